This design comes from an exercise in tuning for small area, a short achievable clock period and few clock cycles per item on the open sky130 flow, not from production work. RTL that was checked went through simulation tests only; none was proved equivalent to the original. The runs stand in the order in which they began. Some may have run side by side, so a run need not build on the results above it, and the first need not be the original design. Not every run is shown, and edits may drop behaviour that the tests do not exercise. The RTL of runs 1, 2, 7 to 11, 17, 18, 24 to 26, 28, 31, 33, 34 and 37 to 40 was laid out without a check of its function.

==> design/flow/design.v <==
module PixelSolverMultiCore (
  input               io_cmd_valid,
  output              io_cmd_ready,
  input      [27:0]   io_cmd_payload_x,
  input      [27:0]   io_cmd_payload_y,
  output              io_rsp_valid,
  input               io_rsp_ready,
  output     [5:0]    io_rsp_payload_iteration,
  input               clk,
  input               reset
);
  reg         ib_v;
  reg  [27:0] ib_x, ib_y;
  reg  [27:0] r0_x, r0_y, r0_x0, r0_y0;
  reg  [5:0]  r0_it;
  reg  [2:0] r0_seq;
  reg         r0_cont;    
  reg         r0_fin;     
  reg         tk;         
  reg  [55:0] r0_snap;
  reg  [1:1] act;
  reg  [5:0]  rob_d [0:7];
  reg  [7:0] rob_v;
  reg  [2:0] head, alloc;
  reg  [3:0] used;
  reg         o_v;
  reg  [5:0]  o_it;
  assign io_cmd_ready = ~ib_v | tk;
  assign io_rsp_valid = o_v;
  assign io_rsp_payload_iteration = o_it;
  wire [27:0] xe = tk ? ib_x : r0_x;
  wire [27:0] ye = tk ? ib_y : r0_y;
  wire [27:0] x0e = tk ? ib_x : r0_x0;
  wire [27:0] y0e = tk ? ib_y : r0_y0;
  wire [5:0]  ite = tk ? 6'd1 : r0_it;
  wire [2:0] seqe = tk ? alloc : r0_seq;
  wire        acte = tk | r0_cont;
  wire        snapok = (r0_it > 6'd4);
  wire        cyce = r0_cont & snapok & ({r0_x, r0_y} == r0_snap);
  wire [55:0] snape = (ite[1:0] == 0) ? {xe, ye} : r0_snap;
  wire        ld = ~o_v | io_rsp_ready;
  wire        pop = ld & rob_v[head];
  wire pp1;
  wire pp2;
  wire pp3;
  wire pp4;
  wire pp5;
  wire pp6;
  wire pp7;
  wire pp8;
  wire pp9;
  wire pp10;
  wire pp11;
  wire pp12;
  wire pp13;
  wire pp14;
  wire pp15;
  wire pp16;
  wire pp17;
  wire pp18;
  wire pp19;
  wire pp20;
  wire pp21;
  wire pp22;
  wire pp23;
  wire pp24;
  wire pp25;
  wire pp26;
  wire pp27;
  wire pp28;
  wire pp29;
  wire pp30;
  wire pp31;
  wire pp32;
  wire pp33;
  wire pp34;
  wire pp35;
  wire pp36;
  wire pp37;
  wire pp38;
  wire pp39;
  wire pp40;
  wire pp41;
  wire pp42;
  wire pp43;
  wire pp44;
  wire pp45;
  wire pp46;
  wire pp47;
  wire pp48;
  wire pp49;
  wire pp50;
  wire pp51;
  wire pp52;
  wire pp53;
  wire pp54;
  wire pp55;
  wire pp56;
  wire pp57;
  wire pp58;
  wire pp59;
  wire pp60;
  wire pp61;
  wire pp62;
  wire pp63;
  wire pp64;
  wire pp65;
  wire pp66;
  wire pp67;
  wire pp68;
  wire pp69;
  wire pp70;
  wire pp71;
  wire pp72;
  wire pp73;
  wire pp74;
  wire pp75;
  wire pp76;
  wire pp77;
  wire pp78;
  wire pp79;
  wire pp80;
  wire pp81;
  wire pp82;
  wire pp83;
  wire pp84;
  wire pp85;
  wire pp86;
  wire pp87;
  wire pp88;
  wire pp89;
  wire pp90;
  wire pp91;
  wire pp92;
  wire pp93;
  wire pp94;
  wire pp95;
  wire pp96;
  wire pp97;
  wire pp98;
  wire pp99;
  wire pp100;
  wire pp101;
  wire pp102;
  wire pp103;
  wire pp104;
  wire pp105;
  wire pp106;
  wire pp107;
  wire pp108;
  wire pp109;
  wire pp110;
  wire pp111;
  wire pp112;
  wire pp113;
  wire pp114;
  wire pp115;
  wire pp116;
  wire pp117;
  wire pp118;
  wire pp119;
  wire pp120;
  wire pp121;
  wire pp122;
  wire pp123;
  wire pp124;
  wire pp125;
  wire pp126;
  wire pp127;
  wire pp128;
  wire pp129;
  wire pp130;
  wire pp131;
  wire pp132;
  wire pp133;
  wire pp134;
  wire pp135;
  wire pp136;
  wire pp137;
  wire pp138;
  wire pp139;
  wire pp140;
  wire pp141;
  wire pp142;
  wire pp143;
  wire pp144;
  wire pp145;
  wire pp146;
  wire pp147;
  wire pp148;
  wire pp149;
  wire pp150;
  wire pp151;
  wire pp152;
  wire pp153;
  wire pp154;
  wire pp155;
  wire pp156;
  wire pp157;
  wire pp158;
  wire pp159;
  wire pp160;
  wire pp161;
  wire pp162;
  wire pp163;
  wire pp164;
  wire pp165;
  wire pp166;
  wire pp167;
  wire pp168;
  wire pp169;
  wire pp170;
  wire pp171;
  wire pp172;
  wire pp173;
  wire pp174;
  wire pp175;
  wire pp176;
  wire pp177;
  wire pp178;
  wire pp179;
  wire pp180;
  wire pp181;
  wire pp182;
  wire pp183;
  wire pp184;
  wire pp185;
  wire pp186;
  wire pp187;
  wire pp188;
  wire pp189;
  wire pp190;
  wire pp191;
  wire pp192;
  wire pp193;
  wire pp194;
  wire pp195;
  wire pp196;
  wire pp197;
  wire pp198;
  wire pp199;
  wire pp200;
  wire pp201;
  wire pp202;
  wire pp203;
  wire pp204;
  wire pp205;
  wire pp206;
  wire pp207;
  wire pp208;
  wire pp209;
  wire pp210;
  wire pp211;
  wire pp212;
  wire pp213;
  wire pp214;
  wire pp215;
  wire pp216;
  wire pp217;
  wire pp218;
  wire pp219;
  wire pp220;
  wire pp221;
  wire pp222;
  wire pp223;
  wire pp224;
  wire pp225;
  wire pp226;
  wire pp227;
  wire pp228;
  wire pp229;
  wire pp230;
  wire pp231;
  wire pp232;
  wire pp233;
  wire pp234;
  wire pp235;
  wire pp236;
  wire pp237;
  wire pp238;
  wire pp239;
  wire pp240;
  wire pp241;
  wire pp242;
  wire pp243;
  wire pp244;
  wire pp245;
  wire pp246;
  wire pp247;
  wire pp248;
  wire pp249;
  wire pp250;
  wire pp251;
  wire pp252;
  wire pp253;
  wire pp254;
  wire pp255;
  wire pp256;
  wire pp257;
  wire pp258;
  wire pp259;
  wire pp260;
  wire pp261;
  wire pp262;
  wire pp263;
  wire pp264;
  wire pp265;
  wire pp266;
  wire pp267;
  wire pp268;
  wire pp269;
  wire pp270;
  wire pp271;
  wire pp272;
  wire pp273;
  wire pp274;
  wire pp275;
  wire pp276;
  wire pp277;
  wire pp278;
  wire pp279;
  wire pp280;
  wire pp281;
  wire pp282;
  wire pp283;
  wire pp284;
  wire pp285;
  wire pp286;
  wire pp287;
  wire pp288;
  wire pp289;
  wire pp290;
  wire pp291;
  wire pp292;
  wire pp293;
  wire pp294;
  wire pp295;
  wire pp296;
  wire pp297;
  wire pp298;
  wire pp299;
  wire pp300;
  wire pp301;
  wire pp302;
  wire pp303;
  wire pp304;
  wire pp305;
  wire pp306;
  wire pp307;
  wire pp308;
  wire pp309;
  wire pp310;
  wire pp311;
  wire pp312;
  wire pp313;
  wire pp314;
  wire pp315;
  wire pp316;
  wire pp317;
  wire pp318;
  wire pp319;
  wire pp320;
  wire pp321;
  wire pp322;
  wire pp323;
  wire pp324;
  wire pp325;
  wire pp326;
  wire pp327;
  wire pp328;
  wire pp329;
  wire pp330;
  wire pp331;
  wire pp332;
  wire pp333;
  wire pp334;
  wire pp335;
  wire pp336;
  wire pp337;
  wire pp338;
  wire pp339;
  wire pp340;
  wire pp341;
  wire pp342;
  wire pp343;
  wire pp344;
  wire pp345;
  wire pp346;
  wire pp347;
  wire pp348;
  wire pp349;
  wire pp350;
  wire pp351;
  wire pp352;
  wire pp353;
  wire pp354;
  wire pp355;
  wire pp356;
  wire pp357;
  wire pp358;
  wire pp359;
  wire pp360;
  wire pp361;
  wire pp362;
  wire pp363;
  wire pp364;
  wire pp365;
  wire pp366;
  wire pp367;
  wire pp368;
  wire pp369;
  wire pp370;
  wire pp371;
  wire pp372;
  wire pp373;
  wire pp374;
  wire pp375;
  wire pp376;
  wire pp377;
  wire pp378;
  wire pp379;
  wire pp380;
  wire pp381;
  wire pp382;
  wire pp383;
  wire pp384;
  wire pp385;
  wire pp386;
  wire pp387;
  wire pp388;
  wire pp389;
  wire pp390;
  wire pp391;
  wire pp392;
  wire pp393;
  wire pp394;
  wire pp395;
  wire pp396;
  wire pp397;
  wire pp398;
  wire pp399;
  wire pp400;
  wire pp401;
  wire pp402;
  wire pp403;
  wire pp404;
  wire pp405;
  wire pp406;
  wire pp407;
  wire pp408;
  wire pp409;
  wire pp410;
  wire pp411;
  wire pp412;
  wire pp413;
  wire pp414;
  wire pp415;
  wire pp416;
  wire pp417;
  wire pp418;
  wire pp419;
  wire pp420;
  wire pp421;
  wire pp422;
  wire pp423;
  wire pp424;
  wire pp425;
  wire pp426;
  wire pp427;
  wire pp428;
  wire pp429;
  wire pp430;
  wire pp431;
  wire pp432;
  wire pp433;
  wire pp434;
  wire pp435;
  wire pp436;
  wire pp437;
  wire pp438;
  wire pp439;
  wire pp440;
  wire pp441;
  wire pp442;
  wire pp443;
  wire pp444;
  wire pp445;
  wire pp446;
  wire pp447;
  wire pp448;
  wire pp449;
  wire pp450;
  wire pp451;
  wire pp452;
  wire pp453;
  wire pp454;
  wire pp455;
  wire pp456;
  wire pp457;
  wire pp458;
  wire pp459;
  wire pp460;
  wire pp461;
  wire pp462;
  wire pp463;
  wire pp464;
  wire pp465;
  wire pp466;
  wire pp467;
  wire pp468;
  wire pp469;
  wire pp470;
  wire pp471;
  wire pp472;
  wire pp473;
  wire pp474;
  wire pp475;
  wire pp476;
  wire pp477;
  wire pp478;
  wire pp479;
  wire pp480;
  wire pp481;
  wire pp482;
  wire pp483;
  wire pp484;
  wire pp485;
  wire pp486;
  wire pp487;
  wire pp488;
  wire pp489;
  wire pp490;
  wire pp491;
  wire pp492;
  wire pp493;
  wire pp494;
  wire pp495;
  wire pp496;
  wire pp497;
  wire pp498;
  wire pp499;
  wire pp500;
  wire pp501;
  wire pp502;
  wire pp503;
  wire pp504;
  wire pp505;
  wire pp506;
  wire pp507;
  wire pp508;
  wire pp509;
  wire pp510;
  wire pp511;
  wire pp512;
  wire pp513;
  wire pp514;
  wire pp515;
  wire pp516;
  wire pp517;
  wire pp518;
  wire pp519;
  wire pp520;
  wire pp521;
  wire pp522;
  wire pp523;
  wire pp524;
  wire pp525;
  wire pp526;
  wire pp527;
  wire pp528;
  wire pp529;
  wire pp530;
  wire pp531;
  wire pp532;
  wire pp533;
  wire pp534;
  wire pp535;
  wire pp536;
  wire pp537;
  wire pp538;
  wire pp539;
  wire pp540;
  wire pp541;
  wire pp542;
  wire pp543;
  wire pp544;
  wire pp545;
  wire pp546;
  wire pp547;
  wire pp548;
  wire pp549;
  wire pp550;
  wire pp551;
  wire pp552;
  wire pp553;
  wire pp554;
  wire pp555;
  wire pp556;
  wire pp557;
  wire pp558;
  wire pp559;
  wire pp560;
  wire pp561;
  wire pp562;
  wire pp563;
  wire pp564;
  wire pp565;
  wire pp566;
  wire pp567;
  wire pp568;
  wire pp569;
  wire pp570;
  wire pp571;
  wire pp572;
  wire pp573;
  wire pp574;
  wire pp575;
  wire pp576;
  wire pp577;
  wire pp578;
  wire pp579;
  wire pp580;
  wire pp581;
  wire pp582;
  wire pp583;
  wire pp584;
  wire pp585;
  wire pp586;
  wire pp587;
  wire pp588;
  wire pp589;
  wire pp590;
  wire pp591;
  wire pp592;
  wire pp593;
  wire pp594;
  wire pp595;
  wire pp596;
  wire pp597;
  wire pp598;
  wire pp599;
  wire pp600;
  wire pp601;
  wire pp602;
  wire pp603;
  wire pp604;
  wire pp605;
  wire pp606;
  wire pp607;
  wire pp608;
  wire pp609;
  wire pp610;
  wire pp611;
  wire pp612;
  wire pp613;
  wire pp614;
  wire pp615;
  wire pp616;
  wire pp617;
  wire pp618;
  wire pp619;
  wire pp620;
  wire pp621;
  wire pp622;
  wire pp623;
  wire pp624;
  wire pp625;
  wire pp626;
  wire pp627;
  wire pp628;
  wire pp629;
  wire pp630;
  wire pp631;
  wire pp632;
  wire pp633;
  wire pp634;
  wire pp635;
  wire pp636;
  wire pp637;
  wire pp638;
  wire pp639;
  wire pp640;
  wire pp641;
  wire pp642;
  wire pp643;
  wire pp644;
  wire pp645;
  wire pp646;
  wire pp647;
  wire pp648;
  wire pp649;
  wire pp650;
  wire pp651;
  wire pp652;
  wire pp653;
  wire pp654;
  wire pp655;
  wire pp656;
  wire pp657;
  wire pp658;
  wire pp659;
  wire pp660;
  wire pp661;
  wire pp662;
  wire pp663;
  wire pp664;
  wire pp665;
  wire pp666;
  wire pp667;
  wire pp668;
  wire pp669;
  wire pp670;
  wire pp671;
  wire pp672;
  wire pp673;
  wire pp674;
  wire pp675;
  wire pp676;
  wire pp677;
  wire pp678;
  wire pp679;
  wire pp680;
  wire pp681;
  wire pp682;
  wire pp683;
  wire pp684;
  wire pp685;
  wire pp686;
  wire pp687;
  wire pp688;
  wire pp689;
  wire pp690;
  wire pp691;
  wire pp692;
  wire pp693;
  wire pp694;
  wire pp695;
  wire pp696;
  wire pp697;
  wire pp698;
  wire pp699;
  wire pp700;
  wire pp701;
  wire pp702;
  wire pp703;
  wire pp704;
  wire pp705;
  wire pp706;
  wire pp707;
  wire pp708;
  wire pp709;
  wire pp710;
  wire pp711;
  wire pp712;
  wire pp713;
  wire pp714;
  wire pp715;
  wire pp716;
  wire pp717;
  wire pp718;
  wire pp719;
  wire pp720;
  wire pp721;
  wire pp722;
  wire pp723;
  wire pp724;
  wire n725;
  wire n726;
  wire n727;
  wire n728;
  wire n729;
  wire n730;
  wire n731;
  wire n732;
  wire n733;
  wire n734;
  wire n735;
  wire n736;
  wire n737;
  wire n738;
  wire n739;
  wire n740;
  wire n741;
  wire n742;
  wire n743;
  wire n744;
  wire n745;
  wire n746;
  wire n747;
  wire n748;
  wire n749;
  wire n750;
  wire n751;
  wire n752;
  wire n753;
  wire bo754;
  wire bt755;
  wire pp756;
  wire pp757;
  wire pp758;
  wire pp759;
  wire pp760;
  wire pp761;
  wire pp762;
  wire pp763;
  wire pp764;
  wire pp765;
  wire pp766;
  wire pp767;
  wire pp768;
  wire pp769;
  wire pp770;
  wire pp771;
  wire pp772;
  wire pp773;
  wire pp774;
  wire pp775;
  wire pp776;
  wire pp777;
  wire pp778;
  wire pp779;
  wire pp780;
  wire pp781;
  wire pp782;
  wire pp783;
  wire pp784;
  wire bo785;
  wire bt786;
  wire pp787;
  wire pp788;
  wire pp789;
  wire pp790;
  wire pp791;
  wire pp792;
  wire pp793;
  wire pp794;
  wire pp795;
  wire pp796;
  wire pp797;
  wire pp798;
  wire pp799;
  wire pp800;
  wire pp801;
  wire pp802;
  wire pp803;
  wire pp804;
  wire pp805;
  wire pp806;
  wire pp807;
  wire pp808;
  wire pp809;
  wire pp810;
  wire pp811;
  wire pp812;
  wire pp813;
  wire pp814;
  wire pp815;
  wire bo816;
  wire bt817;
  wire pp818;
  wire pp819;
  wire pp820;
  wire pp821;
  wire pp822;
  wire pp823;
  wire pp824;
  wire pp825;
  wire pp826;
  wire pp827;
  wire pp828;
  wire pp829;
  wire pp830;
  wire pp831;
  wire pp832;
  wire pp833;
  wire pp834;
  wire pp835;
  wire pp836;
  wire pp837;
  wire pp838;
  wire pp839;
  wire pp840;
  wire pp841;
  wire pp842;
  wire pp843;
  wire pp844;
  wire pp845;
  wire pp846;
  wire bo847;
  wire bt848;
  wire pp849;
  wire pp850;
  wire pp851;
  wire pp852;
  wire pp853;
  wire pp854;
  wire pp855;
  wire pp856;
  wire pp857;
  wire pp858;
  wire pp859;
  wire pp860;
  wire pp861;
  wire pp862;
  wire pp863;
  wire pp864;
  wire pp865;
  wire pp866;
  wire pp867;
  wire pp868;
  wire pp869;
  wire pp870;
  wire pp871;
  wire pp872;
  wire pp873;
  wire pp874;
  wire pp875;
  wire pp876;
  wire pp877;
  wire bo878;
  wire bt879;
  wire pp880;
  wire pp881;
  wire pp882;
  wire pp883;
  wire pp884;
  wire pp885;
  wire pp886;
  wire pp887;
  wire pp888;
  wire pp889;
  wire pp890;
  wire pp891;
  wire pp892;
  wire pp893;
  wire pp894;
  wire pp895;
  wire pp896;
  wire pp897;
  wire pp898;
  wire pp899;
  wire pp900;
  wire pp901;
  wire pp902;
  wire pp903;
  wire pp904;
  wire pp905;
  wire pp906;
  wire pp907;
  wire pp908;
  wire bo909;
  wire bt910;
  wire pp911;
  wire pp912;
  wire pp913;
  wire pp914;
  wire pp915;
  wire pp916;
  wire pp917;
  wire pp918;
  wire pp919;
  wire pp920;
  wire pp921;
  wire pp922;
  wire pp923;
  wire pp924;
  wire pp925;
  wire pp926;
  wire pp927;
  wire pp928;
  wire pp929;
  wire pp930;
  wire pp931;
  wire pp932;
  wire pp933;
  wire pp934;
  wire pp935;
  wire pp936;
  wire pp937;
  wire pp938;
  wire pp939;
  wire bo940;
  wire bt941;
  wire pp942;
  wire pp943;
  wire pp944;
  wire pp945;
  wire pp946;
  wire pp947;
  wire pp948;
  wire pp949;
  wire pp950;
  wire pp951;
  wire pp952;
  wire pp953;
  wire pp954;
  wire pp955;
  wire pp956;
  wire pp957;
  wire pp958;
  wire pp959;
  wire pp960;
  wire pp961;
  wire pp962;
  wire pp963;
  wire pp964;
  wire pp965;
  wire pp966;
  wire pp967;
  wire pp968;
  wire pp969;
  wire pp970;
  wire bo971;
  wire bt972;
  wire pp973;
  wire pp974;
  wire pp975;
  wire pp976;
  wire pp977;
  wire pp978;
  wire pp979;
  wire pp980;
  wire pp981;
  wire pp982;
  wire pp983;
  wire pp984;
  wire pp985;
  wire pp986;
  wire pp987;
  wire pp988;
  wire pp989;
  wire pp990;
  wire pp991;
  wire pp992;
  wire pp993;
  wire pp994;
  wire pp995;
  wire pp996;
  wire pp997;
  wire pp998;
  wire pp999;
  wire pp1000;
  wire pp1001;
  wire bo1002;
  wire bt1003;
  wire pp1004;
  wire pp1005;
  wire pp1006;
  wire pp1007;
  wire pp1008;
  wire pp1009;
  wire pp1010;
  wire pp1011;
  wire pp1012;
  wire pp1013;
  wire pp1014;
  wire pp1015;
  wire pp1016;
  wire pp1017;
  wire pp1018;
  wire pp1019;
  wire pp1020;
  wire pp1021;
  wire pp1022;
  wire pp1023;
  wire pp1024;
  wire pp1025;
  wire pp1026;
  wire pp1027;
  wire pp1028;
  wire pp1029;
  wire pp1030;
  wire pp1031;
  wire pp1032;
  wire bo1033;
  wire bt1034;
  wire pp1035;
  wire pp1036;
  wire pp1037;
  wire pp1038;
  wire pp1039;
  wire pp1040;
  wire pp1041;
  wire pp1042;
  wire pp1043;
  wire pp1044;
  wire pp1045;
  wire pp1046;
  wire pp1047;
  wire pp1048;
  wire pp1049;
  wire pp1050;
  wire pp1051;
  wire pp1052;
  wire pp1053;
  wire pp1054;
  wire pp1055;
  wire pp1056;
  wire pp1057;
  wire pp1058;
  wire pp1059;
  wire pp1060;
  wire pp1061;
  wire pp1062;
  wire pp1063;
  wire bo1064;
  wire bt1065;
  wire pp1066;
  wire pp1067;
  wire pp1068;
  wire pp1069;
  wire pp1070;
  wire pp1071;
  wire pp1072;
  wire pp1073;
  wire pp1074;
  wire pp1075;
  wire pp1076;
  wire pp1077;
  wire pp1078;
  wire pp1079;
  wire pp1080;
  wire pp1081;
  wire pp1082;
  wire pp1083;
  wire pp1084;
  wire pp1085;
  wire pp1086;
  wire pp1087;
  wire pp1088;
  wire pp1089;
  wire pp1090;
  wire pp1091;
  wire pp1092;
  wire pp1093;
  wire bo1094;
  wire bt1095;
  wire pp1096;
  wire pp1097;
  wire pp1098;
  wire pp1099;
  wire pp1100;
  wire pp1101;
  wire pp1102;
  wire pp1103;
  wire pp1104;
  wire pp1105;
  wire pp1106;
  wire pp1107;
  wire pp1108;
  wire pp1109;
  wire pp1110;
  wire pp1111;
  wire pp1112;
  wire pp1113;
  wire pp1114;
  wire pp1115;
  wire pp1116;
  wire pp1117;
  wire pp1118;
  wire pp1119;
  wire pp1120;
  wire pp1121;
  wire bo1122;
  wire bt1123;
  wire pp1124;
  wire pp1125;
  wire pp1126;
  wire pp1127;
  wire pp1128;
  wire pp1129;
  wire pp1130;
  wire pp1131;
  wire pp1132;
  wire pp1133;
  wire pp1134;
  wire pp1135;
  wire pp1136;
  wire pp1137;
  wire pp1138;
  wire pp1139;
  wire pp1140;
  wire pp1141;
  wire pp1142;
  wire pp1143;
  wire pp1144;
  wire pp1145;
  wire pp1146;
  wire pp1147;
  wire bo1148;
  wire bt1149;
  wire pp1150;
  wire pp1151;
  wire pp1152;
  wire pp1153;
  wire pp1154;
  wire pp1155;
  wire pp1156;
  wire pp1157;
  wire pp1158;
  wire pp1159;
  wire pp1160;
  wire pp1161;
  wire pp1162;
  wire pp1163;
  wire pp1164;
  wire pp1165;
  wire pp1166;
  wire pp1167;
  wire pp1168;
  wire pp1169;
  wire pp1170;
  wire pp1171;
  wire s1172, c1173;
  wire s1174, c1175;
  wire s1176, c1177;
  wire s1178, c1179;
  wire s1180, c1181;
  wire s1182, c1183;
  wire s1184, c1185;
  wire s1186, c1187;
  wire s1188, c1189;
  wire s1190, c1191;
  wire s1192, c1193;
  wire s1194, c1195;
  wire s1196, c1197;
  wire s1198, c1199;
  wire s1200, c1201;
  wire s1202, c1203;
  wire s1204, c1205;
  wire s1206, c1207;
  wire s1208, c1209;
  wire s1210, c1211;
  wire s1212, c1213;
  wire s1214, c1215;
  wire s1216, c1217;
  wire s1218, c1219;
  wire s1220, c1221;
  wire s1222, c1223;
  wire s1224, c1225;
  wire s1226, c1227;
  wire s1228, c1229;
  wire s1230, c1231;
  wire s1232, c1233;
  wire s1234, c1235;
  wire s1236, c1237;
  wire s1238, c1239;
  wire s1240, c1241;
  wire s1242, c1243;
  wire s1244, c1245;
  wire s1246, c1247;
  wire s1248, c1249;
  wire s1250, c1251;
  wire s1252, c1253;
  wire s1254, c1255;
  wire s1256, c1257;
  wire s1258, c1259;
  wire s1260, c1261;
  wire s1262, c1263;
  wire s1264, c1265;
  wire s1266, c1267;
  wire s1268, c1269;
  wire s1270, c1271;
  wire s1272, c1273;
  wire s1274, c1275;
  wire s1276, c1277;
  wire s1278, c1279;
  wire s1280, c1281;
  wire s1282, c1283;
  wire s1284, c1285;
  wire s1286, c1287;
  wire s1288, c1289;
  wire s1290, c1291;
  wire s1292, c1293;
  wire s1294, c1295;
  wire s1296, c1297;
  wire s1298, c1299;
  wire s1300, c1301;
  wire s1302, c1303;
  wire s1304, c1305;
  wire s1306, c1307;
  wire s1308, c1309;
  wire s1310, c1311;
  wire s1312, c1313;
  wire s1314, c1315;
  wire s1316, c1317;
  wire s1318, c1319;
  wire s1320, c1321;
  wire s1322, c1323;
  wire s1324, c1325;
  wire s1326, c1327;
  wire s1328, c1329;
  wire s1330, c1331;
  wire s1332, c1333;
  wire s1334, c1335;
  wire s1336, c1337;
  wire s1338, c1339;
  wire s1340, c1341;
  wire s1342, c1343;
  wire s1344, c1345;
  wire s1346, c1347;
  wire s1348, c1349;
  wire s1350, c1351;
  wire s1352, c1353;
  wire s1354, c1355;
  wire s1356, c1357;
  wire s1358, c1359;
  wire s1360, c1361;
  wire s1362, c1363;
  wire s1364, c1365;
  wire s1366, c1367;
  wire s1368, c1369;
  wire s1370, c1371;
  wire s1372, c1373;
  wire s1374, c1375;
  wire s1376, c1377;
  wire s1378, c1379;
  wire s1380, c1381;
  wire s1382, c1383;
  wire s1384, c1385;
  wire s1386, c1387;
  wire s1388, c1389;
  wire s1390, c1391;
  wire s1392, c1393;
  wire s1394, c1395;
  wire s1396, c1397;
  wire s1398, c1399;
  wire s1400, c1401;
  wire s1402, c1403;
  wire s1404, c1405;
  wire s1406, c1407;
  wire s1408, c1409;
  wire s1410, c1411;
  wire s1412, c1413;
  wire s1414, c1415;
  wire s1416, c1417;
  wire s1418, c1419;
  wire s1420, c1421;
  wire s1422, c1423;
  wire s1424, c1425;
  wire s1426, c1427;
  wire s1428, c1429;
  wire s1430, c1431;
  wire s1432, c1433;
  wire s1434, c1435;
  wire s1436, c1437;
  wire s1438, c1439;
  wire s1440, c1441;
  wire s1442, c1443;
  wire s1444, c1445;
  wire s1446, c1447;
  wire s1448, c1449;
  wire s1450, c1451;
  wire s1452, c1453;
  wire s1454, c1455;
  wire s1456, c1457;
  wire s1458, c1459;
  wire s1460, c1461;
  wire s1462, c1463;
  wire s1464, c1465;
  wire s1466, c1467;
  wire s1468, c1469;
  wire s1470, c1471;
  wire s1472, c1473;
  wire s1474, c1475;
  wire s1476, c1477;
  wire s1478, c1479;
  wire s1480, c1481;
  wire s1482, c1483;
  wire s1484, c1485;
  wire s1486, c1487;
  wire s1488, c1489;
  wire s1490, c1491;
  wire s1492, c1493;
  wire s1494, c1495;
  wire s1496, c1497;
  wire s1498, c1499;
  wire s1500, c1501;
  wire s1502, c1503;
  wire s1504, c1505;
  wire s1506, c1507;
  wire s1508, c1509;
  wire s1510, c1511;
  wire s1512, c1513;
  wire s1514, c1515;
  wire s1516, c1517;
  wire s1518, c1519;
  wire s1520, c1521;
  wire s1522, c1523;
  wire s1524, c1525;
  wire s1526, c1527;
  wire s1528, c1529;
  wire s1530, c1531;
  wire s1532, c1533;
  wire s1534, c1535;
  wire s1536, c1537;
  wire s1538, c1539;
  wire s1540, c1541;
  wire s1542, c1543;
  wire s1544, c1545;
  wire s1546, c1547;
  wire s1548, c1549;
  wire s1550, c1551;
  wire s1552, c1553;
  wire s1554, c1555;
  wire s1556, c1557;
  wire s1558, c1559;
  wire s1560, c1561;
  wire s1562, c1563;
  wire s1564, c1565;
  wire s1566, c1567;
  wire s1568, c1569;
  wire s1570, c1571;
  wire s1572, c1573;
  wire s1574, c1575;
  wire s1576, c1577;
  wire s1578, c1579;
  wire s1580, c1581;
  wire s1582, c1583;
  wire s1584, c1585;
  wire s1586, c1587;
  wire s1588, c1589;
  wire s1590, c1591;
  wire s1592, c1593;
  wire s1594, c1595;
  wire s1596, c1597;
  wire s1598, c1599;
  wire s1600, c1601;
  wire s1602, c1603;
  wire s1604, c1605;
  wire s1606, c1607;
  wire s1608, c1609;
  wire s1610, c1611;
  wire s1612, c1613;
  wire s1614, c1615;
  wire s1616, c1617;
  wire s1618, c1619;
  wire s1620, c1621;
  wire s1622, c1623;
  wire s1624, c1625;
  wire s1626, c1627;
  wire s1628, c1629;
  wire s1630, c1631;
  wire s1632, c1633;
  wire s1634, c1635;
  wire s1636, c1637;
  wire s1638, c1639;
  wire s1640, c1641;
  wire s1642, c1643;
  wire s1644, c1645;
  wire s1646, c1647;
  wire s1648, c1649;
  wire s1650, c1651;
  wire s1652, c1653;
  wire s1654, c1655;
  wire s1656, c1657;
  wire s1658, c1659;
  wire s1660, c1661;
  wire s1662, c1663;
  wire s1664, c1665;
  wire s1666, c1667;
  wire s1668, c1669;
  wire s1670, c1671;
  wire s1672, c1673;
  wire s1674, c1675;
  wire s1676, c1677;
  wire s1678, c1679;
  wire s1680, c1681;
  wire s1682, c1683;
  wire s1684, c1685;
  wire s1686, c1687;
  wire s1688, c1689;
  wire s1690, c1691;
  wire s1692, c1693;
  wire s1694, c1695;
  wire s1696, c1697;
  wire s1698, c1699;
  wire s1700, c1701;
  wire s1702, c1703;
  wire s1704, c1705;
  wire s1706, c1707;
  wire s1708, c1709;
  wire s1710, c1711;
  wire s1712, c1713;
  wire s1714, c1715;
  wire s1716, c1717;
  wire s1718, c1719;
  wire s1720, c1721;
  wire s1722, c1723;
  wire s1724, c1725;
  wire s1726, c1727;
  wire s1728, c1729;
  wire s1730, c1731;
  wire s1732, c1733;
  wire s1734, c1735;
  wire s1736, c1737;
  wire s1738, c1739;
  wire s1740, c1741;
  wire s1742, c1743;
  wire s1744, c1745;
  wire s1746, c1747;
  wire s1748, c1749;
  wire s1750, c1751;
  wire s1752, c1753;
  wire s1754, c1755;
  wire s1756, c1757;
  wire s1758, c1759;
  wire s1760, c1761;
  wire s1762, c1763;
  wire s1764, c1765;
  wire s1766, c1767;
  wire s1768, c1769;
  wire s1770, c1771;
  wire s1772, c1773;
  wire s1774, c1775;
  wire s1776, c1777;
  wire s1778, c1779;
  wire s1780, c1781;
  wire s1782, c1783;
  wire s1784, c1785;
  wire s1786, c1787;
  wire s1788, c1789;
  wire s1790, c1791;
  wire s1792, c1793;
  wire s1794, c1795;
  wire s1796, c1797;
  wire s1798, c1799;
  wire s1800, c1801;
  wire s1802, c1803;
  wire s1804, c1805;
  wire s1806, c1807;
  wire s1808, c1809;
  wire s1810, c1811;
  wire s1812, c1813;
  wire s1814, c1815;
  wire s1816, c1817;
  wire s1818, c1819;
  wire s1820, c1821;
  wire s1822, c1823;
  wire s1824, c1825;
  wire s1826, c1827;
  wire s1828, c1829;
  wire s1830, c1831;
  wire s1832, c1833;
  wire s1834, c1835;
  wire s1836, c1837;
  wire s1838, c1839;
  wire s1840, c1841;
  wire s1842, c1843;
  wire s1844, c1845;
  wire s1846, c1847;
  wire s1848, c1849;
  wire s1850, c1851;
  wire s1852, c1853;
  wire s1854, c1855;
  wire s1856, c1857;
  wire s1858, c1859;
  wire s1860, c1861;
  wire s1862, c1863;
  wire s1864, c1865;
  wire s1866, c1867;
  wire s1868, c1869;
  wire s1870, c1871;
  wire s1872, c1873;
  wire s1874, c1875;
  wire s1876, c1877;
  wire s1878, c1879;
  wire s1880, c1881;
  wire s1882, c1883;
  wire s1884, c1885;
  wire s1886, c1887;
  wire s1888, c1889;
  wire s1890, c1891;
  wire s1892, c1893;
  wire s1894, c1895;
  wire s1896, c1897;
  wire s1898, c1899;
  wire s1900, c1901;
  wire s1902, c1903;
  wire s1904, c1905;
  wire s1906, c1907;
  wire s1908, c1909;
  wire s1910, c1911;
  wire s1912, c1913;
  wire s1914, c1915;
  wire s1916, c1917;
  wire s1918, c1919;
  wire s1920, c1921;
  wire s1922, c1923;
  wire s1924, c1925;
  wire s1926, c1927;
  wire s1928, c1929;
  wire s1930, c1931;
  wire s1932, c1933;
  wire s1934, c1935;
  wire s1936, c1937;
  wire s1938, c1939;
  wire s1940, c1941;
  wire s1942, c1943;
  wire s1944, c1945;
  wire s1946, c1947;
  wire s1948, c1949;
  wire s1950, c1951;
  wire s1952, c1953;
  wire s1954, c1955;
  wire s1956, c1957;
  wire s1958, c1959;
  wire s1960, c1961;
  wire s1962, c1963;
  wire s1964, c1965;
  wire s1966, c1967;
  wire s1968, c1969;
  wire s1970, c1971;
  wire s1972, c1973;
  wire s1974, c1975;
  wire s1976, c1977;
  wire s1978, c1979;
  wire s1980, c1981;
  wire s1982, c1983;
  wire s1984, c1985;
  wire s1986, c1987;
  wire s1988, c1989;
  wire s1990, c1991;
  wire s1992, c1993;
  wire s1994, c1995;
  wire s1996, c1997;
  wire s1998, c1999;
  wire s2000, c2001;
  wire s2002, c2003;
  wire s2004, c2005;
  wire s2006, c2007;
  wire s2008, c2009;
  wire s2010, c2011;
  wire s2012, c2013;
  wire s2014, c2015;
  wire s2016, c2017;
  wire s2018, c2019;
  wire s2020, c2021;
  wire s2022, c2023;
  wire s2024, c2025;
  wire s2026, c2027;
  wire s2028, c2029;
  wire s2030, c2031;
  wire s2032, c2033;
  wire s2034, c2035;
  wire s2036, c2037;
  wire s2038, c2039;
  wire s2040, c2041;
  wire s2042, c2043;
  wire s2044, c2045;
  wire s2046, c2047;
  wire s2048, c2049;
  wire s2050, c2051;
  wire s2052, c2053;
  wire s2054, c2055;
  wire s2056, c2057;
  wire s2058, c2059;
  wire s2060, c2061;
  wire s2062, c2063;
  wire s2064, c2065;
  wire s2066, c2067;
  wire s2068, c2069;
  wire s2070, c2071;
  wire s2072, c2073;
  wire s2074, c2075;
  wire s2076, c2077;
  wire s2078, c2079;
  wire s2080, c2081;
  wire s2082, c2083;
  wire s2084, c2085;
  wire s2086, c2087;
  wire s2088, c2089;
  wire s2090, c2091;
  wire s2092, c2093;
  wire s2094, c2095;
  wire s2096, c2097;
  wire s2098, c2099;
  wire s2100, c2101;
  wire s2102, c2103;
  wire s2104, c2105;
  wire s2106, c2107;
  wire s2108, c2109;
  wire s2110, c2111;
  wire s2112, c2113;
  wire s2114, c2115;
  wire s2116, c2117;
  wire s2118, c2119;
  wire s2120, c2121;
  wire s2122, c2123;
  wire s2124, c2125;
  wire s2126, c2127;
  wire s2128, c2129;
  wire s2130, c2131;
  wire s2132, c2133;
  wire s2134, c2135;
  wire s2136, c2137;
  wire s2138, c2139;
  wire s2140, c2141;
  wire s2142, c2143;
  wire s2144, c2145;
  wire s2146, c2147;
  wire s2148, c2149;
  wire s2150, c2151;
  wire s2152, c2153;
  wire s2154, c2155;
  wire s2156, c2157;
  wire s2158, c2159;
  wire s2160, c2161;
  wire s2162, c2163;
  wire s2164, c2165;
  wire s2166, c2167;
  wire s2168, c2169;
  wire s2170, c2171;
  wire s2172, c2173;
  wire s2174, c2175;
  wire s2176, c2177;
  wire s2178, c2179;
  wire s2180, c2181;
  wire s2182, c2183;
  wire s2184, c2185;
  wire s2186, c2187;
  wire s2188, c2189;
  wire s2190, c2191;
  wire s2192, c2193;
  wire s2194, c2195;
  wire s2196, c2197;
  wire s2198, c2199;
  wire s2200, c2201;
  wire s2202, c2203;
  wire s2204, c2205;
  wire s2206, c2207;
  wire s2208, c2209;
  wire s2210, c2211;
  wire s2212, c2213;
  wire s2214, c2215;
  wire s2216, c2217;
  wire s2218, c2219;
  wire s2220, c2221;
  wire s2222, c2223;
  wire s2224, c2225;
  wire s2226, c2227;
  wire s2228, c2229;
  wire s2230, c2231;
  wire s2232, c2233;
  wire s2234, c2235;
  wire s2236, c2237;
  wire s2238, c2239;
  wire s2240, c2241;
  wire s2242, c2243;
  wire s2244, c2245;
  wire s2246, c2247;
  wire s2248, c2249;
  wire s2250, c2251;
  wire s2252, c2253;
  wire s2254, c2255;
  wire s2256, c2257;
  wire s2258, c2259;
  wire s2260, c2261;
  wire s2262, c2263;
  wire s2264, c2265;
  wire s2266, c2267;
  wire s2268, c2269;
  wire s2270, c2271;
  wire s2272, c2273;
  wire s2274, c2275;
  wire s2276, c2277;
  wire s2278, c2279;
  wire s2280, c2281;
  wire s2282, c2283;
  wire s2284, c2285;
  wire s2286, c2287;
  wire s2288, c2289;
  wire s2290, c2291;
  wire s2292, c2293;
  wire s2294, c2295;
  wire s2296, c2297;
  wire s2298, c2299;
  wire s2300, c2301;
  wire s2302, c2303;
  wire s2304, c2305;
  wire s2306, c2307;
  wire s2308, c2309;
  wire s2310, c2311;
  wire s2312, c2313;
  wire s2314, c2315;
  wire s2316, c2317;
  wire s2318, c2319;
  wire s2320, c2321;
  wire s2322, c2323;
  wire s2324, c2325;
  wire s2326, c2327;
  wire s2328, c2329;
  wire s2330, c2331;
  wire s2332, c2333;
  wire s2334, c2335;
  wire s2336, c2337;
  wire s2338, c2339;
  wire s2340, c2341;
  wire s2342, c2343;
  wire s2344, c2345;
  wire s2346, c2347;
  wire s2348, c2349;
  wire s2350, c2351;
  wire s2352, c2353;
  wire s2354, c2355;
  wire s2356, c2357;
  wire s2358, c2359;
  wire s2360, c2361;
  wire s2362, c2363;
  wire s2364, c2365;
  wire s2366, c2367;
  wire s2368, c2369;
  wire s2370, c2371;
  wire s2372, c2373;
  wire s2374, c2375;
  wire s2376, c2377;
  wire s2378, c2379;
  wire s2380, c2381;
  wire s2382, c2383;
  wire s2384, c2385;
  wire s2386, c2387;
  wire s2388, c2389;
  wire s2390, c2391;
  wire s2392, c2393;
  wire s2394, c2395;
  wire s2396, c2397;
  wire s2398, c2399;
  wire s2400, c2401;
  wire s2402, c2403;
  wire s2404, c2405;
  wire s2406, c2407;
  wire s2408, c2409;
  wire s2410, c2411;
  wire s2412, c2413;
  wire s2414, c2415;
  wire s2416, c2417;
  wire s2418, c2419;
  wire s2420, c2421;
  wire s2422, c2423;
  wire s2424, c2425;
  wire s2426, c2427;
  wire s2428, c2429;
  wire s2430, c2431;
  wire s2432, c2433;
  wire s2434, c2435;
  wire s2436, c2437;
  wire s2438, c2439;
  wire s2440, c2441;
  wire s2442, c2443;
  wire s2444, c2445;
  wire s2446, c2447;
  wire s2448, c2449;
  wire s2450, c2451;
  wire s2452, c2453;
  wire s2454, c2455;
  wire s2456, c2457;
  wire s2458, c2459;
  wire s2460, c2461;
  wire s2462, c2463;
  wire s2464, c2465;
  wire s2466, c2467;
  wire s2468, c2469;
  wire s2470, c2471;
  wire s2472, c2473;
  wire s2474, c2475;
  wire s2476, c2477;
  wire s2478, c2479;
  wire s2480, c2481;
  wire s2482, c2483;
  wire s2484, c2485;
  wire s2486, c2487;
  wire s2488, c2489;
  wire s2490, c2491;
  wire s2492, c2493;
  wire s2494, c2495;
  wire s2496, c2497;
  wire s2498, c2499;
  wire s2500, c2501;
  wire s2502, c2503;
  wire s2504, c2505;
  wire s2506, c2507;
  wire s2508, c2509;
  wire s2510, c2511;
  wire s2512, c2513;
  wire s2514, c2515;
  wire s2516, c2517;
  wire s2518, c2519;
  wire s2520, c2521;
  wire s2522, c2523;
  wire s2524, c2525;
  wire s2526, c2527;
  wire s2528, c2529;
  wire s2530, c2531;
  wire s2532, c2533;
  wire s2534, c2535;
  wire s2536, c2537;
  wire s2538, c2539;
  wire s2540, c2541;
  wire s2542, c2543;
  wire s2544, c2545;
  wire s2546, c2547;
  wire s2548, c2549;
  wire s2550, c2551;
  wire s2552, c2553;
  wire s2554, c2555;
  wire s2556, c2557;
  wire s2558, c2559;
  wire s2560, c2561;
  wire s2562, c2563;
  wire s2564, c2565;
  wire s2566, c2567;
  wire s2568, c2569;
  wire s2570, c2571;
  wire s2572, c2573;
  wire s2574, c2575;
  wire s2576, c2577;
  wire s2578, c2579;
  wire s2580, c2581;
  wire s2582, c2583;
  wire s2584, c2585;
  wire s2586, c2587;
  wire s2588, c2589;
  wire s2590, c2591;
  wire s2592, c2593;
  wire s2594, c2595;
  wire s2596, c2597;
  wire s2598, c2599;
  wire s2600, c2601;
  wire s2602, c2603;
  wire s2604, c2605;
  wire s2606, c2607;
  wire s2608, c2609;
  wire s2610, c2611;
  wire s2612, c2613;
  wire s2614, c2615;
  wire s2616, c2617;
  wire s2618, c2619;
  wire s2620, c2621;
  wire s2622, c2623;
  wire s2624, c2625;
  wire s2626, c2627;
  wire s2628, c2629;
  wire s2630, c2631;
  wire s2632, c2633;
  wire s2634, c2635;
  wire s2636, c2637;
  wire s2638, c2639;
  wire s2640, c2641;
  wire s2642, c2643;
  wire s2644, c2645;
  wire s2646, c2647;
  wire s2648, c2649;
  wire s2650, c2651;
  wire s2652, c2653;
  wire s2654, c2655;
  wire s2656, c2657;
  wire s2658, c2659;
  wire s2660, c2661;
  wire s2662, c2663;
  wire s2664, c2665;
  wire s2666, c2667;
  wire s2668, c2669;
  wire s2670, c2671;
  wire s2672, c2673;
  wire s2674, c2675;
  wire s2676, c2677;
  wire s2678, c2679;
  wire s2680, c2681;
  wire s2682, c2683;
  wire s2684, c2685;
  wire s2686, c2687;
  wire s2688, c2689;
  wire s2690, c2691;
  wire s2692, c2693;
  wire s2694, c2695;
  wire s2696, c2697;
  wire s2698, c2699;
  wire s2700, c2701;
  wire s2702, c2703;
  wire s2704, c2705;
  wire s2706, c2707;
  wire s2708, c2709;
  wire s2710, c2711;
  wire s2712, c2713;
  wire s2714, c2715;
  wire s2716, c2717;
  wire s2718, c2719;
  wire s2720, c2721;
  wire s2722, c2723;
  wire s2724, c2725;
  wire s2726, c2727;
  wire s2728, c2729;
  wire s2730, c2731;
  wire s2732, c2733;
  wire s2734, c2735;
  wire s2736, c2737;
  wire s2738, c2739;
  wire s2740, c2741;
  wire s2742, c2743;
  wire s2744, c2745;
  wire s2746, c2747;
  wire s2748, c2749;
  wire s2750, c2751;
  wire s2752, c2753;
  wire s2754, c2755;
  wire s2756, c2757;
  wire s2758, c2759;
  wire s2760, c2761;
  wire s2762, c2763;
  wire s2764, c2765;
  wire s2766, c2767;
  wire s2768, c2769;
  wire s2770, c2771;
  wire s2772, c2773;
  wire s2774, c2775;
  wire s2776, c2777;
  wire s2778, c2779;
  wire s2780, c2781;
  wire s2782, c2783;
  wire s2784, c2785;
  wire s2786, c2787;
  wire s2788, c2789;
  wire s2790, c2791;
  wire s2792, c2793;
  wire s2794, c2795;
  wire s2796, c2797;
  wire s2798, c2799;
  wire s2800, c2801;
  wire s2802, c2803;
  wire s2804, c2805;
  wire s2806, c2807;
  wire s2808, c2809;
  wire s2810, c2811;
  wire s2812, c2813;
  wire s2814, c2815;
  wire s2816, c2817;
  wire s2818, c2819;
  wire s2820, c2821;
  wire s2822, c2823;
  wire s2824, c2825;
  wire s2826, c2827;
  wire s2828, c2829;
  wire s2830, c2831;
  wire s2832, c2833;
  wire s2834, c2835;
  wire s2836, c2837;
  wire s2838, c2839;
  wire s2840, c2841;
  wire s2842, c2843;
  wire s2844, c2845;
  wire s2846, c2847;
  wire s2848, c2849;
  wire s2850, c2851;
  wire s2852, c2853;
  wire s2854, c2855;
  wire s2856, c2857;
  wire s2858, c2859;
  wire s2860, c2861;
  wire s2862, c2863;
  wire s2864, c2865;
  wire s2866, c2867;
  wire s2868, c2869;
  wire s2870, c2871;
  wire s2872, c2873;
  wire s2874, c2875;
  wire s2876, c2877;
  wire s2878, c2879;
  wire s2880, c2881;
  wire s2882, c2883;
  wire s2884, c2885;
  wire s2886, c2887;
  wire s2888, c2889;
  wire s2890, c2891;
  wire s2892, c2893;
  wire s2894, c2895;
  wire s2896, c2897;
  wire s2898, c2899;
  wire s2900, c2901;
  wire s2902, c2903;
  wire s2904, c2905;
  wire s2906, c2907;
  wire s2908, c2909;
  wire s2910, c2911;
  wire s2912, c2913;
  wire s2914, c2915;
  wire s2916, c2917;
  wire s2918, c2919;
  wire s2920, c2921;
  wire s2922, c2923;
  wire s2924, c2925;
  wire s2926, c2927;
  wire s2928, c2929;
  wire s2930, c2931;
  wire s2932, c2933;
  wire s2934, c2935;
  wire s2936, c2937;
  wire s2938, c2939;
  wire s2940, c2941;
  wire s2942, c2943;
  wire s2944, c2945;
  wire s2946, c2947;
  wire s2948, c2949;
  wire s2950, c2951;
  wire s2952, c2953;
  wire s2954, c2955;
  wire s2956, c2957;
  wire s2958, c2959;
  wire s2960, c2961;
  wire s2962, c2963;
  wire s2964, c2965;
  wire s2966, c2967;
  wire s2968, c2969;
  wire s2970, c2971;
  wire s2972, c2973;
  wire s2974, c2975;
  wire s2976, c2977;
  wire s2978, c2979;
  wire s2980, c2981;
  wire s2982, c2983;
  wire s2984, c2985;
  wire s2986, c2987;
  wire s2988, c2989;
  wire s2990, c2991;
  wire s2992, c2993;
  wire s2994, c2995;
  wire s2996, c2997;
  wire s2998, c2999;
  wire s3000, c3001;
  wire s3002, c3003;
  wire s3004, c3005;
  wire s3006, c3007;
  wire s3008, c3009;
  wire s3010, c3011;
  wire s3012, c3013;
  wire s3014, c3015;
  wire s3016, c3017;
  wire s3018, c3019;
  wire s3020, c3021;
  wire s3022, c3023;
  wire s3024, c3025;
  wire s3026, c3027;
  wire s3028, c3029;
  wire s3030, c3031;
  wire s3032, c3033;
  wire s3034, c3035;
  wire s3036, c3037;
  wire s3038, c3039;
  wire s3040, c3041;
  wire s3042, c3043;
  wire s3044, c3045;
  wire s3046, c3047;
  wire s3048, c3049;
  wire s3050, c3051;
  wire s3052, c3053;
  wire s3054, c3055;
  wire s3056, c3057;
  wire s3058, c3059;
  wire s3060, c3061;
  wire s3062, c3063;
  wire s3064, c3065;
  wire s3066, c3067;
  wire s3068, c3069;
  wire s3070, c3071;
  wire s3072, c3073;
  wire s3074, c3075;
  wire s3076, c3077;
  wire s3078, c3079;
  wire s3080, c3081;
  wire s3082, c3083;
  wire s3084, c3085;
  wire s3086, c3087;
  wire s3088, c3089;
  wire s3090, c3091;
  wire s3092, c3093;
  wire s3094, c3095;
  wire s3096, c3097;
  wire s3098, c3099;
  wire s3100, c3101;
  wire s3102, c3103;
  wire s3104, c3105;
  wire s3106, c3107;
  wire s3108, c3109;
  wire s3110, c3111;
  wire s3112, c3113;
  wire s3114, c3115;
  wire s3116, c3117;
  wire s3118, c3119;
  wire s3120, c3121;
  wire s3122, c3123;
  wire s3124, c3125;
  wire s3126, c3127;
  wire s3128, c3129;
  wire s3130, c3131;
  wire s3132, c3133;
  wire s3134, c3135;
  wire s3136, c3137;
  wire s3138, c3139;
  wire s3140, c3141;
  wire s3142, c3143;
  wire s3144, c3145;
  wire s3146, c3147;
  wire s3148, c3149;
  wire s3150, c3151;
  wire s3152, c3153;
  wire s3154, c3155;
  wire s3156, c3157;
  wire s3158, c3159;
  wire s3160, c3161;
  wire s3162, c3163;
  wire s3164, c3165;
  wire s3166, c3167;
  wire s3168, c3169;
  wire s3170, c3171;
  wire s3172, c3173;
  wire s3174, c3175;
  wire s3176, c3177;
  wire s3178, c3179;
  wire s3180, c3181;
  wire s3182, c3183;
  wire s3184, c3185;
  wire s3186, c3187;
  wire s3188, c3189;
  wire s3190, c3191;
  wire s3192, c3193;
  wire s3194, c3195;
  wire s3196, c3197;
  wire s3198, c3199;
  wire s3200, c3201;
  wire s3202, c3203;
  wire s3204, c3205;
  wire s3206, c3207;
  wire s3208, c3209;
  wire s3210, c3211;
  wire s3212, c3213;
  wire s3214, c3215;
  wire s3216, c3217;
  wire s3218, c3219;
  wire s3220, c3221;
  wire s3222, c3223;
  wire s3224, c3225;
  wire s3226, c3227;
  wire s3228, c3229;
  wire s3230, c3231;
  wire s3232, c3233;
  wire s3234, c3235;
  wire s3236, c3237;
  wire s3238, c3239;
  wire s3240, c3241;
  wire s3242, c3243;
  wire s3244, c3245;
  wire s3246, c3247;
  wire s3248, c3249;
  wire s3250, c3251;
  wire s3252, c3253;
  wire s3254, c3255;
  wire s3256, c3257;
  wire s3258, c3259;
  wire s3260, c3261;
  wire s3262, c3263;
  wire s3264, c3265;
  wire s3266, c3267;
  wire s3268, c3269;
  wire s3270, c3271;
  wire s3272, c3273;
  wire s3274, c3275;
  wire s3276, c3277;
  wire s3278, c3279;
  wire s3280, c3281;
  wire s3282, c3283;
  wire s3284, c3285;
  wire s3286, c3287;
  wire s3288, c3289;
  wire s3290, c3291;
  wire s3292, c3293;
  wire s3294, c3295;
  wire [47:0] sum3296;
  reg q1_s1850;
  reg q1_s1848;
  reg q1_s1846;
  reg q1_s1844;
  reg q1_s1842;
  reg q1_s1840;
  reg q1_s1838;
  reg q1_s1836;
  reg q1_s1834;
  reg q1_s1832;
  reg q1_s1830;
  reg q1_s1828;
  reg q1_s1826;
  reg q1_s1824;
  reg q1_s1822;
  reg q1_s1820;
  reg q1_s1818;
  reg q1_s1816;
  reg q1_s1814;
  reg q1_s1812;
  reg q1_s1810;
  reg q1_s1808;
  reg q1_s1806;
  reg q1_s1804;
  reg q1_s1802;
  reg q1_s1800;
  reg q1_s1798;
  reg q1_s1796;
  reg q1_s1794;
  reg q1_s1792;
  reg q1_s1790;
  reg q1_s1788;
  reg q1_s1786;
  reg q1_s1784;
  reg q1_s1782;
  reg q1_s1780;
  reg q1_s1778;
  reg q1_s1776;
  reg q1_s1774;
  reg q1_s1772;
  reg q1_s1770;
  reg q1_s1768;
  reg q1_s1766;
  reg q1_xe_2;
  reg q1_pp2;
  reg q1_pp1;
  reg q1_xe_0;
  reg q1_c1849;
  reg q1_c1847;
  reg q1_c1845;
  reg q1_c1843;
  reg q1_c1841;
  reg q1_c1839;
  reg q1_c1837;
  reg q1_c1835;
  reg q1_c1833;
  reg q1_c1831;
  reg q1_c1829;
  reg q1_c1827;
  reg q1_c1825;
  reg q1_c1823;
  reg q1_c1821;
  reg q1_c1819;
  reg q1_c1817;
  reg q1_c1815;
  reg q1_c1813;
  reg q1_c1811;
  reg q1_c1809;
  reg q1_c1807;
  reg q1_c1805;
  reg q1_c1803;
  reg q1_c1801;
  reg q1_c1799;
  reg q1_c1797;
  reg q1_c1795;
  reg q1_c1793;
  reg q1_c1791;
  reg q1_c1789;
  reg q1_c1787;
  reg q1_c1785;
  reg q1_c1783;
  reg q1_c1781;
  reg q1_c1779;
  reg q1_c1777;
  reg q1_c1775;
  reg q1_c1773;
  reg q1_c1771;
  reg q1_c1769;
  reg q1_c1767;
  reg q1_c1765;
  reg q1_s1764;
  reg q1_xe_1;
  wire [47:0] sum3297;
  reg q1_s2538;
  reg q1_s2536;
  reg q1_s2534;
  reg q1_s2532;
  reg q1_s2530;
  reg q1_s2528;
  reg q1_s2526;
  reg q1_s2524;
  reg q1_s2522;
  reg q1_s2520;
  reg q1_s2518;
  reg q1_s2516;
  reg q1_s2514;
  reg q1_s2512;
  reg q1_s2510;
  reg q1_s2508;
  reg q1_s2506;
  reg q1_s2504;
  reg q1_s2502;
  reg q1_s2500;
  reg q1_s2498;
  reg q1_s2496;
  reg q1_s2494;
  reg q1_s2492;
  reg q1_s2490;
  reg q1_s2488;
  reg q1_s2486;
  reg q1_s2484;
  reg q1_s2482;
  reg q1_s2480;
  reg q1_s2478;
  reg q1_s2476;
  reg q1_s2474;
  reg q1_s2472;
  reg q1_s2470;
  reg q1_s2468;
  reg q1_s2466;
  reg q1_s2464;
  reg q1_s2462;
  reg q1_s2460;
  reg q1_s2458;
  reg q1_s2456;
  reg q1_s2454;
  reg q1_ye_2;
  reg q1_pp364;
  reg q1_pp363;
  reg q1_ye_0;
  reg q1_c2537;
  reg q1_c2535;
  reg q1_c2533;
  reg q1_c2531;
  reg q1_c2529;
  reg q1_c2527;
  reg q1_c2525;
  reg q1_c2523;
  reg q1_c2521;
  reg q1_c2519;
  reg q1_c2517;
  reg q1_c2515;
  reg q1_c2513;
  reg q1_c2511;
  reg q1_c2509;
  reg q1_c2507;
  reg q1_c2505;
  reg q1_c2503;
  reg q1_c2501;
  reg q1_c2499;
  reg q1_c2497;
  reg q1_c2495;
  reg q1_c2493;
  reg q1_c2491;
  reg q1_c2489;
  reg q1_c2487;
  reg q1_c2485;
  reg q1_c2483;
  reg q1_c2481;
  reg q1_c2479;
  reg q1_c2477;
  reg q1_c2475;
  reg q1_c2473;
  reg q1_c2471;
  reg q1_c2469;
  reg q1_c2467;
  reg q1_c2465;
  reg q1_c2463;
  reg q1_c2461;
  reg q1_c2459;
  reg q1_c2457;
  reg q1_c2455;
  reg q1_c2453;
  reg q1_s2452;
  reg q1_ye_1;
  wire [47:0] sum3298;
  reg q1_s3294;
  reg q1_s3292;
  reg q1_s3290;
  reg q1_s3288;
  reg q1_s3286;
  reg q1_s3284;
  reg q1_s3282;
  reg q1_s3280;
  reg q1_s3278;
  reg q1_s3276;
  reg q1_s3274;
  reg q1_s3272;
  reg q1_s3270;
  reg q1_s3268;
  reg q1_s3266;
  reg q1_s3264;
  reg q1_s3262;
  reg q1_s3260;
  reg q1_s3258;
  reg q1_s3256;
  reg q1_s3254;
  reg q1_s3252;
  reg q1_s3250;
  reg q1_s3248;
  reg q1_s3246;
  reg q1_s3244;
  reg q1_s3242;
  reg q1_s3240;
  reg q1_s3238;
  reg q1_s3236;
  reg q1_s3234;
  reg q1_s3232;
  reg q1_s3230;
  reg q1_s3228;
  reg q1_s3226;
  reg q1_s3224;
  reg q1_s3222;
  reg q1_s3220;
  reg q1_s3218;
  reg q1_s3216;
  reg q1_s3214;
  reg q1_s3212;
  reg q1_s3210;
  reg q1_s3208;
  reg q1_s3206;
  reg q1_ye_3;
  reg q1_pp757;
  reg q1_pp756;
  reg q1_c3293;
  reg q1_c3291;
  reg q1_c3289;
  reg q1_c3287;
  reg q1_c3285;
  reg q1_c3283;
  reg q1_c3281;
  reg q1_c3279;
  reg q1_c3277;
  reg q1_c3275;
  reg q1_c3273;
  reg q1_c3271;
  reg q1_c3269;
  reg q1_c3267;
  reg q1_c3265;
  reg q1_c3263;
  reg q1_c3261;
  reg q1_c3259;
  reg q1_c3257;
  reg q1_c3255;
  reg q1_c3253;
  reg q1_c3251;
  reg q1_c3249;
  reg q1_c3247;
  reg q1_c3245;
  reg q1_c3243;
  reg q1_c3241;
  reg q1_c3239;
  reg q1_c3237;
  reg q1_c3235;
  reg q1_c3233;
  reg q1_c3231;
  reg q1_c3229;
  reg q1_c3227;
  reg q1_c3225;
  reg q1_c3223;
  reg q1_c3221;
  reg q1_c3219;
  reg q1_c3217;
  reg q1_c3215;
  reg q1_c3213;
  reg q1_c3211;
  reg q1_c3209;
  reg q1_c3207;
  reg q1_c3205;
  reg q1_s3204;
  wire [27:0] xn3299;
  reg q1_y0e_0;
  wire [27:0] e3300;
  reg q1_x0e_0;
  wire esc3301;
  reg [27:0] p1_x0;
  reg [27:0] p1_y0;
  reg [5:0] p1_it;
  reg [2:0] p1_seq;
  reg [55:0] p1_snap;
  reg [0:0] p1_cyc;
  assign pp1 = xe[0] & xe[1];
  assign pp2 = xe[0] & xe[2];
  assign pp3 = xe[0] & xe[3];
  assign pp4 = xe[0] & xe[4];
  assign pp5 = xe[0] & xe[5];
  assign pp6 = xe[0] & xe[6];
  assign pp7 = xe[0] & xe[7];
  assign pp8 = xe[0] & xe[8];
  assign pp9 = xe[0] & xe[9];
  assign pp10 = xe[0] & xe[10];
  assign pp11 = xe[0] & xe[11];
  assign pp12 = xe[0] & xe[12];
  assign pp13 = xe[0] & xe[13];
  assign pp14 = xe[0] & xe[14];
  assign pp15 = xe[0] & xe[15];
  assign pp16 = xe[0] & xe[16];
  assign pp17 = xe[0] & xe[17];
  assign pp18 = xe[0] & xe[18];
  assign pp19 = xe[0] & xe[19];
  assign pp20 = xe[0] & xe[20];
  assign pp21 = xe[0] & xe[21];
  assign pp22 = xe[0] & xe[22];
  assign pp23 = xe[0] & xe[23];
  assign pp24 = xe[0] & xe[24];
  assign pp25 = xe[0] & xe[25];
  assign pp26 = xe[0] & xe[26];
  assign pp27 = ~(xe[0] & xe[27]);
  assign pp28 = xe[1] & xe[2];
  assign pp29 = xe[1] & xe[3];
  assign pp30 = xe[1] & xe[4];
  assign pp31 = xe[1] & xe[5];
  assign pp32 = xe[1] & xe[6];
  assign pp33 = xe[1] & xe[7];
  assign pp34 = xe[1] & xe[8];
  assign pp35 = xe[1] & xe[9];
  assign pp36 = xe[1] & xe[10];
  assign pp37 = xe[1] & xe[11];
  assign pp38 = xe[1] & xe[12];
  assign pp39 = xe[1] & xe[13];
  assign pp40 = xe[1] & xe[14];
  assign pp41 = xe[1] & xe[15];
  assign pp42 = xe[1] & xe[16];
  assign pp43 = xe[1] & xe[17];
  assign pp44 = xe[1] & xe[18];
  assign pp45 = xe[1] & xe[19];
  assign pp46 = xe[1] & xe[20];
  assign pp47 = xe[1] & xe[21];
  assign pp48 = xe[1] & xe[22];
  assign pp49 = xe[1] & xe[23];
  assign pp50 = xe[1] & xe[24];
  assign pp51 = xe[1] & xe[25];
  assign pp52 = xe[1] & xe[26];
  assign pp53 = ~(xe[1] & xe[27]);
  assign pp54 = xe[2] & xe[3];
  assign pp55 = xe[2] & xe[4];
  assign pp56 = xe[2] & xe[5];
  assign pp57 = xe[2] & xe[6];
  assign pp58 = xe[2] & xe[7];
  assign pp59 = xe[2] & xe[8];
  assign pp60 = xe[2] & xe[9];
  assign pp61 = xe[2] & xe[10];
  assign pp62 = xe[2] & xe[11];
  assign pp63 = xe[2] & xe[12];
  assign pp64 = xe[2] & xe[13];
  assign pp65 = xe[2] & xe[14];
  assign pp66 = xe[2] & xe[15];
  assign pp67 = xe[2] & xe[16];
  assign pp68 = xe[2] & xe[17];
  assign pp69 = xe[2] & xe[18];
  assign pp70 = xe[2] & xe[19];
  assign pp71 = xe[2] & xe[20];
  assign pp72 = xe[2] & xe[21];
  assign pp73 = xe[2] & xe[22];
  assign pp74 = xe[2] & xe[23];
  assign pp75 = xe[2] & xe[24];
  assign pp76 = xe[2] & xe[25];
  assign pp77 = xe[2] & xe[26];
  assign pp78 = ~(xe[2] & xe[27]);
  assign pp79 = xe[3] & xe[4];
  assign pp80 = xe[3] & xe[5];
  assign pp81 = xe[3] & xe[6];
  assign pp82 = xe[3] & xe[7];
  assign pp83 = xe[3] & xe[8];
  assign pp84 = xe[3] & xe[9];
  assign pp85 = xe[3] & xe[10];
  assign pp86 = xe[3] & xe[11];
  assign pp87 = xe[3] & xe[12];
  assign pp88 = xe[3] & xe[13];
  assign pp89 = xe[3] & xe[14];
  assign pp90 = xe[3] & xe[15];
  assign pp91 = xe[3] & xe[16];
  assign pp92 = xe[3] & xe[17];
  assign pp93 = xe[3] & xe[18];
  assign pp94 = xe[3] & xe[19];
  assign pp95 = xe[3] & xe[20];
  assign pp96 = xe[3] & xe[21];
  assign pp97 = xe[3] & xe[22];
  assign pp98 = xe[3] & xe[23];
  assign pp99 = xe[3] & xe[24];
  assign pp100 = xe[3] & xe[25];
  assign pp101 = xe[3] & xe[26];
  assign pp102 = ~(xe[3] & xe[27]);
  assign pp103 = xe[4] & xe[5];
  assign pp104 = xe[4] & xe[6];
  assign pp105 = xe[4] & xe[7];
  assign pp106 = xe[4] & xe[8];
  assign pp107 = xe[4] & xe[9];
  assign pp108 = xe[4] & xe[10];
  assign pp109 = xe[4] & xe[11];
  assign pp110 = xe[4] & xe[12];
  assign pp111 = xe[4] & xe[13];
  assign pp112 = xe[4] & xe[14];
  assign pp113 = xe[4] & xe[15];
  assign pp114 = xe[4] & xe[16];
  assign pp115 = xe[4] & xe[17];
  assign pp116 = xe[4] & xe[18];
  assign pp117 = xe[4] & xe[19];
  assign pp118 = xe[4] & xe[20];
  assign pp119 = xe[4] & xe[21];
  assign pp120 = xe[4] & xe[22];
  assign pp121 = xe[4] & xe[23];
  assign pp122 = xe[4] & xe[24];
  assign pp123 = xe[4] & xe[25];
  assign pp124 = xe[4] & xe[26];
  assign pp125 = ~(xe[4] & xe[27]);
  assign pp126 = xe[5] & xe[6];
  assign pp127 = xe[5] & xe[7];
  assign pp128 = xe[5] & xe[8];
  assign pp129 = xe[5] & xe[9];
  assign pp130 = xe[5] & xe[10];
  assign pp131 = xe[5] & xe[11];
  assign pp132 = xe[5] & xe[12];
  assign pp133 = xe[5] & xe[13];
  assign pp134 = xe[5] & xe[14];
  assign pp135 = xe[5] & xe[15];
  assign pp136 = xe[5] & xe[16];
  assign pp137 = xe[5] & xe[17];
  assign pp138 = xe[5] & xe[18];
  assign pp139 = xe[5] & xe[19];
  assign pp140 = xe[5] & xe[20];
  assign pp141 = xe[5] & xe[21];
  assign pp142 = xe[5] & xe[22];
  assign pp143 = xe[5] & xe[23];
  assign pp144 = xe[5] & xe[24];
  assign pp145 = xe[5] & xe[25];
  assign pp146 = xe[5] & xe[26];
  assign pp147 = ~(xe[5] & xe[27]);
  assign pp148 = xe[6] & xe[7];
  assign pp149 = xe[6] & xe[8];
  assign pp150 = xe[6] & xe[9];
  assign pp151 = xe[6] & xe[10];
  assign pp152 = xe[6] & xe[11];
  assign pp153 = xe[6] & xe[12];
  assign pp154 = xe[6] & xe[13];
  assign pp155 = xe[6] & xe[14];
  assign pp156 = xe[6] & xe[15];
  assign pp157 = xe[6] & xe[16];
  assign pp158 = xe[6] & xe[17];
  assign pp159 = xe[6] & xe[18];
  assign pp160 = xe[6] & xe[19];
  assign pp161 = xe[6] & xe[20];
  assign pp162 = xe[6] & xe[21];
  assign pp163 = xe[6] & xe[22];
  assign pp164 = xe[6] & xe[23];
  assign pp165 = xe[6] & xe[24];
  assign pp166 = xe[6] & xe[25];
  assign pp167 = xe[6] & xe[26];
  assign pp168 = ~(xe[6] & xe[27]);
  assign pp169 = xe[7] & xe[8];
  assign pp170 = xe[7] & xe[9];
  assign pp171 = xe[7] & xe[10];
  assign pp172 = xe[7] & xe[11];
  assign pp173 = xe[7] & xe[12];
  assign pp174 = xe[7] & xe[13];
  assign pp175 = xe[7] & xe[14];
  assign pp176 = xe[7] & xe[15];
  assign pp177 = xe[7] & xe[16];
  assign pp178 = xe[7] & xe[17];
  assign pp179 = xe[7] & xe[18];
  assign pp180 = xe[7] & xe[19];
  assign pp181 = xe[7] & xe[20];
  assign pp182 = xe[7] & xe[21];
  assign pp183 = xe[7] & xe[22];
  assign pp184 = xe[7] & xe[23];
  assign pp185 = xe[7] & xe[24];
  assign pp186 = xe[7] & xe[25];
  assign pp187 = xe[7] & xe[26];
  assign pp188 = ~(xe[7] & xe[27]);
  assign pp189 = xe[8] & xe[9];
  assign pp190 = xe[8] & xe[10];
  assign pp191 = xe[8] & xe[11];
  assign pp192 = xe[8] & xe[12];
  assign pp193 = xe[8] & xe[13];
  assign pp194 = xe[8] & xe[14];
  assign pp195 = xe[8] & xe[15];
  assign pp196 = xe[8] & xe[16];
  assign pp197 = xe[8] & xe[17];
  assign pp198 = xe[8] & xe[18];
  assign pp199 = xe[8] & xe[19];
  assign pp200 = xe[8] & xe[20];
  assign pp201 = xe[8] & xe[21];
  assign pp202 = xe[8] & xe[22];
  assign pp203 = xe[8] & xe[23];
  assign pp204 = xe[8] & xe[24];
  assign pp205 = xe[8] & xe[25];
  assign pp206 = xe[8] & xe[26];
  assign pp207 = ~(xe[8] & xe[27]);
  assign pp208 = xe[9] & xe[10];
  assign pp209 = xe[9] & xe[11];
  assign pp210 = xe[9] & xe[12];
  assign pp211 = xe[9] & xe[13];
  assign pp212 = xe[9] & xe[14];
  assign pp213 = xe[9] & xe[15];
  assign pp214 = xe[9] & xe[16];
  assign pp215 = xe[9] & xe[17];
  assign pp216 = xe[9] & xe[18];
  assign pp217 = xe[9] & xe[19];
  assign pp218 = xe[9] & xe[20];
  assign pp219 = xe[9] & xe[21];
  assign pp220 = xe[9] & xe[22];
  assign pp221 = xe[9] & xe[23];
  assign pp222 = xe[9] & xe[24];
  assign pp223 = xe[9] & xe[25];
  assign pp224 = xe[9] & xe[26];
  assign pp225 = ~(xe[9] & xe[27]);
  assign pp226 = xe[10] & xe[11];
  assign pp227 = xe[10] & xe[12];
  assign pp228 = xe[10] & xe[13];
  assign pp229 = xe[10] & xe[14];
  assign pp230 = xe[10] & xe[15];
  assign pp231 = xe[10] & xe[16];
  assign pp232 = xe[10] & xe[17];
  assign pp233 = xe[10] & xe[18];
  assign pp234 = xe[10] & xe[19];
  assign pp235 = xe[10] & xe[20];
  assign pp236 = xe[10] & xe[21];
  assign pp237 = xe[10] & xe[22];
  assign pp238 = xe[10] & xe[23];
  assign pp239 = xe[10] & xe[24];
  assign pp240 = xe[10] & xe[25];
  assign pp241 = xe[10] & xe[26];
  assign pp242 = ~(xe[10] & xe[27]);
  assign pp243 = xe[11] & xe[12];
  assign pp244 = xe[11] & xe[13];
  assign pp245 = xe[11] & xe[14];
  assign pp246 = xe[11] & xe[15];
  assign pp247 = xe[11] & xe[16];
  assign pp248 = xe[11] & xe[17];
  assign pp249 = xe[11] & xe[18];
  assign pp250 = xe[11] & xe[19];
  assign pp251 = xe[11] & xe[20];
  assign pp252 = xe[11] & xe[21];
  assign pp253 = xe[11] & xe[22];
  assign pp254 = xe[11] & xe[23];
  assign pp255 = xe[11] & xe[24];
  assign pp256 = xe[11] & xe[25];
  assign pp257 = xe[11] & xe[26];
  assign pp258 = ~(xe[11] & xe[27]);
  assign pp259 = xe[12] & xe[13];
  assign pp260 = xe[12] & xe[14];
  assign pp261 = xe[12] & xe[15];
  assign pp262 = xe[12] & xe[16];
  assign pp263 = xe[12] & xe[17];
  assign pp264 = xe[12] & xe[18];
  assign pp265 = xe[12] & xe[19];
  assign pp266 = xe[12] & xe[20];
  assign pp267 = xe[12] & xe[21];
  assign pp268 = xe[12] & xe[22];
  assign pp269 = xe[12] & xe[23];
  assign pp270 = xe[12] & xe[24];
  assign pp271 = xe[12] & xe[25];
  assign pp272 = xe[12] & xe[26];
  assign pp273 = ~(xe[12] & xe[27]);
  assign pp274 = xe[13] & xe[14];
  assign pp275 = xe[13] & xe[15];
  assign pp276 = xe[13] & xe[16];
  assign pp277 = xe[13] & xe[17];
  assign pp278 = xe[13] & xe[18];
  assign pp279 = xe[13] & xe[19];
  assign pp280 = xe[13] & xe[20];
  assign pp281 = xe[13] & xe[21];
  assign pp282 = xe[13] & xe[22];
  assign pp283 = xe[13] & xe[23];
  assign pp284 = xe[13] & xe[24];
  assign pp285 = xe[13] & xe[25];
  assign pp286 = xe[13] & xe[26];
  assign pp287 = ~(xe[13] & xe[27]);
  assign pp288 = xe[14] & xe[15];
  assign pp289 = xe[14] & xe[16];
  assign pp290 = xe[14] & xe[17];
  assign pp291 = xe[14] & xe[18];
  assign pp292 = xe[14] & xe[19];
  assign pp293 = xe[14] & xe[20];
  assign pp294 = xe[14] & xe[21];
  assign pp295 = xe[14] & xe[22];
  assign pp296 = xe[14] & xe[23];
  assign pp297 = xe[14] & xe[24];
  assign pp298 = xe[14] & xe[25];
  assign pp299 = xe[14] & xe[26];
  assign pp300 = ~(xe[14] & xe[27]);
  assign pp301 = xe[15] & xe[16];
  assign pp302 = xe[15] & xe[17];
  assign pp303 = xe[15] & xe[18];
  assign pp304 = xe[15] & xe[19];
  assign pp305 = xe[15] & xe[20];
  assign pp306 = xe[15] & xe[21];
  assign pp307 = xe[15] & xe[22];
  assign pp308 = xe[15] & xe[23];
  assign pp309 = xe[15] & xe[24];
  assign pp310 = xe[15] & xe[25];
  assign pp311 = xe[15] & xe[26];
  assign pp312 = ~(xe[15] & xe[27]);
  assign pp313 = xe[16] & xe[17];
  assign pp314 = xe[16] & xe[18];
  assign pp315 = xe[16] & xe[19];
  assign pp316 = xe[16] & xe[20];
  assign pp317 = xe[16] & xe[21];
  assign pp318 = xe[16] & xe[22];
  assign pp319 = xe[16] & xe[23];
  assign pp320 = xe[16] & xe[24];
  assign pp321 = xe[16] & xe[25];
  assign pp322 = xe[16] & xe[26];
  assign pp323 = ~(xe[16] & xe[27]);
  assign pp324 = xe[17] & xe[18];
  assign pp325 = xe[17] & xe[19];
  assign pp326 = xe[17] & xe[20];
  assign pp327 = xe[17] & xe[21];
  assign pp328 = xe[17] & xe[22];
  assign pp329 = xe[17] & xe[23];
  assign pp330 = xe[17] & xe[24];
  assign pp331 = xe[17] & xe[25];
  assign pp332 = xe[17] & xe[26];
  assign pp333 = ~(xe[17] & xe[27]);
  assign pp334 = xe[18] & xe[19];
  assign pp335 = xe[18] & xe[20];
  assign pp336 = xe[18] & xe[21];
  assign pp337 = xe[18] & xe[22];
  assign pp338 = xe[18] & xe[23];
  assign pp339 = xe[18] & xe[24];
  assign pp340 = xe[18] & xe[25];
  assign pp341 = xe[18] & xe[26];
  assign pp342 = ~(xe[18] & xe[27]);
  assign pp343 = xe[19] & xe[20];
  assign pp344 = xe[19] & xe[21];
  assign pp345 = xe[19] & xe[22];
  assign pp346 = xe[19] & xe[23];
  assign pp347 = xe[19] & xe[24];
  assign pp348 = xe[19] & xe[25];
  assign pp349 = xe[19] & xe[26];
  assign pp350 = ~(xe[19] & xe[27]);
  assign pp351 = xe[20] & xe[21];
  assign pp352 = xe[20] & xe[22];
  assign pp353 = xe[20] & xe[23];
  assign pp354 = xe[20] & xe[24];
  assign pp355 = xe[20] & xe[25];
  assign pp356 = xe[20] & xe[26];
  assign pp357 = xe[21] & xe[22];
  assign pp358 = xe[21] & xe[23];
  assign pp359 = xe[21] & xe[24];
  assign pp360 = xe[21] & xe[25];
  assign pp361 = xe[22] & xe[23];
  assign pp362 = xe[22] & xe[24];
  assign pp363 = ye[0] & ye[1];
  assign pp364 = ye[0] & ye[2];
  assign pp365 = ye[0] & ye[3];
  assign pp366 = ye[0] & ye[4];
  assign pp367 = ye[0] & ye[5];
  assign pp368 = ye[0] & ye[6];
  assign pp369 = ye[0] & ye[7];
  assign pp370 = ye[0] & ye[8];
  assign pp371 = ye[0] & ye[9];
  assign pp372 = ye[0] & ye[10];
  assign pp373 = ye[0] & ye[11];
  assign pp374 = ye[0] & ye[12];
  assign pp375 = ye[0] & ye[13];
  assign pp376 = ye[0] & ye[14];
  assign pp377 = ye[0] & ye[15];
  assign pp378 = ye[0] & ye[16];
  assign pp379 = ye[0] & ye[17];
  assign pp380 = ye[0] & ye[18];
  assign pp381 = ye[0] & ye[19];
  assign pp382 = ye[0] & ye[20];
  assign pp383 = ye[0] & ye[21];
  assign pp384 = ye[0] & ye[22];
  assign pp385 = ye[0] & ye[23];
  assign pp386 = ye[0] & ye[24];
  assign pp387 = ye[0] & ye[25];
  assign pp388 = ye[0] & ye[26];
  assign pp389 = ~(ye[0] & ye[27]);
  assign pp390 = ye[1] & ye[2];
  assign pp391 = ye[1] & ye[3];
  assign pp392 = ye[1] & ye[4];
  assign pp393 = ye[1] & ye[5];
  assign pp394 = ye[1] & ye[6];
  assign pp395 = ye[1] & ye[7];
  assign pp396 = ye[1] & ye[8];
  assign pp397 = ye[1] & ye[9];
  assign pp398 = ye[1] & ye[10];
  assign pp399 = ye[1] & ye[11];
  assign pp400 = ye[1] & ye[12];
  assign pp401 = ye[1] & ye[13];
  assign pp402 = ye[1] & ye[14];
  assign pp403 = ye[1] & ye[15];
  assign pp404 = ye[1] & ye[16];
  assign pp405 = ye[1] & ye[17];
  assign pp406 = ye[1] & ye[18];
  assign pp407 = ye[1] & ye[19];
  assign pp408 = ye[1] & ye[20];
  assign pp409 = ye[1] & ye[21];
  assign pp410 = ye[1] & ye[22];
  assign pp411 = ye[1] & ye[23];
  assign pp412 = ye[1] & ye[24];
  assign pp413 = ye[1] & ye[25];
  assign pp414 = ye[1] & ye[26];
  assign pp415 = ~(ye[1] & ye[27]);
  assign pp416 = ye[2] & ye[3];
  assign pp417 = ye[2] & ye[4];
  assign pp418 = ye[2] & ye[5];
  assign pp419 = ye[2] & ye[6];
  assign pp420 = ye[2] & ye[7];
  assign pp421 = ye[2] & ye[8];
  assign pp422 = ye[2] & ye[9];
  assign pp423 = ye[2] & ye[10];
  assign pp424 = ye[2] & ye[11];
  assign pp425 = ye[2] & ye[12];
  assign pp426 = ye[2] & ye[13];
  assign pp427 = ye[2] & ye[14];
  assign pp428 = ye[2] & ye[15];
  assign pp429 = ye[2] & ye[16];
  assign pp430 = ye[2] & ye[17];
  assign pp431 = ye[2] & ye[18];
  assign pp432 = ye[2] & ye[19];
  assign pp433 = ye[2] & ye[20];
  assign pp434 = ye[2] & ye[21];
  assign pp435 = ye[2] & ye[22];
  assign pp436 = ye[2] & ye[23];
  assign pp437 = ye[2] & ye[24];
  assign pp438 = ye[2] & ye[25];
  assign pp439 = ye[2] & ye[26];
  assign pp440 = ~(ye[2] & ye[27]);
  assign pp441 = ye[3] & ye[4];
  assign pp442 = ye[3] & ye[5];
  assign pp443 = ye[3] & ye[6];
  assign pp444 = ye[3] & ye[7];
  assign pp445 = ye[3] & ye[8];
  assign pp446 = ye[3] & ye[9];
  assign pp447 = ye[3] & ye[10];
  assign pp448 = ye[3] & ye[11];
  assign pp449 = ye[3] & ye[12];
  assign pp450 = ye[3] & ye[13];
  assign pp451 = ye[3] & ye[14];
  assign pp452 = ye[3] & ye[15];
  assign pp453 = ye[3] & ye[16];
  assign pp454 = ye[3] & ye[17];
  assign pp455 = ye[3] & ye[18];
  assign pp456 = ye[3] & ye[19];
  assign pp457 = ye[3] & ye[20];
  assign pp458 = ye[3] & ye[21];
  assign pp459 = ye[3] & ye[22];
  assign pp460 = ye[3] & ye[23];
  assign pp461 = ye[3] & ye[24];
  assign pp462 = ye[3] & ye[25];
  assign pp463 = ye[3] & ye[26];
  assign pp464 = ~(ye[3] & ye[27]);
  assign pp465 = ye[4] & ye[5];
  assign pp466 = ye[4] & ye[6];
  assign pp467 = ye[4] & ye[7];
  assign pp468 = ye[4] & ye[8];
  assign pp469 = ye[4] & ye[9];
  assign pp470 = ye[4] & ye[10];
  assign pp471 = ye[4] & ye[11];
  assign pp472 = ye[4] & ye[12];
  assign pp473 = ye[4] & ye[13];
  assign pp474 = ye[4] & ye[14];
  assign pp475 = ye[4] & ye[15];
  assign pp476 = ye[4] & ye[16];
  assign pp477 = ye[4] & ye[17];
  assign pp478 = ye[4] & ye[18];
  assign pp479 = ye[4] & ye[19];
  assign pp480 = ye[4] & ye[20];
  assign pp481 = ye[4] & ye[21];
  assign pp482 = ye[4] & ye[22];
  assign pp483 = ye[4] & ye[23];
  assign pp484 = ye[4] & ye[24];
  assign pp485 = ye[4] & ye[25];
  assign pp486 = ye[4] & ye[26];
  assign pp487 = ~(ye[4] & ye[27]);
  assign pp488 = ye[5] & ye[6];
  assign pp489 = ye[5] & ye[7];
  assign pp490 = ye[5] & ye[8];
  assign pp491 = ye[5] & ye[9];
  assign pp492 = ye[5] & ye[10];
  assign pp493 = ye[5] & ye[11];
  assign pp494 = ye[5] & ye[12];
  assign pp495 = ye[5] & ye[13];
  assign pp496 = ye[5] & ye[14];
  assign pp497 = ye[5] & ye[15];
  assign pp498 = ye[5] & ye[16];
  assign pp499 = ye[5] & ye[17];
  assign pp500 = ye[5] & ye[18];
  assign pp501 = ye[5] & ye[19];
  assign pp502 = ye[5] & ye[20];
  assign pp503 = ye[5] & ye[21];
  assign pp504 = ye[5] & ye[22];
  assign pp505 = ye[5] & ye[23];
  assign pp506 = ye[5] & ye[24];
  assign pp507 = ye[5] & ye[25];
  assign pp508 = ye[5] & ye[26];
  assign pp509 = ~(ye[5] & ye[27]);
  assign pp510 = ye[6] & ye[7];
  assign pp511 = ye[6] & ye[8];
  assign pp512 = ye[6] & ye[9];
  assign pp513 = ye[6] & ye[10];
  assign pp514 = ye[6] & ye[11];
  assign pp515 = ye[6] & ye[12];
  assign pp516 = ye[6] & ye[13];
  assign pp517 = ye[6] & ye[14];
  assign pp518 = ye[6] & ye[15];
  assign pp519 = ye[6] & ye[16];
  assign pp520 = ye[6] & ye[17];
  assign pp521 = ye[6] & ye[18];
  assign pp522 = ye[6] & ye[19];
  assign pp523 = ye[6] & ye[20];
  assign pp524 = ye[6] & ye[21];
  assign pp525 = ye[6] & ye[22];
  assign pp526 = ye[6] & ye[23];
  assign pp527 = ye[6] & ye[24];
  assign pp528 = ye[6] & ye[25];
  assign pp529 = ye[6] & ye[26];
  assign pp530 = ~(ye[6] & ye[27]);
  assign pp531 = ye[7] & ye[8];
  assign pp532 = ye[7] & ye[9];
  assign pp533 = ye[7] & ye[10];
  assign pp534 = ye[7] & ye[11];
  assign pp535 = ye[7] & ye[12];
  assign pp536 = ye[7] & ye[13];
  assign pp537 = ye[7] & ye[14];
  assign pp538 = ye[7] & ye[15];
  assign pp539 = ye[7] & ye[16];
  assign pp540 = ye[7] & ye[17];
  assign pp541 = ye[7] & ye[18];
  assign pp542 = ye[7] & ye[19];
  assign pp543 = ye[7] & ye[20];
  assign pp544 = ye[7] & ye[21];
  assign pp545 = ye[7] & ye[22];
  assign pp546 = ye[7] & ye[23];
  assign pp547 = ye[7] & ye[24];
  assign pp548 = ye[7] & ye[25];
  assign pp549 = ye[7] & ye[26];
  assign pp550 = ~(ye[7] & ye[27]);
  assign pp551 = ye[8] & ye[9];
  assign pp552 = ye[8] & ye[10];
  assign pp553 = ye[8] & ye[11];
  assign pp554 = ye[8] & ye[12];
  assign pp555 = ye[8] & ye[13];
  assign pp556 = ye[8] & ye[14];
  assign pp557 = ye[8] & ye[15];
  assign pp558 = ye[8] & ye[16];
  assign pp559 = ye[8] & ye[17];
  assign pp560 = ye[8] & ye[18];
  assign pp561 = ye[8] & ye[19];
  assign pp562 = ye[8] & ye[20];
  assign pp563 = ye[8] & ye[21];
  assign pp564 = ye[8] & ye[22];
  assign pp565 = ye[8] & ye[23];
  assign pp566 = ye[8] & ye[24];
  assign pp567 = ye[8] & ye[25];
  assign pp568 = ye[8] & ye[26];
  assign pp569 = ~(ye[8] & ye[27]);
  assign pp570 = ye[9] & ye[10];
  assign pp571 = ye[9] & ye[11];
  assign pp572 = ye[9] & ye[12];
  assign pp573 = ye[9] & ye[13];
  assign pp574 = ye[9] & ye[14];
  assign pp575 = ye[9] & ye[15];
  assign pp576 = ye[9] & ye[16];
  assign pp577 = ye[9] & ye[17];
  assign pp578 = ye[9] & ye[18];
  assign pp579 = ye[9] & ye[19];
  assign pp580 = ye[9] & ye[20];
  assign pp581 = ye[9] & ye[21];
  assign pp582 = ye[9] & ye[22];
  assign pp583 = ye[9] & ye[23];
  assign pp584 = ye[9] & ye[24];
  assign pp585 = ye[9] & ye[25];
  assign pp586 = ye[9] & ye[26];
  assign pp587 = ~(ye[9] & ye[27]);
  assign pp588 = ye[10] & ye[11];
  assign pp589 = ye[10] & ye[12];
  assign pp590 = ye[10] & ye[13];
  assign pp591 = ye[10] & ye[14];
  assign pp592 = ye[10] & ye[15];
  assign pp593 = ye[10] & ye[16];
  assign pp594 = ye[10] & ye[17];
  assign pp595 = ye[10] & ye[18];
  assign pp596 = ye[10] & ye[19];
  assign pp597 = ye[10] & ye[20];
  assign pp598 = ye[10] & ye[21];
  assign pp599 = ye[10] & ye[22];
  assign pp600 = ye[10] & ye[23];
  assign pp601 = ye[10] & ye[24];
  assign pp602 = ye[10] & ye[25];
  assign pp603 = ye[10] & ye[26];
  assign pp604 = ~(ye[10] & ye[27]);
  assign pp605 = ye[11] & ye[12];
  assign pp606 = ye[11] & ye[13];
  assign pp607 = ye[11] & ye[14];
  assign pp608 = ye[11] & ye[15];
  assign pp609 = ye[11] & ye[16];
  assign pp610 = ye[11] & ye[17];
  assign pp611 = ye[11] & ye[18];
  assign pp612 = ye[11] & ye[19];
  assign pp613 = ye[11] & ye[20];
  assign pp614 = ye[11] & ye[21];
  assign pp615 = ye[11] & ye[22];
  assign pp616 = ye[11] & ye[23];
  assign pp617 = ye[11] & ye[24];
  assign pp618 = ye[11] & ye[25];
  assign pp619 = ye[11] & ye[26];
  assign pp620 = ~(ye[11] & ye[27]);
  assign pp621 = ye[12] & ye[13];
  assign pp622 = ye[12] & ye[14];
  assign pp623 = ye[12] & ye[15];
  assign pp624 = ye[12] & ye[16];
  assign pp625 = ye[12] & ye[17];
  assign pp626 = ye[12] & ye[18];
  assign pp627 = ye[12] & ye[19];
  assign pp628 = ye[12] & ye[20];
  assign pp629 = ye[12] & ye[21];
  assign pp630 = ye[12] & ye[22];
  assign pp631 = ye[12] & ye[23];
  assign pp632 = ye[12] & ye[24];
  assign pp633 = ye[12] & ye[25];
  assign pp634 = ye[12] & ye[26];
  assign pp635 = ~(ye[12] & ye[27]);
  assign pp636 = ye[13] & ye[14];
  assign pp637 = ye[13] & ye[15];
  assign pp638 = ye[13] & ye[16];
  assign pp639 = ye[13] & ye[17];
  assign pp640 = ye[13] & ye[18];
  assign pp641 = ye[13] & ye[19];
  assign pp642 = ye[13] & ye[20];
  assign pp643 = ye[13] & ye[21];
  assign pp644 = ye[13] & ye[22];
  assign pp645 = ye[13] & ye[23];
  assign pp646 = ye[13] & ye[24];
  assign pp647 = ye[13] & ye[25];
  assign pp648 = ye[13] & ye[26];
  assign pp649 = ~(ye[13] & ye[27]);
  assign pp650 = ye[14] & ye[15];
  assign pp651 = ye[14] & ye[16];
  assign pp652 = ye[14] & ye[17];
  assign pp653 = ye[14] & ye[18];
  assign pp654 = ye[14] & ye[19];
  assign pp655 = ye[14] & ye[20];
  assign pp656 = ye[14] & ye[21];
  assign pp657 = ye[14] & ye[22];
  assign pp658 = ye[14] & ye[23];
  assign pp659 = ye[14] & ye[24];
  assign pp660 = ye[14] & ye[25];
  assign pp661 = ye[14] & ye[26];
  assign pp662 = ~(ye[14] & ye[27]);
  assign pp663 = ye[15] & ye[16];
  assign pp664 = ye[15] & ye[17];
  assign pp665 = ye[15] & ye[18];
  assign pp666 = ye[15] & ye[19];
  assign pp667 = ye[15] & ye[20];
  assign pp668 = ye[15] & ye[21];
  assign pp669 = ye[15] & ye[22];
  assign pp670 = ye[15] & ye[23];
  assign pp671 = ye[15] & ye[24];
  assign pp672 = ye[15] & ye[25];
  assign pp673 = ye[15] & ye[26];
  assign pp674 = ~(ye[15] & ye[27]);
  assign pp675 = ye[16] & ye[17];
  assign pp676 = ye[16] & ye[18];
  assign pp677 = ye[16] & ye[19];
  assign pp678 = ye[16] & ye[20];
  assign pp679 = ye[16] & ye[21];
  assign pp680 = ye[16] & ye[22];
  assign pp681 = ye[16] & ye[23];
  assign pp682 = ye[16] & ye[24];
  assign pp683 = ye[16] & ye[25];
  assign pp684 = ye[16] & ye[26];
  assign pp685 = ~(ye[16] & ye[27]);
  assign pp686 = ye[17] & ye[18];
  assign pp687 = ye[17] & ye[19];
  assign pp688 = ye[17] & ye[20];
  assign pp689 = ye[17] & ye[21];
  assign pp690 = ye[17] & ye[22];
  assign pp691 = ye[17] & ye[23];
  assign pp692 = ye[17] & ye[24];
  assign pp693 = ye[17] & ye[25];
  assign pp694 = ye[17] & ye[26];
  assign pp695 = ~(ye[17] & ye[27]);
  assign pp696 = ye[18] & ye[19];
  assign pp697 = ye[18] & ye[20];
  assign pp698 = ye[18] & ye[21];
  assign pp699 = ye[18] & ye[22];
  assign pp700 = ye[18] & ye[23];
  assign pp701 = ye[18] & ye[24];
  assign pp702 = ye[18] & ye[25];
  assign pp703 = ye[18] & ye[26];
  assign pp704 = ~(ye[18] & ye[27]);
  assign pp705 = ye[19] & ye[20];
  assign pp706 = ye[19] & ye[21];
  assign pp707 = ye[19] & ye[22];
  assign pp708 = ye[19] & ye[23];
  assign pp709 = ye[19] & ye[24];
  assign pp710 = ye[19] & ye[25];
  assign pp711 = ye[19] & ye[26];
  assign pp712 = ~(ye[19] & ye[27]);
  assign pp713 = ye[20] & ye[21];
  assign pp714 = ye[20] & ye[22];
  assign pp715 = ye[20] & ye[23];
  assign pp716 = ye[20] & ye[24];
  assign pp717 = ye[20] & ye[25];
  assign pp718 = ye[20] & ye[26];
  assign pp719 = ye[21] & ye[22];
  assign pp720 = ye[21] & ye[23];
  assign pp721 = ye[21] & ye[24];
  assign pp722 = ye[21] & ye[25];
  assign pp723 = ye[22] & ye[23];
  assign pp724 = ye[22] & ye[24];
  assign n725 = ~x0e[1];
  assign n726 = ~x0e[2];
  assign n727 = ~x0e[3];
  assign n728 = ~x0e[4];
  assign n729 = ~x0e[5];
  assign n730 = ~x0e[6];
  assign n731 = ~x0e[7];
  assign n732 = ~x0e[8];
  assign n733 = ~x0e[9];
  assign n734 = ~x0e[10];
  assign n735 = ~x0e[11];
  assign n736 = ~x0e[12];
  assign n737 = ~x0e[13];
  assign n738 = ~x0e[14];
  assign n739 = ~x0e[15];
  assign n740 = ~x0e[16];
  assign n741 = ~x0e[17];
  assign n742 = ~x0e[18];
  assign n743 = ~x0e[19];
  assign n744 = ~x0e[20];
  assign n745 = ~x0e[21];
  assign n746 = ~x0e[22];
  assign n747 = ~x0e[23];
  assign n748 = ~x0e[24];
  assign n749 = ~x0e[25];
  assign n750 = ~x0e[26];
  assign n751 = ~x0e[27];
  assign n752 = ~x0e[27];
  assign n753 = ~x0e[0];
  assign bo754 = ye[0];
  assign bt755 = ye[1] & ~ye[0];
  assign pp756 = (bo754 & xe[0]) ^ ye[1];
  assign pp757 = ((bo754 & xe[1]) | (bt755 & xe[0])) ^ ye[1];
  assign pp758 = ((bo754 & xe[2]) | (bt755 & xe[1])) ^ ye[1];
  assign pp759 = ((bo754 & xe[3]) | (bt755 & xe[2])) ^ ye[1];
  assign pp760 = ((bo754 & xe[4]) | (bt755 & xe[3])) ^ ye[1];
  assign pp761 = ((bo754 & xe[5]) | (bt755 & xe[4])) ^ ye[1];
  assign pp762 = ((bo754 & xe[6]) | (bt755 & xe[5])) ^ ye[1];
  assign pp763 = ((bo754 & xe[7]) | (bt755 & xe[6])) ^ ye[1];
  assign pp764 = ((bo754 & xe[8]) | (bt755 & xe[7])) ^ ye[1];
  assign pp765 = ((bo754 & xe[9]) | (bt755 & xe[8])) ^ ye[1];
  assign pp766 = ((bo754 & xe[10]) | (bt755 & xe[9])) ^ ye[1];
  assign pp767 = ((bo754 & xe[11]) | (bt755 & xe[10])) ^ ye[1];
  assign pp768 = ((bo754 & xe[12]) | (bt755 & xe[11])) ^ ye[1];
  assign pp769 = ((bo754 & xe[13]) | (bt755 & xe[12])) ^ ye[1];
  assign pp770 = ((bo754 & xe[14]) | (bt755 & xe[13])) ^ ye[1];
  assign pp771 = ((bo754 & xe[15]) | (bt755 & xe[14])) ^ ye[1];
  assign pp772 = ((bo754 & xe[16]) | (bt755 & xe[15])) ^ ye[1];
  assign pp773 = ((bo754 & xe[17]) | (bt755 & xe[16])) ^ ye[1];
  assign pp774 = ((bo754 & xe[18]) | (bt755 & xe[17])) ^ ye[1];
  assign pp775 = ((bo754 & xe[19]) | (bt755 & xe[18])) ^ ye[1];
  assign pp776 = ((bo754 & xe[20]) | (bt755 & xe[19])) ^ ye[1];
  assign pp777 = ((bo754 & xe[21]) | (bt755 & xe[20])) ^ ye[1];
  assign pp778 = ((bo754 & xe[22]) | (bt755 & xe[21])) ^ ye[1];
  assign pp779 = ((bo754 & xe[23]) | (bt755 & xe[22])) ^ ye[1];
  assign pp780 = ((bo754 & xe[24]) | (bt755 & xe[23])) ^ ye[1];
  assign pp781 = ((bo754 & xe[25]) | (bt755 & xe[24])) ^ ye[1];
  assign pp782 = ((bo754 & xe[26]) | (bt755 & xe[25])) ^ ye[1];
  assign pp783 = ((bo754 & xe[27]) | (bt755 & xe[26])) ^ ye[1];
  assign pp784 = ~(((bo754 & xe[27]) | (bt755 & xe[27])) ^ ye[1]);
  assign bo785 = ye[2] ^ ye[1];
  assign bt786 = (ye[3] & ~ye[2] & ~ye[1]) | (~ye[3] & ye[2] & ye[1]);
  assign pp787 = (bo785 & xe[0]) ^ ye[3];
  assign pp788 = ((bo785 & xe[1]) | (bt786 & xe[0])) ^ ye[3];
  assign pp789 = ((bo785 & xe[2]) | (bt786 & xe[1])) ^ ye[3];
  assign pp790 = ((bo785 & xe[3]) | (bt786 & xe[2])) ^ ye[3];
  assign pp791 = ((bo785 & xe[4]) | (bt786 & xe[3])) ^ ye[3];
  assign pp792 = ((bo785 & xe[5]) | (bt786 & xe[4])) ^ ye[3];
  assign pp793 = ((bo785 & xe[6]) | (bt786 & xe[5])) ^ ye[3];
  assign pp794 = ((bo785 & xe[7]) | (bt786 & xe[6])) ^ ye[3];
  assign pp795 = ((bo785 & xe[8]) | (bt786 & xe[7])) ^ ye[3];
  assign pp796 = ((bo785 & xe[9]) | (bt786 & xe[8])) ^ ye[3];
  assign pp797 = ((bo785 & xe[10]) | (bt786 & xe[9])) ^ ye[3];
  assign pp798 = ((bo785 & xe[11]) | (bt786 & xe[10])) ^ ye[3];
  assign pp799 = ((bo785 & xe[12]) | (bt786 & xe[11])) ^ ye[3];
  assign pp800 = ((bo785 & xe[13]) | (bt786 & xe[12])) ^ ye[3];
  assign pp801 = ((bo785 & xe[14]) | (bt786 & xe[13])) ^ ye[3];
  assign pp802 = ((bo785 & xe[15]) | (bt786 & xe[14])) ^ ye[3];
  assign pp803 = ((bo785 & xe[16]) | (bt786 & xe[15])) ^ ye[3];
  assign pp804 = ((bo785 & xe[17]) | (bt786 & xe[16])) ^ ye[3];
  assign pp805 = ((bo785 & xe[18]) | (bt786 & xe[17])) ^ ye[3];
  assign pp806 = ((bo785 & xe[19]) | (bt786 & xe[18])) ^ ye[3];
  assign pp807 = ((bo785 & xe[20]) | (bt786 & xe[19])) ^ ye[3];
  assign pp808 = ((bo785 & xe[21]) | (bt786 & xe[20])) ^ ye[3];
  assign pp809 = ((bo785 & xe[22]) | (bt786 & xe[21])) ^ ye[3];
  assign pp810 = ((bo785 & xe[23]) | (bt786 & xe[22])) ^ ye[3];
  assign pp811 = ((bo785 & xe[24]) | (bt786 & xe[23])) ^ ye[3];
  assign pp812 = ((bo785 & xe[25]) | (bt786 & xe[24])) ^ ye[3];
  assign pp813 = ((bo785 & xe[26]) | (bt786 & xe[25])) ^ ye[3];
  assign pp814 = ((bo785 & xe[27]) | (bt786 & xe[26])) ^ ye[3];
  assign pp815 = ~(((bo785 & xe[27]) | (bt786 & xe[27])) ^ ye[3]);
  assign bo816 = ye[4] ^ ye[3];
  assign bt817 = (ye[5] & ~ye[4] & ~ye[3]) | (~ye[5] & ye[4] & ye[3]);
  assign pp818 = (bo816 & xe[0]) ^ ye[5];
  assign pp819 = ((bo816 & xe[1]) | (bt817 & xe[0])) ^ ye[5];
  assign pp820 = ((bo816 & xe[2]) | (bt817 & xe[1])) ^ ye[5];
  assign pp821 = ((bo816 & xe[3]) | (bt817 & xe[2])) ^ ye[5];
  assign pp822 = ((bo816 & xe[4]) | (bt817 & xe[3])) ^ ye[5];
  assign pp823 = ((bo816 & xe[5]) | (bt817 & xe[4])) ^ ye[5];
  assign pp824 = ((bo816 & xe[6]) | (bt817 & xe[5])) ^ ye[5];
  assign pp825 = ((bo816 & xe[7]) | (bt817 & xe[6])) ^ ye[5];
  assign pp826 = ((bo816 & xe[8]) | (bt817 & xe[7])) ^ ye[5];
  assign pp827 = ((bo816 & xe[9]) | (bt817 & xe[8])) ^ ye[5];
  assign pp828 = ((bo816 & xe[10]) | (bt817 & xe[9])) ^ ye[5];
  assign pp829 = ((bo816 & xe[11]) | (bt817 & xe[10])) ^ ye[5];
  assign pp830 = ((bo816 & xe[12]) | (bt817 & xe[11])) ^ ye[5];
  assign pp831 = ((bo816 & xe[13]) | (bt817 & xe[12])) ^ ye[5];
  assign pp832 = ((bo816 & xe[14]) | (bt817 & xe[13])) ^ ye[5];
  assign pp833 = ((bo816 & xe[15]) | (bt817 & xe[14])) ^ ye[5];
  assign pp834 = ((bo816 & xe[16]) | (bt817 & xe[15])) ^ ye[5];
  assign pp835 = ((bo816 & xe[17]) | (bt817 & xe[16])) ^ ye[5];
  assign pp836 = ((bo816 & xe[18]) | (bt817 & xe[17])) ^ ye[5];
  assign pp837 = ((bo816 & xe[19]) | (bt817 & xe[18])) ^ ye[5];
  assign pp838 = ((bo816 & xe[20]) | (bt817 & xe[19])) ^ ye[5];
  assign pp839 = ((bo816 & xe[21]) | (bt817 & xe[20])) ^ ye[5];
  assign pp840 = ((bo816 & xe[22]) | (bt817 & xe[21])) ^ ye[5];
  assign pp841 = ((bo816 & xe[23]) | (bt817 & xe[22])) ^ ye[5];
  assign pp842 = ((bo816 & xe[24]) | (bt817 & xe[23])) ^ ye[5];
  assign pp843 = ((bo816 & xe[25]) | (bt817 & xe[24])) ^ ye[5];
  assign pp844 = ((bo816 & xe[26]) | (bt817 & xe[25])) ^ ye[5];
  assign pp845 = ((bo816 & xe[27]) | (bt817 & xe[26])) ^ ye[5];
  assign pp846 = ~(((bo816 & xe[27]) | (bt817 & xe[27])) ^ ye[5]);
  assign bo847 = ye[6] ^ ye[5];
  assign bt848 = (ye[7] & ~ye[6] & ~ye[5]) | (~ye[7] & ye[6] & ye[5]);
  assign pp849 = (bo847 & xe[0]) ^ ye[7];
  assign pp850 = ((bo847 & xe[1]) | (bt848 & xe[0])) ^ ye[7];
  assign pp851 = ((bo847 & xe[2]) | (bt848 & xe[1])) ^ ye[7];
  assign pp852 = ((bo847 & xe[3]) | (bt848 & xe[2])) ^ ye[7];
  assign pp853 = ((bo847 & xe[4]) | (bt848 & xe[3])) ^ ye[7];
  assign pp854 = ((bo847 & xe[5]) | (bt848 & xe[4])) ^ ye[7];
  assign pp855 = ((bo847 & xe[6]) | (bt848 & xe[5])) ^ ye[7];
  assign pp856 = ((bo847 & xe[7]) | (bt848 & xe[6])) ^ ye[7];
  assign pp857 = ((bo847 & xe[8]) | (bt848 & xe[7])) ^ ye[7];
  assign pp858 = ((bo847 & xe[9]) | (bt848 & xe[8])) ^ ye[7];
  assign pp859 = ((bo847 & xe[10]) | (bt848 & xe[9])) ^ ye[7];
  assign pp860 = ((bo847 & xe[11]) | (bt848 & xe[10])) ^ ye[7];
  assign pp861 = ((bo847 & xe[12]) | (bt848 & xe[11])) ^ ye[7];
  assign pp862 = ((bo847 & xe[13]) | (bt848 & xe[12])) ^ ye[7];
  assign pp863 = ((bo847 & xe[14]) | (bt848 & xe[13])) ^ ye[7];
  assign pp864 = ((bo847 & xe[15]) | (bt848 & xe[14])) ^ ye[7];
  assign pp865 = ((bo847 & xe[16]) | (bt848 & xe[15])) ^ ye[7];
  assign pp866 = ((bo847 & xe[17]) | (bt848 & xe[16])) ^ ye[7];
  assign pp867 = ((bo847 & xe[18]) | (bt848 & xe[17])) ^ ye[7];
  assign pp868 = ((bo847 & xe[19]) | (bt848 & xe[18])) ^ ye[7];
  assign pp869 = ((bo847 & xe[20]) | (bt848 & xe[19])) ^ ye[7];
  assign pp870 = ((bo847 & xe[21]) | (bt848 & xe[20])) ^ ye[7];
  assign pp871 = ((bo847 & xe[22]) | (bt848 & xe[21])) ^ ye[7];
  assign pp872 = ((bo847 & xe[23]) | (bt848 & xe[22])) ^ ye[7];
  assign pp873 = ((bo847 & xe[24]) | (bt848 & xe[23])) ^ ye[7];
  assign pp874 = ((bo847 & xe[25]) | (bt848 & xe[24])) ^ ye[7];
  assign pp875 = ((bo847 & xe[26]) | (bt848 & xe[25])) ^ ye[7];
  assign pp876 = ((bo847 & xe[27]) | (bt848 & xe[26])) ^ ye[7];
  assign pp877 = ~(((bo847 & xe[27]) | (bt848 & xe[27])) ^ ye[7]);
  assign bo878 = ye[8] ^ ye[7];
  assign bt879 = (ye[9] & ~ye[8] & ~ye[7]) | (~ye[9] & ye[8] & ye[7]);
  assign pp880 = (bo878 & xe[0]) ^ ye[9];
  assign pp881 = ((bo878 & xe[1]) | (bt879 & xe[0])) ^ ye[9];
  assign pp882 = ((bo878 & xe[2]) | (bt879 & xe[1])) ^ ye[9];
  assign pp883 = ((bo878 & xe[3]) | (bt879 & xe[2])) ^ ye[9];
  assign pp884 = ((bo878 & xe[4]) | (bt879 & xe[3])) ^ ye[9];
  assign pp885 = ((bo878 & xe[5]) | (bt879 & xe[4])) ^ ye[9];
  assign pp886 = ((bo878 & xe[6]) | (bt879 & xe[5])) ^ ye[9];
  assign pp887 = ((bo878 & xe[7]) | (bt879 & xe[6])) ^ ye[9];
  assign pp888 = ((bo878 & xe[8]) | (bt879 & xe[7])) ^ ye[9];
  assign pp889 = ((bo878 & xe[9]) | (bt879 & xe[8])) ^ ye[9];
  assign pp890 = ((bo878 & xe[10]) | (bt879 & xe[9])) ^ ye[9];
  assign pp891 = ((bo878 & xe[11]) | (bt879 & xe[10])) ^ ye[9];
  assign pp892 = ((bo878 & xe[12]) | (bt879 & xe[11])) ^ ye[9];
  assign pp893 = ((bo878 & xe[13]) | (bt879 & xe[12])) ^ ye[9];
  assign pp894 = ((bo878 & xe[14]) | (bt879 & xe[13])) ^ ye[9];
  assign pp895 = ((bo878 & xe[15]) | (bt879 & xe[14])) ^ ye[9];
  assign pp896 = ((bo878 & xe[16]) | (bt879 & xe[15])) ^ ye[9];
  assign pp897 = ((bo878 & xe[17]) | (bt879 & xe[16])) ^ ye[9];
  assign pp898 = ((bo878 & xe[18]) | (bt879 & xe[17])) ^ ye[9];
  assign pp899 = ((bo878 & xe[19]) | (bt879 & xe[18])) ^ ye[9];
  assign pp900 = ((bo878 & xe[20]) | (bt879 & xe[19])) ^ ye[9];
  assign pp901 = ((bo878 & xe[21]) | (bt879 & xe[20])) ^ ye[9];
  assign pp902 = ((bo878 & xe[22]) | (bt879 & xe[21])) ^ ye[9];
  assign pp903 = ((bo878 & xe[23]) | (bt879 & xe[22])) ^ ye[9];
  assign pp904 = ((bo878 & xe[24]) | (bt879 & xe[23])) ^ ye[9];
  assign pp905 = ((bo878 & xe[25]) | (bt879 & xe[24])) ^ ye[9];
  assign pp906 = ((bo878 & xe[26]) | (bt879 & xe[25])) ^ ye[9];
  assign pp907 = ((bo878 & xe[27]) | (bt879 & xe[26])) ^ ye[9];
  assign pp908 = ~(((bo878 & xe[27]) | (bt879 & xe[27])) ^ ye[9]);
  assign bo909 = ye[10] ^ ye[9];
  assign bt910 = (ye[11] & ~ye[10] & ~ye[9]) | (~ye[11] & ye[10] & ye[9]);
  assign pp911 = (bo909 & xe[0]) ^ ye[11];
  assign pp912 = ((bo909 & xe[1]) | (bt910 & xe[0])) ^ ye[11];
  assign pp913 = ((bo909 & xe[2]) | (bt910 & xe[1])) ^ ye[11];
  assign pp914 = ((bo909 & xe[3]) | (bt910 & xe[2])) ^ ye[11];
  assign pp915 = ((bo909 & xe[4]) | (bt910 & xe[3])) ^ ye[11];
  assign pp916 = ((bo909 & xe[5]) | (bt910 & xe[4])) ^ ye[11];
  assign pp917 = ((bo909 & xe[6]) | (bt910 & xe[5])) ^ ye[11];
  assign pp918 = ((bo909 & xe[7]) | (bt910 & xe[6])) ^ ye[11];
  assign pp919 = ((bo909 & xe[8]) | (bt910 & xe[7])) ^ ye[11];
  assign pp920 = ((bo909 & xe[9]) | (bt910 & xe[8])) ^ ye[11];
  assign pp921 = ((bo909 & xe[10]) | (bt910 & xe[9])) ^ ye[11];
  assign pp922 = ((bo909 & xe[11]) | (bt910 & xe[10])) ^ ye[11];
  assign pp923 = ((bo909 & xe[12]) | (bt910 & xe[11])) ^ ye[11];
  assign pp924 = ((bo909 & xe[13]) | (bt910 & xe[12])) ^ ye[11];
  assign pp925 = ((bo909 & xe[14]) | (bt910 & xe[13])) ^ ye[11];
  assign pp926 = ((bo909 & xe[15]) | (bt910 & xe[14])) ^ ye[11];
  assign pp927 = ((bo909 & xe[16]) | (bt910 & xe[15])) ^ ye[11];
  assign pp928 = ((bo909 & xe[17]) | (bt910 & xe[16])) ^ ye[11];
  assign pp929 = ((bo909 & xe[18]) | (bt910 & xe[17])) ^ ye[11];
  assign pp930 = ((bo909 & xe[19]) | (bt910 & xe[18])) ^ ye[11];
  assign pp931 = ((bo909 & xe[20]) | (bt910 & xe[19])) ^ ye[11];
  assign pp932 = ((bo909 & xe[21]) | (bt910 & xe[20])) ^ ye[11];
  assign pp933 = ((bo909 & xe[22]) | (bt910 & xe[21])) ^ ye[11];
  assign pp934 = ((bo909 & xe[23]) | (bt910 & xe[22])) ^ ye[11];
  assign pp935 = ((bo909 & xe[24]) | (bt910 & xe[23])) ^ ye[11];
  assign pp936 = ((bo909 & xe[25]) | (bt910 & xe[24])) ^ ye[11];
  assign pp937 = ((bo909 & xe[26]) | (bt910 & xe[25])) ^ ye[11];
  assign pp938 = ((bo909 & xe[27]) | (bt910 & xe[26])) ^ ye[11];
  assign pp939 = ~(((bo909 & xe[27]) | (bt910 & xe[27])) ^ ye[11]);
  assign bo940 = ye[12] ^ ye[11];
  assign bt941 = (ye[13] & ~ye[12] & ~ye[11]) | (~ye[13] & ye[12] & ye[11]);
  assign pp942 = (bo940 & xe[0]) ^ ye[13];
  assign pp943 = ((bo940 & xe[1]) | (bt941 & xe[0])) ^ ye[13];
  assign pp944 = ((bo940 & xe[2]) | (bt941 & xe[1])) ^ ye[13];
  assign pp945 = ((bo940 & xe[3]) | (bt941 & xe[2])) ^ ye[13];
  assign pp946 = ((bo940 & xe[4]) | (bt941 & xe[3])) ^ ye[13];
  assign pp947 = ((bo940 & xe[5]) | (bt941 & xe[4])) ^ ye[13];
  assign pp948 = ((bo940 & xe[6]) | (bt941 & xe[5])) ^ ye[13];
  assign pp949 = ((bo940 & xe[7]) | (bt941 & xe[6])) ^ ye[13];
  assign pp950 = ((bo940 & xe[8]) | (bt941 & xe[7])) ^ ye[13];
  assign pp951 = ((bo940 & xe[9]) | (bt941 & xe[8])) ^ ye[13];
  assign pp952 = ((bo940 & xe[10]) | (bt941 & xe[9])) ^ ye[13];
  assign pp953 = ((bo940 & xe[11]) | (bt941 & xe[10])) ^ ye[13];
  assign pp954 = ((bo940 & xe[12]) | (bt941 & xe[11])) ^ ye[13];
  assign pp955 = ((bo940 & xe[13]) | (bt941 & xe[12])) ^ ye[13];
  assign pp956 = ((bo940 & xe[14]) | (bt941 & xe[13])) ^ ye[13];
  assign pp957 = ((bo940 & xe[15]) | (bt941 & xe[14])) ^ ye[13];
  assign pp958 = ((bo940 & xe[16]) | (bt941 & xe[15])) ^ ye[13];
  assign pp959 = ((bo940 & xe[17]) | (bt941 & xe[16])) ^ ye[13];
  assign pp960 = ((bo940 & xe[18]) | (bt941 & xe[17])) ^ ye[13];
  assign pp961 = ((bo940 & xe[19]) | (bt941 & xe[18])) ^ ye[13];
  assign pp962 = ((bo940 & xe[20]) | (bt941 & xe[19])) ^ ye[13];
  assign pp963 = ((bo940 & xe[21]) | (bt941 & xe[20])) ^ ye[13];
  assign pp964 = ((bo940 & xe[22]) | (bt941 & xe[21])) ^ ye[13];
  assign pp965 = ((bo940 & xe[23]) | (bt941 & xe[22])) ^ ye[13];
  assign pp966 = ((bo940 & xe[24]) | (bt941 & xe[23])) ^ ye[13];
  assign pp967 = ((bo940 & xe[25]) | (bt941 & xe[24])) ^ ye[13];
  assign pp968 = ((bo940 & xe[26]) | (bt941 & xe[25])) ^ ye[13];
  assign pp969 = ((bo940 & xe[27]) | (bt941 & xe[26])) ^ ye[13];
  assign pp970 = ~(((bo940 & xe[27]) | (bt941 & xe[27])) ^ ye[13]);
  assign bo971 = ye[14] ^ ye[13];
  assign bt972 = (ye[15] & ~ye[14] & ~ye[13]) | (~ye[15] & ye[14] & ye[13]);
  assign pp973 = (bo971 & xe[0]) ^ ye[15];
  assign pp974 = ((bo971 & xe[1]) | (bt972 & xe[0])) ^ ye[15];
  assign pp975 = ((bo971 & xe[2]) | (bt972 & xe[1])) ^ ye[15];
  assign pp976 = ((bo971 & xe[3]) | (bt972 & xe[2])) ^ ye[15];
  assign pp977 = ((bo971 & xe[4]) | (bt972 & xe[3])) ^ ye[15];
  assign pp978 = ((bo971 & xe[5]) | (bt972 & xe[4])) ^ ye[15];
  assign pp979 = ((bo971 & xe[6]) | (bt972 & xe[5])) ^ ye[15];
  assign pp980 = ((bo971 & xe[7]) | (bt972 & xe[6])) ^ ye[15];
  assign pp981 = ((bo971 & xe[8]) | (bt972 & xe[7])) ^ ye[15];
  assign pp982 = ((bo971 & xe[9]) | (bt972 & xe[8])) ^ ye[15];
  assign pp983 = ((bo971 & xe[10]) | (bt972 & xe[9])) ^ ye[15];
  assign pp984 = ((bo971 & xe[11]) | (bt972 & xe[10])) ^ ye[15];
  assign pp985 = ((bo971 & xe[12]) | (bt972 & xe[11])) ^ ye[15];
  assign pp986 = ((bo971 & xe[13]) | (bt972 & xe[12])) ^ ye[15];
  assign pp987 = ((bo971 & xe[14]) | (bt972 & xe[13])) ^ ye[15];
  assign pp988 = ((bo971 & xe[15]) | (bt972 & xe[14])) ^ ye[15];
  assign pp989 = ((bo971 & xe[16]) | (bt972 & xe[15])) ^ ye[15];
  assign pp990 = ((bo971 & xe[17]) | (bt972 & xe[16])) ^ ye[15];
  assign pp991 = ((bo971 & xe[18]) | (bt972 & xe[17])) ^ ye[15];
  assign pp992 = ((bo971 & xe[19]) | (bt972 & xe[18])) ^ ye[15];
  assign pp993 = ((bo971 & xe[20]) | (bt972 & xe[19])) ^ ye[15];
  assign pp994 = ((bo971 & xe[21]) | (bt972 & xe[20])) ^ ye[15];
  assign pp995 = ((bo971 & xe[22]) | (bt972 & xe[21])) ^ ye[15];
  assign pp996 = ((bo971 & xe[23]) | (bt972 & xe[22])) ^ ye[15];
  assign pp997 = ((bo971 & xe[24]) | (bt972 & xe[23])) ^ ye[15];
  assign pp998 = ((bo971 & xe[25]) | (bt972 & xe[24])) ^ ye[15];
  assign pp999 = ((bo971 & xe[26]) | (bt972 & xe[25])) ^ ye[15];
  assign pp1000 = ((bo971 & xe[27]) | (bt972 & xe[26])) ^ ye[15];
  assign pp1001 = ~(((bo971 & xe[27]) | (bt972 & xe[27])) ^ ye[15]);
  assign bo1002 = ye[16] ^ ye[15];
  assign bt1003 = (ye[17] & ~ye[16] & ~ye[15]) | (~ye[17] & ye[16] & ye[15]);
  assign pp1004 = (bo1002 & xe[0]) ^ ye[17];
  assign pp1005 = ((bo1002 & xe[1]) | (bt1003 & xe[0])) ^ ye[17];
  assign pp1006 = ((bo1002 & xe[2]) | (bt1003 & xe[1])) ^ ye[17];
  assign pp1007 = ((bo1002 & xe[3]) | (bt1003 & xe[2])) ^ ye[17];
  assign pp1008 = ((bo1002 & xe[4]) | (bt1003 & xe[3])) ^ ye[17];
  assign pp1009 = ((bo1002 & xe[5]) | (bt1003 & xe[4])) ^ ye[17];
  assign pp1010 = ((bo1002 & xe[6]) | (bt1003 & xe[5])) ^ ye[17];
  assign pp1011 = ((bo1002 & xe[7]) | (bt1003 & xe[6])) ^ ye[17];
  assign pp1012 = ((bo1002 & xe[8]) | (bt1003 & xe[7])) ^ ye[17];
  assign pp1013 = ((bo1002 & xe[9]) | (bt1003 & xe[8])) ^ ye[17];
  assign pp1014 = ((bo1002 & xe[10]) | (bt1003 & xe[9])) ^ ye[17];
  assign pp1015 = ((bo1002 & xe[11]) | (bt1003 & xe[10])) ^ ye[17];
  assign pp1016 = ((bo1002 & xe[12]) | (bt1003 & xe[11])) ^ ye[17];
  assign pp1017 = ((bo1002 & xe[13]) | (bt1003 & xe[12])) ^ ye[17];
  assign pp1018 = ((bo1002 & xe[14]) | (bt1003 & xe[13])) ^ ye[17];
  assign pp1019 = ((bo1002 & xe[15]) | (bt1003 & xe[14])) ^ ye[17];
  assign pp1020 = ((bo1002 & xe[16]) | (bt1003 & xe[15])) ^ ye[17];
  assign pp1021 = ((bo1002 & xe[17]) | (bt1003 & xe[16])) ^ ye[17];
  assign pp1022 = ((bo1002 & xe[18]) | (bt1003 & xe[17])) ^ ye[17];
  assign pp1023 = ((bo1002 & xe[19]) | (bt1003 & xe[18])) ^ ye[17];
  assign pp1024 = ((bo1002 & xe[20]) | (bt1003 & xe[19])) ^ ye[17];
  assign pp1025 = ((bo1002 & xe[21]) | (bt1003 & xe[20])) ^ ye[17];
  assign pp1026 = ((bo1002 & xe[22]) | (bt1003 & xe[21])) ^ ye[17];
  assign pp1027 = ((bo1002 & xe[23]) | (bt1003 & xe[22])) ^ ye[17];
  assign pp1028 = ((bo1002 & xe[24]) | (bt1003 & xe[23])) ^ ye[17];
  assign pp1029 = ((bo1002 & xe[25]) | (bt1003 & xe[24])) ^ ye[17];
  assign pp1030 = ((bo1002 & xe[26]) | (bt1003 & xe[25])) ^ ye[17];
  assign pp1031 = ((bo1002 & xe[27]) | (bt1003 & xe[26])) ^ ye[17];
  assign pp1032 = ~(((bo1002 & xe[27]) | (bt1003 & xe[27])) ^ ye[17]);
  assign bo1033 = ye[18] ^ ye[17];
  assign bt1034 = (ye[19] & ~ye[18] & ~ye[17]) | (~ye[19] & ye[18] & ye[17]);
  assign pp1035 = (bo1033 & xe[0]) ^ ye[19];
  assign pp1036 = ((bo1033 & xe[1]) | (bt1034 & xe[0])) ^ ye[19];
  assign pp1037 = ((bo1033 & xe[2]) | (bt1034 & xe[1])) ^ ye[19];
  assign pp1038 = ((bo1033 & xe[3]) | (bt1034 & xe[2])) ^ ye[19];
  assign pp1039 = ((bo1033 & xe[4]) | (bt1034 & xe[3])) ^ ye[19];
  assign pp1040 = ((bo1033 & xe[5]) | (bt1034 & xe[4])) ^ ye[19];
  assign pp1041 = ((bo1033 & xe[6]) | (bt1034 & xe[5])) ^ ye[19];
  assign pp1042 = ((bo1033 & xe[7]) | (bt1034 & xe[6])) ^ ye[19];
  assign pp1043 = ((bo1033 & xe[8]) | (bt1034 & xe[7])) ^ ye[19];
  assign pp1044 = ((bo1033 & xe[9]) | (bt1034 & xe[8])) ^ ye[19];
  assign pp1045 = ((bo1033 & xe[10]) | (bt1034 & xe[9])) ^ ye[19];
  assign pp1046 = ((bo1033 & xe[11]) | (bt1034 & xe[10])) ^ ye[19];
  assign pp1047 = ((bo1033 & xe[12]) | (bt1034 & xe[11])) ^ ye[19];
  assign pp1048 = ((bo1033 & xe[13]) | (bt1034 & xe[12])) ^ ye[19];
  assign pp1049 = ((bo1033 & xe[14]) | (bt1034 & xe[13])) ^ ye[19];
  assign pp1050 = ((bo1033 & xe[15]) | (bt1034 & xe[14])) ^ ye[19];
  assign pp1051 = ((bo1033 & xe[16]) | (bt1034 & xe[15])) ^ ye[19];
  assign pp1052 = ((bo1033 & xe[17]) | (bt1034 & xe[16])) ^ ye[19];
  assign pp1053 = ((bo1033 & xe[18]) | (bt1034 & xe[17])) ^ ye[19];
  assign pp1054 = ((bo1033 & xe[19]) | (bt1034 & xe[18])) ^ ye[19];
  assign pp1055 = ((bo1033 & xe[20]) | (bt1034 & xe[19])) ^ ye[19];
  assign pp1056 = ((bo1033 & xe[21]) | (bt1034 & xe[20])) ^ ye[19];
  assign pp1057 = ((bo1033 & xe[22]) | (bt1034 & xe[21])) ^ ye[19];
  assign pp1058 = ((bo1033 & xe[23]) | (bt1034 & xe[22])) ^ ye[19];
  assign pp1059 = ((bo1033 & xe[24]) | (bt1034 & xe[23])) ^ ye[19];
  assign pp1060 = ((bo1033 & xe[25]) | (bt1034 & xe[24])) ^ ye[19];
  assign pp1061 = ((bo1033 & xe[26]) | (bt1034 & xe[25])) ^ ye[19];
  assign pp1062 = ((bo1033 & xe[27]) | (bt1034 & xe[26])) ^ ye[19];
  assign pp1063 = ~(((bo1033 & xe[27]) | (bt1034 & xe[27])) ^ ye[19]);
  assign bo1064 = ye[20] ^ ye[19];
  assign bt1065 = (ye[21] & ~ye[20] & ~ye[19]) | (~ye[21] & ye[20] & ye[19]);
  assign pp1066 = (bo1064 & xe[0]) ^ ye[21];
  assign pp1067 = ((bo1064 & xe[1]) | (bt1065 & xe[0])) ^ ye[21];
  assign pp1068 = ((bo1064 & xe[2]) | (bt1065 & xe[1])) ^ ye[21];
  assign pp1069 = ((bo1064 & xe[3]) | (bt1065 & xe[2])) ^ ye[21];
  assign pp1070 = ((bo1064 & xe[4]) | (bt1065 & xe[3])) ^ ye[21];
  assign pp1071 = ((bo1064 & xe[5]) | (bt1065 & xe[4])) ^ ye[21];
  assign pp1072 = ((bo1064 & xe[6]) | (bt1065 & xe[5])) ^ ye[21];
  assign pp1073 = ((bo1064 & xe[7]) | (bt1065 & xe[6])) ^ ye[21];
  assign pp1074 = ((bo1064 & xe[8]) | (bt1065 & xe[7])) ^ ye[21];
  assign pp1075 = ((bo1064 & xe[9]) | (bt1065 & xe[8])) ^ ye[21];
  assign pp1076 = ((bo1064 & xe[10]) | (bt1065 & xe[9])) ^ ye[21];
  assign pp1077 = ((bo1064 & xe[11]) | (bt1065 & xe[10])) ^ ye[21];
  assign pp1078 = ((bo1064 & xe[12]) | (bt1065 & xe[11])) ^ ye[21];
  assign pp1079 = ((bo1064 & xe[13]) | (bt1065 & xe[12])) ^ ye[21];
  assign pp1080 = ((bo1064 & xe[14]) | (bt1065 & xe[13])) ^ ye[21];
  assign pp1081 = ((bo1064 & xe[15]) | (bt1065 & xe[14])) ^ ye[21];
  assign pp1082 = ((bo1064 & xe[16]) | (bt1065 & xe[15])) ^ ye[21];
  assign pp1083 = ((bo1064 & xe[17]) | (bt1065 & xe[16])) ^ ye[21];
  assign pp1084 = ((bo1064 & xe[18]) | (bt1065 & xe[17])) ^ ye[21];
  assign pp1085 = ((bo1064 & xe[19]) | (bt1065 & xe[18])) ^ ye[21];
  assign pp1086 = ((bo1064 & xe[20]) | (bt1065 & xe[19])) ^ ye[21];
  assign pp1087 = ((bo1064 & xe[21]) | (bt1065 & xe[20])) ^ ye[21];
  assign pp1088 = ((bo1064 & xe[22]) | (bt1065 & xe[21])) ^ ye[21];
  assign pp1089 = ((bo1064 & xe[23]) | (bt1065 & xe[22])) ^ ye[21];
  assign pp1090 = ((bo1064 & xe[24]) | (bt1065 & xe[23])) ^ ye[21];
  assign pp1091 = ((bo1064 & xe[25]) | (bt1065 & xe[24])) ^ ye[21];
  assign pp1092 = ((bo1064 & xe[26]) | (bt1065 & xe[25])) ^ ye[21];
  assign pp1093 = ((bo1064 & xe[27]) | (bt1065 & xe[26])) ^ ye[21];
  assign bo1094 = ye[22] ^ ye[21];
  assign bt1095 = (ye[23] & ~ye[22] & ~ye[21]) | (~ye[23] & ye[22] & ye[21]);
  assign pp1096 = (bo1094 & xe[0]) ^ ye[23];
  assign pp1097 = ((bo1094 & xe[1]) | (bt1095 & xe[0])) ^ ye[23];
  assign pp1098 = ((bo1094 & xe[2]) | (bt1095 & xe[1])) ^ ye[23];
  assign pp1099 = ((bo1094 & xe[3]) | (bt1095 & xe[2])) ^ ye[23];
  assign pp1100 = ((bo1094 & xe[4]) | (bt1095 & xe[3])) ^ ye[23];
  assign pp1101 = ((bo1094 & xe[5]) | (bt1095 & xe[4])) ^ ye[23];
  assign pp1102 = ((bo1094 & xe[6]) | (bt1095 & xe[5])) ^ ye[23];
  assign pp1103 = ((bo1094 & xe[7]) | (bt1095 & xe[6])) ^ ye[23];
  assign pp1104 = ((bo1094 & xe[8]) | (bt1095 & xe[7])) ^ ye[23];
  assign pp1105 = ((bo1094 & xe[9]) | (bt1095 & xe[8])) ^ ye[23];
  assign pp1106 = ((bo1094 & xe[10]) | (bt1095 & xe[9])) ^ ye[23];
  assign pp1107 = ((bo1094 & xe[11]) | (bt1095 & xe[10])) ^ ye[23];
  assign pp1108 = ((bo1094 & xe[12]) | (bt1095 & xe[11])) ^ ye[23];
  assign pp1109 = ((bo1094 & xe[13]) | (bt1095 & xe[12])) ^ ye[23];
  assign pp1110 = ((bo1094 & xe[14]) | (bt1095 & xe[13])) ^ ye[23];
  assign pp1111 = ((bo1094 & xe[15]) | (bt1095 & xe[14])) ^ ye[23];
  assign pp1112 = ((bo1094 & xe[16]) | (bt1095 & xe[15])) ^ ye[23];
  assign pp1113 = ((bo1094 & xe[17]) | (bt1095 & xe[16])) ^ ye[23];
  assign pp1114 = ((bo1094 & xe[18]) | (bt1095 & xe[17])) ^ ye[23];
  assign pp1115 = ((bo1094 & xe[19]) | (bt1095 & xe[18])) ^ ye[23];
  assign pp1116 = ((bo1094 & xe[20]) | (bt1095 & xe[19])) ^ ye[23];
  assign pp1117 = ((bo1094 & xe[21]) | (bt1095 & xe[20])) ^ ye[23];
  assign pp1118 = ((bo1094 & xe[22]) | (bt1095 & xe[21])) ^ ye[23];
  assign pp1119 = ((bo1094 & xe[23]) | (bt1095 & xe[22])) ^ ye[23];
  assign pp1120 = ((bo1094 & xe[24]) | (bt1095 & xe[23])) ^ ye[23];
  assign pp1121 = ((bo1094 & xe[25]) | (bt1095 & xe[24])) ^ ye[23];
  assign bo1122 = ye[24] ^ ye[23];
  assign bt1123 = (ye[25] & ~ye[24] & ~ye[23]) | (~ye[25] & ye[24] & ye[23]);
  assign pp1124 = (bo1122 & xe[0]) ^ ye[25];
  assign pp1125 = ((bo1122 & xe[1]) | (bt1123 & xe[0])) ^ ye[25];
  assign pp1126 = ((bo1122 & xe[2]) | (bt1123 & xe[1])) ^ ye[25];
  assign pp1127 = ((bo1122 & xe[3]) | (bt1123 & xe[2])) ^ ye[25];
  assign pp1128 = ((bo1122 & xe[4]) | (bt1123 & xe[3])) ^ ye[25];
  assign pp1129 = ((bo1122 & xe[5]) | (bt1123 & xe[4])) ^ ye[25];
  assign pp1130 = ((bo1122 & xe[6]) | (bt1123 & xe[5])) ^ ye[25];
  assign pp1131 = ((bo1122 & xe[7]) | (bt1123 & xe[6])) ^ ye[25];
  assign pp1132 = ((bo1122 & xe[8]) | (bt1123 & xe[7])) ^ ye[25];
  assign pp1133 = ((bo1122 & xe[9]) | (bt1123 & xe[8])) ^ ye[25];
  assign pp1134 = ((bo1122 & xe[10]) | (bt1123 & xe[9])) ^ ye[25];
  assign pp1135 = ((bo1122 & xe[11]) | (bt1123 & xe[10])) ^ ye[25];
  assign pp1136 = ((bo1122 & xe[12]) | (bt1123 & xe[11])) ^ ye[25];
  assign pp1137 = ((bo1122 & xe[13]) | (bt1123 & xe[12])) ^ ye[25];
  assign pp1138 = ((bo1122 & xe[14]) | (bt1123 & xe[13])) ^ ye[25];
  assign pp1139 = ((bo1122 & xe[15]) | (bt1123 & xe[14])) ^ ye[25];
  assign pp1140 = ((bo1122 & xe[16]) | (bt1123 & xe[15])) ^ ye[25];
  assign pp1141 = ((bo1122 & xe[17]) | (bt1123 & xe[16])) ^ ye[25];
  assign pp1142 = ((bo1122 & xe[18]) | (bt1123 & xe[17])) ^ ye[25];
  assign pp1143 = ((bo1122 & xe[19]) | (bt1123 & xe[18])) ^ ye[25];
  assign pp1144 = ((bo1122 & xe[20]) | (bt1123 & xe[19])) ^ ye[25];
  assign pp1145 = ((bo1122 & xe[21]) | (bt1123 & xe[20])) ^ ye[25];
  assign pp1146 = ((bo1122 & xe[22]) | (bt1123 & xe[21])) ^ ye[25];
  assign pp1147 = ((bo1122 & xe[23]) | (bt1123 & xe[22])) ^ ye[25];
  assign bo1148 = ye[26] ^ ye[25];
  assign bt1149 = (ye[27] & ~ye[26] & ~ye[25]) | (~ye[27] & ye[26] & ye[25]);
  assign pp1150 = (bo1148 & xe[0]) ^ ye[27];
  assign pp1151 = ((bo1148 & xe[1]) | (bt1149 & xe[0])) ^ ye[27];
  assign pp1152 = ((bo1148 & xe[2]) | (bt1149 & xe[1])) ^ ye[27];
  assign pp1153 = ((bo1148 & xe[3]) | (bt1149 & xe[2])) ^ ye[27];
  assign pp1154 = ((bo1148 & xe[4]) | (bt1149 & xe[3])) ^ ye[27];
  assign pp1155 = ((bo1148 & xe[5]) | (bt1149 & xe[4])) ^ ye[27];
  assign pp1156 = ((bo1148 & xe[6]) | (bt1149 & xe[5])) ^ ye[27];
  assign pp1157 = ((bo1148 & xe[7]) | (bt1149 & xe[6])) ^ ye[27];
  assign pp1158 = ((bo1148 & xe[8]) | (bt1149 & xe[7])) ^ ye[27];
  assign pp1159 = ((bo1148 & xe[9]) | (bt1149 & xe[8])) ^ ye[27];
  assign pp1160 = ((bo1148 & xe[10]) | (bt1149 & xe[9])) ^ ye[27];
  assign pp1161 = ((bo1148 & xe[11]) | (bt1149 & xe[10])) ^ ye[27];
  assign pp1162 = ((bo1148 & xe[12]) | (bt1149 & xe[11])) ^ ye[27];
  assign pp1163 = ((bo1148 & xe[13]) | (bt1149 & xe[12])) ^ ye[27];
  assign pp1164 = ((bo1148 & xe[14]) | (bt1149 & xe[13])) ^ ye[27];
  assign pp1165 = ((bo1148 & xe[15]) | (bt1149 & xe[14])) ^ ye[27];
  assign pp1166 = ((bo1148 & xe[16]) | (bt1149 & xe[15])) ^ ye[27];
  assign pp1167 = ((bo1148 & xe[17]) | (bt1149 & xe[16])) ^ ye[27];
  assign pp1168 = ((bo1148 & xe[18]) | (bt1149 & xe[17])) ^ ye[27];
  assign pp1169 = ((bo1148 & xe[19]) | (bt1149 & xe[18])) ^ ye[27];
  assign pp1170 = ((bo1148 & xe[20]) | (bt1149 & xe[19])) ^ ye[27];
  assign pp1171 = ((bo1148 & xe[21]) | (bt1149 & xe[20])) ^ ye[27];
  MandelHA us1172 (.a(pp23), .b(pp48), .s(s1172), .co(c1173));
  MandelHA us1174 (.a(pp24), .b(pp49), .s(s1174), .co(c1175));
  MandelFA us1176 (.a(pp25), .b(pp50), .c(pp74), .s(s1176), .co(c1177));
  MandelHA us1178 (.a(pp97), .b(pp119), .s(s1178), .co(c1179));
  MandelFA us1180 (.a(pp26), .b(pp51), .c(pp75), .s(s1180), .co(c1181));
  MandelHA us1182 (.a(pp98), .b(pp120), .s(s1182), .co(c1183));
  MandelFA us1184 (.a(1'b1), .b(pp27), .c(pp52), .s(s1184), .co(c1185));
  MandelFA us1186 (.a(pp76), .b(pp99), .c(pp121), .s(s1186), .co(c1187));
  MandelFA us1188 (.a(pp142), .b(pp162), .c(pp181), .s(s1188), .co(c1189));
  MandelFA us1190 (.a(pp53), .b(pp77), .c(pp100), .s(s1190), .co(c1191));
  MandelFA us1192 (.a(pp122), .b(pp143), .c(pp163), .s(s1192), .co(c1193));
  MandelFA us1194 (.a(pp78), .b(pp101), .c(pp123), .s(s1194), .co(c1195));
  MandelFA us1196 (.a(pp144), .b(pp164), .c(pp183), .s(s1196), .co(c1197));
  MandelFA us1198 (.a(pp102), .b(pp124), .c(pp145), .s(s1198), .co(c1199));
  MandelFA us1200 (.a(pp125), .b(pp146), .c(pp166), .s(s1200), .co(c1201));
  MandelHA us1202 (.a(pp17), .b(pp42), .s(s1202), .co(c1203));
  MandelHA us1204 (.a(pp18), .b(pp43), .s(s1204), .co(c1205));
  MandelFA us1206 (.a(pp19), .b(pp44), .c(pp68), .s(s1206), .co(c1207));
  MandelFA us1208 (.a(pp91), .b(pp113), .c(pp134), .s(s1208), .co(c1209));
  MandelFA us1210 (.a(pp20), .b(pp45), .c(pp69), .s(s1210), .co(c1211));
  MandelFA us1212 (.a(pp92), .b(pp114), .c(pp135), .s(s1212), .co(c1213));
  MandelFA us1214 (.a(pp21), .b(pp46), .c(pp70), .s(s1214), .co(c1215));
  MandelFA us1216 (.a(pp93), .b(pp115), .c(pp136), .s(s1216), .co(c1217));
  MandelFA us1218 (.a(pp156), .b(pp175), .c(pp193), .s(s1218), .co(c1219));
  MandelFA us1220 (.a(pp22), .b(pp47), .c(pp71), .s(s1220), .co(c1221));
  MandelFA us1222 (.a(pp94), .b(pp116), .c(pp137), .s(s1222), .co(c1223));
  MandelFA us1224 (.a(pp157), .b(pp176), .c(pp194), .s(s1224), .co(c1225));
  MandelFA us1226 (.a(pp72), .b(pp95), .c(pp117), .s(s1226), .co(c1227));
  MandelFA us1228 (.a(pp138), .b(pp158), .c(pp177), .s(s1228), .co(c1229));
  MandelFA us1230 (.a(pp195), .b(pp212), .c(pp228), .s(s1230), .co(c1231));
  MandelHA us1232 (.a(pp243), .b(xe[12]), .s(s1232), .co(c1233));
  MandelFA us1234 (.a(pp73), .b(pp96), .c(pp118), .s(s1234), .co(c1235));
  MandelFA us1236 (.a(pp139), .b(pp159), .c(pp178), .s(s1236), .co(c1237));
  MandelFA us1238 (.a(pp196), .b(pp213), .c(pp229), .s(s1238), .co(c1239));
  MandelFA us1240 (.a(pp244), .b(x0e[6]), .c(s1174), .s(s1240), .co(c1241));
  MandelFA us1242 (.a(pp140), .b(pp160), .c(pp179), .s(s1242), .co(c1243));
  MandelFA us1244 (.a(pp197), .b(pp214), .c(pp230), .s(s1244), .co(c1245));
  MandelFA us1246 (.a(pp245), .b(pp259), .c(xe[13]), .s(s1246), .co(c1247));
  MandelFA us1248 (.a(x0e[7]), .b(s1176), .c(s1178), .s(s1248), .co(c1249));
  MandelFA us1250 (.a(pp141), .b(pp161), .c(pp180), .s(s1250), .co(c1251));
  MandelFA us1252 (.a(pp198), .b(pp215), .c(pp231), .s(s1252), .co(c1253));
  MandelFA us1254 (.a(pp246), .b(pp260), .c(x0e[8]), .s(s1254), .co(c1255));
  MandelFA us1256 (.a(s1180), .b(s1182), .c(c1177), .s(s1256), .co(c1257));
  MandelFA us1258 (.a(pp199), .b(pp216), .c(pp232), .s(s1258), .co(c1259));
  MandelFA us1260 (.a(pp247), .b(pp261), .c(pp274), .s(s1260), .co(c1261));
  MandelFA us1262 (.a(xe[14]), .b(x0e[9]), .c(s1184), .s(s1262), .co(c1263));
  MandelFA us1264 (.a(s1186), .b(s1188), .c(c1181), .s(s1264), .co(c1265));
  MandelFA us1266 (.a(pp182), .b(pp200), .c(pp217), .s(s1266), .co(c1267));
  MandelFA us1268 (.a(pp233), .b(pp248), .c(pp262), .s(s1268), .co(c1269));
  MandelFA us1270 (.a(pp275), .b(x0e[10]), .c(s1190), .s(s1270), .co(c1271));
  MandelFA us1272 (.a(s1192), .b(c1185), .c(c1187), .s(s1272), .co(c1273));
  MandelFA us1274 (.a(pp201), .b(pp218), .c(pp234), .s(s1274), .co(c1275));
  MandelFA us1276 (.a(pp249), .b(pp263), .c(pp276), .s(s1276), .co(c1277));
  MandelFA us1278 (.a(pp288), .b(xe[15]), .c(x0e[11]), .s(s1278), .co(c1279));
  MandelFA us1280 (.a(s1194), .b(s1196), .c(c1191), .s(s1280), .co(c1281));
  MandelFA us1282 (.a(pp165), .b(pp184), .c(pp202), .s(s1282), .co(c1283));
  MandelFA us1284 (.a(pp219), .b(pp235), .c(pp250), .s(s1284), .co(c1285));
  MandelFA us1286 (.a(pp264), .b(pp277), .c(pp289), .s(s1286), .co(c1287));
  MandelFA us1288 (.a(x0e[12]), .b(s1198), .c(c1195), .s(s1288), .co(c1289));
  MandelFA us1290 (.a(pp185), .b(pp203), .c(pp220), .s(s1290), .co(c1291));
  MandelFA us1292 (.a(pp236), .b(pp251), .c(pp265), .s(s1292), .co(c1293));
  MandelFA us1294 (.a(pp278), .b(pp290), .c(pp301), .s(s1294), .co(c1295));
  MandelFA us1296 (.a(xe[16]), .b(x0e[13]), .c(s1200), .s(s1296), .co(c1297));
  MandelFA us1298 (.a(pp147), .b(pp167), .c(pp186), .s(s1298), .co(c1299));
  MandelFA us1300 (.a(pp204), .b(pp221), .c(pp237), .s(s1300), .co(c1301));
  MandelFA us1302 (.a(pp252), .b(pp266), .c(pp279), .s(s1302), .co(c1303));
  MandelFA us1304 (.a(pp291), .b(pp302), .c(x0e[14]), .s(s1304), .co(c1305));
  MandelFA us1306 (.a(pp168), .b(pp187), .c(pp205), .s(s1306), .co(c1307));
  MandelFA us1308 (.a(pp222), .b(pp238), .c(pp253), .s(s1308), .co(c1309));
  MandelFA us1310 (.a(pp267), .b(pp280), .c(pp292), .s(s1310), .co(c1311));
  MandelFA us1312 (.a(pp303), .b(pp313), .c(xe[17]), .s(s1312), .co(c1313));
  MandelFA us1314 (.a(pp188), .b(pp206), .c(pp223), .s(s1314), .co(c1315));
  MandelFA us1316 (.a(pp239), .b(pp254), .c(pp268), .s(s1316), .co(c1317));
  MandelFA us1318 (.a(pp281), .b(pp293), .c(pp304), .s(s1318), .co(c1319));
  MandelFA us1320 (.a(pp207), .b(pp224), .c(pp240), .s(s1320), .co(c1321));
  MandelFA us1322 (.a(pp255), .b(pp269), .c(pp282), .s(s1322), .co(c1323));
  MandelFA us1324 (.a(pp294), .b(pp305), .c(pp315), .s(s1324), .co(c1325));
  MandelFA us1326 (.a(pp225), .b(pp241), .c(pp256), .s(s1326), .co(c1327));
  MandelFA us1328 (.a(pp270), .b(pp283), .c(pp295), .s(s1328), .co(c1329));
  MandelFA us1330 (.a(pp242), .b(pp257), .c(pp271), .s(s1330), .co(c1331));
  MandelFA us1332 (.a(pp284), .b(pp296), .c(pp307), .s(s1332), .co(c1333));
  MandelFA us1334 (.a(pp258), .b(pp272), .c(pp285), .s(s1334), .co(c1335));
  MandelFA us1336 (.a(pp273), .b(pp286), .c(pp298), .s(s1336), .co(c1337));
  MandelHA us1338 (.a(pp11), .b(pp36), .s(s1338), .co(c1339));
  MandelHA us1340 (.a(pp12), .b(pp37), .s(s1340), .co(c1341));
  MandelFA us1342 (.a(pp13), .b(pp38), .c(pp62), .s(s1342), .co(c1343));
  MandelHA us1344 (.a(pp85), .b(pp107), .s(s1344), .co(c1345));
  MandelFA us1346 (.a(pp14), .b(pp39), .c(pp63), .s(s1346), .co(c1347));
  MandelHA us1348 (.a(pp86), .b(pp108), .s(s1348), .co(c1349));
  MandelFA us1350 (.a(pp15), .b(pp40), .c(pp64), .s(s1350), .co(c1351));
  MandelFA us1352 (.a(pp87), .b(pp109), .c(pp130), .s(s1352), .co(c1353));
  MandelHA us1354 (.a(pp150), .b(pp169), .s(s1354), .co(c1355));
  MandelFA us1356 (.a(pp16), .b(pp41), .c(pp65), .s(s1356), .co(c1357));
  MandelFA us1358 (.a(pp88), .b(pp110), .c(pp131), .s(s1358), .co(c1359));
  MandelHA us1360 (.a(pp151), .b(pp170), .s(s1360), .co(c1361));
  MandelFA us1362 (.a(pp66), .b(pp89), .c(pp111), .s(s1362), .co(c1363));
  MandelFA us1364 (.a(pp132), .b(pp152), .c(pp171), .s(s1364), .co(c1365));
  MandelFA us1366 (.a(pp189), .b(xe[9]), .c(s1202), .s(s1366), .co(c1367));
  MandelFA us1368 (.a(pp67), .b(pp90), .c(pp112), .s(s1368), .co(c1369));
  MandelFA us1370 (.a(pp133), .b(pp153), .c(pp172), .s(s1370), .co(c1371));
  MandelFA us1372 (.a(pp190), .b(s1204), .c(c1203), .s(s1372), .co(c1373));
  MandelFA us1374 (.a(pp154), .b(pp173), .c(pp191), .s(s1374), .co(c1375));
  MandelFA us1376 (.a(pp208), .b(xe[10]), .c(x0e[1]), .s(s1376), .co(c1377));
  MandelFA us1378 (.a(s1206), .b(s1208), .c(c1205), .s(s1378), .co(c1379));
  MandelFA us1380 (.a(pp155), .b(pp174), .c(pp192), .s(s1380), .co(c1381));
  MandelFA us1382 (.a(pp209), .b(x0e[2]), .c(s1210), .s(s1382), .co(c1383));
  MandelFA us1384 (.a(s1212), .b(c1207), .c(c1209), .s(s1384), .co(c1385));
  MandelFA us1386 (.a(pp210), .b(pp226), .c(xe[11]), .s(s1386), .co(c1387));
  MandelFA us1388 (.a(x0e[3]), .b(s1214), .c(s1216), .s(s1388), .co(c1389));
  MandelFA us1390 (.a(s1218), .b(c1211), .c(c1213), .s(s1390), .co(c1391));
  MandelFA us1392 (.a(pp211), .b(pp227), .c(x0e[4]), .s(s1392), .co(c1393));
  MandelFA us1394 (.a(s1220), .b(s1222), .c(s1224), .s(s1394), .co(c1395));
  MandelFA us1396 (.a(c1215), .b(c1217), .c(c1219), .s(s1396), .co(c1397));
  MandelFA us1398 (.a(x0e[5]), .b(s1172), .c(s1226), .s(s1398), .co(c1399));
  MandelFA us1400 (.a(s1228), .b(s1230), .c(s1232), .s(s1400), .co(c1401));
  MandelFA us1402 (.a(c1221), .b(c1223), .c(c1225), .s(s1402), .co(c1403));
  MandelFA us1404 (.a(c1173), .b(s1234), .c(s1236), .s(s1404), .co(c1405));
  MandelFA us1406 (.a(s1238), .b(s1240), .c(c1227), .s(s1406), .co(c1407));
  MandelFA us1408 (.a(c1229), .b(c1231), .c(c1233), .s(s1408), .co(c1409));
  MandelFA us1410 (.a(c1175), .b(s1242), .c(s1244), .s(s1410), .co(c1411));
  MandelFA us1412 (.a(s1246), .b(s1248), .c(c1235), .s(s1412), .co(c1413));
  MandelFA us1414 (.a(c1237), .b(c1239), .c(c1241), .s(s1414), .co(c1415));
  MandelFA us1416 (.a(c1179), .b(s1250), .c(s1252), .s(s1416), .co(c1417));
  MandelFA us1418 (.a(s1254), .b(s1256), .c(c1243), .s(s1418), .co(c1419));
  MandelFA us1420 (.a(c1245), .b(c1247), .c(c1249), .s(s1420), .co(c1421));
  MandelFA us1422 (.a(c1183), .b(s1258), .c(s1260), .s(s1422), .co(c1423));
  MandelFA us1424 (.a(s1262), .b(s1264), .c(c1251), .s(s1424), .co(c1425));
  MandelFA us1426 (.a(c1253), .b(c1255), .c(c1257), .s(s1426), .co(c1427));
  MandelFA us1428 (.a(c1189), .b(s1266), .c(s1268), .s(s1428), .co(c1429));
  MandelFA us1430 (.a(s1270), .b(s1272), .c(c1259), .s(s1430), .co(c1431));
  MandelFA us1432 (.a(c1261), .b(c1263), .c(c1265), .s(s1432), .co(c1433));
  MandelFA us1434 (.a(c1193), .b(s1274), .c(s1276), .s(s1434), .co(c1435));
  MandelFA us1436 (.a(s1278), .b(s1280), .c(c1267), .s(s1436), .co(c1437));
  MandelFA us1438 (.a(c1269), .b(c1271), .c(c1273), .s(s1438), .co(c1439));
  MandelFA us1440 (.a(c1197), .b(s1282), .c(s1284), .s(s1440), .co(c1441));
  MandelFA us1442 (.a(s1286), .b(s1288), .c(c1275), .s(s1442), .co(c1443));
  MandelFA us1444 (.a(c1277), .b(c1279), .c(c1281), .s(s1444), .co(c1445));
  MandelFA us1446 (.a(c1199), .b(s1290), .c(s1292), .s(s1446), .co(c1447));
  MandelFA us1448 (.a(s1294), .b(s1296), .c(c1283), .s(s1448), .co(c1449));
  MandelFA us1450 (.a(c1285), .b(c1287), .c(c1289), .s(s1450), .co(c1451));
  MandelFA us1452 (.a(c1201), .b(s1298), .c(s1300), .s(s1452), .co(c1453));
  MandelFA us1454 (.a(s1302), .b(s1304), .c(c1291), .s(s1454), .co(c1455));
  MandelFA us1456 (.a(c1293), .b(c1295), .c(c1297), .s(s1456), .co(c1457));
  MandelFA us1458 (.a(x0e[15]), .b(s1306), .c(s1308), .s(s1458), .co(c1459));
  MandelFA us1460 (.a(s1310), .b(s1312), .c(c1299), .s(s1460), .co(c1461));
  MandelFA us1462 (.a(c1301), .b(c1303), .c(c1305), .s(s1462), .co(c1463));
  MandelFA us1464 (.a(pp314), .b(x0e[16]), .c(s1314), .s(s1464), .co(c1465));
  MandelFA us1466 (.a(s1316), .b(s1318), .c(c1307), .s(s1466), .co(c1467));
  MandelFA us1468 (.a(c1309), .b(c1311), .c(c1313), .s(s1468), .co(c1469));
  MandelFA us1470 (.a(pp324), .b(xe[18]), .c(x0e[17]), .s(s1470), .co(c1471));
  MandelFA us1472 (.a(s1320), .b(s1322), .c(s1324), .s(s1472), .co(c1473));
  MandelFA us1474 (.a(c1315), .b(c1317), .c(c1319), .s(s1474), .co(c1475));
  MandelFA us1476 (.a(pp306), .b(pp316), .c(pp325), .s(s1476), .co(c1477));
  MandelFA us1478 (.a(x0e[18]), .b(s1326), .c(s1328), .s(s1478), .co(c1479));
  MandelFA us1480 (.a(c1321), .b(c1323), .c(c1325), .s(s1480), .co(c1481));
  MandelFA us1482 (.a(pp317), .b(pp326), .c(pp334), .s(s1482), .co(c1483));
  MandelFA us1484 (.a(xe[19]), .b(x0e[19]), .c(s1330), .s(s1484), .co(c1485));
  MandelFA us1486 (.a(s1332), .b(c1327), .c(c1329), .s(s1486), .co(c1487));
  MandelFA us1488 (.a(pp297), .b(pp308), .c(pp318), .s(s1488), .co(c1489));
  MandelFA us1490 (.a(pp327), .b(pp335), .c(x0e[20]), .s(s1490), .co(c1491));
  MandelFA us1492 (.a(s1334), .b(c1331), .c(c1333), .s(s1492), .co(c1493));
  MandelFA us1494 (.a(pp309), .b(pp319), .c(pp328), .s(s1494), .co(c1495));
  MandelFA us1496 (.a(pp336), .b(pp343), .c(xe[20]), .s(s1496), .co(c1497));
  MandelFA us1498 (.a(x0e[21]), .b(s1336), .c(c1335), .s(s1498), .co(c1499));
  MandelFA us1500 (.a(pp287), .b(pp299), .c(pp310), .s(s1500), .co(c1501));
  MandelFA us1502 (.a(pp320), .b(pp329), .c(pp337), .s(s1502), .co(c1503));
  MandelFA us1504 (.a(pp344), .b(x0e[22]), .c(c1337), .s(s1504), .co(c1505));
  MandelFA us1506 (.a(pp300), .b(pp311), .c(pp321), .s(s1506), .co(c1507));
  MandelFA us1508 (.a(pp330), .b(pp338), .c(pp345), .s(s1508), .co(c1509));
  MandelFA us1510 (.a(pp351), .b(xe[21]), .c(x0e[23]), .s(s1510), .co(c1511));
  MandelFA us1512 (.a(pp312), .b(pp322), .c(pp331), .s(s1512), .co(c1513));
  MandelFA us1514 (.a(pp339), .b(pp346), .c(pp352), .s(s1514), .co(c1515));
  MandelFA us1516 (.a(pp323), .b(pp332), .c(pp340), .s(s1516), .co(c1517));
  MandelFA us1518 (.a(pp347), .b(pp353), .c(pp357), .s(s1518), .co(c1519));
  MandelFA us1520 (.a(pp333), .b(pp341), .c(pp348), .s(s1520), .co(c1521));
  MandelFA us1522 (.a(pp342), .b(pp349), .c(pp355), .s(s1522), .co(c1523));
  MandelHA us1524 (.a(pp7), .b(pp32), .s(s1524), .co(c1525));
  MandelHA us1526 (.a(pp8), .b(pp33), .s(s1526), .co(c1527));
  MandelFA us1528 (.a(pp9), .b(pp34), .c(pp58), .s(s1528), .co(c1529));
  MandelHA us1530 (.a(pp81), .b(pp103), .s(s1530), .co(c1531));
  MandelFA us1532 (.a(pp10), .b(pp35), .c(pp59), .s(s1532), .co(c1533));
  MandelHA us1534 (.a(pp82), .b(pp104), .s(s1534), .co(c1535));
  MandelFA us1536 (.a(pp60), .b(pp83), .c(pp105), .s(s1536), .co(c1537));
  MandelFA us1538 (.a(pp126), .b(xe[6]), .c(s1338), .s(s1538), .co(c1539));
  MandelFA us1540 (.a(pp61), .b(pp84), .c(pp106), .s(s1540), .co(c1541));
  MandelFA us1542 (.a(pp127), .b(s1340), .c(c1339), .s(s1542), .co(c1543));
  MandelFA us1544 (.a(pp128), .b(pp148), .c(xe[7]), .s(s1544), .co(c1545));
  MandelFA us1546 (.a(s1342), .b(s1344), .c(c1341), .s(s1546), .co(c1547));
  MandelFA us1548 (.a(pp129), .b(pp149), .c(s1346), .s(s1548), .co(c1549));
  MandelFA us1550 (.a(s1348), .b(c1343), .c(c1345), .s(s1550), .co(c1551));
  MandelFA us1552 (.a(xe[8]), .b(s1350), .c(s1352), .s(s1552), .co(c1553));
  MandelFA us1554 (.a(s1354), .b(c1347), .c(c1349), .s(s1554), .co(c1555));
  MandelFA us1556 (.a(s1356), .b(s1358), .c(s1360), .s(s1556), .co(c1557));
  MandelFA us1558 (.a(c1351), .b(c1353), .c(c1355), .s(s1558), .co(c1559));
  MandelFA us1560 (.a(s1362), .b(s1364), .c(s1366), .s(s1560), .co(c1561));
  MandelFA us1562 (.a(c1357), .b(c1359), .c(c1361), .s(s1562), .co(c1563));
  MandelFA us1564 (.a(s1368), .b(s1370), .c(s1372), .s(s1564), .co(c1565));
  MandelFA us1566 (.a(c1363), .b(c1365), .c(c1367), .s(s1566), .co(c1567));
  MandelFA us1568 (.a(s1374), .b(s1376), .c(s1378), .s(s1568), .co(c1569));
  MandelFA us1570 (.a(c1369), .b(c1371), .c(c1373), .s(s1570), .co(c1571));
  MandelFA us1572 (.a(s1380), .b(s1382), .c(s1384), .s(s1572), .co(c1573));
  MandelFA us1574 (.a(c1375), .b(c1377), .c(c1379), .s(s1574), .co(c1575));
  MandelFA us1576 (.a(s1386), .b(s1388), .c(s1390), .s(s1576), .co(c1577));
  MandelFA us1578 (.a(c1381), .b(c1383), .c(c1385), .s(s1578), .co(c1579));
  MandelFA us1580 (.a(s1392), .b(s1394), .c(s1396), .s(s1580), .co(c1581));
  MandelFA us1582 (.a(c1387), .b(c1389), .c(c1391), .s(s1582), .co(c1583));
  MandelFA us1584 (.a(s1398), .b(s1400), .c(s1402), .s(s1584), .co(c1585));
  MandelFA us1586 (.a(c1393), .b(c1395), .c(c1397), .s(s1586), .co(c1587));
  MandelFA us1588 (.a(s1404), .b(s1406), .c(s1408), .s(s1588), .co(c1589));
  MandelFA us1590 (.a(c1399), .b(c1401), .c(c1403), .s(s1590), .co(c1591));
  MandelFA us1592 (.a(s1410), .b(s1412), .c(s1414), .s(s1592), .co(c1593));
  MandelFA us1594 (.a(c1405), .b(c1407), .c(c1409), .s(s1594), .co(c1595));
  MandelFA us1596 (.a(s1416), .b(s1418), .c(s1420), .s(s1596), .co(c1597));
  MandelFA us1598 (.a(c1411), .b(c1413), .c(c1415), .s(s1598), .co(c1599));
  MandelFA us1600 (.a(s1422), .b(s1424), .c(s1426), .s(s1600), .co(c1601));
  MandelFA us1602 (.a(c1417), .b(c1419), .c(c1421), .s(s1602), .co(c1603));
  MandelFA us1604 (.a(s1428), .b(s1430), .c(s1432), .s(s1604), .co(c1605));
  MandelFA us1606 (.a(c1423), .b(c1425), .c(c1427), .s(s1606), .co(c1607));
  MandelFA us1608 (.a(s1434), .b(s1436), .c(s1438), .s(s1608), .co(c1609));
  MandelFA us1610 (.a(c1429), .b(c1431), .c(c1433), .s(s1610), .co(c1611));
  MandelFA us1612 (.a(s1440), .b(s1442), .c(s1444), .s(s1612), .co(c1613));
  MandelFA us1614 (.a(c1435), .b(c1437), .c(c1439), .s(s1614), .co(c1615));
  MandelFA us1616 (.a(s1446), .b(s1448), .c(s1450), .s(s1616), .co(c1617));
  MandelFA us1618 (.a(c1441), .b(c1443), .c(c1445), .s(s1618), .co(c1619));
  MandelFA us1620 (.a(s1452), .b(s1454), .c(s1456), .s(s1620), .co(c1621));
  MandelFA us1622 (.a(c1447), .b(c1449), .c(c1451), .s(s1622), .co(c1623));
  MandelFA us1624 (.a(s1458), .b(s1460), .c(s1462), .s(s1624), .co(c1625));
  MandelFA us1626 (.a(c1453), .b(c1455), .c(c1457), .s(s1626), .co(c1627));
  MandelFA us1628 (.a(s1464), .b(s1466), .c(s1468), .s(s1628), .co(c1629));
  MandelFA us1630 (.a(c1459), .b(c1461), .c(c1463), .s(s1630), .co(c1631));
  MandelFA us1632 (.a(s1470), .b(s1472), .c(s1474), .s(s1632), .co(c1633));
  MandelFA us1634 (.a(c1465), .b(c1467), .c(c1469), .s(s1634), .co(c1635));
  MandelFA us1636 (.a(s1476), .b(s1478), .c(s1480), .s(s1636), .co(c1637));
  MandelFA us1638 (.a(c1471), .b(c1473), .c(c1475), .s(s1638), .co(c1639));
  MandelFA us1640 (.a(s1482), .b(s1484), .c(s1486), .s(s1640), .co(c1641));
  MandelFA us1642 (.a(c1477), .b(c1479), .c(c1481), .s(s1642), .co(c1643));
  MandelFA us1644 (.a(s1488), .b(s1490), .c(s1492), .s(s1644), .co(c1645));
  MandelFA us1646 (.a(c1483), .b(c1485), .c(c1487), .s(s1646), .co(c1647));
  MandelFA us1648 (.a(s1494), .b(s1496), .c(s1498), .s(s1648), .co(c1649));
  MandelFA us1650 (.a(c1489), .b(c1491), .c(c1493), .s(s1650), .co(c1651));
  MandelFA us1652 (.a(s1500), .b(s1502), .c(s1504), .s(s1652), .co(c1653));
  MandelFA us1654 (.a(c1495), .b(c1497), .c(c1499), .s(s1654), .co(c1655));
  MandelFA us1656 (.a(s1506), .b(s1508), .c(s1510), .s(s1656), .co(c1657));
  MandelFA us1658 (.a(c1501), .b(c1503), .c(c1505), .s(s1658), .co(c1659));
  MandelFA us1660 (.a(x0e[24]), .b(s1512), .c(s1514), .s(s1660), .co(c1661));
  MandelFA us1662 (.a(c1507), .b(c1509), .c(c1511), .s(s1662), .co(c1663));
  MandelFA us1664 (.a(xe[22]), .b(x0e[25]), .c(s1516), .s(s1664), .co(c1665));
  MandelFA us1666 (.a(s1518), .b(c1513), .c(c1515), .s(s1666), .co(c1667));
  MandelFA us1668 (.a(pp354), .b(pp358), .c(x0e[26]), .s(s1668), .co(c1669));
  MandelFA us1670 (.a(s1520), .b(c1517), .c(c1519), .s(s1670), .co(c1671));
  MandelFA us1672 (.a(pp359), .b(pp361), .c(xe[23]), .s(s1672), .co(c1673));
  MandelFA us1674 (.a(x0e[27]), .b(s1522), .c(c1521), .s(s1674), .co(c1675));
  MandelFA us1676 (.a(pp350), .b(pp356), .c(pp360), .s(s1676), .co(c1677));
  MandelFA us1678 (.a(pp362), .b(x0e[27]), .c(c1523), .s(s1678), .co(c1679));
  MandelHA us1680 (.a(pp5), .b(pp30), .s(s1680), .co(c1681));
  MandelHA us1682 (.a(pp6), .b(pp31), .s(s1682), .co(c1683));
  MandelFA us1684 (.a(pp56), .b(pp79), .c(xe[4]), .s(s1684), .co(c1685));
  MandelFA us1686 (.a(pp57), .b(pp80), .c(s1526), .s(s1686), .co(c1687));
  MandelFA us1688 (.a(xe[5]), .b(s1528), .c(s1530), .s(s1688), .co(c1689));
  MandelFA us1690 (.a(s1532), .b(s1534), .c(c1529), .s(s1690), .co(c1691));
  MandelFA us1692 (.a(s1536), .b(s1538), .c(c1533), .s(s1692), .co(c1693));
  MandelFA us1694 (.a(s1540), .b(s1542), .c(c1537), .s(s1694), .co(c1695));
  MandelFA us1696 (.a(s1544), .b(s1546), .c(c1541), .s(s1696), .co(c1697));
  MandelFA us1698 (.a(s1548), .b(s1550), .c(c1545), .s(s1698), .co(c1699));
  MandelFA us1700 (.a(s1552), .b(s1554), .c(c1549), .s(s1700), .co(c1701));
  MandelFA us1702 (.a(s1556), .b(s1558), .c(c1553), .s(s1702), .co(c1703));
  MandelFA us1704 (.a(s1560), .b(s1562), .c(c1557), .s(s1704), .co(c1705));
  MandelFA us1706 (.a(s1564), .b(s1566), .c(c1561), .s(s1706), .co(c1707));
  MandelFA us1708 (.a(s1568), .b(s1570), .c(c1565), .s(s1708), .co(c1709));
  MandelFA us1710 (.a(s1572), .b(s1574), .c(c1569), .s(s1710), .co(c1711));
  MandelFA us1712 (.a(s1576), .b(s1578), .c(c1573), .s(s1712), .co(c1713));
  MandelFA us1714 (.a(s1580), .b(s1582), .c(c1577), .s(s1714), .co(c1715));
  MandelFA us1716 (.a(s1584), .b(s1586), .c(c1581), .s(s1716), .co(c1717));
  MandelFA us1718 (.a(s1588), .b(s1590), .c(c1585), .s(s1718), .co(c1719));
  MandelFA us1720 (.a(s1592), .b(s1594), .c(c1589), .s(s1720), .co(c1721));
  MandelFA us1722 (.a(s1596), .b(s1598), .c(c1593), .s(s1722), .co(c1723));
  MandelFA us1724 (.a(s1600), .b(s1602), .c(c1597), .s(s1724), .co(c1725));
  MandelFA us1726 (.a(s1604), .b(s1606), .c(c1601), .s(s1726), .co(c1727));
  MandelFA us1728 (.a(s1608), .b(s1610), .c(c1605), .s(s1728), .co(c1729));
  MandelFA us1730 (.a(s1612), .b(s1614), .c(c1609), .s(s1730), .co(c1731));
  MandelFA us1732 (.a(s1616), .b(s1618), .c(c1613), .s(s1732), .co(c1733));
  MandelFA us1734 (.a(s1620), .b(s1622), .c(c1617), .s(s1734), .co(c1735));
  MandelFA us1736 (.a(s1624), .b(s1626), .c(c1621), .s(s1736), .co(c1737));
  MandelFA us1738 (.a(s1628), .b(s1630), .c(c1625), .s(s1738), .co(c1739));
  MandelFA us1740 (.a(s1632), .b(s1634), .c(c1629), .s(s1740), .co(c1741));
  MandelFA us1742 (.a(s1636), .b(s1638), .c(c1633), .s(s1742), .co(c1743));
  MandelFA us1744 (.a(s1640), .b(s1642), .c(c1637), .s(s1744), .co(c1745));
  MandelFA us1746 (.a(s1644), .b(s1646), .c(c1641), .s(s1746), .co(c1747));
  MandelFA us1748 (.a(s1648), .b(s1650), .c(c1645), .s(s1748), .co(c1749));
  MandelFA us1750 (.a(s1652), .b(s1654), .c(c1649), .s(s1750), .co(c1751));
  MandelFA us1752 (.a(s1656), .b(s1658), .c(c1653), .s(s1752), .co(c1753));
  MandelFA us1754 (.a(s1660), .b(s1662), .c(c1657), .s(s1754), .co(c1755));
  MandelFA us1756 (.a(s1664), .b(s1666), .c(c1661), .s(s1756), .co(c1757));
  MandelFA us1758 (.a(s1668), .b(s1670), .c(c1665), .s(s1758), .co(c1759));
  MandelFA us1760 (.a(s1672), .b(s1674), .c(c1669), .s(s1760), .co(c1761));
  MandelFA us1762 (.a(s1676), .b(s1678), .c(c1673), .s(s1762), .co(c1763));
  MandelHA us1764 (.a(pp3), .b(pp28), .s(s1764), .co(c1765));
  MandelHA us1766 (.a(pp4), .b(pp29), .s(s1766), .co(c1767));
  MandelFA us1768 (.a(pp54), .b(xe[3]), .c(s1680), .s(s1768), .co(c1769));
  MandelFA us1770 (.a(pp55), .b(s1682), .c(c1681), .s(s1770), .co(c1771));
  MandelFA us1772 (.a(s1524), .b(s1684), .c(c1683), .s(s1772), .co(c1773));
  MandelFA us1774 (.a(c1525), .b(s1686), .c(c1685), .s(s1774), .co(c1775));
  MandelFA us1776 (.a(c1527), .b(s1688), .c(c1687), .s(s1776), .co(c1777));
  MandelFA us1778 (.a(c1531), .b(s1690), .c(c1689), .s(s1778), .co(c1779));
  MandelFA us1780 (.a(c1535), .b(s1692), .c(c1691), .s(s1780), .co(c1781));
  MandelFA us1782 (.a(c1539), .b(s1694), .c(c1693), .s(s1782), .co(c1783));
  MandelFA us1784 (.a(c1543), .b(s1696), .c(c1695), .s(s1784), .co(c1785));
  MandelFA us1786 (.a(c1547), .b(s1698), .c(c1697), .s(s1786), .co(c1787));
  MandelFA us1788 (.a(c1551), .b(s1700), .c(c1699), .s(s1788), .co(c1789));
  MandelFA us1790 (.a(c1555), .b(s1702), .c(c1701), .s(s1790), .co(c1791));
  MandelFA us1792 (.a(c1559), .b(s1704), .c(c1703), .s(s1792), .co(c1793));
  MandelFA us1794 (.a(c1563), .b(s1706), .c(c1705), .s(s1794), .co(c1795));
  MandelFA us1796 (.a(c1567), .b(s1708), .c(c1707), .s(s1796), .co(c1797));
  MandelFA us1798 (.a(c1571), .b(s1710), .c(c1709), .s(s1798), .co(c1799));
  MandelFA us1800 (.a(c1575), .b(s1712), .c(c1711), .s(s1800), .co(c1801));
  MandelFA us1802 (.a(c1579), .b(s1714), .c(c1713), .s(s1802), .co(c1803));
  MandelFA us1804 (.a(c1583), .b(s1716), .c(c1715), .s(s1804), .co(c1805));
  MandelFA us1806 (.a(c1587), .b(s1718), .c(c1717), .s(s1806), .co(c1807));
  MandelFA us1808 (.a(c1591), .b(s1720), .c(c1719), .s(s1808), .co(c1809));
  MandelFA us1810 (.a(c1595), .b(s1722), .c(c1721), .s(s1810), .co(c1811));
  MandelFA us1812 (.a(c1599), .b(s1724), .c(c1723), .s(s1812), .co(c1813));
  MandelFA us1814 (.a(c1603), .b(s1726), .c(c1725), .s(s1814), .co(c1815));
  MandelFA us1816 (.a(c1607), .b(s1728), .c(c1727), .s(s1816), .co(c1817));
  MandelFA us1818 (.a(c1611), .b(s1730), .c(c1729), .s(s1818), .co(c1819));
  MandelFA us1820 (.a(c1615), .b(s1732), .c(c1731), .s(s1820), .co(c1821));
  MandelFA us1822 (.a(c1619), .b(s1734), .c(c1733), .s(s1822), .co(c1823));
  MandelFA us1824 (.a(c1623), .b(s1736), .c(c1735), .s(s1824), .co(c1825));
  MandelFA us1826 (.a(c1627), .b(s1738), .c(c1737), .s(s1826), .co(c1827));
  MandelFA us1828 (.a(c1631), .b(s1740), .c(c1739), .s(s1828), .co(c1829));
  MandelFA us1830 (.a(c1635), .b(s1742), .c(c1741), .s(s1830), .co(c1831));
  MandelFA us1832 (.a(c1639), .b(s1744), .c(c1743), .s(s1832), .co(c1833));
  MandelFA us1834 (.a(c1643), .b(s1746), .c(c1745), .s(s1834), .co(c1835));
  MandelFA us1836 (.a(c1647), .b(s1748), .c(c1747), .s(s1836), .co(c1837));
  MandelFA us1838 (.a(c1651), .b(s1750), .c(c1749), .s(s1838), .co(c1839));
  MandelFA us1840 (.a(c1655), .b(s1752), .c(c1751), .s(s1840), .co(c1841));
  MandelFA us1842 (.a(c1659), .b(s1754), .c(c1753), .s(s1842), .co(c1843));
  MandelFA us1844 (.a(c1663), .b(s1756), .c(c1755), .s(s1844), .co(c1845));
  MandelFA us1846 (.a(c1667), .b(s1758), .c(c1757), .s(s1846), .co(c1847));
  MandelFA us1848 (.a(c1671), .b(s1760), .c(c1759), .s(s1848), .co(c1849));
  MandelFA us1850 (.a(c1675), .b(s1762), .c(c1761), .s(s1850), .co(c1851));
  MandelHA us1852 (.a(pp385), .b(pp410), .s(s1852), .co(c1853));
  MandelHA us1854 (.a(pp386), .b(pp411), .s(s1854), .co(c1855));
  MandelFA us1856 (.a(pp387), .b(pp412), .c(pp436), .s(s1856), .co(c1857));
  MandelHA us1858 (.a(pp459), .b(pp481), .s(s1858), .co(c1859));
  MandelFA us1860 (.a(pp388), .b(pp413), .c(pp437), .s(s1860), .co(c1861));
  MandelHA us1862 (.a(pp460), .b(pp482), .s(s1862), .co(c1863));
  MandelFA us1864 (.a(1'b1), .b(pp389), .c(pp414), .s(s1864), .co(c1865));
  MandelFA us1866 (.a(pp438), .b(pp461), .c(pp483), .s(s1866), .co(c1867));
  MandelFA us1868 (.a(pp504), .b(pp524), .c(pp543), .s(s1868), .co(c1869));
  MandelFA us1870 (.a(pp415), .b(pp439), .c(pp462), .s(s1870), .co(c1871));
  MandelFA us1872 (.a(pp484), .b(pp505), .c(pp525), .s(s1872), .co(c1873));
  MandelFA us1874 (.a(pp440), .b(pp463), .c(pp485), .s(s1874), .co(c1875));
  MandelFA us1876 (.a(pp506), .b(pp526), .c(pp545), .s(s1876), .co(c1877));
  MandelFA us1878 (.a(pp464), .b(pp486), .c(pp507), .s(s1878), .co(c1879));
  MandelFA us1880 (.a(pp487), .b(pp508), .c(pp528), .s(s1880), .co(c1881));
  MandelHA us1882 (.a(pp379), .b(pp404), .s(s1882), .co(c1883));
  MandelHA us1884 (.a(pp380), .b(pp405), .s(s1884), .co(c1885));
  MandelFA us1886 (.a(pp381), .b(pp406), .c(pp430), .s(s1886), .co(c1887));
  MandelFA us1888 (.a(pp453), .b(pp475), .c(pp496), .s(s1888), .co(c1889));
  MandelHA us1890 (.a(pp516), .b(pp535), .s(s1890), .co(c1891));
  MandelFA us1892 (.a(pp382), .b(pp407), .c(pp431), .s(s1892), .co(c1893));
  MandelFA us1894 (.a(pp454), .b(pp476), .c(pp497), .s(s1894), .co(c1895));
  MandelHA us1896 (.a(pp517), .b(pp536), .s(s1896), .co(c1897));
  MandelFA us1898 (.a(pp383), .b(pp408), .c(pp432), .s(s1898), .co(c1899));
  MandelFA us1900 (.a(pp455), .b(pp477), .c(pp498), .s(s1900), .co(c1901));
  MandelFA us1902 (.a(pp518), .b(pp537), .c(pp555), .s(s1902), .co(c1903));
  MandelHA us1904 (.a(pp572), .b(pp588), .s(s1904), .co(c1905));
  MandelFA us1906 (.a(pp384), .b(pp409), .c(pp433), .s(s1906), .co(c1907));
  MandelFA us1908 (.a(pp456), .b(pp478), .c(pp499), .s(s1908), .co(c1909));
  MandelFA us1910 (.a(pp519), .b(pp538), .c(pp556), .s(s1910), .co(c1911));
  MandelHA us1912 (.a(pp573), .b(pp589), .s(s1912), .co(c1913));
  MandelFA us1914 (.a(pp434), .b(pp457), .c(pp479), .s(s1914), .co(c1915));
  MandelFA us1916 (.a(pp500), .b(pp520), .c(pp539), .s(s1916), .co(c1917));
  MandelFA us1918 (.a(pp557), .b(pp574), .c(pp590), .s(s1918), .co(c1919));
  MandelFA us1920 (.a(pp605), .b(ye[12]), .c(n729), .s(s1920), .co(c1921));
  MandelFA us1922 (.a(pp435), .b(pp458), .c(pp480), .s(s1922), .co(c1923));
  MandelFA us1924 (.a(pp501), .b(pp521), .c(pp540), .s(s1924), .co(c1925));
  MandelFA us1926 (.a(pp558), .b(pp575), .c(pp591), .s(s1926), .co(c1927));
  MandelFA us1928 (.a(pp606), .b(n730), .c(s1854), .s(s1928), .co(c1929));
  MandelFA us1930 (.a(pp502), .b(pp522), .c(pp541), .s(s1930), .co(c1931));
  MandelFA us1932 (.a(pp559), .b(pp576), .c(pp592), .s(s1932), .co(c1933));
  MandelFA us1934 (.a(pp607), .b(pp621), .c(ye[13]), .s(s1934), .co(c1935));
  MandelFA us1936 (.a(n731), .b(s1856), .c(s1858), .s(s1936), .co(c1937));
  MandelFA us1938 (.a(pp503), .b(pp523), .c(pp542), .s(s1938), .co(c1939));
  MandelFA us1940 (.a(pp560), .b(pp577), .c(pp593), .s(s1940), .co(c1941));
  MandelFA us1942 (.a(pp608), .b(pp622), .c(n732), .s(s1942), .co(c1943));
  MandelFA us1944 (.a(s1860), .b(s1862), .c(c1857), .s(s1944), .co(c1945));
  MandelFA us1946 (.a(pp561), .b(pp578), .c(pp594), .s(s1946), .co(c1947));
  MandelFA us1948 (.a(pp609), .b(pp623), .c(pp636), .s(s1948), .co(c1949));
  MandelFA us1950 (.a(ye[14]), .b(n733), .c(s1864), .s(s1950), .co(c1951));
  MandelFA us1952 (.a(s1866), .b(s1868), .c(c1861), .s(s1952), .co(c1953));
  MandelFA us1954 (.a(pp544), .b(pp562), .c(pp579), .s(s1954), .co(c1955));
  MandelFA us1956 (.a(pp595), .b(pp610), .c(pp624), .s(s1956), .co(c1957));
  MandelFA us1958 (.a(pp637), .b(n734), .c(s1870), .s(s1958), .co(c1959));
  MandelFA us1960 (.a(s1872), .b(c1865), .c(c1867), .s(s1960), .co(c1961));
  MandelFA us1962 (.a(pp563), .b(pp580), .c(pp596), .s(s1962), .co(c1963));
  MandelFA us1964 (.a(pp611), .b(pp625), .c(pp638), .s(s1964), .co(c1965));
  MandelFA us1966 (.a(pp650), .b(ye[15]), .c(n735), .s(s1966), .co(c1967));
  MandelFA us1968 (.a(s1874), .b(s1876), .c(c1871), .s(s1968), .co(c1969));
  MandelFA us1970 (.a(pp527), .b(pp546), .c(pp564), .s(s1970), .co(c1971));
  MandelFA us1972 (.a(pp581), .b(pp597), .c(pp612), .s(s1972), .co(c1973));
  MandelFA us1974 (.a(pp626), .b(pp639), .c(pp651), .s(s1974), .co(c1975));
  MandelFA us1976 (.a(n736), .b(s1878), .c(c1875), .s(s1976), .co(c1977));
  MandelFA us1978 (.a(pp547), .b(pp565), .c(pp582), .s(s1978), .co(c1979));
  MandelFA us1980 (.a(pp598), .b(pp613), .c(pp627), .s(s1980), .co(c1981));
  MandelFA us1982 (.a(pp640), .b(pp652), .c(pp663), .s(s1982), .co(c1983));
  MandelFA us1984 (.a(ye[16]), .b(n737), .c(s1880), .s(s1984), .co(c1985));
  MandelFA us1986 (.a(pp509), .b(pp529), .c(pp548), .s(s1986), .co(c1987));
  MandelFA us1988 (.a(pp566), .b(pp583), .c(pp599), .s(s1988), .co(c1989));
  MandelFA us1990 (.a(pp614), .b(pp628), .c(pp641), .s(s1990), .co(c1991));
  MandelFA us1992 (.a(pp653), .b(pp664), .c(n738), .s(s1992), .co(c1993));
  MandelFA us1994 (.a(pp530), .b(pp549), .c(pp567), .s(s1994), .co(c1995));
  MandelFA us1996 (.a(pp584), .b(pp600), .c(pp615), .s(s1996), .co(c1997));
  MandelFA us1998 (.a(pp629), .b(pp642), .c(pp654), .s(s1998), .co(c1999));
  MandelFA us2000 (.a(pp665), .b(pp675), .c(ye[17]), .s(s2000), .co(c2001));
  MandelFA us2002 (.a(pp550), .b(pp568), .c(pp585), .s(s2002), .co(c2003));
  MandelFA us2004 (.a(pp601), .b(pp616), .c(pp630), .s(s2004), .co(c2005));
  MandelFA us2006 (.a(pp643), .b(pp655), .c(pp666), .s(s2006), .co(c2007));
  MandelFA us2008 (.a(pp569), .b(pp586), .c(pp602), .s(s2008), .co(c2009));
  MandelFA us2010 (.a(pp617), .b(pp631), .c(pp644), .s(s2010), .co(c2011));
  MandelFA us2012 (.a(pp656), .b(pp667), .c(pp677), .s(s2012), .co(c2013));
  MandelFA us2014 (.a(pp587), .b(pp603), .c(pp618), .s(s2014), .co(c2015));
  MandelFA us2016 (.a(pp632), .b(pp645), .c(pp657), .s(s2016), .co(c2017));
  MandelFA us2018 (.a(pp604), .b(pp619), .c(pp633), .s(s2018), .co(c2019));
  MandelFA us2020 (.a(pp646), .b(pp658), .c(pp669), .s(s2020), .co(c2021));
  MandelFA us2022 (.a(pp620), .b(pp634), .c(pp647), .s(s2022), .co(c2023));
  MandelFA us2024 (.a(pp635), .b(pp648), .c(pp660), .s(s2024), .co(c2025));
  MandelHA us2026 (.a(pp373), .b(pp398), .s(s2026), .co(c2027));
  MandelHA us2028 (.a(pp374), .b(pp399), .s(s2028), .co(c2029));
  MandelFA us2030 (.a(pp375), .b(pp400), .c(pp424), .s(s2030), .co(c2031));
  MandelHA us2032 (.a(pp447), .b(pp469), .s(s2032), .co(c2033));
  MandelFA us2034 (.a(pp376), .b(pp401), .c(pp425), .s(s2034), .co(c2035));
  MandelHA us2036 (.a(pp448), .b(pp470), .s(s2036), .co(c2037));
  MandelFA us2038 (.a(pp377), .b(pp402), .c(pp426), .s(s2038), .co(c2039));
  MandelFA us2040 (.a(pp449), .b(pp471), .c(pp492), .s(s2040), .co(c2041));
  MandelHA us2042 (.a(pp512), .b(pp531), .s(s2042), .co(c2043));
  MandelFA us2044 (.a(pp378), .b(pp403), .c(pp427), .s(s2044), .co(c2045));
  MandelFA us2046 (.a(pp450), .b(pp472), .c(pp493), .s(s2046), .co(c2047));
  MandelHA us2048 (.a(pp513), .b(pp532), .s(s2048), .co(c2049));
  MandelFA us2050 (.a(pp428), .b(pp451), .c(pp473), .s(s2050), .co(c2051));
  MandelFA us2052 (.a(pp494), .b(pp514), .c(pp533), .s(s2052), .co(c2053));
  MandelFA us2054 (.a(pp551), .b(ye[9]), .c(s1882), .s(s2054), .co(c2055));
  MandelFA us2056 (.a(pp429), .b(pp452), .c(pp474), .s(s2056), .co(c2057));
  MandelFA us2058 (.a(pp495), .b(pp515), .c(pp534), .s(s2058), .co(c2059));
  MandelFA us2060 (.a(pp552), .b(s1884), .c(c1883), .s(s2060), .co(c2061));
  MandelFA us2062 (.a(pp553), .b(pp570), .c(ye[10]), .s(s2062), .co(c2063));
  MandelFA us2064 (.a(n725), .b(n753), .c(s1886), .s(s2064), .co(c2065));
  MandelFA us2066 (.a(s1888), .b(s1890), .c(c1885), .s(s2066), .co(c2067));
  MandelFA us2068 (.a(pp554), .b(pp571), .c(n726), .s(s2068), .co(c2069));
  MandelFA us2070 (.a(s1892), .b(s1894), .c(s1896), .s(s2070), .co(c2071));
  MandelFA us2072 (.a(c1887), .b(c1889), .c(c1891), .s(s2072), .co(c2073));
  MandelFA us2074 (.a(ye[11]), .b(n727), .c(s1898), .s(s2074), .co(c2075));
  MandelFA us2076 (.a(s1900), .b(s1902), .c(s1904), .s(s2076), .co(c2077));
  MandelFA us2078 (.a(c1893), .b(c1895), .c(c1897), .s(s2078), .co(c2079));
  MandelFA us2080 (.a(n728), .b(s1906), .c(s1908), .s(s2080), .co(c2081));
  MandelFA us2082 (.a(s1910), .b(s1912), .c(c1899), .s(s2082), .co(c2083));
  MandelFA us2084 (.a(c1901), .b(c1903), .c(c1905), .s(s2084), .co(c2085));
  MandelFA us2086 (.a(s1852), .b(s1914), .c(s1916), .s(s2086), .co(c2087));
  MandelFA us2088 (.a(s1918), .b(s1920), .c(c1907), .s(s2088), .co(c2089));
  MandelFA us2090 (.a(c1909), .b(c1911), .c(c1913), .s(s2090), .co(c2091));
  MandelFA us2092 (.a(c1853), .b(s1922), .c(s1924), .s(s2092), .co(c2093));
  MandelFA us2094 (.a(s1926), .b(s1928), .c(c1915), .s(s2094), .co(c2095));
  MandelFA us2096 (.a(c1917), .b(c1919), .c(c1921), .s(s2096), .co(c2097));
  MandelFA us2098 (.a(c1855), .b(s1930), .c(s1932), .s(s2098), .co(c2099));
  MandelFA us2100 (.a(s1934), .b(s1936), .c(c1923), .s(s2100), .co(c2101));
  MandelFA us2102 (.a(c1925), .b(c1927), .c(c1929), .s(s2102), .co(c2103));
  MandelFA us2104 (.a(c1859), .b(s1938), .c(s1940), .s(s2104), .co(c2105));
  MandelFA us2106 (.a(s1942), .b(s1944), .c(c1931), .s(s2106), .co(c2107));
  MandelFA us2108 (.a(c1933), .b(c1935), .c(c1937), .s(s2108), .co(c2109));
  MandelFA us2110 (.a(c1863), .b(s1946), .c(s1948), .s(s2110), .co(c2111));
  MandelFA us2112 (.a(s1950), .b(s1952), .c(c1939), .s(s2112), .co(c2113));
  MandelFA us2114 (.a(c1941), .b(c1943), .c(c1945), .s(s2114), .co(c2115));
  MandelFA us2116 (.a(c1869), .b(s1954), .c(s1956), .s(s2116), .co(c2117));
  MandelFA us2118 (.a(s1958), .b(s1960), .c(c1947), .s(s2118), .co(c2119));
  MandelFA us2120 (.a(c1949), .b(c1951), .c(c1953), .s(s2120), .co(c2121));
  MandelFA us2122 (.a(c1873), .b(s1962), .c(s1964), .s(s2122), .co(c2123));
  MandelFA us2124 (.a(s1966), .b(s1968), .c(c1955), .s(s2124), .co(c2125));
  MandelFA us2126 (.a(c1957), .b(c1959), .c(c1961), .s(s2126), .co(c2127));
  MandelFA us2128 (.a(c1877), .b(s1970), .c(s1972), .s(s2128), .co(c2129));
  MandelFA us2130 (.a(s1974), .b(s1976), .c(c1963), .s(s2130), .co(c2131));
  MandelFA us2132 (.a(c1965), .b(c1967), .c(c1969), .s(s2132), .co(c2133));
  MandelFA us2134 (.a(c1879), .b(s1978), .c(s1980), .s(s2134), .co(c2135));
  MandelFA us2136 (.a(s1982), .b(s1984), .c(c1971), .s(s2136), .co(c2137));
  MandelFA us2138 (.a(c1973), .b(c1975), .c(c1977), .s(s2138), .co(c2139));
  MandelFA us2140 (.a(c1881), .b(s1986), .c(s1988), .s(s2140), .co(c2141));
  MandelFA us2142 (.a(s1990), .b(s1992), .c(c1979), .s(s2142), .co(c2143));
  MandelFA us2144 (.a(c1981), .b(c1983), .c(c1985), .s(s2144), .co(c2145));
  MandelFA us2146 (.a(n739), .b(s1994), .c(s1996), .s(s2146), .co(c2147));
  MandelFA us2148 (.a(s1998), .b(s2000), .c(c1987), .s(s2148), .co(c2149));
  MandelFA us2150 (.a(c1989), .b(c1991), .c(c1993), .s(s2150), .co(c2151));
  MandelFA us2152 (.a(pp676), .b(n740), .c(s2002), .s(s2152), .co(c2153));
  MandelFA us2154 (.a(s2004), .b(s2006), .c(c1995), .s(s2154), .co(c2155));
  MandelFA us2156 (.a(c1997), .b(c1999), .c(c2001), .s(s2156), .co(c2157));
  MandelFA us2158 (.a(pp686), .b(ye[18]), .c(n741), .s(s2158), .co(c2159));
  MandelFA us2160 (.a(s2008), .b(s2010), .c(s2012), .s(s2160), .co(c2161));
  MandelFA us2162 (.a(c2003), .b(c2005), .c(c2007), .s(s2162), .co(c2163));
  MandelFA us2164 (.a(pp668), .b(pp678), .c(pp687), .s(s2164), .co(c2165));
  MandelFA us2166 (.a(n742), .b(s2014), .c(s2016), .s(s2166), .co(c2167));
  MandelFA us2168 (.a(c2009), .b(c2011), .c(c2013), .s(s2168), .co(c2169));
  MandelFA us2170 (.a(pp679), .b(pp688), .c(pp696), .s(s2170), .co(c2171));
  MandelFA us2172 (.a(ye[19]), .b(n743), .c(s2018), .s(s2172), .co(c2173));
  MandelFA us2174 (.a(s2020), .b(c2015), .c(c2017), .s(s2174), .co(c2175));
  MandelFA us2176 (.a(pp659), .b(pp670), .c(pp680), .s(s2176), .co(c2177));
  MandelFA us2178 (.a(pp689), .b(pp697), .c(n744), .s(s2178), .co(c2179));
  MandelFA us2180 (.a(s2022), .b(c2019), .c(c2021), .s(s2180), .co(c2181));
  MandelFA us2182 (.a(pp671), .b(pp681), .c(pp690), .s(s2182), .co(c2183));
  MandelFA us2184 (.a(pp698), .b(pp705), .c(ye[20]), .s(s2184), .co(c2185));
  MandelFA us2186 (.a(n745), .b(s2024), .c(c2023), .s(s2186), .co(c2187));
  MandelFA us2188 (.a(pp649), .b(pp661), .c(pp672), .s(s2188), .co(c2189));
  MandelFA us2190 (.a(pp682), .b(pp691), .c(pp699), .s(s2190), .co(c2191));
  MandelFA us2192 (.a(pp706), .b(n746), .c(c2025), .s(s2192), .co(c2193));
  MandelFA us2194 (.a(pp662), .b(pp673), .c(pp683), .s(s2194), .co(c2195));
  MandelFA us2196 (.a(pp692), .b(pp700), .c(pp707), .s(s2196), .co(c2197));
  MandelFA us2198 (.a(pp713), .b(ye[21]), .c(n747), .s(s2198), .co(c2199));
  MandelFA us2200 (.a(pp674), .b(pp684), .c(pp693), .s(s2200), .co(c2201));
  MandelFA us2202 (.a(pp701), .b(pp708), .c(pp714), .s(s2202), .co(c2203));
  MandelFA us2204 (.a(pp685), .b(pp694), .c(pp702), .s(s2204), .co(c2205));
  MandelFA us2206 (.a(pp709), .b(pp715), .c(pp719), .s(s2206), .co(c2207));
  MandelFA us2208 (.a(pp695), .b(pp703), .c(pp710), .s(s2208), .co(c2209));
  MandelFA us2210 (.a(pp704), .b(pp711), .c(pp717), .s(s2210), .co(c2211));
  MandelHA us2212 (.a(pp369), .b(pp394), .s(s2212), .co(c2213));
  MandelHA us2214 (.a(pp370), .b(pp395), .s(s2214), .co(c2215));
  MandelFA us2216 (.a(pp371), .b(pp396), .c(pp420), .s(s2216), .co(c2217));
  MandelHA us2218 (.a(pp443), .b(pp465), .s(s2218), .co(c2219));
  MandelFA us2220 (.a(pp372), .b(pp397), .c(pp421), .s(s2220), .co(c2221));
  MandelHA us2222 (.a(pp444), .b(pp466), .s(s2222), .co(c2223));
  MandelFA us2224 (.a(pp422), .b(pp445), .c(pp467), .s(s2224), .co(c2225));
  MandelFA us2226 (.a(pp488), .b(ye[6]), .c(s2026), .s(s2226), .co(c2227));
  MandelFA us2228 (.a(pp423), .b(pp446), .c(pp468), .s(s2228), .co(c2229));
  MandelFA us2230 (.a(pp489), .b(s2028), .c(c2027), .s(s2230), .co(c2231));
  MandelFA us2232 (.a(pp490), .b(pp510), .c(ye[7]), .s(s2232), .co(c2233));
  MandelFA us2234 (.a(s2030), .b(s2032), .c(c2029), .s(s2234), .co(c2235));
  MandelFA us2236 (.a(pp491), .b(pp511), .c(s2034), .s(s2236), .co(c2237));
  MandelFA us2238 (.a(s2036), .b(c2031), .c(c2033), .s(s2238), .co(c2239));
  MandelFA us2240 (.a(ye[8]), .b(s2038), .c(s2040), .s(s2240), .co(c2241));
  MandelFA us2242 (.a(s2042), .b(c2035), .c(c2037), .s(s2242), .co(c2243));
  MandelFA us2244 (.a(s2044), .b(s2046), .c(s2048), .s(s2244), .co(c2245));
  MandelFA us2246 (.a(c2039), .b(c2041), .c(c2043), .s(s2246), .co(c2247));
  MandelFA us2248 (.a(s2050), .b(s2052), .c(s2054), .s(s2248), .co(c2249));
  MandelFA us2250 (.a(c2045), .b(c2047), .c(c2049), .s(s2250), .co(c2251));
  MandelFA us2252 (.a(s2056), .b(s2058), .c(s2060), .s(s2252), .co(c2253));
  MandelFA us2254 (.a(c2051), .b(c2053), .c(c2055), .s(s2254), .co(c2255));
  MandelFA us2256 (.a(s2062), .b(s2064), .c(s2066), .s(s2256), .co(c2257));
  MandelFA us2258 (.a(c2057), .b(c2059), .c(c2061), .s(s2258), .co(c2259));
  MandelFA us2260 (.a(s2068), .b(s2070), .c(s2072), .s(s2260), .co(c2261));
  MandelFA us2262 (.a(c2063), .b(c2065), .c(c2067), .s(s2262), .co(c2263));
  MandelFA us2264 (.a(s2074), .b(s2076), .c(s2078), .s(s2264), .co(c2265));
  MandelFA us2266 (.a(c2069), .b(c2071), .c(c2073), .s(s2266), .co(c2267));
  MandelFA us2268 (.a(s2080), .b(s2082), .c(s2084), .s(s2268), .co(c2269));
  MandelFA us2270 (.a(c2075), .b(c2077), .c(c2079), .s(s2270), .co(c2271));
  MandelFA us2272 (.a(s2086), .b(s2088), .c(s2090), .s(s2272), .co(c2273));
  MandelFA us2274 (.a(c2081), .b(c2083), .c(c2085), .s(s2274), .co(c2275));
  MandelFA us2276 (.a(s2092), .b(s2094), .c(s2096), .s(s2276), .co(c2277));
  MandelFA us2278 (.a(c2087), .b(c2089), .c(c2091), .s(s2278), .co(c2279));
  MandelFA us2280 (.a(s2098), .b(s2100), .c(s2102), .s(s2280), .co(c2281));
  MandelFA us2282 (.a(c2093), .b(c2095), .c(c2097), .s(s2282), .co(c2283));
  MandelFA us2284 (.a(s2104), .b(s2106), .c(s2108), .s(s2284), .co(c2285));
  MandelFA us2286 (.a(c2099), .b(c2101), .c(c2103), .s(s2286), .co(c2287));
  MandelFA us2288 (.a(s2110), .b(s2112), .c(s2114), .s(s2288), .co(c2289));
  MandelFA us2290 (.a(c2105), .b(c2107), .c(c2109), .s(s2290), .co(c2291));
  MandelFA us2292 (.a(s2116), .b(s2118), .c(s2120), .s(s2292), .co(c2293));
  MandelFA us2294 (.a(c2111), .b(c2113), .c(c2115), .s(s2294), .co(c2295));
  MandelFA us2296 (.a(s2122), .b(s2124), .c(s2126), .s(s2296), .co(c2297));
  MandelFA us2298 (.a(c2117), .b(c2119), .c(c2121), .s(s2298), .co(c2299));
  MandelFA us2300 (.a(s2128), .b(s2130), .c(s2132), .s(s2300), .co(c2301));
  MandelFA us2302 (.a(c2123), .b(c2125), .c(c2127), .s(s2302), .co(c2303));
  MandelFA us2304 (.a(s2134), .b(s2136), .c(s2138), .s(s2304), .co(c2305));
  MandelFA us2306 (.a(c2129), .b(c2131), .c(c2133), .s(s2306), .co(c2307));
  MandelFA us2308 (.a(s2140), .b(s2142), .c(s2144), .s(s2308), .co(c2309));
  MandelFA us2310 (.a(c2135), .b(c2137), .c(c2139), .s(s2310), .co(c2311));
  MandelFA us2312 (.a(s2146), .b(s2148), .c(s2150), .s(s2312), .co(c2313));
  MandelFA us2314 (.a(c2141), .b(c2143), .c(c2145), .s(s2314), .co(c2315));
  MandelFA us2316 (.a(s2152), .b(s2154), .c(s2156), .s(s2316), .co(c2317));
  MandelFA us2318 (.a(c2147), .b(c2149), .c(c2151), .s(s2318), .co(c2319));
  MandelFA us2320 (.a(s2158), .b(s2160), .c(s2162), .s(s2320), .co(c2321));
  MandelFA us2322 (.a(c2153), .b(c2155), .c(c2157), .s(s2322), .co(c2323));
  MandelFA us2324 (.a(s2164), .b(s2166), .c(s2168), .s(s2324), .co(c2325));
  MandelFA us2326 (.a(c2159), .b(c2161), .c(c2163), .s(s2326), .co(c2327));
  MandelFA us2328 (.a(s2170), .b(s2172), .c(s2174), .s(s2328), .co(c2329));
  MandelFA us2330 (.a(c2165), .b(c2167), .c(c2169), .s(s2330), .co(c2331));
  MandelFA us2332 (.a(s2176), .b(s2178), .c(s2180), .s(s2332), .co(c2333));
  MandelFA us2334 (.a(c2171), .b(c2173), .c(c2175), .s(s2334), .co(c2335));
  MandelFA us2336 (.a(s2182), .b(s2184), .c(s2186), .s(s2336), .co(c2337));
  MandelFA us2338 (.a(c2177), .b(c2179), .c(c2181), .s(s2338), .co(c2339));
  MandelFA us2340 (.a(s2188), .b(s2190), .c(s2192), .s(s2340), .co(c2341));
  MandelFA us2342 (.a(c2183), .b(c2185), .c(c2187), .s(s2342), .co(c2343));
  MandelFA us2344 (.a(s2194), .b(s2196), .c(s2198), .s(s2344), .co(c2345));
  MandelFA us2346 (.a(c2189), .b(c2191), .c(c2193), .s(s2346), .co(c2347));
  MandelFA us2348 (.a(n748), .b(s2200), .c(s2202), .s(s2348), .co(c2349));
  MandelFA us2350 (.a(c2195), .b(c2197), .c(c2199), .s(s2350), .co(c2351));
  MandelFA us2352 (.a(ye[22]), .b(n749), .c(s2204), .s(s2352), .co(c2353));
  MandelFA us2354 (.a(s2206), .b(c2201), .c(c2203), .s(s2354), .co(c2355));
  MandelFA us2356 (.a(pp716), .b(pp720), .c(n750), .s(s2356), .co(c2357));
  MandelFA us2358 (.a(s2208), .b(c2205), .c(c2207), .s(s2358), .co(c2359));
  MandelFA us2360 (.a(pp721), .b(pp723), .c(ye[23]), .s(s2360), .co(c2361));
  MandelFA us2362 (.a(n751), .b(s2210), .c(c2209), .s(s2362), .co(c2363));
  MandelFA us2364 (.a(pp712), .b(pp718), .c(pp722), .s(s2364), .co(c2365));
  MandelFA us2366 (.a(pp724), .b(n752), .c(c2211), .s(s2366), .co(c2367));
  MandelHA us2368 (.a(pp367), .b(pp392), .s(s2368), .co(c2369));
  MandelHA us2370 (.a(pp368), .b(pp393), .s(s2370), .co(c2371));
  MandelFA us2372 (.a(pp418), .b(pp441), .c(ye[4]), .s(s2372), .co(c2373));
  MandelFA us2374 (.a(pp419), .b(pp442), .c(s2214), .s(s2374), .co(c2375));
  MandelFA us2376 (.a(ye[5]), .b(s2216), .c(s2218), .s(s2376), .co(c2377));
  MandelFA us2378 (.a(s2220), .b(s2222), .c(c2217), .s(s2378), .co(c2379));
  MandelFA us2380 (.a(s2224), .b(s2226), .c(c2221), .s(s2380), .co(c2381));
  MandelFA us2382 (.a(s2228), .b(s2230), .c(c2225), .s(s2382), .co(c2383));
  MandelFA us2384 (.a(s2232), .b(s2234), .c(c2229), .s(s2384), .co(c2385));
  MandelFA us2386 (.a(s2236), .b(s2238), .c(c2233), .s(s2386), .co(c2387));
  MandelFA us2388 (.a(s2240), .b(s2242), .c(c2237), .s(s2388), .co(c2389));
  MandelFA us2390 (.a(s2244), .b(s2246), .c(c2241), .s(s2390), .co(c2391));
  MandelFA us2392 (.a(s2248), .b(s2250), .c(c2245), .s(s2392), .co(c2393));
  MandelFA us2394 (.a(s2252), .b(s2254), .c(c2249), .s(s2394), .co(c2395));
  MandelFA us2396 (.a(s2256), .b(s2258), .c(c2253), .s(s2396), .co(c2397));
  MandelFA us2398 (.a(s2260), .b(s2262), .c(c2257), .s(s2398), .co(c2399));
  MandelFA us2400 (.a(s2264), .b(s2266), .c(c2261), .s(s2400), .co(c2401));
  MandelFA us2402 (.a(s2268), .b(s2270), .c(c2265), .s(s2402), .co(c2403));
  MandelFA us2404 (.a(s2272), .b(s2274), .c(c2269), .s(s2404), .co(c2405));
  MandelFA us2406 (.a(s2276), .b(s2278), .c(c2273), .s(s2406), .co(c2407));
  MandelFA us2408 (.a(s2280), .b(s2282), .c(c2277), .s(s2408), .co(c2409));
  MandelFA us2410 (.a(s2284), .b(s2286), .c(c2281), .s(s2410), .co(c2411));
  MandelFA us2412 (.a(s2288), .b(s2290), .c(c2285), .s(s2412), .co(c2413));
  MandelFA us2414 (.a(s2292), .b(s2294), .c(c2289), .s(s2414), .co(c2415));
  MandelFA us2416 (.a(s2296), .b(s2298), .c(c2293), .s(s2416), .co(c2417));
  MandelFA us2418 (.a(s2300), .b(s2302), .c(c2297), .s(s2418), .co(c2419));
  MandelFA us2420 (.a(s2304), .b(s2306), .c(c2301), .s(s2420), .co(c2421));
  MandelFA us2422 (.a(s2308), .b(s2310), .c(c2305), .s(s2422), .co(c2423));
  MandelFA us2424 (.a(s2312), .b(s2314), .c(c2309), .s(s2424), .co(c2425));
  MandelFA us2426 (.a(s2316), .b(s2318), .c(c2313), .s(s2426), .co(c2427));
  MandelFA us2428 (.a(s2320), .b(s2322), .c(c2317), .s(s2428), .co(c2429));
  MandelFA us2430 (.a(s2324), .b(s2326), .c(c2321), .s(s2430), .co(c2431));
  MandelFA us2432 (.a(s2328), .b(s2330), .c(c2325), .s(s2432), .co(c2433));
  MandelFA us2434 (.a(s2332), .b(s2334), .c(c2329), .s(s2434), .co(c2435));
  MandelFA us2436 (.a(s2336), .b(s2338), .c(c2333), .s(s2436), .co(c2437));
  MandelFA us2438 (.a(s2340), .b(s2342), .c(c2337), .s(s2438), .co(c2439));
  MandelFA us2440 (.a(s2344), .b(s2346), .c(c2341), .s(s2440), .co(c2441));
  MandelFA us2442 (.a(s2348), .b(s2350), .c(c2345), .s(s2442), .co(c2443));
  MandelFA us2444 (.a(s2352), .b(s2354), .c(c2349), .s(s2444), .co(c2445));
  MandelFA us2446 (.a(s2356), .b(s2358), .c(c2353), .s(s2446), .co(c2447));
  MandelFA us2448 (.a(s2360), .b(s2362), .c(c2357), .s(s2448), .co(c2449));
  MandelFA us2450 (.a(s2364), .b(s2366), .c(c2361), .s(s2450), .co(c2451));
  MandelHA us2452 (.a(pp365), .b(pp390), .s(s2452), .co(c2453));
  MandelHA us2454 (.a(pp366), .b(pp391), .s(s2454), .co(c2455));
  MandelFA us2456 (.a(pp416), .b(ye[3]), .c(s2368), .s(s2456), .co(c2457));
  MandelFA us2458 (.a(pp417), .b(s2370), .c(c2369), .s(s2458), .co(c2459));
  MandelFA us2460 (.a(s2212), .b(s2372), .c(c2371), .s(s2460), .co(c2461));
  MandelFA us2462 (.a(c2213), .b(s2374), .c(c2373), .s(s2462), .co(c2463));
  MandelFA us2464 (.a(c2215), .b(s2376), .c(c2375), .s(s2464), .co(c2465));
  MandelFA us2466 (.a(c2219), .b(s2378), .c(c2377), .s(s2466), .co(c2467));
  MandelFA us2468 (.a(c2223), .b(s2380), .c(c2379), .s(s2468), .co(c2469));
  MandelFA us2470 (.a(c2227), .b(s2382), .c(c2381), .s(s2470), .co(c2471));
  MandelFA us2472 (.a(c2231), .b(s2384), .c(c2383), .s(s2472), .co(c2473));
  MandelFA us2474 (.a(c2235), .b(s2386), .c(c2385), .s(s2474), .co(c2475));
  MandelFA us2476 (.a(c2239), .b(s2388), .c(c2387), .s(s2476), .co(c2477));
  MandelFA us2478 (.a(c2243), .b(s2390), .c(c2389), .s(s2478), .co(c2479));
  MandelFA us2480 (.a(c2247), .b(s2392), .c(c2391), .s(s2480), .co(c2481));
  MandelFA us2482 (.a(c2251), .b(s2394), .c(c2393), .s(s2482), .co(c2483));
  MandelFA us2484 (.a(c2255), .b(s2396), .c(c2395), .s(s2484), .co(c2485));
  MandelFA us2486 (.a(c2259), .b(s2398), .c(c2397), .s(s2486), .co(c2487));
  MandelFA us2488 (.a(c2263), .b(s2400), .c(c2399), .s(s2488), .co(c2489));
  MandelFA us2490 (.a(c2267), .b(s2402), .c(c2401), .s(s2490), .co(c2491));
  MandelFA us2492 (.a(c2271), .b(s2404), .c(c2403), .s(s2492), .co(c2493));
  MandelFA us2494 (.a(c2275), .b(s2406), .c(c2405), .s(s2494), .co(c2495));
  MandelFA us2496 (.a(c2279), .b(s2408), .c(c2407), .s(s2496), .co(c2497));
  MandelFA us2498 (.a(c2283), .b(s2410), .c(c2409), .s(s2498), .co(c2499));
  MandelFA us2500 (.a(c2287), .b(s2412), .c(c2411), .s(s2500), .co(c2501));
  MandelFA us2502 (.a(c2291), .b(s2414), .c(c2413), .s(s2502), .co(c2503));
  MandelFA us2504 (.a(c2295), .b(s2416), .c(c2415), .s(s2504), .co(c2505));
  MandelFA us2506 (.a(c2299), .b(s2418), .c(c2417), .s(s2506), .co(c2507));
  MandelFA us2508 (.a(c2303), .b(s2420), .c(c2419), .s(s2508), .co(c2509));
  MandelFA us2510 (.a(c2307), .b(s2422), .c(c2421), .s(s2510), .co(c2511));
  MandelFA us2512 (.a(c2311), .b(s2424), .c(c2423), .s(s2512), .co(c2513));
  MandelFA us2514 (.a(c2315), .b(s2426), .c(c2425), .s(s2514), .co(c2515));
  MandelFA us2516 (.a(c2319), .b(s2428), .c(c2427), .s(s2516), .co(c2517));
  MandelFA us2518 (.a(c2323), .b(s2430), .c(c2429), .s(s2518), .co(c2519));
  MandelFA us2520 (.a(c2327), .b(s2432), .c(c2431), .s(s2520), .co(c2521));
  MandelFA us2522 (.a(c2331), .b(s2434), .c(c2433), .s(s2522), .co(c2523));
  MandelFA us2524 (.a(c2335), .b(s2436), .c(c2435), .s(s2524), .co(c2525));
  MandelFA us2526 (.a(c2339), .b(s2438), .c(c2437), .s(s2526), .co(c2527));
  MandelFA us2528 (.a(c2343), .b(s2440), .c(c2439), .s(s2528), .co(c2529));
  MandelFA us2530 (.a(c2347), .b(s2442), .c(c2441), .s(s2530), .co(c2531));
  MandelFA us2532 (.a(c2351), .b(s2444), .c(c2443), .s(s2532), .co(c2533));
  MandelFA us2534 (.a(c2355), .b(s2446), .c(c2445), .s(s2534), .co(c2535));
  MandelFA us2536 (.a(c2359), .b(s2448), .c(c2447), .s(s2536), .co(c2537));
  MandelFA us2538 (.a(c2363), .b(s2450), .c(c2449), .s(s2538), .co(c2539));
  MandelHA us2540 (.a(pp778), .b(pp807), .s(s2540), .co(c2541));
  MandelHA us2542 (.a(pp779), .b(pp808), .s(s2542), .co(c2543));
  MandelFA us2544 (.a(pp780), .b(pp809), .c(pp838), .s(s2544), .co(c2545));
  MandelHA us2546 (.a(pp867), .b(pp896), .s(s2546), .co(c2547));
  MandelFA us2548 (.a(pp781), .b(pp810), .c(pp839), .s(s2548), .co(c2549));
  MandelHA us2550 (.a(pp868), .b(pp897), .s(s2550), .co(c2551));
  MandelFA us2552 (.a(pp782), .b(pp811), .c(pp840), .s(s2552), .co(c2553));
  MandelFA us2554 (.a(pp869), .b(pp898), .c(pp927), .s(s2554), .co(c2555));
  MandelHA us2556 (.a(pp956), .b(pp985), .s(s2556), .co(c2557));
  MandelFA us2558 (.a(pp783), .b(pp812), .c(pp841), .s(s2558), .co(c2559));
  MandelFA us2560 (.a(pp870), .b(pp899), .c(pp928), .s(s2560), .co(c2561));
  MandelHA us2562 (.a(pp957), .b(pp986), .s(s2562), .co(c2563));
  MandelFA us2564 (.a(1'b1), .b(pp784), .c(pp813), .s(s2564), .co(c2565));
  MandelFA us2566 (.a(pp842), .b(pp871), .c(pp900), .s(s2566), .co(c2567));
  MandelFA us2568 (.a(pp929), .b(pp958), .c(pp987), .s(s2568), .co(c2569));
  MandelFA us2570 (.a(1'b1), .b(pp814), .c(pp843), .s(s2570), .co(c2571));
  MandelFA us2572 (.a(pp872), .b(pp901), .c(pp930), .s(s2572), .co(c2573));
  MandelHA us2574 (.a(pp959), .b(pp988), .s(s2574), .co(c2575));
  MandelFA us2576 (.a(pp815), .b(pp844), .c(pp873), .s(s2576), .co(c2577));
  MandelFA us2578 (.a(pp902), .b(pp931), .c(pp960), .s(s2578), .co(c2579));
  MandelFA us2580 (.a(1'b1), .b(pp845), .c(pp874), .s(s2580), .co(c2581));
  MandelHA us2582 (.a(pp903), .b(pp932), .s(s2582), .co(c2583));
  MandelFA us2584 (.a(pp846), .b(pp875), .c(pp904), .s(s2584), .co(c2585));
  MandelHA us2586 (.a(1'b1), .b(pp876), .s(s2586), .co(c2587));
  MandelHA us2588 (.a(pp772), .b(pp801), .s(s2588), .co(c2589));
  MandelHA us2590 (.a(pp773), .b(pp802), .s(s2590), .co(c2591));
  MandelFA us2592 (.a(pp774), .b(pp803), .c(pp832), .s(s2592), .co(c2593));
  MandelHA us2594 (.a(pp861), .b(pp890), .s(s2594), .co(c2595));
  MandelFA us2596 (.a(pp775), .b(pp804), .c(pp833), .s(s2596), .co(c2597));
  MandelHA us2598 (.a(pp862), .b(pp891), .s(s2598), .co(c2599));
  MandelFA us2600 (.a(pp776), .b(pp805), .c(pp834), .s(s2600), .co(c2601));
  MandelFA us2602 (.a(pp863), .b(pp892), .c(pp921), .s(s2602), .co(c2603));
  MandelFA us2604 (.a(pp950), .b(pp979), .c(pp1008), .s(s2604), .co(c2605));
  MandelFA us2606 (.a(pp777), .b(pp806), .c(pp835), .s(s2606), .co(c2607));
  MandelFA us2608 (.a(pp864), .b(pp893), .c(pp922), .s(s2608), .co(c2609));
  MandelFA us2610 (.a(pp951), .b(pp980), .c(pp1009), .s(s2610), .co(c2611));
  MandelFA us2612 (.a(pp836), .b(pp865), .c(pp894), .s(s2612), .co(c2613));
  MandelFA us2614 (.a(pp923), .b(pp952), .c(pp981), .s(s2614), .co(c2615));
  MandelFA us2616 (.a(pp1010), .b(pp1039), .c(pp1068), .s(s2616), .co(c2617));
  MandelHA us2618 (.a(pp1096), .b(ye[23]), .s(s2618), .co(c2619));
  MandelFA us2620 (.a(pp837), .b(pp866), .c(pp895), .s(s2620), .co(c2621));
  MandelFA us2622 (.a(pp924), .b(pp953), .c(pp982), .s(s2622), .co(c2623));
  MandelFA us2624 (.a(pp1011), .b(pp1040), .c(pp1069), .s(s2624), .co(c2625));
  MandelFA us2626 (.a(pp1097), .b(y0e[4]), .c(s2542), .s(s2626), .co(c2627));
  MandelFA us2628 (.a(pp925), .b(pp954), .c(pp983), .s(s2628), .co(c2629));
  MandelFA us2630 (.a(pp1012), .b(pp1041), .c(pp1070), .s(s2630), .co(c2631));
  MandelFA us2632 (.a(pp1098), .b(pp1124), .c(ye[25]), .s(s2632), .co(c2633));
  MandelFA us2634 (.a(y0e[5]), .b(s2544), .c(s2546), .s(s2634), .co(c2635));
  MandelFA us2636 (.a(pp926), .b(pp955), .c(pp984), .s(s2636), .co(c2637));
  MandelFA us2638 (.a(pp1013), .b(pp1042), .c(pp1071), .s(s2638), .co(c2639));
  MandelFA us2640 (.a(pp1099), .b(pp1125), .c(y0e[6]), .s(s2640), .co(c2641));
  MandelFA us2642 (.a(s2548), .b(s2550), .c(c2545), .s(s2642), .co(c2643));
  MandelFA us2644 (.a(pp1014), .b(pp1043), .c(pp1072), .s(s2644), .co(c2645));
  MandelFA us2646 (.a(pp1100), .b(pp1126), .c(pp1150), .s(s2646), .co(c2647));
  MandelFA us2648 (.a(ye[27]), .b(y0e[7]), .c(s2552), .s(s2648), .co(c2649));
  MandelFA us2650 (.a(s2554), .b(s2556), .c(c2549), .s(s2650), .co(c2651));
  MandelFA us2652 (.a(pp1015), .b(pp1044), .c(pp1073), .s(s2652), .co(c2653));
  MandelFA us2654 (.a(pp1101), .b(pp1127), .c(pp1151), .s(s2654), .co(c2655));
  MandelFA us2656 (.a(y0e[8]), .b(s2558), .c(s2560), .s(s2656), .co(c2657));
  MandelFA us2658 (.a(s2562), .b(c2553), .c(c2555), .s(s2658), .co(c2659));
  MandelFA us2660 (.a(pp1016), .b(pp1045), .c(pp1074), .s(s2660), .co(c2661));
  MandelFA us2662 (.a(pp1102), .b(pp1128), .c(pp1152), .s(s2662), .co(c2663));
  MandelFA us2664 (.a(y0e[9]), .b(s2564), .c(s2566), .s(s2664), .co(c2665));
  MandelFA us2666 (.a(s2568), .b(c2559), .c(c2561), .s(s2666), .co(c2667));
  MandelFA us2668 (.a(pp1017), .b(pp1046), .c(pp1075), .s(s2668), .co(c2669));
  MandelFA us2670 (.a(pp1103), .b(pp1129), .c(pp1153), .s(s2670), .co(c2671));
  MandelFA us2672 (.a(y0e[10]), .b(s2570), .c(s2572), .s(s2672), .co(c2673));
  MandelFA us2674 (.a(s2574), .b(c2565), .c(c2567), .s(s2674), .co(c2675));
  MandelFA us2676 (.a(pp989), .b(pp1018), .c(pp1047), .s(s2676), .co(c2677));
  MandelFA us2678 (.a(pp1076), .b(pp1104), .c(pp1130), .s(s2678), .co(c2679));
  MandelFA us2680 (.a(pp1154), .b(y0e[11]), .c(s2576), .s(s2680), .co(c2681));
  MandelFA us2682 (.a(s2578), .b(c2571), .c(c2573), .s(s2682), .co(c2683));
  MandelFA us2684 (.a(pp961), .b(pp990), .c(pp1019), .s(s2684), .co(c2685));
  MandelFA us2686 (.a(pp1048), .b(pp1077), .c(pp1105), .s(s2686), .co(c2687));
  MandelFA us2688 (.a(pp1131), .b(pp1155), .c(y0e[12]), .s(s2688), .co(c2689));
  MandelFA us2690 (.a(s2580), .b(s2582), .c(c2577), .s(s2690), .co(c2691));
  MandelFA us2692 (.a(pp933), .b(pp962), .c(pp991), .s(s2692), .co(c2693));
  MandelFA us2694 (.a(pp1020), .b(pp1049), .c(pp1078), .s(s2694), .co(c2695));
  MandelFA us2696 (.a(pp1106), .b(pp1132), .c(pp1156), .s(s2696), .co(c2697));
  MandelFA us2698 (.a(y0e[13]), .b(s2584), .c(c2581), .s(s2698), .co(c2699));
  MandelFA us2700 (.a(pp905), .b(pp934), .c(pp963), .s(s2700), .co(c2701));
  MandelFA us2702 (.a(pp992), .b(pp1021), .c(pp1050), .s(s2702), .co(c2703));
  MandelFA us2704 (.a(pp1079), .b(pp1107), .c(pp1133), .s(s2704), .co(c2705));
  MandelFA us2706 (.a(pp1157), .b(y0e[14]), .c(s2586), .s(s2706), .co(c2707));
  MandelFA us2708 (.a(pp877), .b(pp906), .c(pp935), .s(s2708), .co(c2709));
  MandelFA us2710 (.a(pp964), .b(pp993), .c(pp1022), .s(s2710), .co(c2711));
  MandelFA us2712 (.a(pp1051), .b(pp1080), .c(pp1108), .s(s2712), .co(c2713));
  MandelFA us2714 (.a(pp1134), .b(pp1158), .c(y0e[15]), .s(s2714), .co(c2715));
  MandelFA us2716 (.a(1'b1), .b(pp907), .c(pp936), .s(s2716), .co(c2717));
  MandelFA us2718 (.a(pp965), .b(pp994), .c(pp1023), .s(s2718), .co(c2719));
  MandelFA us2720 (.a(pp1052), .b(pp1081), .c(pp1109), .s(s2720), .co(c2721));
  MandelHA us2722 (.a(pp1135), .b(pp1159), .s(s2722), .co(c2723));
  MandelFA us2724 (.a(pp908), .b(pp937), .c(pp966), .s(s2724), .co(c2725));
  MandelFA us2726 (.a(pp995), .b(pp1024), .c(pp1053), .s(s2726), .co(c2727));
  MandelFA us2728 (.a(pp1082), .b(pp1110), .c(pp1136), .s(s2728), .co(c2729));
  MandelFA us2730 (.a(1'b1), .b(pp938), .c(pp967), .s(s2730), .co(c2731));
  MandelFA us2732 (.a(pp996), .b(pp1025), .c(pp1054), .s(s2732), .co(c2733));
  MandelHA us2734 (.a(pp1083), .b(pp1111), .s(s2734), .co(c2735));
  MandelFA us2736 (.a(pp939), .b(pp968), .c(pp997), .s(s2736), .co(c2737));
  MandelFA us2738 (.a(pp1026), .b(pp1055), .c(pp1084), .s(s2738), .co(c2739));
  MandelFA us2740 (.a(1'b1), .b(pp969), .c(pp998), .s(s2740), .co(c2741));
  MandelHA us2742 (.a(pp1027), .b(pp1056), .s(s2742), .co(c2743));
  MandelFA us2744 (.a(pp970), .b(pp999), .c(pp1028), .s(s2744), .co(c2745));
  MandelHA us2746 (.a(1'b1), .b(pp1000), .s(s2746), .co(c2747));
  MandelHA us2748 (.a(pp766), .b(pp795), .s(s2748), .co(c2749));
  MandelHA us2750 (.a(pp767), .b(pp796), .s(s2750), .co(c2751));
  MandelFA us2752 (.a(pp768), .b(pp797), .c(pp826), .s(s2752), .co(c2753));
  MandelHA us2754 (.a(pp855), .b(pp884), .s(s2754), .co(c2755));
  MandelFA us2756 (.a(pp769), .b(pp798), .c(pp827), .s(s2756), .co(c2757));
  MandelHA us2758 (.a(pp856), .b(pp885), .s(s2758), .co(c2759));
  MandelFA us2760 (.a(pp770), .b(pp799), .c(pp828), .s(s2760), .co(c2761));
  MandelFA us2762 (.a(pp857), .b(pp886), .c(pp915), .s(s2762), .co(c2763));
  MandelHA us2764 (.a(pp944), .b(pp973), .s(s2764), .co(c2765));
  MandelFA us2766 (.a(pp771), .b(pp800), .c(pp829), .s(s2766), .co(c2767));
  MandelFA us2768 (.a(pp858), .b(pp887), .c(pp916), .s(s2768), .co(c2769));
  MandelHA us2770 (.a(pp945), .b(pp974), .s(s2770), .co(c2771));
  MandelFA us2772 (.a(pp830), .b(pp859), .c(pp888), .s(s2772), .co(c2773));
  MandelFA us2774 (.a(pp917), .b(pp946), .c(pp975), .s(s2774), .co(c2775));
  MandelFA us2776 (.a(pp1004), .b(ye[17]), .c(s2588), .s(s2776), .co(c2777));
  MandelFA us2778 (.a(pp831), .b(pp860), .c(pp889), .s(s2778), .co(c2779));
  MandelFA us2780 (.a(pp918), .b(pp947), .c(pp976), .s(s2780), .co(c2781));
  MandelFA us2782 (.a(pp1005), .b(s2590), .c(c2589), .s(s2782), .co(c2783));
  MandelFA us2784 (.a(pp919), .b(pp948), .c(pp977), .s(s2784), .co(c2785));
  MandelFA us2786 (.a(pp1006), .b(pp1035), .c(ye[19]), .s(s2786), .co(c2787));
  MandelFA us2788 (.a(s2592), .b(s2594), .c(c2591), .s(s2788), .co(c2789));
  MandelFA us2790 (.a(pp920), .b(pp949), .c(pp978), .s(s2790), .co(c2791));
  MandelFA us2792 (.a(pp1007), .b(pp1036), .c(s2596), .s(s2792), .co(c2793));
  MandelFA us2794 (.a(s2598), .b(c2593), .c(c2595), .s(s2794), .co(c2795));
  MandelFA us2796 (.a(pp1037), .b(pp1066), .c(ye[21]), .s(s2796), .co(c2797));
  MandelFA us2798 (.a(y0e[1]), .b(s2600), .c(s2602), .s(s2798), .co(c2799));
  MandelFA us2800 (.a(s2604), .b(c2597), .c(c2599), .s(s2800), .co(c2801));
  MandelFA us2802 (.a(pp1038), .b(pp1067), .c(y0e[2]), .s(s2802), .co(c2803));
  MandelFA us2804 (.a(s2606), .b(s2608), .c(s2610), .s(s2804), .co(c2805));
  MandelFA us2806 (.a(c2601), .b(c2603), .c(c2605), .s(s2806), .co(c2807));
  MandelFA us2808 (.a(y0e[3]), .b(s2540), .c(s2612), .s(s2808), .co(c2809));
  MandelFA us2810 (.a(s2614), .b(s2616), .c(s2618), .s(s2810), .co(c2811));
  MandelFA us2812 (.a(c2607), .b(c2609), .c(c2611), .s(s2812), .co(c2813));
  MandelFA us2814 (.a(c2541), .b(s2620), .c(s2622), .s(s2814), .co(c2815));
  MandelFA us2816 (.a(s2624), .b(s2626), .c(c2613), .s(s2816), .co(c2817));
  MandelFA us2818 (.a(c2615), .b(c2617), .c(c2619), .s(s2818), .co(c2819));
  MandelFA us2820 (.a(c2543), .b(s2628), .c(s2630), .s(s2820), .co(c2821));
  MandelFA us2822 (.a(s2632), .b(s2634), .c(c2621), .s(s2822), .co(c2823));
  MandelFA us2824 (.a(c2623), .b(c2625), .c(c2627), .s(s2824), .co(c2825));
  MandelFA us2826 (.a(c2547), .b(s2636), .c(s2638), .s(s2826), .co(c2827));
  MandelFA us2828 (.a(s2640), .b(s2642), .c(c2629), .s(s2828), .co(c2829));
  MandelFA us2830 (.a(c2631), .b(c2633), .c(c2635), .s(s2830), .co(c2831));
  MandelFA us2832 (.a(c2551), .b(s2644), .c(s2646), .s(s2832), .co(c2833));
  MandelFA us2834 (.a(s2648), .b(s2650), .c(c2637), .s(s2834), .co(c2835));
  MandelFA us2836 (.a(c2639), .b(c2641), .c(c2643), .s(s2836), .co(c2837));
  MandelFA us2838 (.a(c2557), .b(s2652), .c(s2654), .s(s2838), .co(c2839));
  MandelFA us2840 (.a(s2656), .b(s2658), .c(c2645), .s(s2840), .co(c2841));
  MandelFA us2842 (.a(c2647), .b(c2649), .c(c2651), .s(s2842), .co(c2843));
  MandelFA us2844 (.a(c2563), .b(s2660), .c(s2662), .s(s2844), .co(c2845));
  MandelFA us2846 (.a(s2664), .b(s2666), .c(c2653), .s(s2846), .co(c2847));
  MandelFA us2848 (.a(c2655), .b(c2657), .c(c2659), .s(s2848), .co(c2849));
  MandelFA us2850 (.a(c2569), .b(s2668), .c(s2670), .s(s2850), .co(c2851));
  MandelFA us2852 (.a(s2672), .b(s2674), .c(c2661), .s(s2852), .co(c2853));
  MandelFA us2854 (.a(c2663), .b(c2665), .c(c2667), .s(s2854), .co(c2855));
  MandelFA us2856 (.a(c2575), .b(s2676), .c(s2678), .s(s2856), .co(c2857));
  MandelFA us2858 (.a(s2680), .b(s2682), .c(c2669), .s(s2858), .co(c2859));
  MandelFA us2860 (.a(c2671), .b(c2673), .c(c2675), .s(s2860), .co(c2861));
  MandelFA us2862 (.a(c2579), .b(s2684), .c(s2686), .s(s2862), .co(c2863));
  MandelFA us2864 (.a(s2688), .b(s2690), .c(c2677), .s(s2864), .co(c2865));
  MandelFA us2866 (.a(c2679), .b(c2681), .c(c2683), .s(s2866), .co(c2867));
  MandelFA us2868 (.a(c2583), .b(s2692), .c(s2694), .s(s2868), .co(c2869));
  MandelFA us2870 (.a(s2696), .b(s2698), .c(c2685), .s(s2870), .co(c2871));
  MandelFA us2872 (.a(c2687), .b(c2689), .c(c2691), .s(s2872), .co(c2873));
  MandelFA us2874 (.a(c2585), .b(s2700), .c(s2702), .s(s2874), .co(c2875));
  MandelFA us2876 (.a(s2704), .b(s2706), .c(c2693), .s(s2876), .co(c2877));
  MandelFA us2878 (.a(c2695), .b(c2697), .c(c2699), .s(s2878), .co(c2879));
  MandelFA us2880 (.a(c2587), .b(s2708), .c(s2710), .s(s2880), .co(c2881));
  MandelFA us2882 (.a(s2712), .b(s2714), .c(c2701), .s(s2882), .co(c2883));
  MandelFA us2884 (.a(c2703), .b(c2705), .c(c2707), .s(s2884), .co(c2885));
  MandelFA us2886 (.a(y0e[16]), .b(s2716), .c(s2718), .s(s2886), .co(c2887));
  MandelFA us2888 (.a(s2720), .b(s2722), .c(c2709), .s(s2888), .co(c2889));
  MandelFA us2890 (.a(c2711), .b(c2713), .c(c2715), .s(s2890), .co(c2891));
  MandelFA us2892 (.a(pp1160), .b(y0e[17]), .c(s2724), .s(s2892), .co(c2893));
  MandelFA us2894 (.a(s2726), .b(s2728), .c(c2717), .s(s2894), .co(c2895));
  MandelFA us2896 (.a(c2719), .b(c2721), .c(c2723), .s(s2896), .co(c2897));
  MandelFA us2898 (.a(pp1137), .b(pp1161), .c(y0e[18]), .s(s2898), .co(c2899));
  MandelFA us2900 (.a(s2730), .b(s2732), .c(s2734), .s(s2900), .co(c2901));
  MandelFA us2902 (.a(c2725), .b(c2727), .c(c2729), .s(s2902), .co(c2903));
  MandelFA us2904 (.a(pp1112), .b(pp1138), .c(pp1162), .s(s2904), .co(c2905));
  MandelFA us2906 (.a(y0e[19]), .b(s2736), .c(s2738), .s(s2906), .co(c2907));
  MandelFA us2908 (.a(c2731), .b(c2733), .c(c2735), .s(s2908), .co(c2909));
  MandelFA us2910 (.a(pp1085), .b(pp1113), .c(pp1139), .s(s2910), .co(c2911));
  MandelFA us2912 (.a(pp1163), .b(y0e[20]), .c(s2740), .s(s2912), .co(c2913));
  MandelFA us2914 (.a(s2742), .b(c2737), .c(c2739), .s(s2914), .co(c2915));
  MandelFA us2916 (.a(pp1057), .b(pp1086), .c(pp1114), .s(s2916), .co(c2917));
  MandelFA us2918 (.a(pp1140), .b(pp1164), .c(y0e[21]), .s(s2918), .co(c2919));
  MandelFA us2920 (.a(s2744), .b(c2741), .c(c2743), .s(s2920), .co(c2921));
  MandelFA us2922 (.a(pp1029), .b(pp1058), .c(pp1087), .s(s2922), .co(c2923));
  MandelFA us2924 (.a(pp1115), .b(pp1141), .c(pp1165), .s(s2924), .co(c2925));
  MandelFA us2926 (.a(y0e[22]), .b(s2746), .c(c2745), .s(s2926), .co(c2927));
  MandelFA us2928 (.a(pp1001), .b(pp1030), .c(pp1059), .s(s2928), .co(c2929));
  MandelFA us2930 (.a(pp1088), .b(pp1116), .c(pp1142), .s(s2930), .co(c2931));
  MandelFA us2932 (.a(pp1166), .b(y0e[23]), .c(c2747), .s(s2932), .co(c2933));
  MandelFA us2934 (.a(1'b1), .b(pp1031), .c(pp1060), .s(s2934), .co(c2935));
  MandelFA us2936 (.a(pp1089), .b(pp1117), .c(pp1143), .s(s2936), .co(c2937));
  MandelHA us2938 (.a(pp1167), .b(y0e[24]), .s(s2938), .co(c2939));
  MandelFA us2940 (.a(pp1032), .b(pp1061), .c(pp1090), .s(s2940), .co(c2941));
  MandelFA us2942 (.a(pp1118), .b(pp1144), .c(pp1168), .s(s2942), .co(c2943));
  MandelFA us2944 (.a(1'b1), .b(pp1062), .c(pp1091), .s(s2944), .co(c2945));
  MandelHA us2946 (.a(pp1119), .b(pp1145), .s(s2946), .co(c2947));
  MandelFA us2948 (.a(pp1063), .b(pp1092), .c(pp1120), .s(s2948), .co(c2949));
  MandelHA us2950 (.a(1'b1), .b(pp1093), .s(s2950), .co(c2951));
  MandelHA us2952 (.a(pp762), .b(pp791), .s(s2952), .co(c2953));
  MandelHA us2954 (.a(pp763), .b(pp792), .s(s2954), .co(c2955));
  MandelFA us2956 (.a(pp764), .b(pp793), .c(pp822), .s(s2956), .co(c2957));
  MandelHA us2958 (.a(pp851), .b(pp880), .s(s2958), .co(c2959));
  MandelFA us2960 (.a(pp765), .b(pp794), .c(pp823), .s(s2960), .co(c2961));
  MandelHA us2962 (.a(pp852), .b(pp881), .s(s2962), .co(c2963));
  MandelFA us2964 (.a(pp824), .b(pp853), .c(pp882), .s(s2964), .co(c2965));
  MandelFA us2966 (.a(pp911), .b(ye[11]), .c(s2748), .s(s2966), .co(c2967));
  MandelFA us2968 (.a(pp825), .b(pp854), .c(pp883), .s(s2968), .co(c2969));
  MandelFA us2970 (.a(pp912), .b(s2750), .c(c2749), .s(s2970), .co(c2971));
  MandelFA us2972 (.a(pp913), .b(pp942), .c(ye[13]), .s(s2972), .co(c2973));
  MandelFA us2974 (.a(s2752), .b(s2754), .c(c2751), .s(s2974), .co(c2975));
  MandelFA us2976 (.a(pp914), .b(pp943), .c(s2756), .s(s2976), .co(c2977));
  MandelFA us2978 (.a(s2758), .b(c2753), .c(c2755), .s(s2978), .co(c2979));
  MandelFA us2980 (.a(ye[15]), .b(s2760), .c(s2762), .s(s2980), .co(c2981));
  MandelFA us2982 (.a(s2764), .b(c2757), .c(c2759), .s(s2982), .co(c2983));
  MandelFA us2984 (.a(s2766), .b(s2768), .c(s2770), .s(s2984), .co(c2985));
  MandelFA us2986 (.a(c2761), .b(c2763), .c(c2765), .s(s2986), .co(c2987));
  MandelFA us2988 (.a(s2772), .b(s2774), .c(s2776), .s(s2988), .co(c2989));
  MandelFA us2990 (.a(c2767), .b(c2769), .c(c2771), .s(s2990), .co(c2991));
  MandelFA us2992 (.a(s2778), .b(s2780), .c(s2782), .s(s2992), .co(c2993));
  MandelFA us2994 (.a(c2773), .b(c2775), .c(c2777), .s(s2994), .co(c2995));
  MandelFA us2996 (.a(s2784), .b(s2786), .c(s2788), .s(s2996), .co(c2997));
  MandelFA us2998 (.a(c2779), .b(c2781), .c(c2783), .s(s2998), .co(c2999));
  MandelFA us3000 (.a(s2790), .b(s2792), .c(s2794), .s(s3000), .co(c3001));
  MandelFA us3002 (.a(c2785), .b(c2787), .c(c2789), .s(s3002), .co(c3003));
  MandelFA us3004 (.a(s2796), .b(s2798), .c(s2800), .s(s3004), .co(c3005));
  MandelFA us3006 (.a(c2791), .b(c2793), .c(c2795), .s(s3006), .co(c3007));
  MandelFA us3008 (.a(s2802), .b(s2804), .c(s2806), .s(s3008), .co(c3009));
  MandelFA us3010 (.a(c2797), .b(c2799), .c(c2801), .s(s3010), .co(c3011));
  MandelFA us3012 (.a(s2808), .b(s2810), .c(s2812), .s(s3012), .co(c3013));
  MandelFA us3014 (.a(c2803), .b(c2805), .c(c2807), .s(s3014), .co(c3015));
  MandelFA us3016 (.a(s2814), .b(s2816), .c(s2818), .s(s3016), .co(c3017));
  MandelFA us3018 (.a(c2809), .b(c2811), .c(c2813), .s(s3018), .co(c3019));
  MandelFA us3020 (.a(s2820), .b(s2822), .c(s2824), .s(s3020), .co(c3021));
  MandelFA us3022 (.a(c2815), .b(c2817), .c(c2819), .s(s3022), .co(c3023));
  MandelFA us3024 (.a(s2826), .b(s2828), .c(s2830), .s(s3024), .co(c3025));
  MandelFA us3026 (.a(c2821), .b(c2823), .c(c2825), .s(s3026), .co(c3027));
  MandelFA us3028 (.a(s2832), .b(s2834), .c(s2836), .s(s3028), .co(c3029));
  MandelFA us3030 (.a(c2827), .b(c2829), .c(c2831), .s(s3030), .co(c3031));
  MandelFA us3032 (.a(s2838), .b(s2840), .c(s2842), .s(s3032), .co(c3033));
  MandelFA us3034 (.a(c2833), .b(c2835), .c(c2837), .s(s3034), .co(c3035));
  MandelFA us3036 (.a(s2844), .b(s2846), .c(s2848), .s(s3036), .co(c3037));
  MandelFA us3038 (.a(c2839), .b(c2841), .c(c2843), .s(s3038), .co(c3039));
  MandelFA us3040 (.a(s2850), .b(s2852), .c(s2854), .s(s3040), .co(c3041));
  MandelFA us3042 (.a(c2845), .b(c2847), .c(c2849), .s(s3042), .co(c3043));
  MandelFA us3044 (.a(s2856), .b(s2858), .c(s2860), .s(s3044), .co(c3045));
  MandelFA us3046 (.a(c2851), .b(c2853), .c(c2855), .s(s3046), .co(c3047));
  MandelFA us3048 (.a(s2862), .b(s2864), .c(s2866), .s(s3048), .co(c3049));
  MandelFA us3050 (.a(c2857), .b(c2859), .c(c2861), .s(s3050), .co(c3051));
  MandelFA us3052 (.a(s2868), .b(s2870), .c(s2872), .s(s3052), .co(c3053));
  MandelFA us3054 (.a(c2863), .b(c2865), .c(c2867), .s(s3054), .co(c3055));
  MandelFA us3056 (.a(s2874), .b(s2876), .c(s2878), .s(s3056), .co(c3057));
  MandelFA us3058 (.a(c2869), .b(c2871), .c(c2873), .s(s3058), .co(c3059));
  MandelFA us3060 (.a(s2880), .b(s2882), .c(s2884), .s(s3060), .co(c3061));
  MandelFA us3062 (.a(c2875), .b(c2877), .c(c2879), .s(s3062), .co(c3063));
  MandelFA us3064 (.a(s2886), .b(s2888), .c(s2890), .s(s3064), .co(c3065));
  MandelFA us3066 (.a(c2881), .b(c2883), .c(c2885), .s(s3066), .co(c3067));
  MandelFA us3068 (.a(s2892), .b(s2894), .c(s2896), .s(s3068), .co(c3069));
  MandelFA us3070 (.a(c2887), .b(c2889), .c(c2891), .s(s3070), .co(c3071));
  MandelFA us3072 (.a(s2898), .b(s2900), .c(s2902), .s(s3072), .co(c3073));
  MandelFA us3074 (.a(c2893), .b(c2895), .c(c2897), .s(s3074), .co(c3075));
  MandelFA us3076 (.a(s2904), .b(s2906), .c(s2908), .s(s3076), .co(c3077));
  MandelFA us3078 (.a(c2899), .b(c2901), .c(c2903), .s(s3078), .co(c3079));
  MandelFA us3080 (.a(s2910), .b(s2912), .c(s2914), .s(s3080), .co(c3081));
  MandelFA us3082 (.a(c2905), .b(c2907), .c(c2909), .s(s3082), .co(c3083));
  MandelFA us3084 (.a(s2916), .b(s2918), .c(s2920), .s(s3084), .co(c3085));
  MandelFA us3086 (.a(c2911), .b(c2913), .c(c2915), .s(s3086), .co(c3087));
  MandelFA us3088 (.a(s2922), .b(s2924), .c(s2926), .s(s3088), .co(c3089));
  MandelFA us3090 (.a(c2917), .b(c2919), .c(c2921), .s(s3090), .co(c3091));
  MandelFA us3092 (.a(s2928), .b(s2930), .c(s2932), .s(s3092), .co(c3093));
  MandelFA us3094 (.a(c2923), .b(c2925), .c(c2927), .s(s3094), .co(c3095));
  MandelFA us3096 (.a(s2934), .b(s2936), .c(s2938), .s(s3096), .co(c3097));
  MandelFA us3098 (.a(c2929), .b(c2931), .c(c2933), .s(s3098), .co(c3099));
  MandelFA us3100 (.a(y0e[25]), .b(s2940), .c(s2942), .s(s3100), .co(c3101));
  MandelFA us3102 (.a(c2935), .b(c2937), .c(c2939), .s(s3102), .co(c3103));
  MandelFA us3104 (.a(pp1169), .b(y0e[26]), .c(s2944), .s(s3104), .co(c3105));
  MandelFA us3106 (.a(s2946), .b(c2941), .c(c2943), .s(s3106), .co(c3107));
  MandelFA us3108 (.a(pp1146), .b(pp1170), .c(y0e[27]), .s(s3108), .co(c3109));
  MandelFA us3110 (.a(s2948), .b(c2945), .c(c2947), .s(s3110), .co(c3111));
  MandelFA us3112 (.a(pp1121), .b(pp1147), .c(pp1171), .s(s3112), .co(c3113));
  MandelFA us3114 (.a(y0e[27]), .b(s2950), .c(c2949), .s(s3114), .co(c3115));
  MandelHA us3116 (.a(pp760), .b(pp789), .s(s3116), .co(c3117));
  MandelHA us3118 (.a(pp761), .b(pp790), .s(s3118), .co(c3119));
  MandelFA us3120 (.a(pp820), .b(pp849), .c(ye[7]), .s(s3120), .co(c3121));
  MandelFA us3122 (.a(pp821), .b(pp850), .c(s2954), .s(s3122), .co(c3123));
  MandelFA us3124 (.a(ye[9]), .b(s2956), .c(s2958), .s(s3124), .co(c3125));
  MandelFA us3126 (.a(s2960), .b(s2962), .c(c2957), .s(s3126), .co(c3127));
  MandelFA us3128 (.a(s2964), .b(s2966), .c(c2961), .s(s3128), .co(c3129));
  MandelFA us3130 (.a(s2968), .b(s2970), .c(c2965), .s(s3130), .co(c3131));
  MandelFA us3132 (.a(s2972), .b(s2974), .c(c2969), .s(s3132), .co(c3133));
  MandelFA us3134 (.a(s2976), .b(s2978), .c(c2973), .s(s3134), .co(c3135));
  MandelFA us3136 (.a(s2980), .b(s2982), .c(c2977), .s(s3136), .co(c3137));
  MandelFA us3138 (.a(s2984), .b(s2986), .c(c2981), .s(s3138), .co(c3139));
  MandelFA us3140 (.a(s2988), .b(s2990), .c(c2985), .s(s3140), .co(c3141));
  MandelFA us3142 (.a(s2992), .b(s2994), .c(c2989), .s(s3142), .co(c3143));
  MandelFA us3144 (.a(s2996), .b(s2998), .c(c2993), .s(s3144), .co(c3145));
  MandelFA us3146 (.a(s3000), .b(s3002), .c(c2997), .s(s3146), .co(c3147));
  MandelFA us3148 (.a(s3004), .b(s3006), .c(c3001), .s(s3148), .co(c3149));
  MandelFA us3150 (.a(s3008), .b(s3010), .c(c3005), .s(s3150), .co(c3151));
  MandelFA us3152 (.a(s3012), .b(s3014), .c(c3009), .s(s3152), .co(c3153));
  MandelFA us3154 (.a(s3016), .b(s3018), .c(c3013), .s(s3154), .co(c3155));
  MandelFA us3156 (.a(s3020), .b(s3022), .c(c3017), .s(s3156), .co(c3157));
  MandelFA us3158 (.a(s3024), .b(s3026), .c(c3021), .s(s3158), .co(c3159));
  MandelFA us3160 (.a(s3028), .b(s3030), .c(c3025), .s(s3160), .co(c3161));
  MandelFA us3162 (.a(s3032), .b(s3034), .c(c3029), .s(s3162), .co(c3163));
  MandelFA us3164 (.a(s3036), .b(s3038), .c(c3033), .s(s3164), .co(c3165));
  MandelFA us3166 (.a(s3040), .b(s3042), .c(c3037), .s(s3166), .co(c3167));
  MandelFA us3168 (.a(s3044), .b(s3046), .c(c3041), .s(s3168), .co(c3169));
  MandelFA us3170 (.a(s3048), .b(s3050), .c(c3045), .s(s3170), .co(c3171));
  MandelFA us3172 (.a(s3052), .b(s3054), .c(c3049), .s(s3172), .co(c3173));
  MandelFA us3174 (.a(s3056), .b(s3058), .c(c3053), .s(s3174), .co(c3175));
  MandelFA us3176 (.a(s3060), .b(s3062), .c(c3057), .s(s3176), .co(c3177));
  MandelFA us3178 (.a(s3064), .b(s3066), .c(c3061), .s(s3178), .co(c3179));
  MandelFA us3180 (.a(s3068), .b(s3070), .c(c3065), .s(s3180), .co(c3181));
  MandelFA us3182 (.a(s3072), .b(s3074), .c(c3069), .s(s3182), .co(c3183));
  MandelFA us3184 (.a(s3076), .b(s3078), .c(c3073), .s(s3184), .co(c3185));
  MandelFA us3186 (.a(s3080), .b(s3082), .c(c3077), .s(s3186), .co(c3187));
  MandelFA us3188 (.a(s3084), .b(s3086), .c(c3081), .s(s3188), .co(c3189));
  MandelFA us3190 (.a(s3088), .b(s3090), .c(c3085), .s(s3190), .co(c3191));
  MandelFA us3192 (.a(s3092), .b(s3094), .c(c3089), .s(s3192), .co(c3193));
  MandelFA us3194 (.a(s3096), .b(s3098), .c(c3093), .s(s3194), .co(c3195));
  MandelFA us3196 (.a(s3100), .b(s3102), .c(c3097), .s(s3196), .co(c3197));
  MandelFA us3198 (.a(s3104), .b(s3106), .c(c3101), .s(s3198), .co(c3199));
  MandelFA us3200 (.a(s3108), .b(s3110), .c(c3105), .s(s3200), .co(c3201));
  MandelFA us3202 (.a(s3112), .b(s3114), .c(c3109), .s(s3202), .co(c3203));
  MandelHA us3204 (.a(pp758), .b(pp787), .s(s3204), .co(c3205));
  MandelHA us3206 (.a(pp759), .b(pp788), .s(s3206), .co(c3207));
  MandelFA us3208 (.a(pp818), .b(ye[5]), .c(s3116), .s(s3208), .co(c3209));
  MandelFA us3210 (.a(pp819), .b(s3118), .c(c3117), .s(s3210), .co(c3211));
  MandelFA us3212 (.a(s2952), .b(s3120), .c(c3119), .s(s3212), .co(c3213));
  MandelFA us3214 (.a(c2953), .b(s3122), .c(c3121), .s(s3214), .co(c3215));
  MandelFA us3216 (.a(c2955), .b(s3124), .c(c3123), .s(s3216), .co(c3217));
  MandelFA us3218 (.a(c2959), .b(s3126), .c(c3125), .s(s3218), .co(c3219));
  MandelFA us3220 (.a(c2963), .b(s3128), .c(c3127), .s(s3220), .co(c3221));
  MandelFA us3222 (.a(c2967), .b(s3130), .c(c3129), .s(s3222), .co(c3223));
  MandelFA us3224 (.a(c2971), .b(s3132), .c(c3131), .s(s3224), .co(c3225));
  MandelFA us3226 (.a(c2975), .b(s3134), .c(c3133), .s(s3226), .co(c3227));
  MandelFA us3228 (.a(c2979), .b(s3136), .c(c3135), .s(s3228), .co(c3229));
  MandelFA us3230 (.a(c2983), .b(s3138), .c(c3137), .s(s3230), .co(c3231));
  MandelFA us3232 (.a(c2987), .b(s3140), .c(c3139), .s(s3232), .co(c3233));
  MandelFA us3234 (.a(c2991), .b(s3142), .c(c3141), .s(s3234), .co(c3235));
  MandelFA us3236 (.a(c2995), .b(s3144), .c(c3143), .s(s3236), .co(c3237));
  MandelFA us3238 (.a(c2999), .b(s3146), .c(c3145), .s(s3238), .co(c3239));
  MandelFA us3240 (.a(c3003), .b(s3148), .c(c3147), .s(s3240), .co(c3241));
  MandelFA us3242 (.a(c3007), .b(s3150), .c(c3149), .s(s3242), .co(c3243));
  MandelFA us3244 (.a(c3011), .b(s3152), .c(c3151), .s(s3244), .co(c3245));
  MandelFA us3246 (.a(c3015), .b(s3154), .c(c3153), .s(s3246), .co(c3247));
  MandelFA us3248 (.a(c3019), .b(s3156), .c(c3155), .s(s3248), .co(c3249));
  MandelFA us3250 (.a(c3023), .b(s3158), .c(c3157), .s(s3250), .co(c3251));
  MandelFA us3252 (.a(c3027), .b(s3160), .c(c3159), .s(s3252), .co(c3253));
  MandelFA us3254 (.a(c3031), .b(s3162), .c(c3161), .s(s3254), .co(c3255));
  MandelFA us3256 (.a(c3035), .b(s3164), .c(c3163), .s(s3256), .co(c3257));
  MandelFA us3258 (.a(c3039), .b(s3166), .c(c3165), .s(s3258), .co(c3259));
  MandelFA us3260 (.a(c3043), .b(s3168), .c(c3167), .s(s3260), .co(c3261));
  MandelFA us3262 (.a(c3047), .b(s3170), .c(c3169), .s(s3262), .co(c3263));
  MandelFA us3264 (.a(c3051), .b(s3172), .c(c3171), .s(s3264), .co(c3265));
  MandelFA us3266 (.a(c3055), .b(s3174), .c(c3173), .s(s3266), .co(c3267));
  MandelFA us3268 (.a(c3059), .b(s3176), .c(c3175), .s(s3268), .co(c3269));
  MandelFA us3270 (.a(c3063), .b(s3178), .c(c3177), .s(s3270), .co(c3271));
  MandelFA us3272 (.a(c3067), .b(s3180), .c(c3179), .s(s3272), .co(c3273));
  MandelFA us3274 (.a(c3071), .b(s3182), .c(c3181), .s(s3274), .co(c3275));
  MandelFA us3276 (.a(c3075), .b(s3184), .c(c3183), .s(s3276), .co(c3277));
  MandelFA us3278 (.a(c3079), .b(s3186), .c(c3185), .s(s3278), .co(c3279));
  MandelFA us3280 (.a(c3083), .b(s3188), .c(c3187), .s(s3280), .co(c3281));
  MandelFA us3282 (.a(c3087), .b(s3190), .c(c3189), .s(s3282), .co(c3283));
  MandelFA us3284 (.a(c3091), .b(s3192), .c(c3191), .s(s3284), .co(c3285));
  MandelFA us3286 (.a(c3095), .b(s3194), .c(c3193), .s(s3286), .co(c3287));
  MandelFA us3288 (.a(c3099), .b(s3196), .c(c3195), .s(s3288), .co(c3289));
  MandelFA us3290 (.a(c3103), .b(s3198), .c(c3197), .s(s3290), .co(c3291));
  MandelFA us3292 (.a(c3107), .b(s3200), .c(c3199), .s(s3292), .co(c3293));
  MandelFA us3294 (.a(c3111), .b(s3202), .c(c3201), .s(s3294), .co(c3295));
  assign sum3296 = {q1_s1850, q1_s1848, q1_s1846, q1_s1844, q1_s1842, q1_s1840, q1_s1838, q1_s1836, q1_s1834, q1_s1832, q1_s1830, q1_s1828, q1_s1826, q1_s1824, q1_s1822, q1_s1820, q1_s1818, q1_s1816, q1_s1814, q1_s1812, q1_s1810, q1_s1808, q1_s1806, q1_s1804, q1_s1802, q1_s1800, q1_s1798, q1_s1796, q1_s1794, q1_s1792, q1_s1790, q1_s1788, q1_s1786, q1_s1784, q1_s1782, q1_s1780, q1_s1778, q1_s1776, q1_s1774, q1_s1772, q1_s1770, q1_s1768, q1_s1766, q1_xe_2, q1_pp2, q1_pp1, 1'b0, q1_xe_0} + {q1_c1849, q1_c1847, q1_c1845, q1_c1843, q1_c1841, q1_c1839, q1_c1837, q1_c1835, q1_c1833, q1_c1831, q1_c1829, q1_c1827, q1_c1825, q1_c1823, q1_c1821, q1_c1819, q1_c1817, q1_c1815, q1_c1813, q1_c1811, q1_c1809, q1_c1807, q1_c1805, q1_c1803, q1_c1801, q1_c1799, q1_c1797, q1_c1795, q1_c1793, q1_c1791, q1_c1789, q1_c1787, q1_c1785, q1_c1783, q1_c1781, q1_c1779, q1_c1777, q1_c1775, q1_c1773, q1_c1771, q1_c1769, q1_c1767, q1_c1765, q1_s1764, 1'b0, q1_xe_1, 1'b0, 1'b0};
  assign sum3297 = {q1_s2538, q1_s2536, q1_s2534, q1_s2532, q1_s2530, q1_s2528, q1_s2526, q1_s2524, q1_s2522, q1_s2520, q1_s2518, q1_s2516, q1_s2514, q1_s2512, q1_s2510, q1_s2508, q1_s2506, q1_s2504, q1_s2502, q1_s2500, q1_s2498, q1_s2496, q1_s2494, q1_s2492, q1_s2490, q1_s2488, q1_s2486, q1_s2484, q1_s2482, q1_s2480, q1_s2478, q1_s2476, q1_s2474, q1_s2472, q1_s2470, q1_s2468, q1_s2466, q1_s2464, q1_s2462, q1_s2460, q1_s2458, q1_s2456, q1_s2454, q1_ye_2, q1_pp364, q1_pp363, 1'b0, q1_ye_0} + {q1_c2537, q1_c2535, q1_c2533, q1_c2531, q1_c2529, q1_c2527, q1_c2525, q1_c2523, q1_c2521, q1_c2519, q1_c2517, q1_c2515, q1_c2513, q1_c2511, q1_c2509, q1_c2507, q1_c2505, q1_c2503, q1_c2501, q1_c2499, q1_c2497, q1_c2495, q1_c2493, q1_c2491, q1_c2489, q1_c2487, q1_c2485, q1_c2483, q1_c2481, q1_c2479, q1_c2477, q1_c2475, q1_c2473, q1_c2471, q1_c2469, q1_c2467, q1_c2465, q1_c2463, q1_c2461, q1_c2459, q1_c2457, q1_c2455, q1_c2453, q1_s2452, 1'b0, q1_ye_1, 1'b0, 1'b0};
  assign sum3298 = {q1_s3294, q1_s3292, q1_s3290, q1_s3288, q1_s3286, q1_s3284, q1_s3282, q1_s3280, q1_s3278, q1_s3276, q1_s3274, q1_s3272, q1_s3270, q1_s3268, q1_s3266, q1_s3264, q1_s3262, q1_s3260, q1_s3258, q1_s3256, q1_s3254, q1_s3252, q1_s3250, q1_s3248, q1_s3246, q1_s3244, q1_s3242, q1_s3240, q1_s3238, q1_s3236, q1_s3234, q1_s3232, q1_s3230, q1_s3228, q1_s3226, q1_s3224, q1_s3222, q1_s3220, q1_s3218, q1_s3216, q1_s3214, q1_s3212, q1_s3210, q1_s3208, q1_s3206, q1_ye_3, q1_pp757, q1_pp756} + {q1_c3293, q1_c3291, q1_c3289, q1_c3287, q1_c3285, q1_c3283, q1_c3281, q1_c3279, q1_c3277, q1_c3275, q1_c3273, q1_c3271, q1_c3269, q1_c3267, q1_c3265, q1_c3263, q1_c3261, q1_c3259, q1_c3257, q1_c3255, q1_c3253, q1_c3251, q1_c3249, q1_c3247, q1_c3245, q1_c3243, q1_c3241, q1_c3239, q1_c3237, q1_c3235, q1_c3233, q1_c3231, q1_c3229, q1_c3227, q1_c3225, q1_c3223, q1_c3221, q1_c3219, q1_c3217, q1_c3215, q1_c3213, q1_c3211, q1_c3209, q1_c3207, q1_c3205, q1_s3204, 1'b0, q1_ye_1};
  assign xn3299 = {sum3296[47], sum3296[46], sum3296[45], sum3296[44], sum3296[43], sum3296[42], sum3296[41], sum3296[40], sum3296[39], sum3296[38], sum3296[37], sum3296[36], sum3296[35], sum3296[34], sum3296[33], sum3296[32], sum3296[31], sum3296[30], sum3296[29], sum3296[28], sum3296[27], sum3296[26], sum3296[25], sum3296[24], sum3296[23], sum3296[22], sum3296[21], sum3296[20]} - {sum3297[47], sum3297[46], sum3297[45], sum3297[44], sum3297[43], sum3297[42], sum3297[41], sum3297[40], sum3297[39], sum3297[38], sum3297[37], sum3297[36], sum3297[35], sum3297[34], sum3297[33], sum3297[32], sum3297[31], sum3297[30], sum3297[29], sum3297[28], sum3297[27], sum3297[26], sum3297[25], sum3297[24], sum3297[23], sum3297[22], sum3297[21], sum3297[20]};
  assign e3300 = {sum3296[47], sum3296[46], sum3296[45], sum3296[44], sum3296[43], sum3296[42], sum3296[41], sum3296[40], sum3296[39], sum3296[38], sum3296[37], sum3296[36], sum3296[35], sum3296[34], sum3296[33], sum3296[32], sum3296[31], sum3296[30], sum3296[29], sum3296[28], sum3296[27], sum3296[26], sum3296[25], sum3296[24], sum3296[23], sum3296[22], sum3296[21], sum3296[20]} + {sum3297[47], sum3297[46], sum3297[45], sum3297[44], sum3297[43], sum3297[42], sum3297[41], sum3297[40], sum3297[39], sum3297[38], sum3297[37], sum3297[36], sum3297[35], sum3297[34], sum3297[33], sum3297[32], sum3297[31], sum3297[30], sum3297[29], sum3297[28], sum3297[27], sum3297[26], sum3297[25], sum3297[24], sum3297[23], sum3297[22], sum3297[21], sum3297[20]};
  assign esc3301 = q1_x0e_0 ? (((~e3300[27] & (e3300[22] | e3300[23] | e3300[24] | e3300[25] | e3300[26])) & ~(~e3300[27] & e3300[0] & e3300[1] & e3300[2] & e3300[3] & e3300[4] & e3300[5] & e3300[6] & e3300[7] & e3300[8] & e3300[9] & e3300[10] & e3300[11] & e3300[12] & e3300[13] & e3300[14] & e3300[15] & e3300[16] & e3300[17] & e3300[18] & e3300[19] & e3300[20] & e3300[21] & e3300[22] & e3300[23] & e3300[24] & e3300[25] & e3300[26])) | (e3300[0] & e3300[1] & e3300[2] & e3300[3] & e3300[4] & e3300[5] & e3300[6] & e3300[7] & e3300[8] & e3300[9] & e3300[10] & e3300[11] & e3300[12] & e3300[13] & e3300[14] & e3300[15] & e3300[16] & e3300[17] & e3300[18] & e3300[19] & e3300[20] & e3300[21] & ~e3300[22] & ~e3300[23] & ~e3300[24] & ~e3300[25] & ~e3300[26] & ~e3300[27])) : (~e3300[27] & (e3300[22] | e3300[23] | e3300[24] | e3300[25] | e3300[26]));
  wire [5:0] it_l = p1_it;
  wire esc_l = esc3301;
  wire act_l = act[1];
  wire cyc_l = p1_cyc;
  wire fin_l = esc_l | cyc_l | (it_l == 6'd62);
  wire ib_next = ib_v & ~tk;
  wire room = ({1'b0, used} + {4'd0, tk}) < 5'd8;
  always @(posedge clk) begin
    q1_s1850 <= s1850;
    q1_s1848 <= s1848;
    q1_s1846 <= s1846;
    q1_s1844 <= s1844;
    q1_s1842 <= s1842;
    q1_s1840 <= s1840;
    q1_s1838 <= s1838;
    q1_s1836 <= s1836;
    q1_s1834 <= s1834;
    q1_s1832 <= s1832;
    q1_s1830 <= s1830;
    q1_s1828 <= s1828;
    q1_s1826 <= s1826;
    q1_s1824 <= s1824;
    q1_s1822 <= s1822;
    q1_s1820 <= s1820;
    q1_s1818 <= s1818;
    q1_s1816 <= s1816;
    q1_s1814 <= s1814;
    q1_s1812 <= s1812;
    q1_s1810 <= s1810;
    q1_s1808 <= s1808;
    q1_s1806 <= s1806;
    q1_s1804 <= s1804;
    q1_s1802 <= s1802;
    q1_s1800 <= s1800;
    q1_s1798 <= s1798;
    q1_s1796 <= s1796;
    q1_s1794 <= s1794;
    q1_s1792 <= s1792;
    q1_s1790 <= s1790;
    q1_s1788 <= s1788;
    q1_s1786 <= s1786;
    q1_s1784 <= s1784;
    q1_s1782 <= s1782;
    q1_s1780 <= s1780;
    q1_s1778 <= s1778;
    q1_s1776 <= s1776;
    q1_s1774 <= s1774;
    q1_s1772 <= s1772;
    q1_s1770 <= s1770;
    q1_s1768 <= s1768;
    q1_s1766 <= s1766;
    q1_xe_2 <= xe[2];
    q1_pp2 <= pp2;
    q1_pp1 <= pp1;
    q1_xe_0 <= xe[0];
    q1_c1849 <= c1849;
    q1_c1847 <= c1847;
    q1_c1845 <= c1845;
    q1_c1843 <= c1843;
    q1_c1841 <= c1841;
    q1_c1839 <= c1839;
    q1_c1837 <= c1837;
    q1_c1835 <= c1835;
    q1_c1833 <= c1833;
    q1_c1831 <= c1831;
    q1_c1829 <= c1829;
    q1_c1827 <= c1827;
    q1_c1825 <= c1825;
    q1_c1823 <= c1823;
    q1_c1821 <= c1821;
    q1_c1819 <= c1819;
    q1_c1817 <= c1817;
    q1_c1815 <= c1815;
    q1_c1813 <= c1813;
    q1_c1811 <= c1811;
    q1_c1809 <= c1809;
    q1_c1807 <= c1807;
    q1_c1805 <= c1805;
    q1_c1803 <= c1803;
    q1_c1801 <= c1801;
    q1_c1799 <= c1799;
    q1_c1797 <= c1797;
    q1_c1795 <= c1795;
    q1_c1793 <= c1793;
    q1_c1791 <= c1791;
    q1_c1789 <= c1789;
    q1_c1787 <= c1787;
    q1_c1785 <= c1785;
    q1_c1783 <= c1783;
    q1_c1781 <= c1781;
    q1_c1779 <= c1779;
    q1_c1777 <= c1777;
    q1_c1775 <= c1775;
    q1_c1773 <= c1773;
    q1_c1771 <= c1771;
    q1_c1769 <= c1769;
    q1_c1767 <= c1767;
    q1_c1765 <= c1765;
    q1_s1764 <= s1764;
    q1_xe_1 <= xe[1];
    q1_s2538 <= s2538;
    q1_s2536 <= s2536;
    q1_s2534 <= s2534;
    q1_s2532 <= s2532;
    q1_s2530 <= s2530;
    q1_s2528 <= s2528;
    q1_s2526 <= s2526;
    q1_s2524 <= s2524;
    q1_s2522 <= s2522;
    q1_s2520 <= s2520;
    q1_s2518 <= s2518;
    q1_s2516 <= s2516;
    q1_s2514 <= s2514;
    q1_s2512 <= s2512;
    q1_s2510 <= s2510;
    q1_s2508 <= s2508;
    q1_s2506 <= s2506;
    q1_s2504 <= s2504;
    q1_s2502 <= s2502;
    q1_s2500 <= s2500;
    q1_s2498 <= s2498;
    q1_s2496 <= s2496;
    q1_s2494 <= s2494;
    q1_s2492 <= s2492;
    q1_s2490 <= s2490;
    q1_s2488 <= s2488;
    q1_s2486 <= s2486;
    q1_s2484 <= s2484;
    q1_s2482 <= s2482;
    q1_s2480 <= s2480;
    q1_s2478 <= s2478;
    q1_s2476 <= s2476;
    q1_s2474 <= s2474;
    q1_s2472 <= s2472;
    q1_s2470 <= s2470;
    q1_s2468 <= s2468;
    q1_s2466 <= s2466;
    q1_s2464 <= s2464;
    q1_s2462 <= s2462;
    q1_s2460 <= s2460;
    q1_s2458 <= s2458;
    q1_s2456 <= s2456;
    q1_s2454 <= s2454;
    q1_ye_2 <= ye[2];
    q1_pp364 <= pp364;
    q1_pp363 <= pp363;
    q1_ye_0 <= ye[0];
    q1_c2537 <= c2537;
    q1_c2535 <= c2535;
    q1_c2533 <= c2533;
    q1_c2531 <= c2531;
    q1_c2529 <= c2529;
    q1_c2527 <= c2527;
    q1_c2525 <= c2525;
    q1_c2523 <= c2523;
    q1_c2521 <= c2521;
    q1_c2519 <= c2519;
    q1_c2517 <= c2517;
    q1_c2515 <= c2515;
    q1_c2513 <= c2513;
    q1_c2511 <= c2511;
    q1_c2509 <= c2509;
    q1_c2507 <= c2507;
    q1_c2505 <= c2505;
    q1_c2503 <= c2503;
    q1_c2501 <= c2501;
    q1_c2499 <= c2499;
    q1_c2497 <= c2497;
    q1_c2495 <= c2495;
    q1_c2493 <= c2493;
    q1_c2491 <= c2491;
    q1_c2489 <= c2489;
    q1_c2487 <= c2487;
    q1_c2485 <= c2485;
    q1_c2483 <= c2483;
    q1_c2481 <= c2481;
    q1_c2479 <= c2479;
    q1_c2477 <= c2477;
    q1_c2475 <= c2475;
    q1_c2473 <= c2473;
    q1_c2471 <= c2471;
    q1_c2469 <= c2469;
    q1_c2467 <= c2467;
    q1_c2465 <= c2465;
    q1_c2463 <= c2463;
    q1_c2461 <= c2461;
    q1_c2459 <= c2459;
    q1_c2457 <= c2457;
    q1_c2455 <= c2455;
    q1_c2453 <= c2453;
    q1_s2452 <= s2452;
    q1_ye_1 <= ye[1];
    q1_s3294 <= s3294;
    q1_s3292 <= s3292;
    q1_s3290 <= s3290;
    q1_s3288 <= s3288;
    q1_s3286 <= s3286;
    q1_s3284 <= s3284;
    q1_s3282 <= s3282;
    q1_s3280 <= s3280;
    q1_s3278 <= s3278;
    q1_s3276 <= s3276;
    q1_s3274 <= s3274;
    q1_s3272 <= s3272;
    q1_s3270 <= s3270;
    q1_s3268 <= s3268;
    q1_s3266 <= s3266;
    q1_s3264 <= s3264;
    q1_s3262 <= s3262;
    q1_s3260 <= s3260;
    q1_s3258 <= s3258;
    q1_s3256 <= s3256;
    q1_s3254 <= s3254;
    q1_s3252 <= s3252;
    q1_s3250 <= s3250;
    q1_s3248 <= s3248;
    q1_s3246 <= s3246;
    q1_s3244 <= s3244;
    q1_s3242 <= s3242;
    q1_s3240 <= s3240;
    q1_s3238 <= s3238;
    q1_s3236 <= s3236;
    q1_s3234 <= s3234;
    q1_s3232 <= s3232;
    q1_s3230 <= s3230;
    q1_s3228 <= s3228;
    q1_s3226 <= s3226;
    q1_s3224 <= s3224;
    q1_s3222 <= s3222;
    q1_s3220 <= s3220;
    q1_s3218 <= s3218;
    q1_s3216 <= s3216;
    q1_s3214 <= s3214;
    q1_s3212 <= s3212;
    q1_s3210 <= s3210;
    q1_s3208 <= s3208;
    q1_s3206 <= s3206;
    q1_ye_3 <= ye[3];
    q1_pp757 <= pp757;
    q1_pp756 <= pp756;
    q1_c3293 <= c3293;
    q1_c3291 <= c3291;
    q1_c3289 <= c3289;
    q1_c3287 <= c3287;
    q1_c3285 <= c3285;
    q1_c3283 <= c3283;
    q1_c3281 <= c3281;
    q1_c3279 <= c3279;
    q1_c3277 <= c3277;
    q1_c3275 <= c3275;
    q1_c3273 <= c3273;
    q1_c3271 <= c3271;
    q1_c3269 <= c3269;
    q1_c3267 <= c3267;
    q1_c3265 <= c3265;
    q1_c3263 <= c3263;
    q1_c3261 <= c3261;
    q1_c3259 <= c3259;
    q1_c3257 <= c3257;
    q1_c3255 <= c3255;
    q1_c3253 <= c3253;
    q1_c3251 <= c3251;
    q1_c3249 <= c3249;
    q1_c3247 <= c3247;
    q1_c3245 <= c3245;
    q1_c3243 <= c3243;
    q1_c3241 <= c3241;
    q1_c3239 <= c3239;
    q1_c3237 <= c3237;
    q1_c3235 <= c3235;
    q1_c3233 <= c3233;
    q1_c3231 <= c3231;
    q1_c3229 <= c3229;
    q1_c3227 <= c3227;
    q1_c3225 <= c3225;
    q1_c3223 <= c3223;
    q1_c3221 <= c3221;
    q1_c3219 <= c3219;
    q1_c3217 <= c3217;
    q1_c3215 <= c3215;
    q1_c3213 <= c3213;
    q1_c3211 <= c3211;
    q1_c3209 <= c3209;
    q1_c3207 <= c3207;
    q1_c3205 <= c3205;
    q1_s3204 <= s3204;
    q1_y0e_0 <= y0e[0];
    q1_x0e_0 <= x0e[0];
    p1_x0 <= x0e;
    p1_y0 <= y0e;
    p1_it <= ite;
    p1_seq <= seqe;
    p1_snap <= snape;
    p1_cyc <= cyce;
    r0_x <= {xn3299[27], xn3299[26], xn3299[25], xn3299[24], xn3299[23], xn3299[22], xn3299[21], xn3299[20], xn3299[19], xn3299[18], xn3299[17], xn3299[16], xn3299[15], xn3299[14], xn3299[13], xn3299[12], xn3299[11], xn3299[10], xn3299[9], xn3299[8], xn3299[7], xn3299[6], xn3299[5], xn3299[4], xn3299[3], xn3299[2], xn3299[1], xn3299[0]};
    r0_y <= {sum3298[46], sum3298[45], sum3298[44], sum3298[43], sum3298[42], sum3298[41], sum3298[40], sum3298[39], sum3298[38], sum3298[37], sum3298[36], sum3298[35], sum3298[34], sum3298[33], sum3298[32], sum3298[31], sum3298[30], sum3298[29], sum3298[28], sum3298[27], sum3298[26], sum3298[25], sum3298[24], sum3298[23], sum3298[22], sum3298[21], sum3298[20], q1_y0e_0};
    r0_x0 <= p1_x0;
    r0_y0 <= p1_y0;
    r0_snap <= p1_snap;
    r0_it <= cyc_l ? 6'd63 : it_l + {5'd0, ~esc_l};
    r0_seq <= p1_seq;
    if (~ib_v | tk) begin
      ib_x <= io_cmd_payload_x;
      ib_y <= io_cmd_payload_y;
    end
    if (r0_fin) rob_d[r0_seq] <= r0_it;
    if (ld) o_it <= rob_d[head];
  end
  always @(posedge clk or posedge reset) begin
    if (reset) begin
      ib_v <= 1'b0;
      tk <= 1'b0;
      r0_cont <= 1'b0;
      r0_fin <= 1'b0;
      act <= 1'd0;
      rob_v <= 8'd0;
      head <= 3'd0;
      alloc <= 3'd0;
      used <= 4'd0;
      o_v <= 1'b0;
    end else begin
      ib_v <= (ib_v & ~tk) | io_cmd_valid & (~ib_v | tk);
      tk <= (~act_l | fin_l) & ib_next & room;
      act <= acte;
      r0_cont <= act_l & ~fin_l;
      r0_fin <= act_l & fin_l;
      if (tk) alloc <= alloc + 1'b1;
      used <= used + {3'd0, tk} - {3'd0, pop};
      if (pop) head <= head + 1'b1;
      if (ld) o_v <= rob_v[head];
      rob_v <= (rob_v & ~({7'd0, pop} << head)) | ({7'd0, r0_fin} << r0_seq);
    end
  end
endmodule
module MandelFA (input a, input b, input c, output s, output co);
  assign s = a ^ b ^ c;
  assign co = (a & b) | (a & c) | (b & c);
endmodule
module MandelHA (input a, input b, output s, output co);
  assign s = a ^ b;
  assign co = a & b;
endmodule
==> design/flow/run.sh <==
#!/bin/bash
# synth_recipe.tcl (not shown) runs the flow's synth.tcl, then flattens the netlist and writes it again
# the make line also repeats each setting of config.mk as NAME=value (left out here)
make -C /OpenROAD-flow-scripts/flow DESIGN_CONFIG=/design/flow/config.mk WORK_HOME=/design/flow/orfs CLKGATE_MAP_FILE= SYNTH_SCRIPT=/design/flow/synth_recipe.tcl finish
==> design/flow/config.mk <==
export PLATFORM = sky130hd
export DESIGN_NAME = PixelSolverMultiCore
export DESIGN_NICKNAME = PixelSolverMultiCore
export VERILOG_FILES = /design/flow/design.v
export SDC_FILE = /design/flow/constraint.sdc
export NUM_CORES = 8
export LEC_CHECK = 0
export ABC_CLOCK_PERIOD_IN_PS = 3000
export CAP_MARGIN = 20
export CORE_MARGIN = 2
export CORE_UTILIZATION = 50
export SETUP_SLACK_MARGIN = 5
export SLEW_MARGIN = 20
export SYNTH_HIERARCHICAL = 1
==> design/flow/constraint.sdc <==
create_clock -name core_clock -period 10.0 [get_ports {clk}]
set_input_delay 2.0000 -clock core_clock [delete_from_list [all_inputs] [get_ports {clk}]]
set_output_delay 2.0000 -clock core_clock [all_outputs]
set_load 0.01 [all_outputs]
==> results by group, run 1 <==
Floorplanning
  – Core ar.: 0.1165 sq mm
  – Row cnt: 125
  – # IOs: 68
  – Die height: 347.2 um
  – Die area: 0.1205 sq mm
  – Chip width: 347.2 um
  – Starting utilization of the core area: 0.5053

Synthesis
  – Mean Syn Cell Area: 10.67 sq um
  – Main synth FF type: dfxtp_1
  – Syn Std Cell Area: 0.05888 sq mm
  – Ys Warns: 7
  – Register area share after synthesis: 0.2608
  – Most area-hungry cell type in the Yosys netlist: fa_1
  – Async SR Flop Fraction: 0.03399
  – #FFs+latches synth: 706
  – Synth top area share: 0.3336
  – Count of cell types in the netlist: 87
  – Number of synthesized flops with an enable pin: 110
  – Synthesized instance count: 5517
  – Dominant cells by area after synthesis: fa_1, dfxtp_1, xnor2_1

GRT
  – Grt met1 use: 0.5020
  – Largest net degree at the start of global routing: 72
  – GRT Util Overall: 0.4059
  – GRT overflow: 0
  – Initial antenna violation count: 22
  – Global route hottest layer: met2
  – M2 GR Usage: 0.5628
  – Global-route wire length before repair: 349000 um
  – Met3 GRT Util: 0.1920
  – Vias in the first global route: 49350

Cells and area
  – Commonest non-fill, non-tap cell in the layout: fa_1
  – Synthesis-to-layout area growth: 29.58%
  – Layout cell share with drive strength beyond 1: 0.2582
  – Final #Nets: 7248
  – Most frequent cells in the layout: fa_1, nor2_1, dfxtp_1, xnor2_1, buf_4

Timing
  – Slew Viols, Final: 0
  – Unrepaired setup endpoints after global routing: yes
  – Slew headroom: 0.1860
  – Fin crit period: 6129 ps
  – Fin crit share: 0.6129
  – Hold Violations, Final: 0
  – Worst Tran Pin Value: 1208 ps
  – F_max: 163.2 MHz
  – Sum of negative setup slack: 0 ps
  – Endpoints failing setup: 0
  – Clk_skew: 74.51 ps

Min path
  – Hold WC Path Type: reg2reg

Clock tree
  – Clock sinks: 706
  – Clk slew on worst S/H paths: 60 ps
  – Root Buffer: clkbuf_16
  – CTS tree: built
  – H-tree depth: 3
  – Hold_buf cts: 0
  – Clk latency of the worst-skew pair: 760 ps
  – Total CTS buffers: 81
  – Clock buffer depth: 3

Worst setup path
  – Crit path kind: reg2reg
  – CP arrival: 6750 ps
  – Slowest cell on crit path: o31a_4
  – CP max FO: 5
  – Largest stage delay, worst path: 430 ps
  – CP Data Required Time: 10620 ps
  – CP bufs+invs: 3
  – Crit. End Element: register
  – CP startpoint kind: register
  – Top delay family on crit path: simple AND/OR/NAND/NOR gates
  – CP dominant cell by count: ha_4

Place
  – Input/output buffers: 67
  – Dpl hpwl: 142700 um
  – Placer Congestion: 0.9744

Route
  – DR pass1 iterations: 9
  – Via count: 49330
  – Vias/cell: 6.555
  – Per-cell routed wire length: 33.18 um
  – Post-route antenna net violation count: 0
  – DRC: 0
  – WL final: 249700 um
  – DR iter-0 viols: 7284

Flow run
  – Number of max-cap violations: 0

Run status
  – Status: timing/DRC/antenna clean
Yosys cell counts, drive strengths merged, types with 66 or more instances:
master and n:
fa 981, nor2 821, dfxtp 572, xnor2 420, a22oi 299, clkbuf 294
ha 283, inv 226, nand2 215, a21oi 205, o21ai 168, buf 119
edfxtp 110, o21a 92, mux2 69, xor2 66
through the flow:
step	area, sq um	hold slack (ps)	utilization	worst slack (ps)	std cells
final	76290	310.9	0.6548	3871	7526
after global routing	76280	309.1	0.6546	3715	7519
after CTS	73580	303.2	0.6315	3897	7386
after detailed placement	61350	312.1	0.5266	2748	6833
after global placement	61350	309.7	0.5265	2771	6833
after floorplan	59420	309.6	-	4494	5528
flip-flops by register name (all words and copies together), names as in the netlist, 3 cells and up:
name and cells:
alloc 3, p1_x0 28, r0_y0 28, rob_d 48, head 3, r0_y 27
ib_x 28, rob_v 8, p1_it 6, r0_it 6, r0_seq 3, r0_x0 28
used 4, r0_x 28, o_it 6, p1_seq 3, r0_snap 56, p1_snap 56
ib_y 28, p1_y0 28
area by class of cell:
class                   count  area, sq um
well taps                1524         1907
repair buffers            720        10200
clock inverters            45        691.9
multi-input cells        4176        44790
flip-flops and latches    706        15370
diodes                     10        25.02
repair inverters            2        12.51
clock buffers             106         2212
fillers                  8484        40220
inverters                 237         1085
worst paths after layout:
kind                            cells after the start  slack [ps]   startpoint           to
worst max-delay path                               30        3870     q1_s2456     r0_it[5]
worst min-delay path                                0         310  p1_snap[36]  r0_snap[36]
worst max register to register                     30        3870     q1_s2456     r0_it[5]
worst min register to register                      0         310  p1_snap[36]  r0_snap[36]
max in group asynchronous                           3        8110        reset         ib_v
min in group asynchronous                           2        1490        reset      used[3]
modules after synthesis (local to each module, per instance):
| module | flip-flops and latches | times used |
|---|---|---|
| MandelHA | 0 | 79 |
| MandelFA | 0 | 978 |
| PixelSolverMultiCore | 706 | 1 |
what timing repair did:
action | in CTS | in global routing
gates resized for setup | 917 | 327
setup endpoints to repair | 198 | 136
gates cloned | 89 | 10
buffers inserted | 313 | 119
pin swaps | 361 | 279
endpoints found under the hold margin | 0 | 0
routing by layer:
| layer | part of all wire | up-vias |
|---|---|---|
| met5 | 0.0021 | - |
| met4 | 0.089 | 22 |
| met3 | 0.16 | 1348 |
| met2 | 0.40 | 4137 |
| met1 | 0.35 | 24520 |
| li1 | - | 19300 |
cell families after synthesis:
family / synth area share
and+or+nand+nor: 0.09098
adders and majority gates: 0.3937
AOI/OAI and AO/OA: 0.1181
DFF: 0.2608
buffers and inverters: 0.04174
xor gates and xnor gates: 0.07268
muxes: 0.02195
other: 0.00006369
Power of run 1 is left out: the tool's default activity adds up to more than one toggle a clock period on the data nets, which glitch-free logic cannot reach.
## Run 2: large edit since run 1, in outline
design/flow/design.v: 5148 -> 5779 lines; modules unchanged: 2
  PixelSolverMultiCore: edited, 5140 -> 5771 lines, shown in part
==> module PixelSolverMultiCore, changes in run 2, first 56 of 6163 lines <==
@@ -12,13 +12,14 @@
   reg         ib_v;
   reg  [27:0] ib_x, ib_y;
   reg  [27:0] r0_x, r0_y, r0_x0, r0_y0;
-  reg  [5:0]  r0_it;
+  reg  [5:0]  r0_it;       
+  reg         r0_esc;      
+  reg         r0_cyc;      
   reg  [2:0] r0_seq;
-  reg         r0_cont;    
-  reg         r0_fin;     
-  reg         tk;         
+  reg         r0_act;      
   reg  [55:0] r0_snap;
-  reg  [1:1] act;
+  reg  [1:1] act;        
+  reg         tk;          
   reg  [5:0]  rob_d [0:7];
   reg  [7:0] rob_v;
   reg  [2:0] head, alloc;
@@ -28,16 +29,11 @@
   assign io_cmd_ready = ~ib_v | tk;
   assign io_rsp_valid = o_v;
   assign io_rsp_payload_iteration = o_it;
-  wire [27:0] xe = tk ? ib_x : r0_x;
-  wire [27:0] ye = tk ? ib_y : r0_y;
-  wire [27:0] x0e = tk ? ib_x : r0_x0;
-  wire [27:0] y0e = tk ? ib_y : r0_y0;
-  wire [5:0]  ite = tk ? 6'd1 : r0_it;
-  wire [2:0] seqe = tk ? alloc : r0_seq;
-  wire        acte = tk | r0_cont;
-  wire        snapok = (r0_it > 6'd4);
-  wire        cyce = r0_cont & snapok & ({r0_x, r0_y} == r0_snap);
-  wire [55:0] snape = (ite[1:0] == 0) ? {xe, ye} : r0_snap;
+  wire        fin0 = r0_act & (r0_esc | r0_cyc | (r0_it == 6'd62));
+  wire [5:0]  res0 = r0_cyc ? 6'd63 : r0_it + {5'd0, ~r0_esc};
+  wire [5:0]  itc = r0_it + 6'd1;    
+  wire        cyce = (itc > 6'd4) & ({r0_x, r0_y} == r0_snap);
+  wire [55:0] snape = (itc[1:0] == 0) ? {r0_x, r0_y} : r0_snap;
   wire        ld = ~o_v | io_rsp_ready;
   wire        pop = ld & rob_v[head];
   wire pp1;
@@ -1217,7 +1213,8 @@
   wire s1178, c1179;
   wire s1180, c1181;
   wire s1182, c1183;
-  wire s1184, c1185;
+  wire s1184;
+  wire c1185;
   wire s1186, c1187;
   wire s1188, c1189;
   wire s1190, c1191;
@@ -1507,49 +1504,179 @@
   wire s1758, c1759;
   wire s1760, c1761;
   wire s1762, c1763;
--- a/design/flow/config.mk
+++ b/design/flow/config.mk
@@ -9,6 +9,5 @@
 export CAP_MARGIN = 20
 export CORE_MARGIN = 2
 export CORE_UTILIZATION = 50
-export SETUP_SLACK_MARGIN = 5
 export SLEW_MARGIN = 20
 export SYNTH_HIERARCHICAL = 1
==> run 2 against run 1 <==
- fmax fell by 1.6%
- via count is 18% lower
- sequential share of layout area rose by 6.4 points
- register-to-register slack worse by 100 ps
- synthesized cell count shrank 2.3%
- clock skew decreased by 22 ps
- clock-buffer cell count grew 31
- largest cell class unchanged
==> results by group, run 2 <==
Timing
  – Worst Tran Pin Value: 1086 ps (-121.9 ps)
  – Fin crit share: 0.6231 (+0.01023)
  – Sum of negative setup slack: 0 ps (unchanged)
  – F_max: 160.5 MHz (-1.6%)
  – Fin crit period: 6231 ps (+102.3 ps)
  – Unrepaired setup endpoints after global routing: no
  – Clk_skew: 52.16 ps (-22.36 ps)

Cells and area
  – Final #Nets: 6601 (-8.9%)
  – Synthesis-to-layout area growth: 8.666%
  – Area of the multi-input gates: 0.04242 sq mm (-5.3%)
  – Top flop regs: p1_snap x56, r0_snap x56, rob_d x48

Min path
  – Hold WC Path Type: reg2reg
  – Hold worst-path end: r0_snap[55]

Route
  – Wire length on met1: 72320 um (-18%)
  – Via count: 40550 (-18%)
  – DR pass1 iterations: 7 (-2)
  – Per-cell routed wire length: 25.54 um (-23%)
  – WL final: 177300 um (-29%)
  – Routed wl met3: 13430 um (-65%)
  – Post-route antenna net violation count: 0 (unchanged)

Synthesis
  – Multiplexer share of the synthesized area: 0.02346 (+0.001504)
  – Most area-hungry cell type in the Yosys netlist: fa_1
  – Async SR Flop Fraction: 0.02748 (-0.006515)
  – Post-synthesis simple-gate area fraction: 0.1060 (+0.01505)
  – Post-Synth Adder-Cell Area: 0.3941 (about the same)
  – Main synth FF type: dfxtp_1
  – #FFs+latches synth: 837 (+19%)
  – Most numerous cell in the Yosys netlist: fa_1
  – Synth top area share: 0.3466 (+0.01300)
  – Mean Syn Cell Area: 11.63 sq um (+9.0%)

Worst setup path
  – CP bufs+invs: 1 (-2)
  – Crit path kind: reg2reg
  – RR Startpoint: q1_pp758
  – Largest stage delay, worst path: 730 ps (+300 ps)
  – Worst R2R End: r0_y[27]
  – Crit path launch: q1_pp758
  – Critical Path Stages: 23 (-23%)

Clock tree
  – Clk latency of the worst-skew pair: 750 ps (about the same)
  – Postcts setup bufs: 0 (-100%)
  – H-tree depth: 3 (unchanged)
  – Cts repair resizes: 0 (-100%)
  – CTS tree: built

Place
  – Placer Congestion: 0.8590 (-12%)
  – Dpl hpwl: 118700 um (-17%)

Run status
  – Status: timing/DRC/antenna clean

GRT
  – GRT overflow: 0 (unchanged)
  – GRT Util Overall: 0.2866 (-0.1193)

Floorplanning
  – Starting utilization of the core area: 0.5050 (about the same)
  – Chip width: 358.1 um (+3.1%)
run 2: changes by cell type after synthesis, moves of 103 or more:
cell / before / now
fa_1: 981 / 1085
clkbuf_1: 294 / 401
nor2_1: 821 / 114
and2_1: 9 / 680
dfxtp_1: 572 / 704
a21oi_1: 205 / 102
run 2: final cells by class:
| type | instances | area share |
|---|---|---|
| Multi-Input combinational cell | 3915 | 0.6228 |
| Sequential cell | 837 | 0.2650 |
| Clock buffer | 137 | 0.04113 |
| Tap cell | 1637 | 0.03007 |
| Timing Repair Buffer | 170 | 0.02160 |
| Inverter | 197 | 0.01086 |
| Clock inverter | 43 | 0.008377 |
| Antenna cell | 3 | 0.0001102 |
run 2: stage by stage:
| stage | worst slack (ps) | hold WS (ps) | instance area [sq um] | util | cells |
|---|---|---|---|---|---|
| 2_1_floorplan | 4973 | 309.6 | 62680 | - | 5390 |
| 5_1_grt | 3328 | 312.6 | 68100 | 0.5487 | 6936 |
| 4_1_cts | 3812 | 296.2 | 68050 | 0.5483 | 6934 |
| 3_3_place_gp | 3918 | 310.0 | 64680 | 0.5211 | 6754 |
| 6_report | 3769 | 300.0 | 68110 | 0.5487 | 6939 |
| 3_5_place_dp | 3915 | 312.1 | 64680 | 0.5211 | 6754 |
run 2: per-module statistics from Yosys (local to each module, per instance):
module	cell area [sq um]	flip-flops and latches	copies in the design	cells
MandelHA	12.51	0	77	1
PixelSolverMultiCore	40110	837	1	4234
MandelFA	20.02	0	1079	1
Power of run 2 is not shown: the default activity estimate is doubtful for this run.
## Run 3: large edit since run 2, in outline
design/flow/design.v: 5779 -> 5620 lines; modules unchanged: 2
  PixelSolverMultiCore: edited, 5771 -> 5612 lines, shown in part
==> module PixelSolverMultiCore, changes in run 3, first 81 of 2392 lines <==
@@ -9,24 +9,23 @@
   input               clk,
   input               reset
 );
-  reg         ib_v;
-  reg  [27:0] ib_x, ib_y;
   reg  [27:0] r0_x, r0_y, r0_x0, r0_y0;
   reg  [5:0]  r0_it;       
   reg         r0_esc;      
   reg         r0_cyc;      
-  reg  [2:0] r0_seq;
+  reg  [1:0] r0_seq;
   reg         r0_act;      
   reg  [55:0] r0_snap;
   reg  [1:1] act;        
   reg         tk;          
-  reg  [5:0]  rob_d [0:7];
-  reg  [7:0] rob_v;
-  reg  [2:0] head, alloc;
-  reg  [3:0] used;
+  reg  [5:0]  rob_d [0:3];
+  reg  [3:0] rob_v;
+  reg  [1:0] head, alloc;
+  reg  [2:0] used;
   reg         o_v;
   reg  [5:0]  o_it;
-  assign io_cmd_ready = ~ib_v | tk;
+  assign io_cmd_ready = tk;
+  wire        acc = tk & io_cmd_valid;
   assign io_rsp_valid = o_v;
   assign io_rsp_payload_iteration = o_it;
   wire        fin0 = r0_act & (r0_esc | r0_cyc | (r0_it == 6'd62));
@@ -1504,179 +1503,49 @@
   wire s1758, c1759;
   wire s1760, c1761;
   wire s1762, c1763;
-  reg q1_pp3;
-  reg q1_pp28;
   wire s1764, c1765;
-  reg q1_pp4;
-  reg q1_pp29;
   wire s1766, c1767;
-  reg q1_pp54;
-  reg q1_r0_x_3;
-  reg q1_s1680;
   wire s1768, c1769;
-  reg q1_pp55;
-  reg q1_s1682;
-  reg q1_c1681;
   wire s1770, c1771;
-  reg q1_s1524;
-  reg q1_s1684;
-  reg q1_c1683;
   wire s1772, c1773;
-  reg q1_c1525;
-  reg q1_s1686;
-  reg q1_c1685;
   wire s1774, c1775;
-  reg q1_c1527;
-  reg q1_s1688;
-  reg q1_c1687;
   wire s1776, c1777;
-  reg q1_c1531;
-  reg q1_s1690;
-  reg q1_c1689;
   wire s1778, c1779;
-  reg q1_c1535;
-  reg q1_s1692;
-  reg q1_c1691;
   wire s1780, c1781;
-  reg q1_c1539;
-  reg q1_s1694;
-  reg q1_c1693;
   wire s1782, c1783;
-  reg q1_c1543;
-  reg q1_s1696;
-  reg q1_c1695;
   wire s1784, c1785;
-  reg q1_c1547;
-  reg q1_s1698;
-  reg q1_c1697;
--- a/design/flow/config.mk
+++ b/design/flow/config.mk
@@ -5,9 +5,9 @@
 export SDC_FILE = /design/flow/constraint.sdc
 export NUM_CORES = 8
 export LEC_CHECK = 0
-export ABC_CLOCK_PERIOD_IN_PS = 3000
 export CAP_MARGIN = 20
 export CORE_MARGIN = 2
 export CORE_UTILIZATION = 50
+export SETUP_SLACK_MARGIN = 4
 export SLEW_MARGIN = 20
 export SYNTH_HIERARCHICAL = 1
==> run 3 against run 2 <==
- still clean on timing, DRC and antenna
- die area fell by 8.0%
- synthesized cell count decreased by 5.8%
- critical path depth down 10
- clock-buffer cell count shrank 34
- sequential share of layout area shrank 4.1 points
- wire length decreased by 10%
- global-route usage is 0.68 points lower
- register-to-register slack improved by 530 ps
- final cell count down 6.8%
- area after synthesis decreased by 8.1%
- fmax up 9.3%
- first-iteration DRC count fell by 10%
- largest cell class unchanged
- highest routed layer is now met4
==> results by group, run 3 <==
Min path
  – Hold WC Path Type: reg2reg

Cells and area
  – Synthesis-to-layout area growth: 8.041%
  – Final instance area: 0.06225 sq mm (-8.6%)
  – Final core utilization: 0.5444 (-0.004299)
  – Top flop regs: p1_snap x56, r0_snap x56
  – Final #Nets: 6271 (-5.0%)
  – Area of the multi-input gates: 0.04149 sq mm (-2.2%)

Timing
  – Clk_skew: 58.74 ps (+6.586 ps)
  – Endpoints failing setup: 0
  – Fin crit period: 5700 ps (-530.6 ps)
  – Sum of negative setup slack: 0 ps (unchanged)
  – Fin crit share: 0.5700 (-0.05306)
  – F_max: 175.4 MHz (+9.3%)
  – Worst Tran Pin Value: 1184 ps (+97.42 ps)

Synthesis
  – Most numerous cell in the Yosys netlist: fa_1
  – Most area-hungry cell type in the Yosys netlist: fa_1
  – Synth top area share: 0.3766 (+0.03007)
  – Main synth FF type: dfxtp_1
  – Dominant cells by area after synthesis: fa_1, dfxtp_1, and2_1
  – Ys Warns: 7
  – Post-synthesis simple-gate area fraction: 0.1127 (+0.006679)
  – Multiplexer share of the synthesized area: 0.02072 (-0.002740)
  – Number of synthesized flops with an enable pin: 30
  – Post-Synth Adder-Cell Area: 0.4274 (+0.03337)
  – Async SR Flop Fraction: 0.02226 (-0.005224)
  – Mean Syn Cell Area: 11.35 sq um (-2.4%)

Route
  – DR pass1 iterations: 6 (-1)
  – Post-route antenna net violation count: 0 (unchanged)
  – Routed wl met3: 10620 um (-21%)
  – Top sig layer: met4

Clock tree
  – Postcts setup bufs: 0 (unchanged)
  – H-tree depth: 3 (unchanged)
  – Clk latency of the worst-skew pair: 710 ps (-40 ps)
  – CTS tree: built

Run status
  – Status: timing/DRC/antenna clean

Worst setup path
  – Largest stage delay, worst path: 640 ps (-90 ps)
  – Crit path kind: reg2reg
  – Critical Path Stages: 13 (-43%)
  – Crit. End Element: register
  – Crit path launch: r0_y[5]
  – RR Startpoint: r0_y[5]
  – Worst R2R End: q1_s3261

GRT
  – Initial antenna violation count: 0
  – GRT overflow: 0 (unchanged)
  – GRT Util Overall: 0.2798 (-0.006777)

Place
  – Post-Place Cell Area: 0.05948 sq mm (-8.0%)
  – Dpl hpwl: 109400 um (-7.8%)
  – Placer Congestion: 0.8759 (+2.0%)

Floorplanning
  – Chip width: 343.5 um (-4.1%)
==> run 3: cell count changes in the layout (fill, tap and decap cells not counted), moves of 8 or more <==
cell	delta
o21ai_1	+8
nand2_1	-10
a21oi_1	-14
o21ai_0	-41
nor2_1	-24
dfxtp_1	-74
clkbuf_16	-19
o21a_1	-8
clkbuf_1	-8
xor2_1	-9
nor3_1	-10
edfxtp_1	-80
==> run 3: worst min-delay path by stage <==
stage	cells past startpoint	endpoint	slack (ps)	from
6_report	0	r0_snap[19]	320	p1_snap[19]
4_1_cts	0	r0_snap[19]	320	p1_snap[19]
3_3_place_gp	0	r0_snap[40]	310	p1_snap[40]
3_5_place_dp	0	r0_snap[51]	310	p1_snap[51]
5_1_grt	0	r0_snap[40]	330	p1_snap[40]
2_1_floorplan	0	r0_snap[0]	310	p1_snap[0]
==> run 3: cell type report <==
cell class,instances,area share
well taps,1512,0.03039
flip-flops and latches,674,0.2238
repair buffers,172,0.02344
multi-input cells,3775,0.6664
clock inverters,39,0.009025
diodes,2,0.00008040
clock buffers,103,0.03533
inverters,190,0.01146
==> run 3: cells by family after synthesis <==
| family | after synthesis |
|---|---|
| buf+inv | 626 |
| fa+ha+maj | 1318 |
| flops | 674 |
| xor+xnor | 426 |
| compound gates | 756 |
| simple gates | 1173 |
| mux | 102 |
==> run 3: per-stage QoR <==
step	std cells	worst slack, ps
after floorplan	5075	5195
after global placement	6323	4462
after global routing	6465	4137
after CTS	6465	4364
after detailed placement	6323	4439
final	6467	4300
Testbench counts for the RTL of run 3, summed over its fixed seeds: cycles 260,505, pixels 8,192.
Power of run 3 is not shown: the default activity estimate is doubtful for this run.
==> run 4, diff against run 3 <==
--- a/design/flow/config.mk
+++ b/design/flow/config.mk
@@ -8,6 +8,5 @@
 export CAP_MARGIN = 20
 export CORE_MARGIN = 2
 export CORE_UTILIZATION = 50
-export SETUP_SLACK_MARGIN = 4
 export SLEW_MARGIN = 20
 export SYNTH_HIERARCHICAL = 1
==> run 4 against run 3 <==
- fmax stayed put
- clock skew is the same
- final cell count is the same
- critical path type unchanged
- clock-buffer cell count unchanged
- global-route usage unchanged
- die area did not move
- utilization stayed put
- synthesized cell count is the same
- via count unchanged
- register-to-register slack hardly changed
==> results by group, run 4 <==
Synthesis
  – Synth top area share: 0.3766 (unchanged)
  – Mean Syn Cell Area: 11.35 sq um (unchanged)
  – Async SR Flop Fraction: 0.02226 (unchanged)
  – Main synth FF type: dfxtp_1
  – Ys Warns: 7 (unchanged)
  – Dominant cells by area after synthesis: fa_1, dfxtp_1, and2_1
  – Synthesized instance count: 5075
  – Count of cell types in the netlist: 82
  – Most area-hungry cell type in the Yosys netlist: fa_1
  – Number of synthesized flops with an enable pin: 30 (unchanged)
  – Most numerous cell in the Yosys netlist: fa_1

Floorplanning
  – Die height: 343.5 um
  – Chip width: 343.5 um (unchanged)
  – Starting utilization of the core area: 0.5039

Cells and area
  – Finished Layout Cells: 6467 (unchanged)
  – Final #Nets: 6271 (unchanged)
  – Synthesis-to-layout area growth: 8.041% (unchanged)
  – Top flop regs: p1_snap x56, r0_snap x56

Worst setup path
  – Largest stage delay, worst path: 640 ps (about the same)
  – Crit. End Element: register
  – Top delay family on crit path: adder cells
  – CP dominant cell by count: fa_1
  – Crit path kind: reg2reg

Clock tree
  – Postcts setup bufs: 0 (unchanged)
  – CTS tree: built
  – Clk latency of the worst-skew pair: 710 ps (about the same)
  – H-tree depth: 3 (unchanged)
  – Clk slew on worst S/H paths: 70 ps

Route
  – Routed wl met3: 10620 um (unchanged)
  – Post-route antenna net violation count: 0 (unchanged)
  – Top sig layer: met4
  – DR pass1 iterations: 6 (unchanged)

Place
  – # placed instances: 6323 (unchanged)
  – Dpl hpwl: 109400 um (unchanged)

Timing
  – Fin crit period: 5700 ps (unchanged)
  – Worst Tran Pin Value: 1184 ps (unchanged)
  – Clk_skew: 58.74 ps (unchanged)
  – Sum of negative setup slack: 0 ps (unchanged)
  – F_max: 175.4 MHz (unchanged)
  – Endpoints failing setup: 0 (unchanged)
  – Fin crit share: 0.5700 (unchanged)

GRT
  – GRT Util Overall: 0.2798 (unchanged)
  – Global route hottest layer: met2
  – GRT overflow: 0 (unchanged)
  – Initial antenna violation count: 0 (unchanged)
  – Global-route wire length before repair: 248700 um
  – Grt met1 use: 0.3689

Run status
  – Status: timing/DRC/antenna clean

Min path
  – Hold WC Path Type: reg2reg
-- run 4: cell counts after synthesis --
Identical to the previous run, type by type.
-- run 4: final timing paths --
check                             from          end  slack, ps  cells after the start
setup / recovery               r0_y[5]     q1_s3261       4300                     13
hold / removal             p1_snap[19]  r0_snap[19]        320                      0
setup reg to reg               r0_y[5]     q1_s3261       4300                     13
hold reg to reg            p1_snap[19]  r0_snap[19]        320                      0
max in group asynchronous        reset           tk       7900                      2
min in group asynchronous        reset     rob_v[3]       1670                      2
-- run 4: through the flow --
stage	util	cell area (sq um)	hold slack (ps)	worst slack, ps
floorplan	-	57620	309.6	5195
global placement	0.5202	59480	309.7	4462
detailed placement	0.5202	59480	312.1	4439
CTS	0.5443	62240	321.9	4364
global route	0.5444	62250	328.6	4137
finish	0.5444	62250	315.1	4300
-- run 4: kinds of logic after synthesis --
logic type	Yosys count	share of synthesized area
muxes	102	0.02072
adders and majority gates	1318	0.4274
xor gates and xnor gates	426	0.06476
DFF	674	0.2407
buffers and inverters	626	0.04091
AOI/OAI and AO/OA	756	0.09277
and+or+nand+nor	1173	0.1127
-- run 4: area by class of cell --
cell class | instances | area (sq um)
Fill cell | 9906 | 52090
Timing Repair Buffer | 172 | 1459
Multi-Input combinational cell | 3775 | 41490
Antenna cell | 2 | 5.005
Clock inverter | 39 | 561.8
Clock buffer | 103 | 2200
Tap cell | 1512 | 1892
Inverter | 190 | 713.2
Sequential cell | 674 | 13930
Power of run 4 is not shown: the default activity estimate is doubtful for this run.
==> run 5, diff against run 4 <==
--- a/design/flow/config.mk
+++ b/design/flow/config.mk
@@ -8,5 +8,6 @@
 export CAP_MARGIN = 20
 export CORE_MARGIN = 2
 export CORE_UTILIZATION = 50
+export SETUP_SLACK_MARGIN = 5
 export SLEW_MARGIN = 20
 export SYNTH_HIERARCHICAL = 1
==> run 5 against run 4 <==
- sequential share of layout area down 0.31 points
- clock-buffer cell count stayed put
- critical path depth down 4
- final cell count up 0.51%
- fmax increased by 16%
- hold slack better by 2.3 ps
- synthesized cell count unchanged
- via count is 1.1% higher
- critical endpoint is now q1_s3251
- highest routed layer is now met5
==> results by group, run 5 <==
Timing
  – Hold Slack: 317.4 ps (+2.294 ps)
  – F_max: 203.1 MHz (+16%)
  – Sum of negative setup slack: 0 ps (unchanged)
  – Final Worst Setup Slack: 5077 ps (+777.8 ps)
  – Fin crit period: 4923 ps (-777.8 ps)
  – Fin crit share: 0.4923 (-0.07778)
  – Worst Tran Pin Value: 878.1 ps (-305.7 ps)
  – Clk_skew: 56.89 ps (-1.849 ps)
  – Endpoints failing setup: 0 (unchanged)

Synthesis
  – Main synth FF type: dfxtp_1
  – Number of synthesized flops with an enable pin: 30 (unchanged)
  – Synth Area in Compound Gates: 0.09277 (unchanged)
  – Async SR Flop Fraction: 0.02226 (unchanged)
  – Synth top area share: 0.3766 (unchanged)
  – Post-synth top cells: fa_1, and2_1, dfxtp_1
  – Xor/xnor share of the synthesized area: 0.06476 (unchanged)
  – Count of cell types in the netlist: 82 (unchanged)
  – Largest family of logic cells by synthesized area: adder cells
  – Multiplexer share of the synthesized area: 0.02072 (unchanged)
  – Post-synthesis simple-gate area fraction: 0.1127 (unchanged)
  – Synthesized instance count: 5075 (unchanged)

GRT
  – Global route hottest layer: met2
  – Initial antenna violation count: 2 (+2)
  – Global-route wire length before repair: 251900 um (+1.3%)
  – GRT Util Overall: 0.2844 (+0.004587)
  – GRT overflow: 0 (unchanged)
  – Grt met1 use: 0.3711 (+0.002171)

Min path
  – Hold WC Path Type: reg2reg

Cells and area
  – Final #Nets: 6306 (+0.56%)
  – Finished Layout Cells: 6500 (+0.51%)
  – Final core utilization: 0.5529 (+0.008513)

Worst setup path
  – CP dominant cell by count: fa_1
  – Crit path kind: reg2reg
  – Largest stage delay, worst path: 650 ps (about the same)
  – Top delay family on crit path: adder cells
  – Crit. End Element: register

Clock tree
  – H-tree depth: 3 (unchanged)
  – Clk latency of the worst-skew pair: 700 ps (about the same)
  – CTS tree: built

Floorplanning
  – Die height: 343.5 um (unchanged)
  – Starting utilization of the core area: 0.5039 (unchanged)
  – Chip width: 343.5 um (unchanged)

Place
  – Post-Place Cell Area: 0.05948 sq mm (unchanged)
  – Dpl hpwl: 109400 um (unchanged)
  – # placed instances: 6323 (unchanged)
  – Setup WS pre-CTS: 4439 ps (unchanged)

Route
  – Post-route antenna net violation count: 0 (unchanged)
  – DR pass1 iterations: 7 (+1)

Run status
  – Status: timing/DRC/antenna clean
## run 5: what timing repair did
item,CTS,global route
gates cloned,5,3
setup endpoints to repair,52,50
setup buffers,17,10
resized for setup,45,76
pin swaps,7,14
hold buffers,0,0
## run 5: routing by layer
layer	part of all wire	routed length, um
met3	0.076	12440
met5	0.000079	13
met1	0.40	64850
met4	0.051	8401
met2	0.48	78080
## run 5: Yosys stat by module (local to each module, per instance)
module	cell area, sq um	flops+latches
MandelFA	20.02	0
MandelHA	12.51	0
PixelSolverMultiCore	35050	674
## run 5: worst paths after layout
kind	from	endpoint	slack (ps)	cells after the start
max in group asynchronous	reset	tk	7890	2
max reg2reg	r0_x[23]	q1_s3251	5080	9
min	p1_snap[19]	r0_snap[19]	320	0
min reg2reg	p1_snap[19]	r0_snap[19]	320	0
min in group asynchronous	reset	rob_v[3]	1680	2
max	r0_x[23]	q1_s3251	5080	9
## run 5: worst reg2reg max path, cell delays in order (launching register included)
cell and delay (ps):
dfxtp_2 650, buf_4 580, a22oi_1 300, xnor2_1 260, fa_1 490, fa_1 510, fa_1 580, fa_1 480
fa_1 590, fa_1 410
## run 5: layout make-up
cell class	count	area, sq um
Fill cell	9824	51120
Multi-Input combinational cell	3779	41730
Sequential cell	674	13950
Clock buffer	103	2200
Timing Repair Buffer	203	2170
Tap cell	1512	1892
Inverter	190	713.2
Clock inverter	39	561.8
Power of run 5 is not shown: the default activity estimate is doubtful for this run.
==> run 6, diff against run 5 <==
==> design/flow/flow/run.sh (new file) <==
#!/bin/bash
set -euo pipefail
MARGIN=${MARGIN:-7}
sed "s/SETUP_SLACK_MARGIN=[0-9.]*/SETUP_SLACK_MARGIN=$MARGIN/" standard.sh > standard_margin.sh
bash standard_margin.sh > standard.log 2>&1
==> design/flow/standard.sh (new file) <==
#!/bin/bash
# synth_recipe.tcl (not shown) runs the flow's synth.tcl, then flattens the netlist and writes it again
# the make line also repeats each setting of config.mk as NAME=value (left out here)
make -C /OpenROAD-flow-scripts/flow DESIGN_CONFIG=/design/flow/config.mk WORK_HOME=/design/flow/orfs CLKGATE_MAP_FILE= SYNTH_SCRIPT=/design/flow/synth_recipe.tcl "${@:-finish}"
removed: design/flow/run.sh
==> run 6 against run 5 <==
- clock-buffer cell count grew 14
- wire length rose by 28%
- via count is 12% higher
- critical path depth increased by 1
- worst setup slack improved by 300 ps
- final cell count grew 7.0%
- non-clock buffer count grew 429
- utilization grew 9.2 points
- global-route usage rose by 7.0 points
- sequential share of layout area is 3.0 points lower
- hold slack better by 4.8 ps
- fmax up 6.5%
- critical path type unchanged
==> results by group, run 6 <==
Run status
  – Status: timing/DRC/antenna clean

Synthesis
  – Number of synthesized flops with an enable pin: 30 (unchanged)
  – Synth top area share: 0.3766 (unchanged)
  – Async SR Flop Fraction: 0.02226 (unchanged)
  – Main synth FF type: dfxtp_1
  – Xor/xnor share of the synthesized area: 0.06476 (unchanged)
  – Multiplexer share of the synthesized area: 0.02072 (unchanged)
  – Post-synthesis simple-gate area fraction: 0.1127 (unchanged)
  – Largest family of logic cells by synthesized area: adder cells
  – Synth Area in Compound Gates: 0.09277 (unchanged)

Clock tree
  – H-tree depth: 3 (unchanged)
  – Hold_buf cts: 0 (unchanged)
  – CTS tree: built
  – Clk latency of the worst-skew pair: 720 ps (+20 ps)

Cells and area
  – Invs w/o clock: 190 (unchanged)
  – Fillers: 8414 (-14%)
  – Signal buffers: 632 (+210%)
  – Final clock-cell share: 0.03941 (-0.004270)
  – Flip-flop and latch count: 674 (unchanged)
  – Data buffer area share: 0.1215 (+0.08718)
  – Fraction of area in multi-input gates: 0.6124 (-0.04768)
  – Seq/total area: 0.1908 (-0.02988)
  – # clk buffers: 117 (+14%)
  – Comb_multi_in: 3781 (+0.053%)
  – Final #Nets: 6738 (+6.9%)
  – Largest cell class: multi-input combinational cells

Worst setup path
  – RR Startpoint: r0_y[7]
  – Crit path launch: r0_y[7]
  – Worst R2R End: q1_s3253
  – CP dominant cell by count: fa_2
  – Largest stage delay, worst path: 660 ps (about the same)
  – R2R depth: 10 (+1)

GRT
  – Initial antenna violation count: 15 (+13)
  – GRT Util Overall: 0.3540 (+0.06952)
  – Global-route wire length before repair: 301200 um (+20%)

Timing
  – Sum of negative setup slack: 0 ps (unchanged)
  – Endpoints failing setup: 0 (unchanged)
  – Fin crit share: 0.4623 (-0.03000)
  – Worst Tran Pin Value: 1083 ps (+205.3 ps)
  – Fin crit period: 4623 ps (-300.0 ps)

Min path
  – Hold depth: 0 (unchanged)
  – Hold_sp: p1_snap[30]
  – Hold worst-path end: r0_snap[30]
  – Hold WC Path Type: reg2reg

Place
  – Dpl hpwl: 109700 um (+0.23%)
  – Setup WS pre-CTS: 4612 ps (+172.7 ps)

Floorplanning
  – Tapcells: 1512 (unchanged)
  – Starting utilization of the core area: 0.5039 (unchanged)
  – Die height: 343.5 um (unchanged)
## run 6: modules after synthesis (local to each module, per instance)
module	flip-flops and latches	copies in the design	area (sq um)
MandelFA	0	1079	20.02
MandelHA	0	77	12.51
PixelSolverMultiCore	674	1	35050
## run 6: routing by layer
metal | wire, um | vias to the layer above | global-route usage | share of wire
li1 | - | 17190 | - | -
met1 | 74930 | 21930 | 0.4357 | 0.36
met2 | 93080 | 2763 | 0.5432 | 0.44
met3 | 24600 | 947 | 0.1121 | 0.12
met4 | 16640 | 16 | 0.2186 | 0.079
met5 | 245 | - | 0.005208 | 0.0012
## run 6: cell families after synthesis
kind of cell / Yosys count
buf+inv: 626
simple gates: 1173
flops: 674
fa+ha+maj: 1318
xor+xnor: 426
compound gates: 756
mux: 102
## run 6: worst max-delay path: cells and delay by family, from the launching register on
kind | cells | cell delay [ps]
XOR/XNOR | 1 | 160
buffers and inverters | 1 | 150
flip-flops | 1 | 520
AO/OA/AOI/OAI | 1 | 230
adder cells (fa/ha/maj) | 7 | 3430
## run 6: through the flow
stage	cells	util	hold slack, ps
after floorplan	5075	-	309.6
after global placement	6302	0.5288	310.0
after detailed placement	6302	0.5288	312.1
after CTS	6860	0.6292	322.4
after global routing	6940	0.6448	324.4
final	6954	0.6451	322.2
## run 6: timing repair
action | in CTS | in global routing
setup buffers | 338 | 71
resized for setup | 914 | 270
setup endpoints to repair | 353 | 336
pin swaps | 501 | 357
gates cloned | 70 | 8
Power of run 6 is not shown: the default activity estimate is doubtful for this run.
## Run 7: large edit since run 6, in outline
design/flow/design.v: 5620 -> 5582 lines; modules unchanged: 2
  PixelSolverMultiCore: edited, 5612 -> 5574 lines, shown in part
==> module PixelSolverMultiCore, changes in run 7, first 109 of 5069 lines <==
@@ -17,6 +17,7 @@
   reg         r0_act;      
   reg  [55:0] r0_snap;
   reg  [1:1] act;        
+  reg  [13:0] r0_bo, r0_bt;  
   reg         tk;          
   reg  [5:0]  rob_d [0:3];
   reg  [3:0] rob_v;
@@ -788,8 +789,8 @@
   wire n751;
   wire n752;
   wire n753;
-  wire bo754;
-  wire bt755;
+  wire pp754;
+  wire pp755;
   wire pp756;
   wire pp757;
   wire pp758;
@@ -819,8 +820,8 @@
   wire pp782;
   wire pp783;
   wire pp784;
-  wire bo785;
-  wire bt786;
+  wire pp785;
+  wire pp786;
   wire pp787;
   wire pp788;
   wire pp789;
@@ -850,8 +851,8 @@
   wire pp813;
   wire pp814;
   wire pp815;
-  wire bo816;
-  wire bt817;
+  wire pp816;
+  wire pp817;
   wire pp818;
   wire pp819;
   wire pp820;
@@ -881,8 +882,8 @@
   wire pp844;
   wire pp845;
   wire pp846;
-  wire bo847;
-  wire bt848;
+  wire pp847;
+  wire pp848;
   wire pp849;
   wire pp850;
   wire pp851;
@@ -912,8 +913,8 @@
   wire pp875;
   wire pp876;
   wire pp877;
-  wire bo878;
-  wire bt879;
+  wire pp878;
+  wire pp879;
   wire pp880;
   wire pp881;
   wire pp882;
@@ -943,8 +944,8 @@
   wire pp906;
   wire pp907;
   wire pp908;
-  wire bo909;
-  wire bt910;
+  wire pp909;
+  wire pp910;
   wire pp911;
   wire pp912;
   wire pp913;
@@ -974,8 +975,8 @@
   wire pp937;
   wire pp938;
   wire pp939;
-  wire bo940;
-  wire bt941;
+  wire pp940;
+  wire pp941;
   wire pp942;
   wire pp943;
   wire pp944;
@@ -1005,8 +1006,8 @@
   wire pp968;
   wire pp969;
   wire pp970;
-  wire bo971;
-  wire bt972;
+  wire pp971;
+  wire pp972;
   wire pp973;
   wire pp974;
   wire pp975;
@@ -1036,8 +1037,8 @@
   wire pp999;
   wire pp1000;
   wire pp1001;
-  wire bo1002;
-  wire bt1003;
+  wire pp1002;
+  wire pp1003;
   wire pp1004;
   wire pp1005;
   wire pp1006;
@@ -1067,8 +1068,8 @@
   wire pp1030;
removed: design/flow/flow/run.sh
removed: design/flow/standard.sh
==> design/flow/run.sh (new file) <==
#!/bin/bash
# synth_recipe.tcl (not shown) runs the flow's synth.tcl, then flattens the netlist and writes it again
# the make line also repeats each setting of config.mk as NAME=value (left out here)
make -C /OpenROAD-flow-scripts/flow DESIGN_CONFIG=/design/flow/config.mk WORK_HOME=/design/flow/orfs CLKGATE_MAP_FILE= SYNTH_SCRIPT=/design/flow/synth_recipe.tcl finish
==> run 7 against run 6 <==
- still clean
- sequential share of layout area grew 3.9 points
- final area down 14%
- via count down 12%
- critical path depth fell by 1
==> results by group, run 7 <==
Run status
  – Status: timing/DRC/antenna clean

Route
  – Post-route antenna net violation count: 0
  – Top sig layer: met5
  – Met2 wire length: 79860 um (-14%)
  – Wire length on met1: 64660 um (-14%)
  – Routed wl met3: 11570 um (-53%)

Synthesis
  – Most area-hungry cell type in the Yosys netlist: fa_1
  – Post-synth top cells: fa_1, and2_1, dfxtp_1
  – #FFs+latches synth: 701
  – Synth top area share: 0.3734 (-0.003195)
  – Async SR Flop Fraction: 0.02140 (-0.0008572)
  – Main synth FF type: dfxtp_1

GRT
  – Initial antenna violation count: 5 (-10)
  – Global route hottest layer: met2
  – M2 GR Usage: 0.4784 (-0.06476)
  – Met3 GRT Util: 0.05178 (-0.06029)
  – Global-route wire length before repair: 254000 um (-16%)
  – GRT Util Overall: 0.2857 (-0.06830)
  – Grt met1 use: 0.3624 (-0.07325)

Clock tree
  – H-tree depth: 3 (unchanged)
  – Postcts setup bufs: 9 (-97%)
  – CTS tree: built
  – Cts repair resizes: 33 (-96%)

Floorplanning
  – Starting utilization of the core area: 0.5021 (-0.001798)
  – Tapcells: 1524 (+0.79%)
  – Die height: 344.9 um (+0.42%)

Cells and area
  – Signal buffers: 165 (-74%)
  – Largest cell class: multi-input combinational cells
  – Finished Layout Cells: 6475 (-6.9%)
  – Fraction of area in multi-input gates: 0.6599 (+0.04745)
  – Fillers: 10080 (+20%)
  – Seq/total area: 0.2294 (+0.03853)
  – Final clock-cell share: 0.04619 (+0.006784)
  – Comb_multi_in: 3735 (-1.2%)
  – Flip-flop and latch count: 701 (+4.0%)
  – Data buffer area share: 0.02239 (-0.09910)
  – Commonest non-fill, non-tap cell in the layout: fa_1
  – # clk buffers: 104 (-11%)
  – Register area: 0.01450 sq mm

Place
  – Dpl hpwl: 109500 um (-0.20%)
  – Setup WS pre-CTS: 4306 ps (-305.2 ps)
  – # placed instances: 6313 (+0.17%)

Min path
  – Hold WC Path Type: reg2reg

Timing
  – Worst Tran Pin Value: 1137 ps (+53.15 ps)
  – Clk_skew: 45.03 ps
  – Sum of negative setup slack: 0 ps (unchanged)
  – Fin crit share: 0.4932 (+0.03091)
  – Fin crit period: 4932 ps (+309.1 ps)
  – Endpoints failing setup: 0 (unchanged)
-- run 7: metrics by stage --
| step | hold slack [ps] | utilization |
|---|---|---|
| floorplan | 309.6 | - |
| CTS | 318.2 | 0.5447 |
| global placement | 309.7 | 0.5174 |
| detailed placement | 312.1 | 0.5174 |
| global route | 321.7 | 0.5460 |
| finish | 315.1 | 0.5460 |
-- run 7: logic make-up after synthesis --
| kind of cell | share of synthesized area |
|---|---|
| adders and majority gates | 0.4215 |
| and+or+nand+nor | 0.1038 |
| AOI/OAI and AO/OA | 0.09136 |
| DFF | 0.2480 |
| buffers and inverters | 0.03917 |
| xor gates and xnor gates | 0.07988 |
| muxes | 0.01639 |
-- run 7: worst max-delay path, cell delays in order, from the launching register on --
cell and delay [ps]:
dfxtp_2 860, buf_4 610, a22oi_1 170, xnor2_1 190, ha_1 340, fa_1 560, fa_1 460, fa_1 520
fa_1 630, fa_1 440
-- run 7: path summary, 6_finish.rpt --
check | from | to | slack, ps | cells past startpoint
max in group asynchronous | reset | tk | 7900 | 2
min | p1_snap[12] | r0_snap[12] | 320 | 0
min in group asynchronous | reset | used[0] | 1670 | 2
max reg2reg | r0_x[13] | q1_s3221 | 5070 | 9
min reg2reg | p1_snap[12] | r0_snap[12] | 320 | 0
max | r0_x[13] | q1_s3221 | 5070 | 9
-- run 7: per-module statistics from Yosys (local to each module, per instance) --
module                cell area [sq um]  times used  cells  flops+latches
PixelSolverMultiCore              35550           1   3886            701
MandelFA                          20.02        1079      1              0
MandelHA                          12.51          77      1              0
Power of run 7 is not shown: default switching activity piles up to over one toggle a cycle in this logic, so the estimate is an artifact.
## Run 8: large edit since run 7, in outline
design/flow/design.v: 5582 -> 6652 lines; modules unchanged: 2
  PixelSolverMultiCore: edited, 5574 -> 6644 lines, shown in part
==> module PixelSolverMultiCore, changes in run 8, first 104 of 9149 lines <==
@@ -13,16 +13,16 @@
   reg  [5:0]  r0_it;       
   reg         r0_esc;      
   reg         r0_cyc;      
-  reg  [1:0] r0_seq;
+  reg  [2:0] r0_seq;
   reg         r0_act;      
   reg  [55:0] r0_snap;
-  reg  [1:1] act;        
+  reg  [2:1] act;        
   reg  [13:0] r0_bo, r0_bt;  
   reg         tk;          
-  reg  [5:0]  rob_d [0:3];
-  reg  [3:0] rob_v;
-  reg  [1:0] head, alloc;
-  reg  [2:0] used;
+  reg  [5:0]  rob_d [0:7];
+  reg  [7:0] rob_v;
+  reg  [2:0] head, alloc;
+  reg  [3:0] used;
   reg         o_v;
   reg  [5:0]  o_it;
   assign io_cmd_ready = tk;
@@ -760,35 +760,35 @@
   wire pp722;
   wire pp723;
   wire pp724;
-  wire n725;
-  wire n726;
-  wire n727;
-  wire n728;
-  wire n729;
-  wire n730;
-  wire n731;
-  wire n732;
-  wire n733;
-  wire n734;
-  wire n735;
-  wire n736;
-  wire n737;
-  wire n738;
-  wire n739;
-  wire n740;
-  wire n741;
-  wire n742;
-  wire n743;
-  wire n744;
-  wire n745;
-  wire n746;
-  wire n747;
-  wire n748;
-  wire n749;
-  wire n750;
-  wire n751;
-  wire n752;
-  wire n753;
+  wire pp725;
+  wire pp726;
+  wire pp727;
+  wire pp728;
+  wire pp729;
+  wire pp730;
+  wire pp731;
+  wire pp732;
+  wire pp733;
+  wire pp734;
+  wire pp735;
+  wire pp736;
+  wire pp737;
+  wire pp738;
+  wire pp739;
+  wire pp740;
+  wire pp741;
+  wire pp742;
+  wire pp743;
+  wire pp744;
+  wire pp745;
+  wire pp746;
+  wire pp747;
+  wire pp748;
+  wire pp749;
+  wire pp750;
+  wire pp751;
+  wire pp752;
+  wire pp753;
   wire pp754;
   wire pp755;
   wire pp756;
@@ -1150,60 +1150,52 @@
   wire pp1112;
   wire pp1113;
   wire pp1114;
-  wire pp1115;
-  wire pp1116;
-  wire pp1117;
-  wire pp1118;
-  wire pp1119;
-  wire pp1120;
-  wire pp1121;
-  wire pp1122;
-  wire pp1123;
-  wire pp1124;
-  wire pp1125;
-  wire pp1126;
==> run 8 against run 7 <==
- still clean on timing, DRC and antenna
- synthesized cell count is 20% higher
- critical path depth is 8 lower
- die area is 19% higher
- area after synthesis is 19% higher
- sequential share of layout area is 10 points higher
- worst setup slack better by 880 ps
- hold slack worse by 10 ps
- first-iteration DRC count is 25% higher
- sequential cell count is 520 higher
- critical path type is now reg2out
==> results by group, run 8 <==
Run status
  – Status: timing/DRC/antenna clean

Timing
  – Worst Tran Pin Value: 1113 ps (-23.10 ps)
  – Fin crit period: 4052 ps (-879.8 ps)
  – Slew headroom: 0.2577
  – Sum of negative setup slack: 0 ps (unchanged)
  – Endpoints failing setup: 0 (unchanged)
  – Clk_skew: 34.25 ps (-10.77 ps)
  – Fin crit share: 0.4052 (-0.08798)

Min path
  – Hold WC Path Type: reg2reg
  – Hold depth: 0 (unchanged)
  – Hold worst-path end: p2_x0[15]
  – Hold_sp: p1_x0[15]

Worst setup path
  – Largest stage delay, worst path: 650 ps (-210 ps)
  – Slowest cell on crit path: dfrtp_4
  – Worst R2R End: q1_s3081
  – CP Cell Sequence: clkdlybuf4s50_1
  – Reg2reg setup slack: 5990 ps (+920 ps)
  – Top delay family on crit path: flip-flops
  – CP bufs+invs: 1 (unchanged)
  – R2R depth: 8 (-1)

Synthesis
  – Synth top area share: 0.3303 (-0.04315)
  – Synthesized instance count: 6060
  – Main synth FF type: dfxtp_1
  – Most area-hungry cell type in the Yosys netlist: dfxtp_1
  – Post-synth top cells: dfxtp_1, fa_1, nand2_1
  – #FFs+latches synth: 1221 (+74%)

Route
  – Post-route antenna net violation count: 0 (unchanged)
  – Wire length on met1: 73230 um (+13%)
  – Top sig layer: met5
  – Met2 wire length: 88500 um (+11%)

Cells and area
  – Finished Layout Cells: 7872 (+22%)
  – Fillers: 11670 (+16%)
  – Commonest non-fill, non-tap cell in the layout: dfxtp_1
  – Final core utilization: 0.5552 (+0.009113)

Clock tree
  – CTS tree: built
  – Cts repair resizes: 0 (-100%)
  – Postcts setup bufs: 0 (-9)
  – Root Buffer: clkbuf_16
  – H-tree depth: 4 (+1)

GRT
  – Grt met1 use: 0.3466 (-0.01581)
  – Initial antenna violation count: 1 (-4)
  – M2 GR Usage: 0.4359 (-0.04247)
  – GRT Util Overall: 0.2705 (-0.01517)
  – Global route hottest layer: met2
  – Met3 GRT Util: 0.06234 (+0.01056)

Place
  – Dpl hpwl: 122600 um (+12%)
  – # placed instances: 7623 (+21%)
  – Placer Congestion: 0.8316

Floorplanning
  – Starting utilization of the core area: 0.5043 (+0.002216)
-- run 8: cell type report --
cell class | count | area, sq um | area share
well taps | 1794 | 2245 | 0.02941
clock inverters | 56 | 696.9 | 0.009130
flip-flops and latches | 1221 | 25160 | 0.3296
repair buffers | 174 | 1486 | 0.01947
diodes | 3 | 7.507 | 0.00009835
clock buffers | 190 | 4015 | 0.05260
inverters | 662 | 2485 | 0.03255
multi-input cells | 3772 | 40240 | 0.5272
-- run 8: how the worst max path moves through the flow --
stage                       startpoint           end  slack, ps  cells past startpoint
after floorplan                r0_y[3]      q1_s3097       6490                      8
after global placement    io_rsp_ready       used[1]       5750                      9
after detailed placement  io_rsp_ready       used[1]       5810                      9
after CTS                           tk  io_cmd_ready       5870                      1
after global routing          q2_s3302     r0_bt[12]       5840                     12
final                               tk  io_cmd_ready       5950                      1
-- run 8: cell families (layout without fill, tap and decap cells) --
family	count (synthesis)	in the layout	share of synthesized area
adders and majority gates	1312	1312	0.3541
and+or+nand+nor	1092	1092	0.06799
DFF	1221	1221	0.3620
xor gates and xnor gates	525	525	0.06642
AOI/OAI and AO/OA	751	751	0.07456
muxes	92	92	0.01718
buffers and inverters	1067	1082	0.05776
other	0	3	0
-- run 8: through the flow --
| step | setup WS [ps] | hold slack, ps |
|---|---|---|
| after floorplan | 6491 | 309.6 |
| after global placement | 5748 | 309.5 |
| after detailed placement | 5813 | 312.1 |
| after CTS | 5873 | 310.6 |
| after global routing | 5837 | 315.0 |
| final | 5948 | 304.8 |
Power of run 8 is not shown: the default activity estimate is doubtful for this run.
==> run 9, diff against run 8 <==
==> design/flow/flow/run.sh (new file) <==
#!/bin/bash
set -euo pipefail
MARGIN=${MARGIN:-6}
sed "s/SETUP_SLACK_MARGIN=[0-9.]*/SETUP_SLACK_MARGIN=$MARGIN/" standard.sh > standard_margin.sh
bash standard_margin.sh > standard.log 2>&1
==> design/flow/standard.sh (new file) <==
#!/bin/bash
# synth_recipe.tcl (not shown) runs the flow's synth.tcl, then flattens the netlist and writes it again
# the make line also repeats each setting of config.mk as NAME=value (left out here)
make -C /OpenROAD-flow-scripts/flow DESIGN_CONFIG=/design/flow/config.mk WORK_HOME=/design/flow/orfs CLKGATE_MAP_FILE= SYNTH_SCRIPT=/design/flow/synth_recipe.tcl "${@:-finish}"
removed: design/flow/run.sh
==> run 9 against run 8 <==
- hold slack hardly changed
- area after synthesis is the same
- final area hardly changed
- utilization is essentially flat
- worst setup slack better by 120 ps
- die area stayed put
- critical path type is now reg2reg
- largest cell class unchanged
==> results by group, run 9 <==
Run status
  – Status: timing/DRC/antenna clean

Place
  – Placer Congestion: 0.8316 (unchanged)
  – Setup WS pre-CTS: 5813 ps (unchanged)
  – Dpl hpwl: 122600 um (unchanged)
  – # placed instances: 7623 (unchanged)

Worst setup path
  – Slowest cell on crit path: fa_1
  – R2R depth: 8 (unchanged)
  – CP Capture Point: q1_s3081
  – CP bufs+invs: 3 (+2)
  – Reg2reg setup slack: 6070 ps (+80 ps)
  – Crit path launch: r0_y[11]
  – Worst R2R End: q1_s3081
  – Largest stage delay, worst path: 600 ps (-50 ps)
  – CP Cell Sequence: buf_4, clkinvlp_4, buf_4, xnor2_1, fa_1, fa_1, fa_1, fa_1
  – Critical Path Stages: 8 (+7)
  – Top delay family on crit path: adder cells

Cells and area
  – Seq/total area: 0.3294 (about the same)
  – Invs w/o clock: 662 (unchanged)
  – Register area: 0.02516 sq mm (unchanged)
  – Comb_multi_in: 3772 (unchanged)
  – Area of the multi-input gates: 0.04025 sq mm (about the same)
  – Fraction of area in multi-input gates: 0.5271 (about the same)
  – N_diodes: 2 (-1)
  – Final core utilization: 0.5554 (about the same)
  – Signal buffers: 176 (+1.1%)
  – Finished Layout Cells: 7873 (+0.013%)
  – Largest cell class: multi-input combinational cells
  – Data buffer area share: 0.01976 (+0.0002847)
  – Final clock-cell share: 0.06170 (about the same)
  – Commonest non-fill, non-tap cell in the layout: dfxtp_1

Timing
  – Worst Tran Pin Value: 1096 ps (-17.54 ps)
  – Final Worst Setup Slack: 6071 ps (+122.7 ps)
  – Fin crit period: 3929 ps (-122.7 ps)
  – Clk_skew: 35.39 ps (+1.133 ps)
  – Endpoints failing setup: 0 (unchanged)
  – Hold Slack: 304.6 ps (-0.1540 ps)
  – Slew headroom: 0.2694 (+0.01169)
  – Sum of negative setup slack: 0 ps (unchanged)

Clock tree
  – CTS tree: built
  – Root Buffer: clkbuf_16

Synthesis
  – Most area-hungry cell type in the Yosys netlist: dfxtp_1
  – Number of synthesized flops with an enable pin: 54
  – #FFs+latches synth: 1221 (unchanged)
  – Main synth FF type: dfxtp_1
  – Post-synth top cells: dfxtp_1, fa_1, nand2_1
  – Synth top area share: 0.3303 (unchanged)

Floorplanning
  – Starting utilization of the core area: 0.5043 (unchanged)
  – Tapcells: 1794 (unchanged)

GRT
  – GRT Util Overall: 0.2706 (about the same)
[run 9: how the worst min path moves through the flow]
stage,startpoint,end,slack [ps],cells past startpoint
after floorplan,p1_cyc,p2_cyc,310,0
after global placement,p1_x0[17],p2_x0[17],310,0
after detailed placement,p1_snap[23],p2_snap[23],310,0
after CTS,p1_snap[46],p2_snap[46],310,0
after global routing,p2_snap[25],r0_snap[25],310,0
final,p1_x0[15],p2_x0[15],300,0
[run 9: repair_timing]
item	CTS	global route
pin swaps	0	4
resized for setup	0	6
endpoints found under the setup margin	1	9
buffers inserted	1	1
[run 9: cells by family (layout without fill, tap and decap cells)]
family / count (synthesis) / after routing / share of synthesized area
AO/OA/AOI/OAI: 751 / 751 / 0.07456
buffers and inverters: 1067 / 1084 / 0.05776
adder cells (fa/ha/maj): 1312 / 1312 / 0.3541
multiplexers: 92 / 92 / 0.01718
AND/OR/NAND/NOR: 1092 / 1092 / 0.06799
other: 0 / 2 / 0
flip-flops: 1221 / 1221 / 0.3620
XOR/XNOR: 525 / 525 / 0.06642
[run 9: per-module statistics from Yosys (local to each module, per instance)]
module | area (sq um) | cells | flip-flops and latches
PixelSolverMultiCore | 47600 | 4970 | 1221
MandelFA | 20.02 | 1 | 0
MandelHA | 12.51 | 1 | 0
[run 9: routing by layer]
metal	global-route usage	share of wire
met1	0.3470	0.39
met2	0.4360	0.47
met3	0.06234	0.083
met4	0.1269	0.049
met5	0	0.000070
Power of run 9 is not shown: the default activity estimate is doubtful for this run.
==> run 10, diff against run 9 <==
==> design/flow/flow/run.sh (replaced) <==
#!/bin/bash
set -euo pipefail
MARGIN=${MARGIN:-7}
sed "s/SETUP_SLACK_MARGIN=[0-9.]*/SETUP_SLACK_MARGIN=$MARGIN/" standard.sh > standard_margin.sh
bash standard_margin.sh > standard.log 2>&1
==> run 10 against run 9 <==
- sequential share of layout area down 1.7 points
- register-to-register slack improved by 350 ps
- worst setup slack improved by 350 ps
- highest routed layer unchanged
- still clean on timing, DRC and antenna
- non-clock buffer count rose by 165
- sequential cell count stayed put
- fmax grew 9.9%
- final area rose by 5.7%
- critical path type unchanged
- clock-buffer cell count fell by 9
- largest cell class unchanged
- utilization is 3.2 points higher
- global-route usage up 1.6 points
- final cell count increased by 2.1%
==> results by group, run 10 <==
Synthesis
  – Post-synthesis simple-gate area fraction: 0.06799 (unchanged)
  – Xor/xnor share of the synthesized area: 0.06642 (unchanged)
  – Synth Area in Compound Gates: 0.07456 (unchanged)
  – #FFs+latches synth: 1221 (unchanged)
  – Synth top area share: 0.3303 (unchanged)
  – Multiplexer share of the synthesized area: 0.01718 (unchanged)
  – Most area-hungry cell type in the Yosys netlist: dfxtp_1
  – Number of synthesized flops with an enable pin: 54 (unchanged)
  – Largest family of logic cells by synthesized area: adder cells
  – Post-Synth Adder-Cell Area: 0.3541 (unchanged)
  – Post-synth top cells: dfxtp_1, fa_1, nand2_1
  – Main synth FF type: dfxtp_1

Place
  – Setup WS pre-CTS: 5953 ps (+139.6 ps)
  – Dpl hpwl: 123600 um (+0.84%)
  – Post-Place Cell Area: 0.07175 sq mm
  – Placer Congestion: 0.8398 (+0.99%)
  – # placed instances: 7633 (+0.13%)

Floorplanning
  – Starting utilization of the core area: 0.5043 (unchanged)

Cells and area
  – Finished Layout Cells: 8037 (+2.1%)
  – Commonest non-fill, non-tap cell in the layout: dfxtp_1

Route
  – Top sig layer: met5
  – Met2 wire length: 93130 um (+5.4%)
  – Routed wl met3: 18480 um (+19%)
  – Wire length on met1: 76530 um (+3.8%)

Timing
  – Fin crit period: 3577 ps (-352.5 ps)
  – Sum of negative setup slack: 0 ps (unchanged)
  – Clk_skew: 37.89 ps (+2.498 ps)
  – Worst Tran Pin Value: 1026 ps (-69.84 ps)
  – Fin crit share: 0.3577
  – Final Worst Setup Slack: 6423 ps (+352.5 ps)
  – Slew headroom: 0.3096 (+0.04025)

Worst setup path
  – Reg2reg setup slack: 6420 ps (+350 ps)
  – Crit. End Element: register
  – R2R depth: 13 (+5)
  – Worst R2R End: r0_bt[13]
  – CP arrival: 4250 ps

GRT
  – Initial antenna violation count: 3
  – Met3 GRT Util: 0.06604 (+0.003697)
  – GRT Util Overall: 0.2868 (+0.01616)
  – Vias in the first global route: 48430
  – Grt met1 use: 0.3658 (+0.01887)
  – M2 GR Usage: 0.4594 (+0.02332)
  – Global route hottest layer: met2

Clock tree
  – Root Buffer: clkbuf_16
  – Cts repair resizes: 385 (+385)
  – Postcts setup bufs: 89 (+88)

Run status
  – Status: timing/DRC/antenna clean

Min path
  – Hold worst-path end: p2_y0[0]
  – Hold_sp: p1_y0[0]
-- run 10: cell type report --
class,instances,area (sq um),area share
inverters,662,2540,0.03146
repair buffers,341,4564,0.05654
clock buffers,181,3761,0.04659
flip-flops and latches,1221,25260,0.3128
well taps,1794,2245,0.02780
multi-input cells,3772,41490,0.5139
diodes,2,5.005,0.00006199
clock inverters,64,869.6,0.01077
-- run 10: cells by family after synthesis --
kind of cell	Yosys count
compound gates	751
xor+xnor	525
fa+ha+maj	1312
buf+inv	1067
flops	1221
mux	92
simple gates	1092
-- run 10: metrics by stage --
step	util	hold WS [ps]
final	0.5872	305.2
after global routing	0.5871	304.0
after CTS	0.5775	304.7
after detailed placement	0.5219	312.1
after global placement	0.5219	309.6
after floorplan	-	309.6
-- run 10: critical path, stage by stage (launching register included) --
cell	delay, ps
dfxtp_2	320
inv_2	40
fa_2	370
fa_2	380
a211oi_4	300
o211ai_4	150
a31oi_4	240
o211ai_2	160
a2111o_1	510
a41oi_2	270
xor2_2	150
buf_4	170
and3_4	140
o31a_1	270
-- run 10: Yosys stat by module (local to each module, per instance) --
| module | cells | cell area [sq um] |
|---|---|---|
| MandelFA | 1 | 20.02 |
| MandelHA | 1 | 12.51 |
| PixelSolverMultiCore | 4970 | 47600 |
-- run 10: worst max-delay path by stage --
stage	start	endpoint
floorplan	io_rsp_ready	used[2]
global placement	io_rsp_ready	used[1]
detailed placement	io_rsp_ready	used[1]
CTS	q2_s3302	r0_bt[12]
global route	q2_s3302	r0_bt[13]
finish	q2_s3302	r0_bt[13]
Power of run 10 is not shown: the default activity estimate is doubtful for this run.
--- run 11: outline of the changes from run 10 ---
design/flow/design.v: 6652 -> 5790 lines; modules unchanged: 2
  PixelSolverMultiCore: edited, 6644 -> 5782 lines, shown in part
==> module PixelSolverMultiCore, changes in run 11, first 90 of 3402 lines <==
@@ -13,16 +13,16 @@
   reg  [5:0]  r0_it;       
   reg         r0_esc;      
   reg         r0_cyc;      
-  reg  [2:0] r0_seq;
+  reg  [1:0] r0_seq;
   reg         r0_act;      
   reg  [55:0] r0_snap;
-  reg  [2:1] act;        
+  reg  [1:1] act;        
   reg  [13:0] r0_bo, r0_bt;  
   reg         tk;          
-  reg  [5:0]  rob_d [0:7];
-  reg  [7:0] rob_v;
-  reg  [2:0] head, alloc;
-  reg  [3:0] used;
+  reg  [5:0]  rob_d [0:3];
+  reg  [3:0] rob_v;
+  reg  [1:0] head, alloc;
+  reg  [2:0] used;
   reg         o_v;
   reg  [5:0]  o_it;
   assign io_cmd_ready = tk;
@@ -1471,274 +1471,103 @@
   wire s1668, c1669;
   wire n1670;
   wire s1671, c1672;
-  reg q1_pp5;
-  reg q1_pp30;
   wire s1673;
   wire c1674;
-  reg q1_pp6;
-  reg q1_pp31;
   wire s1675;
   wire c1676;
-  reg q1_pp56;
-  reg q1_pp79;
-  reg q1_s1496;
   wire s1677, c1678;
-  reg q1_pp57;
-  reg q1_pp80;
-  reg q1_s1498;
   wire s1679, c1680;
-  reg q1_s1500;
-  reg q1_s1502;
-  reg q1_c1499;
   wire s1681, c1682;
-  reg q1_s1504;
-  reg q1_s1506;
-  reg q1_c1501;
   wire s1683, c1684;
-  reg q1_s1508;
-  reg q1_s1511;
-  reg q1_c1505;
   wire s1685, c1686;
-  reg q1_s1513;
-  reg q1_s1515;
-  reg q1_c1509;
   wire s1687, c1688;
-  reg q1_s1517;
-  reg q1_s1520;
-  reg q1_c1514;
   wire s1689, c1690;
-  reg q1_s1522;
-  reg q1_s1524;
-  reg q1_c1518;
   wire s1691, c1692;
-  reg q1_s1526;
-  reg q1_s1529;
-  reg q1_c1523;
   wire s1693, c1694;
-  reg q1_s1531;
-  reg q1_s1533;
-  reg q1_c1527;
   wire s1695, c1696;
-  reg q1_s1535;
-  reg q1_s1537;
-  reg q1_c1532;
   wire s1697, c1698;
-  reg q1_s1539;
-  reg q1_s1541;
-  reg q1_c1536;
   wire s1699, c1700;
-  reg q1_s1543;
-  reg q1_s1546;
-  reg q1_c1540;
   wire s1701, c1702;
-  reg q1_s1548;
-  reg q1_s1551;
-  reg q1_c1544;
==> design/flow/flow/run.sh (replaced) <==
#!/bin/bash
set -euo pipefail
MARGIN=${MARGIN:-6}
sed "s/SETUP_SLACK_MARGIN=[0-9.]*/SETUP_SLACK_MARGIN=$MARGIN/" standard.sh > standard_margin.sh
bash standard_margin.sh > standard.log 2>&1
==> run 11 against run 10 <==
- still clean
- final cell count decreased by 13%
- hold slack about the same
- synthesized cell count decreased by 10%
- utilization increased by 0.38 points
- register-to-register slack got worse by 1400 ps
- final area decreased by 17%
- via count decreased by 9.6%
- clock-buffer cell count decreased by 82
- critical endpoint is now r0_bt[8]
- largest cell class unchanged
==> results by group, run 11 <==
Run status
  – Status: timing/DRC/antenna clean

GRT
  – Met3 GRT Util: 0.06819 (+0.002150)
  – M2 GR Usage: 0.4920 (+0.03262)
  – Global route hottest layer: met2
  – Vias in the first global route: 43660 (-9.8%)
  – Initial antenna violation count: 2 (-1)
  – Global-route wire length before repair: 263100 um

Synthesis
  – Synth top area share: 0.3802 (+0.04994)
  – Post-synthesis simple-gate area fraction: 0.08195 (+0.01395)
  – Post-Synth Adder-Cell Area: 0.4291 (+0.07500)
  – Number of synthesized flops with an enable pin: 30 (-44%)
  – Most area-hungry cell type in the Yosys netlist: fa_1
  – #FFs+latches synth: 645 (-47%)
  – Multiplexer share of the synthesized area: 0.01747 (+0.0002938)
  – Synth Area in Compound Gates: 0.08795 (+0.01339)
  – Xor/xnor share of the synthesized area: 0.08087 (+0.01445)
  – Largest family of logic cells by synthesized area: adder cells

Timing
  – Fin crit period: 5018 ps (+1441 ps)
  – Worst Tran Pin Value: 1229 ps (+202.6 ps)
  – Clk_skew: 36.68 ps (-1.204 ps)
  – Fin crit share: 0.5018 (+0.1441)
  – Sum of negative setup slack: 0 ps (unchanged)
  – Slew headroom: 0.1798 (-0.1299)

Min path
  – Hold_sp: p1_snap[3]
  – Hold WC Path Type: reg2reg
  – Hold worst-path end: r0_snap[3]

Worst setup path
  – Reg2reg setup slack: 4980 ps (-1440 ps)
  – Crit. End Element: register
  – Slowest cell on crit path: fa_2
  – Largest stage delay, worst path: 400 ps (-110 ps)
  – CP bufs+invs: 2 (unchanged)
  – CP arrival: 5590 ps (+1340 ps)
  – CP Cell Sequence: inv_2, ha_4, a31o_4, a21o_1, a21o_1, a21o_1, a21o_1, a2111oi_4, o21bai_2, a31oi_4, o21ai_4, fa_2, fa_2, a211oi_4, o21ai_2, a21bo_4, buf_4, o21a_4, a21o_1, a21o_1, xnor2_2, nor3_2, o31a_1
  – CP dominant cell by count: a21o_1
  – R2R depth: 23 (+10)
  – Crit path kind: reg2reg
  – Top delay family on crit path: compound AO/OA/AOI/OAI gates
  – Worst R2R End: r0_bt[8]

Cells and area
  – Commonest non-fill, non-tap cell in the layout: fa_1

Clock tree
  – CTS tree: built
  – Root Buffer: clkbuf_16
  – Clock sinks: 645

Flow run
  – Number of max-cap violations: 0

Route
  – Routed wl met3: 17040 um (-7.8%)
  – Top sig layer: met4
  – Met2 wire length: 84140 um (-9.7%)
  – DR pass1 iterations: 8

Place
  – Placer Congestion: 0.8493 (+1.1%)
  – Dpl hpwl: 108600 um (-12%)
[run 11: layout make-up]
cell class                      count  area, sq um
Inverter                          663         2633
Timing Repair Buffer              341         4567
Timing Repair inverter              2        27.53
Antenna cell                        2        5.005
Clock inverter                     45        615.6
Sequential cell                   645        13460
Clock buffer                       99         2142
Multi-Input combinational cell   3724        41330
Tap cell                         1500         1877
Fill cell                        9306        46150
[run 11: worst max path at each step]
stage,from,slack [ps],cells after the start,endpoint
5_1_grt,q1_s3263,4810,23,r0_bt[13]
3_5_place_dp,r0_y[11],4630,9,q1_s3320
3_3_place_gp,q1_s3263,4720,23,r0_bt[13]
2_1_floorplan,q1_s3263,5400,23,r0_bt[13]
4_1_cts,q1_s3263,4860,22,r0_bt[13]
6_report,q1_s3263,4980,23,r0_bt[8]
[run 11: what timing repair did]
| item | CTS | global route |
|---|---|---|
| buffers inserted | 98 | 51 |
| gates cloned | 17 | 15 |
| pin swaps | 115 | 145 |
| resized for setup | 400 | 203 |
| setup endpoints to repair | 224 | 144 |
[run 11: through the flow]
stage | util | setup WS [ps] | std cells | hold WS (ps) | instance area [sq um]
after floorplan | - | 5395 | 5430 | 309.6 | 57480
final | 0.5909 | 4982 | 7021 | 304.9 | 66660
after global routing | 0.5909 | 4806 | 7019 | 327.2 | 66660
after global placement | 0.5234 | 4716 | 6694 | 310.1 | 59040
after detailed placement | 0.5234 | 4633 | 6694 | 313.2 | 59040
after CTS | 0.5758 | 4859 | 6953 | 312.6 | 64960
Power of run 11 is not shown: default switching activity piles up to over one toggle a cycle in this logic, so the estimate is an artifact.
--- run 12: outline of the changes from run 11 ---
design/flow/design.v: 5790 -> 6652 lines; modules unchanged: 2
  PixelSolverMultiCore: edited, 5782 -> 6644 lines, shown in part
==> module PixelSolverMultiCore, changes in run 12, first 90 of 3410 lines <==
@@ -13,16 +13,16 @@
   reg  [5:0]  r0_it;       
   reg         r0_esc;      
   reg         r0_cyc;      
-  reg  [1:0] r0_seq;
+  reg  [2:0] r0_seq;
   reg         r0_act;      
   reg  [55:0] r0_snap;
-  reg  [1:1] act;        
+  reg  [2:1] act;        
   reg  [13:0] r0_bo, r0_bt;  
   reg         tk;          
-  reg  [5:0]  rob_d [0:3];
-  reg  [3:0] rob_v;
-  reg  [1:0] head, alloc;
-  reg  [2:0] used;
+  reg  [5:0]  rob_d [0:7];
+  reg  [7:0] rob_v;
+  reg  [2:0] head, alloc;
+  reg  [3:0] used;
   reg         o_v;
   reg  [5:0]  o_it;
   assign io_cmd_ready = tk;
@@ -1471,103 +1471,274 @@
   wire s1668, c1669;
   wire n1670;
   wire s1671, c1672;
+  reg q1_pp5;
+  reg q1_pp30;
   wire s1673;
   wire c1674;
+  reg q1_pp6;
+  reg q1_pp31;
   wire s1675;
   wire c1676;
+  reg q1_pp56;
+  reg q1_pp79;
+  reg q1_s1496;
   wire s1677, c1678;
+  reg q1_pp57;
+  reg q1_pp80;
+  reg q1_s1498;
   wire s1679, c1680;
+  reg q1_s1500;
+  reg q1_s1502;
+  reg q1_c1499;
   wire s1681, c1682;
+  reg q1_s1504;
+  reg q1_s1506;
+  reg q1_c1501;
   wire s1683, c1684;
+  reg q1_s1508;
+  reg q1_s1511;
+  reg q1_c1505;
   wire s1685, c1686;
+  reg q1_s1513;
+  reg q1_s1515;
+  reg q1_c1509;
   wire s1687, c1688;
+  reg q1_s1517;
+  reg q1_s1520;
+  reg q1_c1514;
   wire s1689, c1690;
+  reg q1_s1522;
+  reg q1_s1524;
+  reg q1_c1518;
   wire s1691, c1692;
+  reg q1_s1526;
+  reg q1_s1529;
+  reg q1_c1523;
   wire s1693, c1694;
+  reg q1_s1531;
+  reg q1_s1533;
+  reg q1_c1527;
   wire s1695, c1696;
+  reg q1_s1535;
+  reg q1_s1537;
+  reg q1_c1532;
   wire s1697, c1698;
+  reg q1_s1539;
+  reg q1_s1541;
+  reg q1_c1536;
   wire s1699, c1700;
+  reg q1_s1543;
+  reg q1_s1546;
+  reg q1_c1540;
   wire s1701, c1702;
+  reg q1_s1548;
+  reg q1_s1551;
+  reg q1_c1544;
==> design/flow/flow/run.sh (replaced) <==
#!/bin/bash
set -euo pipefail
MARGIN=${MARGIN:-7}
sed "s/SETUP_SLACK_MARGIN=[0-9.]*/SETUP_SLACK_MARGIN=$MARGIN/" standard.sh > standard_margin.sh
bash standard_margin.sh > standard.log 2>&1
--- a/design/flow/config.mk
+++ b/design/flow/config.mk
@@ -7,7 +7,8 @@
 export LEC_CHECK = 0
 export CAP_MARGIN = 20
 export CORE_MARGIN = 2
-export CORE_UTILIZATION = 50
+export CORE_UTILIZATION = 60
+export CTS_BUF_LIST = sky130_fd_sc_hd__clkbuf_4
 export SETUP_SLACK_MARGIN = 5
 export SLEW_MARGIN = 20
 export SYNTH_HIERARCHICAL = 1
==> run 12 against run 11 <==
- synthesized cell count is 12% higher
- register-to-register slack better by 1800 ps
- wire length is 16% higher
- clock-buffer cell count is 366 higher
- final area is 20% higher
- sequential cell count is 576 higher
- non-clock buffer count is 7 lower
- still clean
- global-route usage is 4.7 points higher
- critical path depth is 22 lower
- first-iteration DRC count is 3.7% lower
- highest routed layer is now met5
==> results by group, run 12 <==
Worst setup path
  – Top delay family on crit path: flip-flops
  – Crit path kind: reg2out
  – Crit. End Element: output pin
  – CP Cell Sequence: buf_6
  – Reg2reg setup slack: 6820 ps (+1840 ps)
  – Slowest cell on crit path: dfrtp_4
  – CP bufs+invs: 1 (-1)
  – Crit path launch: tk

Clock tree
  – Clock sinks: 1221 (+89%)
  – Cts repair resizes: 379 (-5.3%)
  – Root Buffer: clkbuf_4
  – Postcts setup bufs: 78 (-20%)

Timing
  – Slew headroom: 0.3425 (+0.1628)
  – Worst Tran Pin Value: 975.9 ps (-252.8 ps)
  – Final Worst Setup Slack: 6059 ps (+1077 ps)
  – Fin crit period: 3941 ps (-1077 ps)

Synthesis
  – #FFs+latches synth: 1221 (+89%)
  – Most area-hungry cell type in the Yosys netlist: dfxtp_1
  – Number of synthesized flops with an enable pin: 54 (+80%)
  – Synth top area share: 0.3297 (-0.05054)

Cells and area
  – Fillers: 8621 (-7.4%)
  – Fraction of area in multi-input gates: 0.5197 (-0.1004)
  – Data buffer area share: 0.05824 (-0.01027)
  – # clk buffers: 465 (+370%)
  – Comb_multi_in: 3803 (+2.1%)
  – Seq/total area: 0.3176 (+0.1157)
  – Commonest non-fill, non-tap cell in the layout: dfxtp_1
  – Largest cell class: multi-input combinational cells
  – Area of the multi-input gates: 0.04142 sq mm (+0.21%)
  – N_diodes: 11 (+9)
  – Invs w/o clock: 660 (-0.75%)
  – Final clock-cell share: 0.04830 (+0.006936)
  – Register area: 0.02532 sq mm (+88%)

Route
  – DR pass1 iterations: 6 (-2)
  – Routed wl met3: 19890 um (+17%)
  – Met2 wire length: 94830 um (+13%)
  – WL final: 203800 um
  – Top sig layer: met5

Run status
  – Status: timing/DRC/antenna clean

GRT
  – Vias in the first global route: 49630 (+14%)
  – Initial antenna violation count: 8 (+6)
  – Global-route wire length before repair: 302300 um (+15%)

Place
  – Setup WS pre-CTS: 5925 ps (+1292 ps)
  – Placer Congestion: 0.8565 (+0.85%)
  – Dpl hpwl: 121900 um (+12%)

Flow run
  – Number of max-cap violations: 0 (unchanged)

Min path
  – Hold WC Path Type: reg2reg
  – Hold_sp: p1_y0[14]

Floorplanning
  – Tapcells: 1512 (+0.80%)
## run 12: cell count changes after synthesis, sizes merged, moves of 10 or more
cell / delta
nand2: +34
edfxtp: +24
nor2: -11
a21oi: +10
xor2: +52
xnor2: -46
o21ai: +21
dfxtp: +544
## run 12: final timing paths
check / to / cells past startpoint
setup / recovery: io_cmd_ready / 1
hold / removal: p2_y0[14] / 0
setup reg to reg: q1_s3081 / 8
hold reg to reg: p2_y0[14] / 0
max in group asynchronous: tk / 2
min in group asynchronous: used[2] / 2
## run 12: metrics by stage
stage               instances  instance area (sq um)  hold WS [ps]  utilization
floorplan                6087                  69820         309.6            -
global placement         7369                  71410         309.6       0.6228
detailed placement       7369                  71410         312.1       0.6228
CTS                      8019                  78230         292.4       0.6823
global route             8081                  79700         293.2       0.6951
finish                   8083                  79700         289.2       0.6952
## run 12: per-module statistics from Yosys, one instance, submodules excluded
module,area [sq um],times used,cells,flip-flops and latches
MandelHA,12.51,11,1,0
MandelFA,20.02,1079,1,0
PixelSolverMultiCore,47730,1,4997,1221
## run 12: routing by layer
metal	track usage	up-vias
met5	0	-
met1	0.4359	23440
met4	0.1993	8
li1	-	19940
met3	0.09425	686
met2	0.5493	2636
## run 12: kinds of logic after synthesis
family / Yosys count / share of synthesized area
adder cells (fa/ha/maj): 1312 / 0.3532
flip-flops: 1221 / 0.3613
AND/OR/NAND/NOR: 1108 / 0.06891
buffers and inverters: 1063 / 0.05789
AO/OA/AOI/OAI: 754 / 0.07358
XOR/XNOR: 533 / 0.06731
multiplexers: 96 / 0.01776
Testbench counts for the RTL of run 12, summed over its fixed seeds: cycles 262,439, pixels 8,192.
Power of run 12 is not shown: the default activity estimate is doubtful for this run.
==> run 13, diff against run 12 <==
--- a/design/flow/config.mk
+++ b/design/flow/config.mk
@@ -8,7 +8,7 @@
 export CAP_MARGIN = 20
 export CORE_MARGIN = 2
 export CORE_UTILIZATION = 60
-export CTS_BUF_LIST = sky130_fd_sc_hd__clkbuf_4
+export CTS_BUF_LIST = sky130_fd_sc_hd__clkbuf_8
 export SETUP_SLACK_MARGIN = 5
 export SLEW_MARGIN = 20
 export SYNTH_HIERARCHICAL = 1
==> run 13 against run 12 <==
- hold slack gained 6.3 ps
- critical path depth is the same
- first-iteration DRC count grew 2.8%
- worst setup slack gained 350 ps
- non-clock buffer count shrank 6
==> results by group, run 13 <==
GRT
  – Vias in the first global route: 48920 (-1.4%)
  – Initial antenna violation count: 9 (+1)
  – Global-route wire length before repair: 301400 um (-0.29%)

Cells and area
  – Final clock-cell share: 0.05860 (+0.01029)
  – Comb_multi_in: 3803 (unchanged)
  – # clk buffers: 267 (-43%)
  – Final core utilization: 0.7027 (+0.007508)
  – Largest cell class: multi-input combinational cells
  – N_diodes: 4 (-7)
  – Area of the multi-input gates: 0.04152 sq mm (+0.24%)
  – Fraction of area in multi-input gates: 0.5154 (-0.004325)
  – Final instance area: 0.08056 sq mm (+1.1%)
  – Register area: 0.02531 sq mm (about the same)
  – Data buffer area share: 0.05666 (-0.001585)
  – Commonest non-fill, non-tap cell in the layout: dfxtp_1
  – Seq/total area: 0.3141 (-0.003534)

Timing
  – Final Worst Setup Slack: 6413 ps (+354.5 ps)
  – Fin crit period: 3587 ps (-354.5 ps)
  – Worst Tran Pin Value: 862.1 ps (-113.8 ps)
  – Hold Slack: 295.5 ps (+6.326 ps)
  – Slew headroom: 0.4200 (+0.07741)

Worst setup path
  – Crit path launch: tk
  – Worst R2R End: q1_s3077
  – Crit. End Element: output pin
  – Critical Path Stages: 1 (unchanged)
  – CP Capture Point: io_cmd_ready
  – Slowest cell on crit path: dfrtp_4
  – Reg2reg setup slack: 6770 ps (-50 ps)
  – CP Cell Sequence: buf_6
  – CP bufs+invs: 1 (unchanged)

Synthesis
  – #FFs+latches synth: 1221 (unchanged)
  – Most area-hungry cell type in the Yosys netlist: dfxtp_1
  – Number of synthesized flops with an enable pin: 54 (unchanged)
  – Synth top area share: 0.3297 (unchanged)

Route
  – WL final: 202400 um (-0.69%)
  – DR pass1 iterations: 6 (unchanged)

Min path
  – Hold depth: 0 (unchanged)
  – Hold WC Path Type: reg2reg
  – Hold_sp: p1_x0[18]
  – Hold worst-path end: p2_x0[18]

Floorplanning
  – Tapcells: 1512 (unchanged)

Place
  – Setup WS pre-CTS: 5925 ps (unchanged)
  – Dpl hpwl: 121900 um (unchanged)
  – Placer Congestion: 0.8565 (unchanged)
  – Post-Place Cell Area: 0.07141 sq mm (unchanged)
  – # placed instances: 7369 (unchanged)

Run status
  – Status: timing/DRC/antenna clean

Clock tree
  – Root Buffer: clkbuf_8

Flow run
  – Number of max-cap violations: 0 (unchanged)
-- run 13: cell types whose count changed in the layout (fill, tap and decap cells not counted), moves of 5 or more --
cell | previous run | this run
inv_12 | 2 | 9
bufinv_16 | 2 | 16
fa_1 | 1049 | 1026
a22oi_1 | 327 | 317
buf_6 | 28 | 23
clkinv_1 | 60 | 2
a22oi_2 | 35 | 45
clkbuf_4 | 465 | 0
inv_1 | 641 | 679
fa_2 | 33 | 56
diode_2 | 11 | 4
clkinv_2 | 11 | 33
clkbuf_8 | 0 | 267
-- run 13: logic make-up (layout without fill, tap and decap cells) --
| logic type | Yosys count | count (layout) | share of synthesized area |
|---|---|---|---|
| adder cells (fa/ha/maj) | 1312 | 1312 | 0.3532 |
| flip-flops | 1221 | 1221 | 0.3613 |
| AND/OR/NAND/NOR | 1108 | 1108 | 0.06891 |
| buffers and inverters | 1063 | 1362 | 0.05789 |
| AO/OA/AOI/OAI | 754 | 754 | 0.07358 |
| XOR/XNOR | 533 | 533 | 0.06731 |
| multiplexers | 96 | 96 | 0.01776 |
| other | 0 | 4 | 0 |
-- run 13: timing repair --
action / in CTS / in global routing
hold endpoints to repair: 0 / 0
setup buffers: 76 / 42
resized for setup: 378 / 226
gates cloned: 31 / 6
endpoints found under the setup margin: 308 / 141
pin swaps: 92 / 162
-- run 13: layer usage --
layer	GRT usage	vias up	wire length, um
met5	0	-	27
met3	0.09215	652	19380
met4	0.1950	4	13110
met1	0.4364	23260	75930
li1	-	19520	-
met2	0.5499	2481	93940
Power of run 13 is not shown: the default activity estimate is doubtful for this run.
==> run 14, diff against run 13 <==
--- a/design/flow/config.mk
+++ b/design/flow/config.mk
@@ -8,7 +8,9 @@
 export CAP_MARGIN = 20
 export CORE_MARGIN = 2
 export CORE_UTILIZATION = 60
-export CTS_BUF_LIST = sky130_fd_sc_hd__clkbuf_8
+export CTS_BUF_LIST = sky130_fd_sc_hd__clkbuf_16
+export CTS_CLUSTER_DIAMETER = 150
+export CTS_CLUSTER_SIZE = 24
 export SETUP_SLACK_MARGIN = 5
 export SLEW_MARGIN = 20
 export SYNTH_HIERARCHICAL = 1
==> run 14 against run 13 <==
- highest routed layer unchanged
- first-iteration DRC count is 1.1% lower
- via count is 3.1% lower
- critical path depth stayed put
- critical path type unchanged
- largest cell class unchanged
- fmax is 6.8% higher
- clock-buffer cell count is 211 lower
- still clean on timing, DRC and antenna
==> results by group, run 14 <==
Run status
  – Status: timing/DRC/antenna clean

GRT
  – Largest net degree at the start of global routing: 97
  – Initial antenna violation count: 6 (-3)
  – Vias in the first global route: 47020 (-3.9%)
  – Global-route wire length before repair: 293100 um (-2.7%)

Synthesis
  – Multiplexer share of the synthesized area: 0.01776 (unchanged)
  – Post-synthesis simple-gate area fraction: 0.06891 (unchanged)
  – Xor/xnor share of the synthesized area: 0.06731 (unchanged)
  – Number of synthesized flops with an enable pin: 54 (unchanged)
  – Dominant cells by area after synthesis: dfxtp_1, fa_1, xnor2_1
  – Post-Synth Adder-Cell Area: 0.3532 (unchanged)
  – Largest family of logic cells by synthesized area: adder cells
  – #FFs+latches synth: 1221 (unchanged)
  – Synth Area in Compound Gates: 0.07358 (unchanged)
  – Most area-hungry cell type in the Yosys netlist: dfxtp_1
  – Synth top area share: 0.3297 (unchanged)

Timing
  – Slew Viols, Final: 0
  – Worst Tran Pin Value: 1106 ps (+244.1 ps)
  – Slew headroom: 0.2547 (-0.1652)
  – Fin crit period: 3360 ps (-227.4 ps)
  – Endpoints failing setup: 0

Clock tree
  – Root Buffer: clkbuf_16

Min path
  – Hold WC Path Type: reg2reg
  – Hold_sp: p1_snap[20]
  – Hold worst-path end: p2_snap[20]
  – Hold depth: 0 (unchanged)

Route
  – WL final: 197300 um (-2.5%)
  – Post-route antenna net violation count: 0
  – DR pass1 iterations: 7 (+1)

Place
  – Placer Congestion: 0.8565 (unchanged)
  – Dpl hpwl: 121900 um (unchanged)
  – Post-Place Cell Area: 0.07141 sq mm (unchanged)

Worst setup path
  – Worst R2R End: q1_s3081
  – Top delay family on crit path: flip-flops
  – CP Cell Sequence: buf_6
  – CP Capture Point: io_cmd_ready
  – Crit path launch: tk
  – Crit. End Element: output pin
  – CP bufs+invs: 1 (unchanged)
  – Critical Path Stages: 1 (unchanged)
  – Slowest cell on crit path: dfrtp_4
  – Reg2reg setup slack: 6770 ps (about the same)

Cells and area
  – Layout cell share with drive strength beyond 1: 0.1138
  – Final instance area: 0.07692 sq mm (-4.5%)
  – Commonest non-fill, non-tap cell in the layout: dfxtp_1
  – Most frequent cells in the layout: dfxtp_1, fa_1, nand2_1, inv_1, xnor2_1
  – Top flop regs: p1_snap x56, p2_snap x56, r0_snap x56

Flow run
  – Number of max-cap violations: 0 (unchanged)

Floorplanning
  – # IOs: 68
run 14: cell counts after synthesis:
No cell type changed its count.
run 14: per-layer routing:
metal	wire, um	up-vias	GRT usage
met3	18360	544	0.08146
met4	12550	4	0.1758
li1	-	19020	-
met1	74890	22710	0.4288
met2	91490	2221	0.5369
met5	27	-	0
run 14: what timing repair did:
item,4_1_cts,5_1_grt
resized for setup,378,186
pin swaps,116,99
setup endpoints to repair,308,139
cloned,27,6
buffers inserted,74,30
run 14: final cells by class:
type / instances / area, sq um
clock buffer: 56 / 1401
antenna: 1 / 2.502
tap: 1512 / 1892
inverter: 660 / 2540
fill: 8784 / 37740
clock inverter: 11 / 100.1
timing repair buffer: 310 / 4300
sequential: 1221 / 25290
multi-input combinational: 3803 / 41390
run 14: metrics by stage:
stage	hold WS, ps	std cells	util	setup slack, ps
2_1_floorplan	309.6	6087	-	6714
3_3_place_gp	309.6	7369	0.6228	5925
3_5_place_dp	312.1	7369	0.6228	5925
4_1_cts	310.6	7537	0.6602	6567
5_1_grt	325.7	7573	0.6709	6587
6_report	321.5	7574	0.6709	6640
run 14: cell families after synthesis:
group / after synthesis
muxes: 96
xor gates and xnor gates: 533
buffers and inverters: 1063
and+or+nand+nor: 1108
adders and majority gates: 1312
DFF: 1221
AOI/OAI and AO/OA: 754
run 14: per-module statistics from Yosys (local to each module, per instance):
module	cells	flip-flops and latches	cell area, sq um
PixelSolverMultiCore	4997	1221	47730
MandelFA	1	0	20.02
MandelHA	1	0	12.51
Power of run 14 is not shown: the default activity estimate is doubtful for this run.
==> run 15, diff against run 14 <==
==> design/flow/flow/run.sh (replaced) <==
#!/bin/bash
set -euo pipefail
MARGIN=${MARGIN:-8}
sed "s/SETUP_SLACK_MARGIN=[0-9.]*/SETUP_SLACK_MARGIN=$MARGIN/" standard.sh > standard_margin.sh
bash standard_margin.sh > standard.log 2>&1
==> run 15 against run 14 <==
- still clean
- register-to-register slack better by 90 ps
- synthesized cell count unchanged
- wire length up 16%
- clock-buffer cell count unchanged
- final cell count up 5.5%
- worst setup slack better by 13 ps
- utilization up 11 points
- first-iteration DRC count up 25%
- critical endpoint unchanged
- largest cell class unchanged
- highest routed layer unchanged
==> results by group, run 15 <==
Run status
  – Status: timing/DRC/antenna clean

Synthesis
  – Post-synthesis simple-gate area fraction: 0.06891 (unchanged)
  – Post-Synth Adder-Cell Area: 0.3532 (unchanged)
  – Most area-hungry cell type in the Yosys netlist: dfxtp_1
  – Synth Area in Compound Gates: 0.07358 (unchanged)
  – Synth top area share: 0.3297 (unchanged)
  – Largest family of logic cells by synthesized area: adder cells
  – Dominant cells by area after synthesis: dfxtp_1, fa_1, xnor2_1
  – Number of synthesized flops with an enable pin: 54 (unchanged)
  – Multiplexer share of the synthesized area: 0.01776 (unchanged)
  – Xor/xnor share of the synthesized area: 0.06731 (unchanged)
  – #FFs+latches synth: 1221 (unchanged)

Cells and area
  – Commonest non-fill, non-tap cell in the layout: dfxtp_1
  – N_diodes: 3 (+2)
  – Final instance area: 0.08923 sq mm (+16%)
  – Final clock-cell share: 0.01663 (-0.002889)
  – Invs w/o clock: 661 (+0.15%)
  – # clk buffers: 56 (unchanged)
  – Seq/total area: 0.2850 (-0.04384)
  – Largest cell class: multi-input combinational cells
  – Top flop regs: p1_snap x56, p2_snap x56, r0_snap x56
  – Area of the multi-input gates: 0.04690 sq mm (+13%)
  – Layout cell share with drive strength beyond 1: 0.3745 (+0.2607)
  – Finished Layout Cells: 7987 (+5.5%)
  – Data buffer area share: 0.1222 (+0.06631)
  – Signal buffers: 719 (+130%)
  – Fraction of area in multi-input gates: 0.5256 (-0.01252)
  – Register area: 0.02543 sq mm (+0.53%)

Floorplanning
  – # IOs: 68 (unchanged)
  – Tapcells: 1512 (unchanged)

Timing
  – Fin crit period: 3346 ps (-13.33 ps)
  – Endpoints failing setup: 0 (unchanged)
  – Worst Tran Pin Value: 769.0 ps (-337.1 ps)
  – Hold Slack: 323.3 ps (+1.765 ps)

Clock tree
  – Root Buffer: clkbuf_16

Min path
  – Hold depth: 0 (unchanged)
  – Hold WC Path Type: reg2reg

Worst setup path
  – Crit. End Element: output pin
  – Top delay family on crit path: flip-flops
  – Critical Path Stages: 1 (unchanged)
  – CP Cell Sequence: buf_6
  – CP bufs+invs: 1 (unchanged)

GRT
  – Initial antenna violation count: 6 (unchanged)
  – Global-route wire length before repair: 324500 um (+11%)
  – Largest net degree at the start of global routing: 60 (-38%)

Flow run
  – Number of max-cap violations: 0 (unchanged)

Route
  – DR pass1 iterations: 8 (+1)

Place
  – Post-Place Cell Area: 0.07429 sq mm (+4.0%)
  – Placer Congestion: 0.8540 (-0.29%)
==> run 15: changes by cell type in the layout (fill, tap and decap cells not counted), moves of 71 or more <==
cell,delta
a22oi_1,-124
a22oi_2,+124
buf_12,+79
buf_16,+76
buf_4,+104
buf_6,+99
fa_1,-555
fa_2,+555
inv_1,-82
inv_2,+71
nand2_1,-181
nand2_4,+135
o21ai_0,-130
o21ai_1,+77
==> run 15: metal layers <==
| metal | share of wire | wire length (um) | vias up | GRT usage |
|---|---|---|---|---|
| met2 | 0.44 | 101200 | 2895 | 0.5837 |
| met3 | 0.12 | 26490 | 866 | 0.1050 |
| met1 | 0.36 | 81450 | 24400 | 0.4746 |
| met4 | 0.082 | 18790 | 4 | 0.2360 |
| met5 | 0.00010 | 23 | - | 0 |
| li1 | - | - | 19900 | - |
==> run 15: how the worst max path moves through the flow <==
stage	to	start	slack, ps
after CTS	io_cmd_ready	tk	6610
final	io_cmd_ready	tk	6650
after floorplan	used[2]	io_rsp_ready	6760
after global placement	q1_s3089	r0_x[14]	5980
after global routing	io_cmd_ready	tk	6610
after detailed placement	q1_s3089	r0_x[14]	5940
==> run 15: timing repair <==
action	4_1_cts	5_1_grt
pin swaps	589	409
buffers inserted	307	143
gates resized for setup	1349	448
endpoints found under the setup margin	797	733
cloned	85	20
==> run 15: modules after synthesis, one instance, submodules excluded <==
module,times used,cells inside
MandelHA,11,1
PixelSolverMultiCore,1,4997
MandelFA,1079,1
Power of run 15 is not shown: the default activity estimate is doubtful for this run.
==> run 16, diff against run 15 <==
==> design/flow/flow/run.sh (replaced) <==
#!/bin/bash
set -euo pipefail
MARGIN=${MARGIN:-7}
sed "s/SETUP_SLACK_MARGIN=[0-9.]*/SETUP_SLACK_MARGIN=$MARGIN/" standard.sh > standard_margin.sh
bash standard_margin.sh > standard.log 2>&1
--- a/design/flow/config.mk
+++ b/design/flow/config.mk
@@ -7,7 +7,7 @@
 export LEC_CHECK = 0
 export CAP_MARGIN = 20
 export CORE_MARGIN = 2
-export CORE_UTILIZATION = 60
+export CORE_UTILIZATION = 70
 export CTS_BUF_LIST = sky130_fd_sc_hd__clkbuf_16
 export CTS_CLUSTER_DIAMETER = 150
 export CTS_CLUSTER_SIZE = 24
==> run 16 against run 15 <==
- still clean
- via count is 4.4% lower
- global-route usage up 0.97 points
- register-to-register slack is essentially flat
- worst setup slack lost 32 ps
- clock skew shrank 11 ps
- synthesized cell count stayed put
- fmax down 0.96%
- utilization up 0.80 points
- critical path depth did not move
- clock-buffer cell count unchanged
- largest cell class unchanged
==> results by group, run 16 <==
Route
  – Top sig layer: met5
  – Routed wl met3: 22910 um (-14%)
  – Met2 wire length: 89110 um (-12%)
  – WL final: 197300 um
  – DR pass1 iterations: 6 (-2)

Synthesis
  – Synth Area in Compound Gates: 0.07358 (unchanged)
  – Xor/xnor share of the synthesized area: 0.06731 (unchanged)
  – Most area-hungry cell type in the Yosys netlist: dfxtp_1
  – Number of synthesized flops with an enable pin: 54 (unchanged)
  – #FFs+latches synth: 1221 (unchanged)
  – Largest family of logic cells by synthesized area: adder cells
  – Post-synthesis simple-gate area fraction: 0.06891 (unchanged)
  – Dominant cells by area after synthesis: dfxtp_1, fa_1, xnor2_1
  – Post-Synth Adder-Cell Area: 0.3532 (unchanged)
  – Multiplexer share of the synthesized area: 0.01776 (unchanged)
  – Post-synth top cells: dfxtp_1, fa_1, nand2_1
  – Synth top area share: 0.3297 (unchanged)

Worst setup path
  – CP Cell Sequence: buf_6
  – Crit. End Element: output pin
  – CP Data Required Time: 8000 ps
  – CP bufs+invs: 1 (unchanged)

Timing
  – Worst Tran Pin Value: 903.0 ps (+133.9 ps)
  – Endpoints failing setup: 0 (unchanged)
  – Hold Slack: 330.4 ps (+7.174 ps)
  – Fin crit period: 3379 ps (+32.42 ps)
  – Fin crit share: 0.3379

GRT
  – Initial antenna violation count: 2 (-4)
  – Global route hottest layer: met2
  – Met3 GRT Util: 0.1123 (+0.007282)
  – Global-route wire length before repair: 293100 um (-9.7%)
  – Largest net degree at the start of global routing: 149 (+150%)
  – M2 GR Usage: 0.6021 (+0.01841)
  – Grt met1 use: 0.4762 (+0.001644)

Floorplanning
  – # IOs: 68 (unchanged)
  – Chip width: 319.0 um

Cells and area
  – Register area: 0.02529 sq mm (-0.55%)
  – Final instance area: 0.07738 sq mm (-13%)
  – Finished Layout Cells: 7388 (-7.5%)
  – Top flop regs: p1_snap x56, p2_snap x56, r0_snap x56
  – Layout cell share with drive strength beyond 1: 0.1195 (-0.2550)
  – Commonest non-fill, non-tap cell in the layout: dfxtp_1

Place
  – Post-Place Cell Area: 0.07110 sq mm (-4.3%)
  – Placer Congestion: 0.9007 (+5.5%)

Clock tree
  – Clock buffer depth: 3
  – Clock sinks: 1221
  – Root Buffer: clkbuf_16

Flow run
  – Number of max-cap violations: 0 (unchanged)

Min path
  – Hold WC Path Type: reg2reg

Run status
  – Status: timing/DRC/antenna clean
run 16: per-module statistics from Yosys, one instance, submodules excluded:
| module | times used | cells | flops+latches |
|---|---|---|---|
| PixelSolverMultiCore | 1 | 4997 | 1221 |
| MandelFA | 1079 | 1 | 0 |
| MandelHA | 11 | 1 | 0 |
run 16: cells by family after synthesis:
group                      count (synthesis)
DFF                                     1221
xor gates and xnor gates                 533
adders and majority gates               1312
muxes                                     96
AOI/OAI and AO/OA                        754
and+or+nand+nor                         1108
buffers and inverters                   1063
run 16: what timing repair did:
action                                  in CTS  in global routing
setup buffers                               98                 39
resized for setup                          396                166
endpoints found under the setup margin     298                131
cloned                                      33                  9
pin swaps                                  100                115
run 16: worst paths after layout:
path | start | to | slack (ps) | cells past startpoint
worst min register to register | p2_snap[12] | r0_snap[12] | 330 | 0
worst max-delay path | tk | io_cmd_ready | 6620 | 1
max in group asynchronous | reset | tk | 7620 | 2
min in group asynchronous | reset | rob_v[1] | 1750 | 2
worst min-delay path | p2_snap[12] | r0_snap[12] | 330 | 0
worst max register to register | r0_x[23] | q1_s3085 | 6850 | 8
run 16: cell type report:
class / instances / area share
Tap cell: 1287 / 0.02081
Inverter: 660 / 0.03299
Multi-Input combinational cell: 3803 / 0.5358
Timing Repair Buffer: 347 / 0.06413
Clock inverter: 12 / 0.001310
Clock buffer: 56 / 0.01811
Antenna cell: 2 / 0.00006468
Sequential cell: 1221 / 0.3268
Power of run 16 is not shown: the default activity estimate is doubtful for this run.
==> run 17, diff against run 16 <==
--- a/design/flow/design.v
+++ b/design/flow/design.v
@@ -11,14 +11,16 @@
 );
   reg  [27:0] r0_x, r0_y, r0_x0, r0_y0;
   reg  [5:0]  r0_it;       
-  reg         r0_esc;      
-  reg         r0_cyc;      
+  reg         r0_lesc;     
   reg  [2:0] r0_seq;
   reg         r0_act;      
   reg  [55:0] r0_snap;
   reg  [2:1] act;        
   reg  [13:0] r0_bo, r0_bt;  
   reg         tk;          
+  reg         wb_v;        
+  reg  [2:0] wb_seq;      
+  reg  [5:0]  wb_res;      
   reg  [5:0]  rob_d [0:7];
   reg  [7:0] rob_v;
   reg  [2:0] head, alloc;
@@ -29,13 +31,24 @@
   wire        acc = tk & io_cmd_valid;
   assign io_rsp_valid = o_v;
   assign io_rsp_payload_iteration = o_it;
-  wire        fin0 = r0_act & (r0_esc | r0_cyc | (r0_it == 6'd62));
-  wire [5:0]  res0 = r0_cyc ? 6'd63 : r0_it + {5'd0, ~r0_esc};
-  wire [5:0]  itc = r0_it + 6'd1;    
-  wire        cyce = (itc > 6'd4) & ({r0_x, r0_y} == r0_snap);
+  wire [5:0]  itc = r0_it + 6'd1;
+  wire        inx = (r0_x[27:22] == 6'd0) | (r0_x[27:22] == 6'h3f);
+  wire        iny = (r0_y[27:22] == 6'd0) | (r0_y[27:22] == 6'h3f);
+  wire [3:0]  qx = r0_x[21:18] ^ {4{r0_x[27]}};
+  wire [3:0]  qy = r0_y[21:18] ^ {4{r0_y[27]}};
+  wire [8:0]  q2 = qx * qx + qy * qy;
+  wire        big = inx & iny & (q2 >= 9'd64);
+  wire        cyc = (itc > 6'd4) & ({r0_x, r0_y} == r0_snap);
   wire [55:0] snape = (itc[1:0] == 0) ? {r0_x, r0_y} : r0_snap;
+  wire        live = r0_act & ~r0_lesc;
+  wire        fe0 = live & (big | cyc | (itc == 6'd62));    
+  wire        f620 = ~big & ~cyc;                           
+  wire        fl0 = r0_act & r0_lesc;                       
   wire        ld = ~o_v | io_rsp_ready;
   wire        pop = ld & rob_v[head];
+  wire        wr = wb_v | fl0;
+  wire [2:0] wr_seq = wb_v ? wb_seq : r0_seq;
+  wire [5:0]  wr_res = wb_v ? wb_res : r0_it;
   wire pp1;
   wire pp2;
   wire pp3;
@@ -3296,12 +3309,16 @@
   reg [5:0] p2_it;
   reg [2:0] p1_seq;
   reg [2:0] p2_seq;
-  reg [0:0] p1_fin;
-  reg [0:0] p2_fin;
+  reg [0:0] p1_fe;
+  reg [0:0] p2_fe;
+  reg [0:0] p1_f62;
+  reg [0:0] p2_f62;
+  reg [0:0] p1_bg;
+  reg [0:0] p2_bg;
+  reg [0:0] p1_fl;
+  reg [0:0] p2_fl;
   reg [55:0] p1_snap;
   reg [55:0] p2_snap;
-  reg [0:0] p1_cyc;
-  reg [0:0] p2_cyc;
   reg q1_r0_y0_0;
   reg q2_q1_r0_y0_0;
   assign pp1 = ~(r0_x[0] & r0_x[1]);
@@ -5858,10 +5875,12 @@
   assign esc3646 = ~sum3645[28] & (sum3645[23] | sum3645[24] | sum3645[25] | sum3645[26] | sum3645[27]);
   wire [5:0] it_l = p2_it;
   wire esc_l = esc3646;
-  wire fin_l = p2_fin;
-  wire cyc_l = p2_cyc;
-  wire cont_l = act[2] & ~fin_l;
-  wire free_n = ~act[1] | p1_fin;
+  wire fe_l = p2_fe;
+  wire f62_l = p2_f62;
+  wire bg_l = p2_bg;
+  wire fl_l = p2_fl;
+  wire cont_l = act[2] & ~fe_l & ~fl_l;
+  wire free_n = ~act[1] | p1_fe | p1_fl;
   wire room = ({1'b0, used} + {4'd0, tk}) < 5'd8;
   function [27:0] booth;   
     input [27:0] v;
@@ -6587,37 +6606,41 @@
     p2_it <= p1_it;
     p1_seq <= r0_seq;
     p2_seq <= p1_seq;
-    p1_fin <= fin0;
-    p2_fin <= p1_fin;
+    p1_fe <= fe0;
+    p2_fe <= p1_fe;
+    p1_f62 <= f620;
+    p2_f62 <= p1_f62;
+    p1_bg <= big;
+    p2_bg <= p1_bg;
+    p1_fl <= fl0;
+    p2_fl <= p1_fl;
     p1_snap <= snape;
     p2_snap <= p1_snap;
-    p1_cyc <= cyce;
-    p2_cyc <= p1_cyc;
     q1_r0_y0_0 <= r0_y0[0];
     q2_q1_r0_y0_0 <= q1_r0_y0_0;
     if (tk) begin
       r0_x <= io_cmd_payload_x;
-      {r0_bt, r0_bo} <= bn_c;
       r0_y <= io_cmd_payload_y;
+      {r0_bt, r0_bo} <= bn_c;
       r0_x0 <= io_cmd_payload_x;
       r0_y0 <= io_cmd_payload_y;
       r0_it <= 6'd0;
-      r0_esc <= 1'b0;
-      r0_cyc <= 1'b0;
+      r0_lesc <= 1'b0;
       r0_seq <= alloc;
     end else begin
       r0_x <= {sum3530[28], sum3530[27], sum3530[26], sum3530[25], sum3530[24], sum3530[23], sum3530[22], sum3530[21], sum3530[20], sum3530[19], sum3530[18], sum3530[17], sum3530[16], sum3530[15], sum3530[14], sum3530[13], sum3530[12], sum3530[11], sum3530[10], sum3530[9], sum3530[8], sum3530[7], sum3530[6], sum3530[5], sum3530[4], sum3530[3], sum3530[2], sum3530[1]};
-      {r0_bt, r0_bo} <= bn_l;
       r0_y <= {sum3531[27], sum3531[26], sum3531[25], sum3531[24], sum3531[23], sum3531[22], sum3531[21], sum3531[20], sum3531[19], sum3531[18], sum3531[17], sum3531[16], sum3531[15], sum3531[14], sum3531[13], sum3531[12], sum3531[11], sum3531[10], sum3531[9], sum3531[8], sum3531[7], sum3531[6], sum3531[5], sum3531[4], sum3531[3], sum3531[2], sum3531[1], q2_q1_r0_y0_0};
+      {r0_bt, r0_bo} <= bn_l;
       r0_x0 <= p2_x0;
       r0_y0 <= p2_y0;
       r0_it <= it_l;
-      r0_esc <= esc_l;
-      r0_cyc <= cyc_l;
+      r0_lesc <= esc_l;
       r0_seq <= p2_seq;
     end
     r0_snap <= p2_snap;
-    if (fin0) rob_d[r0_seq] <= res0;
+    wb_seq <= p2_seq;
+    wb_res <= (bg_l | (f62_l & esc_l)) ? it_l : 6'd63;
+    if (wr) rob_d[wr_seq] <= wr_res;
     if (ld) o_it <= rob_d[head];
   end
   always @(posedge clk or posedge reset) begin
@@ -6625,6 +6648,7 @@
       tk <= 1'b0;
       r0_act <= 1'b0;
       act <= 2'd0;
+      wb_v <= 1'b0;
       rob_v <= 8'd0;
       head <= 3'd0;
       alloc <= 3'd0;
@@ -6634,11 +6658,12 @@
       tk <= free_n & room;
       r0_act <= acc | cont_l;
       act <= {act[1:1], r0_act};
+      wb_v <= act[2] & fe_l;
       if (acc) alloc <= alloc + 1'b1;
       used <= used + {3'd0, acc} - {3'd0, pop};
       if (pop) head <= head + 1'b1;
       if (ld) o_v <= rob_v[head];
-      rob_v <= (rob_v & ~({7'd0, pop} << head)) | ({7'd0, fin0} << r0_seq);
+      rob_v <= (rob_v & ~({7'd0, pop} << head)) | ({7'd0, wr} << wr_seq);
     end
   end
 endmodule
--- a/design/flow/config.mk
+++ b/design/flow/config.mk
@@ -7,7 +7,7 @@
 export LEC_CHECK = 0
 export CAP_MARGIN = 20
 export CORE_MARGIN = 2
-export CORE_UTILIZATION = 70
+export CORE_UTILIZATION = 60
 export CTS_BUF_LIST = sky130_fd_sc_hd__clkbuf_16
 export CTS_CLUSTER_DIAMETER = 150
 export CTS_CLUSTER_SIZE = 24
==> run 17 against run 16 <==
- final cell count rose by 4.6%
- sequential share of layout area hardly changed
- clock skew rose by 26 ps
- final area up 0.92%
- highest routed layer unchanged
- area after synthesis up 1.8%
- still clean
- global-route usage down 6.5 points
- hold slack lost 38 ps
- via count is 1.4% lower
- wire length fell by 1.6%
- synthesized cell count up 2.4%
==> results by group, run 17 <==
Run status
  – Status: timing/DRC/antenna clean

Synthesis
  – Count of cell types in the netlist: 72
  – Most area-hungry cell type in the Yosys netlist: dfxtp_1
  – Number of synthesized flops with an enable pin: 54 (unchanged)
  – Dominant cells by area after synthesis: dfxtp_1, fa_1, xnor2_1
  – Main synth FF type: dfxtp_1
  – Post-synth top cells: dfxtp_1, fa_1, nand2_1
  – Synth top area share: 0.3274 (-0.002280)

GRT
  – Global route hottest layer: met2
  – GRT Util Overall: 0.3224
  – Largest net degree at the start of global routing: 83 (-44%)
  – Initial antenna violation count: 6 (+4)
  – Global-route wire length before repair: 289600 um (-1.2%)
  – Met3 GRT Util: 0.07141 (-0.04086)
  – Grt met1 use: 0.4103 (-0.06597)
  – Vias in the first global route: 47850

Route
  – Routed wl met3: 17090 um (-25%)
  – DR pass1 iterations: 7 (+1)
  – Met2 wire length: 92680 um (+4.0%)
  – Post-route antenna net violation count: 0
  – WL final: 194100 um (-1.6%)
  – Top sig layer: met5

Cells and area
  – Commonest non-fill, non-tap cell in the layout: dfxtp_1
  – Layout cell share with drive strength beyond 1: 0.1244 (+0.004888)
  – Register area: 0.02552 sq mm (+0.95%)
  – Area of the multi-input gates: 0.04254 sq mm
  – Finished Layout Cells: 7729 (+4.6%)
  – Top flop regs: p1_snap x56, p2_snap x56, r0_snap x56

Floorplanning
  – # IOs: 68 (unchanged)
  – Chip width: 347.2 um (+8.8%)
  – Die area: 0.1206 sq mm
  – Die height: 347.2 um

Clock tree
  – Clock buffer depth: 3 (unchanged)
  – Root Buffer: clkbuf_16
  – Clock sinks: 1234 (+1.1%)

Timing
  – Endpoints failing setup: 0 (unchanged)
  – Hold Slack: 292.0 ps (-38.43 ps)
  – Fin crit period: 4492 ps (+1113 ps)
  – Fin crit share: 0.4492 (+0.1113)
  – Worst Tran Pin Value: 933.8 ps (+30.81 ps)

Flow run
  – Number of max-cap violations: 0 (unchanged)

Worst setup path
  – CP Data Required Time: 10620 ps (+2620 ps)
  – CP startpoint kind: register
  – Top delay family on crit path: adder cells
  – Crit. End Element: register
  – CP Cell Sequence: buf_12, ha_4, nand2_4, fa_1, fa_1, inv_1, fa_1, inv_1, fa_1, inv_1, ha_2, inv_2, fa_2, nor2b_2, o21ai_2, and4_1, o21ai_2, a21oi_2, nor3_4, a21oi_2, buf_4
  – CP bufs+invs: 6 (+5)

Min path
  – Hold WC Path Type: reg2reg

Place
  – Placer Congestion: 0.8616 (-4.3%)
## run 17: path summary, 6_finish.rpt
kind,from,slack (ps),to,depth (start not counted)
setup / recovery,r0_x[19],5510,p1_f62,21
hold / removal,p2_snap[21],290,r0_snap[21],0
setup reg to reg,r0_x[19],5510,p1_f62,21
hold reg to reg,p2_snap[21],290,r0_snap[21],0
max in group asynchronous,reset,7570,tk,2
min in group asynchronous,reset,1750,rob_v[2],2
## run 17: layout make-up
type / count / area share
Multi-Input combinational cell: 3899 / 0.5448
Sequential cell: 1234 / 0.3269
Timing Repair Buffer: 315 / 0.05036
Inverter: 687 / 0.03344
Tap cell: 1524 / 0.02442
Clock buffer: 57 / 0.01827
Clock inverter: 13 / 0.001795
## run 17: repair_timing
action,CTS,global route
buffers inserted,64,59
gates resized for setup,323,260
pin swaps,90,205
cloned,11,10
endpoints found under the setup margin,311,162
## run 17: kinds of logic after synthesis
group | Yosys count | synth area share
DFF | 1234 | 0.3588
buffers and inverters | 1098 | 0.05834
and+or+nand+nor | 1134 | 0.06893
xor gates and xnor gates | 528 | 0.06542
muxes | 105 | 0.01887
AOI/OAI and AO/OA | 794 | 0.07666
adders and majority gates | 1338 | 0.3529
## run 17: metrics by stage
stage	cell area (sq um)	utilization
final	78080	0.6702
after global routing	78080	0.6702
after CTS	76330	0.6551
after detailed placement	72710	0.6241
after global placement	72710	0.6241
after floorplan	71170	-
Power of run 17 is not shown: default switching activity piles up to over one toggle a cycle in this logic, so the estimate is an artifact.
==> run 18, diff against run 17 <==
==> design/flow/flow/run.sh (replaced) <==
#!/bin/bash
set -euo pipefail
MARGIN=${MARGIN:-6.5}
sed "s/SETUP_SLACK_MARGIN=[0-9.]*/SETUP_SLACK_MARGIN=$MARGIN/" standard.sh > standard_margin.sh
bash standard_margin.sh > standard.log 2>&1
==> run 18 against run 17 <==
- first-iteration DRC count is 7.5% lower
- via count is 2.0% lower
- synthesized cell count stayed put
- largest cell class unchanged
- critical path type unchanged
- hold slack better by 21 ps
- fmax is 0.29% lower
- clock skew is 10 ps lower
- still clean on timing, DRC and antenna
- utilization is 2.5 points lower
- non-clock buffer count is 109 lower
==> results by group, run 18 <==
Synthesis
  – Main synth FF type: dfxtp_1
  – Post-synthesis simple-gate area fraction: 0.06893 (unchanged)
  – Post-Synth Adder-Cell Area: 0.3529 (unchanged)
  – Most area-hungry cell type in the Yosys netlist: dfxtp_1
  – Xor/xnor share of the synthesized area: 0.06542 (unchanged)
  – Post-synth top cells: dfxtp_1, fa_1, nand2_1
  – Number of synthesized flops with an enable pin: 54 (unchanged)
  – Largest family of logic cells by synthesized area: adder cells
  – Synth top area share: 0.3274 (unchanged)
  – Dominant cells by area after synthesis: dfxtp_1, fa_1, xnor2_1
  – Multiplexer share of the synthesized area: 0.01887 (unchanged)
  – Count of cell types in the netlist: 72 (unchanged)

Run status
  – Status: timing/DRC/antenna clean

Timing
  – Fin crit share: 0.4505 (+0.001308)
  – F_max: 222.0 MHz
  – Hold Slack: 313.4 ps (+21.37 ps)
  – Clk_skew: 41.56 ps
  – Endpoints failing setup: 0 (unchanged)
  – Worst Tran Pin Value: 1015 ps (+81.24 ps)

GRT
  – Vias in the first global route: 47340 (-1.1%)
  – GRT Util Overall: 0.3140 (-0.008400)
  – Initial antenna violation count: 2 (-4)
  – Largest net degree at the start of global routing: 81 (-2.4%)

Cells and area
  – Final #Nets: 7483
  – Top flop regs: p1_snap x56, p2_snap x56, r0_snap x56
  – Commonest non-fill, non-tap cell in the layout: dfxtp_1
  – Finished Layout Cells: 7620 (-1.4%)
  – Layout cell share with drive strength beyond 1: 0.06645 (-0.05797)

Place
  – Placer Congestion: 0.8713 (+1.1%)
  – Dpl hpwl: 126900 um

Worst setup path
  – Top delay family on crit path: adder cells
  – CP bufs+invs: 5 (-1)
  – CP Data Required Time: 10630 ps (about the same)
  – Crit. End Element: register
  – Reg2reg setup slack: 5500 ps (about the same)
  – CP Cell Sequence: buf_12, ha_4, nand2_4, fa_1, fa_1, inv_1, fa_1, inv_1, fa_1, inv_2, ha_4, inv_2, fa_2, nor2b_2, o21ai_2, and4_1, o21ai_2, a21oi_2, nor3_2, a21oi_2, a21oi_2

Clock tree
  – Total CTS buffers: 57
  – Root Buffer: clkbuf_16
  – Cts repair resizes: 90 (-72%)
  – Clock sinks: 1234 (unchanged)

Route
  – Post-route antenna net violation count: 0 (unchanged)
  – Vias/cell: 5.829
  – DR pass1 iterations: 6 (-1)
  – WL final: 186300 um (-4.0%)

Flow run
  – Number of max-cap violations: 0 (unchanged)

Min path
  – Hold WC Path Type: reg2reg

Floorplanning
  – Die height: 347.2 um (unchanged)
  – # IOs: 68 (unchanged)
  – Chip width: 347.2 um (unchanged)
## run 18: cell counts after synthesis
No cell type changed its count.
## run 18: final timing paths
check / start / to / depth (start not counted)
min: p2_snap[42] / r0_snap[42] / 0
max: r0_y[27] / p1_fe / 21
min reg2reg: p2_snap[42] / r0_snap[42] / 0
max reg2reg: r0_y[27] / p1_fe / 21
min in group asynchronous: reset / tk / 2
max in group asynchronous: reset / tk / 2
## run 18: cell type report
cell class,instances,area (sq um)
Multi-Input combinational cell,3899,41430
Fill cell,9293,41370
Sequential cell,1234,25480
Inverter,687,2582
Timing Repair Buffer,206,2222
Tap cell,1524,1907
Clock buffer,57,1426
Clock inverter,12,87.58
Antenna cell,1,2.502
## run 18: stage by stage
| step | util | area, sq um |
|---|---|---|
| 3_5_place_dp | 0.6236 | 72660 |
| 3_3_place_gp | 0.6236 | 72660 |
| 4_1_cts | 0.6414 | 74730 |
| 6_report | 0.6449 | 75140 |
| 5_1_grt | 0.6449 | 75140 |
| 2_1_floorplan | - | 70820 |
## run 18: routing by layer
metal / track usage / routed length (um)
met1: 0.4108 / 73700
met2: 0.5122 / 88270
met3: 0.06247 / 15310
met4: 0.1344 / 9045
met5: 0 / 0
## run 18: per-module statistics from Yosys, one instance, submodules excluded
module                cells  times used  flip-flops and latches  cell area [sq um]
MandelHA                  1          11                       0              12.51
PixelSolverMultiCore   5141           1                    1234              48950
MandelFA                  1        1079                       0              20.02
Power of run 18 is left out for the same reason.
==> run 19, diff against run 18 <==
--- a/design/flow/design.v
+++ b/design/flow/design.v
@@ -36,8 +36,7 @@
   wire        iny = (r0_y[27:22] == 6'd0) | (r0_y[27:22] == 6'h3f);
   wire [3:0]  qx = r0_x[21:18] ^ {4{r0_x[27]}};
   wire [3:0]  qy = r0_y[21:18] ^ {4{r0_y[27]}};
-  wire [8:0]  q2 = qx * qx + qy * qy;
-  wire        big = inx & iny & (q2 >= 9'd64);
+  wire        big = inx & iny & (qx[3] | qy[3] | (qx[2] & qy[2] & ((~qx[1] & qy[1] & qy[0]) | (qx[1] & ~qx[0] & qy[1]) | (qx[1] & qx[0]))));
   wire        cyc = (itc > 6'd4) & ({r0_x, r0_y} == r0_snap);
   wire [55:0] snape = (itc[1:0] == 0) ? {r0_x, r0_y} : r0_snap;
   wire        live = r0_act & ~r0_lesc;
@@ -6642,10 +6641,11 @@
     wb_res <= (bg_l | (f62_l & esc_l)) ? it_l : 6'd63;
     if (wr) rob_d[wr_seq] <= wr_res;
     if (ld) o_it <= rob_d[head];
+    tk <= free_n & room;
+    o_v <= ~reset & (ld ? rob_v[head] : o_v);
   end
   always @(posedge clk or posedge reset) begin
     if (reset) begin
-      tk <= 1'b0;
       r0_act <= 1'b0;
       act <= 2'd0;
       wb_v <= 1'b0;
@@ -6653,16 +6653,13 @@
       head <= 3'd0;
       alloc <= 3'd0;
       used <= 4'd0;
-      o_v <= 1'b0;
     end else begin
-      tk <= free_n & room;
       r0_act <= acc | cont_l;
       act <= {act[1:1], r0_act};
       wb_v <= act[2] & fe_l;
       if (acc) alloc <= alloc + 1'b1;
       used <= used + {3'd0, acc} - {3'd0, pop};
       if (pop) head <= head + 1'b1;
-      if (ld) o_v <= rob_v[head];
       rob_v <= (rob_v & ~({7'd0, pop} << head)) | ({7'd0, wr} << wr_seq);
     end
   end
==> design/flow/flow/run.sh (replaced) <==
#!/bin/bash
set -euo pipefail
MARGIN=${MARGIN:-7}
sed "s/SETUP_SLACK_MARGIN=[0-9.]*/SETUP_SLACK_MARGIN=$MARGIN/" standard.sh > standard_margin.sh
bash standard_margin.sh > standard.log 2>&1
==> run 19 against run 18 <==
- non-clock buffer count is 113 higher
- final area rose by 3.6%
- final cell count grew 0.80%
- synthesized cell count is 0.74% lower
- global-route usage increased by 2.4 points
- fmax is 32% higher
- utilization grew 2.6 points
- critical endpoint is now wb_res[4]
- largest cell class unchanged
- highest routed layer unchanged
==> results by group, run 19 <==
Run status
  – Status: timing/DRC/antenna clean

GRT
  – GRT Util Overall: 0.3381 (+0.02405)
  – Vias in the first global route: 48140 (+1.7%)
  – Grt met1 use: 0.4353 (+0.02452)
  – Largest net degree at the start of global routing: 101 (+25%)
  – M2 GR Usage: 0.5488 (+0.03669)
  – Initial antenna violation count: 3 (+1)
  – Met3 GRT Util: 0.06618 (+0.003710)

Worst setup path
  – Top delay family on crit path: compound AO/OA/AOI/OAI gates
  – RR Startpoint: q2_c3614
  – R2R depth: 13 (-38%)
  – CP Cell Sequence: inv_2, ha_4, a21o_1, a21o_1, a211o_1, a2111oi_4, o221ai_4, a221o_2, xnor2_4, buf_12, clkbuf_16, o32ai_2, a21oi_1
  – Reg2reg setup slack: 6580 ps (+1080 ps)
  – CP bufs+invs: 3 (-2)
  – CP Capture Point: wb_res[4]
  – Critical Path Stages: 13 (-38%)
  – CP Data Required Time: 10600 ps (-30 ps)

Synthesis
  – Post-synth top cells: dfxtp_1, fa_1, nand2_1
  – Count of cell types in the netlist: 73 (+1.4%)
  – Number of synthesized flops with an enable pin: 54 (unchanged)
  – Synth top area share: 0.3304 (+0.002999)
  – Most area-hungry cell type in the Yosys netlist: dfxtp_1

Timing
  – Hold Slack: 320.5 ps (+7.093 ps)
  – Endpoints failing setup: 0 (unchanged)
  – F_max: 292.4 MHz (+32%)
  – Clk_skew: 43.40 ps (+1.843 ps)
  – Fin crit share: 0.3420 (-0.1084)

Route
  – Top sig layer: met4
  – Routed wl met3: 18550 um (+21%)
  – WL final: 202400 um (+8.6%)
  – DR pass1 iterations: 6 (unchanged)
  – Vias/cell: 5.917 (+1.5%)
  – Post-route antenna net violation count: 0 (unchanged)

Min path
  – Hold_sp: p1_snap[29]
  – Hold WC Path Type: reg2reg

Floorplanning
  – # IOs: 68 (unchanged)
  – Die height: 346.0 um (-0.36%)
  – Chip width: 346.0 um (-0.36%)

Cells and area
  – Register area: 0.02554 sq mm (+0.22%)
  – Layout cell share with drive strength beyond 1: 0.1093 (+0.04288)
  – Final instance area: 0.07786 sq mm (+3.6%)
  – Final #Nets: 7521 (+0.51%)
  – Final core utilization: 0.6709 (+0.02604)
  – Commonest non-fill, non-tap cell in the layout: dfxtp_1
  – Fillers: 8948 (-3.7%)

Clock tree
  – Total CTS buffers: 57 (unchanged)
  – Root Buffer: clkbuf_16

Place
  – Post-Place Cell Area: 0.07218 sq mm (-0.67%)

Flow run
  – Number of max-cap violations: 0 (unchanged)
-- run 19: worst min-delay path by stage --
stage | to | slack (ps) | depth (start not counted)
2_1_floorplan | p2_bg | 310 | 0
3_3_place_gp | p2_x0[7] | 310 | 0
3_5_place_dp | r0_snap[44] | 310 | 0
4_1_cts | p2_snap[29] | 320 | 0
5_1_grt | p2_snap[27] | 320 | 0
6_report | p2_snap[29] | 320 | 0
-- run 19: layout make-up --
cell class              count  area share
flip-flops and latches   1234      0.3280
repair buffers            319     0.05787
well taps                1524     0.02449
clock buffers              59     0.01896
diodes                      1  0.00003214
multi-input cells        3859      0.5366
clock inverters             9   0.0006588
inverters                 676     0.03338
-- run 19: kinds of logic (layout without fill, tap and decap cells) --
group,Yosys count,count (layout),synth area share
buffers and inverters,1092,1063,0.05854
XOR/XNOR,529,529,0.06630
AO/OA/AOI/OAI,800,800,0.07800
AND/OR/NAND/NOR,1120,1120,0.06809
multiplexers,96,96,0.01762
other,0,1,0
flip-flops,1234,1234,0.3614
adder cells (fa/ha/maj),1314,1314,0.3501
-- run 19: repair_timing --
item | in CTS | in global routing
endpoints found under the setup margin | 323 | 128
gates resized for setup | 346 | 204
pin swaps | 57 | 118
buffers inserted | 71 | 30
endpoints found under the hold margin | 0 | 0
gates cloned | 27 | 9
-- run 19: Yosys stat by module, one instance, submodules excluded --
module,times used,cells inside
MandelFA,1079,1
PixelSolverMultiCore,1,5095
MandelHA,11,1
Testbench counts for the RTL of run 19, summed over its fixed seeds: cycles 255,610, pixels 8,192.
Power of run 19 is left out for the same reason.
==> run 20, diff against run 19 <==
==> design/flow/flow/run.sh (replaced) <==
#!/bin/bash
set -euo pipefail
MARGIN=${MARGIN:-6.5}
sed "s/SETUP_SLACK_MARGIN=[0-9.]*/SETUP_SLACK_MARGIN=$MARGIN/" standard.sh > standard_margin.sh
bash standard_margin.sh > standard.log 2>&1
==> run 20 against run 19 <==
- area after synthesis stayed put
- largest cell class unchanged
- still clean
- clock-buffer cell count is 1 lower
- sequential cell count is the same
- via count is 3.1% lower
- wire length fell by 8.3%
==> results by group, run 20 <==
GRT
  – Initial antenna violation count: 3 (unchanged)
  – Met3 GRT Util: 0.05919 (-0.006983)
  – GRT Util Overall: 0.3166 (-0.02143)
  – Largest net degree at the start of global routing: 97 (-4.0%)
  – Grt met1 use: 0.4147 (-0.02069)
  – M2 GR Usage: 0.5204 (-0.02840)

Worst setup path
  – CP Data Required Time: 10590 ps (about the same)
  – Reg2reg setup slack: 6500 ps (-80 ps)
  – Critical Path Stages: 7 (-6)
  – CP Cell Sequence: buf_6, inv_2, buf_4, xnor2_1, fa_1, fa_1, fa_1
  – Top delay family on crit path: adder cells
  – RR Startpoint: r0_y[21]
  – CP Capture Point: q1_s3093
  – CP bufs+invs: 3 (unchanged)

Route
  – Post-route antenna net violation count: 0 (unchanged)
  – Top sig layer: met5
  – Routed wl met3: 14960 um (-19%)
  – DR pass1 iterations: 6 (unchanged)
  – Vias/cell: 5.826 (-1.5%)
  – WL final: 185700 um (-8.3%)

Synthesis
  – Post-synth top cells: dfxtp_1, fa_1, nand2_1
  – Post-Synth Adder-Cell Area: 0.3501 (unchanged)
  – Xor/xnor share of the synthesized area: 0.06630 (unchanged)
  – Most area-hungry cell type in the Yosys netlist: dfxtp_1
  – Multiplexer share of the synthesized area: 0.01762 (unchanged)
  – Synth top area share: 0.3304 (unchanged)
  – Count of cell types in the netlist: 73 (unchanged)
  – Number of synthesized flops with an enable pin: 54 (unchanged)
  – Synth Area in Compound Gates: 0.07800 (unchanged)
  – Largest family of logic cells by synthesized area: adder cells

Floorplanning
  – Die height: 346.0 um (unchanged)
  – Chip width: 346.0 um (unchanged)

Cells and area
  – Final #Nets: 7394 (-1.7%)
  – Fillers: 9282 (+3.7%)
  – Commonest non-fill, non-tap cell in the layout: dfxtp_1
  – Register area: 0.02543 sq mm (-0.42%)
  – Layout cell share with drive strength beyond 1: 0.05988 (-0.04945)

Min path
  – Hold depth: 0 (unchanged)
  – Hold worst-path end: r0_snap[5]
  – Hold_sp: p2_snap[5]

Run status
  – Status: timing/DRC/antenna clean

Clock tree
  – Postcts setup bufs: 6 (-92%)
  – Cts repair resizes: 43 (-88%)
  – Root Buffer: clkbuf_16
  – Total CTS buffers: 57 (unchanged)

Timing
  – Clk_skew: 48.96 ps (+5.555 ps)
  – Fin crit share: 0.3504 (+0.008316)
  – F_max: 285.4 MHz (-2.4%)

Flow run
  – Number of max-cap violations: 0 (unchanged)
run 20: cell types whose count changed in the layout (fill, tap and decap cells not counted), moves of 23 or more:
cell,before,now
buf_6,46,12
a22oi_2,35,0
dfxtp_4,41,10
fa_1,1056,1082
fa_2,26,0
a22oi_1,330,365
dfxtp_1,1093,1116
bufbuf_16,25,0
buf_12,52,6
run 20: Yosys stat by module, one instance, submodules excluded:
| module | times used | flops+latches | cell area (sq um) |
|---|---|---|---|
| MandelHA | 11 | 0 | 12.51 |
| PixelSolverMultiCore | 1 | 1234 | 48430 |
| MandelFA | 1079 | 0 | 20.02 |
run 20: stage by stage:
step / utilization / hold slack, ps / cell area (sq um)
floorplan: - / 309.6 / 70170
global placement: 0.6210 / 309.5 / 72060
detailed placement: 0.6210 / 312.1 / 72060
global route: 0.6388 / 309.8 / 74130
finish: 0.6388 / 316.1 / 74140
CTS: 0.6360 / 308.8 / 73810
run 20: cell families (layout without fill, tap and decap cells):
logic type      after synthesis  count (layout)
buf+inv                    1092             936
mux                          96              96
fa+ha+maj                  1314            1314
other cells                   0               5
flops                      1234            1234
compound gates              800             800
simple gates               1120            1120
xor+xnor                    529             529
run 20: cell type report:
cell class | instances | share of cell area
multi-input cells | 3859 | 0.5508
well taps | 1524 | 0.02572
inverters | 676 | 0.03443
repair buffers | 192 | 0.02540
clock inverters | 10 | 0.0008101
flip-flops and latches | 1234 | 0.3431
diodes | 5 | 0.0001688
clock buffers | 58 | 0.01958
Power of run 20 is left out for the same reason.
==> run 21, diff against run 20 <==
==> design/flow/flow/run.sh (replaced) <==
#!/bin/bash
set -euo pipefail
MARGIN=${MARGIN:-6}
sed "s/SETUP_SLACK_MARGIN=[0-9.]*/SETUP_SLACK_MARGIN=$MARGIN/" standard.sh > standard_margin.sh
bash standard_margin.sh > standard.log 2>&1
==> run 21 against run 20 <==
- still clean
- clock-buffer cell count fell by 1
- sequential cell count did not move
- wire length fell by 1.1%
- worst setup slack got worse by 460 ps
- area after synthesis did not move
- non-clock buffer count fell by 17
- die area did not move
- final cell count fell by 0.28%
- register-to-register slack got worse by 460 ps
- synthesized cell count did not move
- critical path type unchanged
==> results by group, run 21 <==
Run status
  – Status: timing/DRC/antenna clean

Synthesis
  – Multiplexer share of the synthesized area: 0.01762 (unchanged)
  – Count of cell types in the netlist: 73 (unchanged)
  – Post-Synth Adder-Cell Area: 0.3501 (unchanged)
  – Most area-hungry cell type in the Yosys netlist: dfxtp_1
  – Synth Area in Compound Gates: 0.07800 (unchanged)
  – Synth top area share: 0.3304 (unchanged)
  – Post-synth top cells: dfxtp_1, fa_1, nand2_1
  – Largest family of logic cells by synthesized area: adder cells
  – Xor/xnor share of the synthesized area: 0.06630 (unchanged)

Min path
  – Hold_sp: p2_snap[53]
  – Hold depth: 0 (unchanged)

Flow run
  – Number of max-cap violations: 0 (unchanged)

Clock tree
  – Total CTS buffers: 57 (unchanged)
  – Clk slew on worst S/H paths: 120 ps
  – Root Buffer: clkbuf_16

Timing
  – Hold Violations, Final: 0
  – Fin crit share: 0.3960 (+0.04562)
  – F_max: 252.5 MHz (-12%)
  – Clk_skew: 38.62 ps (-10.33 ps)
  – Hold Slack: 317.5 ps (+1.400 ps)

Worst setup path
  – Slowest cell on crit path: dfxtp_2
  – Reg2reg setup slack: 6040 ps (-460 ps)
  – CP Data Required Time: 10600 ps (about the same)
  – CP Capture Point: q1_s3093
  – Critical Path Stages: 8 (+1)
  – CP bufs+invs: 2 (-1)
  – CP Cell Sequence: buf_4, a22oi_1, xnor2_1, ha_1, inv_1, fa_1, fa_1, fa_1
  – RR Startpoint: r0_x[16]
  – Top delay family on crit path: adder cells

Place
  – Post-Place Cell Area: 0.07204 sq mm (about the same)

Cells and area
  – Register area: 0.02541 sq mm (about the same)
  – Layout cell share with drive strength beyond 1: 0.05456 (-0.005320)
  – Fillers: 9352 (+0.75%)
  – Final instance area: 0.07359 sq mm (-0.74%)
  – Commonest non-fill, non-tap cell in the layout: dfxtp_1
  – Final #Nets: 7377 (-0.23%)

Floorplanning
  – Starting utilization of the core area: 0.6046
  – Die height: 346.0 um (unchanged)
  – Chip width: 346.0 um (unchanged)

Route
  – DR iter-0 viols: 3792
  – WL final: 183700 um (-1.1%)
  – Post-route antenna net violation count: 0 (unchanged)
  – Vias/cell: 5.844 (+0.31%)
  – DR pass1 iterations: 6 (unchanged)

GRT
  – GRT overflow: 0
  – Largest net degree at the start of global routing: 94 (-3.1%)
  – GRT Util Overall: 0.3141 (-0.002512)
  – Global-route wire length before repair: 282900 um
## run 21: what timing repair did
action                                  4_1_cts  5_1_grt
endpoints found under the setup margin        0       21
gates resized for setup                       0        5
buffers inserted                              0        1
## run 21: per-layer routing
layer | global-route usage | routed length (um)
met5 | 0.01080 | 195
met4 | 0.1418 | 9244
met3 | 0.05683 | 15930
met2 | 0.5127 | 86790
met1 | 0.4108 | 71510
## run 21: modules after synthesis, one instance, submodules excluded
| module | cells | flip-flops and latches |
|---|---|---|
| MandelHA | 1 | 0 |
| PixelSolverMultiCore | 5095 | 1234 |
| MandelFA | 1 | 0 |
## run 21: area by class of cell
| cell class | count | area share |
|---|---|---|
| antenna | 1 | 0.00003401 |
| clock buffer | 57 | 0.01938 |
| clock inverter | 11 | 0.001088 |
| inverter | 676 | 0.03448 |
| multi-input combinational | 3859 | 0.5534 |
| sequential | 1234 | 0.3453 |
| tap | 1524 | 0.02591 |
| timing repair buffer | 175 | 0.02045 |
## run 21: cells by family after synthesis
logic type / Yosys count
AO/OA/AOI/OAI: 800
XOR/XNOR: 529
adder cells (fa/ha/maj): 1314
buffers and inverters: 1092
flip-flops: 1234
multiplexers: 96
AND/OR/NAND/NOR: 1120
## run 21: stage by stage
step,instances,utilization,setup WS [ps]
after floorplan,6185,-,6474
after global placement,7467,0.6207,5694
after detailed placement,7467,0.6207,5695
after CTS,7535,0.6337,6046
after global routing,7536,0.6341,6019
final,7537,0.6341,6040
Power of run 21 is left out for the same reason.
==> run 22, diff against run 21 <==
==> design/flow/flow/run.sh (replaced) <==
#!/bin/bash
set -euo pipefail
MARGIN=${MARGIN:-6.75}
sed "s/SETUP_SLACK_MARGIN=[0-9.]*/SETUP_SLACK_MARGIN=$MARGIN/" standard.sh > standard_margin.sh
bash standard_margin.sh > standard.log 2>&1
==> run 22 against run 21 <==
- final cell count rose by 0.80%
- global-route usage increased by 0.73 points
- register-to-register slack better by 530 ps
- synthesized cell count did not move
- via count increased by 0.98%
- sequential share of layout area fell by 0.69 points
- utilization increased by 1.4 points
- hold slack worse by 2.3 ps
- final area is 2.3% higher
- wire length rose by 3.4%
- critical endpoint is now r0_lesc
==> results by group, run 22 <==
Worst setup path
  – CP Data Required Time: 10650 ps (+50 ps)
  – RR Startpoint: q2_s3615
  – Largest stage delay, worst path: 520 ps
  – CP Cell Sequence: inv_2, ha_4, a21o_1, a21o_1, a211o_1, a2111oi_4, o221ai_4, a221o_2, xnor2_4, buf_12, clkbuf_16, buf_12, a211oi_2
  – Reg2reg setup slack: 6570 ps (+530 ps)
  – Slowest cell on crit path: a2111oi_4
  – CP bufs+invs: 4 (+2)
  – CP max FO: 6

Clock tree
  – Clk slew on worst S/H paths: 100 ps (-20 ps)
  – Root Buffer: clkbuf_16

Route
  – Top sig layer: met5
  – DR iter-0 viols: 3670 (-3.2%)
  – Met2 wire length: 90530 um (+4.3%)
  – DR pass1 iterations: 6 (unchanged)
  – Wire length on met1: 74420 um (+4.1%)
  – Post-route antenna net violation count: 0 (unchanged)
  – WL final: 190000 um (+3.4%)
  – Vias/cell: 5.855 (+0.18%)

Timing
  – Clk_skew: 37.91 ps (-0.7127 ps)
  – Fin crit share: 0.3431 (-0.05292)
  – F_max: 291.5 MHz (+15%)
  – Final Worst Setup Slack: 6569 ps (+529.2 ps)
  – Hold Violations, Final: 0 (unchanged)
  – Slew headroom: 0.2844

Cells and area
  – N_diodes: 0 (-1)
  – Commonest non-fill, non-tap cell in the layout: dfxtp_1
  – Layout cell share with drive strength beyond 1: 0.07492 (+0.02036)
  – Final #Nets: 7439 (+0.84%)

Run status
  – Status: timing/DRC/antenna clean

Min path
  – Hold_sp: p1_snap[49]
  – Hold depth: 0 (unchanged)

Synthesis
  – Count of cell types in the netlist: 73 (unchanged)
  – Post-Synth Adder-Cell Area: 0.3501 (unchanged)
  – Most area-hungry cell type in the Yosys netlist: dfxtp_1
  – Synth top area share: 0.3304 (unchanged)
  – Synth Area in Compound Gates: 0.07800 (unchanged)
  – Multiplexer share of the synthesized area: 0.01762 (unchanged)

GRT
  – Initial antenna violation count: 3
  – M2 GR Usage: 0.5268 (+0.01410)
  – Global route hottest layer: met2
  – GRT Util Overall: 0.3214 (+0.007255)
  – Largest net degree at the start of global routing: 101 (+7.4%)
  – Global-route wire length before repair: 289100 um (+2.2%)
  – Met3 GRT Util: 0.06360 (+0.006768)

Place
  – Dpl hpwl: 123500 um

Floorplanning
  – Core ar.: 0.1160 sq mm
  – Die height: 346.0 um (unchanged)
  – Starting utilization of the core area: 0.6046 (unchanged)
  – Chip width: 346.0 um (unchanged)
run 22: changes by cell type in the layout (fill, tap and decap cells not counted), moves of 11 or more:
cell,before,now
buf_12,1,32
buf_4,104,89
buf_6,3,26
buf_8,0,11
dfxtp_2,40,23
dfxtp_4,1,23
run 22: metrics by stage:
| step | instance area, sq um | hold slack (ps) | std cells | utilization |
|---|---|---|---|---|
| after detailed placement | 72070 | 312.1 | 7466 | 0.6210 |
| after CTS | 74460 | 325.4 | 7561 | 0.6417 |
| final | 75260 | 315.2 | 7597 | 0.6485 |
| after global placement | 72070 | 309.5 | 7466 | 0.6210 |
| after global routing | 75260 | 331.9 | 7597 | 0.6485 |
| after floorplan | 70230 | 309.6 | 6185 | - |
run 22: cell type report:
cell class                      count  area (sq um)
Multi-Input combinational cell   3859         41090
Tap cell                         1524          1907
Inverter                          676          2564
Clock buffer                       58          1451
Clock inverter                      9         75.07
Sequential cell                  1234         25470
Fill cell                        9279         40790
Timing Repair Buffer              237          2705
run 22: how the worst max path moves through the flow:
stage                       from  slack (ps)   endpoint  depth (start not counted)
floorplan           io_rsp_ready        6700    used[2]                          8
global placement    io_rsp_ready        5890    used[1]                          9
detailed placement  io_rsp_ready        5900    used[1]                          9
CTS                     q2_s3615        6620  wb_res[3]                         12
global route            q2_s3615        6500    r0_lesc                         13
finish                  q2_s3615        6570    r0_lesc                         13
run 22: timing repair:
item	CTS	global route
setup endpoints to repair	239	95
gates cloned	2	5
setup buffers	26	31
pin swaps	10	30
gates resized for setup	160	99
Power of run 22 is left out for the same reason.
==> run 23, diff against run 22 <==
==> design/flow/flow/run.sh (replaced) <==
#!/bin/bash
set -euo pipefail
MARGIN=${MARGIN:-6.5}
sed "s/SETUP_SLACK_MARGIN=[0-9.]*/SETUP_SLACK_MARGIN=$MARGIN/" standard.sh > standard_margin.sh
bash standard_margin.sh > standard.log 2>&1
--- a/design/flow/config.mk
+++ b/design/flow/config.mk
@@ -11,6 +11,7 @@
 export CTS_BUF_LIST = sky130_fd_sc_hd__clkbuf_16
 export CTS_CLUSTER_DIAMETER = 150
 export CTS_CLUSTER_SIZE = 24
+export PLACE_DENSITY = 0.72
 export SETUP_SLACK_MARGIN = 5
 export SLEW_MARGIN = 20
 export SYNTH_HIERARCHICAL = 1
==> run 23 against run 22 <==
- utilization down 1.0 points
- synthesized cell count unchanged
- critical path depth down 8
- global-route usage down 1.3 points
==> results by group, run 23 <==
Run status
  – Status: timing/DRC/antenna clean

Synthesis
  – Multiplexer share of the synthesized area: 0.01762 (unchanged)
  – Most area-hungry cell type in the Yosys netlist: dfxtp_1
  – Count of cell types in the netlist: 73 (unchanged)
  – Register area share after synthesis: 0.3614
  – Post-Synth Adder-Cell Area: 0.3501 (unchanged)
  – Synth top area share: 0.3304 (unchanged)
  – Post-synth top cells: dfxtp_1, fa_1, nand2_1
  – Largest family of logic cells by synthesized area: adder cells
  – Syn Std Cell Area: 0.07016 sq mm
  – Synth Area in Compound Gates: 0.07800 (unchanged)

GRT
  – GRT overflow: 0
  – Largest net degree at the start of global routing: 93 (-7.9%)
  – Global-route wire length before repair: 281200 um (-2.7%)
  – M2 GR Usage: 0.5044 (-0.02246)
  – Met3 GRT Util: 0.07262 (+0.009024)
  – Initial antenna violation count: 3 (unchanged)
  – GRT Util Overall: 0.3087 (-0.01265)
  – Global route hottest layer: met2

Floorplanning
  – Starting utilization of the core area: 0.6046 (unchanged)
  – Core ar.: 0.1160 sq mm (unchanged)
  – Die height: 346.0 um (unchanged)
  – Chip width: 346.0 um (unchanged)

Route
  – DR iter-0 viols: 4403 (+20%)
  – WL final: 182500 um (-4.0%)
  – Vias/cell: 5.955 (+1.7%)
  – DR pass1 iterations: 9 (+3)

Clock tree
  – Root Buffer: clkbuf_16
  – Postcts setup bufs: 6 (-77%)
  – Clk slew on worst S/H paths: 100 ps (about the same)
  – Cts repair resizes: 47 (-71%)

Min path
  – Hold depth: 0 (unchanged)
  – Hold_sp: p2_snap[24]

Place
  – Dpl hpwl: 121200 um (-1.8%)

Timing
  – Hold Slack: 312.9 ps (-2.348 ps)
  – Clk_skew: 49.75 ps (+11.84 ps)
  – Hold Violations, Final: 0 (unchanged)
  – F_max: 284.7 MHz (-2.3%)
  – Slew headroom: 0.2448 (-0.03964)

Worst setup path
  – CP arrival: 4170 ps
  – CP max FO: 30 (+24)
  – CP Data Required Time: 10660 ps (about the same)
  – Crit path kind: reg2reg
  – Reg2reg setup slack: 6490 ps (-80 ps)
  – Worst R2R End: q1_s1581

Cells and area
  – Final #Nets: 7388 (-0.69%)
  – Final core utilization: 0.6384 (-0.01016)
  – Layout cell share with drive strength beyond 1: 0.05795 (-0.01697)

Flow run
  – Number of max-cap violations: 0
==> run 23: Yosys stat by module, one instance, submodules excluded <==
module	area [sq um]	flip-flops and latches
MandelHA	12.51	0
PixelSolverMultiCore	48430	1234
MandelFA	20.02	0
==> run 23: area by class of cell <==
cell class,instances,area [sq um]
Inverter,676,2559
Timing Repair Buffer,186,1831
Clock buffer,57,1426
Multi-Input combinational cell,3859,40810
Clock inverter,10,105.1
Sequential cell,1234,25440
Fill cell,8984,41970
Tap cell,1524,1907
Antenna cell,2,5.005
==> run 23: worst max-delay path by stage <==
stage / start / endpoint / slack (ps) / cells after the start
after floorplan: r0_y[1] / q1_s2310 / 6600 / 8
after global placement: io_rsp_ready / used[1] / 5970 / 9
after detailed placement: io_rsp_ready / used[2] / 5980 / 9
after CTS: tk / io_cmd_ready / 6330 / 1
after global routing: q2_s3314 / r0_bt[13] / 6490 / 10
final: r0_x[12] / q1_s1581 / 6490 / 5
==> run 23: critical path: stages (launching register included) <==
cell and delay [ps]:
dfxtp_2 1040, buf_4 630, nand2_1 180, fa_1 520, fa_1 530, fa_1 540
==> run 23: layer usage <==
metal  wire length [um]  part of all wire
met5                 43           0.00024
met4              11330             0.062
met3              17780             0.097
met2              86390              0.47
met1              66920              0.37
==> run 23: per-stage QoR <==
step	setup WS (ps)	instances	cell area, sq um
4_1_cts	6326	7533	73740
3_3_place_gp	5966	7460	71980
6_report	6487	7548	74080
5_1_grt	6485	7546	74080
2_1_floorplan	6595	6185	70170
3_5_place_dp	5976	7460	71980
Power of run 23 is left out for the same reason.
--- run 24: outline of the changes from run 23 ---
design/flow/design.v: 6674 -> 6564 lines; modules unchanged: 2
  PixelSolverMultiCore: edited, 6666 -> 6556 lines, shown in part
==> module PixelSolverMultiCore, changes in run 24, first 95 of 1029 lines <==
@@ -2959,177 +2959,150 @@
   wire [20:0] co3361;
   reg q1_pp726;
   reg q1_pp725;
-  wire n3362;
-  wire s3363, c3364;
-  wire n3365;
+  wire s3362, c3363;
+  wire s3364, c3365;
   wire s3366, c3367;
-  wire n3368;
-  wire s3369, c3370;
-  wire n3371;
+  wire s3368, c3369;
+  wire s3370, c3371;
   wire s3372, c3373;
-  wire n3374;
-  wire s3375, c3376;
-  wire n3377;
+  wire s3374, c3375;
+  wire s3376, c3377;
   wire s3378, c3379;
-  wire n3380;
-  wire s3381, c3382;
-  wire n3383;
+  wire s3380, c3381;
+  wire s3382, c3383;
   wire s3384, c3385;
-  wire n3386;
-  wire s3387, c3388;
-  wire n3389;
+  wire s3386, c3387;
+  wire s3388, c3389;
   wire s3390, c3391;
-  wire n3392;
-  wire s3393, c3394;
-  wire n3395;
+  wire s3392, c3393;
+  wire s3394, c3395;
   wire s3396, c3397;
-  wire n3398;
-  wire s3399, c3400;
-  wire n3401;
+  wire s3398, c3399;
+  wire s3400, c3401;
   wire s3402, c3403;
-  wire n3404;
-  wire s3405, c3406;
-  wire n3407;
+  wire s3404, c3405;
+  wire s3406, c3407;
   wire s3408, c3409;
-  wire n3410;
-  wire s3411, c3412;
-  wire n3413;
+  wire s3410, c3411;
+  wire s3412, c3413;
   wire s3414, c3415;
-  wire n3416;
-  wire s3417, c3418;
-  wire n3419;
-  wire s3420, c3421;
-  wire n3422;
-  wire s3423, c3424;
-  wire n3425;
-  wire s3426, c3427;
-  wire n3428;
-  wire s3429, c3430;
-  wire n3431;
-  wire s3432, c3433;
-  wire n3434;
-  wire s3435, c3436;
-  wire n3437;
-  wire s3438, c3439;
-  wire n3440;
-  wire s3441, c3442;
-  wire n3443;
-  wire s3444, c3445;
-  wire n3446;
-  wire s3447, c3448;
-  wire n3449;
+  wire s3416, c3417;
+  wire mj3418;
+  wire mj3419;
+  wire mj3420;
+  wire mj3421;
+  wire mj3422;
+  wire mj3423;
+  wire mj3424;
+  wire mj3425;
+  wire mj3426;
+  wire mj3427;
+  wire mj3428;
+  wire mj3429;
+  wire mj3430;
--- a/design/flow/config.mk
+++ b/design/flow/config.mk
@@ -11,7 +11,6 @@
 export CTS_BUF_LIST = sky130_fd_sc_hd__clkbuf_16
 export CTS_CLUSTER_DIAMETER = 150
 export CTS_CLUSTER_SIZE = 24
-export PLACE_DENSITY = 0.72
 export SETUP_SLACK_MARGIN = 5
 export SLEW_MARGIN = 20
 export SYNTH_HIERARCHICAL = 1
==> run 24 against run 23 <==
- sequential cell count is the same
- critical endpoint unchanged
- clock-buffer cell count is the same
- first-iteration DRC count shrank 16%
- area after synthesis shrank 1.2%
==> results by group, run 24 <==
Synthesis
  – Post-synth top cells: dfxtp_1, fa_1, nand2_1
  – Count of cell types in the netlist: 77 (+5.5%)
  – Register area share after synthesis: 0.3657 (+0.004350)
  – Syn Std Cell Area: 0.06933 sq mm (-1.2%)
  – Synth top area share: 0.3344 (+0.003977)
  – Most area-hungry cell type in the Yosys netlist: dfxtp_1

Place
  – Post-Place Cell Area: 0.07119 sq mm (-1.1%)
  – # placed instances: 7340 (-1.6%)
  – Dpl hpwl: 121500 um (+0.25%)

Floorplanning
  – Starting utilization of the core area: 0.6055 (+0.0008906)
  – Core ar.: 0.1145 sq mm (-1.3%)
  – Die height: 343.9 um (-0.59%)
  – Chip width: 343.9 um (-0.59%)

Timing
  – Final Worst Setup Slack: 6381 ps (-105.8 ps)
  – Slew Viols, Final: 0
  – F_max: 276.4 MHz (-2.9%)
  – Hold Violations, Final: 0 (unchanged)
  – Clk_skew: 46.91 ps (-2.841 ps)

Route
  – DR iter-0 viols: 3704 (-16%)
  – Routed wl met3: 15860 um (-11%)
  – Top sig layer: met4
  – Met2 wire length: 86010 um (-0.44%)
  – Wire length on met1: 70700 um (+5.6%)
  – WL final: 181800 um (-0.34%)
  – DR pass1 iterations: 9 (unchanged)

Cells and area
  – Final instance area: 0.07307 sq mm (-1.4%)
  – Layout cell share with drive strength beyond 1: 0.06035 (+0.002395)
  – Final #Nets: 7237 (-2.0%)
  – Final core utilization: 0.6381 (about the same)
  – Finished Layout Cells: 7412 (-1.8%)

Worst setup path
  – Largest stage delay, worst path: 980 ps (-60 ps)
  – Slowest cell on crit path: dfxtp_2
  – CP max FO: 34 (+13%)
  – CP Data Required Time: 10590 ps (-70 ps)
  – CP Cell Sequence: buf_4, nand2_1, fa_1, fa_1, fa_1
  – Crit path kind: reg2reg
  – CP dominant cell by count: fa_1

GRT
  – Met3 GRT Util: 0.06498 (-0.007642)
  – GRT overflow: 0 (unchanged)
  – Global route hottest layer: met2
  – GRT Util Overall: 0.3155 (+0.006783)
  – Initial antenna violation count: 6 (+3)
  – M2 GR Usage: 0.5175 (+0.01310)
  – Global-route wire length before repair: 278100 um (-1.1%)
  – Largest net degree at the start of global routing: 83 (-11%)

Clock tree
  – Cts repair resizes: 51 (+8.5%)
  – Root Buffer: clkbuf_16
  – Postcts setup bufs: 2 (-4)

Run status
  – Status: timing/DRC/antenna clean
## run 24: layout make-up
| class | instances | area [sq um] |
|---|---|---|
| multi-input cells | 3835 | 40300 |
| clock inverters | 10 | 105.1 |
| clock buffers | 57 | 1426 |
| repair buffers | 176 | 1678 |
| inverters | 587 | 2220 |
| diodes | 1 | 2.502 |
| well taps | 1512 | 1892 |
| flip-flops and latches | 1234 | 25440 |
| fillers | 9354 | 41430 |
## run 24: cell families after synthesis
logic type | count (synthesis) | synth area share
mux | 98 | 0.01817
xor+xnor | 538 | 0.06818
compound gates | 832 | 0.08107
fa+ha+maj | 1286 | 0.3462
simple gates | 1081 | 0.06638
flops | 1234 | 0.3657
buf+inv | 1000 | 0.05427
## run 24: critical path, delay by kind of cell (launching register included)
| family | cells | cell delay [ps] |
|---|---|---|
| simple gates | 1 | 170 |
| buf+inv | 1 | 710 |
| flops | 1 | 980 |
| fa+ha+maj | 3 | 1590 |
## run 24: per-module statistics from Yosys (local to each module, per instance)
| module | flip-flops and latches | area, sq um |
|---|---|---|
| PixelSolverMultiCore | 1234 | 48160 |
| MandelFA | 0 | 20.02 |
| MandelHA | 0 | 12.51 |
## run 24: final timing paths
path                           start        end  slack, ps  cells past startpoint
min in group asynchronous      reset   rob_v[0]       1780                      2
setup reg to reg            r0_x[19]   q1_s1581       6380                      5
max in group asynchronous      reset    head[0]       7640                      2
hold / removal             p1_x0[22]  p2_x0[22]        330                      0
setup / recovery            r0_x[19]   q1_s1581       6380                      5
hold reg to reg            p1_x0[22]  p2_x0[22]        330                      0
Power of run 24 is left out for the same reason.
==> run 25: too many edits to list; what changed since run 24 <==
design/flow/design.v: 6564 -> 6390 lines; modules unchanged: 2
  PixelSolverMultiCore: edited, 6556 -> 6382 lines, shown in part
==> module PixelSolverMultiCore, changes in run 25, first 89 of 7160 lines <==
@@ -1162,17 +1162,14 @@
   wire pp1112;
   wire pp1113;
   wire pp1114;
-  wire s1115;
-  wire c1116;
-  wire s1117;
-  wire c1118;
-  wire s1119, c1120;
-  wire s1121;
-  wire c1122;
-  wire s1123, c1124;
-  wire s1125;
-  wire c1126;
-  wire s1127, c1128;
+  wire n1115;
+  wire s1116, c1117;
+  wire s1118, c1119;
+  wire s1120, c1121;
+  wire s1122, c1123;
+  wire s1124, c1125;
+  wire s1126, c1127;
+  wire n1128;
   wire s1129, c1130;
   wire s1131, c1132;
   wire s1133, c1134;
@@ -1181,42 +1178,40 @@
   wire s1139, c1140;
   wire s1141, c1142;
   wire s1143, c1144;
-  wire s1145;
-  wire c1146;
-  wire s1147;
-  wire c1148;
+  wire s1145, c1146;
+  wire s1147, c1148;
   wire s1149, c1150;
   wire s1151, c1152;
-  wire s1153, c1154;
-  wire s1155, c1156;
-  wire s1157, c1158;
-  wire s1159, c1160;
-  wire s1161, c1162;
-  wire s1163, c1164;
-  wire s1165, c1166;
-  wire s1167, c1168;
-  wire s1169, c1170;
-  wire s1171, c1172;
-  wire s1173, c1174;
-  wire s1175;
-  wire c1176;
-  wire s1177, c1178;
+  wire n1153;
+  wire s1154, c1155;
+  wire s1156, c1157;
+  wire s1158, c1159;
+  wire s1160, c1161;
+  wire s1162, c1163;
+  wire s1164, c1165;
+  wire s1166, c1167;
+  wire s1168, c1169;
+  wire s1170, c1171;
+  wire s1172, c1173;
+  wire s1174, c1175;
+  wire s1176, c1177;
+  wire n1178;
   wire s1179, c1180;
   wire s1181, c1182;
   wire s1183, c1184;
   wire s1185, c1186;
   wire s1187, c1188;
   wire s1189, c1190;
-  wire n1191;
-  wire s1192, c1193;
+  wire s1191, c1192;
+  wire n1193;
   wire s1194, c1195;
   wire s1196, c1197;
   wire s1198, c1199;
   wire s1200, c1201;
-  wire s1202, c1203;
-  wire s1204, c1205;
-  wire s1206, c1207;
-  wire n1208;
+  wire n1202;
+  wire s1203, c1204;
+  wire s1205, c1206;
+  wire s1207, c1208;
   wire s1209, c1210;
==> run 25 against run 24 <==
- clock skew down 6.8 ps
- utilization down 0.46 points
- final area down 2.7%
- worst setup slack better by 170 ps
- non-clock buffer count down 19
- sequential share of layout area down 1.2 points
- first-iteration DRC count up 4.2%
- final cell count down 1.3%
- clock-buffer cell count down 3
- sequential cell count down 77
- area after synthesis down 2.3%
- wire length down 1.1%
- largest cell class unchanged
- highest routed layer unchanged
==> results by group, run 25 <==
Run status
  – Status: timing/DRC/antenna clean

Floorplanning
  – Chip width: 340.0 um (-1.1%)
  – Starting utilization of the core area: 0.6039 (-0.001571)
  – Core ar.: 0.1122 sq mm (-2.0%)

Cells and area
  – Commonest non-fill, non-tap cell in the layout: fa_1
  – Final core utilization: 0.6335 (-0.004647)
  – N_diodes: 0 (-1)
  – Register area: 0.02391 sq mm (-6.0%)
  – Layout cell share with drive strength beyond 1: 0.05609 (-0.004258)
  – Fillers: 8991 (-3.9%)
  – Final #Nets: 7127 (-1.5%)
  – Area of the multi-input gates: 0.04029 sq mm (about the same)

Synthesis
  – Mean Syn Cell Area: 11.30 sq um
  – Synth Area in Compound Gates: 0.08635 (+0.005281)
  – Syn Std Cell Area: 0.06775 sq mm (-2.3%)
  – Most area-hungry cell type in the Yosys netlist: dfxtp_1
  – #FFs+latches synth: 1157
  – Count of cell types in the netlist: 80 (+3.9%)
  – Post-Synth Adder-Cell Area: 0.3519 (+0.005679)
  – Largest family of logic cells by synthesized area: adder cells
  – Post-synth top cells: dfxtp_1, fa_1, nand2_1
  – Multiplexer share of the synthesized area: 0.01900 (+0.0008285)
  – Synth top area share: 0.3194 (-0.01498)
  – Register area share after synthesis: 0.3515 (-0.01425)

Worst setup path
  – Crit path launch: r0_x[14]
  – CP bufs+invs: 1 (unchanged)
  – R2R depth: 6 (+1)
  – Largest stage delay, worst path: 760 ps (-220 ps)
  – Critical Path Stages: 6 (+1)
  – CP Cell Sequence: buf_4, a22oi_1, xnor2_1, fa_1, fa_1, fa_1
  – RR Startpoint: r0_x[14]
  – Slowest cell on crit path: dfxtp_4
  – CP max FO: 30 (-12%)
  – Top delay family on crit path: adder cells
  – CP dominant cell by count: fa_1

Route
  – WL final: 179900 um (-1.1%)
  – DR pass1 iterations: 8 (-1)
  – DR iter-0 viols: 3860 (+4.2%)

GRT
  – Global-route wire length before repair: 278200 um (about the same)
  – GRT Util Overall: 0.3188 (+0.003227)
  – Largest net degree at the start of global routing: 95 (+14%)
  – Initial antenna violation count: 1 (-5)
  – GRT overflow: 0 (unchanged)

Place
  – Dpl hpwl: 117900 um (-2.9%)

Timing
  – Clk_skew: 40.16 ps (-6.757 ps)
  – Hold Violations, Final: 0 (unchanged)
  – Final Worst Setup Slack: 6549 ps (+167.3 ps)

Min path
  – Hold_sp: p1_snap[19]

Clock tree
  – Root Buffer: clkbuf_16
==> run 25: worst register-to-register path, stage by stage, from the launching register on <==
cell     delay [ps]
dfxtp_4         760
buf_4           590
a22oi_1         230
xnor2_1         260
fa_1            470
fa_1            540
fa_1            510
==> run 25: metrics by stage <==
| step | instance area, sq um | cells |
|---|---|---|
| floorplan | 67760 | 5997 |
| global placement | 69440 | 7236 |
| detailed placement | 69450 | 7237 |
| CTS | 70980 | 7310 |
| global route | 71070 | 7312 |
| finish | 71070 | 7312 |
==> run 25: routing by layer <==
layer | vias to the layer above | wire (um) | global-route usage
met5 | - | 0 | 0
met4 | 0 | 9493 | 0.1486
met3 | 513 | 16010 | 0.06485
met2 | 2128 | 84740 | 0.5123
met1 | 22060 | 69680 | 0.4182
li1 | 18650 | - | -
==> run 25: path summary, 6_finish.rpt <==
kind / to / slack, ps
worst min-delay path: p2_snap[19] / 320
worst max register to register: q1_s3064 / 6550
max in group asynchronous: wb_v / 7650
worst min register to register: p2_snap[19] / 320
min in group asynchronous: head[2] / 1800
worst max-delay path: q1_s3064 / 6550
==> run 25: layout make-up <==
type                            count  area share
Clock buffer                       54     0.01901
Clock inverter                     16    0.001391
Inverter                          560     0.02963
Multi-Input combinational cell   3868      0.5669
Sequential cell                  1157      0.3364
Tap cell                         1500     0.02641
Timing Repair Buffer              157     0.02028
==> run 25: repair_timing <==
item                                    CTS  global route
pin swaps                                 0             3
endpoints found under the setup margin  107            92
gates cloned                              0             0
gates resized for setup                  23            23
hold endpoints to repair                  0             0
buffers inserted                          3             2
Power of run 25 is left out for the same reason.
==> run 26, diff against run 25 <==
==> design/flow/flow/run.sh (replaced) <==
#!/bin/bash
set -euo pipefail
MARGIN=${MARGIN:-7}
sed "s/SETUP_SLACK_MARGIN=[0-9.]*/SETUP_SLACK_MARGIN=$MARGIN/" standard.sh > standard_margin.sh
bash standard_margin.sh > standard.log 2>&1
==> run 26 against run 25 <==
- first-iteration DRC count increased by 12%
- synthesized cell count unchanged
- critical path type unchanged
- register-to-register slack improved by 200 ps
- area after synthesis unchanged
- fmax increased by 6.1%
- largest cell class unchanged
- critical endpoint is now wb_res[0]
- still clean on timing, DRC and antenna
==> results by group, run 26 <==
Clock tree
  – Cts repair resizes: 271 (+1100%)
  – Root Buffer: clkbuf_16
  – Postcts setup bufs: 20 (+17)

Min path
  – Hold_sp: p1_snap[30]

GRT
  – Initial antenna violation count: 2 (+1)
  – Grt met1 use: 0.4315 (+0.01327)
  – Largest net degree at the start of global routing: 80 (-16%)
  – M2 GR Usage: 0.5350 (+0.02266)
  – Global-route wire length before repair: 284500 um (+2.2%)
  – Met3 GRT Util: 0.06244 (-0.002402)

Worst setup path
  – Slowest cell on crit path: o211ai_1
  – RR Startpoint: q2_s3489
  – CP Cell Sequence: inv_2, ha_4, a211oi_2, o211ai_1, o2111ai_2, a311oi_4, buf_4, mux2i_2, a2111oi_2, a32oi_2, buf_12, a31oi_1
  – Largest stage delay, worst path: 640 ps (-120 ps)
  – Worst R2R End: wb_res[0]
  – Reg2reg setup slack: 6750 ps (+200 ps)
  – Critical Path Stages: 12 (+6)
  – CP bufs+invs: 3 (+2)
  – Top delay family on crit path: compound AO/OA/AOI/OAI gates

Synthesis
  – Register area share after synthesis: 0.3515 (unchanged)
  – Syn Std Cell Area: 0.06775 sq mm (unchanged)
  – Post-synth top cells: dfxtp_1, fa_1, nand2_1
  – Synth top area share: 0.3194 (unchanged)
  – Count of cell types in the netlist: 80 (unchanged)
  – #FFs+latches synth: 1157 (unchanged)
  – Mean Syn Cell Area: 11.30 sq um (unchanged)
  – Most area-hungry cell type in the Yosys netlist: dfxtp_1

Cells and area
  – Flip-flop and latch count: 1157 (unchanged)
  – Signal buffers: 213 (+36%)
  – Invs w/o clock: 560 (unchanged)
  – Fraction of area in multi-input gates: 0.5611 (-0.005790)
  – N_diodes: 0 (unchanged)
  – Area of the multi-input gates: 0.04116 sq mm (+2.2%)
  – Largest cell class: multi-input combinational cells
  – Fillers: 8792 (-2.2%)
  – Commonest non-fill, non-tap cell in the layout: fa_1
  – Final #Nets: 7183 (+0.79%)
  – Data buffer area share: 0.03703 (+0.01675)

Route
  – DR pass1 iterations: 7 (-1)
  – Met2 wire length: 90080 um (+6.3%)
  – Routed wl met3: 17870 um (+12%)
  – Wire length on met1: 72360 um (+3.8%)

Timing
  – Clk_skew: 38.81 ps (-1.348 ps)
  – Hold Violations, Final: 0 (unchanged)

Floorplanning
  – Starting utilization of the core area: 0.6039 (unchanged)
  – Chip width: 340.0 um (unchanged)
  – Core ar.: 0.1122 sq mm (unchanged)

Place
  – Dpl hpwl: 117600 um (-0.27%)

Run status
  – Status: timing/DRC/antenna clean
[run 26: cell counts after synthesis]
No cell type changed its count.
[run 26: through the flow]
| step | utilization | cells | setup slack, ps | hold slack (ps) | instance area (sq um) |
|---|---|---|---|---|---|
| 2_1_floorplan | - | 5997 | 6714 | 309.6 | 67800 |
| 3_3_place_gp | 0.6193 | 7236 | 5954 | 309.6 | 69480 |
| 3_5_place_dp | 0.6193 | 7236 | 5954 | 312.1 | 69480 |
| 4_1_cts | 0.6418 | 7325 | 6721 | 320.8 | 72000 |
| 5_1_grt | 0.6538 | 7367 | 6678 | 325.9 | 73350 |
| 6_report | 0.6538 | 7367 | 6749 | 317.9 | 73350 |
[run 26: kinds of logic (layout without fill, tap and decap cells)]
family / after synthesis / in the layout / share of synthesized area
buffers and inverters: 972 / 842 / 0.05437
DFF: 1157 / 1157 / 0.3515
AOI/OAI and AO/OA: 853 / 853 / 0.08635
and+or+nand+nor: 1118 / 1118 / 0.06881
adders and majority gates: 1269 / 1269 / 0.3519
xor gates and xnor gates: 527 / 527 / 0.06812
muxes: 101 / 101 / 0.01900
[run 26: modules after synthesis (local to each module, per instance)]
module / flip-flops and latches / area (sq um)
MandelHA: 0 / 12.51
PixelSolverMultiCore: 1157 / 46410
MandelFA: 0 / 20.02
[run 26: worst min path at each step]
stage,endpoint
finish,p2_snap[30]
global placement,r0_snap[42]
CTS,p2_snap[7]
detailed placement,p1_y0[7]
global route,p2_snap[4]
floorplan,p1_y0[11]
Power of run 26 is left out for the same reason.
==> run 27: too many edits to list; what changed since run 26 <==
design/flow/design.v: 6390 -> 6399 lines; modules unchanged: 2
  PixelSolverMultiCore: edited, 6382 -> 6391 lines, shown in part
==> module PixelSolverMultiCore, changes in run 27, first 44 of 975 lines <==
@@ -17,6 +17,8 @@
   reg  [55:0] r0_snap;
   reg  [2:1] act;        
   reg  [13:0] r0_bo, r0_bt;  
+  reg  [13:0] r0_bn;         
+  reg  [27:0] r0_xn;         
   reg         tk;          
   reg         wb_v;        
   reg  [2:0] wb_seq;      
@@ -2748,7 +2750,7 @@
   wire s3247;
   wire c3248;
   reg q1_s2838;
-  reg q1_r0_y_7;
+  reg q1_r0_bn_3;
   wire n3249;
   wire s3250;
   wire c3251;
@@ -2872,6 +2874,7 @@
   reg q1_s2558;
   reg q1_pp726;
   reg q1_pp725;
+  reg q1_r0_bn_0;
   wire s3346, c3347;
   wire s3348, c3349;
   wire s3350, c3351;
@@ -3902,396 +3905,396 @@
   assign pp722 = ~(r0_y[21] & r0_y[25]);
   assign pp723 = ~(r0_y[22] & r0_y[23]);
   assign pp724 = ~(r0_y[22] & r0_y[24]);
-  assign pp725 = ~((r0_bo[0] & r0_x[0]) ^ r0_y[1]);
-  assign pp726 = ~(((r0_bo[0] & r0_x[1]) | (r0_bt[0] & r0_x[0])) ^ r0_y[1]);
-  assign pp727 = ~(((r0_bo[0] & r0_x[2]) | (r0_bt[0] & r0_x[1])) ^ r0_y[1]);
-  assign pp728 = ~(((r0_bo[0] & r0_x[3]) | (r0_bt[0] & r0_x[2])) ^ r0_y[1]);
-  assign pp729 = ~(((r0_bo[0] & r0_x[4]) | (r0_bt[0] & r0_x[3])) ^ r0_y[1]);
-  assign pp730 = ~(((r0_bo[0] & r0_x[5]) | (r0_bt[0] & r0_x[4])) ^ r0_y[1]);
-  assign pp731 = ~(((r0_bo[0] & r0_x[6]) | (r0_bt[0] & r0_x[5])) ^ r0_y[1]);
-  assign pp732 = ~(((r0_bo[0] & r0_x[7]) | (r0_bt[0] & r0_x[6])) ^ r0_y[1]);
-  assign pp733 = ~(((r0_bo[0] & r0_x[8]) | (r0_bt[0] & r0_x[7])) ^ r0_y[1]);
-  assign pp734 = ~(((r0_bo[0] & r0_x[9]) | (r0_bt[0] & r0_x[8])) ^ r0_y[1]);
-  assign pp735 = ~(((r0_bo[0] & r0_x[10]) | (r0_bt[0] & r0_x[9])) ^ r0_y[1]);
-  assign pp736 = ~(((r0_bo[0] & r0_x[11]) | (r0_bt[0] & r0_x[10])) ^ r0_y[1]);
-  assign pp737 = ~(((r0_bo[0] & r0_x[12]) | (r0_bt[0] & r0_x[11])) ^ r0_y[1]);
-  assign pp738 = ~(((r0_bo[0] & r0_x[13]) | (r0_bt[0] & r0_x[12])) ^ r0_y[1]);
==> run 27 against run 26 <==
- final cell count increased by 0.58%
- fmax decreased by 0.35%
- wire length decreased by 3.5%
- synthesized cell count increased by 0.55%
- non-clock buffer count decreased by 8
- worst setup slack got worse by 11 ps
- clock-buffer cell count unchanged
- via count decreased by 1.4%
- sequential share of layout area increased by 1.0 points
- final area decreased by 1.0%
- sequential cell count increased by 28
- highest routed layer is now met4
==> results by group, run 27 <==
Synthesis
  – Count of cell types in the netlist: 79 (-1.3%)
  – Number of synthesized flops with an enable pin: 54
  – Post-synthesis simple-gate area fraction: 0.06667 (-0.002141)
  – Register area share after synthesis: 0.3592 (+0.007782)
  – Most area-hungry cell type in the Yosys netlist: dfxtp_1
  – Post-synth top cells: dfxtp_1, fa_1, nand2_1
  – Largest family of logic cells by synthesized area: adder cells
  – Syn Std Cell Area: 0.06785 sq mm (+0.14%)
  – Dominant cells by area after synthesis: dfxtp_1, fa_1, xnor2_1
  – Post-Synth Adder-Cell Area: 0.3514 (-0.0004802)
  – Synth top area share: 0.3272 (+0.007826)
  – Synth Area in Compound Gates: 0.07935 (-0.006996)

Timing
  – Endpoints failing setup: 0
  – F_max: 306.5 MHz
  – Clk_skew: 61.75 ps (+22.94 ps)
  – Hold Violations, Final: 0 (unchanged)
  – Hold Slack: 314.9 ps (-3.027 ps)

Worst setup path
  – Worst R2R End: r0_bt[13]
  – CP bufs+invs: 1 (-2)
  – Top delay family on crit path: flip-flops
  – CP Cell Sequence: buf_2
  – Largest stage delay, worst path: 380 ps (-260 ps)
  – Slowest cell on crit path: edfxtp_1
  – Critical Path Stages: 1 (-11)
  – CP Capture Point: io_rsp_payload_iteration[4]

Run status
  – Status: timing/DRC/antenna clean

Cells and area
  – Most frequent cells in the layout: dfxtp_1, fa_1, nand2_1, inv_1, xnor2_1
  – Final instance area: 0.07260 sq mm (-1.0%)
  – Fillers: 8907 (+1.3%)
  – Final #Nets: 7227 (+0.61%)
  – Final core utilization: 0.6463 (-0.007544)

GRT
  – GRT Util Overall: 0.3263
  – Vias in the first global route: 46520
  – Initial antenna violation count: 3 (+1)
  – Global-route wire length before repair: 284700 um (+0.10%)
  – Largest net degree at the start of global routing: 81 (+1.3%)

Place
  – Post-Place Cell Area: 0.06960 sq mm (+0.17%)
  – Setup WS pre-CTS: 5944 ps (-10.32 ps)
  – # placed instances: 7277 (+0.57%)
  – Dpl hpwl: 121700 um (+3.5%)

Route
  – DR pass1 iterations: 7 (unchanged)
  – Post-route antenna net violation count: 0

Floorplanning
  – Starting utilization of the core area: 0.6039 (about the same)
  – Chip width: 340.3 um (about the same)
  – Core ar.: 0.1123 sq mm (+0.14%)

Clock tree
  – Clk slew on worst S/H paths: 110 ps
  – Root Buffer: clkbuf_16

Min path
  – Hold worst-path end: p2_snap[23]
  – Hold_sp: p1_snap[23]
-- run 27: changes by cell type after synthesis, sizes merged, moves of 12 or more --
cell / previous run / this run
a22oi: 363 / 0
o22ai: 2 / 364
xnor2: 404 / 455
inv: 551 / 601
xor2: 123 / 76
dfxtp: 1081 / 1109
clkbuf: 281 / 259
o21ai: 205 / 183
a21oi: 77 / 98
o21a: 10 / 25
a31oi: 21 / 9
nand3: 31 / 19
nor2: 99 / 87
-- run 27: cell type report --
class,count,area (sq um),area share
clock inverters,10,115.1,0.001585
multi-input cells,3845,40390,0.5563
diodes,4,10.01,0.0001379
flip-flops and latches,1185,24500,0.3375
well taps,1500,1877,0.02585
clock buffers,55,1376,0.01896
repair inverters,3,22.52,0.0003102
repair buffers,205,1964,0.02706
inverters,603,2351,0.03238
-- run 27: per-layer routing --
layer  track usage  vias to the layer above  part of all wire
met3       0.06043                      543             0.084
met1        0.4544                    22130              0.42
met5             0                        -                 0
met2        0.5066                     2094              0.45
li1              -                    18830                 -
met4        0.1375                        0             0.046
-- run 27: what timing repair did --
| action | 4_1_cts | 5_1_grt |
|---|---|---|
| setup endpoints to repair | 305 | 152 |
| gates resized for setup | 196 | 104 |
| pin swaps | 68 | 29 |
| cloned | 4 | 0 |
| setup buffers | 43 | 17 |
-- run 27: Yosys stat by module (local to each module, per instance) --
module	copies in the design	cells inside
MandelFA	1058	1
MandelHA	13	1
PixelSolverMultiCore	1	4959
Testbench counts for the RTL of run 27, summed over its fixed seeds: cycles 255,610, pixels 8,192.
Power of run 27 is left out for the same reason.
==> run 28, diff against run 27 <==
--- a/design/flow/design.v
+++ b/design/flow/design.v
@@ -14,7 +14,7 @@
   reg         r0_lesc;     
   reg  [2:0] r0_seq;
   reg         r0_act;      
-  reg  [55:0] r0_snap;
+  reg  [44:0] r0_snap;
   reg  [2:1] act;        
   reg  [13:0] r0_bo, r0_bt;  
   reg  [13:0] r0_bn;         
@@ -29,7 +29,8 @@
   reg  [3:0] used;
   reg         o_v;
   reg  [5:0]  o_it;
-  assign io_cmd_ready = tk;
+  reg         tk_o;        
+  assign io_cmd_ready = tk_o;
   wire        acc = tk & io_cmd_valid;
   assign io_rsp_valid = o_v;
   assign io_rsp_payload_iteration = o_it;
@@ -39,14 +40,16 @@
   wire [3:0]  qx = r0_x[21:18] ^ {4{r0_x[27]}};
   wire [3:0]  qy = r0_y[21:18] ^ {4{r0_y[27]}};
   wire        big = inx & iny & (qx[3] | qy[3] | (qx[2] & qy[2] & ((~qx[1] & qy[1] & qy[0]) | (qx[1] & ~qx[0] & qy[1]) | (qx[1] & qx[0]))));
-  wire        cyc = (itc > 6'd4) & ({r0_x, r0_y} == r0_snap);
-  wire [55:0] snape = (itc[1:0] == 0) ? {r0_x, r0_y} : r0_snap;
+  wire        zsmall = (r0_x[27:21] == {7{r0_x[21]}}) & (r0_y[27:21] == {7{r0_y[21]}});
+  wire        cyc = (itc > 6'd4) & zsmall & r0_snap[44] & ({r0_x[21:0], r0_y[21:0]} == r0_snap[43:0]);
+  wire [44:0] snape = (itc[1:0] == 0) ? {zsmall, r0_x[21:0], r0_y[21:0]} : r0_snap;
   wire        live = r0_act & ~r0_lesc;
   wire        fe0 = live & (big | cyc | (itc == 6'd62));    
   wire        f620 = ~big & ~cyc;                           
   wire        fl0 = r0_act & r0_lesc;                       
-  wire        ld = ~o_v | io_rsp_ready;
-  wire        pop = ld & rob_v[head];
+  wire        pop = o_v & io_rsp_ready;
+  wire [2:0] head_n = head + {2'd0, pop};
+  wire        byp = wr & (wr_seq == head_n);
   wire        wr = wb_v | fl0;
   wire [2:0] wr_seq = wb_v ? wb_seq : r0_seq;
   wire [5:0]  wr_res = wb_v ? wb_res : r0_it;
@@ -3177,8 +3180,8 @@
   reg [0:0] p2_bg;
   reg [0:0] p1_fl;
   reg [0:0] p2_fl;
-  reg [55:0] p1_snap;
-  reg [55:0] p2_snap;
+  reg [44:0] p1_snap;
+  reg [44:0] p2_snap;
   reg q1_r0_y0_0;
   reg q2_q1_r0_y0_0;
   assign pp1 = ~(r0_x[0] & r0_x[1]);
@@ -6365,12 +6368,13 @@
     wb_seq <= p2_seq;
     wb_res <= (bg_l | (f62_l & esc_l)) ? it_l : 6'd63;
     if (wr) rob_d[wr_seq] <= wr_res;
-    if (ld) o_it <= rob_d[head];
-    tk <= free_n & room;
-    o_v <= ~reset & (ld ? rob_v[head] : o_v);
+    o_it <= byp ? wr_res : rob_d[head_n];
+    tk_o <= ~reset & free_n & room;
+    o_v <= ~reset & (byp | rob_v[head_n]);
   end
   always @(posedge clk or posedge reset) begin
     if (reset) begin
+      tk <= 1'b0;
       r0_act <= 1'b0;
       act <= 2'd0;
       wb_v <= 1'b0;
@@ -6379,6 +6383,7 @@
       alloc <= 3'd0;
       used <= 4'd0;
     end else begin
+      tk <= free_n & room;
       r0_act <= acc | cont_l;
       act <= {act[1:1], r0_act};
       wb_v <= act[2] & fe_l;
==> run 28 against run 27 <==
- still clean
- synthesized cell count barely moved
- critical endpoint unchanged
- fmax fell by 21%
- non-clock buffer count rose by 13
- largest cell class unchanged
- critical path depth increased by 3
- highest routed layer is now met5
==> results by group, run 28 <==
Run status
  – Status: timing/DRC/antenna clean

Synthesis
  – Dominant cells by area after synthesis: dfxtp_1, fa_1, xnor2_1
  – Synth top area share: 0.3203 (-0.006944)
  – Register area share after synthesis: 0.3502 (-0.009053)
  – Syn Std Cell Area: 0.06744 sq mm (-0.60%)
  – Most area-hungry cell type in the Yosys netlist: dfxtp_1
  – Number of synthesized flops with an enable pin: 48 (-11%)
  – Post-synth top cells: dfxtp_1, fa_1, nand2_1

Cells and area
  – Final core utilization: 0.6528 (+0.006535)
  – Register area: 0.02378 sq mm (-2.9%)
  – Area of the multi-input gates: 0.04086 sq mm (+1.2%)
  – Final #Nets: 7267 (+0.55%)
  – Most frequent cells in the layout: fa_1, dfxtp_1, nand2_1, inv_1, xnor2_1
  – Final instance area: 0.07254 sq mm (about the same)

Timing
  – Sum of negative setup slack: 0 ps
  – Endpoints failing setup: 0 (unchanged)
  – Unrepaired setup endpoints after global routing: yes
  – Clk_skew: 55.98 ps (-5.770 ps)
  – F_max: 242.7 MHz (-21%)
  – Hold Violations, Final: 0 (unchanged)
  – Hold Slack: 322.3 ps (+7.372 ps)

Floorplanning
  – Core ar.: 0.1111 sq mm (-1.1%)
  – Chip width: 339.3 um (-0.29%)
  – Starting utilization of the core area: 0.6069 (+0.002986)

Place
  – Setup WS pre-CTS: 6135 ps (+190.8 ps)
  – Post-Place Cell Area: 0.06924 sq mm (-0.51%)
  – Dpl hpwl: 126000 um (+3.5%)
  – # placed instances: 7274 (-0.041%)
  – Placer Congestion: 0.8774

Clock tree
  – CTS tree: built
  – Cts repair resizes: 215 (+9.7%)
  – Root Buffer: clkbuf_16
  – Clk slew on worst S/H paths: 110 ps (about the same)
  – H-tree depth: 2
  – Postcts setup bufs: 42 (-2.3%)

GRT
  – Largest net degree at the start of global routing: 104 (+28%)
  – GRT Util Overall: 0.3277 (+0.001470)
  – Vias in the first global route: 46920 (+0.85%)
  – Initial antenna violation count: 7 (+4)
  – Global-route wire length before repair: 284800 um (about the same)

Route
  – Per-cell routed wire length: 24.96 um
  – DR iter-0 viols: 3760
  – Post-route antenna net violation count: 0 (unchanged)
  – DR pass1 iterations: 6 (-1)

Worst setup path
  – Largest stage delay, worst path: 490 ps (+110 ps)
  – CP arrival: 2120 ps
  – CP Cell Sequence: buf_12, mux4_2, mux2_4, buf_6
  – CP bufs+invs: 2 (+1)
  – Slowest cell on crit path: mux4_2
run 28: cell type report:
| class | instances | area share |
|---|---|---|
| Multi-Input combinational cell | 3875 | 0.5632 |
| Sequential cell | 1150 | 0.3278 |
| Inverter | 621 | 0.03327 |
| Timing Repair Buffer | 218 | 0.02992 |
| Tap cell | 1488 | 0.02566 |
| Clock buffer | 53 | 0.01828 |
| Clock inverter | 11 | 0.001225 |
| Timing Repair inverter | 5 | 0.0005174 |
| Antenna cell | 1 | 0.00003450 |
run 28: worst paths after layout:
path,start,endpoint,slack (ps),depth (start not counted)
setup / recovery,register,io_rsp_payload_iteration[4],5880,4
setup reg to reg,q1_r0_y_14,q2_s3505,6910,6
min in group asynchronous,reset,used[0],1920,2
hold reg to reg,p1_x0[19],p2_x0[19],320,0
max in group asynchronous,reset,tk,7420,2
hold / removal,p1_x0[19],p2_x0[19],320,0
run 28: layer usage:
metal | part of all wire | vias to the layer above | track usage
li1 | - | 18950 | -
met1 | 0.41 | 22390 | 0.4505
met2 | 0.46 | 2084 | 0.5199
met3 | 0.088 | 498 | 0.06228
met4 | 0.044 | 2 | 0.1259
met5 | 0.000049 | - | 0
run 28: logic make-up after synthesis:
family / count (synthesis) / synth area share
buffers and inverters: 1009 / 0.05627
AO/OA/AOI/OAI: 873 / 0.08321
AND/OR/NAND/NOR: 1115 / 0.06955
flip-flops: 1150 / 0.3502
XOR/XNOR: 512 / 0.06705
multiplexers: 92 / 0.01762
adder cells (fa/ha/maj): 1283 / 0.3561
Power of run 28 is left out for the same reason.
==> run 29, diff against run 28 <==
--- a/design/flow/design.v
+++ b/design/flow/design.v
@@ -29,8 +29,7 @@
   reg  [3:0] used;
   reg         o_v;
   reg  [5:0]  o_it;
-  reg         tk_o;        
-  assign io_cmd_ready = tk_o;
+  assign io_cmd_ready = tk;
   wire        acc = tk & io_cmd_valid;
   assign io_rsp_valid = o_v;
   assign io_rsp_payload_iteration = o_it;
@@ -47,9 +46,8 @@
   wire        fe0 = live & (big | cyc | (itc == 6'd62));    
   wire        f620 = ~big & ~cyc;                           
   wire        fl0 = r0_act & r0_lesc;                       
-  wire        pop = o_v & io_rsp_ready;
-  wire [2:0] head_n = head + {2'd0, pop};
-  wire        byp = wr & (wr_seq == head_n);
+  wire        ld = ~o_v | io_rsp_ready;
+  wire        pop = ld & rob_v[head];
   wire        wr = wb_v | fl0;
   wire [2:0] wr_seq = wb_v ? wb_seq : r0_seq;
   wire [5:0]  wr_res = wb_v ? wb_res : r0_it;
@@ -6368,13 +6366,12 @@
     wb_seq <= p2_seq;
     wb_res <= (bg_l | (f62_l & esc_l)) ? it_l : 6'd63;
     if (wr) rob_d[wr_seq] <= wr_res;
-    o_it <= byp ? wr_res : rob_d[head_n];
-    tk_o <= ~reset & free_n & room;
-    o_v <= ~reset & (byp | rob_v[head_n]);
+    if (ld) o_it <= rob_d[head];
+    tk <= free_n & room;
+    o_v <= ~reset & (ld ? rob_v[head] : o_v);
   end
   always @(posedge clk or posedge reset) begin
     if (reset) begin
-      tk <= 1'b0;
       r0_act <= 1'b0;
       act <= 2'd0;
       wb_v <= 1'b0;
@@ -6383,7 +6380,6 @@
       alloc <= 3'd0;
       used <= 4'd0;
     end else begin
-      tk <= free_n & room;
       r0_act <= acc | cont_l;
       act <= {act[1:1], r0_act};
       wb_v <= act[2] & fe_l;
==> run 29 against run 28 <==
- area after synthesis down 0.67%
- clock-buffer cell count unchanged
- fmax is 28% higher
- hold slack got worse by 2.4 ps
- critical path type unchanged
==> results by group, run 29 <==
Timing
  – Clk_skew: 32.71 ps (-23.26 ps)
  – Unrepaired setup endpoints after global routing: yes
  – Hold Slack: 319.9 ps (-2.415 ps)
  – Hold Violations, Final: 0 (unchanged)
  – F_max: 310.1 MHz (+28%)
  – Sum of negative setup slack: 0 ps (unchanged)
  – Endpoints failing setup: 0 (unchanged)

Place
  – Placer Congestion: 0.9154 (+4.3%)
  – Post-Place Cell Area: 0.06873 sq mm (-0.74%)
  – Dpl hpwl: 120600 um (-4.3%)
  – # placed instances: 7214 (-0.82%)

Worst setup path
  – Crit path launch: o_it[3]
  – CP bufs+invs: 1 (-1)
  – CP Cell Sequence: buf_2
  – CP startpoint kind: register
  – CP arrival: 1220 ps (-900 ps)
  – Largest stage delay, worst path: 370 ps (-120 ps)
  – Slowest cell on crit path: edfxtp_1

GRT
  – Initial antenna violation count: 6 (-1)
  – GRT Util Overall: 0.3254 (-0.002375)
  – Largest net degree at the start of global routing: 81 (-22%)
  – Vias in the first global route: 46170 (-1.6%)
  – Global-route wire length before repair: 282000 um (-1.0%)

Synthesis
  – Multiplexer share of the synthesized area: 0.01739 (-0.0002367)
  – Post-synthesis simple-gate area fraction: 0.07039 (+0.0008398)
  – Synth Area in Compound Gates: 0.07904 (-0.004167)
  – Largest family of logic cells by synthesized area: adder cells
  – Register area share after synthesis: 0.3540 (+0.003767)
  – Number of synthesized flops with an enable pin: 54 (+13%)
  – Synth top area share: 0.3215 (+0.001251)
  – Syn Std Cell Area: 0.06699 sq mm (-0.67%)
  – Post-synth top cells: dfxtp_1, fa_1, nand2_1
  – Xor/xnor share of the synthesized area: 0.06680 (-0.0002415)
  – Post-Synth Adder-Cell Area: 0.3574 (+0.001267)
  – Most area-hungry cell type in the Yosys netlist: dfxtp_1
  – Dominant cells by area after synthesis: dfxtp_1, fa_1, xnor2_1

Route
  – DR iter-0 viols: 3500 (-6.9%)
  – DR pass1 iterations: 6 (unchanged)
  – Post-route antenna net violation count: 0 (unchanged)

Floorplanning
  – Core ar.: 0.1107 sq mm (-0.41%)
  – Chip width: 338.2 um (-0.33%)
  – Starting utilization of the core area: 0.6054 (-0.001547)

Min path
  – Hold_sp: p2_snap[6]

Cells and area
  – Final core utilization: 0.6504 (-0.002420)
  – Final instance area: 0.07198 sq mm (-0.78%)

Clock tree
  – H-tree depth: 2 (unchanged)
  – CTS tree: built
  – Clk slew on worst S/H paths: 90 ps (-20 ps)

Run status
  – Status: timing/DRC/antenna clean
run 29: cell count changes in the layout (fill, tap and decap cells not counted), moves of 9 or more:
cell,delta
nor2_1,+11
a21o_1,-20
inv_1,-34
o21ai_0,+17
a21oi_1,-12
ha_1,-9
buf_12,-13
o211ai_1,+10
run 29: path summary, 6_finish.rpt:
path	cells after the start	slack, ps	to
hold reg to reg	0	320	r0_snap[6]
setup reg to reg	5	6870	q2_s3456
max in group asynchronous	2	7560	head[0]
setup / recovery	1	6780	io_rsp_payload_iteration[3]
hold / removal	0	320	r0_snap[6]
min in group asynchronous	2	1800	head[2]
run 29: repair_timing:
| item | CTS | global route |
|---|---|---|
| gates cloned | 5 | 1 |
| setup buffers | 45 | 33 |
| pin swaps | 81 | 72 |
| setup endpoints to repair | 308 | 203 |
| resized for setup | 196 | 143 |
run 29: routing by layer:
layer	GRT usage	routed length (um)	part of all wire	up-vias
li1	-	-	-	18750
met1	0.4510	75310	0.41	22030
met2	0.5088	82620	0.45	2096
met3	0.06503	16160	0.089	517
met4	0.1250	8330	0.046	4
met5	0	26	0.00014	-
run 29: layout make-up:
type	count	area, sq um	share of cell area
Multi-Input combinational cell	3839	40380	0.5609
Sequential cell	1152	23890	0.3319
Inverter	595	2332	0.03240
Timing Repair Buffer	219	2079	0.02889
Tap cell	1488	1862	0.02587
Clock buffer	53	1326	0.01843
Clock inverter	9	72.57	0.001008
Timing Repair inverter	5	37.54	0.0005215
Antenna cell	2	5.005	0.00006953
Testbench counts for the RTL of run 29, summed over its fixed seeds: cycles 255,610, pixels 8,192.
Power of run 29 is left out for the same reason.
==> run 30, diff against run 29 <==
==> design/flow/flow/run.sh (replaced) <==
#!/bin/bash
set -euo pipefail
MARGIN=${MARGIN:-6.8}
sed "s/SETUP_SLACK_MARGIN=[0-9.]*/SETUP_SLACK_MARGIN=$MARGIN/" standard.sh > standard_margin.sh
bash standard_margin.sh > standard.log 2>&1
==> run 30 against run 29 <==
- via count shrank 0.99%
- still clean on timing, DRC and antenna
- first-iteration DRC count up 0.94%
- hold slack improved by 3.8 ps
==> results by group, run 30 <==
Synthesis
  – Dominant cells by area after synthesis: dfxtp_1, fa_1, xnor2_1
  – Post-synth top cells: dfxtp_1, fa_1, nand2_1
  – Number of synthesized flops with an enable pin: 54 (unchanged)
  – Synth top area share: 0.3215 (unchanged)
  – Largest family of logic cells by synthesized area: adder cells
  – Xor/xnor share of the synthesized area: 0.06680 (unchanged)
  – Register area share after synthesis: 0.3540 (unchanged)
  – Multiplexer share of the synthesized area: 0.01739 (unchanged)
  – Synth Area in Compound Gates: 0.07904 (unchanged)
  – Post-synthesis simple-gate area fraction: 0.07039 (unchanged)

Route
  – DR pass1 iterations: 8 (+2)
  – Post-route antenna net violation count: 0 (unchanged)
  – DR iter-0 viols: 3533 (+0.94%)

Worst setup path
  – Largest stage delay, worst path: 380 ps (about the same)
  – CP arrival: 1240 ps (+20 ps)
  – Slowest cell on crit path: edfxtp_1
  – CP Cell Sequence: buf_2
  – CP Capture Point: io_rsp_payload_iteration[5]
  – Crit path launch: o_it[5]
  – Critical Path Stages: 1 (unchanged)
  – CP startpoint kind: register

Clock tree
  – CTS tree: built
  – Clk latency of the worst-skew pair: 720 ps
  – H-tree depth: 2 (unchanged)

Floorplanning
  – Starting utilization of the core area: 0.6054 (unchanged)
  – Chip width: 338.2 um (unchanged)
  – Core ar.: 0.1107 sq mm (unchanged)

Timing
  – Hold Violations, Final: 0 (unchanged)
  – Clk_skew: 30.87 ps (-1.839 ps)
  – Sum of negative setup slack: 0 ps (unchanged)
  – Slew headroom: 0.2000
  – Unrepaired setup endpoints after global routing: yes
  – Hold Slack: 323.7 ps (+3.825 ps)
  – F_max: 308.3 MHz (-0.58%)

Min path
  – Hold_sp: p2_snap[8]
  – Hold worst-path end: r0_snap[8]
  – Hold depth: 0 (unchanged)

GRT
  – Initial antenna violation count: 3 (-3)
  – GRT Util Overall: 0.3225 (-0.002901)
  – Global-route wire length before repair: 280000 um (-0.70%)
  – Vias in the first global route: 46600 (+0.93%)
  – Largest net degree at the start of global routing: 79 (-2.5%)

Place
  – Placer Congestion: 0.9089 (-0.71%)
  – Post-Place Cell Area: 0.06876 sq mm (about the same)
  – # placed instances: 7218 (+0.055%)
  – Dpl hpwl: 120600 um (about the same)

Run status
  – Status: timing/DRC/antenna clean

Cells and area
  – Final instance area: 0.07066 sq mm (-1.8%)
  – Final core utilization: 0.6385 (-0.01192)
==> run 30: logic make-up after synthesis <==
group	Yosys count
multiplexers	90
AO/OA/AOI/OAI	841
flip-flops	1152
AND/OR/NAND/NOR	1120
buffers and inverters	982
XOR/XNOR	511
adder cells (fa/ha/maj)	1277
==> run 30: Yosys stat by module (local to each module, per instance) <==
| module | cells inside | area (sq um) | flip-flops and latches | times used |
|---|---|---|---|---|
| MandelFA | 1 | 20.02 | 0 | 1058 |
| MandelHA | 1 | 12.51 | 0 | 13 |
| PixelSolverMultiCore | 4902 | 45650 | 1152 | 1 |
==> run 30: repair_timing <==
action | 4_1_cts | 5_1_grt
resized for setup | 81 | 50
pin swaps | 5 | 27
cloned | 1 | 0
endpoints found under the hold margin | 0 | 0
setup buffers | 6 | 8
setup endpoints to repair | 221 | 86
==> run 30: layer usage <==
layer / up-vias / routed length [um] / global-route usage
li1: 18630 / - / -
met1: 21860 / 75330 / 0.4481
met2: 2016 / 81650 / 0.5024
met3: 461 / 15450 / 0.06295
met4: 2 / 7721 / 0.1271
met5: - / 14 / 0.002083
==> run 30: cell type report <==
cell class	count	area [sq um]
fill	8907	40010
multi-input combinational	3839	39870
clock inverter	9	62.56
timing repair buffer	159	1428
sequential	1152	23800
antenna	3	7.507
inverter	595	2271
tap	1488	1862
clock buffer	54	1351
timing repair inverter	1	7.507
Power of run 30 is left out for the same reason.
==> run 31, diff against run 30 <==
--- a/design/flow/design.v
+++ b/design/flow/design.v
@@ -23,13 +23,14 @@
   reg         wb_v;        
   reg  [2:0] wb_seq;      
   reg  [5:0]  wb_res;      
-  reg  [5:0]  rob_d [0:7];
+  reg  [47:0] rob_d;    
   reg  [7:0] rob_v;
   reg  [2:0] head, alloc;
   reg  [3:0] used;
   reg         o_v;
   reg  [5:0]  o_it;
-  assign io_cmd_ready = tk;
+  reg         tk_o;        
+  assign io_cmd_ready = tk_o;
   wire        acc = tk & io_cmd_valid;
   assign io_rsp_valid = o_v;
   assign io_rsp_payload_iteration = o_it;
@@ -46,8 +47,9 @@
   wire        fe0 = live & (big | cyc | (itc == 6'd62));    
   wire        f620 = ~big & ~cyc;                           
   wire        fl0 = r0_act & r0_lesc;                       
-  wire        ld = ~o_v | io_rsp_ready;
-  wire        pop = ld & rob_v[head];
+  wire        pop = o_v & io_rsp_ready;
+  wire [2:0] head_n = head + {2'd0, pop};
+  wire        byp = wr & (wr_seq == head_n);
   wire        wr = wb_v | fl0;
   wire [2:0] wr_seq = wb_v ? wb_seq : r0_seq;
   wire [5:0]  wr_res = wb_v ? wb_res : r0_it;
@@ -6365,13 +6367,14 @@
     r0_snap <= p2_snap;
     wb_seq <= p2_seq;
     wb_res <= (bg_l | (f62_l & esc_l)) ? it_l : 6'd63;
-    if (wr) rob_d[wr_seq] <= wr_res;
-    if (ld) o_it <= rob_d[head];
-    tk <= free_n & room;
-    o_v <= ~reset & (ld ? rob_v[head] : o_v);
+    if (wr) rob_d[wr_seq*6 +: 6] <= wr_res;
+    o_it <= byp ? wr_res : rob_d[head_n*6 +: 6];
+    tk_o <= ~reset & free_n & room;
+    o_v <= ~reset & (byp | rob_v[head_n]);
   end
   always @(posedge clk or posedge reset) begin
     if (reset) begin
+      tk <= 1'b0;
       r0_act <= 1'b0;
       act <= 2'd0;
       wb_v <= 1'b0;
@@ -6380,6 +6383,7 @@
       alloc <= 3'd0;
       used <= 4'd0;
     end else begin
+      tk <= free_n & room;
       r0_act <= acc | cont_l;
       act <= {act[1:1], r0_act};
       wb_v <= act[2] & fe_l;
==> design/flow/flow/run.sh (replaced) <==
#!/bin/bash
set -euo pipefail
MARGIN=${MARGIN:-7}
sed "s/SETUP_SLACK_MARGIN=[0-9.]*/SETUP_SLACK_MARGIN=$MARGIN/" standard.sh > standard_margin.sh
bash standard_margin.sh > standard.log 2>&1
==> run 31 against run 30 <==
- non-clock buffer count increased by 148
- die area is 1.6% higher
- final area is 6.0% higher
- wire length up 7.2%
- clock-buffer cell count grew 1
- global-route usage up 1.7 points
- sequential share of layout area decreased by 1.8 points
- worst setup slack worse by 160 ps
- area after synthesis up 1.6%
- utilization up 2.7 points
- register-to-register slack worse by 190 ps
- critical path type is now reg2reg
- highest routed layer is now met4
==> results by group, run 31 <==
Clock tree
  – Postcts setup bufs: 106 (+100)
  – Clk latency of the worst-skew pair: 740 ps (+20 ps)
  – H-tree depth: 2 (unchanged)
  – Cts repair resizes: 377 (+370%)
  – CTS tree: built

Timing
  – Fin crit share: 0.3400
  – Hold Violations, Final: 0 (unchanged)
  – F_max: 294.1 MHz (-4.6%)
  – Slew headroom: 0.3410 (+0.1410)
  – Sum of negative setup slack: 0 ps (unchanged)
  – Clk_skew: 38.27 ps (+7.399 ps)
  – Unrepaired setup endpoints after global routing: yes

Synthesis
  – Dominant cells by area after synthesis: dfxtp_1, fa_1, xnor2_1
  – Post-synth top cells: dfxtp_1, fa_1, nand2_1
  – Synth top area share: 0.3181 (-0.003400)
  – Number of synthesized flops with an enable pin: 48 (-11%)
  – Register area share after synthesis: 0.3478 (-0.006199)

Route
  – Post-route antenna net violation count: 0 (unchanged)
  – Routed wl met3: 18150 um (+17%)
  – WL final: 193200 um
  – Via count: 45630
  – Wire length on met1: 80480 um (+6.8%)
  – Met2 wire length: 85400 um (+4.6%)
  – DR pass1 iterations: 6 (-2)
  – Top sig layer: met4
  – DR iter-0 viols: 3973 (+12%)

Worst setup path
  – CP max FO: 6
  – Reg2reg setup slack: 6600 ps
  – CP startpoint kind: register
  – Slowest cell on crit path: fa_2
  – Crit path kind: reg2reg
  – Largest stage delay, worst path: 620 ps (+240 ps)
  – CP arrival: 3980 ps (+2740 ps)

Cells and area
  – Final core utilization: 0.6657 (+0.02727)
  – Area of the multi-input gates: 0.04216 sq mm (+5.8%)
  – N_diodes: 0 (-3)
  – Fillers: 8712 (-2.2%)
  – Commonest non-fill, non-tap cell in the layout: fa_1

GRT
  – GRT Util Overall: 0.3391 (+0.01665)
  – Grt met1 use: 0.4805 (+0.03237)
  – Met3 GRT Util: 0.07136 (+0.008408)
  – Largest net degree at the start of global routing: 98 (+24%)
  – M2 GR Usage: 0.5136 (+0.01116)
  – Initial antenna violation count: 3 (unchanged)
  – Global route hottest layer: met2
  – Vias in the first global route: 48070 (+3.1%)

Place
  – Placer Congestion: 0.8836 (-2.8%)

Run status
  – Status: timing/DRC/antenna clean

Floorplanning
  – Chip width: 340.9 um (+0.80%)
==> run 31: stage by stage <==
| stage | hold WS (ps) | cells | worst slack (ps) | cell area, sq um |
|---|---|---|---|---|
| final | 316.4 | 7670 | 6600 | 74890 |
| after global routing | 318.4 | 7670 | 6504 | 74890 |
| after CTS | 307.9 | 7620 | 6665 | 73780 |
| after detailed placement | 312.1 | 7437 | 4852 | 70010 |
| after global placement | 309.6 | 7437 | 4842 | 70010 |
| after floorplan | 309.6 | 6188 | 6352 | 68400 |
==> run 31: cell type report <==
type | count | share of cell area
sequential | 1153 | 0.3186
clock buffer | 55 | 0.01838
timing repair inverter | 5 | 0.0005012
multi-input combinational | 4018 | 0.5630
inverter | 622 | 0.03239
tap | 1500 | 0.02506
clock inverter | 10 | 0.001136
timing repair buffer | 307 | 0.04091
==> run 31: logic make-up (layout without fill, tap and decap cells) <==
family,after synthesis,count (layout),synth area share
AOI/OAI and AO/OA,924,924,0.08466
muxes,89,90,0.01700
buffers and inverters,1018,999,0.05616
DFF,1153,1153,0.3478
and+or+nand+nor,1192,1192,0.07292
xor gates and xnor gates,522,522,0.06737
adders and majority gates,1290,1290,0.3541
==> run 31: final timing paths <==
path                           from         to  cells after the start
min in group asynchronous     reset   rob_v[6]                      2
setup / recovery               wb_v  rob_d[14]                     15
hold reg to reg            p1_x0[3]   p2_x0[3]                      0
setup reg to reg               wb_v  rob_d[14]                     15
max in group asynchronous     reset       wb_v                      2
hold / removal             p1_x0[3]   p2_x0[3]                      0
Power of run 31 is left out for the same reason.
==> run 32, diff against run 31 <==
--- a/design/flow/design.v
+++ b/design/flow/design.v
@@ -23,14 +23,13 @@
   reg         wb_v;        
   reg  [2:0] wb_seq;      
   reg  [5:0]  wb_res;      
-  reg  [47:0] rob_d;    
+  reg  [5:0]  rob_d [0:7];
   reg  [7:0] rob_v;
   reg  [2:0] head, alloc;
   reg  [3:0] used;
   reg         o_v;
   reg  [5:0]  o_it;
-  reg         tk_o;        
-  assign io_cmd_ready = tk_o;
+  assign io_cmd_ready = tk;
   wire        acc = tk & io_cmd_valid;
   assign io_rsp_valid = o_v;
   assign io_rsp_payload_iteration = o_it;
@@ -47,9 +46,8 @@
   wire        fe0 = live & (big | cyc | (itc == 6'd62));    
   wire        f620 = ~big & ~cyc;                           
   wire        fl0 = r0_act & r0_lesc;                       
-  wire        pop = o_v & io_rsp_ready;
-  wire [2:0] head_n = head + {2'd0, pop};
-  wire        byp = wr & (wr_seq == head_n);
+  wire        ld = ~o_v | io_rsp_ready;
+  wire        pop = ld & rob_v[head];
   wire        wr = wb_v | fl0;
   wire [2:0] wr_seq = wb_v ? wb_seq : r0_seq;
   wire [5:0]  wr_res = wb_v ? wb_res : r0_it;
@@ -6367,14 +6365,13 @@
     r0_snap <= p2_snap;
     wb_seq <= p2_seq;
     wb_res <= (bg_l | (f62_l & esc_l)) ? it_l : 6'd63;
-    if (wr) rob_d[wr_seq*6 +: 6] <= wr_res;
-    o_it <= byp ? wr_res : rob_d[head_n*6 +: 6];
-    tk_o <= ~reset & free_n & room;
-    o_v <= ~reset & (byp | rob_v[head_n]);
+    if (wr) rob_d[wr_seq] <= wr_res;
+    if (ld) o_it <= rob_d[head];
+    tk <= free_n & room;
+    o_v <= ~reset & (ld ? rob_v[head] : o_v);
   end
   always @(posedge clk or posedge reset) begin
     if (reset) begin
-      tk <= 1'b0;
       r0_act <= 1'b0;
       act <= 2'd0;
       wb_v <= 1'b0;
@@ -6383,7 +6380,6 @@
       alloc <= 3'd0;
       used <= 4'd0;
     end else begin
-      tk <= free_n & room;
       r0_act <= acc | cont_l;
       act <= {act[1:1], r0_act};
       wb_v <= act[2] & fe_l;
==> design/flow/flow/run.sh (replaced) <==
#!/bin/bash
set -euo pipefail
MARGIN=${MARGIN:-7.25}
sed "s/SETUP_SLACK_MARGIN=[0-9.]*/SETUP_SLACK_MARGIN=$MARGIN/" standard.sh > standard_margin.sh
bash standard_margin.sh > standard.log 2>&1
==> run 32 against run 31 <==
- still clean
- sequential cell count decreased by 1
- fmax increased by 5.0%
- area after synthesis fell by 1.6%
- utilization grew 1.6 points
- non-clock buffer count increased by 39
- critical path depth shrank 14
- clock-buffer cell count unchanged
- sequential share of layout area decreased by 0.14 points
- final area increased by 0.75%
- clock skew fell by 7.9 ps
- worst setup slack improved by 160 ps
- die area down 1.6%
- critical path type is now reg2out
==> results by group, run 32 <==
Synthesis
  – Xor/xnor share of the synthesized area: 0.06680 (-0.0005625)
  – Synth Area in Compound Gates: 0.07904 (-0.005622)
  – Multiplexer share of the synthesized area: 0.01739 (+0.0003895)
  – Post-Synth Adder-Cell Area: 0.3574 (+0.003241)
  – Synth top area share: 0.3215 (+0.003400)
  – Post-synthesis simple-gate area fraction: 0.07039 (-0.002526)
  – Number of synthesized flops with an enable pin: 54 (+13%)
  – Register area share after synthesis: 0.3540 (+0.006199)
  – Largest family of logic cells by synthesized area: adder cells

Cells and area
  – Comb_multi_in: 3839 (-4.5%)
  – Commonest non-fill, non-tap cell in the layout: dfxtp_1
  – Flip-flop and latch count: 1152 (-0.087%)
  – Data buffer area share: 0.05779 (+0.01687)
  – Seq/total area: 0.3172 (-0.001432)
  – # clk buffers: 55 (unchanged)
  – Fraction of area in multi-input gates: 0.5490 (-0.01394)
  – Area of the multi-input gates: 0.04143 sq mm (-1.7%)
  – Final instance area: 0.07546 sq mm (+0.75%)
  – Final clock-cell share: 0.01870 (-0.0008089)
  – Invs w/o clock: 600 (-4.3%)
  – N_diodes: 2 (+2)

Worst setup path
  – Crit path launch: o_it[0]
  – Reg2reg setup slack: 6890 ps (+290 ps)
  – Crit path kind: reg2out
  – CP max FO: 1 (-5)
  – Slowest cell on crit path: edfxtp_1
  – Critical Path Stages: 1 (-14)
  – CP startpoint kind: register
  – CP arrival: 1240 ps (-2740 ps)

Place
  – Placer Congestion: 0.8822 (-0.16%)

Min path
  – Hold_sp: p1_seq[2]

Timing
  – Hold Violations, Final: 0 (unchanged)
  – F_max: 308.9 MHz (+5.0%)
  – Unrepaired setup endpoints after global routing: yes

Run status
  – Status: timing/DRC/antenna clean

Clock tree
  – Clk latency of the worst-skew pair: 720 ps (-20 ps)
  – CTS tree: built
  – H-tree depth: 2 (unchanged)

GRT
  – Met3 GRT Util: 0.07042 (-0.0009392)
  – Largest net degree at the start of global routing: 68 (-31%)
  – GRT Util Overall: 0.3406 (+0.001502)
  – Global route hottest layer: met2
  – M2 GR Usage: 0.5358 (+0.02223)
  – Grt met1 use: 0.4641 (-0.01640)

Route
  – WL final: 197400 um (+2.2%)
  – DR iter-0 viols: 4043 (+1.8%)
  – Via count: 45060 (-1.3%)
  – DR pass1 iterations: 6 (unchanged)

Floorplanning
  – Tapcells: 1488 (-0.80%)
-- run 32: cell types whose count changed in the layout (fill, tap and decap cells not counted), moves of 17 or more --
cell     change
fa_2        +45
nand2_1     -38
o22ai_1     -24
fa_1        -46
buf_16      +17
o21ai_1     -30
xnor2_1     -19
dfxtp_2     -23
dfxtp_4     +18
o21ai_0     -20
buf_12      +26
inv_1       -46
buf_4       -26
-- run 32: modules after synthesis, one instance, submodules excluded --
| module | cells inside | copies in the design | area (sq um) | flip-flops and latches |
|---|---|---|---|---|
| PixelSolverMultiCore | 4902 | 1 | 45650 | 1152 |
| MandelHA | 1 | 13 | 12.51 | 0 |
| MandelFA | 1 | 1058 | 20.02 | 0 |
-- run 32: repair_timing --
item                                    in CTS  in global routing
gates resized for setup                    435                285
endpoints found under the setup margin     476                287
buffers inserted                           109                 72
gates cloned                                15                 10
hold buffers                                 0                  0
pin swaps                                  130                132
hold endpoints to repair                     0                  0
-- run 32: per-stage QoR --
stage	std cells	worst slack, ps	hold WS, ps	utilization
after floorplan	5973	6756	309.6	-
after global placement	7218	6012	309.7	0.6219
after detailed placement	7219	6007	312.1	0.6221
after CTS	7406	6705	331.8	0.6613
after global routing	7488	6696	335.2	0.6818
final	7490	6763	328.1	0.6818
-- run 32: routing by layer --
layer  share of wire  vias up
met3           0.099      704
met1            0.39    22880
met2            0.45     2466
met5        0.000046        -
met4           0.054        2
li1                -    19010
Testbench counts for the RTL of run 32, summed over its fixed seeds: cycles 255,610, pixels 8,192.
Power of run 32 is left out for the same reason.
==> run 33, diff against run 32 <==
--- a/design/flow/design.v
+++ b/design/flow/design.v
@@ -23,13 +23,14 @@
   reg         wb_v;        
   reg  [2:0] wb_seq;      
   reg  [5:0]  wb_res;      
-  reg  [5:0]  rob_d [0:7];
+  reg  [47:0] rob_d;    
   reg  [7:0] rob_v;
   reg  [2:0] head, alloc;
   reg  [3:0] used;
   reg         o_v;
   reg  [5:0]  o_it;
-  assign io_cmd_ready = tk;
+  reg         tk_o;        
+  assign io_cmd_ready = tk_o;
   wire        acc = tk & io_cmd_valid;
   assign io_rsp_valid = o_v;
   assign io_rsp_payload_iteration = o_it;
@@ -46,8 +47,23 @@
   wire        fe0 = live & (big | cyc | (itc == 6'd62));    
   wire        f620 = ~big & ~cyc;                           
   wire        fl0 = r0_act & r0_lesc;                       
-  wire        ld = ~o_v | io_rsp_ready;
-  wire        pop = ld & rob_v[head];
+  wire        pop = o_v & io_rsp_ready;
+  wire [2:0] head_n = head + {2'd0, pop};
+  wire        byp = wr & (wr_seq == head_n);
+  reg  [5:0]  rob_rd;
+  always @(*) begin
+    case (head_n)
+      3'd0: rob_rd = rob_d[5:0];
+      3'd1: rob_rd = rob_d[11:6];
+      3'd2: rob_rd = rob_d[17:12];
+      3'd3: rob_rd = rob_d[23:18];
+      3'd4: rob_rd = rob_d[29:24];
+      3'd5: rob_rd = rob_d[35:30];
+      3'd6: rob_rd = rob_d[41:36];
+      3'd7: rob_rd = rob_d[47:42];
+      default: rob_rd = 6'd0;
+    endcase
+  end
   wire        wr = wb_v | fl0;
   wire [2:0] wr_seq = wb_v ? wb_seq : r0_seq;
   wire [5:0]  wr_res = wb_v ? wb_res : r0_it;
@@ -6365,13 +6381,21 @@
     r0_snap <= p2_snap;
     wb_seq <= p2_seq;
     wb_res <= (bg_l | (f62_l & esc_l)) ? it_l : 6'd63;
-    if (wr) rob_d[wr_seq] <= wr_res;
-    if (ld) o_it <= rob_d[head];
-    tk <= free_n & room;
-    o_v <= ~reset & (ld ? rob_v[head] : o_v);
+    if (wr & (wr_seq == 3'd0)) rob_d[5:0] <= wr_res;
+    if (wr & (wr_seq == 3'd1)) rob_d[11:6] <= wr_res;
+    if (wr & (wr_seq == 3'd2)) rob_d[17:12] <= wr_res;
+    if (wr & (wr_seq == 3'd3)) rob_d[23:18] <= wr_res;
+    if (wr & (wr_seq == 3'd4)) rob_d[29:24] <= wr_res;
+    if (wr & (wr_seq == 3'd5)) rob_d[35:30] <= wr_res;
+    if (wr & (wr_seq == 3'd6)) rob_d[41:36] <= wr_res;
+    if (wr & (wr_seq == 3'd7)) rob_d[47:42] <= wr_res;
+    o_it <= byp ? wr_res : rob_rd;
+    tk_o <= ~reset & free_n & room;
+    o_v <= ~reset & (byp | rob_v[head_n]);
   end
   always @(posedge clk or posedge reset) begin
     if (reset) begin
+      tk <= 1'b0;
       r0_act <= 1'b0;
       act <= 2'd0;
       wb_v <= 1'b0;
@@ -6380,6 +6404,7 @@
       alloc <= 3'd0;
       used <= 4'd0;
     end else begin
+      tk <= free_n & room;
       r0_act <= acc | cont_l;
       act <= {act[1:1], r0_act};
       wb_v <= act[2] & fe_l;
==> design/flow/flow/run.sh (replaced) <==
#!/bin/bash
set -euo pipefail
MARGIN=${MARGIN:-7}
sed "s/SETUP_SLACK_MARGIN=[0-9.]*/SETUP_SLACK_MARGIN=$MARGIN/" standard.sh > standard_margin.sh
bash standard_margin.sh > standard.log 2>&1
==> run 33 against run 32 <==
- utilization down 2.7 points
- final area down 3.7%
- clock skew up 16 ps
- sequential cell count up 1
- global-route usage down 1.1 points
- critical path type is now in2reg
- still clean on timing, DRC and antenna
- wire length down 4.7%
==> results by group, run 33 <==
Worst setup path
  – CP startpoint kind: primary input
  – Slowest cell on crit path: ha_4
  – CP bufs+invs: 2
  – CP arrival: 3920 ps (+2680 ps)
  – CP dominant cell by count: ha_4
  – CP max FO: 6 (+5)
  – Crit path kind: in2reg

Clock tree
  – Clk latency of the worst-skew pair: 730 ps (about the same)
  – Clock buffer depth: 3
  – CTS tree: built
  – Clock sinks: 1153
  – H-tree depth: 2 (unchanged)
  – Hold_buf cts: 0 (unchanged)

Synthesis
  – Register area share after synthesis: 0.3519 (-0.002100)
  – Synth top area share: 0.3219 (+0.0003502)
  – Number of synthesized flops with an enable pin: 48 (-11%)

Floorplanning
  – Chip width: 338.9 um
  – Row cnt: 122
  – Tapcells: 1488 (unchanged)

Timing
  – Unrepaired setup endpoints after global routing: yes
  – F_max: 302.8 MHz (-2.0%)
  – Sum of negative setup slack: 0 ps
  – Final Worst Setup Slack: 6698 ps (-64.98 ps)
  – Fin crit period: 3302 ps
  – Hold Violations, Final: 0 (unchanged)
  – Clk_skew: 46.67 ps

Cells and area
  – Top reg by flops: rob_d
  – Final core utilization: 0.6547 (-0.02716)
  – Flip-flop and latch count: 1153 (+0.087%)
  – Area of the multi-input gates: 0.04074 sq mm (-1.7%)
  – Comb_multi_in: 3909 (+1.8%)
  – Commonest non-fill, non-tap cell in the layout: fa_1
  – Invs w/o clock: 617 (+2.8%)
  – # clk buffers: 55 (unchanged)
  – N_diodes: 3 (+1)
  – Final clock-cell share: 0.02017 (+0.001463)
  – Seq/total area: 0.3278 (+0.01063)
  – Fraction of area in multi-input gates: 0.5608 (+0.01177)
  – Data buffer area share: 0.03243 (-0.02536)

Run status
  – Status: timing/DRC/antenna clean

Place
  – Placer Congestion: 0.8717 (-1.2%)
  – Setup WS pre-CTS: 5252 ps (-754.9 ps)

Route
  – Vias/cell: 5.947
  – DR iter-0 viols: 4055 (+0.30%)
  – WL final: 188100 um (-4.7%)
  – Via count: 44360 (-1.6%)
  – DR pass1 iterations: 6 (unchanged)

GRT
  – GRT Util Overall: 0.3297 (-0.01090)
  – Largest net degree at the start of global routing: 90 (+32%)
[run 33: stage by stage]
stage	hold slack (ps)	std cells	area (sq um)
4_1_cts	328.5	7419	71660
2_1_floorplan	309.6	6069	67400
6_report	328.5	7460	72650
5_1_grt	331.1	7457	72640
3_3_place_gp	309.6	7315	69130
3_5_place_dp	312.1	7316	69140
[run 33: worst paths after layout]
check                             start        end  slack (ps)  depth (start not counted)
hold reg to reg               p1_seq[0]  p2_seq[0]         330                          0
min in group asynchronous         reset    used[2]        1940                          2
setup reg to reg               q1_c2331   q2_s3454        6870                          5
max in group asynchronous         reset         tk        7410                          2
setup / recovery           io_rsp_ready    o_it[0]        6700                         11
hold / removal                p1_seq[0]  p2_seq[0]         330                          0
[run 33: per-layer routing]
metal  global-route usage  vias up  wire length (um)
li1                     -    19020                 -
met1               0.4651    22540             78600
met2               0.5014     2282             83630
met3              0.06954      520             17420
met4               0.1308        0              8400
met5                    0        -                 0
[run 33: what timing repair did]
item	in CTS	in global routing
pin swaps	73	70
resized for setup	219	157
gates cloned	6	3
buffers inserted	31	35
endpoints found under the setup margin	307	204
[run 33: cells by family (layout without fill, tap and decap cells)]
group,after synthesis,count (layout),share of synthesized area
muxes,82,82,0.01402
xor gates and xnor gates,517,517,0.06729
adders and majority gates,1283,1283,0.3569
other,0,3,0
buffers and inverters,1007,907,0.05619
and+or+nand+nor,1132,1132,0.06993
DFF,1153,1153,0.3519
AOI/OAI and AO/OA,895,895,0.08382
Power of run 33 is left out for the same reason.
==> run 34, diff against run 33 <==
==> design/flow/flow/run.sh (replaced) <==
#!/bin/bash
set -euo pipefail
MARGIN=${MARGIN:-6.8}
sed "s/SETUP_SLACK_MARGIN=[0-9.]*/SETUP_SLACK_MARGIN=$MARGIN/" standard.sh > standard_margin.sh
bash standard_margin.sh > standard.log 2>&1
==> run 34 against run 33 <==
- final cell count decreased by 0.50%
- via count down 0.14%
- clock skew is essentially flat
- sequential cell count unchanged
- area after synthesis unchanged
- global-route usage up 0.78 points
- hold slack lost 6.2 ps
- sequential share of layout area rose by 0.45 points
==> results by group, run 34 <==
Worst setup path
  – Crit path kind: in2reg
  – CP Capture Point: o_it[0]
  – Critical Path Stages: 11 (unchanged)
  – Largest stage delay, worst path: 330 ps
  – CP dominant cell by count: ha_4
  – Reg2reg setup slack: 6730 ps (-140 ps)
  – Worst R2R End: q1_s3132
  – CP max FO: 6 (unchanged)
  – RR Startpoint: r0_xn[19]
  – R2R depth: 5 (unchanged)
  – CP arrival: 3900 ps (-20 ps)
  – CP startpoint kind: primary input

Route
  – Routed wl met3: 15970 um (-8.3%)
  – DR iter-0 viols: 3609 (-11%)
  – Vias/cell: 5.968 (+0.36%)
  – Wire length on met1: 75410 um (-4.1%)
  – Top sig layer: met4
  – DR pass1 iterations: 5 (-1)
  – Met2 wire length: 88800 um (+6.2%)
  – WL final: 189700 um (+0.89%)

Place
  – Setup WS pre-CTS: 5173 ps (-79.30 ps)
  – Placer Congestion: 0.9104 (+4.4%)
  – Post-Place Cell Area: 0.06913 sq mm (about the same)
  – # placed instances: 7311 (-0.068%)

Cells and area
  – Top reg by flops: rob_d
  – Final core utilization: 0.6447 (-0.01000)
  – Final instance area: 0.07154 sq mm (-1.5%)

Timing
  – Unrepaired setup endpoints after global routing: yes
  – Sum of negative setup slack: 0 ps (unchanged)
  – Hold Slack: 322.2 ps (-6.210 ps)
  – Clk_skew: 46.85 ps (+0.1781 ps)
  – Hold Violations, Final: 0 (unchanged)
  – F_max: 304.3 MHz (+0.50%)
  – Fin crit period: 3286 ps (-16.57 ps)

Min path
  – Hold_sp: r0_y0[6]
  – Hold worst-path end: p1_y0[6]
  – Hold depth: 0 (unchanged)

Clock tree
  – Clock buffer depth: 3 (unchanged)
  – Hold_buf cts: 0 (unchanged)
  – CTS tree: built
  – H-tree depth: 2 (unchanged)

Floorplanning
  – Row cnt: 122 (unchanged)

GRT
  – Largest net degree at the start of global routing: 134 (+49%)
  – Global route hottest layer: met2
  – Grt met1 use: 0.4446 (-0.02049)
  – GRT Util Overall: 0.3375 (+0.007767)
  – Met3 GRT Util: 0.06959 (about the same)

Synthesis
  – Register area share after synthesis: 0.3519 (unchanged)

Run status
  – Status: timing/DRC/antenna clean
-- run 34: cell types whose count changed in the layout (fill, tap and decap cells not counted), moves of 9 or more --
cell	delta
dfxtp_1	+13
dfxtp_4	-9
fa_2	-25
inv_4	-11
buf_12	-11
fa_1	+25
-- run 34: cell families (layout without fill, tap and decap cells) --
logic type / count (synthesis) / in the layout / share of synthesized area
xor+xnor: 517 / 517 / 0.06729
mux: 82 / 82 / 0.01402
other cells: 0 / 2 / 0
flops: 1153 / 1153 / 0.3519
simple gates: 1132 / 1132 / 0.06993
fa+ha+maj: 1283 / 1283 / 0.3569
buf+inv: 1007 / 871 / 0.05619
compound gates: 895 / 895 / 0.08382
-- run 34: what timing repair did --
| item | CTS | global route |
|---|---|---|
| setup endpoints to repair | 240 | 143 |
| setup buffers | 19 | 23 |
| cloned | 1 | 1 |
| pin swaps | 8 | 25 |
| resized for setup | 103 | 80 |
-- run 34: cell type report --
type / count / area [sq um]
Antenna cell: 2 / 5.005
Clock buffer: 54 / 1351
Clock inverter: 11 / 130.1
Fill cell: 8863 / 39430
Inverter: 613 / 2331
Multi-Input combinational cell: 3909 / 40290
Sequential cell: 1153 / 23780
Tap cell: 1488 / 1862
Timing Repair Buffer: 191 / 1777
Timing Repair inverter: 2 / 15.01
-- run 34: per-module statistics from Yosys, one instance, submodules excluded --
module                cells inside  copies in the design  flops+latches  cell area, sq um
MandelHA                         1                    13              0             12.51
MandelFA                         1                  1058              0             20.02
PixelSolverMultiCore          4998                     1           1153             45950
Power of run 34 is left out for the same reason.
==> run 35, diff against run 34 <==
==> design/flow/design.v: back to that of run 29 <==
--- a/design/flow/config.mk
+++ b/design/flow/config.mk
@@ -7,7 +7,7 @@
 export LEC_CHECK = 0
 export CAP_MARGIN = 20
 export CORE_MARGIN = 2
-export CORE_UTILIZATION = 60
+export CORE_UTILIZATION = 65
 export CTS_BUF_LIST = sky130_fd_sc_hd__clkbuf_16
 export CTS_CLUSTER_DIAMETER = 150
 export CTS_CLUSTER_SIZE = 24
==> run 35 against run 34 <==
- wire length decreased by 6.0%
- via count shrank 1.7%
- final area decreased by 1.5%
- global-route usage increased by 0.90 points
- final cell count down 3.2%
- critical endpoint is now io_rsp_payload_iteration[2]
- largest cell class unchanged
- highest routed layer unchanged
==> results by group, run 35 <==
Min path
  – Hold worst-path end: p1_y0[12]
  – Hold depth: 0 (unchanged)
  – Hold_sp: r0_y0[12]

GRT
  – Met3 GRT Util: 0.08019 (+0.01059)
  – Largest net degree at the start of global routing: 68 (-49%)
  – Grt met1 use: 0.4729 (+0.02824)
  – GRT Util Overall: 0.3465 (+0.008976)
  – Global route hottest layer: met2

Worst setup path
  – Worst R2R End: q1_s3106
  – R2R depth: 5 (unchanged)
  – CP arrival: 1220 ps (-2680 ps)
  – Reg2reg setup slack: 6800 ps (+70 ps)
  – CP startpoint kind: register
  – RR Startpoint: r0_xn[8]
  – CP max FO: 1 (-5)
  – Largest stage delay, worst path: 380 ps (+50 ps)

Cells and area
  – Top reg by flops: rob_d
  – Final instance area: 0.07050 sq mm (-1.5%)
  – Final core utilization: 0.6910 (+0.04631)
  – Final #Nets: 7144

Floorplanning
  – Row cnt: 117 (-4.1%)

Place
  – Setup WS pre-CTS: 5905 ps (+732.1 ps)
  – Post-Place Cell Area: 0.06855 sq mm (-0.83%)
  – Dpl hpwl: 119400 um
  – Placer Congestion: 0.9140 (+0.40%)
  – # placed instances: 7091 (-3.0%)

Route
  – DR iter-0 viols: 4314 (+20%)
  – DR pass1 iterations: 8 (+3)
  – Vias/cell: 6.063 (+1.6%)

Synthesis
  – Post-Synth Adder-Cell Area: 0.3574 (+0.0004792)
  – Mean Syn Cell Area: 11.22 sq um
  – Synth Area in Compound Gates: 0.07904 (-0.004779)
  – Post-synthesis simple-gate area fraction: 0.07039 (+0.0004628)
  – Register area share after synthesis: 0.3540 (+0.002100)
  – Largest family of logic cells by synthesized area: adder cells
  – Xor/xnor share of the synthesized area: 0.06680 (-0.0004828)

Timing
  – Hold Slack: 318.2 ps (-4.000 ps)
  – Unrepaired setup endpoints after global routing: yes
  – Sum of negative setup slack: 0 ps (unchanged)
  – Clk_skew: 43.59 ps (-3.264 ps)
  – F_max: 311.0 MHz (+2.2%)
  – Hold Violations, Final: 0 (unchanged)
  – Fin crit period: 3215 ps (-70.58 ps)

Run status
  – Status: timing/DRC/antenna clean

Clock tree
  – Cts repair resizes: 77 (-25%)
  – Clock buffer depth: 3 (unchanged)
  – CTS tree: built
  – Hold_buf cts: 0 (unchanged)
  – Postcts setup bufs: 10 (-9)
run 35: worst max-delay path by stage:
stage / startpoint / to / slack (ps) / cells past startpoint
final: o_it[2] / io_rsp_payload_iteration[2] / 6780 / 1
after global routing: o_it[2] / io_rsp_payload_iteration[2] / 6720 / 1
after CTS: o_it[2] / io_rsp_payload_iteration[2] / 6710 / 1
after detailed placement: io_rsp_ready / used[1] / 5900 / 9
after global placement: io_rsp_ready / used[1] / 5900 / 9
after floorplan: io_rsp_ready / used[2] / 6710 / 8
run 35: cell type report:
cell class                      count  area (sq um)
Antenna cell                        2         5.005
Tap cell                         1368          1712
Sequential cell                  1152         23800
Timing Repair Buffer              165          1459
Clock buffer                       54          1351
Timing Repair inverter              1         7.507
Inverter                          595          2278
Clock inverter                      9         62.56
Fill cell                        7754         31530
Multi-Input combinational cell   3839         39830
run 35: per-module statistics from Yosys, one instance, submodules excluded:
module,flops+latches,copies in the design,cells inside
PixelSolverMultiCore,1152,1,4902
MandelFA,0,1058,1
MandelHA,0,13,1
run 35: cell families after synthesis:
group                      after synthesis
buffers and inverters                  982
muxes                                   90
adders and majority gates             1277
AOI/OAI and AO/OA                      841
xor gates and xnor gates               511
and+or+nand+nor                       1120
DFF                                   1152
run 35: layer usage:
| layer | vias up | share of wire |
|---|---|---|
| li1 | 18630 | - |
| met1 | 22010 | 0.40 |
| met2 | 2350 | 0.45 |
| met3 | 576 | 0.098 |
| met4 | 0 | 0.046 |
| met5 | - | 0 |
Testbench counts for the RTL of run 35, summed over its fixed seeds: cycles 255,610, pixels 8,192.
Power of run 35 is left out for the same reason.
==> run 36, diff against run 35 <==
--- a/design/flow/config.mk
+++ b/design/flow/config.mk
@@ -7,10 +7,10 @@
 export LEC_CHECK = 0
 export CAP_MARGIN = 20
 export CORE_MARGIN = 2
-export CORE_UTILIZATION = 65
+export CORE_UTILIZATION = 60
 export CTS_BUF_LIST = sky130_fd_sc_hd__clkbuf_16
-export CTS_CLUSTER_DIAMETER = 150
-export CTS_CLUSTER_SIZE = 24
+export CTS_CLUSTER_DIAMETER = 120
+export CTS_CLUSTER_SIZE = 20
 export SETUP_SLACK_MARGIN = 5
 export SLEW_MARGIN = 20
 export SYNTH_HIERARCHICAL = 1
==> run 36 against run 35 <==
- global-route usage down 2.3 points
- register-to-register slack better by 20 ps
- hold slack better by 5.3 ps
- sequential cell count unchanged
- worst setup slack better by 22 ps
- via count down 0.85%
- final area up 0.81%
- largest cell class unchanged
- wire length up 1.2%
- clock-buffer cell count up 13
- utilization down 4.9 points
==> results by group, run 36 <==
Place
  – Input/output buffers: 67
  – Placer Congestion: 0.9089 (-0.56%)

Synthesis
  – Xor/xnor share of the synthesized area: 0.06680 (unchanged)
  – Mean Syn Cell Area: 11.22 sq um (unchanged)
  – Register area share after synthesis: 0.3540 (unchanged)
  – Syn Std Cell Area: 0.06699 sq mm
  – Largest family of logic cells by synthesized area: adder cells
  – Synth Area in Compound Gates: 0.07904 (unchanged)
  – Post-synthesis simple-gate area fraction: 0.07039 (unchanged)
  – Synth top area share: 0.3215
  – Post-Synth Adder-Cell Area: 0.3574 (unchanged)

GRT
  – Grt met1 use: 0.4487 (-0.02413)
  – GRT Util Overall: 0.3239 (-0.02259)
  – Largest net degree at the start of global routing: 79 (+16%)
  – Met3 GRT Util: 0.06520 (-0.01499)
  – GRT overflow: 0
  – Global route hottest layer: met2

Timing
  – Sum of negative setup slack: 0 ps (unchanged)
  – F_max: 313.2 MHz (+0.70%)
  – Hold Violations, Final: 0 (unchanged)
  – Clk_skew: 24.60 ps (-18.99 ps)
  – Worst Tran Pin Value: 1176 ps
  – Unrepaired setup endpoints after global routing: yes
  – Fin crit period: 3193 ps (-22.40 ps)
  – Hold Slack: 323.5 ps (+5.294 ps)

Route
  – Wire length on met1: 74780 um (+3.7%)
  – Top sig layer: met5
  – Vias/cell: 5.901 (-2.7%)
  – Per-cell routed wire length: 24.67 um
  – Routed wl met3: 15890 um (-9.1%)
  – Met2 wire length: 81260 um (+0.89%)
  – DR pass1 iterations: 8 (unchanged)
  – DR iter-0 viols: 3312 (-23%)

Cells and area
  – Top reg by flops: rob_d
  – Final instance area: 0.07108 sq mm (+0.81%)
  – Final #Nets: 7153 (+0.13%)

Clock tree
  – Hold_buf cts: 0 (unchanged)
  – Postcts setup bufs: 8 (-2)
  – Total CTS buffers: 67
  – CTS tree: built
  – Cts repair resizes: 78 (+1.3%)

Run status
  – Status: timing/DRC/antenna clean

Floorplanning
  – Row cnt: 122 (+4.3%)

Worst setup path
  – CP arrival: 1190 ps (-30 ps)
  – CP startpoint kind: register
  – Top delay family on crit path: flip-flops
  – CP max FO: 1 (unchanged)
  – Largest stage delay, worst path: 370 ps (about the same)
  – Slowest cell on crit path: edfxtp_1
==> run 36: cell counts after synthesis <==
No cell type changed its count.
==> run 36: cell type report <==
type / instances / area (sq um)
Antenna cell: 2 / 5.005
Clock buffer: 67 / 1677
Clock inverter: 15 / 112.6
Fill cell: 8896 / 39590
Inverter: 595 / 2271
Multi-Input combinational cell: 3839 / 39910
Sequential cell: 1152 / 23800
Tap cell: 1488 / 1862
Timing Repair Buffer: 160 / 1435
Timing Repair inverter: 1 / 7.507
==> run 36: per-module statistics from Yosys, one instance, submodules excluded <==
| module | times used | flops+latches | cell area (sq um) | cells inside |
|---|---|---|---|---|
| MandelFA | 1058 | 0 | 20.02 | 1 |
| MandelHA | 13 | 0 | 12.51 | 1 |
| PixelSolverMultiCore | 1 | 1152 | 45650 | 4902 |
==> run 36: worst paths after layout <==
path | slack (ps) | cells past startpoint | start | end
max | 6810 | 1 | o_it[0] | io_rsp_payload_iteration[0]
min | 320 | 0 | p1_x0[26] | p2_x0[26]
max reg2reg | 6820 | 5 | r0_bn[10] | q1_s3046
min reg2reg | 320 | 0 | p1_x0[26] | p2_x0[26]
max in group asynchronous | 7550 | 2 | reset | head[0]
min in group asynchronous | 1850 | 2 | reset | rob_v[4]
==> run 36: per-stage QoR <==
stage / std cells / worst slack [ps] / utilization
final: 7319 / 6807 / 0.6423
after CTS: 7309 / 6756 / 0.6393
after global placement: 7218 / 5915 / 0.6213
after global routing: 7317 / 6672 / 0.6422
after detailed placement: 7218 / 5896 / 0.6213
after floorplan: 5973 / 6714 / -
Power of run 36 is left out for the same reason.
==> run 37, diff against run 36 <==
--- a/design/flow/design.v
+++ b/design/flow/design.v
@@ -29,10 +29,12 @@
   reg  [3:0] used;
   reg         o_v;
   reg  [5:0]  o_it;
-  assign io_cmd_ready = tk;
+  reg         tk_o, o_vp;   
+  reg  [5:0]  o_itp;        
+  assign io_cmd_ready = tk_o;
   wire        acc = tk & io_cmd_valid;
-  assign io_rsp_valid = o_v;
-  assign io_rsp_payload_iteration = o_it;
+  assign io_rsp_valid = o_vp;
+  assign io_rsp_payload_iteration = o_itp;
   wire [5:0]  itc = r0_it + 6'd1;
   wire        inx = (r0_x[27:22] == 6'd0) | (r0_x[27:22] == 6'h3f);
   wire        iny = (r0_y[27:22] == 6'd0) | (r0_y[27:22] == 6'h3f);
@@ -6367,11 +6369,13 @@
     wb_res <= (bg_l | (f62_l & esc_l)) ? it_l : 6'd63;
     if (wr) rob_d[wr_seq] <= wr_res;
     if (ld) o_it <= rob_d[head];
-    tk <= free_n & room;
-    o_v <= ~reset & (ld ? rob_v[head] : o_v);
+    o_itp <= ld ? rob_d[head] : o_it;
+    tk_o <= ~reset & free_n & room;
+    o_vp <= ~reset & (ld ? rob_v[head] : o_v);
   end
   always @(posedge clk or posedge reset) begin
     if (reset) begin
+      tk <= 1'b0;
       r0_act <= 1'b0;
       act <= 2'd0;
       wb_v <= 1'b0;
@@ -6379,13 +6383,16 @@
       head <= 3'd0;
       alloc <= 3'd0;
       used <= 4'd0;
+      o_v <= 1'b0;
     end else begin
+      tk <= free_n & room;
       r0_act <= acc | cont_l;
       act <= {act[1:1], r0_act};
       wb_v <= act[2] & fe_l;
       if (acc) alloc <= alloc + 1'b1;
       used <= used + {3'd0, acc} - {3'd0, pop};
       if (pop) head <= head + 1'b1;
+      if (ld) o_v <= rob_v[head];
       rob_v <= (rob_v & ~({7'd0, pop} << head)) | ({7'd0, wr} << wr_seq);
     end
   end
==> design/flow/flow/run.sh (replaced) <==
#!/bin/bash
set -euo pipefail
MARGIN=${MARGIN:-7}
sed "s/SETUP_SLACK_MARGIN=[0-9.]*/SETUP_SLACK_MARGIN=$MARGIN/" standard.sh > standard_margin.sh
bash standard_margin.sh > standard.log 2>&1
--- a/design/flow/config.mk
+++ b/design/flow/config.mk
@@ -9,8 +9,8 @@
 export CORE_MARGIN = 2
 export CORE_UTILIZATION = 60
 export CTS_BUF_LIST = sky130_fd_sc_hd__clkbuf_16
-export CTS_CLUSTER_DIAMETER = 120
-export CTS_CLUSTER_SIZE = 20
+export CTS_CLUSTER_DIAMETER = 150
+export CTS_CLUSTER_SIZE = 24
 export SETUP_SLACK_MARGIN = 5
 export SLEW_MARGIN = 20
 export SYNTH_HIERARCHICAL = 1
==> run 37 against run 36 <==
- hold slack lost 10 ps
- area after synthesis grew 0.54%
- synthesized cell count grew 0.79%
- sequential cell count grew 2
- utilization grew 1.1 points
- global-route usage grew 0.74 points
- critical endpoint is now io_rsp_payload_iteration[3]
==> results by group, run 37 <==
Run status
  – Status: timing/DRC/antenna clean

Timing
  – Fin crit period: 3199 ps (+5.640 ps)
  – Clk_skew: 30.72 ps (+6.126 ps)
  – Hold Violations, Final: 0 (unchanged)
  – Endpoints failing setup: 0
  – Worst Tran Pin Value: 1016 ps (-160.5 ps)
  – Hold Slack: 313.6 ps (-9.986 ps)
  – Final Worst Setup Slack: 6801 ps (-5.640 ps)
  – Unrepaired setup endpoints after global routing: yes
  – F_max: 312.6 MHz (-0.18%)
  – Sum of negative setup slack: 0 ps (unchanged)

Worst setup path
  – Slowest cell on crit path: edfxtp_1
  – Critical Path Stages: 1 (unchanged)
  – CP startpoint kind: register
  – Worst R2R End: r0_xn[24]
  – CP Capture Point: io_rsp_payload_iteration[3]
  – CP max FO: 1 (unchanged)
  – Crit path launch: o_itp[3]
  – RR Startpoint: q2_co3344_20
  – R2R depth: 12 (+7)
  – Reg2reg setup slack: 6890 ps (+70 ps)
  – CP arrival: 1200 ps (about the same)
  – Largest stage delay, worst path: 360 ps (about the same)

Cells and area
  – Final core utilization: 0.6535 (+0.01126)
  – N_diodes: 0 (-2)
  – Final instance area: 0.07252 sq mm (+2.0%)
  – Final #Nets: 7258 (+1.5%)

Clock tree
  – CTS tree: built
  – Total CTS buffers: 54 (-19%)

Route
  – Met2 wire length: 86330 um (+6.2%)
  – Per-cell routed wire length: 25.30 um (+2.6%)
  – Top sig layer: met4
  – Wire length on met1: 74830 um (about the same)
  – DR iter-0 viols: 3720 (+12%)
  – Routed wl met3: 18020 um (+13%)

Synthesis
  – Register area share after synthesis: 0.3528 (-0.001170)
  – Synth top area share: 0.3198 (-0.001738)
  – Mean Syn Cell Area: 11.19 sq um (-0.24%)

GRT
  – Met3 GRT Util: 0.07240 (+0.007203)
  – Grt met1 use: 0.4503 (+0.001622)
  – Largest net degree at the start of global routing: 82 (+3.8%)
  – GRT overflow: 0 (unchanged)
  – Global route hottest layer: met2

Place
  – # placed instances: 7263 (+0.62%)
  – Setup WS pre-CTS: 5946 ps (+50.32 ps)
  – Input/output buffers: 67 (unchanged)

Floorplanning
  – Row cnt: 122 (unchanged)

Min path
  – Hold_sp: p2_snap[31]
  – Hold worst-path end: r0_snap[31]
## run 37: worst reg2reg max path: stages, from the launching register on
cell	delay, ps
dfxtp_2	360
inv_2	50
ha_4	220
a21o_1	150
a21o_1	200
a2111oi_4	410
o31ai_4	110
a221o_2	480
a221oi_4	290
buf_6	160
o22ai_4	90
a222oi_1	350
and2_1	190
## run 37: kinds of logic (layout without fill, tap and decap cells)
logic type	Yosys count	in the layout	synth area share
multiplexers	101	101	0.01908
AND/OR/NAND/NOR	1123	1123	0.06966
AO/OA/AOI/OAI	856	856	0.08127
adder cells (fa/ha/maj)	1277	1277	0.3555
XOR/XNOR	507	507	0.06592
flip-flops	1154	1154	0.3528
buffers and inverters	1002	912	0.05584
## run 37: area by class of cell
class / count / area, sq um
clock inverter: 10 / 85.08
tap: 1488 / 1862
timing repair buffer: 237 / 2341
timing repair inverter: 5 / 37.54
inverter: 605 / 2345
multi-input combinational: 3864 / 40580
fill: 8781 / 38450
clock buffer: 55 / 1376
sequential: 1154 / 23900
## run 37: what timing repair did
| item | 4_1_cts | 5_1_grt |
|---|---|---|
| setup endpoints to repair | 329 | 164 |
| buffers inserted | 49 | 34 |
| resized for setup | 211 | 121 |
| cloned | 7 | 0 |
| pin swaps | 80 | 56 |
| hold buffers | 0 | 0 |
## run 37: Yosys stat by module (local to each module, per instance)
module	cells inside	flops+latches	area [sq um]
MandelFA	1	0	20.02
PixelSolverMultiCore	4949	1154	46020
MandelHA	1	0	12.51
Power of run 37 is left out for the same reason.
==> run 38, diff against run 37 <==
==> design/flow/flow/run.sh (replaced) <==
#!/bin/bash
set -euo pipefail
MARGIN=${MARGIN:-6.8}
sed "s/SETUP_SLACK_MARGIN=[0-9.]*/SETUP_SLACK_MARGIN=$MARGIN/" standard.sh > standard_margin.sh
bash standard_margin.sh > standard.log 2>&1
==> run 38 against run 37 <==
- global-route usage shrank 0.93 points
- sequential share of layout area up 0.46 points
- highest routed layer is now met5
- worst setup slack worse by 53 ps
- first-iteration DRC count fell by 3.2%
- critical path depth grew 5
- clock skew rose by 13 ps
- final area down 1.5%
- via count fell by 1.2%
- non-clock buffer count shrank 52
- hold slack gained 13 ps
- critical path type is now reg2reg
- die area unchanged
==> results by group, run 38 <==
Place
  – Input/output buffers: 67 (unchanged)
  – Setup WS pre-CTS: 5923 ps (-22.64 ps)
  – Placer Congestion: 0.9005

Synthesis
  – Register area share after synthesis: 0.3528 (unchanged)
  – Syn Std Cell Area: 0.06736 sq mm
  – Dominant cells by area after synthesis: dfxtp_1, fa_1, xnor2_1
  – Main synth FF type: dfxtp_1
  – Synth top area share: 0.3198 (unchanged)
  – Mean Syn Cell Area: 11.19 sq um (unchanged)

Route
  – Post-route antenna net violation count: 0
  – Wire length on met1: 74500 um (-0.45%)
  – Per-cell routed wire length: 24.73 um (-2.2%)
  – Routed wl met3: 15880 um (-12%)
  – Top sig layer: met5
  – DR iter-0 viols: 3600 (-3.2%)
  – Met2 wire length: 84530 um (-2.1%)

Timing
  – F_max: 307.5 MHz (-1.6%)
  – Endpoints failing setup: 0 (unchanged)
  – Worst Tran Pin Value: 1040 ps (+24.66 ps)
  – Hold Violations, Final: 0 (unchanged)
  – Hold Slack: 326.6 ps (+13.07 ps)
  – Sum of negative setup slack: 0 ps (unchanged)
  – Final Worst Setup Slack: 6748 ps (-53.16 ps)
  – Clk_skew: 44.16 ps (+13.43 ps)
  – Fin crit period: 3252 ps (+53.16 ps)
  – Fin crit share: 0.3252

Worst setup path
  – CP max FO: 32 (+31)
  – Largest stage delay, worst path: 540 ps (+180 ps)
  – Critical Path Stages: 6 (+5)
  – CP arrival: 3900 ps (+2700 ps)
  – CP startpoint kind: register
  – Reg2reg setup slack: 6750 ps (-140 ps)
  – CP Capture Point: q1_s3122
  – Worst R2R End: q1_s3122
  – RR Startpoint: r0_bn[6]
  – Crit path launch: r0_bn[6]

Floorplanning
  – Row cnt: 122 (unchanged)
  – # IOs: 68

Cells and area
  – Final instance area: 0.07140 sq mm (-1.5%)
  – Final #Nets: 7205 (-0.73%)
  – Final core utilization: 0.6434 (-0.01010)
  – Fillers: 8932 (+1.7%)

Clock tree
  – Hold_buf cts: 0 (unchanged)
  – Total CTS buffers: 54 (unchanged)

GRT
  – Initial antenna violation count: 6
  – Largest net degree at the start of global routing: 84 (+2.4%)
  – GRT overflow: 0 (unchanged)

Run status
  – Status: timing/DRC/antenna clean

Flow run
  – Number of max-cap violations: 0
## run 38: layout make-up
cell class	count	area, sq um	share of cell area
Sequential cell	1154	23850	0.3341
Clock inverter	10	107.6	0.001507
Clock buffer	54	1351	0.01893
Multi-Input combinational cell	3864	40200	0.5630
Timing Repair inverter	4	30.03	0.0004206
Timing Repair Buffer	185	1673	0.02343
Tap cell	1488	1862	0.02608
Antenna cell	4	10.01	0.0001402
Inverter	605	2315	0.03242
## run 38: kinds of logic after synthesis
group,share of synthesized area
fa+ha+maj,0.3555
compound gates,0.08127
simple gates,0.06966
flops,0.3528
buf+inv,0.05584
mux,0.01908
xor+xnor,0.06592
## run 38: per-layer routing
metal | vias to the layer above | global-route usage
met5 | - | 0.001250
met4 | 4 | 0.1126
met3 | 479 | 0.06135
met2 | 2127 | 0.5156
met1 | 22140 | 0.4417
li1 | 18830 | -
## run 38: how the worst min path moves through the flow
stage                startpoint           to  slack, ps  depth (start not counted)
CTS                   r0_y0[18]    p1_y0[18]        320                          0
finish              p1_snap[43]  p2_snap[43]        330                          0
floorplan             r0_y0[11]    p1_y0[11]        310                          0
global placement    p1_snap[21]  p2_snap[21]        310                          0
global route          p1_seq[2]    p2_seq[2]        340                          0
detailed placement     p1_y0[0]     p2_y0[0]        310                          0
## run 38: repair_timing
| item | 4_1_cts | 5_1_grt |
|---|---|---|
| buffers inserted | 14 | 15 |
| setup endpoints to repair | 251 | 120 |
| gates resized for setup | 93 | 69 |
| hold endpoints to repair | 0 | 0 |
| pin swaps | 7 | 33 |
| gates cloned | 1 | 3 |
Power of run 38 is left out for the same reason.
==> run 39, diff against run 38 <==
--- a/design/flow/design.v
+++ b/design/flow/design.v
@@ -6368,7 +6368,6 @@
     wb_seq <= p2_seq;
     wb_res <= (bg_l | (f62_l & esc_l)) ? it_l : 6'd63;
     if (wr) rob_d[wr_seq] <= wr_res;
-    if (ld) o_it <= rob_d[head];
     o_itp <= ld ? rob_d[head] : o_it;
     tk_o <= ~reset & free_n & room;
     o_vp <= ~reset & (ld ? rob_v[head] : o_v);
@@ -6384,6 +6383,7 @@
       alloc <= 3'd0;
       used <= 4'd0;
       o_v <= 1'b0;
+      o_it <= 6'd0;
     end else begin
       tk <= free_n & room;
       r0_act <= acc | cont_l;
@@ -6393,6 +6393,7 @@
       used <= used + {3'd0, acc} - {3'd0, pop};
       if (pop) head <= head + 1'b1;
       if (ld) o_v <= rob_v[head];
+      if (ld) o_it <= rob_d[head];
       rob_v <= (rob_v & ~({7'd0, pop} << head)) | ({7'd0, wr} << wr_seq);
     end
   end
==> design/flow/flow/run.sh (replaced) <==
#!/bin/bash
set -euo pipefail
MARGIN=${MARGIN:-7}
sed "s/SETUP_SLACK_MARGIN=[0-9.]*/SETUP_SLACK_MARGIN=$MARGIN/" standard.sh > standard_margin.sh
bash standard_margin.sh > standard.log 2>&1
==> run 39 against run 38 <==
- sequential cell count rose by 6
- sequential share of layout area fell by 0.21 points
- clock-buffer cell count did not move
- register-to-register slack improved by 60 ps
- clock skew fell by 6.9 ps
- first-iteration DRC count fell by 9.3%
- worst setup slack improved by 64 ps
==> results by group, run 39 <==
Cells and area
  – Fillers: 8750 (-2.0%)
  – Final core utilization: 0.6510 (+0.007611)
  – Final #Nets: 7264 (+0.82%)
  – Final instance area: 0.07225 sq mm (+1.2%)

Floorplanning
  – # IOs: 68 (unchanged)
  – Row cnt: 122 (unchanged)
  – Starting utilization of the core area: 0.6073

Route
  – Per-cell routed wire length: 24.08 um (-2.7%)
  – Via count: 43390
  – Met2 wire length: 81970 um (-3.0%)
  – DR iter-0 viols: 3267 (-9.3%)
  – Top sig layer: met5
  – Wire length on met1: 75530 um (+1.4%)
  – Routed wl met3: 13800 um (-13%)

Worst setup path
  – Largest stage delay, worst path: 400 ps (-140 ps)
  – CP max FO: 4 (-88%)
  – CP startpoint kind: register
  – CP bufs+invs: 4

Flow run
  – Number of max-cap violations: 0 (unchanged)

Clock tree
  – Clk slew on worst S/H paths: 90 ps
  – Postcts setup bufs: 42 (+28)
  – Total CTS buffers: 54 (unchanged)
  – Cts repair resizes: 212 (+130%)
  – Hold_buf cts: 0 (unchanged)

Synthesis
  – Dominant cells by area after synthesis: dfxtp_1, fa_1, xnor2_1
  – Synth top area share: 0.3214 (+0.001592)
  – Mean Syn Cell Area: 11.15 sq um (-0.34%)
  – Main synth FF type: dfxtp_1
  – Register area share after synthesis: 0.3539 (+0.001127)

GRT
  – Grt met1 use: 0.4459 (+0.004220)
  – Met3 GRT Util: 0.05584 (-0.005515)
  – Largest net degree at the start of global routing: 87 (+3.6%)
  – M2 GR Usage: 0.4970 (-0.01866)
  – GRT overflow: 0 (unchanged)
  – Global route hottest layer: met2
  – Initial antenna violation count: 4 (-2)

Timing
  – Sum of negative setup slack: 0 ps (unchanged)
  – F_max: 313.7 MHz (+2.0%)
  – Endpoints failing setup: 0 (unchanged)
  – Hold Violations, Final: 0 (unchanged)
  – Final Worst Setup Slack: 6812 ps (+63.72 ps)
  – Clk_skew: 37.28 ps (-6.877 ps)
  – Fin crit share: 0.3188 (-0.006372)
  – Hold Slack: 319.8 ps (-6.804 ps)
  – Fin crit period: 3188 ps (-63.72 ps)
  – Worst Tran Pin Value: 942.3 ps (-98.07 ps)

Run status
  – Status: timing/DRC/antenna clean

Place
  – Input/output buffers: 67 (unchanged)
  – Setup WS pre-CTS: 6010 ps (+86.43 ps)
-- run 39: cell types whose count changed after synthesis, sizes merged, moves of 7 or more --
cell / change
a211oi: -8
o21ai: +31
a21oi: +23
nor3: +11
mux2: -22
buf: +24
inv: +17
nand2b: +15
a21o: -23
clkbuf: -27
nand2: -7
nand4: -7
-- run 39: kinds of logic after synthesis --
kind of cell	synth area share
buffers and inverters	0.05764
XOR/XNOR	0.06744
flip-flops	0.3539
adder cells (fa/ha/maj)	0.3552
multiplexers	0.01598
AO/OA/AOI/OAI	0.07992
AND/OR/NAND/NOR	0.06986
-- run 39: cell type report --
class	instances	area, sq um	area share
Antenna cell	3	7.507	0.0001039
Multi-Input combinational cell	3868	40520	0.5609
Timing Repair inverter	4	30.03	0.0004156
Tap cell	1488	1862	0.02577
Clock buffer	54	1351	0.01870
Inverter	622	2397	0.03318
Timing Repair Buffer	217	1988	0.02752
Sequential cell	1160	23990	0.3320
Clock inverter	11	101.3	0.001403
-- run 39: final timing paths --
| check | start | endpoint | slack (ps) | cells after the start |
|---|---|---|---|---|
| setup / recovery | q2_s3278 | r0_bo[12] | 6810 | 15 |
| hold / removal | p1_y0[1] | p2_y0[1] | 320 | 0 |
| setup reg to reg | q2_s3278 | r0_bo[12] | 6810 | 15 |
| hold reg to reg | p1_y0[1] | p2_y0[1] | 320 | 0 |
| max in group asynchronous | reset | head[1] | 7890 | 3 |
| min in group asynchronous | reset | tk | 1780 | 3 |
Power of run 39 is left out for the same reason.
==> run 40, diff against run 39 <==
==> design/flow/flow/run.sh (replaced) <==
#!/bin/bash
set -euo pipefail
MARGIN=${MARGIN:-7.1}
sed "s/SETUP_SLACK_MARGIN=[0-9.]*/SETUP_SLACK_MARGIN=$MARGIN/" standard.sh > standard_margin.sh
bash standard_margin.sh > standard.log 2>&1
==> run 40 against run 39 <==
- die area unchanged
- critical path depth decreased by 3
- non-clock buffer count increased by 15
- fmax decreased by 0.34%
- first-iteration DRC count increased by 3.5%
- synthesized cell count unchanged
- sequential share of layout area decreased by 0.24 points
- clock-buffer cell count unchanged
- critical path type unchanged
- critical endpoint is now r0_bt[13]
- highest routed layer is now met4
==> results by group, run 40 <==
Run status
  – Status: timing/DRC/antenna clean

Floorplanning
  – Die area: 0.1150 sq mm
  – # IOs: 68 (unchanged)
  – Starting utilization of the core area: 0.6073 (unchanged)
  – Row cnt: 122 (unchanged)

Synthesis
  – Register area share after synthesis: 0.3539 (unchanged)
  – Multiplexer share of the synthesized area: 0.01598 (unchanged)
  – Post-Synth Adder-Cell Area: 0.3552 (unchanged)
  – Post-synthesis simple-gate area fraction: 0.06986 (unchanged)
  – Xor/xnor share of the synthesized area: 0.06744 (unchanged)
  – Main synth FF type: dfxtp_1
  – Dominant cells by area after synthesis: dfxtp_1, fa_1, xnor2_1
  – Synth top area share: 0.3214 (unchanged)
  – Mean Syn Cell Area: 11.15 sq um (unchanged)
  – Syn Std Cell Area: 0.06740 sq mm
  – Largest family of logic cells by synthesized area: adder cells
  – Synth Area in Compound Gates: 0.07992 (unchanged)

Route
  – DR iter-0 viols: 3380 (+3.5%)
  – Per-cell routed wire length: 24.26 um (+0.74%)
  – Via count: 43330 (-0.15%)

Clock tree
  – Postcts setup bufs: 63 (+50%)
  – Total CTS buffers: 54 (unchanged)
  – H-tree depth: 2
  – Hold_buf cts: 0 (unchanged)
  – Root Buffer: clkbuf_16
  – Clk slew on worst S/H paths: 110 ps (+20 ps)

GRT
  – GRT overflow: 0 (unchanged)
  – Initial antenna violation count: 4 (unchanged)
  – Largest net degree at the start of global routing: 83 (-4.6%)

Worst setup path
  – CP Cell Sequence: inv_2, fa_2, a211o_1, a211oi_4, or3_4, nand2_4, o41ai_4, o211ai_1, a21oi_2, xnor2_2, and3_1, o31a_1
  – CP Data Required Time: 10610 ps
  – CP startpoint kind: register
  – Largest stage delay, worst path: 390 ps (about the same)

Timing
  – F_max: 312.6 MHz (-0.34%)
  – Sum of negative setup slack: 0 ps (unchanged)
  – Slew Viols, Final: 0
  – Clk_skew: 42.60 ps (+5.323 ps)
  – Endpoints failing setup: 0 (unchanged)
  – Fin crit period: 3199 ps (+10.86 ps)
  – Fin crit share: 0.3199 (+0.001086)
  – Worst Tran Pin Value: 872.4 ps (-69.90 ps)
  – Hold Violations, Final: 0 (unchanged)
  – Unrepaired setup endpoints after global routing: yes

Place
  – Input/output buffers: 67 (unchanged)

Flow run
  – Number of max-cap violations: 0 (unchanged)

Cells and area
  – N_diodes: 0 (-3)
  – Final #Nets: 7279 (+0.21%)
  – Top reg by flops: rob_d
  – Fillers: 8788 (+0.43%)
run 40: worst paths after layout:
kind	startpoint	to	slack, ps	cells past startpoint
setup / recovery	q2_c3277	r0_bt[13]	6800	12
hold / removal	p1_y0[8]	p2_y0[8]	320	0
setup reg to reg	q2_c3277	r0_bt[13]	6800	12
hold reg to reg	p1_y0[8]	p2_y0[8]	320	0
max in group asynchronous	reset	head[0]	7630	2
min in group asynchronous	reset	tk	1800	2
run 40: routing by layer:
layer  GRT usage  wire length, um  vias up
met4      0.1196             7635        0
met5           0                0        -
met1      0.4423            75620    22090
met3     0.05337            14180      452
li1            -                -    18920
met2      0.5049            83020     1870
run 40: cell type report:
type	count	area, sq um	area share
multi-input combinational	3868	40790	0.5596
sequential	1160	24020	0.3296
inverter	622	2419	0.03318
timing repair buffer	232	2297	0.03152
tap	1488	1862	0.02554
clock buffer	54	1351	0.01854
clock inverter	11	118.9	0.001631
timing repair inverter	4	27.53	0.0003776
run 40: stage by stage:
step	setup slack, ps	util	area (sq um)	instances	hold slack (ps)
floorplan	6750	-	67480	6044	309.6
finish	6801	0.6568	72890	7439	320.6
detailed placement	6052	0.6223	69060	7279	312.1
CTS	6770	0.6491	72030	7411	331.5
global route	6729	0.6568	72890	7439	336.4
global placement	6043	0.6223	69050	7279	309.8
run 40: cells by family after synthesis:
kind of cell / after synthesis
adder cells (fa/ha/maj): 1277
flip-flops: 1160
AND/OR/NAND/NOR: 1122
buffers and inverters: 1016
AO/OA/AOI/OAI: 867
XOR/XNOR: 519
multiplexers: 83
Power of run 40 is left out for the same reason.

-- port drivers added, routing unchanged --
The results above use ideal ports. As a check the final layouts listed here were re-extracted and re-timed, cells and wires unchanged.
Step 1 (the two cells are an assumption about what drives the block):
set clk [get_ports {clk}]
set_driving_cell -lib_cell sky130_fd_sc_hd__clkbuf_16 $clk
set_driving_cell -lib_cell sky130_fd_sc_hd__buf_2 [delete_from_list [all_inputs] $clk]
Step 2 also shifts input and output timing later by t, the mid clock arrival at the registers, as if the neighbouring blocks saw the same clock.
Three values: no drivers, after step 1, after step 2; two values: the first two.
| run | t (ns) | setup slack, ns | hold WS [ns] | clock arrival spread, ns |
|---|---|---|---|---|
| run 1 | 0.796 | 3.871 / 3.871 / 3.871 | 0.311 / 0.311 / 0.311 | 0.076 / 0.076 |
| run 2 | 0.801 | 3.769 / 3.769 / 3.769 | 0.300 / 0.300 / 0.300 | 0.054 / 0.054 |
| run 3 | 0.757 | 4.300 / 4.300 / 4.300 | 0.315 / 0.315 / 0.315 | 0.060 / 0.060 |
| run 4 | 0.757 | 4.300 / 4.300 / 4.300 | 0.315 / 0.315 / 0.315 | 0.060 / 0.060 |
| run 5 | 0.753 | 5.077 / 5.077 / 5.077 | 0.317 / 0.317 / 0.317 | 0.057 / 0.058 |
| run 6 | 0.771 | 5.377 / 5.377 / 5.377 | 0.322 / 0.322 / 0.322 | 0.039 / 0.038 |
| run 7 | 0.764 | 5.068 / 5.068 / 5.068 | 0.315 / 0.315 / 0.315 | 0.045 / 0.045 |
| run 8 | 0.851 | 5.948 / 5.866 / 5.798 | 0.305 / 0.305 / 0.305 | 0.034 / 0.034 |
| run 9 | 0.852 | 6.071 / 6.071 / 5.809 | 0.305 / 0.305 / 0.305 | 0.036 / 0.036 |
| run 10 | 0.853 | 6.423 / 6.423 / 6.238 | 0.305 / 0.305 / 0.305 | 0.041 / 0.040 |
| run 11 | 0.740 | 4.982 / 4.982 / 4.982 | 0.305 / 0.305 / 0.305 | 0.037 / 0.038 |
| run 12 | 1.341 | 6.059 / 5.989 / 5.954 | 0.289 / 0.289 / 0.289 | 0.109 / 0.109 |
| run 13 | 1.016 | 6.413 / 6.342 / 6.187 | 0.295 / 0.295 / 0.295 | 0.044 / 0.044 |
| run 14 | 0.793 | 6.640 / 6.567 / 6.267 | 0.322 / 0.322 / 0.322 | 0.039 / 0.039 |
| run 15 | 0.810 | 6.654 / 6.573 / 6.552 | 0.323 / 0.323 / 0.323 | 0.040 / 0.039 |
| run 16 | 0.803 | 6.621 / 6.548 / 6.375 | 0.330 / 0.330 / 0.330 | 0.030 / 0.030 |
| run 17 | 0.813 | 5.508 / 5.508 / 5.508 | 0.292 / 0.292 / 0.292 | 0.054 / 0.054 |
| run 18 | 0.779 | 5.495 / 5.495 / 5.495 | 0.313 / 0.313 / 0.313 | 0.049 / 0.050 |
| run 19 | 0.800 | 6.579 / 6.579 / 6.351 | 0.320 / 0.320 / 0.320 | 0.045 / 0.046 |
| run 20 | 0.784 | 6.496 / 6.496 / 5.919 | 0.316 / 0.316 / 0.316 | 0.054 / 0.053 |
| run 21 | 0.804 | 6.040 / 6.040 / 5.683 | 0.318 / 0.318 / 0.318 | 0.044 / 0.044 |
| run 22 | 0.805 | 6.569 / 6.569 / 6.136 | 0.315 / 0.315 / 0.315 | 0.045 / 0.045 |
| run 23 | 0.798 | 6.487 / 6.487 / 5.990 | 0.313 / 0.313 / 0.313 | 0.051 / 0.051 |
| run 24 | 0.795 | 6.381 / 6.381 / 5.981 | 0.327 / 0.327 / 0.327 | 0.047 / 0.047 |
| run 25 | 0.778 | 6.549 / 6.538 / 5.939 | 0.317 / 0.317 / 0.317 | 0.045 / 0.045 |
| run 26 | 0.784 | 6.749 / 6.700 / 6.447 | 0.318 / 0.318 / 0.318 | 0.042 / 0.043 |
| run 27 | 0.798 | 6.737 / 6.659 / 6.260 | 0.315 / 0.315 / 0.315 | 0.063 / 0.064 |
| run 28 | 0.789 | 5.880 / 5.799 / 6.380 | 0.322 / 0.322 / 0.322 | 0.057 / 0.057 |
| run 29 | 0.772 | 6.775 / 6.697 / 6.390 | 0.320 / 0.320 / 0.320 | 0.037 / 0.037 |
| run 30 | 0.783 | 6.757 / 6.677 / 6.194 | 0.324 / 0.324 / 0.324 | 0.032 / 0.032 |
| run 31 | 0.793 | 6.600 / 6.600 / 6.266 | 0.316 / 0.316 / 0.316 | 0.050 / 0.050 |
| run 32 | 0.775 | 6.763 / 6.688 / 6.551 | 0.328 / 0.328 / 0.328 | 0.030 / 0.030 |
| run 33 | 0.784 | 6.698 / 6.726 / 5.955 | 0.328 / 0.328 / 0.328 | 0.047 / 0.047 |
| run 34 | 0.784 | 6.714 / 6.697 / 5.966 | 0.322 / 0.322 / 0.322 | 0.048 / 0.048 |
| run 35 | 0.770 | 6.785 / 6.713 / 6.159 | 0.318 / 0.318 / 0.318 | 0.044 / 0.044 |
| run 36 | 0.746 | 6.807 / 6.728 / 6.177 | 0.324 / 0.324 / 0.324 | 0.027 / 0.027 |
| run 37 | 0.766 | 6.801 / 6.727 / 6.416 | 0.314 / 0.314 / 0.314 | 0.044 / 0.043 |
| run 38 | 0.772 | 6.748 / 6.718 / 6.147 | 0.327 / 0.327 / 0.327 | 0.045 / 0.045 |
| run 39 | 0.792 | 6.812 / 6.773 / 6.404 | 0.320 / 0.320 / 0.320 | 0.040 / 0.040 |
| run 40 | 0.782 | 6.801 / 6.753 / 6.441 | 0.321 / 0.321 / 0.321 | 0.048 / 0.047 |
After both steps setup and hold are still met in every run listed. For run 34, which loses most, drivers alone change the setup slack by -0.017 ns; drivers and shift together by -0.748 ns.
